This is an optimization exercise on Yosys and OpenROAD, whose aim is small area and a short achievable clock period, not a production implementation.
RTL that was checked went through simulation tests only; none was proved equivalent to the original.
The runs stand in the order in which they began. Some may have run side by side, so a run need not build on the results above it, and the first need not be the original design.
Not every run is shown, and edits may drop behaviour that the tests do not exercise.
The RTL of runs 1 to 13 was laid out without a check of its function.
No activity file was given, so power comes from the tool's default toggle rates.

`flow/design.v`:
```
module round_mult (
    input logic [23:0] mantissa_in,           
    input logic guard_bit,                    
    input logic sticky_bit,                   
    input logic sign,                         
    input logic [2:0] round,                  
    output logic [24:0] result,               
    output logic inexact                      
);
    typedef enum logic [2:0] {
        IEEE_near = 3'b000,   
        IEEE_zero = 3'b001,   
        IEEE_pinf = 3'b010,   
        IEEE_ninf = 3'b011,   
        near_up  = 3'b100,    
        away_zero = 3'b101    
    } round_t;
    logic round_increment;        
    logic [24:0] mantissa_temp;   
    always_comb begin
        round_t rounding_mode;
        rounding_mode = round_t'(round);
        round_increment = 1'b0;
        unique case (rounding_mode)  
            IEEE_near: round_increment = (guard_bit && (sticky_bit || mantissa_in[0]));  
            IEEE_zero: round_increment = 1'b0;  
            IEEE_pinf: round_increment = (sign == 1'b0) && (guard_bit || sticky_bit);  
            IEEE_ninf: round_increment = (sign == 1'b1) && (guard_bit || sticky_bit);  
            near_up: round_increment = guard_bit && (sign == 1'b0 || sticky_bit);  
            away_zero: round_increment = guard_bit || sticky_bit;  
            default: round_increment = (guard_bit && (sticky_bit || mantissa_in[0]));  
        endcase
        mantissa_temp = {1'b0, mantissa_in} + round_increment;  
        inexact = guard_bit || sticky_bit;
        result = mantissa_temp;
    end
endmodule
module normalize_mult (
    input logic [47:0] P,                     
    input logic [9:0] exponent_sum,           
    output logic guard_bit,                   
    output logic sticky_bit,                  
    output logic [22:0] normalized_mantissa,  
    output logic [9:0] normalized_exponent    
);
    logic msb;         
    logic [22:0] mantissa_temp;  
    logic [21:0] sticky_source;  
    always_comb begin
        msb = P[47];
        if (msb == 1'b1) begin
            normalized_exponent = exponent_sum + 10'b0000000001;
            normalized_mantissa = P[46:24];
            guard_bit = P[23];
            sticky_source = P[22:0];
        end else begin
            normalized_exponent = exponent_sum;
            normalized_mantissa = P[45:23];
            guard_bit = P[22];
            sticky_source = P[21:0];
        end
        sticky_bit = |sticky_source;  
    end
endmodule
module exception_handling (
    input logic [31:0] a,  
    input logic [31:0] b,  
    input logic [31:0] z_calc,  
    input logic overflow,  
    input logic underflow,  
    input logic inexact,  
    input logic [2:0] round,  
    output logic [31:0] z,  
    output logic zero_f, 
    output logic inf_f,
    output logic nan_f,
    output logic tiny_f,
    output logic huge_f,
    output logic inexact_f
);
    typedef enum logic [2:0] {
        IEEE_near = 3'b000,   
        IEEE_zero = 3'b001,   
        IEEE_pinf = 3'b010,   
        IEEE_ninf = 3'b011,   
        near_up  = 3'b100,    
        away_zero = 3'b101    
    } round_t;
    typedef enum logic [2:0] {
        ZERO = 3'b000,
        INF = 3'b001,
        NORM = 3'b010,
        MIN_NORM = 3'b011,
        MAX_NORM = 3'b100
    } interp_t;
    function automatic interp_t num_interp(logic [31:0] value); 
        logic [7:0] exponent;
        begin
            exponent = value[30:23];
            if (exponent == 8'b00000000) begin
                num_interp = ZERO;  
            end else if (exponent == 8'b11111111) begin
                num_interp = INF;  
            end else begin
                num_interp = NORM;
            end
        end
    endfunction
    function automatic logic [30:0] z_num(interp_t interp);
        begin
            unique case (interp) 
                ZERO: z_num = 31'b0;  
                INF: z_num = 31'b1111111100000000000000000000000; 
                MIN_NORM: z_num = 31'b0000000100000000000000000000000;  
                MAX_NORM: z_num = 31'b1111111011111111111111111111111;  
                default: z_num = 31'b0;
            endcase
        end
    endfunction
    interp_t a_type;
    interp_t b_type;
    interp_t z_type;
    round_t round_mode;
    always_comb begin
        zero_f = 1'b0;
        inf_f = 1'b0;
        nan_f = 1'b0;
        tiny_f = 1'b0;
        huge_f = 1'b0;
        inexact_f = 1'b0;
        round_mode = round_t'(round);  
        a_type = num_interp(a);
        b_type = num_interp(b);
        z_type = num_interp(z_calc);
        unique case ({a_type, b_type})
            {ZERO, ZERO}, {ZERO, NORM}, {NORM, ZERO}: begin
                z = {z_calc[31], z_num(ZERO)};  
                zero_f = 1'b1;  
            end
            {ZERO, INF}, {INF, ZERO}: begin
                z = {1'b0, z_num(INF)};  
                inf_f = 1'b1;  
                nan_f = 1'b1;  
            end
            {INF, INF}, {INF, NORM}, {NORM, INF}: begin
                z = {z_calc[31], z_num(INF)};  
                inf_f = 1'b1;  
            end
            {NORM, NORM}: begin
                if (overflow) begin
                huge_f = 1'b1;     
                inexact_f = 1'b1;  
                case (round)
                    IEEE_near: begin
                        z = {z_calc[31], z_num(INF)};  
                        inf_f = 1'b1; 
                    end
                    IEEE_zero: z = {z_calc[31], z_num(MAX_NORM)};  
                    IEEE_pinf: if (z_calc[31]) begin
                        z = {z_calc[31], z_num(MAX_NORM)};  
                    end else begin
                        z = {z_calc[31], z_num(INF)};  
                        inf_f = 1'b1;
                    end
                    IEEE_ninf: if (z_calc[31]) begin
                        z = {z_calc[31], z_num(INF)};  
                        inf_f = 1'b1;
                    end else begin
                        z = {z_calc[31], z_num(MAX_NORM)};  
                    end
                    near_up: begin
                        z = {z_calc[31], z_num(INF)};  
                        inf_f = 1'b1;
                    end
                    away_zero: begin
                        z = {z_calc[31], z_num(INF)};  
                        inf_f = 1'b1;
                    end
                    default: begin
                        z = {z_calc[31], z_num(INF)};  
                        inf_f = 1'b1;
                    end
                endcase
                end else if (underflow) begin
                tiny_f = 1'b1;
                inexact_f = 1'b1;
                case (round)
                    IEEE_near: begin
                        z = {z_calc[31], z_num(ZERO)};  
                        zero_f = 1'b1;
                    end
                    IEEE_zero: begin 
                        z = {z_calc[31], z_num(ZERO)};
                        zero_f = 1'b1;
                    end
                    IEEE_pinf: begin
                        if (z_calc[31]) begin
                            z = {z_calc[31], z_num(ZERO)};  
                            zero_f = 1'b1;
                        end else begin
                            z = {z_calc[31], z_num(MIN_NORM)};  
                        end
                    end
                    IEEE_ninf: begin
                        if (z_calc[31]) begin
                            z = {z_calc[31], z_num(MIN_NORM)};  
                        end else begin
                            z = {z_calc[31], z_num(ZERO)};  
                            zero_f = 1'b1;
                        end
                    end
                    near_up: begin
                        z = {z_calc[31], z_num(ZERO)};  
                        zero_f = 1'b1;
                    end
                    away_zero: z = {z_calc[31], z_num(MIN_NORM)}; 
                    default: begin
                        z = {z_calc[31], z_num(ZERO)};  
                        zero_f = 1'b1;
                    end
                endcase
                end else begin
                z = z_calc;
                inexact_f = inexact;
                end
            end
            default: begin
                z = z_calc;  
                inexact_f = inexact;
            end
        endcase
    end
endmodule
module fp_mult (
    input logic [31:0] a,       
    input logic [31:0] b,       
    input logic [2:0] rnd,      
    output logic [31:0] z,      
    output logic [7:0] status   
);
    logic sign_a, sign_b, sign_z;
    logic [7:0] exp_a, exp_b; 
    logic [9:0] exp_sum, exp_norm;  
    logic [47:0] prod;
    logic [23:0] mant_a, mant_b;  
    logic [22:0] mant_norm;  
    logic guard_bit, sticky_bit;
    logic [24:0] mant_round;  
    logic overflow, underflow, inexact;
    logic zero_f, inf_f, nan_f, tiny_f, huge_f, inexact_f;
    logic [23:0] post_rounding_mantissa;
    logic [9:0] temp;
    logic addition;
    always_comb begin
        sign_a = a[31];
        sign_b = b[31];
        sign_z = sign_a ^ sign_b;  
        exp_a = a[30:23];
        exp_b = b[30:23];
        exp_sum = exp_a + exp_b - 8'd127;  
        mant_a = {1'b1, a[22:0]};
        mant_b = {1'b1, b[22:0]};
        prod = mant_a * mant_b;
        addition = (mant_round[24] == 1'b1) ? 1 : 0;  
        if (addition == 1) begin
            post_rounding_mantissa = mant_round >> 1;  
        end else begin
            post_rounding_mantissa = mant_round;  
        end
        temp = exp_norm + addition;  
        overflow = ($signed(temp) > $signed(254));
        underflow = ($signed(temp) < $signed(1));
        status = {2'b0, inexact_f, huge_f, tiny_f, nan_f, inf_f, zero_f};
    end
    normalize_mult norm_mult_inst (
        .P(prod),
        .exponent_sum(exp_sum[9:0]),
        .guard_bit(guard_bit),
        .sticky_bit(sticky_bit),
        .normalized_mantissa(mant_norm),
        .normalized_exponent(exp_norm)
    );
    round_mult round_mult_inst (
        .mantissa_in({1'b1, mant_norm}),
        .guard_bit(guard_bit),
        .sticky_bit(sticky_bit),
        .sign(sign_z),
        .round(rnd),
        .result(mant_round),
        .inexact(inexact)
    );
    exception_handling exc_handling_inst (
        .a(a),
        .b(b),
        .z_calc({sign_z, temp[7:0], post_rounding_mantissa[22:0]}),  
        .overflow(overflow),
        .underflow(underflow),
        .inexact(inexact),
        .round(rnd),
        .z(z),
        .zero_f(zero_f),
        .inf_f(inf_f),
        .nan_f(nan_f),
        .tiny_f(tiny_f),
        .huge_f(huge_f),
        .inexact_f(inexact_f)
    );
endmodule
module fp_mult_top (
     clk, rst, rnd, a, b, z, status
);
    input logic [31:0] a, b;   
    input logic [2:0] rnd;  
    output logic [31:0] z;     
    output logic [7:0] status;   
    input logic clk, rst; 
    logic [31:0] a1, b1;   
    logic [2:0] rnd1;  
    logic [31:0] z1;     
    logic [7:0] status1;   
    fp_mult multiplier(a1,b1,rnd1,z1,status1);
    always @(posedge clk)
       if (rst == 1)
          begin 
             a1 <= '0;
             b1 <= '0;
	     rnd1 <= '0;
             z <= '0;
             status <= '0;
          end
       else
          begin
             a1 <= a;
             b1 <= b;
	     rnd1 <= rnd;
             z <= z1;
             status <= status1;
          end
endmodule
```
`flow/run.sh`:
```
#!/bin/bash
# synth_recipe.tcl (not shown) runs the flow's synth.tcl, then flattens the netlist and writes it again
# the make line also repeats each setting of config.mk as NAME=value (left out here)
make -C /OpenROAD-flow-scripts/flow DESIGN_CONFIG=/design/flow/config.mk WORK_HOME=/design/flow/orfs CLKGATE_MAP_FILE= SYNTH_SCRIPT=/design/flow/synth_recipe.tcl finish
```
`flow/config.mk`:
```
export PLATFORM = sky130hd
export DESIGN_NAME = fp_mult_top
export DESIGN_NICKNAME = fp_mult_top
export VERILOG_FILES = /design/flow/design.v
export SDC_FILE = /design/flow/constraint.sdc
export NUM_CORES = 4
export LEC_CHECK = 0
export CAP_MARGIN = 20
export CORE_MARGIN = 2
export CORE_UTILIZATION = 40
export SLEW_MARGIN = 20
```
`flow/constraint.sdc`:
```
create_clock -name core_clock -period 11.0 [get_ports {clk}]
set_input_delay 2.2000 -clock core_clock [delete_from_list [all_inputs] [get_ports {clk}]]
set_output_delay 2.2000 -clock core_clock [all_outputs]
set_load 0.01 [all_outputs]
```
==> results of run 1 <==
[metrics by stage]
stage          util [%]  total power, µW
2_1_floorplan         -             3530
3_3_place_gp       44.9             5080
3_5_place_dp       44.9             5080
4_1_cts            45.4             5520
5_1_grt            46.0             6190
6_report           46.0             5630
[how the worst max path moves through the flow]
stage | startpoint | endpoint | slack [ns]
final | b1[11] | z[10] | 0.43
after global routing | b1[11] | z[23] | -0.01
after CTS | a1[21] | z[12] | 0.01
after detailed placement | a1[20] | z[11] | -0.28
after global placement | a1[20] | z[9] | 0.003
after floorplan | a1[12] | z[3] | 0.02
[timing repair]
item,CTS,global route
cloned,0,2
gates resized for setup,9,108
pin swaps,2,17
endpoints found under the setup margin,28,36
hold buffers,0,0
buffers inserted,1,7
[registers in the layout, summed over array words and instances, names as in the netlist]
| register | cells |
|---|---|
| a1 | 32 |
| b1 | 32 |
| rnd1 | 3 |
| status | 6 |
| z | 32 |
[logic make-up after synthesis]
family / share of synthesized area, %
AO/OA/AOI/OAI: 8.92
XOR/XNOR: 2.83
adder cells (fa/ha/maj): 48.8
buffers and inverters: 11.0
flip-flops: 8.51
multiplexers: 0.618
other: 0.0152
AND/OR/NAND/NOR: 19.3
[worst max-delay path, delay by kind of cell, from the launching register on]
kind                       cells  cell delay [ns]
DFF                            1             0.40
adders and majority gates     11             4.65
AOI/OAI and AO/OA             12             2.16
and+or+nand+nor               13             2.11
buffers and inverters         10             1.13
[layout make-up]
class                           instances  area share, %
Clock buffer                           10          0.810
Multi-Input combinational cell       2044           70.8
Tap cell                              790           3.50
Sequential cell                       105           7.65
Clock inverter                          6          0.217
Timing Repair Buffer                  274           9.23
Inverter                              581           7.75
[synthesized netlist by cell type, types with 20 or more instances]
cell type / number / area, µm²
sky130_fd_sc_hd__a21o_1: 26 / 195
sky130_fd_sc_hd__a21oi_1: 80 / 400
sky130_fd_sc_hd__and2_1: 233 / 1460
sky130_fd_sc_hd__buf_2: 20 / 100
sky130_fd_sc_hd__clkbuf_1: 104 / 390
sky130_fd_sc_hd__dfxtp_1: 105 / 2100
sky130_fd_sc_hd__fa_1: 483 / 9670
sky130_fd_sc_hd__ha_1: 190 / 2380
sky130_fd_sc_hd__inv_1: 578 / 2170
sky130_fd_sc_hd__nand2_1: 373 / 1400
sky130_fd_sc_hd__nand3_1: 36 / 180
sky130_fd_sc_hd__nand4_1: 21 / 131
sky130_fd_sc_hd__nor2_1: 100 / 375
sky130_fd_sc_hd__nor2b_1: 78 / 488
sky130_fd_sc_hd__nor3_1: 21 / 105
sky130_fd_sc_hd__o21ai_0: 56 / 280
sky130_fd_sc_hd__xnor2_1: 51 / 447
sky130_fd_sc_hd__xor2_1: 27 / 236
[where the power goes]
group / switching (µW) / leakage, µW / internal (µW)
sequential: 37.4 / 0.000881 / 425
clock: 202 / 0.000138 / 160
combinational: 2870 / 0.0124 / 1930
[metal layers]
layer | share of wire, % | vias to the layer above
met5 | 0 | -
met2 | 49 | 517
met4 | 2.4 | 0
li1 | - | 9099
met1 | 45 | 10005
met3 | 4.3 | 82
==> impl_metrics.sql, run 1 <==
INSERT INTO impl_metrics (metric_group, metric, value, unit) VALUES
('synthesis', 'postSynthAreaPerCell', '8.63', 'µm²'),
('global_routing', 'met2_track_demand_over_resource', '40.9', '%'),
('setup_path', 'crit_path_start_kind', 'register', ''),
('outcome', 'run_status', 'timing/DRC/antenna clean', ''),
('detailed_routing', 'drc', '0', ''),
('finish', 'layout.cells.most_common_list', 'sky130_fd_sc_hd__inv_1 (576), sky130_fd_sc_hd__fa_1 (481), sky130_fd_sc_hd__nand2_1 (372)', ''),
('global_routing', 'globalRoute.totalOverflow', '0', ''),
('global_routing', 'global_route.usage.met1', '32.8', '%'),
('place', 'preCtsSetupSlack', '-0.279', 'ns'),
('die', 'start_util', '40.2', '%'),
('power_and_ir_drop', 'power.density', '199', 'nW/µm²'),
('detailed_routing', 'vias', '19703', ''),
('synthesis', 'async_reset_ff_share', '0', '%'),
('global_routing', 'first_global_vias', '21275', ''),
('detailed_routing', 'remaining_number_of_nets_flagged_by_the_antenna_check_after_routing', '0', ''),
('finish', 'drive_gt1_share', '9.04', '%'),
('detailed_routing', 'drt-vias-per-instance', '5.17', ''),
('global_routing', 'antenna_violations_before_repair', '1', ''),
('setup_path', 'cp-end-kind', 'register', ''),
('synthesis', 'synth.ff_latch_count', '105', ''),
('sta', 'tns', '0', 'ns'),
('setup_path', 'critPathRequiredTime', '11.34', 'ns'),
('finish', 'antenna_cells', '0', ''),
('die', 'core.rowCount', '91', ''),
('sta', 'timing.final.hold_violations', '0', ''),
('sta', 'finalHoldWorstSlack', '0.771', 'ns'),
('worst_hold_path', 'hold_crit_start', 'a1[31]', ''),
('sta', 'maxClockFrequency', '94.6', 'MHz'),
('cts', 'clock_tree_from_tritoncts', 'yes', ''),
('setup_path', 'critPathKind', 'register to register', ''),
('cts', 'numCtsBuffers', '9', ''),
('setup_path', 'critPathMaxStageDelay', '0.60', 'ns'),
('worst_hold_path', 'min_to', 'z[31]', ''),
('power_and_ir_drop', 'irDropWorstVdd', '0.000263', 'V'),
('setup_path', 'r2r-start', 'b1[11]', ''),
('finish', 'register_area', '2160', 'µm²'),
('global_routing', 'grt_first_pass_wirelength', '119000', 'µm'),
('die', 'core', '61400', 'µm²'),
('detailed_routing', 'detail_route.wl_per_cell', '19.1', 'µm'),
('cts', 'clk_pin_slew', '0.09', 'ns'),
('finish', 'nets', '3757', ''),
('synthesis', 'synth-edff-count', '0', ''),
('setup_path', 'crit_arrival', '10.91', 'ns'),
('sta', 'fin_crit', '10.57', 'ns'),
('global_routing', 'global_route_usage_sum', '24.0', '%'),
('place', 'detailed_place_hpwl', '62500', 'µm'),
('place', 'dpl.cell_count', '3784', ''),
('die', 'width_of_the_die', '253', 'µm'),
('setup_path', 'setup.reg_to_reg.worst_slack', '0.43', 'ns'),
('synthesis', 'post_synth_instance_area', '24700', 'µm²'),
('finish', 'finished_layout_cell_area', '28300', 'µm²'),
('die', 'die-height', '253', 'µm'),
('place', 'gpl.final_weighted_congestion', '0.915', ''),
('die', 'pin_count', '109', ''),
('finish', 'layout.filler_cells', '5917', ''),
('finish', 'synthToLayoutAreaGrowth', '14.4', '%'),
('detailed_routing', 'wl', '72900', 'µm'),
('setup_path', 'rr_worst_depth', '46', ''),
('synthesis', 'synth_cell_type_count', '88', ''),
('setup_path', 'critPathSlowestCell', 'sky130_fd_sc_hd__fa_1', ''),
('worst_hold_path', 'hold_class', 'register to register', ''),
('worst_hold_path', 'worstHoldPathCells', '3', ''),
('cts', 'cts-htree-levels', '3', ''),
('sta', 'clock-skew-final', '0.0127', 'ns'),
('flow_run', 'timing.max_cap.violations', '0', ''),
('synthesis', 'syn-instance-count', '2861', ''),
('sta', 'setup_viol', '0', ''),
('cts', 'sinks_on_clock_net', '105', ''),
('sta', 'fin_crit_sh', '96.1', '%'),
('place', 'placement.io_buffers', '106', ''),
('cts', 'clk-insertion-delay-late', '0.41', 'ns');
==> run 2, diff against run 1 <==
==> flow/design.v (replaced) <==
module fp_mult_round (
    input  logic [47:22] p,       
    input  logic       s,
    input  logic       sticky,
    input  logic [7:0] e0,        
    input  logic [2:0] ovf,
    input  logic [2:0] unf,
    input  logic       rne, incg, incn, ovinf, unmin,
    input  logic       nn,        
    input  logic       cz, cnan, cinf,
    output logic [31:0] z,
    output logic [7:0]  status
);
    logic h, g, lsb, inc, carry, inexact, ov, un;
    logic [22:0] frac, fr;
    logic [7:0] ex;
    logic [1:0] k;
    always_comb begin
        h = p[47];
        frac = h ? p[46:24] : p[45:23];
        g = h ? p[23] : p[22];
        lsb = h ? p[24] : p[23];
        inc = g ? (incg | (rne & lsb)) : incn;
        fr = frac + {22'b0, inc};
        carry = inc & (&frac);
        k = {1'b0, h} + {1'b0, carry};
        ov = ovf[k];
        un = unf[k];
        ex = e0 + {6'b0, k};
        inexact = g | sticky;
        z[31] = s & ~cnan;
        if (nn & ov) z[30:0] = ovinf ? {8'hFF, 23'h0} : {8'hFE, 23'h7FFFFF};
        else if (nn & un) z[30:0] = unmin ? {8'h01, 23'h0} : 31'h0;
        else if (nn) z[30:0] = {ex, fr};
        else if (cnan | cinf) z[30:0] = {8'hFF, 23'h0};
        else z[30:0] = 31'h0;
        status[7:6] = 2'b00;
        status[5] = nn & (ov | un | inexact);
        status[4] = nn & ov;
        status[3] = nn & un;
        status[2] = cnan;
        status[1] = cnan | cinf | (nn & ov & ovinf);
        status[0] = cz | (nn & un & ~unmin);
    end
endmodule
module fp_mult_prep (
    input  logic [31:0] a,
    input  logic [31:0] b,
    output logic [25:1] x3,       
    output logic [7:0]  s1, s2, s3, s4,  
    output logic [6:0]  ng,       
    output logic [9:0]  e0,       
    output logic        cz,       
    output logic        cnan,     
    output logic        cinf,     
    output logic        sticky    
);
    logic [26:0] y;               
    logic [25:0] xa;
    logic az, ai, bz, bi;
    logic [22:0] za, zb;          
    logic nst;
    assign y = {2'b00, 1'b1, b[22:0], 1'b0};
    assign xa = {2'b00, 1'b1, a[22:0]};
    assign x3 = xa[25:1] + {xa[24:0]};
    genvar j;
    generate
        for (j = 0; j < 8; j = j + 1) begin : g_rec
            logic ya, yb, yc, ye;
            assign ya = y[3*j+3];
            assign yb = y[3*j+2];
            assign yc = y[3*j+1];
            assign ye = y[3*j];
            assign s1[j] = (yc ^ ye) & ~(ya ^ yb);
            assign s2[j] = (yb & ~yc & ~ye) | (~yb & yc & ye);
            assign s3[j] = (yc ^ ye) & (ya ^ yb);
            assign s4[j] = ya ? (~yb & ~yc & ~ye) : (yb & yc & ye);
            if (j < 7) begin : g_ng
                assign ng[j] = ya;
            end
        end
    endgenerate
    assign e0 = {2'b00, a[30:23]} + {2'b00, b[30:23]} - 10'd127;
    assign az = (a[30:23] == 8'h00);
    assign ai = (a[30:23] == 8'hFF);
    assign bz = (b[30:23] == 8'h00);
    assign bi = (b[30:23] == 8'hFF);
    assign cz = (az | bz) & ~(ai | bi);
    assign cnan = (az & bi) | (ai & bz);
    assign cinf = (ai | bi) & ~(az | bz);
    always_comb begin
        za[0] = 1'b1;
        zb[0] = 1'b1;
        for (int i = 1; i < 23; i++) begin
            za[i] = za[i-1] & ~a[i-1];
            zb[i] = zb[i-1] & ~b[i-1];
        end
        nst = 1'b0;
        for (int i = 0; i < 23; i++) nst = nst | (za[i] & zb[22-i]);
        sticky = ~nst;
    end
endmodule
module fp_mult_flags (
    input  logic [9:0] e0,        
    input  logic [2:0] rnd,
    input  logic       s,
    input  logic       sticky,
    output logic [2:0] ovf,       
    output logic [2:0] unf,       
    output logic       rne,       
    output logic       incg,      
    output logic       incn,      
    output logic       ovinf,     
    output logic       unmin      
);
    always_comb begin
        for (int k = 0; k < 3; k++) begin
            ovf[k] = $signed(e0) > $signed(10'd254 - 10'(k));
            unf[k] = $signed(e0) < $signed(10'd1 - 10'(k));
        end
        rne = 1'b0; incg = 1'b0; incn = 1'b0; ovinf = 1'b1; unmin = 1'b0;
        case (rnd)
            3'd1: begin ovinf = 1'b0; end
            3'd2: begin incg = ~s; incn = ~s & sticky; ovinf = ~s; unmin = ~s; end
            3'd3: begin incg = s; incn = s & sticky; ovinf = s; unmin = s; end
            3'd4: begin incg = ~s | sticky; end
            3'd5: begin incg = 1'b1; incn = sticky; unmin = 1'b1; end
            default: begin rne = 1'b1; incg = sticky; end
        endcase
    end
endmodule
module fp_mult_tree (
    input  logic [22:0] x,    
    input  logic [25:1] x3,   
    input  logic [7:0]  s1, s2, s3, s4,  
    input  logic [6:0]  ng,   
    output logic [47:22] p    
);
  logic pp0_0;
  logic pp0_1;
  logic pp0_2;
  logic pp0_3;
  logic pp0_4;
  logic pp0_5;
  logic pp0_6;
  logic pp0_7;
  logic pp0_8;
  logic pp0_9;
  logic pp0_10;
  logic pp0_11;
  logic pp0_12;
  logic pp0_13;
  logic pp0_14;
  logic pp0_15;
  logic pp0_16;
  logic pp0_17;
  logic pp0_18;
  logic pp0_19;
  logic pp0_20;
  logic pp0_21;
  logic pp0_22;
  logic pp0_23;
  logic pp0_24;
  logic pp0_25;
  logic ns0;
  logic pp1_0;
  logic pp1_1;
  logic pp1_2;
  logic pp1_3;
  logic pp1_4;
  logic pp1_5;
  logic pp1_6;
  logic pp1_7;
  logic pp1_8;
  logic pp1_9;
  logic pp1_10;
  logic pp1_11;
  logic pp1_12;
  logic pp1_13;
  logic pp1_14;
  logic pp1_15;
  logic pp1_16;
  logic pp1_17;
  logic pp1_18;
  logic pp1_19;
  logic pp1_20;
  logic pp1_21;
  logic pp1_22;
  logic pp1_23;
  logic pp1_24;
  logic pp1_25;
  logic ns1;
  logic pp2_0;
  logic pp2_1;
  logic pp2_2;
  logic pp2_3;
  logic pp2_4;
  logic pp2_5;
  logic pp2_6;
  logic pp2_7;
  logic pp2_8;
  logic pp2_9;
  logic pp2_10;
  logic pp2_11;
  logic pp2_12;
  logic pp2_13;
  logic pp2_14;
  logic pp2_15;
  logic pp2_16;
  logic pp2_17;
  logic pp2_18;
  logic pp2_19;
  logic pp2_20;
  logic pp2_21;
  logic pp2_22;
  logic pp2_23;
  logic pp2_24;
  logic pp2_25;
  logic ns2;
  logic pp3_0;
  logic pp3_1;
  logic pp3_2;
  logic pp3_3;
  logic pp3_4;
  logic pp3_5;
  logic pp3_6;
  logic pp3_7;
  logic pp3_8;
  logic pp3_9;
  logic pp3_10;
  logic pp3_11;
  logic pp3_12;
  logic pp3_13;
  logic pp3_14;
  logic pp3_15;
  logic pp3_16;
  logic pp3_17;
  logic pp3_18;
  logic pp3_19;
  logic pp3_20;
  logic pp3_21;
  logic pp3_22;
  logic pp3_23;
  logic pp3_24;
  logic pp3_25;
  logic ns3;
  logic pp4_0;
  logic pp4_1;
  logic pp4_2;
  logic pp4_3;
  logic pp4_4;
  logic pp4_5;
  logic pp4_6;
  logic pp4_7;
  logic pp4_8;
  logic pp4_9;
  logic pp4_10;
  logic pp4_11;
  logic pp4_12;
  logic pp4_13;
  logic pp4_14;
  logic pp4_15;
  logic pp4_16;
  logic pp4_17;
  logic pp4_18;
  logic pp4_19;
  logic pp4_20;
  logic pp4_21;
  logic pp4_22;
  logic pp4_23;
  logic pp4_24;
  logic pp4_25;
  logic ns4;
  logic pp5_0;
  logic pp5_1;
  logic pp5_2;
  logic pp5_3;
  logic pp5_4;
  logic pp5_5;
  logic pp5_6;
  logic pp5_7;
  logic pp5_8;
  logic pp5_9;
  logic pp5_10;
  logic pp5_11;
  logic pp5_12;
  logic pp5_13;
  logic pp5_14;
  logic pp5_15;
  logic pp5_16;
  logic pp5_17;
  logic pp5_18;
  logic pp5_19;
  logic pp5_20;
  logic pp5_21;
  logic pp5_22;
  logic pp5_23;
  logic pp5_24;
  logic pp5_25;
  logic ns5;
  logic pp6_0;
  logic pp6_1;
  logic pp6_2;
  logic pp6_3;
  logic pp6_4;
  logic pp6_5;
  logic pp6_6;
  logic pp6_7;
  logic pp6_8;
  logic pp6_9;
  logic pp6_10;
  logic pp6_11;
  logic pp6_12;
  logic pp6_13;
  logic pp6_14;
  logic pp6_15;
  logic pp6_16;
  logic pp6_17;
  logic pp6_18;
  logic pp6_19;
  logic pp6_20;
  logic pp6_21;
  logic pp6_22;
  logic pp6_23;
  logic pp6_24;
  logic pp6_25;
  logic ns6;
  logic pp7_0;
  logic pp7_1;
  logic pp7_2;
  logic pp7_3;
  logic pp7_4;
  logic pp7_5;
  logic pp7_6;
  logic pp7_7;
  logic pp7_8;
  logic pp7_9;
  logic pp7_10;
  logic pp7_11;
  logic pp7_12;
  logic pp7_13;
  logic pp7_14;
  logic pp7_15;
  logic pp7_16;
  logic pp7_17;
  logic pp7_18;
  logic pp7_19;
  logic pp7_20;
  logic pp7_21;
  logic pp7_22;
  logic pp7_23;
  logic pp7_24;
  logic pp7_25;
  logic hs0;
  logic hc0;
  logic hs1;
  logic hc1;
  logic hs2;
  logic hc2;
  logic fs3;
  logic fc3;
  logic hs4;
  logic hc4;
  logic fs5;
  logic fc5;
  logic hs6;
  logic hc6;
  logic fs7;
  logic fc7;
  logic hs8;
  logic hc8;
  logic fs9;
  logic fc9;
  logic fs10;
  logic fc10;
  logic hs11;
  logic hc11;
  logic fs12;
  logic fc12;
  logic fs13;
  logic fc13;
  logic hs14;
  logic hc14;
  logic fs15;
  logic fc15;
  logic fs16;
  logic fc16;
  logic hs17;
  logic hc17;
  logic fs18;
  logic fc18;
  logic fs19;
  logic fc19;
  logic fs20;
  logic fc20;
  logic hs21;
  logic hc21;
  logic fs22;
  logic fc22;
  logic fs23;
  logic fc23;
  logic fs24;
  logic fc24;
  logic hs25;
  logic hc25;
  logic fs26;
  logic fc26;
  logic fs27;
  logic fc27;
  logic fs28;
  logic fc28;
  logic hs29;
  logic hc29;
  logic fs30;
  logic fc30;
  logic fs31;
  logic fc31;
  logic fs32;
  logic fc32;
  logic fs33;
  logic fc33;
  logic hs34;
  logic hc34;
  logic fs35;
  logic fc35;
  logic fs36;
  logic fc36;
  logic fs37;
  logic fc37;
  logic fs38;
  logic fc38;
  logic hs39;
  logic hc39;
  logic fs40;
  logic fc40;
  logic fs41;
  logic fc41;
  logic fs42;
  logic fc42;
  logic fs43;
  logic fc43;
  logic hs44;
  logic hc44;
  logic fs45;
  logic fc45;
  logic fs46;
  logic fc46;
  logic fs47;
  logic fc47;
  logic fs48;
  logic fc48;
  logic fs49;
  logic fc49;
  logic hs50;
  logic hc50;
  logic fs51;
  logic fc51;
  logic fs52;
  logic fc52;
  logic fs53;
  logic fc53;
  logic fs54;
  logic fc54;
  logic fs55;
  logic fc55;
  logic hs56;
  logic hc56;
  logic fs57;
  logic fc57;
  logic fs58;
  logic fc58;
  logic fs59;
  logic fc59;
  logic fs60;
  logic fc60;
  logic fs61;
  logic fc61;
  logic hs62;
  logic hc62;
  logic fs63;
  logic fc63;
  logic fs64;
  logic fc64;
  logic fs65;
  logic fc65;
  logic fs66;
  logic fc66;
  logic fs67;
  logic fc67;
  logic fs68;
  logic fc68;
  logic hs69;
  logic hc69;
  logic fs70;
  logic fc70;
  logic fs71;
  logic fc71;
  logic fs72;
  logic fc72;
  logic fs73;
  logic fc73;
  logic fs74;
  logic fc74;
  logic fs75;
  logic fc75;
  logic hs76;
  logic hc76;
  logic fs77;
  logic fc77;
  logic fs78;
  logic fc78;
  logic fs79;
  logic fc79;
  logic fs80;
  logic fc80;
  logic fs81;
  logic fc81;
  logic fs82;
  logic fc82;
  logic hs83;
  logic hc83;
  logic fs84;
  logic fc84;
  logic fs85;
  logic fc85;
  logic fs86;
  logic fc86;
  logic fs87;
  logic fc87;
  logic fs88;
  logic fc88;
  logic fs89;
  logic fc89;
  logic fs90;
  logic fc90;
  logic fs91;
  logic fc91;
  logic fs92;
  logic fc92;
  logic fs93;
  logic fc93;
  logic fs94;
  logic fc94;
  logic fs95;
  logic fc95;
  logic fs96;
  logic fc96;
  logic fs97;
  logic fc97;
  logic fs98;
  logic fc98;
  logic fs99;
  logic fc99;
  logic fs100;
  logic fc100;
  logic fs101;
  logic fc101;
  logic fs102;
  logic fc102;
  logic fs103;
  logic fc103;
  logic fs104;
  logic fc104;
  logic hs105;
  logic hc105;
  logic fs106;
  logic fc106;
  logic fs107;
  logic fc107;
  logic fs108;
  logic fc108;
  logic fs109;
  logic fc109;
  logic fs110;
  logic fc110;
  logic fs111;
  logic fc111;
  logic fs112;
  logic fc112;
  logic hs113;
  logic hc113;
  logic fs114;
  logic fc114;
  logic fs115;
  logic fc115;
  logic fs116;
  logic fc116;
  logic fs117;
  logic fc117;
  logic fs118;
  logic fc118;
  logic fs119;
  logic fc119;
  logic fs120;
  logic fc120;
  logic hs121;
  logic hc121;
  logic fs122;
  logic fc122;
  logic fs123;
  logic fc123;
  logic fs124;
  logic fc124;
  logic fs125;
  logic fc125;
  logic fs126;
  logic fc126;
  logic fs127;
  logic fc127;
  logic fs128;
  logic fc128;
  logic fs129;
  logic fc129;
  logic fs130;
  logic fc130;
  logic fs131;
  logic fc131;
  logic fs132;
  logic fc132;
  logic fs133;
  logic fc133;
  logic fs134;
  logic fc134;
  logic hs135;
  logic hc135;
  logic fs136;
  logic fc136;
  logic fs137;
  logic fc137;
  logic fs138;
  logic fc138;
  logic fs139;
  logic fc139;
  logic fs140;
  logic fc140;
  logic fs141;
  logic fc141;
  logic hs142;
  logic hc142;
  logic fs143;
  logic fc143;
  logic fs144;
  logic fc144;
  logic fs145;
  logic fc145;
  logic fs146;
  logic fc146;
  logic fs147;
  logic fc147;
  logic fs148;
  logic fc148;
  logic fs149;
  logic fc149;
  logic fs150;
  logic fc150;
  logic fs151;
  logic fc151;
  logic fs152;
  logic fc152;
  logic fs153;
  logic fc153;
  logic hs154;
  logic hc154;
  logic fs155;
  logic fc155;
  logic fs156;
  logic fc156;
  logic fs157;
  logic fc157;
  logic fs158;
  logic fc158;
  logic fs159;
  logic fc159;
  logic hs160;
  logic hc160;
  logic fs161;
  logic fc161;
  logic fs162;
  logic fc162;
  logic fs163;
  logic fc163;
  logic fs164;
  logic fc164;
  logic fs165;
  logic fc165;
  logic fs166;
  logic fc166;
  logic fs167;
  logic fc167;
  logic fs168;
  logic fc168;
  logic fs169;
  logic fc169;
  logic hs170;
  logic hc170;
  logic fs171;
  logic fc171;
  logic fs172;
  logic fc172;
  logic fs173;
  logic fc173;
  logic fs174;
  logic fc174;
  logic hs175;
  logic hc175;
  logic fs176;
  logic fc176;
  logic fs177;
  logic fc177;
  logic fs178;
  logic fc178;
  logic fs179;
  logic fc179;
  logic fs180;
  logic fc180;
  logic fs181;
  logic fc181;
  logic fs182;
  logic fc182;
  logic hs183;
  logic hc183;
  logic fs184;
  logic fc184;
  logic fs185;
  logic fc185;
  logic fs186;
  logic fc186;
  logic hs187;
  logic hc187;
  logic fs188;
  logic fc188;
  logic fs189;
  logic fc189;
  logic fs190;
  logic fc190;
  logic fs191;
  logic fc191;
  logic fs192;
  logic fc192;
  logic hs193;
  logic hc193;
  logic fs194;
  logic fc194;
  logic fs195;
  logic fc195;
  logic hs196;
  logic hc196;
  logic fs197;
  logic fc197;
  logic fs198;
  logic fc198;
  logic fs199;
  logic fc199;
  logic hs200;
  logic hc200;
  logic fs201;
  logic fc201;
  logic hs202;
  logic hc202;
  logic hs203;
  logic hc203;
  assign pp0_0 = ng[0] ^ ((s1[0] & x[0]) | (s3[0] & x[0]));
  assign pp0_1 = ng[0] ^ ((s1[0] & x[1]) | (s2[0] & x[0]) | (s3[0] & x3[1]));
  assign pp0_2 = ng[0] ^ ((s1[0] & x[2]) | (s2[0] & x[1]) | (s4[0] & x[0]) | (s3[0] & x3[2]));
  assign pp0_3 = ng[0] ^ ((s1[0] & x[3]) | (s2[0] & x[2]) | (s4[0] & x[1]) | (s3[0] & x3[3]));
  assign pp0_4 = ng[0] ^ ((s1[0] & x[4]) | (s2[0] & x[3]) | (s4[0] & x[2]) | (s3[0] & x3[4]));
  assign pp0_5 = ng[0] ^ ((s1[0] & x[5]) | (s2[0] & x[4]) | (s4[0] & x[3]) | (s3[0] & x3[5]));
  assign pp0_6 = ng[0] ^ ((s1[0] & x[6]) | (s2[0] & x[5]) | (s4[0] & x[4]) | (s3[0] & x3[6]));
  assign pp0_7 = ng[0] ^ ((s1[0] & x[7]) | (s2[0] & x[6]) | (s4[0] & x[5]) | (s3[0] & x3[7]));
  assign pp0_8 = ng[0] ^ ((s1[0] & x[8]) | (s2[0] & x[7]) | (s4[0] & x[6]) | (s3[0] & x3[8]));
  assign pp0_9 = ng[0] ^ ((s1[0] & x[9]) | (s2[0] & x[8]) | (s4[0] & x[7]) | (s3[0] & x3[9]));
  assign pp0_10 = ng[0] ^ ((s1[0] & x[10]) | (s2[0] & x[9]) | (s4[0] & x[8]) | (s3[0] & x3[10]));
  assign pp0_11 = ng[0] ^ ((s1[0] & x[11]) | (s2[0] & x[10]) | (s4[0] & x[9]) | (s3[0] & x3[11]));
  assign pp0_12 = ng[0] ^ ((s1[0] & x[12]) | (s2[0] & x[11]) | (s4[0] & x[10]) | (s3[0] & x3[12]));
  assign pp0_13 = ng[0] ^ ((s1[0] & x[13]) | (s2[0] & x[12]) | (s4[0] & x[11]) | (s3[0] & x3[13]));
  assign pp0_14 = ng[0] ^ ((s1[0] & x[14]) | (s2[0] & x[13]) | (s4[0] & x[12]) | (s3[0] & x3[14]));
  assign pp0_15 = ng[0] ^ ((s1[0] & x[15]) | (s2[0] & x[14]) | (s4[0] & x[13]) | (s3[0] & x3[15]));
  assign pp0_16 = ng[0] ^ ((s1[0] & x[16]) | (s2[0] & x[15]) | (s4[0] & x[14]) | (s3[0] & x3[16]));
  assign pp0_17 = ng[0] ^ ((s1[0] & x[17]) | (s2[0] & x[16]) | (s4[0] & x[15]) | (s3[0] & x3[17]));
  assign pp0_18 = ng[0] ^ ((s1[0] & x[18]) | (s2[0] & x[17]) | (s4[0] & x[16]) | (s3[0] & x3[18]));
  assign pp0_19 = ng[0] ^ ((s1[0] & x[19]) | (s2[0] & x[18]) | (s4[0] & x[17]) | (s3[0] & x3[19]));
  assign pp0_20 = ng[0] ^ ((s1[0] & x[20]) | (s2[0] & x[19]) | (s4[0] & x[18]) | (s3[0] & x3[20]));
  assign pp0_21 = ng[0] ^ ((s1[0] & x[21]) | (s2[0] & x[20]) | (s4[0] & x[19]) | (s3[0] & x3[21]));
  assign pp0_22 = ng[0] ^ ((s1[0] & x[22]) | (s2[0] & x[21]) | (s4[0] & x[20]) | (s3[0] & x3[22]));
  assign pp0_23 = ng[0] ^ (s1[0] | (s2[0] & x[22]) | (s4[0] & x[21]) | (s3[0] & x3[23]));
  assign pp0_24 = ng[0] ^ (s2[0] | (s4[0] & x[22]) | (s3[0] & x3[24]));
  assign pp0_25 = ng[0] ^ (s4[0] | (s3[0] & x3[25]));
  assign ns0 = ~ng[0];
  assign pp1_0 = ng[1] ^ ((s1[1] & x[0]) | (s3[1] & x[0]));
  assign pp1_1 = ng[1] ^ ((s1[1] & x[1]) | (s2[1] & x[0]) | (s3[1] & x3[1]));
  assign pp1_2 = ng[1] ^ ((s1[1] & x[2]) | (s2[1] & x[1]) | (s4[1] & x[0]) | (s3[1] & x3[2]));
  assign pp1_3 = ng[1] ^ ((s1[1] & x[3]) | (s2[1] & x[2]) | (s4[1] & x[1]) | (s3[1] & x3[3]));
  assign pp1_4 = ng[1] ^ ((s1[1] & x[4]) | (s2[1] & x[3]) | (s4[1] & x[2]) | (s3[1] & x3[4]));
  assign pp1_5 = ng[1] ^ ((s1[1] & x[5]) | (s2[1] & x[4]) | (s4[1] & x[3]) | (s3[1] & x3[5]));
  assign pp1_6 = ng[1] ^ ((s1[1] & x[6]) | (s2[1] & x[5]) | (s4[1] & x[4]) | (s3[1] & x3[6]));
  assign pp1_7 = ng[1] ^ ((s1[1] & x[7]) | (s2[1] & x[6]) | (s4[1] & x[5]) | (s3[1] & x3[7]));
  assign pp1_8 = ng[1] ^ ((s1[1] & x[8]) | (s2[1] & x[7]) | (s4[1] & x[6]) | (s3[1] & x3[8]));
  assign pp1_9 = ng[1] ^ ((s1[1] & x[9]) | (s2[1] & x[8]) | (s4[1] & x[7]) | (s3[1] & x3[9]));
  assign pp1_10 = ng[1] ^ ((s1[1] & x[10]) | (s2[1] & x[9]) | (s4[1] & x[8]) | (s3[1] & x3[10]));
  assign pp1_11 = ng[1] ^ ((s1[1] & x[11]) | (s2[1] & x[10]) | (s4[1] & x[9]) | (s3[1] & x3[11]));
  assign pp1_12 = ng[1] ^ ((s1[1] & x[12]) | (s2[1] & x[11]) | (s4[1] & x[10]) | (s3[1] & x3[12]));
  assign pp1_13 = ng[1] ^ ((s1[1] & x[13]) | (s2[1] & x[12]) | (s4[1] & x[11]) | (s3[1] & x3[13]));
  assign pp1_14 = ng[1] ^ ((s1[1] & x[14]) | (s2[1] & x[13]) | (s4[1] & x[12]) | (s3[1] & x3[14]));
  assign pp1_15 = ng[1] ^ ((s1[1] & x[15]) | (s2[1] & x[14]) | (s4[1] & x[13]) | (s3[1] & x3[15]));
  assign pp1_16 = ng[1] ^ ((s1[1] & x[16]) | (s2[1] & x[15]) | (s4[1] & x[14]) | (s3[1] & x3[16]));
  assign pp1_17 = ng[1] ^ ((s1[1] & x[17]) | (s2[1] & x[16]) | (s4[1] & x[15]) | (s3[1] & x3[17]));
  assign pp1_18 = ng[1] ^ ((s1[1] & x[18]) | (s2[1] & x[17]) | (s4[1] & x[16]) | (s3[1] & x3[18]));
  assign pp1_19 = ng[1] ^ ((s1[1] & x[19]) | (s2[1] & x[18]) | (s4[1] & x[17]) | (s3[1] & x3[19]));
  assign pp1_20 = ng[1] ^ ((s1[1] & x[20]) | (s2[1] & x[19]) | (s4[1] & x[18]) | (s3[1] & x3[20]));
  assign pp1_21 = ng[1] ^ ((s1[1] & x[21]) | (s2[1] & x[20]) | (s4[1] & x[19]) | (s3[1] & x3[21]));
  assign pp1_22 = ng[1] ^ ((s1[1] & x[22]) | (s2[1] & x[21]) | (s4[1] & x[20]) | (s3[1] & x3[22]));
  assign pp1_23 = ng[1] ^ (s1[1] | (s2[1] & x[22]) | (s4[1] & x[21]) | (s3[1] & x3[23]));
  assign pp1_24 = ng[1] ^ (s2[1] | (s4[1] & x[22]) | (s3[1] & x3[24]));
  assign pp1_25 = ng[1] ^ (s4[1] | (s3[1] & x3[25]));
  assign ns1 = ~ng[1];
  assign pp2_0 = ng[2] ^ ((s1[2] & x[0]) | (s3[2] & x[0]));
  assign pp2_1 = ng[2] ^ ((s1[2] & x[1]) | (s2[2] & x[0]) | (s3[2] & x3[1]));
  assign pp2_2 = ng[2] ^ ((s1[2] & x[2]) | (s2[2] & x[1]) | (s4[2] & x[0]) | (s3[2] & x3[2]));
  assign pp2_3 = ng[2] ^ ((s1[2] & x[3]) | (s2[2] & x[2]) | (s4[2] & x[1]) | (s3[2] & x3[3]));
  assign pp2_4 = ng[2] ^ ((s1[2] & x[4]) | (s2[2] & x[3]) | (s4[2] & x[2]) | (s3[2] & x3[4]));
  assign pp2_5 = ng[2] ^ ((s1[2] & x[5]) | (s2[2] & x[4]) | (s4[2] & x[3]) | (s3[2] & x3[5]));
  assign pp2_6 = ng[2] ^ ((s1[2] & x[6]) | (s2[2] & x[5]) | (s4[2] & x[4]) | (s3[2] & x3[6]));
  assign pp2_7 = ng[2] ^ ((s1[2] & x[7]) | (s2[2] & x[6]) | (s4[2] & x[5]) | (s3[2] & x3[7]));
  assign pp2_8 = ng[2] ^ ((s1[2] & x[8]) | (s2[2] & x[7]) | (s4[2] & x[6]) | (s3[2] & x3[8]));
  assign pp2_9 = ng[2] ^ ((s1[2] & x[9]) | (s2[2] & x[8]) | (s4[2] & x[7]) | (s3[2] & x3[9]));
  assign pp2_10 = ng[2] ^ ((s1[2] & x[10]) | (s2[2] & x[9]) | (s4[2] & x[8]) | (s3[2] & x3[10]));
  assign pp2_11 = ng[2] ^ ((s1[2] & x[11]) | (s2[2] & x[10]) | (s4[2] & x[9]) | (s3[2] & x3[11]));
  assign pp2_12 = ng[2] ^ ((s1[2] & x[12]) | (s2[2] & x[11]) | (s4[2] & x[10]) | (s3[2] & x3[12]));
  assign pp2_13 = ng[2] ^ ((s1[2] & x[13]) | (s2[2] & x[12]) | (s4[2] & x[11]) | (s3[2] & x3[13]));
  assign pp2_14 = ng[2] ^ ((s1[2] & x[14]) | (s2[2] & x[13]) | (s4[2] & x[12]) | (s3[2] & x3[14]));
  assign pp2_15 = ng[2] ^ ((s1[2] & x[15]) | (s2[2] & x[14]) | (s4[2] & x[13]) | (s3[2] & x3[15]));
  assign pp2_16 = ng[2] ^ ((s1[2] & x[16]) | (s2[2] & x[15]) | (s4[2] & x[14]) | (s3[2] & x3[16]));
  assign pp2_17 = ng[2] ^ ((s1[2] & x[17]) | (s2[2] & x[16]) | (s4[2] & x[15]) | (s3[2] & x3[17]));
  assign pp2_18 = ng[2] ^ ((s1[2] & x[18]) | (s2[2] & x[17]) | (s4[2] & x[16]) | (s3[2] & x3[18]));
  assign pp2_19 = ng[2] ^ ((s1[2] & x[19]) | (s2[2] & x[18]) | (s4[2] & x[17]) | (s3[2] & x3[19]));
  assign pp2_20 = ng[2] ^ ((s1[2] & x[20]) | (s2[2] & x[19]) | (s4[2] & x[18]) | (s3[2] & x3[20]));
  assign pp2_21 = ng[2] ^ ((s1[2] & x[21]) | (s2[2] & x[20]) | (s4[2] & x[19]) | (s3[2] & x3[21]));
  assign pp2_22 = ng[2] ^ ((s1[2] & x[22]) | (s2[2] & x[21]) | (s4[2] & x[20]) | (s3[2] & x3[22]));
  assign pp2_23 = ng[2] ^ (s1[2] | (s2[2] & x[22]) | (s4[2] & x[21]) | (s3[2] & x3[23]));
  assign pp2_24 = ng[2] ^ (s2[2] | (s4[2] & x[22]) | (s3[2] & x3[24]));
  assign pp2_25 = ng[2] ^ (s4[2] | (s3[2] & x3[25]));
  assign ns2 = ~ng[2];
  assign pp3_0 = ng[3] ^ ((s1[3] & x[0]) | (s3[3] & x[0]));
  assign pp3_1 = ng[3] ^ ((s1[3] & x[1]) | (s2[3] & x[0]) | (s3[3] & x3[1]));
  assign pp3_2 = ng[3] ^ ((s1[3] & x[2]) | (s2[3] & x[1]) | (s4[3] & x[0]) | (s3[3] & x3[2]));
  assign pp3_3 = ng[3] ^ ((s1[3] & x[3]) | (s2[3] & x[2]) | (s4[3] & x[1]) | (s3[3] & x3[3]));
  assign pp3_4 = ng[3] ^ ((s1[3] & x[4]) | (s2[3] & x[3]) | (s4[3] & x[2]) | (s3[3] & x3[4]));
  assign pp3_5 = ng[3] ^ ((s1[3] & x[5]) | (s2[3] & x[4]) | (s4[3] & x[3]) | (s3[3] & x3[5]));
  assign pp3_6 = ng[3] ^ ((s1[3] & x[6]) | (s2[3] & x[5]) | (s4[3] & x[4]) | (s3[3] & x3[6]));
  assign pp3_7 = ng[3] ^ ((s1[3] & x[7]) | (s2[3] & x[6]) | (s4[3] & x[5]) | (s3[3] & x3[7]));
  assign pp3_8 = ng[3] ^ ((s1[3] & x[8]) | (s2[3] & x[7]) | (s4[3] & x[6]) | (s3[3] & x3[8]));
  assign pp3_9 = ng[3] ^ ((s1[3] & x[9]) | (s2[3] & x[8]) | (s4[3] & x[7]) | (s3[3] & x3[9]));
  assign pp3_10 = ng[3] ^ ((s1[3] & x[10]) | (s2[3] & x[9]) | (s4[3] & x[8]) | (s3[3] & x3[10]));
  assign pp3_11 = ng[3] ^ ((s1[3] & x[11]) | (s2[3] & x[10]) | (s4[3] & x[9]) | (s3[3] & x3[11]));
  assign pp3_12 = ng[3] ^ ((s1[3] & x[12]) | (s2[3] & x[11]) | (s4[3] & x[10]) | (s3[3] & x3[12]));
  assign pp3_13 = ng[3] ^ ((s1[3] & x[13]) | (s2[3] & x[12]) | (s4[3] & x[11]) | (s3[3] & x3[13]));
  assign pp3_14 = ng[3] ^ ((s1[3] & x[14]) | (s2[3] & x[13]) | (s4[3] & x[12]) | (s3[3] & x3[14]));
  assign pp3_15 = ng[3] ^ ((s1[3] & x[15]) | (s2[3] & x[14]) | (s4[3] & x[13]) | (s3[3] & x3[15]));
  assign pp3_16 = ng[3] ^ ((s1[3] & x[16]) | (s2[3] & x[15]) | (s4[3] & x[14]) | (s3[3] & x3[16]));
  assign pp3_17 = ng[3] ^ ((s1[3] & x[17]) | (s2[3] & x[16]) | (s4[3] & x[15]) | (s3[3] & x3[17]));
  assign pp3_18 = ng[3] ^ ((s1[3] & x[18]) | (s2[3] & x[17]) | (s4[3] & x[16]) | (s3[3] & x3[18]));
  assign pp3_19 = ng[3] ^ ((s1[3] & x[19]) | (s2[3] & x[18]) | (s4[3] & x[17]) | (s3[3] & x3[19]));
  assign pp3_20 = ng[3] ^ ((s1[3] & x[20]) | (s2[3] & x[19]) | (s4[3] & x[18]) | (s3[3] & x3[20]));
  assign pp3_21 = ng[3] ^ ((s1[3] & x[21]) | (s2[3] & x[20]) | (s4[3] & x[19]) | (s3[3] & x3[21]));
  assign pp3_22 = ng[3] ^ ((s1[3] & x[22]) | (s2[3] & x[21]) | (s4[3] & x[20]) | (s3[3] & x3[22]));
  assign pp3_23 = ng[3] ^ (s1[3] | (s2[3] & x[22]) | (s4[3] & x[21]) | (s3[3] & x3[23]));
  assign pp3_24 = ng[3] ^ (s2[3] | (s4[3] & x[22]) | (s3[3] & x3[24]));
  assign pp3_25 = ng[3] ^ (s4[3] | (s3[3] & x3[25]));
  assign ns3 = ~ng[3];
  assign pp4_0 = ng[4] ^ ((s1[4] & x[0]) | (s3[4] & x[0]));
  assign pp4_1 = ng[4] ^ ((s1[4] & x[1]) | (s2[4] & x[0]) | (s3[4] & x3[1]));
  assign pp4_2 = ng[4] ^ ((s1[4] & x[2]) | (s2[4] & x[1]) | (s4[4] & x[0]) | (s3[4] & x3[2]));
  assign pp4_3 = ng[4] ^ ((s1[4] & x[3]) | (s2[4] & x[2]) | (s4[4] & x[1]) | (s3[4] & x3[3]));
  assign pp4_4 = ng[4] ^ ((s1[4] & x[4]) | (s2[4] & x[3]) | (s4[4] & x[2]) | (s3[4] & x3[4]));
  assign pp4_5 = ng[4] ^ ((s1[4] & x[5]) | (s2[4] & x[4]) | (s4[4] & x[3]) | (s3[4] & x3[5]));
  assign pp4_6 = ng[4] ^ ((s1[4] & x[6]) | (s2[4] & x[5]) | (s4[4] & x[4]) | (s3[4] & x3[6]));
  assign pp4_7 = ng[4] ^ ((s1[4] & x[7]) | (s2[4] & x[6]) | (s4[4] & x[5]) | (s3[4] & x3[7]));
  assign pp4_8 = ng[4] ^ ((s1[4] & x[8]) | (s2[4] & x[7]) | (s4[4] & x[6]) | (s3[4] & x3[8]));
  assign pp4_9 = ng[4] ^ ((s1[4] & x[9]) | (s2[4] & x[8]) | (s4[4] & x[7]) | (s3[4] & x3[9]));
  assign pp4_10 = ng[4] ^ ((s1[4] & x[10]) | (s2[4] & x[9]) | (s4[4] & x[8]) | (s3[4] & x3[10]));
  assign pp4_11 = ng[4] ^ ((s1[4] & x[11]) | (s2[4] & x[10]) | (s4[4] & x[9]) | (s3[4] & x3[11]));
  assign pp4_12 = ng[4] ^ ((s1[4] & x[12]) | (s2[4] & x[11]) | (s4[4] & x[10]) | (s3[4] & x3[12]));
  assign pp4_13 = ng[4] ^ ((s1[4] & x[13]) | (s2[4] & x[12]) | (s4[4] & x[11]) | (s3[4] & x3[13]));
  assign pp4_14 = ng[4] ^ ((s1[4] & x[14]) | (s2[4] & x[13]) | (s4[4] & x[12]) | (s3[4] & x3[14]));
  assign pp4_15 = ng[4] ^ ((s1[4] & x[15]) | (s2[4] & x[14]) | (s4[4] & x[13]) | (s3[4] & x3[15]));
  assign pp4_16 = ng[4] ^ ((s1[4] & x[16]) | (s2[4] & x[15]) | (s4[4] & x[14]) | (s3[4] & x3[16]));
  assign pp4_17 = ng[4] ^ ((s1[4] & x[17]) | (s2[4] & x[16]) | (s4[4] & x[15]) | (s3[4] & x3[17]));
  assign pp4_18 = ng[4] ^ ((s1[4] & x[18]) | (s2[4] & x[17]) | (s4[4] & x[16]) | (s3[4] & x3[18]));
  assign pp4_19 = ng[4] ^ ((s1[4] & x[19]) | (s2[4] & x[18]) | (s4[4] & x[17]) | (s3[4] & x3[19]));
  assign pp4_20 = ng[4] ^ ((s1[4] & x[20]) | (s2[4] & x[19]) | (s4[4] & x[18]) | (s3[4] & x3[20]));
  assign pp4_21 = ng[4] ^ ((s1[4] & x[21]) | (s2[4] & x[20]) | (s4[4] & x[19]) | (s3[4] & x3[21]));
  assign pp4_22 = ng[4] ^ ((s1[4] & x[22]) | (s2[4] & x[21]) | (s4[4] & x[20]) | (s3[4] & x3[22]));
  assign pp4_23 = ng[4] ^ (s1[4] | (s2[4] & x[22]) | (s4[4] & x[21]) | (s3[4] & x3[23]));
  assign pp4_24 = ng[4] ^ (s2[4] | (s4[4] & x[22]) | (s3[4] & x3[24]));
  assign pp4_25 = ng[4] ^ (s4[4] | (s3[4] & x3[25]));
  assign ns4 = ~ng[4];
  assign pp5_0 = ng[5] ^ ((s1[5] & x[0]) | (s3[5] & x[0]));
  assign pp5_1 = ng[5] ^ ((s1[5] & x[1]) | (s2[5] & x[0]) | (s3[5] & x3[1]));
  assign pp5_2 = ng[5] ^ ((s1[5] & x[2]) | (s2[5] & x[1]) | (s4[5] & x[0]) | (s3[5] & x3[2]));
  assign pp5_3 = ng[5] ^ ((s1[5] & x[3]) | (s2[5] & x[2]) | (s4[5] & x[1]) | (s3[5] & x3[3]));
  assign pp5_4 = ng[5] ^ ((s1[5] & x[4]) | (s2[5] & x[3]) | (s4[5] & x[2]) | (s3[5] & x3[4]));
  assign pp5_5 = ng[5] ^ ((s1[5] & x[5]) | (s2[5] & x[4]) | (s4[5] & x[3]) | (s3[5] & x3[5]));
  assign pp5_6 = ng[5] ^ ((s1[5] & x[6]) | (s2[5] & x[5]) | (s4[5] & x[4]) | (s3[5] & x3[6]));
  assign pp5_7 = ng[5] ^ ((s1[5] & x[7]) | (s2[5] & x[6]) | (s4[5] & x[5]) | (s3[5] & x3[7]));
  assign pp5_8 = ng[5] ^ ((s1[5] & x[8]) | (s2[5] & x[7]) | (s4[5] & x[6]) | (s3[5] & x3[8]));
  assign pp5_9 = ng[5] ^ ((s1[5] & x[9]) | (s2[5] & x[8]) | (s4[5] & x[7]) | (s3[5] & x3[9]));
  assign pp5_10 = ng[5] ^ ((s1[5] & x[10]) | (s2[5] & x[9]) | (s4[5] & x[8]) | (s3[5] & x3[10]));
  assign pp5_11 = ng[5] ^ ((s1[5] & x[11]) | (s2[5] & x[10]) | (s4[5] & x[9]) | (s3[5] & x3[11]));
  assign pp5_12 = ng[5] ^ ((s1[5] & x[12]) | (s2[5] & x[11]) | (s4[5] & x[10]) | (s3[5] & x3[12]));
  assign pp5_13 = ng[5] ^ ((s1[5] & x[13]) | (s2[5] & x[12]) | (s4[5] & x[11]) | (s3[5] & x3[13]));
  assign pp5_14 = ng[5] ^ ((s1[5] & x[14]) | (s2[5] & x[13]) | (s4[5] & x[12]) | (s3[5] & x3[14]));
  assign pp5_15 = ng[5] ^ ((s1[5] & x[15]) | (s2[5] & x[14]) | (s4[5] & x[13]) | (s3[5] & x3[15]));
  assign pp5_16 = ng[5] ^ ((s1[5] & x[16]) | (s2[5] & x[15]) | (s4[5] & x[14]) | (s3[5] & x3[16]));
  assign pp5_17 = ng[5] ^ ((s1[5] & x[17]) | (s2[5] & x[16]) | (s4[5] & x[15]) | (s3[5] & x3[17]));
  assign pp5_18 = ng[5] ^ ((s1[5] & x[18]) | (s2[5] & x[17]) | (s4[5] & x[16]) | (s3[5] & x3[18]));
  assign pp5_19 = ng[5] ^ ((s1[5] & x[19]) | (s2[5] & x[18]) | (s4[5] & x[17]) | (s3[5] & x3[19]));
  assign pp5_20 = ng[5] ^ ((s1[5] & x[20]) | (s2[5] & x[19]) | (s4[5] & x[18]) | (s3[5] & x3[20]));
  assign pp5_21 = ng[5] ^ ((s1[5] & x[21]) | (s2[5] & x[20]) | (s4[5] & x[19]) | (s3[5] & x3[21]));
  assign pp5_22 = ng[5] ^ ((s1[5] & x[22]) | (s2[5] & x[21]) | (s4[5] & x[20]) | (s3[5] & x3[22]));
  assign pp5_23 = ng[5] ^ (s1[5] | (s2[5] & x[22]) | (s4[5] & x[21]) | (s3[5] & x3[23]));
  assign pp5_24 = ng[5] ^ (s2[5] | (s4[5] & x[22]) | (s3[5] & x3[24]));
  assign pp5_25 = ng[5] ^ (s4[5] | (s3[5] & x3[25]));
  assign ns5 = ~ng[5];
  assign pp6_0 = ng[6] ^ ((s1[6] & x[0]) | (s3[6] & x[0]));
  assign pp6_1 = ng[6] ^ ((s1[6] & x[1]) | (s2[6] & x[0]) | (s3[6] & x3[1]));
  assign pp6_2 = ng[6] ^ ((s1[6] & x[2]) | (s2[6] & x[1]) | (s4[6] & x[0]) | (s3[6] & x3[2]));
  assign pp6_3 = ng[6] ^ ((s1[6] & x[3]) | (s2[6] & x[2]) | (s4[6] & x[1]) | (s3[6] & x3[3]));
  assign pp6_4 = ng[6] ^ ((s1[6] & x[4]) | (s2[6] & x[3]) | (s4[6] & x[2]) | (s3[6] & x3[4]));
  assign pp6_5 = ng[6] ^ ((s1[6] & x[5]) | (s2[6] & x[4]) | (s4[6] & x[3]) | (s3[6] & x3[5]));
  assign pp6_6 = ng[6] ^ ((s1[6] & x[6]) | (s2[6] & x[5]) | (s4[6] & x[4]) | (s3[6] & x3[6]));
  assign pp6_7 = ng[6] ^ ((s1[6] & x[7]) | (s2[6] & x[6]) | (s4[6] & x[5]) | (s3[6] & x3[7]));
  assign pp6_8 = ng[6] ^ ((s1[6] & x[8]) | (s2[6] & x[7]) | (s4[6] & x[6]) | (s3[6] & x3[8]));
  assign pp6_9 = ng[6] ^ ((s1[6] & x[9]) | (s2[6] & x[8]) | (s4[6] & x[7]) | (s3[6] & x3[9]));
  assign pp6_10 = ng[6] ^ ((s1[6] & x[10]) | (s2[6] & x[9]) | (s4[6] & x[8]) | (s3[6] & x3[10]));
  assign pp6_11 = ng[6] ^ ((s1[6] & x[11]) | (s2[6] & x[10]) | (s4[6] & x[9]) | (s3[6] & x3[11]));
  assign pp6_12 = ng[6] ^ ((s1[6] & x[12]) | (s2[6] & x[11]) | (s4[6] & x[10]) | (s3[6] & x3[12]));
  assign pp6_13 = ng[6] ^ ((s1[6] & x[13]) | (s2[6] & x[12]) | (s4[6] & x[11]) | (s3[6] & x3[13]));
  assign pp6_14 = ng[6] ^ ((s1[6] & x[14]) | (s2[6] & x[13]) | (s4[6] & x[12]) | (s3[6] & x3[14]));
  assign pp6_15 = ng[6] ^ ((s1[6] & x[15]) | (s2[6] & x[14]) | (s4[6] & x[13]) | (s3[6] & x3[15]));
  assign pp6_16 = ng[6] ^ ((s1[6] & x[16]) | (s2[6] & x[15]) | (s4[6] & x[14]) | (s3[6] & x3[16]));
  assign pp6_17 = ng[6] ^ ((s1[6] & x[17]) | (s2[6] & x[16]) | (s4[6] & x[15]) | (s3[6] & x3[17]));
  assign pp6_18 = ng[6] ^ ((s1[6] & x[18]) | (s2[6] & x[17]) | (s4[6] & x[16]) | (s3[6] & x3[18]));
  assign pp6_19 = ng[6] ^ ((s1[6] & x[19]) | (s2[6] & x[18]) | (s4[6] & x[17]) | (s3[6] & x3[19]));
  assign pp6_20 = ng[6] ^ ((s1[6] & x[20]) | (s2[6] & x[19]) | (s4[6] & x[18]) | (s3[6] & x3[20]));
  assign pp6_21 = ng[6] ^ ((s1[6] & x[21]) | (s2[6] & x[20]) | (s4[6] & x[19]) | (s3[6] & x3[21]));
  assign pp6_22 = ng[6] ^ ((s1[6] & x[22]) | (s2[6] & x[21]) | (s4[6] & x[20]) | (s3[6] & x3[22]));
  assign pp6_23 = ng[6] ^ (s1[6] | (s2[6] & x[22]) | (s4[6] & x[21]) | (s3[6] & x3[23]));
  assign pp6_24 = ng[6] ^ (s2[6] | (s4[6] & x[22]) | (s3[6] & x3[24]));
  assign pp6_25 = ng[6] ^ (s4[6] | (s3[6] & x3[25]));
  assign ns6 = ~ng[6];
  assign pp7_0 = ~((s1[7] & x[0]) | (s3[7] & x[0]));
  assign pp7_1 = ~((s1[7] & x[1]) | (s2[7] & x[0]) | (s3[7] & x3[1]));
  assign pp7_2 = ~((s1[7] & x[2]) | (s2[7] & x[1]) | (s4[7] & x[0]) | (s3[7] & x3[2]));
  assign pp7_3 = ~((s1[7] & x[3]) | (s2[7] & x[2]) | (s4[7] & x[1]) | (s3[7] & x3[3]));
  assign pp7_4 = ~((s1[7] & x[4]) | (s2[7] & x[3]) | (s4[7] & x[2]) | (s3[7] & x3[4]));
  assign pp7_5 = ~((s1[7] & x[5]) | (s2[7] & x[4]) | (s4[7] & x[3]) | (s3[7] & x3[5]));
  assign pp7_6 = ~((s1[7] & x[6]) | (s2[7] & x[5]) | (s4[7] & x[4]) | (s3[7] & x3[6]));
  assign pp7_7 = ~((s1[7] & x[7]) | (s2[7] & x[6]) | (s4[7] & x[5]) | (s3[7] & x3[7]));
  assign pp7_8 = ~((s1[7] & x[8]) | (s2[7] & x[7]) | (s4[7] & x[6]) | (s3[7] & x3[8]));
  assign pp7_9 = ~((s1[7] & x[9]) | (s2[7] & x[8]) | (s4[7] & x[7]) | (s3[7] & x3[9]));
  assign pp7_10 = ~((s1[7] & x[10]) | (s2[7] & x[9]) | (s4[7] & x[8]) | (s3[7] & x3[10]));
  assign pp7_11 = ~((s1[7] & x[11]) | (s2[7] & x[10]) | (s4[7] & x[9]) | (s3[7] & x3[11]));
  assign pp7_12 = ~((s1[7] & x[12]) | (s2[7] & x[11]) | (s4[7] & x[10]) | (s3[7] & x3[12]));
  assign pp7_13 = ~((s1[7] & x[13]) | (s2[7] & x[12]) | (s4[7] & x[11]) | (s3[7] & x3[13]));
  assign pp7_14 = ~((s1[7] & x[14]) | (s2[7] & x[13]) | (s4[7] & x[12]) | (s3[7] & x3[14]));
  assign pp7_15 = ~((s1[7] & x[15]) | (s2[7] & x[14]) | (s4[7] & x[13]) | (s3[7] & x3[15]));
  assign pp7_16 = ~((s1[7] & x[16]) | (s2[7] & x[15]) | (s4[7] & x[14]) | (s3[7] & x3[16]));
  assign pp7_17 = ~((s1[7] & x[17]) | (s2[7] & x[16]) | (s4[7] & x[15]) | (s3[7] & x3[17]));
  assign pp7_18 = ~((s1[7] & x[18]) | (s2[7] & x[17]) | (s4[7] & x[16]) | (s3[7] & x3[18]));
  assign pp7_19 = ~((s1[7] & x[19]) | (s2[7] & x[18]) | (s4[7] & x[17]) | (s3[7] & x3[19]));
  assign pp7_20 = ~((s1[7] & x[20]) | (s2[7] & x[19]) | (s4[7] & x[18]) | (s3[7] & x3[20]));
  assign pp7_21 = ~((s1[7] & x[21]) | (s2[7] & x[20]) | (s4[7] & x[19]) | (s3[7] & x3[21]));
  assign pp7_22 = ~((s1[7] & x[22]) | (s2[7] & x[21]) | (s4[7] & x[20]) | (s3[7] & x3[22]));
  assign pp7_23 = ~(s1[7] | (s2[7] & x[22]) | (s4[7] & x[21]) | (s3[7] & x3[23]));
  assign pp7_24 = ~(s2[7] | (s4[7] & x[22]) | (s3[7] & x3[24]));
  assign pp7_25 = ~(s4[7] | (s3[7] & x3[25]));
  assign hs0 = ng[1] ^ pp0_3;
  assign hc0 = ng[1] & pp0_3;
  assign hs1 = pp0_4 ^ pp1_1;
  assign hc1 = pp0_4 & pp1_1;
  assign hs2 = pp0_5 ^ pp1_2;
  assign hc2 = pp0_5 & pp1_2;
  assign fs3 = ng[2] ^ pp0_6 ^ pp1_3;
  assign fc3 = (ng[2] & pp0_6) | (ng[2] & pp1_3) | (pp0_6 & pp1_3);
  assign hs4 = pp2_0 ^ hc2;
  assign hc4 = pp2_0 & hc2;
  assign fs5 = pp0_7 ^ pp1_4 ^ pp2_1;
  assign fc5 = (pp0_7 & pp1_4) | (pp0_7 & pp2_1) | (pp1_4 & pp2_1);
  assign hs6 = fc3 ^ hc4;
  assign hc6 = fc3 & hc4;
  assign fs7 = pp0_8 ^ pp1_5 ^ pp2_2;
  assign fc7 = (pp0_8 & pp1_5) | (pp0_8 & pp2_2) | (pp1_5 & pp2_2);
  assign hs8 = fc5 ^ fs7;
  assign hc8 = fc5 & fs7;
  assign fs9 = ng[3] ^ pp0_9 ^ pp1_6;
  assign fc9 = (ng[3] & pp0_9) | (ng[3] & pp1_6) | (pp0_9 & pp1_6);
  assign fs10 = pp2_3 ^ pp3_0 ^ fc7;
  assign fc10 = (pp2_3 & pp3_0) | (pp2_3 & fc7) | (pp3_0 & fc7);
  assign hs11 = fs9 ^ hc8;
  assign hc11 = fs9 & hc8;
  assign fs12 = pp0_10 ^ pp1_7 ^ pp2_4;
  assign fc12 = (pp0_10 & pp1_7) | (pp0_10 & pp2_4) | (pp1_7 & pp2_4);
  assign fs13 = pp3_1 ^ fc9 ^ fs12;
  assign fc13 = (pp3_1 & fc9) | (pp3_1 & fs12) | (fc9 & fs12);
  assign hs14 = fc10 ^ hc11;
  assign hc14 = fc10 & hc11;
  assign fs15 = pp0_11 ^ pp1_8 ^ pp2_5;
  assign fc15 = (pp0_11 & pp1_8) | (pp0_11 & pp2_5) | (pp1_8 & pp2_5);
  assign fs16 = pp3_2 ^ fc12 ^ fs15;
  assign fc16 = (pp3_2 & fc12) | (pp3_2 & fs15) | (fc12 & fs15);
  assign hs17 = fc13 ^ fs16;
  assign hc17 = fc13 & fs16;
  assign fs18 = ng[4] ^ pp0_12 ^ pp1_9;
  assign fc18 = (ng[4] & pp0_12) | (ng[4] & pp1_9) | (pp0_12 & pp1_9);
  assign fs19 = pp2_6 ^ pp3_3 ^ pp4_0;
  assign fc19 = (pp2_6 & pp3_3) | (pp2_6 & pp4_0) | (pp3_3 & pp4_0);
  assign fs20 = fc15 ^ fs18 ^ fs19;
  assign fc20 = (fc15 & fs18) | (fc15 & fs19) | (fs18 & fs19);
  assign hs21 = fc16 ^ fs20;
  assign hc21 = fc16 & fs20;
  assign fs22 = pp0_13 ^ pp1_10 ^ pp2_7;
  assign fc22 = (pp0_13 & pp1_10) | (pp0_13 & pp2_7) | (pp1_10 & pp2_7);
  assign fs23 = pp3_4 ^ pp4_1 ^ fc18;
  assign fc23 = (pp3_4 & pp4_1) | (pp3_4 & fc18) | (pp4_1 & fc18);
  assign fs24 = fc19 ^ fs22 ^ fc20;
  assign fc24 = (fc19 & fs22) | (fc19 & fc20) | (fs22 & fc20);
  assign hs25 = fs23 ^ hc21;
  assign hc25 = fs23 & hc21;
  assign fs26 = pp0_14 ^ pp1_11 ^ pp2_8;
  assign fc26 = (pp0_14 & pp1_11) | (pp0_14 & pp2_8) | (pp1_11 & pp2_8);
  assign fs27 = pp3_5 ^ pp4_2 ^ fc22;
  assign fc27 = (pp3_5 & pp4_2) | (pp3_5 & fc22) | (pp4_2 & fc22);
  assign fs28 = fs26 ^ fc23 ^ fs27;
  assign fc28 = (fs26 & fc23) | (fs26 & fs27) | (fc23 & fs27);
  assign hs29 = fc24 ^ hc25;
  assign hc29 = fc24 & hc25;
  assign fs30 = ng[5] ^ pp0_15 ^ pp1_12;
  assign fc30 = (ng[5] & pp0_15) | (ng[5] & pp1_12) | (pp0_15 & pp1_12);
  assign fs31 = pp2_9 ^ pp3_6 ^ pp4_3;
  assign fc31 = (pp2_9 & pp3_6) | (pp2_9 & pp4_3) | (pp3_6 & pp4_3);
  assign fs32 = pp5_0 ^ fc26 ^ fs30;
  assign fc32 = (pp5_0 & fc26) | (pp5_0 & fs30) | (fc26 & fs30);
  assign fs33 = fs31 ^ fc27 ^ fs32;
  assign fc33 = (fs31 & fc27) | (fs31 & fs32) | (fc27 & fs32);
  assign hs34 = fc28 ^ fs33;
  assign hc34 = fc28 & fs33;
  assign fs35 = pp0_16 ^ pp1_13 ^ pp2_10;
  assign fc35 = (pp0_16 & pp1_13) | (pp0_16 & pp2_10) | (pp1_13 & pp2_10);
  assign fs36 = pp3_7 ^ pp4_4 ^ pp5_1;
  assign fc36 = (pp3_7 & pp4_4) | (pp3_7 & pp5_1) | (pp4_4 & pp5_1);
  assign fs37 = fc30 ^ fc31 ^ fs35;
  assign fc37 = (fc30 & fc31) | (fc30 & fs35) | (fc31 & fs35);
  assign fs38 = fs36 ^ fc32 ^ fs37;
  assign fc38 = (fs36 & fc32) | (fs36 & fs37) | (fc32 & fs37);
  assign hs39 = fc33 ^ fs38;
  assign hc39 = fc33 & fs38;
  assign fs40 = pp0_17 ^ pp1_14 ^ pp2_11;
  assign fc40 = (pp0_17 & pp1_14) | (pp0_17 & pp2_11) | (pp1_14 & pp2_11);
  assign fs41 = pp3_8 ^ pp4_5 ^ pp5_2;
  assign fc41 = (pp3_8 & pp4_5) | (pp3_8 & pp5_2) | (pp4_5 & pp5_2);
  assign fs42 = fc35 ^ fc36 ^ fs40;
  assign fc42 = (fc35 & fc36) | (fc35 & fs40) | (fc36 & fs40);
  assign fs43 = fs41 ^ fc37 ^ fs42;
  assign fc43 = (fs41 & fc37) | (fs41 & fs42) | (fc37 & fs42);
  assign hs44 = fc38 ^ fs43;
  assign hc44 = fc38 & fs43;
  assign fs45 = ng[6] ^ pp0_18 ^ pp1_15;
  assign fc45 = (ng[6] & pp0_18) | (ng[6] & pp1_15) | (pp0_18 & pp1_15);
  assign fs46 = pp2_12 ^ pp3_9 ^ pp4_6;
  assign fc46 = (pp2_12 & pp3_9) | (pp2_12 & pp4_6) | (pp3_9 & pp4_6);
  assign fs47 = pp5_3 ^ pp6_0 ^ fc40;
  assign fc47 = (pp5_3 & pp6_0) | (pp5_3 & fc40) | (pp6_0 & fc40);
  assign fs48 = fc41 ^ fs45 ^ fs46;
  assign fc48 = (fc41 & fs45) | (fc41 & fs46) | (fs45 & fs46);
  assign fs49 = fc42 ^ fs47 ^ fs48;
  assign fc49 = (fc42 & fs47) | (fc42 & fs48) | (fs47 & fs48);
  assign hs50 = fc43 ^ fs49;
  assign hc50 = fc43 & fs49;
  assign fs51 = pp0_19 ^ pp1_16 ^ pp2_13;
  assign fc51 = (pp0_19 & pp1_16) | (pp0_19 & pp2_13) | (pp1_16 & pp2_13);
  assign fs52 = pp3_10 ^ pp4_7 ^ pp5_4;
  assign fc52 = (pp3_10 & pp4_7) | (pp3_10 & pp5_4) | (pp4_7 & pp5_4);
  assign fs53 = pp6_1 ^ fc45 ^ fc46;
  assign fc53 = (pp6_1 & fc45) | (pp6_1 & fc46) | (fc45 & fc46);
  assign fs54 = fs51 ^ fs52 ^ fc47;
  assign fc54 = (fs51 & fs52) | (fs51 & fc47) | (fs52 & fc47);
  assign fs55 = fc48 ^ fs53 ^ fs54;
  assign fc55 = (fc48 & fs53) | (fc48 & fs54) | (fs53 & fs54);
  assign hs56 = fc49 ^ hc50;
  assign hc56 = fc49 & hc50;
  assign fs57 = pp0_20 ^ pp1_17 ^ pp2_14;
  assign fc57 = (pp0_20 & pp1_17) | (pp0_20 & pp2_14) | (pp1_17 & pp2_14);
  assign fs58 = pp3_11 ^ pp4_8 ^ pp5_5;
  assign fc58 = (pp3_11 & pp4_8) | (pp3_11 & pp5_5) | (pp4_8 & pp5_5);
  assign fs59 = pp6_2 ^ fc51 ^ fc52;
  assign fc59 = (pp6_2 & fc51) | (pp6_2 & fc52) | (fc51 & fc52);
  assign fs60 = fs57 ^ fs58 ^ fc53;
  assign fc60 = (fs57 & fs58) | (fs57 & fc53) | (fs58 & fc53);
  assign fs61 = fs59 ^ fc54 ^ fs60;
  assign fc61 = (fs59 & fc54) | (fs59 & fs60) | (fc54 & fs60);
  assign hs62 = fc55 ^ fs61;
  assign hc62 = fc55 & fs61;
  assign fs63 = 1'b1 ^ pp0_21 ^ pp1_18;
  assign fc63 = (1'b1 & pp0_21) | (1'b1 & pp1_18) | (pp0_21 & pp1_18);
  assign fs64 = pp2_15 ^ pp3_12 ^ pp4_9;
  assign fc64 = (pp2_15 & pp3_12) | (pp2_15 & pp4_9) | (pp3_12 & pp4_9);
  assign fs65 = pp5_6 ^ pp6_3 ^ pp7_0;
  assign fc65 = (pp5_6 & pp6_3) | (pp5_6 & pp7_0) | (pp6_3 & pp7_0);
  assign fs66 = fc57 ^ fc58 ^ fs63;
  assign fc66 = (fc57 & fc58) | (fc57 & fs63) | (fc58 & fs63);
  assign fs67 = fs64 ^ fs65 ^ fc59;
  assign fc67 = (fs64 & fs65) | (fs64 & fc59) | (fs65 & fc59);
  assign fs68 = fs66 ^ fc60 ^ fs67;
  assign fc68 = (fs66 & fc60) | (fs66 & fs67) | (fc60 & fs67);
  assign hs69 = fc61 ^ fs68;
  assign hc69 = fc61 & fs68;
  assign fs70 = pp0_22 ^ pp1_19 ^ pp2_16;
  assign fc70 = (pp0_22 & pp1_19) | (pp0_22 & pp2_16) | (pp1_19 & pp2_16);
  assign fs71 = pp3_13 ^ pp4_10 ^ pp5_7;
  assign fc71 = (pp3_13 & pp4_10) | (pp3_13 & pp5_7) | (pp4_10 & pp5_7);
  assign fs72 = pp6_4 ^ pp7_1 ^ fc63;
  assign fc72 = (pp6_4 & pp7_1) | (pp6_4 & fc63) | (pp7_1 & fc63);
  assign fs73 = fc64 ^ fc65 ^ fs70;
  assign fc73 = (fc64 & fc65) | (fc64 & fs70) | (fc65 & fs70);
  assign fs74 = fs71 ^ fc66 ^ fs72;
  assign fc74 = (fs71 & fc66) | (fs71 & fs72) | (fc66 & fs72);
  assign fs75 = fs73 ^ fc67 ^ fs74;
  assign fc75 = (fs73 & fc67) | (fs73 & fs74) | (fc67 & fs74);
  assign hs76 = fc68 ^ fs75;
  assign hc76 = fc68 & fs75;
  assign fs77 = pp0_23 ^ pp1_20 ^ pp2_17;
  assign fc77 = (pp0_23 & pp1_20) | (pp0_23 & pp2_17) | (pp1_20 & pp2_17);
  assign fs78 = pp3_14 ^ pp4_11 ^ pp5_8;
  assign fc78 = (pp3_14 & pp4_11) | (pp3_14 & pp5_8) | (pp4_11 & pp5_8);
  assign fs79 = pp6_5 ^ pp7_2 ^ fc70;
  assign fc79 = (pp6_5 & pp7_2) | (pp6_5 & fc70) | (pp7_2 & fc70);
  assign fs80 = fc71 ^ fs77 ^ fs78;
  assign fc80 = (fc71 & fs77) | (fc71 & fs78) | (fs77 & fs78);
  assign fs81 = fc72 ^ fc73 ^ fs79;
  assign fc81 = (fc72 & fc73) | (fc72 & fs79) | (fc73 & fs79);
  assign fs82 = fs80 ^ fc74 ^ fs81;
  assign fc82 = (fs80 & fc74) | (fs80 & fs81) | (fc74 & fs81);
  assign hs83 = fc75 ^ fs82;
  assign hc83 = fc75 & fs82;
  assign fs84 = x[0] ^ pp0_24 ^ pp1_21;
  assign fc84 = (x[0] & pp0_24) | (x[0] & pp1_21) | (pp0_24 & pp1_21);
  assign fs85 = pp2_18 ^ pp3_15 ^ pp4_12;
  assign fc85 = (pp2_18 & pp3_15) | (pp2_18 & pp4_12) | (pp3_15 & pp4_12);
  assign fs86 = pp5_9 ^ pp6_6 ^ pp7_3;
  assign fc86 = (pp5_9 & pp6_6) | (pp5_9 & pp7_3) | (pp6_6 & pp7_3);
  assign fs87 = fc77 ^ fc78 ^ fs84;
  assign fc87 = (fc77 & fc78) | (fc77 & fs84) | (fc78 & fs84);
  assign fs88 = fs85 ^ fs86 ^ fc79;
  assign fc88 = (fs85 & fs86) | (fs85 & fc79) | (fs86 & fc79);
  assign fs89 = fc80 ^ fs87 ^ fc81;
  assign fc89 = (fc80 & fs87) | (fc80 & fc81) | (fs87 & fc81);
  assign fs90 = fs88 ^ fc82 ^ fs89;
  assign fc90 = (fs88 & fc82) | (fs88 & fs89) | (fc82 & fs89);
  assign fs91 = x[1] ^ pp0_25 ^ pp1_22;
  assign fc91 = (x[1] & pp0_25) | (x[1] & pp1_22) | (pp0_25 & pp1_22);
  assign fs92 = pp2_19 ^ pp3_16 ^ pp4_13;
  assign fc92 = (pp2_19 & pp3_16) | (pp2_19 & pp4_13) | (pp3_16 & pp4_13);
  assign fs93 = pp5_10 ^ pp6_7 ^ pp7_4;
  assign fc93 = (pp5_10 & pp6_7) | (pp5_10 & pp7_4) | (pp6_7 & pp7_4);
  assign fs94 = fc84 ^ fc85 ^ fc86;
  assign fc94 = (fc84 & fc85) | (fc84 & fc86) | (fc85 & fc86);
  assign fs95 = fs91 ^ fs92 ^ fs93;
  assign fc95 = (fs91 & fs92) | (fs91 & fs93) | (fs92 & fs93);
  assign fs96 = fc87 ^ fs94 ^ fs95;
  assign fc96 = (fc87 & fs94) | (fc87 & fs95) | (fs94 & fs95);
  assign fs97 = fc88 ^ fs96 ^ fc89;
  assign fc97 = (fc88 & fs96) | (fc88 & fc89) | (fs96 & fc89);
  assign fs98 = 1'b1 ^ ns0 ^ x[2];
  assign fc98 = (1'b1 & ns0) | (1'b1 & x[2]) | (ns0 & x[2]);
  assign fs99 = pp1_23 ^ pp2_20 ^ pp3_17;
  assign fc99 = (pp1_23 & pp2_20) | (pp1_23 & pp3_17) | (pp2_20 & pp3_17);
  assign fs100 = pp4_14 ^ pp5_11 ^ pp6_8;
  assign fc100 = (pp4_14 & pp5_11) | (pp4_14 & pp6_8) | (pp5_11 & pp6_8);
  assign fs101 = pp7_5 ^ fs98 ^ fc91;
  assign fc101 = (pp7_5 & fs98) | (pp7_5 & fc91) | (fs98 & fc91);
  assign fs102 = fc92 ^ fc93 ^ fs99;
  assign fc102 = (fc92 & fc93) | (fc92 & fs99) | (fc93 & fs99);
  assign fs103 = fs100 ^ fc94 ^ fc95;
  assign fc103 = (fs100 & fc94) | (fs100 & fc95) | (fc94 & fc95);
  assign fs104 = fs101 ^ fs102 ^ fc96;
  assign fc104 = (fs101 & fs102) | (fs101 & fc96) | (fs102 & fc96);
  assign hs105 = fs103 ^ fs104;
  assign hc105 = fs103 & fs104;
  assign fs106 = 1'b1 ^ x[3] ^ pp1_24;
  assign fc106 = (1'b1 & x[3]) | (1'b1 & pp1_24) | (x[3] & pp1_24);
  assign fs107 = pp2_21 ^ pp3_18 ^ pp4_15;
  assign fc107 = (pp2_21 & pp3_18) | (pp2_21 & pp4_15) | (pp3_18 & pp4_15);
  assign fs108 = pp5_12 ^ pp6_9 ^ pp7_6;
  assign fc108 = (pp5_12 & pp6_9) | (pp5_12 & pp7_6) | (pp6_9 & pp7_6);
  assign fs109 = fc98 ^ fc99 ^ fc100;
  assign fc109 = (fc98 & fc99) | (fc98 & fc100) | (fc99 & fc100);
  assign fs110 = fs106 ^ fs107 ^ fs108;
  assign fc110 = (fs106 & fs107) | (fs106 & fs108) | (fs107 & fs108);
  assign fs111 = fc101 ^ fc102 ^ fs109;
  assign fc111 = (fc101 & fc102) | (fc101 & fs109) | (fc102 & fs109);
  assign fs112 = fs110 ^ fc103 ^ fs111;
  assign fc112 = (fs110 & fc103) | (fs110 & fs111) | (fc103 & fs111);
  assign hs113 = fc104 ^ fs112;
  assign hc113 = fc104 & fs112;
  assign fs114 = 1'b1 ^ x[4] ^ pp1_25;
  assign fc114 = (1'b1 & x[4]) | (1'b1 & pp1_25) | (x[4] & pp1_25);
  assign fs115 = pp2_22 ^ pp3_19 ^ pp4_16;
  assign fc115 = (pp2_22 & pp3_19) | (pp2_22 & pp4_16) | (pp3_19 & pp4_16);
  assign fs116 = pp5_13 ^ pp6_10 ^ pp7_7;
  assign fc116 = (pp5_13 & pp6_10) | (pp5_13 & pp7_7) | (pp6_10 & pp7_7);
  assign fs117 = fc106 ^ fc107 ^ fc108;
  assign fc117 = (fc106 & fc107) | (fc106 & fc108) | (fc107 & fc108);
  assign fs118 = fs114 ^ fs115 ^ fs116;
  assign fc118 = (fs114 & fs115) | (fs114 & fs116) | (fs115 & fs116);
  assign fs119 = fc109 ^ fc110 ^ fs117;
  assign fc119 = (fc109 & fc110) | (fc109 & fs117) | (fc110 & fs117);
  assign fs120 = fs118 ^ fc111 ^ fs119;
  assign fc120 = (fs118 & fc111) | (fs118 & fs119) | (fc111 & fs119);
  assign hs121 = fc112 ^ fs120;
  assign hc121 = fc112 & fs120;
  assign fs122 = ns1 ^ x[5] ^ pp2_23;
  assign fc122 = (ns1 & x[5]) | (ns1 & pp2_23) | (x[5] & pp2_23);
  assign fs123 = pp3_20 ^ pp4_17 ^ pp5_14;
  assign fc123 = (pp3_20 & pp4_17) | (pp3_20 & pp5_14) | (pp4_17 & pp5_14);
  assign fs124 = pp6_11 ^ pp7_8 ^ fc114;
  assign fc124 = (pp6_11 & pp7_8) | (pp6_11 & fc114) | (pp7_8 & fc114);
  assign fs125 = fc115 ^ fc116 ^ fs122;
  assign fc125 = (fc115 & fc116) | (fc115 & fs122) | (fc116 & fs122);
  assign fs126 = fs123 ^ fc117 ^ fc118;
  assign fc126 = (fs123 & fc117) | (fs123 & fc118) | (fc117 & fc118);
  assign fs127 = fs124 ^ fs125 ^ fc119;
  assign fc127 = (fs124 & fs125) | (fs124 & fc119) | (fs125 & fc119);
  assign fs128 = fs126 ^ fc120 ^ fs127;
  assign fc128 = (fs126 & fc120) | (fs126 & fs127) | (fc120 & fs127);
  assign fs129 = 1'b1 ^ x[6] ^ pp2_24;
  assign fc129 = (1'b1 & x[6]) | (1'b1 & pp2_24) | (x[6] & pp2_24);
  assign fs130 = pp3_21 ^ pp4_18 ^ pp5_15;
  assign fc130 = (pp3_21 & pp4_18) | (pp3_21 & pp5_15) | (pp4_18 & pp5_15);
  assign fs131 = pp6_12 ^ pp7_9 ^ fc122;
  assign fc131 = (pp6_12 & pp7_9) | (pp6_12 & fc122) | (pp7_9 & fc122);
  assign fs132 = fc123 ^ fs129 ^ fs130;
  assign fc132 = (fc123 & fs129) | (fc123 & fs130) | (fs129 & fs130);
  assign fs133 = fc124 ^ fc125 ^ fs131;
  assign fc133 = (fc124 & fc125) | (fc124 & fs131) | (fc125 & fs131);
  assign fs134 = fs132 ^ fc126 ^ fs133;
  assign fc134 = (fs132 & fc126) | (fs132 & fs133) | (fc126 & fs133);
  assign hs135 = fc127 ^ fs134;
  assign hc135 = fc127 & fs134;
  assign fs136 = 1'b1 ^ x[7] ^ pp2_25;
  assign fc136 = (1'b1 & x[7]) | (1'b1 & pp2_25) | (x[7] & pp2_25);
  assign fs137 = pp3_22 ^ pp4_19 ^ pp5_16;
  assign fc137 = (pp3_22 & pp4_19) | (pp3_22 & pp5_16) | (pp4_19 & pp5_16);
  assign fs138 = pp6_13 ^ pp7_10 ^ fc129;
  assign fc138 = (pp6_13 & pp7_10) | (pp6_13 & fc129) | (pp7_10 & fc129);
  assign fs139 = fc130 ^ fs136 ^ fs137;
  assign fc139 = (fc130 & fs136) | (fc130 & fs137) | (fs136 & fs137);
  assign fs140 = fc131 ^ fc132 ^ fs138;
  assign fc140 = (fc131 & fc132) | (fc131 & fs138) | (fc132 & fs138);
  assign fs141 = fs139 ^ fc133 ^ fs140;
  assign fc141 = (fs139 & fc133) | (fs139 & fs140) | (fc133 & fs140);
  assign hs142 = fc134 ^ fs141;
  assign hc142 = fc134 & fs141;
  assign fs143 = ns2 ^ x[8] ^ pp3_23;
  assign fc143 = (ns2 & x[8]) | (ns2 & pp3_23) | (x[8] & pp3_23);
  assign fs144 = pp4_20 ^ pp5_17 ^ pp6_14;
  assign fc144 = (pp4_20 & pp5_17) | (pp4_20 & pp6_14) | (pp5_17 & pp6_14);
  assign fs145 = pp7_11 ^ fc136 ^ fc137;
  assign fc145 = (pp7_11 & fc136) | (pp7_11 & fc137) | (fc136 & fc137);
  assign fs146 = fs143 ^ fs144 ^ fc138;
  assign fc146 = (fs143 & fs144) | (fs143 & fc138) | (fs144 & fc138);
  assign fs147 = fc139 ^ fs145 ^ fc140;
  assign fc147 = (fc139 & fs145) | (fc139 & fc140) | (fs145 & fc140);
  assign fs148 = fs146 ^ fc141 ^ fs147;
  assign fc148 = (fs146 & fc141) | (fs146 & fs147) | (fc141 & fs147);
  assign fs149 = 1'b1 ^ x[9] ^ pp3_24;
  assign fc149 = (1'b1 & x[9]) | (1'b1 & pp3_24) | (x[9] & pp3_24);
  assign fs150 = pp4_21 ^ pp5_18 ^ pp6_15;
  assign fc150 = (pp4_21 & pp5_18) | (pp4_21 & pp6_15) | (pp5_18 & pp6_15);
  assign fs151 = pp7_12 ^ fc143 ^ fc144;
  assign fc151 = (pp7_12 & fc143) | (pp7_12 & fc144) | (fc143 & fc144);
  assign fs152 = fs149 ^ fs150 ^ fc145;
  assign fc152 = (fs149 & fs150) | (fs149 & fc145) | (fs150 & fc145);
  assign fs153 = fs151 ^ fc146 ^ fs152;
  assign fc153 = (fs151 & fc146) | (fs151 & fs152) | (fc146 & fs152);
  assign hs154 = fc147 ^ fs153;
  assign hc154 = fc147 & fs153;
  assign fs155 = 1'b1 ^ x[10] ^ pp3_25;
  assign fc155 = (1'b1 & x[10]) | (1'b1 & pp3_25) | (x[10] & pp3_25);
  assign fs156 = pp4_22 ^ pp5_19 ^ pp6_16;
  assign fc156 = (pp4_22 & pp5_19) | (pp4_22 & pp6_16) | (pp5_19 & pp6_16);
  assign fs157 = pp7_13 ^ fc149 ^ fc150;
  assign fc157 = (pp7_13 & fc149) | (pp7_13 & fc150) | (fc149 & fc150);
  assign fs158 = fs155 ^ fs156 ^ fc151;
  assign fc158 = (fs155 & fs156) | (fs155 & fc151) | (fs156 & fc151);
  assign fs159 = fs157 ^ fc152 ^ fs158;
  assign fc159 = (fs157 & fc152) | (fs157 & fs158) | (fc152 & fs158);
  assign hs160 = fc153 ^ fs159;
  assign hc160 = fc153 & fs159;
  assign fs161 = ns3 ^ x[11] ^ pp4_23;
  assign fc161 = (ns3 & x[11]) | (ns3 & pp4_23) | (x[11] & pp4_23);
  assign fs162 = pp5_20 ^ pp6_17 ^ pp7_14;
  assign fc162 = (pp5_20 & pp6_17) | (pp5_20 & pp7_14) | (pp6_17 & pp7_14);
  assign fs163 = fc155 ^ fc156 ^ fs161;
  assign fc163 = (fc155 & fc156) | (fc155 & fs161) | (fc156 & fs161);
  assign fs164 = fs162 ^ fc157 ^ fs163;
  assign fc164 = (fs162 & fc157) | (fs162 & fs163) | (fc157 & fs163);
  assign fs165 = fc158 ^ fs164 ^ fc159;
  assign fc165 = (fc158 & fs164) | (fc158 & fc159) | (fs164 & fc159);
  assign fs166 = 1'b1 ^ x[12] ^ pp4_24;
  assign fc166 = (1'b1 & x[12]) | (1'b1 & pp4_24) | (x[12] & pp4_24);
  assign fs167 = pp5_21 ^ pp6_18 ^ pp7_15;
  assign fc167 = (pp5_21 & pp6_18) | (pp5_21 & pp7_15) | (pp6_18 & pp7_15);
  assign fs168 = fc161 ^ fc162 ^ fs166;
  assign fc168 = (fc161 & fc162) | (fc161 & fs166) | (fc162 & fs166);
  assign fs169 = fs167 ^ fc163 ^ fs168;
  assign fc169 = (fs167 & fc163) | (fs167 & fs168) | (fc163 & fs168);
  assign hs170 = fc164 ^ fs169;
  assign hc170 = fc164 & fs169;
  assign fs171 = 1'b1 ^ x[13] ^ pp4_25;
  assign fc171 = (1'b1 & x[13]) | (1'b1 & pp4_25) | (x[13] & pp4_25);
  assign fs172 = pp5_22 ^ pp6_19 ^ pp7_16;
  assign fc172 = (pp5_22 & pp6_19) | (pp5_22 & pp7_16) | (pp6_19 & pp7_16);
  assign fs173 = fc166 ^ fc167 ^ fs171;
  assign fc173 = (fc166 & fc167) | (fc166 & fs171) | (fc167 & fs171);
  assign fs174 = fs172 ^ fc168 ^ fs173;
  assign fc174 = (fs172 & fc168) | (fs172 & fs173) | (fc168 & fs173);
  assign hs175 = fc169 ^ fs174;
  assign hc175 = fc169 & fs174;
  assign fs176 = ns4 ^ x[14] ^ pp5_23;
  assign fc176 = (ns4 & x[14]) | (ns4 & pp5_23) | (x[14] & pp5_23);
  assign fs177 = pp6_20 ^ pp7_17 ^ fc171;
  assign fc177 = (pp6_20 & pp7_17) | (pp6_20 & fc171) | (pp7_17 & fc171);
  assign fs178 = fc172 ^ fs176 ^ fc173;
  assign fc178 = (fc172 & fs176) | (fc172 & fc173) | (fs176 & fc173);
  assign fs179 = fs177 ^ fc174 ^ fs178;
  assign fc179 = (fs177 & fc174) | (fs177 & fs178) | (fc174 & fs178);
  assign fs180 = 1'b1 ^ x[15] ^ pp5_24;
  assign fc180 = (1'b1 & x[15]) | (1'b1 & pp5_24) | (x[15] & pp5_24);
  assign fs181 = pp6_21 ^ pp7_18 ^ fc176;
  assign fc181 = (pp6_21 & pp7_18) | (pp6_21 & fc176) | (pp7_18 & fc176);
  assign fs182 = fs180 ^ fc177 ^ fs181;
  assign fc182 = (fs180 & fc177) | (fs180 & fs181) | (fc177 & fs181);
  assign hs183 = fc178 ^ fs182;
  assign hc183 = fc178 & fs182;
  assign fs184 = 1'b1 ^ x[16] ^ pp5_25;
  assign fc184 = (1'b1 & x[16]) | (1'b1 & pp5_25) | (x[16] & pp5_25);
  assign fs185 = pp6_22 ^ pp7_19 ^ fc180;
  assign fc185 = (pp6_22 & pp7_19) | (pp6_22 & fc180) | (pp7_19 & fc180);
  assign fs186 = fs184 ^ fc181 ^ fs185;
  assign fc186 = (fs184 & fc181) | (fs184 & fs185) | (fc181 & fs185);
  assign hs187 = fc182 ^ fs186;
  assign hc187 = fc182 & fs186;
  assign fs188 = ns5 ^ x[17] ^ pp6_23;
  assign fc188 = (ns5 & x[17]) | (ns5 & pp6_23) | (x[17] & pp6_23);
  assign fs189 = pp7_20 ^ fc184 ^ fs188;
  assign fc189 = (pp7_20 & fc184) | (pp7_20 & fs188) | (fc184 & fs188);
  assign fs190 = fc185 ^ fs189 ^ fc186;
  assign fc190 = (fc185 & fs189) | (fc185 & fc186) | (fs189 & fc186);
  assign fs191 = 1'b1 ^ x[18] ^ pp6_24;
  assign fc191 = (1'b1 & x[18]) | (1'b1 & pp6_24) | (x[18] & pp6_24);
  assign fs192 = pp7_21 ^ fc188 ^ fs191;
  assign fc192 = (pp7_21 & fc188) | (pp7_21 & fs191) | (fc188 & fs191);
  assign hs193 = fc189 ^ fs192;
  assign hc193 = fc189 & fs192;
  assign fs194 = 1'b1 ^ x[19] ^ pp6_25;
  assign fc194 = (1'b1 & x[19]) | (1'b1 & pp6_25) | (x[19] & pp6_25);
  assign fs195 = pp7_22 ^ fc191 ^ fs194;
  assign fc195 = (pp7_22 & fc191) | (pp7_22 & fs194) | (fc191 & fs194);
  assign hs196 = fc192 ^ fs195;
  assign hc196 = fc192 & fs195;
  assign fs197 = ns6 ^ x[20] ^ pp7_23;
  assign fc197 = (ns6 & x[20]) | (ns6 & pp7_23) | (x[20] & pp7_23);
  assign fs198 = fc194 ^ fs197 ^ fc195;
  assign fc198 = (fc194 & fs197) | (fc194 & fc195) | (fs197 & fc195);
  assign fs199 = 1'b1 ^ x[21] ^ pp7_24;
  assign fc199 = (1'b1 & x[21]) | (1'b1 & pp7_24) | (x[21] & pp7_24);
  assign hs200 = fc197 ^ fs199;
  assign hc200 = fc197 & fs199;
  assign fs201 = 1'b1 ^ x[22] ^ pp7_25;
  assign fc201 = (1'b1 & x[22]) | (1'b1 & pp7_25) | (x[22] & pp7_25);
  assign hs202 = fc199 ^ fs201;
  assign hc202 = fc199 & fs201;
  assign hs203 = 1'b1 ^ fc201;
  assign hc203 = 1'b1 & fc201;
  logic [47:0] ra, rb, sum;
  assign ra = {hc202, hc200, fc198, hc196, hc193, fc190, hc187, hc183, fc179, hc175, hc170, fc165, hc160, hc154, fc148, hc142, hc135, fc128, hc121, hc113, hc105, fc97, fc90, hc83, hc76, hc69, hc62, hc56, fs55, hc44, hc39, hc34, hc29, fs28, fs24, hc17, hc14, fs13, fs10, hc6, fs5, fs3, hc1, hc0, pp1_0, pp0_2, pp0_1, pp0_0};
  assign rb = {hs203, hs202, hs200, fs198, hs196, hs193, fs190, hs187, hs183, fs179, hs175, hs170, fs165, hs160, hs154, fs148, hs142, hs135, fs128, hs121, hs113, hs105, fs97, fs90, hs83, hs76, hs69, hs62, hs56, hs50, hs44, hs39, hs34, hs29, hs25, hs21, hs17, hs14, hs11, hs8, hs6, hs4, hs2, hs1, hs0, 1'b0, 1'b0, ng[0]};
  assign sum = ra + rb;
  assign p = sum[47:22];
endmodule
module fp_mult_top (
     clk, rst, rnd, a, b, z, status
);
    input logic [31:0] a, b;
    input logic [2:0] rnd;
    output logic [31:0] z;
    output logic [7:0] status;
    input logic clk, rst;
    logic [25:1] x3_a;
    logic [7:0] s1_a, s2_a, s3_a, s4_a;
    logic [6:0] ng_a;
    logic [9:0] e0_a;
    logic cz_a, cnan_a, cinf_a, sticky_a;
    fp_mult_prep prep (
        .a(a), .b(b), .x3(x3_a), .s1(s1_a), .s2(s2_a), .s3(s3_a), .s4(s4_a),
        .ng(ng_a), .e0(e0_a), .cz(cz_a), .cnan(cnan_a), .cinf(cinf_a),
        .sticky(sticky_a)
    );
    logic [22:0] x1;
    logic [25:1] x31;
    logic [7:0] s11, s21, s31, s41;
    logic [6:0] ng1;
    logic [9:0] e01;
    logic [2:0] rnd1;
    logic sticky1, sg1, cz1, cnan1, cinf1;
    always_ff @(posedge clk) begin
        x1 <= a[22:0];
        x31 <= x3_a;
        s11 <= s1_a; s21 <= s2_a; s31 <= s3_a; s41 <= s4_a;
        ng1 <= ng_a;
        e01 <= e0_a;
        rnd1 <= rnd;
        sticky1 <= sticky_a;
    end
    always_ff @(posedge clk) begin
        if (rst) begin
            sg1 <= 1'b0; cz1 <= 1'b1; cnan1 <= 1'b0; cinf1 <= 1'b0;
        end else begin
            sg1 <= a[31] ^ b[31]; cz1 <= cz_a; cnan1 <= cnan_a; cinf1 <= cinf_a;
        end
    end
    logic [47:22] p_b;
    logic [2:0] ovf_b, unf_b;
    logic rne_b, incg_b, incn_b, ovinf_b, unmin_b;
    fp_mult_tree tree (
        .x(x1), .x3(x31), .s1(s11), .s2(s21), .s3(s31), .s4(s41), .ng(ng1),
        .p(p_b)
    );
    fp_mult_flags flags (
        .e0(e01), .rnd(rnd1), .s(sg1), .sticky(sticky1),
        .ovf(ovf_b), .unf(unf_b), .rne(rne_b), .incg(incg_b), .incn(incn_b),
        .ovinf(ovinf_b), .unmin(unmin_b)
    );
    logic [47:22] p2;
    logic [7:0] e02;
    logic [2:0] ovf2, unf2;
    logic rne2, incg2, incn2, ovinf2, unmin2, sticky2;
    logic sg2, nn2, cz2, cnan2, cinf2;
    always_ff @(posedge clk) begin
        p2 <= p_b;
        e02 <= e01[7:0];
        ovf2 <= ovf_b; unf2 <= unf_b;
        rne2 <= rne_b; incg2 <= incg_b; incn2 <= incn_b;
        ovinf2 <= ovinf_b; unmin2 <= unmin_b;
        sticky2 <= sticky1;
    end
    always_ff @(posedge clk) begin
        if (rst) begin
            sg2 <= 1'b0; nn2 <= 1'b0; cz2 <= 1'b0; cnan2 <= 1'b0; cinf2 <= 1'b0;
        end else begin
            sg2 <= sg1; nn2 <= ~(cz1 | cnan1 | cinf1);
            cz2 <= cz1; cnan2 <= cnan1; cinf2 <= cinf1;
        end
    end
    fp_mult_round round (
        .p(p2), .s(sg2), .sticky(sticky2), .e0(e02), .ovf(ovf2), .unf(unf2),
        .rne(rne2), .incg(incg2), .incn(incn2), .ovinf(ovinf2), .unmin(unmin2),
        .nn(nn2), .cz(cz2), .cnan(cnan2), .cinf(cinf2),
        .z(z), .status(status)
    );
endmodule
==> impl_metrics.sql, run 2 <==
INSERT INTO impl_metrics (metric_group, metric, value, unit) VALUES
('die', 'core', '46400', 'µm²'),
('cts', 'post_cts_repair_resize_count', '0', ''),
('finish', 'antenna_cells', '0', ''),
('cts', 'clk_root_buffer_cell', 'sky130_fd_sc_hd__clkbuf_16', ''),
('outcome', 'run_status', 'timing/DRC/antenna clean', ''),
('die', 'pin_count', '109', ''),
('global_routing', 'global_route_usage_sum', '27.1', '%'),
('synthesis', 'synthMostInstantiatedCell', 'sky130_fd_sc_hd__xnor2_1', ''),
('cts', 'clock_tree_from_tritoncts', 'yes', ''),
('die', 'die-height', '220', 'µm'),
('detailed_routing', 'dr.first_iter.drc_count', '1785', ''),
('place', 'gpl.final_weighted_congestion', '0.953', ''),
('cts', 'clk-insertion-delay-late', '0.50', 'ns'),
('detailed_routing', 'wl_met1', '27100', 'µm'),
('setup_path', 'critPathRequiredTime', '8.80', 'ns'),
('synthesis', 'post_synth_instance_area', '18700', 'µm²'),
('place', 'placement.io_buffers', '106', ''),
('sta', 'report.final.slew_viol_count', '0', ''),
('synthesis', 'ranking_of_synthesized_cells_by_area', 'sky130_fd_sc_hd__dfxtp_1 (17%), sky130_fd_sc_hd__fa_1 (16%), sky130_fd_sc_hd__xnor2_1 (10%)', ''),
('sta', 'tns', '0', 'ns'),
('sta', 'worst_slew_pin_slew', '1.15', 'ns'),
('global_routing', 'grt_first_pass_wirelength', '99300', 'µm'),
('place', 'detailed_place_hpwl', '44700', 'µm'),
('setup_path', 'cp-end-kind', 'output port', ''),
('synthesis', 'postSynthAreaPerCell', '8.69', 'µm²'),
('flow_run', 'timing.max_cap.violations', '0', ''),
('cts', 'ctsLongestPathBuffers', '2', ''),
('cts', 'cts-htree-levels', '4', ''),
('finish', 'mostFrequentLayoutCell', 'sky130_fd_sc_hd__xnor2_1', ''),
('worst_hold_path', 'hold_class', 'register to register', ''),
('synthesis', 'synth-edff-count', '0', ''),
('global_routing', 'grt_max_degree', '49', ''),
('synthesis', 'synth_sequential_area_ratio', '16.7', '%'),
('global_routing', 'antenna_violations_before_repair', '1', ''),
('die', 'core.rowCount', '79', ''),
('finish', 'drive_gt1_share', '4.74', '%'),
('sta', 'grt_setup_unrepaired', 'false', ''),
('cts', 'clk_pin_slew', '0.06', 'ns'),
('global_routing', 'globalRoute.totalOverflow', '0', ''),
('detailed_routing', 'remaining_number_of_nets_flagged_by_the_antenna_check_after_routing', '0', ''),
('global_routing', 'first_global_vias', '16679', ''),
('cts', 'hold_buffers', '0', ''),
('setup_path', 'crit_arrival', '4.80', 'ns'),
('synthesis', 'synth_cell_type_count', '73', ''),
('finish', 'layout.filler_cells', '4544', ''),
('detailed_routing', 'wl', '64900', 'µm'),
('synthesis', 'yosys-top-cells-count', 'sky130_fd_sc_hd__xnor2_1 (213), sky130_fd_sc_hd__inv_1 (204), sky130_fd_sc_hd__a221oi_1 (169), sky130_fd_sc_hd__clkbuf_1 (169), sky130_fd_sc_hd__a22o_1 (161)', ''),
('synthesis', 'post-synth-top-area-cell', 'sky130_fd_sc_hd__dfxtp_1', ''),
('setup_path', 'critPathKind', 'register to output port', ''),
('sta', 'timing.final.hold_violations', '0', ''),
('cts', 'postCtsSetupRepairBufs', '0', ''),
('cts', 'sinks_on_clock_net', '156', ''),
('synthesis', 'yosys_warnings', '4', ''),
('die', 'start_util', '40.3', '%'),
('sta', 'fin_crit_sh', '63.7', '%'),
('finish', 'synthToLayoutAreaGrowth', '11.0', '%'),
('synthesis', 'synth.ff_latch_count', '156', ''),
('sta', 'setup_viol', '0', ''),
('detailed_routing', 'vias', '16899', ''),
('detailed_routing', 'highest-signal-layer', 'met5', ''),
('synthesis', 'dominantRegCellSynth', 'sky130_fd_sc_hd__dfxtp_1', ''),
('setup_path', 'crit_path_start_kind', 'register', ''),
('cts', 'numCtsBuffers', '17', ''),
('finish', 'nets', '2499', ''),
('synthesis', 'yosys.area.top_type_share', '16.7', '%'),
('sta', 'maxClockFrequency', '143', 'MHz'),
('place', 'placed_cell_area', '20200', 'µm²'),
('finish', 'biggestRegsByFlops', 'p2 x26, x31 x25, x1 x23', ''),
('finish', 'layout.cells.most_common_list', 'sky130_fd_sc_hd__xnor2_1 (213), sky130_fd_sc_hd__inv_1 (204), sky130_fd_sc_hd__a221oi_1 (169)', ''),
('finish', 'largest_register', 'p2', ''),
('detailed_routing', 'detail_route.wl_per_cell', '23.5', 'µm'),
('detailed_routing', 'drt-vias-per-instance', '6.13', ''),
('detailed_routing', 'met2WireLength', '27900', 'µm'),
('sta', 'max-slew-margin-rel', '23.5', '%'),
('setup_path', 'path_max_fanout', '48', ''),
('detailed_routing', 'drc', '0', ''),
('die', 'floorplan_die_area', '48500', 'µm²'),
('finish', 'largest_reg_flops', '26', ''),
('sta', 'fin_crit', '7.00', 'ns'),
('die', 'width_of_the_die', '220', 'µm'),
('detailed_routing', 'met3_length', '7020', 'µm'),
('detailed_routing', 'drt-pass1-iter-count', '6', ''),
('finish', 'finished_layout_cell_area', '20800', 'µm²'),
('sta', 'clock-skew-final', '0.0243', 'ns'),
('synthesis', 'syn-instance-count', '2153', ''),
('synthesis', 'async_reset_ff_share', '0', '%');
## run 2: cell count changes after synthesis, sizes merged, moves of 161 or more
cell and change:
and2 -224, xnor2 +161, a221oi +165, nand2 -257, fa -329, a22o +161, inv -370
## run 2: layout make-up
| cell class | count | area [µm²] | area share (%) |
|---|---|---|---|
| repair buffers | 161 | 1470 | 7.10 |
| well taps | 607 | 759 | 3.66 |
| clock inverters | 13 | 128 | 0.615 |
| clock buffers | 18 | 439 | 2.12 |
| inverters | 210 | 788 | 3.80 |
| flip-flops and latches | 156 | 3120 | 15.0 |
| multi-input cells | 1593 | 14000 | 67.7 |
## run 2: cell families after synthesis
kind of cell	after synthesis	synth area share [%]
compound gates	646	26.5
xor+xnor	269	12.6
fa+ha+maj	291	25.7
buf+inv	405	8.22
flops	156	16.7
mux	13	0.696
other cells	1	0.0201
simple gates	372	9.66
## run 2: per-stage QoR
step	setup slack [ns]	std cells	utilization, %	hold WS, ns
after floorplan	5.19	2154	-	0.351
after global placement	4.45	2727	43.6	0.364
after detailed placement	4.38	2727	43.6	0.362
after CTS	3.85	2758	44.8	0.371
after global routing	3.51	2758	44.8	0.378
final	4.00	2758	44.8	0.370
## run 2: critical path: stages, from the launching register on
cell and delay (ns):
sky130_fd_sc_hd__dfxtp_1 0.32, sky130_fd_sc_hd__buf_4 0.41, sky130_fd_sc_hd__nand2_1 0.16, sky130_fd_sc_hd__and2_1 0.21
sky130_fd_sc_hd__nor3_1 0.19, sky130_fd_sc_hd__nand4_1 0.11, sky130_fd_sc_hd__nor4b_1 0.34, sky130_fd_sc_hd__ha_1 0.36
sky130_fd_sc_hd__mux2i_1 0.18, sky130_fd_sc_hd__o21ai_0 0.19, sky130_fd_sc_hd__nor3_1 0.80, sky130_fd_sc_hd__o21ai_0 0.21
sky130_fd_sc_hd__o31ai_1 0.24, sky130_fd_sc_hd__clkdlybuf4s50_1 0.58
## run 2: per-layer routing
layer,track usage [%],vias up
met5,0,-
met4,12.8,2
met3,8.14,206
met2,41.5,974
met1,34.9,8040
li1,-,7677
## run 2: final timing paths
| path | start | end | slack [ns] | cells past startpoint |
|---|---|---|---|---|
| worst max-delay path | p2[47] | z[6] | 4.00 | 13 |
| worst min-delay path | e01[6] | e02[6] | 0.37 | 0 |
| worst max register to register | s41[0] | p2[38] | 4.69 | 19 |
| worst min register to register | e01[6] | e02[6] | 0.37 | 0 |
Power of run 2 is not shown: the default activity estimate is doubtful for this run.
==> run 3, diff against run 2 <==
--- a/flow/config.mk
+++ b/flow/config.mk
@@ -7,2 +7,3 @@
 export LEC_CHECK = 0
+export ABC_CLOCK_PERIOD_IN_PS = 4000
 export CAP_MARGIN = 20
@@ -10,2 +11,3 @@
 export CORE_UTILIZATION = 40
+export SETUP_SLACK_MARGIN = 5
 export SLEW_MARGIN = 20
==> impl_metrics.sql, run 3 <==
INSERT INTO impl_metrics (metric_group, metric, value, unit) VALUES
('synthesis', 'yosys-top-cells-count', 'sky130_fd_sc_hd__xnor2_1 (213), sky130_fd_sc_hd__inv_1 (204), sky130_fd_sc_hd__a221oi_1 (169), sky130_fd_sc_hd__clkbuf_1 (169), sky130_fd_sc_hd__a22o_1 (161)', ''),
('sta', 'report.final.slew_viol_count', '0', ''),
('global_routing', 'grt_first_pass_wirelength', '100000', 'µm'),
('finish', 'biggestRegsByFlops', 'p2 x26, x31 x25, x1 x23', ''),
('synthesis', 'yosys.area.top_type_share', '16.7', '%'),
('sta', 'tns', '0', 'ns'),
('worst_hold_path', 'min_to', 'e02[6]', ''),
('detailed_routing', 'drc', '0', ''),
('setup_path', 'r2r-start', 'x31[19]', ''),
('die', 'width_of_the_die', '220', 'µm'),
('sta', 'fin_crit', '5.89', 'ns'),
('sta', 'worst_slew_pin_slew', '0.891', 'ns'),
('setup_path', 'crit_path_frequent_cell', 'sky130_fd_sc_hd__buf_4', ''),
('die', 'core', '46400', 'µm²'),
('sta', 'clock-skew-final', '0.0271', 'ns'),
('detailed_routing', 'wl', '66500', 'µm'),
('synthesis', 'yosys_warnings', '4', ''),
('synthesis', 'syn-instance-count', '2153', ''),
('setup_path', 'crit_arrival', '3.69', 'ns'),
('global_routing', 'globalRoute.totalOverflow', '0', ''),
('place', 'placement.io_buffers', '106', ''),
('sta', 'max-slew-margin-rel', '40.2', '%'),
('setup_path', 'cp-end-kind', 'output port', ''),
('global_routing', 'grt_max_degree', '29', ''),
('synthesis', 'synth_sequential_area_ratio', '16.7', '%'),
('finish', 'nets', '2530', ''),
('cts', 'clk-insertion-delay-late', '0.50', 'ns'),
('setup_path', 'critPathKind', 'register to output port', ''),
('detailed_routing', 'vias', '17130', ''),
('die', 'start_util', '40.3', '%'),
('finish', 'synthToLayoutAreaGrowth', '14.7', '%'),
('detailed_routing', 'dr.first_iter.drc_count', '1875', ''),
('finish', 'largest_reg_flops', '26', ''),
('finish', 'drive_gt1_share', '10.0', '%'),
('setup_path', 'path_max_fanout', '8', ''),
('synthesis', 'postSynthAreaPerCell', '8.69', 'µm²'),
('die', 'floorplan_die_area', '48500', 'µm²'),
('finish', 'layout.cells.most_common_list', 'sky130_fd_sc_hd__xnor2_1 (213), sky130_fd_sc_hd__inv_1 (203), sky130_fd_sc_hd__a22o_1 (161)', ''),
('synthesis', 'synth_cell_type_count', '73', ''),
('die', 'die-height', '220', 'µm'),
('synthesis', 'async_reset_ff_share', '0', '%'),
('synthesis', 'synthMostInstantiatedCell', 'sky130_fd_sc_hd__xnor2_1', ''),
('sta', 'fin_crit_sh', '53.5', '%'),
('place', 'gpl.final_weighted_congestion', '0.953', ''),
('detailed_routing', 'drt-pass1-iter-count', '6', ''),
('setup_path', 'critPathMaxStageDelay', '0.38', 'ns'),
('synthesis', 'post-synth-top-area-cell', 'sky130_fd_sc_hd__dfxtp_1', ''),
('cts', 'numCtsBuffers', '17', ''),
('sta', 'maxClockFrequency', '170', 'MHz'),
('synthesis', 'synth-edff-count', '0', ''),
('cts', 'sinks_on_clock_net', '156', ''),
('cts', 'clk_pin_slew', '0.06', 'ns'),
('setup_path', 'cp_cell_sequence', 'clkbuf_16 > nor2b_4 > a21o_1 > nand4_1 > nor4b_2 > ha_2 > buf_4 > mux2i_1 > o21ai_2 > buf_4 > nor2_4 > buf_4 > nand2_4 > o21ai_0 > clkdlybuf4s15_1', ''),
('die', 'pin_count', '109', ''),
('global_routing', 'first_global_vias', '16796', ''),
('setup_path', 'crit_family', 'simple AND/OR/NAND/NOR gates', ''),
('cts', 'clk_root_buffer_cell', 'sky130_fd_sc_hd__clkbuf_16', ''),
('finish', 'mostFrequentLayoutCell', 'sky130_fd_sc_hd__xnor2_1', ''),
('place', 'dpl.cell_count', '2727', ''),
('detailed_routing', 'drt-vias-per-instance', '6.14', ''),
('worst_hold_path', 'worstHoldPathCells', '0', ''),
('detailed_routing', 'detail_route.wl_per_cell', '23.8', 'µm'),
('flow_run', 'timing.max_cap.violations', '0', ''),
('setup_path', 'critPathRequiredTime', '8.80', 'ns'),
('finish', 'largest_register', 'p2', ''),
('outcome', 'run_status', 'timing/DRC/antenna clean', ''),
('worst_hold_path', 'hold_crit_start', 'e01[6]', ''),
('sta', 'grt_setup_unrepaired', 'true', ''),
('setup_path', 'buf_inv_on_cp', '5', ''),
('setup_path', 'setup.reg_to_reg.worst_slack', '5.15', 'ns'),
('worst_hold_path', 'hold_class', 'register to register', ''),
('synthesis', 'post_synth_instance_area', '18700', 'µm²'),
('global_routing', 'antenna_violations_before_repair', '1', ''),
('sta', 'setup_viol', '0', ''),
('cts', 'ctsLongestPathBuffers', '2', ''),
('setup_path', 'critPathSlowestCell', 'sky130_fd_sc_hd__dfxtp_4', ''),
('setup_path', 'critical_path_cell_count', '15', ''),
('sta', 'timing.final.hold_violations', '0', ''),
('sta', 'finalHoldWorstSlack', '0.370', 'ns'),
('synthesis', 'ranking_of_synthesized_cells_by_area', 'sky130_fd_sc_hd__dfxtp_1 (17%), sky130_fd_sc_hd__fa_1 (16%), sky130_fd_sc_hd__xnor2_1 (10%)', ''),
('setup_path', 'critical_path.reg2reg.endpoint', 'p2[38]', ''),
('cts', 'cts-htree-levels', '4', ''),
('place', 'detailed_place_hpwl', '44700', 'µm'),
('setup_path', 'rr_worst_depth', '19', ''),
('die', 'core.rowCount', '79', ''),
('finish', 'antenna_cells', '0', ''),
('finish', 'layout.cells.non_filler', '2789', ''),
('global_routing', 'global_route_usage_sum', '27.4', '%'),
('synthesis', 'synth.ff_latch_count', '156', ''),
('setup_path', 'crit_path_start_kind', 'register', ''),
('cts', 'clock_tree_from_tritoncts', 'yes', ''),
('detailed_routing', 'remaining_number_of_nets_flagged_by_the_antenna_check_after_routing', '0', ''),
('synthesis', 'dominantRegCellSynth', 'sky130_fd_sc_hd__dfxtp_1', '');
## run 3: cell counts after synthesis
Identical to the previous run, type by type.
## run 3: metal layers
metal | wire length, µm | vias to the layer above | GRT usage, % | share of wire [%]
li1 | - | 7747 | - | -
met5 | 11 | - | 0 | 0.017
met1 | 26600 | 8086 | 35.1 | 40
met3 | 7790 | 220 | 8.36 | 12
met2 | 29100 | 1075 | 42.3 | 44
met4 | 2940 | 2 | 12.5 | 4.4
## run 3: kinds of logic (layout without fill, tap and decap cells)
family,after synthesis,count (layout),share of synthesized area (%)
AOI/OAI and AO/OA,646,646,26.5
muxes,13,13,0.696
DFF,156,156,16.7
and+or+nand+nor,372,375,9.66
adders and majority gates,291,291,25.7
other,1,2,0.0201
buffers and inverters,405,430,8.22
xor gates and xnor gates,269,269,12.6
## run 3: worst max path at each step
stage / startpoint / to
global placement: p2[47] / z[6]
finish: p2[47] / z[2]
detailed placement: p2[47] / z[6]
CTS: p2[47] / z[12]
global route: p2[32] / z[21]
floorplan: p2[47] / z[22]
## run 3: through the flow
stage          setup WS, ns  cell area (µm²)  util, %
3_3_place_gp           4.45            20200     43.6
6_report               5.11            21500     46.3
4_1_cts                4.84            21000     45.3
5_1_grt                4.86            21500     46.3
3_5_place_dp           4.38            20200     43.6
2_1_floorplan          5.19            18700        -
## run 3: layout make-up
| cell class | instances | area [µm²] |
|---|---|---|
| fill | 4469 | 24900 |
| multi-input combinational | 1596 | 14400 |
| sequential | 156 | 3160 |
| timing repair buffer | 189 | 1750 |
| clock buffer | 18 | 439 |
| tap | 607 | 759 |
| clock inverter | 13 | 128 |
| inverter | 210 | 797 |
## run 3: what timing repair did
action / in CTS / in global routing
setup buffers: 11 / 14
setup endpoints to repair: 38 / 43
pin swaps: 7 / 18
cloned: 4 / 2
hold buffers: 0 / 0
gates resized for setup: 94 / 104
## run 3: worst reg2reg max path, cell delays in order, from the launching register on
cell and delay, ns:
sky130_fd_sc_hd__dfxtp_1 0.51, sky130_fd_sc_hd__a22o_1 0.29, sky130_fd_sc_hd__a221oi_1 0.30, sky130_fd_sc_hd__xor2_1 0.18
sky130_fd_sc_hd__fa_2 0.46, sky130_fd_sc_hd__fa_1 0.42, sky130_fd_sc_hd__fa_1 0.48, sky130_fd_sc_hd__inv_1 0.05
sky130_fd_sc_hd__fa_1 0.43, sky130_fd_sc_hd__ha_1 0.29, sky130_fd_sc_hd__ha_1 0.34, sky130_fd_sc_hd__and4_1 0.27
sky130_fd_sc_hd__and3_1 0.20, sky130_fd_sc_hd__nor4bb_1 0.14, sky130_fd_sc_hd__a221o_1 0.41, sky130_fd_sc_hd__o221ai_4 0.21
sky130_fd_sc_hd__o21ai_2 0.14, sky130_fd_sc_hd__or3_4 0.36, sky130_fd_sc_hd__a31oi_4 0.16, sky130_fd_sc_hd__xnor2_1 0.12
Power of run 3 is not shown: the default activity estimate is doubtful for this run.
==> run 4, diff against run 3 <==
--- a/flow/config.mk
+++ b/flow/config.mk
@@ -7,3 +7,2 @@
 export LEC_CHECK = 0
-export ABC_CLOCK_PERIOD_IN_PS = 4000
 export CAP_MARGIN = 20
==> impl_metrics.sql, run 4 <==
INSERT INTO impl_metrics (metric_group, metric, value, unit) VALUES
('cts', 'clock_tree_from_tritoncts', 'yes', ''),
('finish', 'antenna_cells', '0', ''),
('synthesis', 'synth.ff_latch_count', '156', ''),
('sta', 'timing.final.hold_violations', '0', ''),
('synthesis', 'dominantRegCellSynth', 'sky130_fd_sc_hd__dfxtp_1', ''),
('synthesis', 'async_reset_ff_share', '0', '%'),
('setup_path', 'buf_inv_on_cp', '5', ''),
('finish', 'layout.filler_cells', '4469', ''),
('finish', 'largest_reg_flops', '26', ''),
('flow_run', 'timing.max_cap.violations', '0', ''),
('setup_path', 'critPathMaxStageDelay', '0.38', 'ns'),
('die', 'pin_count', '109', ''),
('sta', 'maxClockFrequency', '170', 'MHz'),
('sta', 'fin_crit', '5.89', 'ns'),
('global_routing', 'global_route_usage_sum', '27.4', '%'),
('finish', 'synthToLayoutAreaGrowth', '14.7', '%'),
('synthesis', 'ranking_of_synthesized_cells_by_area', 'sky130_fd_sc_hd__dfxtp_1 (17%), sky130_fd_sc_hd__fa_1 (16%), sky130_fd_sc_hd__xnor2_1 (10%)', ''),
('setup_path', 'setup.reg_to_reg.worst_slack', '5.15', 'ns'),
('worst_hold_path', 'hold_class', 'register to register', ''),
('synthesis', 'yosys.area.top_type_share', '16.7', '%'),
('sta', 'worst_slew_pin_slew', '0.891', 'ns'),
('setup_path', 'crit_path_frequent_cell', 'sky130_fd_sc_hd__buf_4', ''),
('setup_path', 'crit_family', 'simple AND/OR/NAND/NOR gates', ''),
('place', 'placement.io_buffers', '106', ''),
('sta', 'report.final.slew_viol_count', '0', ''),
('synthesis', 'synthMostInstantiatedCell', 'sky130_fd_sc_hd__xnor2_1', ''),
('cts', 'ctsLongestPathBuffers', '2', ''),
('sta', 'fin_crit_sh', '53.5', '%'),
('die', 'core', '46400', 'µm²'),
('sta', 'clock-skew-final', '0.0271', 'ns'),
('setup_path', 'critical_path.reg2reg.endpoint', 'p2[38]', ''),
('detailed_routing', 'detail_route.wl_per_cell', '23.8', 'µm'),
('setup_path', 'crit_path_start_kind', 'register', ''),
('setup_path', 'cp_cell_sequence', 'clkbuf_16 > nor2b_4 > a21o_1 > nand4_1 > nor4b_2 > ha_2 > buf_4 > mux2i_1 > o21ai_2 > buf_4 > nor2_4 > buf_4 > nand2_4 > o21ai_0 > clkdlybuf4s15_1', ''),
('finish', 'mostFrequentLayoutCell', 'sky130_fd_sc_hd__xnor2_1', ''),
('synthesis', 'synth_cell_type_count', '73', ''),
('die', 'die-height', '220', 'µm'),
('place', 'gpl.final_weighted_congestion', '0.953', ''),
('finish', 'nets', '2530', ''),
('setup_path', 'rr_worst_depth', '19', ''),
('setup_path', 'path_max_fanout', '8', ''),
('global_routing', 'globalRoute.totalOverflow', '0', ''),
('detailed_routing', 'dr.first_iter.drc_count', '1875', ''),
('sta', 'setup_viol', '0', ''),
('global_routing', 'grt_max_degree', '29', ''),
('synthesis', 'synth_sequential_area_ratio', '16.7', '%'),
('finish', 'layout.cells.non_filler', '2789', ''),
('setup_path', 'crit_arrival', '3.69', 'ns'),
('global_routing', 'antenna_violations_before_repair', '1', ''),
('setup_path', 'critical_path_cell_count', '15', ''),
('detailed_routing', 'drt-pass1-iter-count', '6', ''),
('cts', 'clk_pin_slew', '0.06', 'ns'),
('synthesis', 'syn-instance-count', '2153', ''),
('cts', 'cts-htree-levels', '4', ''),
('die', 'core.rowCount', '79', ''),
('setup_path', 'worst_setup_path_startpoint', 'p2[47]', ''),
('finish', 'layout.cells.most_common_list', 'sky130_fd_sc_hd__xnor2_1 (213), sky130_fd_sc_hd__inv_1 (203), sky130_fd_sc_hd__a22o_1 (161)', ''),
('cts', 'clk_root_buffer_cell', 'sky130_fd_sc_hd__clkbuf_16', ''),
('global_routing', 'grt_first_pass_wirelength', '100000', 'µm'),
('detailed_routing', 'wl', '66500', 'µm'),
('detailed_routing', 'drc', '0', ''),
('cts', 'clk-insertion-delay-late', '0.50', 'ns'),
('place', 'dpl.cell_count', '2727', ''),
('synthesis', 'yosys-top-cells-count', 'sky130_fd_sc_hd__xnor2_1 (213), sky130_fd_sc_hd__inv_1 (204), sky130_fd_sc_hd__a221oi_1 (169), sky130_fd_sc_hd__clkbuf_1 (169), sky130_fd_sc_hd__a22o_1 (161)', ''),
('finish', 'largest_register', 'p2', ''),
('sta', 'tns', '0', 'ns'),
('global_routing', 'first_global_vias', '16796', ''),
('die', 'start_util', '40.3', '%'),
('detailed_routing', 'remaining_number_of_nets_flagged_by_the_antenna_check_after_routing', '0', ''),
('setup_path', 'worstSetupEndpoint', 'z[2]', ''),
('setup_path', 'critPathRequiredTime', '8.80', 'ns'),
('place', 'detailed_place_hpwl', '44700', 'µm'),
('cts', 'sinks_on_clock_net', '156', ''),
('finish', 'drive_gt1_share', '10.0', '%'),
('setup_path', 'r2r-start', 'x31[19]', ''),
('synthesis', 'synth-edff-count', '0', ''),
('detailed_routing', 'vias', '17130', ''),
('sta', 'grt_setup_unrepaired', 'true', ''),
('detailed_routing', 'drt-vias-per-instance', '6.14', ''),
('setup_path', 'critPathSlowestCell', 'sky130_fd_sc_hd__dfxtp_4', ''),
('outcome', 'run_status', 'timing/DRC/antenna clean', ''),
('sta', 'max-slew-margin-rel', '40.2', '%'),
('synthesis', 'post_synth_instance_area', '18700', 'µm²'),
('setup_path', 'cp-end-kind', 'output port', ''),
('die', 'width_of_the_die', '220', 'µm'),
('cts', 'numCtsBuffers', '17', ''),
('die', 'floorplan_die_area', '48500', 'µm²'),
('synthesis', 'postSynthAreaPerCell', '8.69', 'µm²'),
('finish', 'biggestRegsByFlops', 'p2 x26, x31 x25, x1 x23', ''),
('setup_path', 'critPathKind', 'register to output port', ''),
('synthesis', 'post-synth-top-area-cell', 'sky130_fd_sc_hd__dfxtp_1', ''),
('synthesis', 'yosys_warnings', '4', '');
## run 4: how the worst min path moves through the flow
stage | endpoint | slack (ns) | cells past startpoint | start
after global routing | e02[5] | 0.38 | 0 | e01[5]
after floorplan | e02[3] | 0.35 | 0 | e01[3]
final | e02[6] | 0.37 | 0 | e01[6]
after detailed placement | e02[5] | 0.36 | 0 | e01[5]
after global placement | e02[5] | 0.36 | 0 | e01[5]
after CTS | e02[5] | 0.37 | 0 | e01[5]
## run 4: through the flow
step	hold WS (ns)	cell area (µm²)	worst slack, ns	utilization (%)
floorplan	0.351	18700	5.19	-
global placement	0.364	20200	4.45	43.6
detailed placement	0.362	20200	4.38	43.6
CTS	0.371	21000	4.84	45.3
global route	0.378	21500	4.86	46.3
finish	0.370	21500	5.11	46.3
## run 4: kinds of logic after synthesis
logic type      Yosys count  share of synthesized area [%]
buf+inv                 405                           8.22
other cells               1                         0.0201
fa+ha+maj               291                           25.7
xor+xnor                269                           12.6
mux                      13                          0.696
simple gates            372                           9.66
flops                   156                           16.7
compound gates          646                           26.5
## run 4: routing by layer
| metal | GRT usage [%] | share of wire, % | vias to the layer above |
|---|---|---|---|
| met4 | 12.5 | 4.4 | 2 |
| li1 | - | - | 7747 |
| met1 | 35.1 | 40 | 8086 |
| met3 | 8.36 | 12 | 220 |
| met5 | 0 | 0.017 | - |
| met2 | 42.3 | 44 | 1075 |
## run 4: timing repair
item,in CTS,in global routing
setup endpoints to repair,38,43
hold buffers,0,0
pin swaps,7,18
gates resized for setup,94,104
cloned,4,2
setup buffers,11,14
## run 4: worst register-to-register path, stage by stage (launching register included)
cell and delay [ns]:
sky130_fd_sc_hd__dfxtp_1 0.51, sky130_fd_sc_hd__a22o_1 0.29, sky130_fd_sc_hd__a221oi_1 0.30, sky130_fd_sc_hd__xor2_1 0.18
sky130_fd_sc_hd__fa_2 0.46, sky130_fd_sc_hd__fa_1 0.42, sky130_fd_sc_hd__fa_1 0.48, sky130_fd_sc_hd__inv_1 0.05
sky130_fd_sc_hd__fa_1 0.43, sky130_fd_sc_hd__ha_1 0.29, sky130_fd_sc_hd__ha_1 0.34, sky130_fd_sc_hd__and4_1 0.27
sky130_fd_sc_hd__and3_1 0.20, sky130_fd_sc_hd__nor4bb_1 0.14, sky130_fd_sc_hd__a221o_1 0.41, sky130_fd_sc_hd__o221ai_4 0.21
sky130_fd_sc_hd__o21ai_2 0.14, sky130_fd_sc_hd__or3_4 0.36, sky130_fd_sc_hd__a31oi_4 0.16, sky130_fd_sc_hd__xnor2_1 0.12
## run 4: area by class of cell
class,count,area [µm²],share of cell area [%]
Sequential cell,156,3160,14.7
Tap cell,607,759,3.54
Timing Repair Buffer,189,1750,8.15
Clock inverter,13,128,0.595
Inverter,210,797,3.71
Clock buffer,18,439,2.05
Multi-Input combinational cell,1596,14400,67.2
Power of run 4 is not shown: the default activity estimate is doubtful for this run.
==> run 5, diff against run 4 <==
==> flow/flow/run.sh (new file) <==
#!/bin/bash
set -euo pipefail
bash standard.sh SETUP_SLACK_MARGIN=6 finish > standard_make.log 2>&1
==> flow/standard.sh (new file) <==
#!/bin/bash
# synth_recipe.tcl (not shown) runs the flow's synth.tcl, then flattens the netlist and writes it again
# the make line also repeats each setting of config.mk as NAME=value (left out here)
make -C /OpenROAD-flow-scripts/flow DESIGN_CONFIG=/design/flow/config.mk WORK_HOME=/design/flow/orfs CLKGATE_MAP_FILE= SYNTH_SCRIPT=/design/flow/synth_recipe.tcl "${@:-finish}"
--- a/flow/config.mk
+++ b/flow/config.mk
@@ -10,3 +10,2 @@
 export CORE_UTILIZATION = 40
-export SETUP_SLACK_MARGIN = 5
 export SLEW_MARGIN = 20
removed: flow/run.sh
==> impl_metrics.sql, run 5 <==
INSERT INTO impl_metrics (metric_group, metric, value, unit) VALUES
('synthesis', 'yosys_warnings', '4', ''),
('die', 'core.rowCount', '79', ''),
('synthesis', 'yosys.area.top_type_share', '16.7', '%'),
('global_routing', 'antenna_violations_before_repair', '0', ''),
('sta', 'tns', '0', 'ns'),
('setup_path', 'setup.reg_to_reg.worst_slack', '5.47', 'ns'),
('worst_hold_path', 'hold_class', 'register to register', ''),
('die', 'floorplan_die_area', '48500', 'µm²'),
('detailed_routing', 'drc', '0', ''),
('finish', 'nets', '2600', ''),
('setup_path', 'critPathRequiredTime', '8.80', 'ns'),
('synthesis', 'postSynthAreaPerCell', '8.69', 'µm²'),
('finish', 'synthToLayoutAreaGrowth', '24.4', '%'),
('finish', 'largest_reg_flops', '26', ''),
('cts', 'hold_buffers', '0', ''),
('cts', 'clk_pin_slew', '0.06', 'ns'),
('synthesis', 'post-synth-top-area-cell', 'sky130_fd_sc_hd__dfxtp_1', ''),
('detailed_routing', 'dr.first_iter.drc_count', '1691', ''),
('sta', 'setup_viol', '0', ''),
('global_routing', 'first_global_vias', '17335', ''),
('synthesis', 'syn-instance-count', '2153', ''),
('finish', 'largest_register', 'p2', ''),
('cts', 'clk_root_buffer_cell', 'sky130_fd_sc_hd__clkbuf_16', ''),
('synthesis', 'synthMostInstantiatedCell', 'sky130_fd_sc_hd__xnor2_1', ''),
('die', 'die-height', '220', 'µm'),
('outcome', 'run_status', 'timing/DRC/antenna clean', ''),
('synthesis', 'post_synth_instance_area', '18700', 'µm²'),
('finish', 'layout.cells.most_common_list', 'sky130_fd_sc_hd__xnor2_1 (210), sky130_fd_sc_hd__inv_1 (185), sky130_fd_sc_hd__a22o_1 (161)', ''),
('sta', 'fin_crit_sh', '51.4', '%'),
('global_routing', 'global_route_usage_sum', '26.8', '%'),
('sta', 'clock-skew-final', '0.0147', 'ns'),
('die', 'pin_count', '109', ''),
('die', 'core', '46400', 'µm²'),
('worst_hold_path', 'hold_crit_start', 'e01[3]', ''),
('global_routing', 'grt_max_degree', '29', ''),
('setup_path', 'crit_path_start_kind', 'register', ''),
('finish', 'antenna_cells', '0', ''),
('cts', 'clk-insertion-delay-late', '0.46', 'ns'),
('synthesis', 'synth_sequential_area_ratio', '16.7', '%'),
('setup_path', 'worst_setup_path_startpoint', 'p2[47]', ''),
('place', 'detailed_place_hpwl', '43900', 'µm'),
('cts', 'sinks_on_clock_net', '156', ''),
('synthesis', 'yosys-top-cells-count', 'sky130_fd_sc_hd__xnor2_1 (213), sky130_fd_sc_hd__inv_1 (204), sky130_fd_sc_hd__a221oi_1 (169), sky130_fd_sc_hd__clkbuf_1 (169), sky130_fd_sc_hd__a22o_1 (161)', ''),
('finish', 'biggestRegsByFlops', 'p2 x26, x31 x25, x1 x23', ''),
('sta', 'grt_setup_unrepaired', 'true', ''),
('die', 'start_util', '40.3', '%'),
('setup_path', 'worstSetupEndpoint', 'z[22]', ''),
('worst_hold_path', 'worstHoldPathCells', '0', ''),
('setup_path', 'path_max_fanout', '7', ''),
('cts', 'ctsLongestPathBuffers', '2', ''),
('synthesis', 'ranking_of_synthesized_cells_by_area', 'sky130_fd_sc_hd__dfxtp_1 (17%), sky130_fd_sc_hd__fa_1 (16%), sky130_fd_sc_hd__xnor2_1 (10%)', ''),
('setup_path', 'r2r-start', 'x1[20]', ''),
('cts', 'numCtsBuffers', '17', ''),
('detailed_routing', 'vias', '17539', ''),
('detailed_routing', 'drt-vias-per-instance', '6.13', ''),
('sta', 'fin_crit', '5.65', 'ns'),
('flow_run', 'timing.max_cap.violations', '0', ''),
('setup_path', 'critPathKind', 'register to output port', ''),
('detailed_routing', 'detail_route.wl_per_cell', '23.0', 'µm'),
('sta', 'timing.final.hold_violations', '0', ''),
('setup_path', 'cp-end-kind', 'output port', ''),
('detailed_routing', 'remaining_number_of_nets_flagged_by_the_antenna_check_after_routing', '0', ''),
('synthesis', 'synth.ff_latch_count', '156', ''),
('synthesis', 'dominantRegCellSynth', 'sky130_fd_sc_hd__dfxtp_1', ''),
('detailed_routing', 'drt-pass1-iter-count', '5', ''),
('synthesis', 'synth-edff-count', '0', ''),
('sta', 'report.final.slew_viol_count', '0', ''),
('die', 'width_of_the_die', '220', 'µm'),
('place', 'gpl.final_weighted_congestion', '0.908', ''),
('sta', 'max-slew-margin-rel', '51.7', '%'),
('synthesis', 'synth_cell_type_count', '73', ''),
('cts', 'cts-htree-levels', '4', ''),
('setup_path', 'crit_arrival', '3.45', 'ns'),
('cts', 'clock_tree_from_tritoncts', 'yes', ''),
('sta', 'worst_slew_pin_slew', '0.723', 'ns'),
('setup_path', 'rr_worst_depth', '21', ''),
('finish', 'mostFrequentLayoutCell', 'sky130_fd_sc_hd__xnor2_1', ''),
('place', 'placement.io_buffers', '106', ''),
('setup_path', 'critical_path.reg2reg.endpoint', 'p2[33]', ''),
('detailed_routing', 'wl', '65800', 'µm'),
('finish', 'drive_gt1_share', '22.5', '%'),
('global_routing', 'globalRoute.totalOverflow', '0', ''),
('synthesis', 'async_reset_ff_share', '0', '%'),
('global_routing', 'grt_first_pass_wirelength', '100000', 'µm'),
('sta', 'maxClockFrequency', '177', 'MHz');
-- run 5: changes by cell type in the layout (fill, tap and decap cells not counted), moves of 25 or more --
cell	change
sky130_fd_sc_hd__ha_1	-25
sky130_fd_sc_hd__buf_6	+35
sky130_fd_sc_hd__fa_2	+26
sky130_fd_sc_hd__a221oi_1	-42
sky130_fd_sc_hd__fa_1	-26
sky130_fd_sc_hd__a221oi_2	+41
sky130_fd_sc_hd__buf_2	+28
-- run 5: per-layer routing --
layer,vias to the layer above,global-route usage [%],part of all wire (%)
li1,7904,-,-
met1,8549,34.2,41
met2,914,42.2,45
met3,172,7.67,10
met4,0,11.6,3.9
met5,-,0,0
-- run 5: logic make-up after synthesis --
kind of cell / count (synthesis) / synth area share (%)
other cells: 1 / 0.0201
flops: 156 / 16.7
compound gates: 646 / 26.5
buf+inv: 405 / 8.22
xor+xnor: 269 / 12.6
mux: 13 / 0.696
simple gates: 372 / 9.66
fa+ha+maj: 291 / 25.7
-- run 5: worst min-delay path by stage --
stage	end	slack (ns)
final	e02[3]	0.37
after CTS	e02[2]	0.37
after floorplan	e02[3]	0.35
after detailed placement	e02[2]	0.36
after global placement	e02[2]	0.36
after global routing	e02[2]	0.38
-- run 5: what timing repair did --
item | CTS | global route
resized for setup | 407 | 111
setup endpoints to repair | 62 | 64
gates cloned | 6 | 2
setup buffers | 72 | 27
pin swaps | 114 | 108
hold endpoints to repair | 0 | 0
-- run 5: critical path, stage by stage (launching register included) --
cell and delay [ns]:
sky130_fd_sc_hd__dfxtp_4 0.37, sky130_fd_sc_hd__buf_4 0.15, sky130_fd_sc_hd__mux2i_1 0.12, sky130_fd_sc_hd__nor2_2 0.19, sky130_fd_sc_hd__nand3_1 0.17, sky130_fd_sc_hd__nor4b_2 0.30, sky130_fd_sc_hd__ha_2 0.37, sky130_fd_sc_hd__mux2i_1 0.21
sky130_fd_sc_hd__o21ai_2 0.11, sky130_fd_sc_hd__buf_12 0.14, sky130_fd_sc_hd__nor3_4 0.25, sky130_fd_sc_hd__buf_4 0.17, sky130_fd_sc_hd__buf_6 0.10, sky130_fd_sc_hd__o31ai_2 0.05, sky130_fd_sc_hd__o21ai_1 0.13, sky130_fd_sc_hd__buf_2 0.15
-- run 5: metrics by stage --
stage / area (µm²) / utilization (%) / hold WS, ns / std cells / worst slack (ns)
2_1_floorplan: 19300 / - / 0.351 / 2154 / 5.83
3_3_place_gp: 20500 / 44.2 / 0.363 / 2721 / 4.57
3_5_place_dp: 20500 / 44.2 / 0.361 / 2721 / 4.57
4_1_cts: 22500 / 48.6 / 0.373 / 2830 / 5.29
5_1_grt: 23300 / 50.2 / 0.380 / 2859 / 5.20
6_report: 23300 / 50.2 / 0.371 / 2859 / 5.35
-- run 5: area by class of cell --
cell class	instances	area, µm²
fillers	4305	23100
repair buffers	260	2500
flip-flops and latches	156	3230
multi-input cells	1595	15400
inverters	210	803
clock inverters	11	109
clock buffers	20	467
well taps	607	759
Power of run 5 is left out: the tool's default activity adds up to more than one toggle a clock period on the data nets, which glitch-free logic cannot reach.
==> run 6, diff against run 5 <==
==> flow/flow/run.sh (replaced) <==
#!/bin/bash
set -euo pipefail
bash standard.sh SETUP_SLACK_MARGIN=7 finish > standard_make.log 2>&1
==> impl_metrics.sql, run 6 <==
INSERT INTO impl_metrics (metric_group, metric, value, unit) VALUES
('outcome', 'run_status', 'timing/DRC/antenna clean', ''),
('sta', 'fin_crit_sh', '51.1', '%'),
('synthesis', 'yosys.area.top_type_share', '16.7', '%'),
('sta', 'maxClockFrequency', '178', 'MHz'),
('finish', 'nets', '2612', ''),
('sta', 'max-slew-margin-rel', '51.2', '%'),
('cts', 'ctsLongestPathBuffers', '2', ''),
('synthesis', 'synth.ff_latch_count', '156', ''),
('die', 'width_of_the_die', '220', 'µm'),
('synthesis', 'async_reset_ff_share', '0', '%'),
('detailed_routing', 'drt-pass1-iter-count', '7', ''),
('synthesis', 'post_synth_instance_area', '18700', 'µm²'),
('place', 'gpl.final_weighted_congestion', '0.911', ''),
('setup_path', 'critPathSlowestCell', 'sky130_fd_sc_hd__ha_2', ''),
('sta', 'worst_slew_pin_slew', '0.731', 'ns'),
('die', 'pin_count', '109', ''),
('setup_path', 'crit_path_start_kind', 'register', ''),
('place', 'detailed_place_hpwl', '44900', 'µm'),
('flow_run', 'timing.max_cap.violations', '0', ''),
('detailed_routing', 'dr.first_iter.drc_count', '1440', ''),
('detailed_routing', 'wl', '66100', 'µm'),
('global_routing', 'grt_first_pass_wirelength', '102000', 'µm'),
('sta', 'tns', '0', 'ns'),
('synthesis', 'post-synth-top-area-cell', 'sky130_fd_sc_hd__dfxtp_1', ''),
('global_routing', 'antenna_violations_before_repair', '0', ''),
('setup_path', 'cp-end-kind', 'output port', ''),
('setup_path', 'path_max_fanout', '6', ''),
('synthesis', 'ranking_of_synthesized_cells_by_area', 'sky130_fd_sc_hd__dfxtp_1 (17%), sky130_fd_sc_hd__fa_1 (16%), sky130_fd_sc_hd__xnor2_1 (10%)', ''),
('setup_path', 'critPathMaxStageDelay', '0.39', 'ns'),
('synthesis', 'synth_cell_type_count', '73', ''),
('die', 'core.rowCount', '79', ''),
('synthesis', 'yosys-top-cells-count', 'sky130_fd_sc_hd__xnor2_1 (213), sky130_fd_sc_hd__inv_1 (204), sky130_fd_sc_hd__a221oi_1 (169), sky130_fd_sc_hd__clkbuf_1 (169), sky130_fd_sc_hd__a22o_1 (161)', ''),
('die', 'core', '46400', 'µm²'),
('finish', 'synthToLayoutAreaGrowth', '30.6', '%'),
('setup_path', 'critPathRequiredTime', '8.80', 'ns'),
('die', 'floorplan_die_area', '48500', 'µm²'),
('die', 'start_util', '40.3', '%'),
('place', 'placement.io_buffers', '106', ''),
('cts', 'sinks_on_clock_net', '156', ''),
('finish', 'largest_reg_flops', '26', ''),
('sta', 'timing.final.hold_violations', '0', ''),
('sta', 'fin_crit', '5.62', 'ns'),
('sta', 'setup_viol', '0', ''),
('cts', 'numCtsBuffers', '17', ''),
('synthesis', 'syn-instance-count', '2153', ''),
('sta', 'finalHoldWorstSlack', '0.370', 'ns'),
('sta', 'grt_setup_unrepaired', 'true', ''),
('synthesis', 'synth-edff-count', '0', ''),
('synthesis', 'dominantRegCellSynth', 'sky130_fd_sc_hd__dfxtp_1', ''),
('synthesis', 'synthMostInstantiatedCell', 'sky130_fd_sc_hd__xnor2_1', ''),
('global_routing', 'grt_max_degree', '29', ''),
('global_routing', 'global_route_usage_sum', '26.9', '%'),
('detailed_routing', 'remaining_number_of_nets_flagged_by_the_antenna_check_after_routing', '0', ''),
('synthesis', 'postSynthAreaPerCell', '8.69', 'µm²'),
('cts', 'clk_root_buffer_cell', 'sky130_fd_sc_hd__clkbuf_16', ''),
('cts', 'clock_tree_from_tritoncts', 'yes', ''),
('detailed_routing', 'detail_route.wl_per_cell', '23.0', 'µm'),
('sta', 'report.final.slew_viol_count', '0', ''),
('worst_hold_path', 'hold_class', 'register to register', ''),
('synthesis', 'yosys_warnings', '4', ''),
('detailed_routing', 'drt-vias-per-instance', '6.11', ''),
('finish', 'layout.cells.most_common_list', 'sky130_fd_sc_hd__xnor2_1 (204), sky130_fd_sc_hd__inv_1 (187), sky130_fd_sc_hd__a22o_1 (161)', ''),
('cts', 'clk-insertion-delay-late', '0.43', 'ns'),
('detailed_routing', 'drc', '0', ''),
('setup_path', 'critPathKind', 'register to output port', ''),
('synthesis', 'synth_sequential_area_ratio', '16.7', '%'),
('finish', 'biggestRegsByFlops', 'p2 x26, x31 x25, x1 x23', ''),
('finish', 'drive_gt1_share', '28.2', '%'),
('setup_path', 'cp_cell_sequence', 'buf_6 > nand2b_4 > and2_4 > nor3_2 > nand4_1 > nor4b_2 > ha_2 > mux2i_2 > o21ai_4 > nand2_4 > or2_4 > buf_6 > buf_6 > o21ai_4 > buf_6', ''),
('cts', 'clk_pin_slew', '0.07', 'ns'),
('die', 'die-height', '220', 'µm'),
('setup_path', 'crit_path_frequent_cell', 'sky130_fd_sc_hd__buf_6', ''),
('setup_path', 'crit_arrival', '3.42', 'ns'),
('finish', 'antenna_cells', '0', ''),
('finish', 'mostFrequentLayoutCell', 'sky130_fd_sc_hd__xnor2_1', ''),
('global_routing', 'first_global_vias', '17667', ''),
('cts', 'cts-htree-levels', '4', ''),
('global_routing', 'globalRoute.totalOverflow', '0', ''),
('sta', 'clock-skew-final', '0.0126', 'ns'),
('cts', 'hold_buffers', '0', ''),
('finish', 'largest_register', 'p2', ''),
('detailed_routing', 'vias', '17551', '');
## run 6: metal layers
layer / routed length, µm / GRT usage, % / up-vias
met4: 2900 / 11.0 / 0
met3: 6550 / 5.81 / 213
met1: 27700 / 36.0 / 8464
met5: 0 / 0 / -
met2: 29000 / 42.0 / 953
li1: - / - / 7921
## run 6: critical path: cells and delay by family, from the launching register on
kind | cells | cell delay (ns)
buffers and inverters | 4 | 0.49
DFF | 1 | 0.38
AOI/OAI and AO/OA | 2 | 0.30
muxes | 1 | 0.18
adders and majority gates | 1 | 0.39
and+or+nand+nor | 7 | 1.25
## run 6: what timing repair did
action	4_1_cts	5_1_grt
endpoints found under the setup margin	84	72
setup buffers	79	33
pin swaps	133	122
resized for setup	499	155
cloned	6	2
## run 6: cell families (layout without fill, tap and decap cells)
| kind of cell | after synthesis | count (layout) | share of synthesized area, % |
|---|---|---|---|
| AO/OA/AOI/OAI | 646 | 646 | 26.5 |
| multiplexers | 13 | 13 | 0.696 |
| flip-flops | 156 | 156 | 16.7 |
| AND/OR/NAND/NOR | 372 | 375 | 9.66 |
| XOR/XNOR | 269 | 269 | 12.6 |
| buffers and inverters | 405 | 513 | 8.22 |
| other | 1 | 2 | 0.0201 |
| adder cells (fa/ha/maj) | 291 | 291 | 25.7 |
## run 6: area by class of cell
cell class | instances | area, µm²
repair buffers | 271 | 2740
inverters | 210 | 825
fillers | 4176 | 21900
clock inverters | 13 | 123
multi-input cells | 1596 | 16300
clock buffers | 19 | 453
flip-flops and latches | 156 | 3220
well taps | 607 | 759
## run 6: stage by stage
stage / util [%] / setup WS [ns] / area (µm²) / std cells
6_report: 52.7 / 5.38 / 24400 / 2872
5_1_grt: 52.7 / 5.23 / 24400 / 2872
4_1_cts: 50.7 / 5.27 / 23500 / 2837
3_5_place_dp: 45.5 / 4.44 / 21100 / 2720
3_3_place_gp: 45.5 / 4.52 / 21100 / 2720
2_1_floorplan: - / 5.83 / 20000 / 2154
## run 6: path summary, 6_finish.rpt
check	start	to	cells after the start	slack [ns]
hold / removal	e01[5]	e02[5]	0	0.37
hold reg to reg	e01[5]	e02[5]	0	0.37
setup / recovery	p2[47]	z[21]	15	5.38
setup reg to reg	s41[0]	p2[38]	20	5.46
Power of run 6 is not shown: the default activity estimate is doubtful for this run.
==> run 7, diff against run 6 <==
--- a/flow/design.v
+++ b/flow/design.v
@@ -1,3 +1,5 @@
 module fp_mult_round (
-    input  logic [47:22] p,       
+    input  logic [23:0] hp,       
+    input  logic       p23,
+    input  logic       p22,
     input  logic       s,
@@ -13,32 +15,51 @@
 );
-    logic h, g, lsb, inc, carry, inexact, ov, un;
-    logic [22:0] frac, fr;
-    logic [7:0] ex;
-    logic [1:0] k;
+    function automatic logic [39:0] fmt(input logic [22:0] fr, input logic [7:0] ex,
+                                        input logic ov, input logic un, input logic inexact,
+                                        input logic s, input logic ovinf, input logic unmin,
+                                        input logic nn, input logic cz, input logic cnan,
+                                        input logic cinf);
+        logic [31:0] zz;
+        logic [7:0] st;
+        zz[31] = s & ~cnan;
+        if (nn & ov) zz[30:0] = ovinf ? {8'hFF, 23'h0} : {8'hFE, 23'h7FFFFF};
+        else if (nn & un) zz[30:0] = unmin ? {8'h01, 23'h0} : 31'h0;
+        else if (nn) zz[30:0] = {ex, fr};
+        else if (cnan | cinf) zz[30:0] = {8'hFF, 23'h0};
+        else zz[30:0] = 31'h0;
+        st[7:6] = 2'b00;
+        st[5] = nn & (ov | un | inexact);
+        st[4] = nn & ov;
+        st[3] = nn & un;
+        st[2] = cnan;
+        st[1] = cnan | cinf | (nn & ov & ovinf);
+        st[0] = cz | (nn & un & ~unmin);
+        fmt = {st, zz};
+    endfunction
+    logic h, inc1, inc0, up0, c, inexact;
+    logic [24:0] t;               
+    logic [22:0] fr;
+    logic [39:0] r0, r1;
     always_comb begin
-        h = p[47];
-        frac = h ? p[46:24] : p[45:23];
-        g = h ? p[23] : p[22];
-        lsb = h ? p[24] : p[23];
-        inc = g ? (incg | (rne & lsb)) : incn;
-        fr = frac + {22'b0, inc};
-        carry = inc & (&frac);
-        k = {1'b0, h} + {1'b0, carry};
-        ov = ovf[k];
-        un = unf[k];
-        ex = e0 + {6'b0, k};
-        inexact = g | sticky;
-        z[31] = s & ~cnan;
-        if (nn & ov) z[30:0] = ovinf ? {8'hFF, 23'h0} : {8'hFE, 23'h7FFFFF};
-        else if (nn & un) z[30:0] = unmin ? {8'h01, 23'h0} : 31'h0;
-        else if (nn) z[30:0] = {ex, fr};
-        else if (cnan | cinf) z[30:0] = {8'hFF, 23'h0};
-        else z[30:0] = 31'h0;
-        status[7:6] = 2'b00;
-        status[5] = nn & (ov | un | inexact);
-        status[4] = nn & ov;
-        status[3] = nn & un;
-        status[2] = cnan;
-        status[1] = cnan | cinf | (nn & ov & ovinf);
-        status[0] = cz | (nn & un & ~unmin);
+        h = hp[23];
+        t = {hp, 1'b1};
+        for (int l = 0; l < 5; l++)
+            for (int i = 1; i < 25; i++)
+                if (((i - 1) >> l) & 1) t[i] = t[i] & t[(((i - 1) >> l) << l)];
+        inc1 = p23 ? (incg | (rne & hp[0])) : incn;
+        inc0 = p22 ? (incg | (rne & p23)) : incn;
+        up0 = inc0 & p23;
+        if (h) begin
+            fr = hp[22:0] ^ ({23{inc1}} & t[22:0]);
+            c = inc1 & t[24];
+            inexact = p23 | sticky;
+        end else begin
+            fr = {hp[21:0] ^ ({22{up0}} & t[21:0]), p23 ^ inc0};
+            c = up0 & t[23];
+            inexact = p22 | sticky;
+        end
+        r0 = fmt(fr, e0 + {7'b0, h}, h ? ovf[1] : ovf[0], h ? unf[1] : unf[0], inexact,
+                 s, ovinf, unmin, nn, cz, cnan, cinf);
+        r1 = fmt(23'h0, e0 + {6'b0, h, ~h}, h ? ovf[2] : ovf[1], h ? unf[2] : unf[1], inexact,
+                 s, ovinf, unmin, nn, cz, cnan, cinf);
+        {status, z} = c ? r1 : r0;
     end
@@ -395,4 +416,4 @@
   logic fc20;
-  logic hs21;
-  logic hc21;
+  logic fs21;
+  logic fc21;
   logic fs22;
@@ -403,4 +424,4 @@
   logic fc24;
-  logic hs25;
-  logic hc25;
+  logic fs25;
+  logic fc25;
   logic fs26;
@@ -411,4 +432,4 @@
   logic fc28;
-  logic hs29;
-  logic hc29;
+  logic fs29;
+  logic fc29;
   logic fs30;
@@ -421,4 +442,4 @@
   logic fc33;
-  logic hs34;
-  logic hc34;
+  logic fs34;
+  logic fc34;
   logic fs35;
@@ -429,10 +450,10 @@
   logic fc37;
-  logic fs38;
-  logic fc38;
-  logic hs39;
-  logic hc39;
+  logic hs38;
+  logic hc38;
+  logic fs39;
+  logic fc39;
   logic fs40;
   logic fc40;
-  logic fs41;
-  logic fc41;
+  logic hs41;
+  logic hc41;
   logic fs42;
@@ -441,34 +462,34 @@
   logic fc43;
-  logic hs44;
-  logic hc44;
-  logic fs45;
-  logic fc45;
+  logic fs44;
+  logic fc44;
+  logic hs45;
+  logic hc45;
   logic fs46;
   logic fc46;
-  logic fs47;
-  logic fc47;
+  logic hs47;
+  logic hc47;
   logic fs48;
   logic fc48;
-  logic fs49;
-  logic fc49;
+  logic hs49;
+  logic hc49;
   logic hs50;
   logic hc50;
-  logic fs51;
-  logic fc51;
-  logic fs52;
-  logic fc52;
-  logic fs53;
-  logic fc53;
+  logic hs51;
+  logic hc51;
+  logic hs52;
+  logic hc52;
+  logic hs53;
+  logic hc53;
   logic fs54;
   logic fc54;
-  logic fs55;
-  logic fc55;
-  logic hs56;
-  logic hc56;
-  logic fs57;
-  logic fc57;
+  logic hs55;
+  logic hc55;
+  logic fs56;
+  logic fc56;
+  logic hs57;
+  logic hc57;
   logic fs58;
   logic fc58;
-  logic fs59;
-  logic fc59;
+  logic hs59;
+  logic hc59;
   logic fs60;
@@ -477,4 +498,4 @@
   logic fc61;
-  logic hs62;
-  logic hc62;
+  logic fs62;
+  logic fc62;
   logic fs63;
@@ -491,4 +512,4 @@
   logic fc68;
-  logic hs69;
-  logic hc69;
+  logic fs69;
+  logic fc69;
   logic fs70;
@@ -505,4 +526,4 @@
   logic fc75;
-  logic hs76;
-  logic hc76;
+  logic fs76;
+  logic fc76;
   logic fs77;
@@ -519,4 +540,4 @@
   logic fc82;
-  logic hs83;
-  logic hc83;
+  logic fs83;
+  logic fc83;
   logic fs84;
@@ -563,4 +584,4 @@
   logic fc104;
-  logic hs105;
-  logic hc105;
+  logic fs105;
+  logic fc105;
   logic fs106;
@@ -571,8 +592,8 @@
   logic fc108;
-  logic fs109;
-  logic fc109;
+  logic hs109;
+  logic hc109;
   logic fs110;
   logic fc110;
-  logic fs111;
-  logic fc111;
+  logic hs111;
+  logic hc111;
   logic fs112;
@@ -581,10 +602,10 @@
   logic hc113;
-  logic fs114;
-  logic fc114;
-  logic fs115;
-  logic fc115;
-  logic fs116;
-  logic fc116;
-  logic fs117;
-  logic fc117;
+  logic hs114;
+  logic hc114;
+  logic hs115;
+  logic hc115;
+  logic hs116;
+  logic hc116;
+  logic hs117;
+  logic hc117;
   logic fs118;
@@ -595,4 +616,4 @@
   logic fc120;
-  logic hs121;
-  logic hc121;
+  logic fs121;
+  logic fc121;
   logic fs122;
@@ -623,4 +644,4 @@
   logic fc134;
-  logic hs135;
-  logic hc135;
+  logic fs135;
+  logic fc135;
   logic fs136;
@@ -637,4 +658,4 @@
   logic fc141;
-  logic hs142;
-  logic hc142;
+  logic fs142;
+  logic fc142;
   logic fs143;
@@ -663,14 +684,14 @@
   logic hc154;
-  logic fs155;
-  logic fc155;
-  logic fs156;
-  logic fc156;
-  logic fs157;
-  logic fc157;
-  logic fs158;
-  logic fc158;
+  logic hs155;
+  logic hc155;
+  logic hs156;
+  logic hc156;
+  logic hs157;
+  logic hc157;
+  logic hs158;
+  logic hc158;
   logic fs159;
   logic fc159;
-  logic hs160;
-  logic hc160;
+  logic fs160;
+  logic fc160;
   logic fs161;
@@ -693,4 +714,4 @@
   logic fc169;
-  logic hs170;
-  logic hc170;
+  logic fs170;
+  logic fc170;
   logic fs171;
@@ -703,4 +724,4 @@
   logic fc174;
-  logic hs175;
-  logic hc175;
+  logic fs175;
+  logic fc175;
   logic fs176;
@@ -719,4 +740,4 @@
   logic fc182;
-  logic hs183;
-  logic hc183;
+  logic fs183;
+  logic fc183;
   logic fs184;
@@ -727,4 +748,4 @@
   logic fc186;
-  logic hs187;
-  logic hc187;
+  logic fs187;
+  logic fc187;
   logic fs188;
@@ -739,4 +760,4 @@
   logic fc192;
-  logic hs193;
-  logic hc193;
+  logic fs193;
+  logic fc193;
   logic fs194;
@@ -745,4 +766,4 @@
   logic fc195;
-  logic hs196;
-  logic hc196;
+  logic fs196;
+  logic fc196;
   logic fs197;
@@ -755,8 +776,2 @@
   logic hc200;
-  logic fs201;
-  logic fc201;
-  logic hs202;
-  logic hc202;
-  logic hs203;
-  logic hc203;
   assign pp0_0 = ng[0] ^ ((s1[0] & x[0]) | (s3[0] & x[0]));
@@ -976,413 +991,407 @@
   assign pp7_25 = ~(s4[7] | (s3[7] & x3[25]));
-  assign hs0 = ng[1] ^ pp0_3;
-  assign hc0 = ng[1] & pp0_3;
-  assign hs1 = pp0_4 ^ pp1_1;
-  assign hc1 = pp0_4 & pp1_1;
-  assign hs2 = pp0_5 ^ pp1_2;
-  assign hc2 = pp0_5 & pp1_2;
-  assign fs3 = ng[2] ^ pp0_6 ^ pp1_3;
-  assign fc3 = (ng[2] & pp0_6) | (ng[2] & pp1_3) | (pp0_6 & pp1_3);
-  assign hs4 = pp2_0 ^ hc2;
-  assign hc4 = pp2_0 & hc2;
-  assign fs5 = pp0_7 ^ pp1_4 ^ pp2_1;
-  assign fc5 = (pp0_7 & pp1_4) | (pp0_7 & pp2_1) | (pp1_4 & pp2_1);
-  assign hs6 = fc3 ^ hc4;
-  assign hc6 = fc3 & hc4;
-  assign fs7 = pp0_8 ^ pp1_5 ^ pp2_2;
-  assign fc7 = (pp0_8 & pp1_5) | (pp0_8 & pp2_2) | (pp1_5 & pp2_2);
-  assign hs8 = fc5 ^ fs7;
-  assign hc8 = fc5 & fs7;
-  assign fs9 = ng[3] ^ pp0_9 ^ pp1_6;
-  assign fc9 = (ng[3] & pp0_9) | (ng[3] & pp1_6) | (pp0_9 & pp1_6);
-  assign fs10 = pp2_3 ^ pp3_0 ^ fc7;
-  assign fc10 = (pp2_3 & pp3_0) | (pp2_3 & fc7) | (pp3_0 & fc7);
-  assign hs11 = fs9 ^ hc8;
-  assign hc11 = fs9 & hc8;
-  assign fs12 = pp0_10 ^ pp1_7 ^ pp2_4;
-  assign fc12 = (pp0_10 & pp1_7) | (pp0_10 & pp2_4) | (pp1_7 & pp2_4);
-  assign fs13 = pp3_1 ^ fc9 ^ fs12;
-  assign fc13 = (pp3_1 & fc9) | (pp3_1 & fs12) | (fc9 & fs12);
-  assign hs14 = fc10 ^ hc11;
-  assign hc14 = fc10 & hc11;
-  assign fs15 = pp0_11 ^ pp1_8 ^ pp2_5;
-  assign fc15 = (pp0_11 & pp1_8) | (pp0_11 & pp2_5) | (pp1_8 & pp2_5);
-  assign fs16 = pp3_2 ^ fc12 ^ fs15;
-  assign fc16 = (pp3_2 & fc12) | (pp3_2 & fs15) | (fc12 & fs15);
-  assign hs17 = fc13 ^ fs16;
-  assign hc17 = fc13 & fs16;
-  assign fs18 = ng[4] ^ pp0_12 ^ pp1_9;
-  assign fc18 = (ng[4] & pp0_12) | (ng[4] & pp1_9) | (pp0_12 & pp1_9);
-  assign fs19 = pp2_6 ^ pp3_3 ^ pp4_0;
-  assign fc19 = (pp2_6 & pp3_3) | (pp2_6 & pp4_0) | (pp3_3 & pp4_0);
-  assign fs20 = fc15 ^ fs18 ^ fs19;
-  assign fc20 = (fc15 & fs18) | (fc15 & fs19) | (fs18 & fs19);
-  assign hs21 = fc16 ^ fs20;
-  assign hc21 = fc16 & fs20;
-  assign fs22 = pp0_13 ^ pp1_10 ^ pp2_7;
-  assign fc22 = (pp0_13 & pp1_10) | (pp0_13 & pp2_7) | (pp1_10 & pp2_7);
-  assign fs23 = pp3_4 ^ pp4_1 ^ fc18;
-  assign fc23 = (pp3_4 & pp4_1) | (pp3_4 & fc18) | (pp4_1 & fc18);
-  assign fs24 = fc19 ^ fs22 ^ fc20;
-  assign fc24 = (fc19 & fs22) | (fc19 & fc20) | (fs22 & fc20);
-  assign hs25 = fs23 ^ hc21;
-  assign hc25 = fs23 & hc21;
-  assign fs26 = pp0_14 ^ pp1_11 ^ pp2_8;
-  assign fc26 = (pp0_14 & pp1_11) | (pp0_14 & pp2_8) | (pp1_11 & pp2_8);
-  assign fs27 = pp3_5 ^ pp4_2 ^ fc22;
-  assign fc27 = (pp3_5 & pp4_2) | (pp3_5 & fc22) | (pp4_2 & fc22);
-  assign fs28 = fs26 ^ fc23 ^ fs27;
-  assign fc28 = (fs26 & fc23) | (fs26 & fs27) | (fc23 & fs27);
-  assign hs29 = fc24 ^ hc25;
-  assign hc29 = fc24 & hc25;
-  assign fs30 = ng[5] ^ pp0_15 ^ pp1_12;
-  assign fc30 = (ng[5] & pp0_15) | (ng[5] & pp1_12) | (pp0_15 & pp1_12);
-  assign fs31 = pp2_9 ^ pp3_6 ^ pp4_3;
-  assign fc31 = (pp2_9 & pp3_6) | (pp2_9 & pp4_3) | (pp3_6 & pp4_3);
-  assign fs32 = pp5_0 ^ fc26 ^ fs30;
-  assign fc32 = (pp5_0 & fc26) | (pp5_0 & fs30) | (fc26 & fs30);
-  assign fs33 = fs31 ^ fc27 ^ fs32;
-  assign fc33 = (fs31 & fc27) | (fs31 & fs32) | (fc27 & fs32);
-  assign hs34 = fc28 ^ fs33;
-  assign hc34 = fc28 & fs33;
-  assign fs35 = pp0_16 ^ pp1_13 ^ pp2_10;
-  assign fc35 = (pp0_16 & pp1_13) | (pp0_16 & pp2_10) | (pp1_13 & pp2_10);
-  assign fs36 = pp3_7 ^ pp4_4 ^ pp5_1;
-  assign fc36 = (pp3_7 & pp4_4) | (pp3_7 & pp5_1) | (pp4_4 & pp5_1);
-  assign fs37 = fc30 ^ fc31 ^ fs35;
-  assign fc37 = (fc30 & fc31) | (fc30 & fs35) | (fc31 & fs35);
-  assign fs38 = fs36 ^ fc32 ^ fs37;
-  assign fc38 = (fs36 & fc32) | (fs36 & fs37) | (fc32 & fs37);
-  assign hs39 = fc33 ^ fs38;
-  assign hc39 = fc33 & fs38;
-  assign fs40 = pp0_17 ^ pp1_14 ^ pp2_11;
-  assign fc40 = (pp0_17 & pp1_14) | (pp0_17 & pp2_11) | (pp1_14 & pp2_11);
-  assign fs41 = pp3_8 ^ pp4_5 ^ pp5_2;
-  assign fc41 = (pp3_8 & pp4_5) | (pp3_8 & pp5_2) | (pp4_5 & pp5_2);
-  assign fs42 = fc35 ^ fc36 ^ fs40;
-  assign fc42 = (fc35 & fc36) | (fc35 & fs40) | (fc36 & fs40);
-  assign fs43 = fs41 ^ fc37 ^ fs42;
-  assign fc43 = (fs41 & fc37) | (fs41 & fs42) | (fc37 & fs42);
-  assign hs44 = fc38 ^ fs43;
-  assign hc44 = fc38 & fs43;
-  assign fs45 = ng[6] ^ pp0_18 ^ pp1_15;
-  assign fc45 = (ng[6] & pp0_18) | (ng[6] & pp1_15) | (pp0_18 & pp1_15);
-  assign fs46 = pp2_12 ^ pp3_9 ^ pp4_6;
-  assign fc46 = (pp2_12 & pp3_9) | (pp2_12 & pp4_6) | (pp3_9 & pp4_6);
-  assign fs47 = pp5_3 ^ pp6_0 ^ fc40;
-  assign fc47 = (pp5_3 & pp6_0) | (pp5_3 & fc40) | (pp6_0 & fc40);
-  assign fs48 = fc41 ^ fs45 ^ fs46;
-  assign fc48 = (fc41 & fs45) | (fc41 & fs46) | (fs45 & fs46);
-  assign fs49 = fc42 ^ fs47 ^ fs48;
-  assign fc49 = (fc42 & fs47) | (fc42 & fs48) | (fs47 & fs48);
-  assign hs50 = fc43 ^ fs49;
-  assign hc50 = fc43 & fs49;
-  assign fs51 = pp0_19 ^ pp1_16 ^ pp2_13;
-  assign fc51 = (pp0_19 & pp1_16) | (pp0_19 & pp2_13) | (pp1_16 & pp2_13);
-  assign fs52 = pp3_10 ^ pp4_7 ^ pp5_4;
-  assign fc52 = (pp3_10 & pp4_7) | (pp3_10 & pp5_4) | (pp4_7 & pp5_4);
-  assign fs53 = pp6_1 ^ fc45 ^ fc46;
-  assign fc53 = (pp6_1 & fc45) | (pp6_1 & fc46) | (fc45 & fc46);
-  assign fs54 = fs51 ^ fs52 ^ fc47;
-  assign fc54 = (fs51 & fs52) | (fs51 & fc47) | (fs52 & fc47);
-  assign fs55 = fc48 ^ fs53 ^ fs54;
-  assign fc55 = (fc48 & fs53) | (fc48 & fs54) | (fs53 & fs54);
-  assign hs56 = fc49 ^ hc50;
-  assign hc56 = fc49 & hc50;
-  assign fs57 = pp0_20 ^ pp1_17 ^ pp2_14;
-  assign fc57 = (pp0_20 & pp1_17) | (pp0_20 & pp2_14) | (pp1_17 & pp2_14);
-  assign fs58 = pp3_11 ^ pp4_8 ^ pp5_5;
-  assign fc58 = (pp3_11 & pp4_8) | (pp3_11 & pp5_5) | (pp4_8 & pp5_5);
-  assign fs59 = pp6_2 ^ fc51 ^ fc52;
-  assign fc59 = (pp6_2 & fc51) | (pp6_2 & fc52) | (fc51 & fc52);
-  assign fs60 = fs57 ^ fs58 ^ fc53;
-  assign fc60 = (fs57 & fs58) | (fs57 & fc53) | (fs58 & fc53);
-  assign fs61 = fs59 ^ fc54 ^ fs60;
-  assign fc61 = (fs59 & fc54) | (fs59 & fs60) | (fc54 & fs60);
-  assign hs62 = fc55 ^ fs61;
-  assign hc62 = fc55 & fs61;
-  assign fs63 = 1'b1 ^ pp0_21 ^ pp1_18;
-  assign fc63 = (1'b1 & pp0_21) | (1'b1 & pp1_18) | (pp0_21 & pp1_18);
-  assign fs64 = pp2_15 ^ pp3_12 ^ pp4_9;
-  assign fc64 = (pp2_15 & pp3_12) | (pp2_15 & pp4_9) | (pp3_12 & pp4_9);
-  assign fs65 = pp5_6 ^ pp6_3 ^ pp7_0;
-  assign fc65 = (pp5_6 & pp6_3) | (pp5_6 & pp7_0) | (pp6_3 & pp7_0);
-  assign fs66 = fc57 ^ fc58 ^ fs63;
-  assign fc66 = (fc57 & fc58) | (fc57 & fs63) | (fc58 & fs63);
-  assign fs67 = fs64 ^ fs65 ^ fc59;
-  assign fc67 = (fs64 & fs65) | (fs64 & fc59) | (fs65 & fc59);
-  assign fs68 = fs66 ^ fc60 ^ fs67;
-  assign fc68 = (fs66 & fc60) | (fs66 & fs67) | (fc60 & fs67);
-  assign hs69 = fc61 ^ fs68;
-  assign hc69 = fc61 & fs68;
-  assign fs70 = pp0_22 ^ pp1_19 ^ pp2_16;
-  assign fc70 = (pp0_22 & pp1_19) | (pp0_22 & pp2_16) | (pp1_19 & pp2_16);
-  assign fs71 = pp3_13 ^ pp4_10 ^ pp5_7;
-  assign fc71 = (pp3_13 & pp4_10) | (pp3_13 & pp5_7) | (pp4_10 & pp5_7);
-  assign fs72 = pp6_4 ^ pp7_1 ^ fc63;
-  assign fc72 = (pp6_4 & pp7_1) | (pp6_4 & fc63) | (pp7_1 & fc63);
-  assign fs73 = fc64 ^ fc65 ^ fs70;
-  assign fc73 = (fc64 & fc65) | (fc64 & fs70) | (fc65 & fs70);
-  assign fs74 = fs71 ^ fc66 ^ fs72;
-  assign fc74 = (fs71 & fc66) | (fs71 & fs72) | (fc66 & fs72);
-  assign fs75 = fs73 ^ fc67 ^ fs74;
-  assign fc75 = (fs73 & fc67) | (fs73 & fs74) | (fc67 & fs74);
-  assign hs76 = fc68 ^ fs75;
-  assign hc76 = fc68 & fs75;
-  assign fs77 = pp0_23 ^ pp1_20 ^ pp2_17;
-  assign fc77 = (pp0_23 & pp1_20) | (pp0_23 & pp2_17) | (pp1_20 & pp2_17);
-  assign fs78 = pp3_14 ^ pp4_11 ^ pp5_8;
-  assign fc78 = (pp3_14 & pp4_11) | (pp3_14 & pp5_8) | (pp4_11 & pp5_8);
-  assign fs79 = pp6_5 ^ pp7_2 ^ fc70;
-  assign fc79 = (pp6_5 & pp7_2) | (pp6_5 & fc70) | (pp7_2 & fc70);
-  assign fs80 = fc71 ^ fs77 ^ fs78;
-  assign fc80 = (fc71 & fs77) | (fc71 & fs78) | (fs77 & fs78);
-  assign fs81 = fc72 ^ fc73 ^ fs79;
-  assign fc81 = (fc72 & fc73) | (fc72 & fs79) | (fc73 & fs79);
-  assign fs82 = fs80 ^ fc74 ^ fs81;
-  assign fc82 = (fs80 & fc74) | (fs80 & fs81) | (fc74 & fs81);
-  assign hs83 = fc75 ^ fs82;
-  assign hc83 = fc75 & fs82;
-  assign fs84 = x[0] ^ pp0_24 ^ pp1_21;
-  assign fc84 = (x[0] & pp0_24) | (x[0] & pp1_21) | (pp0_24 & pp1_21);
-  assign fs85 = pp2_18 ^ pp3_15 ^ pp4_12;
-  assign fc85 = (pp2_18 & pp3_15) | (pp2_18 & pp4_12) | (pp3_15 & pp4_12);
-  assign fs86 = pp5_9 ^ pp6_6 ^ pp7_3;
-  assign fc86 = (pp5_9 & pp6_6) | (pp5_9 & pp7_3) | (pp6_6 & pp7_3);
-  assign fs87 = fc77 ^ fc78 ^ fs84;
-  assign fc87 = (fc77 & fc78) | (fc77 & fs84) | (fc78 & fs84);
-  assign fs88 = fs85 ^ fs86 ^ fc79;
-  assign fc88 = (fs85 & fs86) | (fs85 & fc79) | (fs86 & fc79);
-  assign fs89 = fc80 ^ fs87 ^ fc81;
-  assign fc89 = (fc80 & fs87) | (fc80 & fc81) | (fs87 & fc81);
-  assign fs90 = fs88 ^ fc82 ^ fs89;
-  assign fc90 = (fs88 & fc82) | (fs88 & fs89) | (fc82 & fs89);
-  assign fs91 = x[1] ^ pp0_25 ^ pp1_22;
-  assign fc91 = (x[1] & pp0_25) | (x[1] & pp1_22) | (pp0_25 & pp1_22);
-  assign fs92 = pp2_19 ^ pp3_16 ^ pp4_13;
-  assign fc92 = (pp2_19 & pp3_16) | (pp2_19 & pp4_13) | (pp3_16 & pp4_13);
-  assign fs93 = pp5_10 ^ pp6_7 ^ pp7_4;
-  assign fc93 = (pp5_10 & pp6_7) | (pp5_10 & pp7_4) | (pp6_7 & pp7_4);
-  assign fs94 = fc84 ^ fc85 ^ fc86;
-  assign fc94 = (fc84 & fc85) | (fc84 & fc86) | (fc85 & fc86);
-  assign fs95 = fs91 ^ fs92 ^ fs93;
-  assign fc95 = (fs91 & fs92) | (fs91 & fs93) | (fs92 & fs93);
-  assign fs96 = fc87 ^ fs94 ^ fs95;
-  assign fc96 = (fc87 & fs94) | (fc87 & fs95) | (fs94 & fs95);
-  assign fs97 = fc88 ^ fs96 ^ fc89;
-  assign fc97 = (fc88 & fs96) | (fc88 & fc89) | (fs96 & fc89);
-  assign fs98 = 1'b1 ^ ns0 ^ x[2];
-  assign fc98 = (1'b1 & ns0) | (1'b1 & x[2]) | (ns0 & x[2]);
-  assign fs99 = pp1_23 ^ pp2_20 ^ pp3_17;
-  assign fc99 = (pp1_23 & pp2_20) | (pp1_23 & pp3_17) | (pp2_20 & pp3_17);
-  assign fs100 = pp4_14 ^ pp5_11 ^ pp6_8;
-  assign fc100 = (pp4_14 & pp5_11) | (pp4_14 & pp6_8) | (pp5_11 & pp6_8);
-  assign fs101 = pp7_5 ^ fs98 ^ fc91;
-  assign fc101 = (pp7_5 & fs98) | (pp7_5 & fc91) | (fs98 & fc91);
-  assign fs102 = fc92 ^ fc93 ^ fs99;
-  assign fc102 = (fc92 & fc93) | (fc92 & fs99) | (fc93 & fs99);
-  assign fs103 = fs100 ^ fc94 ^ fc95;
-  assign fc103 = (fs100 & fc94) | (fs100 & fc95) | (fc94 & fc95);
-  assign fs104 = fs101 ^ fs102 ^ fc96;
-  assign fc104 = (fs101 & fs102) | (fs101 & fc96) | (fs102 & fc96);
-  assign hs105 = fs103 ^ fs104;
-  assign hc105 = fs103 & fs104;
-  assign fs106 = 1'b1 ^ x[3] ^ pp1_24;
-  assign fc106 = (1'b1 & x[3]) | (1'b1 & pp1_24) | (x[3] & pp1_24);
-  assign fs107 = pp2_21 ^ pp3_18 ^ pp4_15;
-  assign fc107 = (pp2_21 & pp3_18) | (pp2_21 & pp4_15) | (pp3_18 & pp4_15);
-  assign fs108 = pp5_12 ^ pp6_9 ^ pp7_6;
-  assign fc108 = (pp5_12 & pp6_9) | (pp5_12 & pp7_6) | (pp6_9 & pp7_6);
-  assign fs109 = fc98 ^ fc99 ^ fc100;
-  assign fc109 = (fc98 & fc99) | (fc98 & fc100) | (fc99 & fc100);
-  assign fs110 = fs106 ^ fs107 ^ fs108;
-  assign fc110 = (fs106 & fs107) | (fs106 & fs108) | (fs107 & fs108);
-  assign fs111 = fc101 ^ fc102 ^ fs109;
-  assign fc111 = (fc101 & fc102) | (fc101 & fs109) | (fc102 & fs109);
-  assign fs112 = fs110 ^ fc103 ^ fs111;
-  assign fc112 = (fs110 & fc103) | (fs110 & fs111) | (fc103 & fs111);
-  assign hs113 = fc104 ^ fs112;
-  assign hc113 = fc104 & fs112;
-  assign fs114 = 1'b1 ^ x[4] ^ pp1_25;
-  assign fc114 = (1'b1 & x[4]) | (1'b1 & pp1_25) | (x[4] & pp1_25);
-  assign fs115 = pp2_22 ^ pp3_19 ^ pp4_16;
-  assign fc115 = (pp2_22 & pp3_19) | (pp2_22 & pp4_16) | (pp3_19 & pp4_16);
-  assign fs116 = pp5_13 ^ pp6_10 ^ pp7_7;
-  assign fc116 = (pp5_13 & pp6_10) | (pp5_13 & pp7_7) | (pp6_10 & pp7_7);
-  assign fs117 = fc106 ^ fc107 ^ fc108;
-  assign fc117 = (fc106 & fc107) | (fc106 & fc108) | (fc107 & fc108);
-  assign fs118 = fs114 ^ fs115 ^ fs116;
-  assign fc118 = (fs114 & fs115) | (fs114 & fs116) | (fs115 & fs116);
-  assign fs119 = fc109 ^ fc110 ^ fs117;
-  assign fc119 = (fc109 & fc110) | (fc109 & fs117) | (fc110 & fs117);
-  assign fs120 = fs118 ^ fc111 ^ fs119;
-  assign fc120 = (fs118 & fc111) | (fs118 & fs119) | (fc111 & fs119);
-  assign hs121 = fc112 ^ fs120;
-  assign hc121 = fc112 & fs120;
-  assign fs122 = ns1 ^ x[5] ^ pp2_23;
-  assign fc122 = (ns1 & x[5]) | (ns1 & pp2_23) | (x[5] & pp2_23);
-  assign fs123 = pp3_20 ^ pp4_17 ^ pp5_14;
-  assign fc123 = (pp3_20 & pp4_17) | (pp3_20 & pp5_14) | (pp4_17 & pp5_14);
-  assign fs124 = pp6_11 ^ pp7_8 ^ fc114;
-  assign fc124 = (pp6_11 & pp7_8) | (pp6_11 & fc114) | (pp7_8 & fc114);
-  assign fs125 = fc115 ^ fc116 ^ fs122;
-  assign fc125 = (fc115 & fc116) | (fc115 & fs122) | (fc116 & fs122);
-  assign fs126 = fs123 ^ fc117 ^ fc118;
-  assign fc126 = (fs123 & fc117) | (fs123 & fc118) | (fc117 & fc118);
-  assign fs127 = fs124 ^ fs125 ^ fc119;
-  assign fc127 = (fs124 & fs125) | (fs124 & fc119) | (fs125 & fc119);
-  assign fs128 = fs126 ^ fc120 ^ fs127;
-  assign fc128 = (fs126 & fc120) | (fs126 & fs127) | (fc120 & fs127);
-  assign fs129 = 1'b1 ^ x[6] ^ pp2_24;
-  assign fc129 = (1'b1 & x[6]) | (1'b1 & pp2_24) | (x[6] & pp2_24);
-  assign fs130 = pp3_21 ^ pp4_18 ^ pp5_15;
-  assign fc130 = (pp3_21 & pp4_18) | (pp3_21 & pp5_15) | (pp4_18 & pp5_15);
-  assign fs131 = pp6_12 ^ pp7_9 ^ fc122;
-  assign fc131 = (pp6_12 & pp7_9) | (pp6_12 & fc122) | (pp7_9 & fc122);
-  assign fs132 = fc123 ^ fs129 ^ fs130;
-  assign fc132 = (fc123 & fs129) | (fc123 & fs130) | (fs129 & fs130);
-  assign fs133 = fc124 ^ fc125 ^ fs131;
-  assign fc133 = (fc124 & fc125) | (fc124 & fs131) | (fc125 & fs131);
-  assign fs134 = fs132 ^ fc126 ^ fs133;
-  assign fc134 = (fs132 & fc126) | (fs132 & fs133) | (fc126 & fs133);
-  assign hs135 = fc127 ^ fs134;
-  assign hc135 = fc127 & fs134;
-  assign fs136 = 1'b1 ^ x[7] ^ pp2_25;
-  assign fc136 = (1'b1 & x[7]) | (1'b1 & pp2_25) | (x[7] & pp2_25);
-  assign fs137 = pp3_22 ^ pp4_19 ^ pp5_16;
-  assign fc137 = (pp3_22 & pp4_19) | (pp3_22 & pp5_16) | (pp4_19 & pp5_16);
-  assign fs138 = pp6_13 ^ pp7_10 ^ fc129;
-  assign fc138 = (pp6_13 & pp7_10) | (pp6_13 & fc129) | (pp7_10 & fc129);
-  assign fs139 = fc130 ^ fs136 ^ fs137;
-  assign fc139 = (fc130 & fs136) | (fc130 & fs137) | (fs136 & fs137);
-  assign fs140 = fc131 ^ fc132 ^ fs138;
-  assign fc140 = (fc131 & fc132) | (fc131 & fs138) | (fc132 & fs138);
-  assign fs141 = fs139 ^ fc133 ^ fs140;
-  assign fc141 = (fs139 & fc133) | (fs139 & fs140) | (fc133 & fs140);
-  assign hs142 = fc134 ^ fs141;
-  assign hc142 = fc134 & fs141;
-  assign fs143 = ns2 ^ x[8] ^ pp3_23;
-  assign fc143 = (ns2 & x[8]) | (ns2 & pp3_23) | (x[8] & pp3_23);
-  assign fs144 = pp4_20 ^ pp5_17 ^ pp6_14;
-  assign fc144 = (pp4_20 & pp5_17) | (pp4_20 & pp6_14) | (pp5_17 & pp6_14);
-  assign fs145 = pp7_11 ^ fc136 ^ fc137;
-  assign fc145 = (pp7_11 & fc136) | (pp7_11 & fc137) | (fc136 & fc137);
-  assign fs146 = fs143 ^ fs144 ^ fc138;
-  assign fc146 = (fs143 & fs144) | (fs143 & fc138) | (fs144 & fc138);
-  assign fs147 = fc139 ^ fs145 ^ fc140;
-  assign fc147 = (fc139 & fs145) | (fc139 & fc140) | (fs145 & fc140);
-  assign fs148 = fs146 ^ fc141 ^ fs147;
-  assign fc148 = (fs146 & fc141) | (fs146 & fs147) | (fc141 & fs147);
-  assign fs149 = 1'b1 ^ x[9] ^ pp3_24;
-  assign fc149 = (1'b1 & x[9]) | (1'b1 & pp3_24) | (x[9] & pp3_24);
-  assign fs150 = pp4_21 ^ pp5_18 ^ pp6_15;
-  assign fc150 = (pp4_21 & pp5_18) | (pp4_21 & pp6_15) | (pp5_18 & pp6_15);
-  assign fs151 = pp7_12 ^ fc143 ^ fc144;
-  assign fc151 = (pp7_12 & fc143) | (pp7_12 & fc144) | (fc143 & fc144);
-  assign fs152 = fs149 ^ fs150 ^ fc145;
-  assign fc152 = (fs149 & fs150) | (fs149 & fc145) | (fs150 & fc145);
-  assign fs153 = fs151 ^ fc146 ^ fs152;
-  assign fc153 = (fs151 & fc146) | (fs151 & fs152) | (fc146 & fs152);
-  assign hs154 = fc147 ^ fs153;
-  assign hc154 = fc147 & fs153;
-  assign fs155 = 1'b1 ^ x[10] ^ pp3_25;
-  assign fc155 = (1'b1 & x[10]) | (1'b1 & pp3_25) | (x[10] & pp3_25);
-  assign fs156 = pp4_22 ^ pp5_19 ^ pp6_16;
-  assign fc156 = (pp4_22 & pp5_19) | (pp4_22 & pp6_16) | (pp5_19 & pp6_16);
-  assign fs157 = pp7_13 ^ fc149 ^ fc150;
-  assign fc157 = (pp7_13 & fc149) | (pp7_13 & fc150) | (fc149 & fc150);
-  assign fs158 = fs155 ^ fs156 ^ fc151;
-  assign fc158 = (fs155 & fs156) | (fs155 & fc151) | (fs156 & fc151);
-  assign fs159 = fs157 ^ fc152 ^ fs158;
-  assign fc159 = (fs157 & fc152) | (fs157 & fs158) | (fc152 & fs158);
-  assign hs160 = fc153 ^ fs159;
-  assign hc160 = fc153 & fs159;
-  assign fs161 = ns3 ^ x[11] ^ pp4_23;
-  assign fc161 = (ns3 & x[11]) | (ns3 & pp4_23) | (x[11] & pp4_23);
-  assign fs162 = pp5_20 ^ pp6_17 ^ pp7_14;
-  assign fc162 = (pp5_20 & pp6_17) | (pp5_20 & pp7_14) | (pp6_17 & pp7_14);
-  assign fs163 = fc155 ^ fc156 ^ fs161;
-  assign fc163 = (fc155 & fc156) | (fc155 & fs161) | (fc156 & fs161);
-  assign fs164 = fs162 ^ fc157 ^ fs163;
-  assign fc164 = (fs162 & fc157) | (fs162 & fs163) | (fc157 & fs163);
-  assign fs165 = fc158 ^ fs164 ^ fc159;
-  assign fc165 = (fc158 & fs164) | (fc158 & fc159) | (fs164 & fc159);
-  assign fs166 = 1'b1 ^ x[12] ^ pp4_24;
-  assign fc166 = (1'b1 & x[12]) | (1'b1 & pp4_24) | (x[12] & pp4_24);
-  assign fs167 = pp5_21 ^ pp6_18 ^ pp7_15;
-  assign fc167 = (pp5_21 & pp6_18) | (pp5_21 & pp7_15) | (pp6_18 & pp7_15);
-  assign fs168 = fc161 ^ fc162 ^ fs166;
-  assign fc168 = (fc161 & fc162) | (fc161 & fs166) | (fc162 & fs166);
-  assign fs169 = fs167 ^ fc163 ^ fs168;
-  assign fc169 = (fs167 & fc163) | (fs167 & fs168) | (fc163 & fs168);
-  assign hs170 = fc164 ^ fs169;
-  assign hc170 = fc164 & fs169;
-  assign fs171 = 1'b1 ^ x[13] ^ pp4_25;
-  assign fc171 = (1'b1 & x[13]) | (1'b1 & pp4_25) | (x[13] & pp4_25);
-  assign fs172 = pp5_22 ^ pp6_19 ^ pp7_16;
-  assign fc172 = (pp5_22 & pp6_19) | (pp5_22 & pp7_16) | (pp6_19 & pp7_16);
-  assign fs173 = fc166 ^ fc167 ^ fs171;
-  assign fc173 = (fc166 & fc167) | (fc166 & fs171) | (fc167 & fs171);
-  assign fs174 = fs172 ^ fc168 ^ fs173;
-  assign fc174 = (fs172 & fc168) | (fs172 & fs173) | (fc168 & fs173);
-  assign hs175 = fc169 ^ fs174;
-  assign hc175 = fc169 & fs174;
-  assign fs176 = ns4 ^ x[14] ^ pp5_23;
-  assign fc176 = (ns4 & x[14]) | (ns4 & pp5_23) | (x[14] & pp5_23);
-  assign fs177 = pp6_20 ^ pp7_17 ^ fc171;
-  assign fc177 = (pp6_20 & pp7_17) | (pp6_20 & fc171) | (pp7_17 & fc171);
-  assign fs178 = fc172 ^ fs176 ^ fc173;
-  assign fc178 = (fc172 & fs176) | (fc172 & fc173) | (fs176 & fc173);
-  assign fs179 = fs177 ^ fc174 ^ fs178;
-  assign fc179 = (fs177 & fc174) | (fs177 & fs178) | (fc174 & fs178);
-  assign fs180 = 1'b1 ^ x[15] ^ pp5_24;
-  assign fc180 = (1'b1 & x[15]) | (1'b1 & pp5_24) | (x[15] & pp5_24);
-  assign fs181 = pp6_21 ^ pp7_18 ^ fc176;
-  assign fc181 = (pp6_21 & pp7_18) | (pp6_21 & fc176) | (pp7_18 & fc176);
-  assign fs182 = fs180 ^ fc177 ^ fs181;
-  assign fc182 = (fs180 & fc177) | (fs180 & fs181) | (fc177 & fs181);
-  assign hs183 = fc178 ^ fs182;
-  assign hc183 = fc178 & fs182;
-  assign fs184 = 1'b1 ^ x[16] ^ pp5_25;
-  assign fc184 = (1'b1 & x[16]) | (1'b1 & pp5_25) | (x[16] & pp5_25);
-  assign fs185 = pp6_22 ^ pp7_19 ^ fc180;
-  assign fc185 = (pp6_22 & pp7_19) | (pp6_22 & fc180) | (pp7_19 & fc180);
-  assign fs186 = fs184 ^ fc181 ^ fs185;
-  assign fc186 = (fs184 & fc181) | (fs184 & fs185) | (fc181 & fs185);
-  assign hs187 = fc182 ^ fs186;
-  assign hc187 = fc182 & fs186;
-  assign fs188 = ns5 ^ x[17] ^ pp6_23;
-  assign fc188 = (ns5 & x[17]) | (ns5 & pp6_23) | (x[17] & pp6_23);
-  assign fs189 = pp7_20 ^ fc184 ^ fs188;
-  assign fc189 = (pp7_20 & fc184) | (pp7_20 & fs188) | (fc184 & fs188);
-  assign fs190 = fc185 ^ fs189 ^ fc186;
-  assign fc190 = (fc185 & fs189) | (fc185 & fc186) | (fs189 & fc186);
-  assign fs191 = 1'b1 ^ x[18] ^ pp6_24;
-  assign fc191 = (1'b1 & x[18]) | (1'b1 & pp6_24) | (x[18] & pp6_24);
-  assign fs192 = pp7_21 ^ fc188 ^ fs191;
-  assign fc192 = (pp7_21 & fc188) | (pp7_21 & fs191) | (fc188 & fs191);
-  assign hs193 = fc189 ^ fs192;
-  assign hc193 = fc189 & fs192;
-  assign fs194 = 1'b1 ^ x[19] ^ pp6_25;
-  assign fc194 = (1'b1 & x[19]) | (1'b1 & pp6_25) | (x[19] & pp6_25);
-  assign fs195 = pp7_22 ^ fc191 ^ fs194;
-  assign fc195 = (pp7_22 & fc191) | (pp7_22 & fs194) | (fc191 & fs194);
-  assign hs196 = fc192 ^ fs195;
-  assign hc196 = fc192 & fs195;
-  assign fs197 = ns6 ^ x[20] ^ pp7_23;
-  assign fc197 = (ns6 & x[20]) | (ns6 & pp7_23) | (x[20] & pp7_23);
-  assign fs198 = fc194 ^ fs197 ^ fc195;
-  assign fc198 = (fc194 & fs197) | (fc194 & fc195) | (fs197 & fc195);
-  assign fs199 = 1'b1 ^ x[21] ^ pp7_24;
-  assign fc199 = (1'b1 & x[21]) | (1'b1 & pp7_24) | (x[21] & pp7_24);
-  assign hs200 = fc197 ^ fs199;
-  assign hc200 = fc197 & fs199;
-  assign fs201 = 1'b1 ^ x[22] ^ pp7_25;
-  assign fc201 = (1'b1 & x[22]) | (1'b1 & pp7_25) | (x[22] & pp7_25);
-  assign hs202 = fc199 ^ fs201;
-  assign hc202 = fc199 & fs201;
-  assign hs203 = 1'b1 ^ fc201;
-  assign hc203 = 1'b1 & fc201;
+  assign hs0 = ng[5] ^ pp0_15;
+  assign hc0 = ng[5] & pp0_15;
+  assign hs1 = pp0_16 ^ pp1_13;
+  assign hc1 = pp0_16 & pp1_13;
+  assign hs2 = pp0_17 ^ pp1_14;
+  assign hc2 = pp0_17 & pp1_14;
+  assign fs3 = ng[6] ^ pp0_18 ^ pp1_15;
+  assign fc3 = (ng[6] & pp0_18) | (ng[6] & pp1_15) | (pp0_18 & pp1_15);
+  assign hs4 = pp2_12 ^ pp3_9;
+  assign hc4 = pp2_12 & pp3_9;
+  assign fs5 = pp0_19 ^ pp1_16 ^ pp2_13;
+  assign fc5 = (pp0_19 & pp1_16) | (pp0_19 & pp2_13) | (pp1_16 & pp2_13);
+  assign hs6 = pp3_10 ^ pp4_7;
+  assign hc6 = pp3_10 & pp4_7;
+  assign fs7 = pp0_20 ^ pp1_17 ^ pp2_14;
+  assign fc7 = (pp0_20 & pp1_17) | (pp0_20 & pp2_14) | (pp1_17 & pp2_14);
+  assign hs8 = pp3_11 ^ pp4_8;
+  assign hc8 = pp3_11 & pp4_8;
+  assign fs9 = 1'b1 ^ pp0_21 ^ pp1_18;
+  assign fc9 = (1'b1 & pp0_21) | (1'b1 & pp1_18) | (pp0_21 & pp1_18);
+  assign fs10 = pp2_15 ^ pp3_12 ^ pp4_9;
+  assign fc10 = (pp2_15 & pp3_12) | (pp2_15 & pp4_9) | (pp3_12 & pp4_9);
+  assign hs11 = pp5_6 ^ pp6_3;
+  assign hc11 = pp5_6 & pp6_3;
+  assign fs12 = pp0_22 ^ pp1_19 ^ pp2_16;
+  assign fc12 = (pp0_22 & pp1_19) | (pp0_22 & pp2_16) | (pp1_19 & pp2_16);
+  assign fs13 = pp3_13 ^ pp4_10 ^ pp5_7;
+  assign fc13 = (pp3_13 & pp4_10) | (pp3_13 & pp5_7) | (pp4_10 & pp5_7);
+  assign hs14 = pp6_4 ^ pp7_1;
+  assign hc14 = pp6_4 & pp7_1;
+  assign fs15 = pp0_23 ^ pp1_20 ^ pp2_17;
+  assign fc15 = (pp0_23 & pp1_20) | (pp0_23 & pp2_17) | (pp1_20 & pp2_17);
+  assign fs16 = pp3_14 ^ pp4_11 ^ pp5_8;
+  assign fc16 = (pp3_14 & pp4_11) | (pp3_14 & pp5_8) | (pp4_11 & pp5_8);
+  assign hs17 = pp6_5 ^ pp7_2;
+  assign hc17 = pp6_5 & pp7_2;
+  assign fs18 = x[0] ^ pp0_24 ^ pp1_21;
+  assign fc18 = (x[0] & pp0_24) | (x[0] & pp1_21) | (pp0_24 & pp1_21);
+  assign fs19 = pp2_18 ^ pp3_15 ^ pp4_12;
+  assign fc19 = (pp2_18 & pp3_15) | (pp2_18 & pp4_12) | (pp3_15 & pp4_12);
+  assign fs20 = pp5_9 ^ pp6_6 ^ pp7_3;
+  assign fc20 = (pp5_9 & pp6_6) | (pp5_9 & pp7_3) | (pp6_6 & pp7_3);
+  assign fs21 = x[1] ^ pp0_25 ^ pp1_22;
+  assign fc21 = (x[1] & pp0_25) | (x[1] & pp1_22) | (pp0_25 & pp1_22);
+  assign fs22 = pp2_19 ^ pp3_16 ^ pp4_13;
+  assign fc22 = (pp2_19 & pp3_16) | (pp2_19 & pp4_13) | (pp3_16 & pp4_13);
+  assign fs23 = pp5_10 ^ pp6_7 ^ pp7_4;
+  assign fc23 = (pp5_10 & pp6_7) | (pp5_10 & pp7_4) | (pp6_7 & pp7_4);
+  assign fs24 = ng[0] ^ x[2] ^ pp1_23;
+  assign fc24 = (ng[0] & x[2]) | (ng[0] & pp1_23) | (x[2] & pp1_23);
+  assign fs25 = pp2_20 ^ pp3_17 ^ pp4_14;
+  assign fc25 = (pp2_20 & pp3_17) | (pp2_20 & pp4_14) | (pp3_17 & pp4_14);
+  assign fs26 = pp5_11 ^ pp6_8 ^ pp7_5;
+  assign fc26 = (pp5_11 & pp6_8) | (pp5_11 & pp7_5) | (pp6_8 & pp7_5);
+  assign fs27 = ng[0] ^ x[3] ^ pp1_24;
+  assign fc27 = (ng[0] & x[3]) | (ng[0] & pp1_24) | (x[3] & pp1_24);
+  assign fs28 = pp2_21 ^ pp3_18 ^ pp4_15;
+  assign fc28 = (pp2_21 & pp3_18) | (pp2_21 & pp4_15) | (pp3_18 & pp4_15);
+  assign fs29 = pp5_12 ^ pp6_9 ^ pp7_6;
+  assign fc29 = (pp5_12 & pp6_9) | (pp5_12 & pp7_6) | (pp6_9 & pp7_6);
+  assign fs30 = ng[0] ^ x[4] ^ pp1_25;
+  assign fc30 = (ng[0] & x[4]) | (ng[0] & pp1_25) | (x[4] & pp1_25);
+  assign fs31 = pp2_22 ^ pp3_19 ^ pp4_16;
+  assign fc31 = (pp2_22 & pp3_19) | (pp2_22 & pp4_16) | (pp3_19 & pp4_16);
+  assign fs32 = pp5_13 ^ pp6_10 ^ pp7_7;
+  assign fc32 = (pp5_13 & pp6_10) | (pp5_13 & pp7_7) | (pp6_10 & pp7_7);
+  assign fs33 = ns0 ^ ns1 ^ x[5];
+  assign fc33 = (ns0 & ns1) | (ns0 & x[5]) | (ns1 & x[5]);
+  assign fs34 = pp2_23 ^ pp3_20 ^ pp4_17;
+  assign fc34 = (pp2_23 & pp3_20) | (pp2_23 & pp4_17) | (pp3_20 & pp4_17);
+  assign fs35 = pp5_14 ^ pp6_11 ^ pp7_8;
+  assign fc35 = (pp5_14 & pp6_11) | (pp5_14 & pp7_8) | (pp6_11 & pp7_8);
+  assign fs36 = 1'b1 ^ x[6] ^ pp2_24;
+  assign fc36 = (1'b1 & x[6]) | (1'b1 & pp2_24) | (x[6] & pp2_24);
+  assign fs37 = pp3_21 ^ pp4_18 ^ pp5_15;
+  assign fc37 = (pp3_21 & pp4_18) | (pp3_21 & pp5_15) | (pp4_18 & pp5_15);
+  assign hs38 = pp6_12 ^ pp7_9;
+  assign hc38 = pp6_12 & pp7_9;
+  assign fs39 = 1'b1 ^ x[7] ^ pp2_25;
+  assign fc39 = (1'b1 & x[7]) | (1'b1 & pp2_25) | (x[7] & pp2_25);
+  assign fs40 = pp3_22 ^ pp4_19 ^ pp5_16;
+  assign fc40 = (pp3_22 & pp4_19) | (pp3_22 & pp5_16) | (pp4_19 & pp5_16);
+  assign hs41 = pp6_13 ^ pp7_10;
+  assign hc41 = pp6_13 & pp7_10;
+  assign fs42 = ns2 ^ x[8] ^ pp3_23;
+  assign fc42 = (ns2 & x[8]) | (ns2 & pp3_23) | (x[8] & pp3_23);
+  assign fs43 = pp4_20 ^ pp5_17 ^ pp6_14;
+  assign fc43 = (pp4_20 & pp5_17) | (pp4_20 & pp6_14) | (pp5_17 & pp6_14);
+  assign fs44 = 1'b1 ^ x[9] ^ pp3_24;
+  assign fc44 = (1'b1 & x[9]) | (1'b1 & pp3_24) | (x[9] & pp3_24);
+  assign hs45 = pp4_21 ^ pp5_18;
+  assign hc45 = pp4_21 & pp5_18;
+  assign fs46 = 1'b1 ^ x[10] ^ pp3_25;
+  assign fc46 = (1'b1 & x[10]) | (1'b1 & pp3_25) | (x[10] & pp3_25);
+  assign hs47 = pp4_22 ^ pp5_19;
+  assign hc47 = pp4_22 & pp5_19;
+  assign fs48 = ns3 ^ x[11] ^ pp4_23;
+  assign fc48 = (ns3 & x[11]) | (ns3 & pp4_23) | (x[11] & pp4_23);
+  assign hs49 = 1'b1 ^ x[12];
+  assign hc49 = 1'b1 & x[12];
+  assign hs50 = 1'b1 ^ x[13];
+  assign hc50 = 1'b1 & x[13];
+  assign hs51 = ng[3] ^ pp0_9;
+  assign hc51 = ng[3] & pp0_9;
+  assign hs52 = pp0_10 ^ pp1_7;
+  assign hc52 = pp0_10 & pp1_7;
+  assign hs53 = pp0_11 ^ pp1_8;
+  assign hc53 = pp0_11 & pp1_8;
+  assign fs54 = ng[4] ^ pp0_12 ^ pp1_9;
+  assign fc54 = (ng[4] & pp0_12) | (ng[4] & pp1_9) | (pp0_12 & pp1_9);
+  assign hs55 = pp2_6 ^ pp3_3;
+  assign hc55 = pp2_6 & pp3_3;
+  assign fs56 = pp0_13 ^ pp1_10 ^ pp2_7;
+  assign fc56 = (pp0_13 & pp1_10) | (pp0_13 & pp2_7) | (pp1_10 & pp2_7);
+  assign hs57 = pp3_4 ^ pp4_1;
+  assign hc57 = pp3_4 & pp4_1;
+  assign fs58 = pp0_14 ^ pp1_11 ^ pp2_8;
+  assign fc58 = (pp0_14 & pp1_11) | (pp0_14 & pp2_8) | (pp1_11 & pp2_8);
+  assign hs59 = pp3_5 ^ pp4_2;
+  assign hc59 = pp3_5 & pp4_2;
+  assign fs60 = pp1_12 ^ pp2_9 ^ pp3_6;
+  assign fc60 = (pp1_12 & pp2_9) | (pp1_12 & pp3_6) | (pp2_9 & pp3_6);
+  assign fs61 = pp4_3 ^ pp5_0 ^ hs0;
+  assign fc61 = (pp4_3 & pp5_0) | (pp4_3 & hs0) | (pp5_0 & hs0);
+  assign fs62 = pp2_10 ^ pp3_7 ^ pp4_4;
+  assign fc62 = (pp2_10 & pp3_7) | (pp2_10 & pp4_4) | (pp3_7 & pp4_4);
+  assign fs63 = pp5_1 ^ hc0 ^ hs1;
+  assign fc63 = (pp5_1 & hc0) | (pp5_1 & hs1) | (hc0 & hs1);
+  assign fs64 = pp2_11 ^ pp3_8 ^ pp4_5;
+  assign fc64 = (pp2_11 & pp3_8) | (pp2_11 & pp4_5) | (pp3_8 & pp4_5);
+  assign fs65 = pp5_2 ^ hc1 ^ hs2;
+  assign fc65 = (pp5_2 & hc1) | (pp5_2 & hs2) | (hc1 & hs2);
+  assign fs66 = pp4_6 ^ pp5_3 ^ pp6_0;
+  assign fc66 = (pp4_6 & pp5_3) | (pp4_6 & pp6_0) | (pp5_3 & pp6_0);
+  assign fs67 = hc2 ^ hs4 ^ fs3;
+  assign fc67 = (hc2 & hs4) | (hc2 & fs3) | (hs4 & fs3);
+  assign fs68 = pp5_4 ^ pp6_1 ^ hc4;
+  assign fc68 = (pp5_4 & pp6_1) | (pp5_4 & hc4) | (pp6_1 & hc4);
+  assign fs69 = hs6 ^ fc3 ^ fs5;
+  assign fc69 = (hs6 & fc3) | (hs6 & fs5) | (fc3 & fs5);
+  assign fs70 = pp5_5 ^ pp6_2 ^ hc6;
+  assign fc70 = (pp5_5 & pp6_2) | (pp5_5 & hc6) | (pp6_2 & hc6);
+  assign fs71 = hs8 ^ fc5 ^ fs7;
+  assign fc71 = (hs8 & fc5) | (hs8 & fs7) | (fc5 & fs7);
+  assign fs72 = pp7_0 ^ hc8 ^ hs11;
+  assign fc72 = (pp7_0 & hc8) | (pp7_0 & hs11) | (hc8 & hs11);
+  assign fs73 = fc7 ^ fs9 ^ fs10;
+  assign fc73 = (fc7 & fs9) | (fc7 & fs10) | (fs9 & fs10);
+  assign fs74 = hc11 ^ hs14 ^ fc9;
+  assign fc74 = (hc11 & hs14) | (hc11 & fc9) | (hs14 & fc9);
+  assign fs75 = fc10 ^ fs12 ^ fs13;
+  assign fc75 = (fc10 & fs12) | (fc10 & fs13) | (fs12 & fs13);
+  assign fs76 = hc14 ^ hs17 ^ fc12;
+  assign fc76 = (hc14 & hs17) | (hc14 & fc12) | (hs17 & fc12);
+  assign fs77 = fc13 ^ fs15 ^ fs16;
+  assign fc77 = (fc13 & fs15) | (fc13 & fs16) | (fs15 & fs16);
+  assign fs78 = hc17 ^ fc15 ^ fc16;
+  assign fc78 = (hc17 & fc15) | (hc17 & fc16) | (fc15 & fc16);
+  assign fs79 = fs18 ^ fs19 ^ fs20;
+  assign fc79 = (fs18 & fs19) | (fs18 & fs20) | (fs19 & fs20);
+  assign fs80 = fc18 ^ fc19 ^ fc20;
+  assign fc80 = (fc18 & fc19) | (fc18 & fc20) | (fc19 & fc20);
+  assign fs81 = fs21 ^ fs22 ^ fs23;
+  assign fc81 = (fs21 & fs22) | (fs21 & fs23) | (fs22 & fs23);
+  assign fs82 = fc21 ^ fc22 ^ fc23;
+  assign fc82 = (fc21 & fc22) | (fc21 & fc23) | (fc22 & fc23);
+  assign fs83 = fs24 ^ fs25 ^ fs26;
+  assign fc83 = (fs24 & fs25) | (fs24 & fs26) | (fs25 & fs26);
+  assign fs84 = fc24 ^ fc25 ^ fc26;
+  assign fc84 = (fc24 & fc25) | (fc24 & fc26) | (fc25 & fc26);
+  assign fs85 = fs27 ^ fs28 ^ fs29;
+  assign fc85 = (fs27 & fs28) | (fs27 & fs29) | (fs28 & fs29);
+  assign fs86 = fc27 ^ fc28 ^ fc29;
+  assign fc86 = (fc27 & fc28) | (fc27 & fc29) | (fc28 & fc29);
+  assign fs87 = fs30 ^ fs31 ^ fs32;
+  assign fc87 = (fs30 & fs31) | (fs30 & fs32) | (fs31 & fs32);
+  assign fs88 = fs33 ^ fc30 ^ fc31;
+  assign fc88 = (fs33 & fc30) | (fs33 & fc31) | (fc30 & fc31);
+  assign fs89 = fc32 ^ fs34 ^ fs35;
+  assign fc89 = (fc32 & fs34) | (fc32 & fs35) | (fs34 & fs35);
+  assign fs90 = fc33 ^ hs38 ^ fc34;
+  assign fc90 = (fc33 & hs38) | (fc33 & fc34) | (hs38 & fc34);
+  assign fs91 = fc35 ^ fs36 ^ fs37;
+  assign fc91 = (fc35 & fs36) | (fc35 & fs37) | (fs36 & fs37);
+  assign fs92 = hc38 ^ hs41 ^ fc36;
+  assign fc92 = (hc38 & hs41) | (hc38 & fc36) | (hs41 & fc36);
+  assign fs93 = fc37 ^ fs39 ^ fs40;
+  assign fc93 = (fc37 & fs39) | (fc37 & fs40) | (fs39 & fs40);
+  assign fs94 = pp7_11 ^ hc41 ^ fc39;
+  assign fc94 = (pp7_11 & hc41) | (pp7_11 & fc39) | (hc41 & fc39);
+  assign fs95 = fc40 ^ fs42 ^ fs43;
+  assign fc95 = (fc40 & fs42) | (fc40 & fs43) | (fs42 & fs43);
+  assign fs96 = pp6_15 ^ pp7_12 ^ hs45;
+  assign fc96 = (pp6_15 & pp7_12) | (pp6_15 & hs45) | (pp7_12 & hs45);
+  assign fs97 = fc42 ^ fc43 ^ fs44;
+  assign fc97 = (fc42 & fc43) | (fc42 & fs44) | (fc43 & fs44);
+  assign fs98 = pp6_16 ^ pp7_13 ^ hc45;
+  assign fc98 = (pp6_16 & pp7_13) | (pp6_16 & hc45) | (pp7_13 & hc45);
+  assign fs99 = hs47 ^ fc44 ^ fs46;
+  assign fc99 = (hs47 & fc44) | (hs47 & fs46) | (fc44 & fs46);
+  assign fs100 = pp5_20 ^ pp6_17 ^ pp7_14;
+  assign fc100 = (pp5_20 & pp6_17) | (pp5_20 & pp7_14) | (pp6_17 & pp7_14);
+  assign fs101 = hc47 ^ fc46 ^ fs48;
+  assign fc101 = (hc47 & fc46) | (hc47 & fs48) | (fc46 & fs48);
+  assign fs102 = pp4_24 ^ pp5_21 ^ pp6_18;
+  assign fc102 = (pp4_24 & pp5_21) | (pp4_24 & pp6_18) | (pp5_21 & pp6_18);
+  assign fs103 = pp7_15 ^ hs49 ^ fc48;
+  assign fc103 = (pp7_15 & hs49) | (pp7_15 & fc48) | (hs49 & fc48);
+  assign fs104 = hc49 ^ pp4_25 ^ pp5_22;
+  assign fc104 = (hc49 & pp4_25) | (hc49 & pp5_22) | (pp4_25 & pp5_22);
+  assign fs105 = pp6_19 ^ pp7_16 ^ hs50;
+  assign fc105 = (pp6_19 & pp7_16) | (pp6_19 & hs50) | (pp7_16 & hs50);
+  assign fs106 = ns4 ^ x[14] ^ hc50;
+  assign fc106 = (ns4 & x[14]) | (ns4 & hc50) | (x[14] & hc50);
+  assign fs107 = pp5_23 ^ pp6_20 ^ pp7_17;
+  assign fc107 = (pp5_23 & pp6_20) | (pp5_23 & pp7_17) | (pp6_20 & pp7_17);
+  assign fs108 = 1'b1 ^ x[15] ^ pp5_24;
+  assign fc108 = (1'b1 & x[15]) | (1'b1 & pp5_24) | (x[15] & pp5_24);
+  assign hs109 = pp6_21 ^ pp7_18;
+  assign hc109 = pp6_21 & pp7_18;
+  assign fs110 = 1'b1 ^ x[16] ^ pp5_25;
+  assign fc110 = (1'b1 & x[16]) | (1'b1 & pp5_25) | (x[16] & pp5_25);
+  assign hs111 = pp6_22 ^ pp7_19;
+  assign hc111 = pp6_22 & pp7_19;
+  assign fs112 = ns5 ^ x[17] ^ pp6_23;
+  assign fc112 = (ns5 & x[17]) | (ns5 & pp6_23) | (x[17] & pp6_23);
+  assign hs113 = 1'b1 ^ x[18];
+  assign hc113 = 1'b1 & x[18];
+  assign hs114 = 1'b1 ^ x[19];
+  assign hc114 = 1'b1 & x[19];
+  assign hs115 = ng[2] ^ pp0_6;
+  assign hc115 = ng[2] & pp0_6;
+  assign hs116 = pp0_7 ^ pp1_4;
+  assign hc116 = pp0_7 & pp1_4;
+  assign hs117 = pp0_8 ^ pp1_5;
+  assign hc117 = pp0_8 & pp1_5;
+  assign fs118 = pp1_6 ^ pp2_3 ^ pp3_0;
+  assign fc118 = (pp1_6 & pp2_3) | (pp1_6 & pp3_0) | (pp2_3 & pp3_0);
+  assign fs119 = pp2_4 ^ pp3_1 ^ hc51;
+  assign fc119 = (pp2_4 & pp3_1) | (pp2_4 & hc51) | (pp3_1 & hc51);
+  assign fs120 = pp2_5 ^ pp3_2 ^ hc52;
+  assign fc120 = (pp2_5 & pp3_2) | (pp2_5 & hc52) | (pp3_2 & hc52);
+  assign fs121 = pp4_0 ^ hc53 ^ hs55;
+  assign fc121 = (pp4_0 & hc53) | (pp4_0 & hs55) | (hc53 & hs55);
+  assign fs122 = hc55 ^ hs57 ^ fc54;
+  assign fc122 = (hc55 & hs57) | (hc55 & fc54) | (hs57 & fc54);
+  assign fs123 = hc57 ^ hs59 ^ fc56;
+  assign fc123 = (hc57 & hs59) | (hc57 & fc56) | (hs59 & fc56);
+  assign fs124 = hc59 ^ fc58 ^ fs60;
+  assign fc124 = (hc59 & fc58) | (hc59 & fs60) | (fc58 & fs60);
+  assign fs125 = fc60 ^ fs62 ^ fc61;
+  assign fc125 = (fc60 & fs62) | (fc60 & fc61) | (fs62 & fc61);
+  assign fs126 = fc62 ^ fs64 ^ fc63;
+  assign fc126 = (fc62 & fs64) | (fc62 & fc63) | (fs64 & fc63);
+  assign fs127 = fc64 ^ fs66 ^ fc65;
+  assign fc127 = (fc64 & fs66) | (fc64 & fc65) | (fs66 & fc65);
+  assign fs128 = fc66 ^ fs68 ^ fc67;
+  assign fc128 = (fc66 & fs68) | (fc66 & fc67) | (fs68 & fc67);
+  assign fs129 = fc68 ^ fs70 ^ fc69;
+  assign fc129 = (fc68 & fs70) | (fc68 & fc69) | (fs70 & fc69);
+  assign fs130 = fc70 ^ fs72 ^ fc71;
+  assign fc130 = (fc70 & fs72) | (fc70 & fc71) | (fs72 & fc71);
+  assign fs131 = fc72 ^ fc73 ^ fs74;
+  assign fc131 = (fc72 & fc73) | (fc72 & fs74) | (fc73 & fs74);
+  assign fs132 = fc74 ^ fc75 ^ fs76;
+  assign fc132 = (fc74 & fc75) | (fc74 & fs76) | (fc75 & fs76);
+  assign fs133 = fc76 ^ fc77 ^ fs78;
+  assign fc133 = (fc76 & fc77) | (fc76 & fs78) | (fc77 & fs78);
+  assign fs134 = fc78 ^ fc79 ^ fs80;
+  assign fc134 = (fc78 & fc79) | (fc78 & fs80) | (fc79 & fs80);
+  assign fs135 = fc80 ^ fc81 ^ fs82;
+  assign fc135 = (fc80 & fc81) | (fc80 & fs82) | (fc81 & fs82);
+  assign fs136 = fc82 ^ fc83 ^ fs84;
+  assign fc136 = (fc82 & fc83) | (fc82 & fs84) | (fc83 & fs84);
+  assign fs137 = fc84 ^ fc85 ^ fs86;
+  assign fc137 = (fc84 & fc85) | (fc84 & fs86) | (fc85 & fs86);
+  assign fs138 = fc86 ^ fc87 ^ fs88;
+  assign fc138 = (fc86 & fc87) | (fc86 & fs88) | (fc87 & fs88);
+  assign fs139 = fc88 ^ fc89 ^ fs90;
+  assign fc139 = (fc88 & fc89) | (fc88 & fs90) | (fc89 & fs90);
+  assign fs140 = fc90 ^ fc91 ^ fs92;
+  assign fc140 = (fc90 & fc91) | (fc90 & fs92) | (fc91 & fs92);
+  assign fs141 = fc92 ^ fc93 ^ fs94;
+  assign fc141 = (fc92 & fc93) | (fc92 & fs94) | (fc93 & fs94);
+  assign fs142 = fc94 ^ fs96 ^ fc95;
+  assign fc142 = (fc94 & fs96) | (fc94 & fc95) | (fs96 & fc95);
+  assign fs143 = fc96 ^ fs98 ^ fc97;
+  assign fc143 = (fc96 & fs98) | (fc96 & fc97) | (fs98 & fc97);
+  assign fs144 = fs100 ^ fc98 ^ fc99;
+  assign fc144 = (fs100 & fc98) | (fs100 & fc99) | (fc98 & fc99);
+  assign fs145 = fc100 ^ fs102 ^ fc101;
+  assign fc145 = (fc100 & fs102) | (fc100 & fc101) | (fs102 & fc101);
+  assign fs146 = fc102 ^ fs104 ^ fs105;
+  assign fc146 = (fc102 & fs104) | (fc102 & fs105) | (fs104 & fs105);
+  assign fs147 = fc104 ^ fc105 ^ fs106;
+  assign fc147 = (fc104 & fc105) | (fc104 & fs106) | (fc105 & fs106);
+  assign fs148 = hs109 ^ fc106 ^ fc107;
+  assign fc148 = (hs109 & fc106) | (hs109 & fc107) | (fc106 & fc107);
+  assign fs149 = hc109 ^ hs111 ^ fc108;
+  assign fc149 = (hc109 & hs111) | (hc109 & fc108) | (hs111 & fc108);
+  assign fs150 = pp7_20 ^ hc111 ^ fc110;
+  assign fc150 = (pp7_20 & hc111) | (pp7_20 & fc110) | (hc111 & fc110);
+  assign fs151 = pp6_24 ^ pp7_21 ^ hs113;
+  assign fc151 = (pp6_24 & pp7_21) | (pp6_24 & hs113) | (pp7_21 & hs113);
+  assign fs152 = hc113 ^ pp6_25 ^ pp7_22;
+  assign fc152 = (hc113 & pp6_25) | (hc113 & pp7_22) | (pp6_25 & pp7_22);
+  assign fs153 = ns6 ^ x[20] ^ hc114;
+  assign fc153 = (ns6 & x[20]) | (ns6 & hc114) | (x[20] & hc114);
+  assign hs154 = 1'b1 ^ x[21];
+  assign hc154 = 1'b1 & x[21];
+  assign hs155 = 1'b1 ^ x[22];
+  assign hc155 = 1'b1 & x[22];
+  assign hs156 = ng[1] ^ pp0_3;
+  assign hc156 = ng[1] & pp0_3;
+  assign hs157 = pp0_4 ^ pp1_1;
+  assign hc157 = pp0_4 & pp1_1;
+  assign hs158 = pp0_5 ^ pp1_2;
+  assign hc158 = pp0_5 & pp1_2;
+  assign fs159 = pp1_3 ^ pp2_0 ^ hs115;
+  assign fc159 = (pp1_3 & pp2_0) | (pp1_3 & hs115) | (pp2_0 & hs115);
+  assign fs160 = pp2_1 ^ hc115 ^ hs116;
+  assign fc160 = (pp2_1 & hc115) | (pp2_1 & hs116) | (hc115 & hs116);
+  assign fs161 = pp2_2 ^ hc116 ^ hs117;
+  assign fc161 = (pp2_2 & hc116) | (pp2_2 & hs117) | (hc116 & hs117);
+  assign fs162 = hc117 ^ hs51 ^ fs118;
+  assign fc162 = (hc117 & hs51) | (hc117 & fs118) | (hs51 & fs118);
+  assign fs163 = hs52 ^ fc118 ^ fs119;
+  assign fc163 = (hs52 & fc118) | (hs52 & fs119) | (fc118 & fs119);
+  assign fs164 = hs53 ^ fc119 ^ fs120;
+  assign fc164 = (hs53 & fc119) | (hs53 & fs120) | (fc119 & fs120);
+  assign fs165 = fs54 ^ fc120 ^ fs121;
+  assign fc165 = (fs54 & fc120) | (fs54 & fs121) | (fc120 & fs121);
+  assign fs166 = fs56 ^ fc121 ^ fs122;
+  assign fc166 = (fs56 & fc121) | (fs56 & fs122) | (fc121 & fs122);
+  assign fs167 = fs58 ^ fc122 ^ fs123;
+  assign fc167 = (fs58 & fc122) | (fs58 & fs123) | (fc122 & fs123);
+  assign fs168 = fc123 ^ fs61 ^ fs124;
+  assign fc168 = (fc123 & fs61) | (fc123 & fs124) | (fs61 & fs124);
+  assign fs169 = fs63 ^ fc124 ^ fs125;
+  assign fc169 = (fs63 & fc124) | (fs63 & fs125) | (fc124 & fs125);
+  assign fs170 = fs65 ^ fc125 ^ fs126;
+  assign fc170 = (fs65 & fc125) | (fs65 & fs126) | (fc125 & fs126);
+  assign fs171 = fs67 ^ fc126 ^ fs127;
+  assign fc171 = (fs67 & fc126) | (fs67 & fs127) | (fc126 & fs127);
+  assign fs172 = fs69 ^ fc127 ^ fs128;
+  assign fc172 = (fs69 & fc127) | (fs69 & fs128) | (fc127 & fs128);
+  assign fs173 = fs71 ^ fc128 ^ fs129;
+  assign fc173 = (fs71 & fc128) | (fs71 & fs129) | (fc128 & fs129);
+  assign fs174 = fs73 ^ fc129 ^ fs130;
+  assign fc174 = (fs73 & fc129) | (fs73 & fs130) | (fc129 & fs130);
+  assign fs175 = fs75 ^ fc130 ^ fs131;
+  assign fc175 = (fs75 & fc130) | (fs75 & fs131) | (fc130 & fs131);
+  assign fs176 = fs77 ^ fc131 ^ fs132;
+  assign fc176 = (fs77 & fc131) | (fs77 & fs132) | (fc131 & fs132);
+  assign fs177 = fs79 ^ fc132 ^ fs133;
+  assign fc177 = (fs79 & fc132) | (fs79 & fs133) | (fc132 & fs133);
+  assign fs178 = fs81 ^ fc133 ^ fs134;
+  assign fc178 = (fs81 & fc133) | (fs81 & fs134) | (fc133 & fs134);
+  assign fs179 = fs83 ^ fc134 ^ fs135;
+  assign fc179 = (fs83 & fc134) | (fs83 & fs135) | (fc134 & fs135);
+  assign fs180 = fs85 ^ fc135 ^ fs136;
+  assign fc180 = (fs85 & fc135) | (fs85 & fs136) | (fc135 & fs136);
+  assign fs181 = fs87 ^ fc136 ^ fs137;
+  assign fc181 = (fs87 & fc136) | (fs87 & fs137) | (fc136 & fs137);
+  assign fs182 = fs89 ^ fc137 ^ fs138;
+  assign fc182 = (fs89 & fc137) | (fs89 & fs138) | (fc137 & fs138);
+  assign fs183 = fs91 ^ fc138 ^ fs139;
+  assign fc183 = (fs91 & fc138) | (fs91 & fs139) | (fc138 & fs139);
+  assign fs184 = fs93 ^ fc139 ^ fs140;
+  assign fc184 = (fs93 & fc139) | (fs93 & fs140) | (fc139 & fs140);
+  assign fs185 = fs95 ^ fc140 ^ fs141;
+  assign fc185 = (fs95 & fc140) | (fs95 & fs141) | (fc140 & fs141);
+  assign fs186 = fs97 ^ fc141 ^ fs142;
+  assign fc186 = (fs97 & fc141) | (fs97 & fs142) | (fc141 & fs142);
+  assign fs187 = fs99 ^ fc142 ^ fs143;
+  assign fc187 = (fs99 & fc142) | (fs99 & fs143) | (fc142 & fs143);
+  assign fs188 = fs101 ^ fc143 ^ fs144;
+  assign fc188 = (fs101 & fc143) | (fs101 & fs144) | (fc143 & fs144);
+  assign fs189 = fs103 ^ fc144 ^ fs145;
+  assign fc189 = (fs103 & fc144) | (fs103 & fs145) | (fc144 & fs145);
+  assign fs190 = fc103 ^ fs146 ^ fc145;
+  assign fc190 = (fc103 & fs146) | (fc103 & fc145) | (fs146 & fc145);
+  assign fs191 = fs107 ^ fc146 ^ fs147;
+  assign fc191 = (fs107 & fc146) | (fs107 & fs147) | (fc146 & fs147);
+  assign fs192 = fs108 ^ fc147 ^ fs148;
+  assign fc192 = (fs108 & fc147) | (fs108 & fs148) | (fc147 & fs148);
+  assign fs193 = fs110 ^ fc148 ^ fs149;
+  assign fc193 = (fs110 & fc148) | (fs110 & fs149) | (fc148 & fs149);
+  assign fs194 = fs112 ^ fc149 ^ fs150;
+  assign fc194 = (fs112 & fc149) | (fs112 & fs150) | (fc149 & fs150);
+  assign fs195 = fc112 ^ fs151 ^ fc150;
+  assign fc195 = (fc112 & fs151) | (fc112 & fc150) | (fs151 & fc150);
+  assign fs196 = hs114 ^ fc151 ^ fs152;
+  assign fc196 = (hs114 & fc151) | (hs114 & fs152) | (fc151 & fs152);
+  assign fs197 = pp7_23 ^ fc152 ^ fs153;
+  assign fc197 = (pp7_23 & fc152) | (pp7_23 & fs153) | (fc152 & fs153);
+  assign fs198 = pp7_24 ^ hs154 ^ fc153;
+  assign fc198 = (pp7_24 & hs154) | (pp7_24 & fc153) | (hs154 & fc153);
+  assign fs199 = hc154 ^ pp7_25 ^ hs155;
+  assign fc199 = (hc154 & pp7_25) | (hc154 & hs155) | (pp7_25 & hs155);
+  assign hs200 = 1'b1 ^ hc155;
+  assign hc200 = 1'b1 & hc155;
   logic [47:0] ra, rb, sum;
-  assign ra = {hc202, hc200, fc198, hc196, hc193, fc190, hc187, hc183, fc179, hc175, hc170, fc165, hc160, hc154, fc148, hc142, hc135, fc128, hc121, hc113, hc105, fc97, fc90, hc83, hc76, hc69, hc62, hc56, fs55, hc44, hc39, hc34, hc29, fs28, fs24, hc17, hc14, fs13, fs10, hc6, fs5, fs3, hc1, hc0, pp1_0, pp0_2, pp0_1, pp0_0};
-  assign rb = {hs203, hs202, hs200, fs198, hs196, hs193, fs190, hs187, hs183, fs179, hs175, hs170, fs165, hs160, hs154, fs148, hs142, hs135, fs128, hs121, hs113, hs105, fs97, fs90, hs83, hs76, hs69, hs62, hs56, hs50, hs44, hs39, hs34, hs29, hs25, hs21, hs17, hs14, hs11, hs8, hs6, hs4, hs2, hs1, hs0, 1'b0, 1'b0, ng[0]};
+  assign ra = {fc199, fc198, fc197, fc196, fc195, fc194, fc193, fc192, fc191, fc190, fc189, fc188, fc187, fc186, fc185, fc184, fc183, fc182, fc181, fc180, fc179, fc178, fc177, fc176, fc175, fc174, fc173, fc172, fc171, fc170, fc169, fc168, fc167, fc166, fc165, fc164, fc163, fc162, fc161, fc160, fc159, hc158, hc157, hc156, hs156, pp0_2, pp0_1, ng[0]};
+  assign rb = {hs200, fs199, fs198, fs197, fs196, fs195, fs194, fs193, fs192, fs191, fs190, fs189, fs188, fs187, fs186, fs185, fs184, fs183, fs182, fs181, fs180, fs179, fs178, fs177, fs176, fs175, fs174, fs173, fs172, fs171, fs170, fs169, fs168, fs167, fs166, fs165, fs164, fs163, fs162, fs161, fs160, fs159, hs158, hs157, pp1_0, 1'b0, 1'b0, pp0_0};
   assign sum = ra + rb;
@@ -1465,3 +1474,3 @@
     fp_mult_round round (
-        .p(p2), .s(sg2), .sticky(sticky2), .e0(e02), .ovf(ovf2), .unf(unf2),
+        .hp(p2[47:24]), .p23(p2[23]), .p22(p2[22]), .s(sg2), .sticky(sticky2), .e0(e02), .ovf(ovf2), .unf(unf2),
         .rne(rne2), .incg(incg2), .incn(incn2), .ovinf(ovinf2), .unmin(unmin2),
==> flow/run.sh (new file) <==
#!/bin/bash
# synth_recipe.tcl (not shown) runs the flow's synth.tcl, then flattens the netlist and writes it again
# the make line also repeats each setting of config.mk as NAME=value (left out here)
make -C /OpenROAD-flow-scripts/flow DESIGN_CONFIG=/design/flow/config.mk WORK_HOME=/design/flow/orfs CLKGATE_MAP_FILE= SYNTH_SCRIPT=/design/flow/synth_recipe.tcl finish
--- a/flow/config.mk
+++ b/flow/config.mk
@@ -10,2 +10,3 @@
 export CORE_UTILIZATION = 40
+export SETUP_SLACK_MARGIN = 5
 export SLEW_MARGIN = 20
removed: flow/flow/run.sh
removed: flow/standard.sh
==> impl_metrics.sql, run 7 <==
INSERT INTO impl_metrics (metric_group, metric, value, unit) VALUES
('global_routing', 'groute.layer.met3.usage', '7.70', '%'),
('cts', 'clk_pin_slew', '0.07', 'ns'),
('die', 'floorplan_die_area', '50100', 'µm²'),
('finish', 'layout.cells.most_common_list', 'sky130_fd_sc_hd__xnor2_1 (213), sky130_fd_sc_hd__inv_1 (185), sky130_fd_sc_hd__a221oi_1 (168)', ''),
('global_routing', 'grt_first_pass_wirelength', '103000', 'µm'),
('global_routing', 'first_global_vias', '17794', ''),
('synthesis', 'yosys_warnings', '4', ''),
('cts', 'numCtsBuffers', '17', ''),
('setup_path', 'crit_path_start_kind', 'register', ''),
('finish', 'mostFrequentLayoutCell', 'sky130_fd_sc_hd__xnor2_1', ''),
('synthesis', 'postSynthAreaPerCell', '8.60', 'µm²'),
('finish', 'antenna_cells', '0', ''),
('detailed_routing', 'dr.first_iter.drc_count', '2052', ''),
('sta', 'tns', '0', 'ns'),
('detailed_routing', 'drt-pass1-iter-count', '7', ''),
('finish', 'largest_register', 'p2', ''),
('setup_path', 'r2r-start', 'ng1[3]', ''),
('sta', 'fin_crit_sh', '52.5', '%'),
('die', 'die-height', '224', 'µm'),
('place', 'gpl.final_weighted_congestion', '0.941', ''),
('die', 'core', '47700', 'µm²'),
('setup_path', 'crit_arrival', '3.58', 'ns'),
('synthesis', 'synth.ff_latch_count', '156', ''),
('sta', 'finalHoldWorstSlack', '0.374', 'ns'),
('setup_path', 'critPathKind', 'register to output port', ''),
('cts', 'ctsLongestPathBuffers', '2', ''),
('global_routing', 'global_route.usage.met1', '34.8', '%'),
('flow_run', 'timing.max_cap.violations', '0', ''),
('die', 'width_of_the_die', '224', 'µm'),
('die', 'start_util', '40.5', '%'),
('finish', 'synthToLayoutAreaGrowth', '11.2', '%'),
('detailed_routing', 'drt-vias-per-instance', '6.30', ''),
('worst_hold_path', 'hold_class', 'register to register', ''),
('worst_hold_path', 'hold_crit_start', 'e01[5]', ''),
('synthesis', 'post-synth-top-area-cell', 'sky130_fd_sc_hd__fa_1', ''),
('cts', 'clk-insertion-delay-late', '0.46', 'ns'),
('finish', 'layout.cells.non_filler', '2835', ''),
('setup_path', 'critPathMaxStageDelay', '0.47', 'ns'),
('global_routing', 'met2_track_demand_over_resource', '40.0', '%'),
('global_routing', 'globalRoute.totalOverflow', '0', ''),
('setup_path', 'cp-end-kind', 'output port', ''),
('synthesis', 'syn-instance-count', '2245', ''),
('cts', 'clk_root_buffer_cell', 'sky130_fd_sc_hd__clkbuf_16', ''),
('setup_path', 'worst_setup_path_startpoint', 'p2[23]', ''),
('sta', 'setup_viol', '0', ''),
('finish', 'nets', '2560', ''),
('sta', 'clock-skew-final', '0.0127', 'ns'),
('synthesis', 'yosys.area.top_type_share', '16.9', '%'),
('detailed_routing', 'remaining_number_of_nets_flagged_by_the_antenna_check_after_routing', '0', ''),
('setup_path', 'buf_inv_on_cp', '3', ''),
('place', 'dpl.cell_count', '2785', ''),
('global_routing', 'busiest_layer', 'met2', ''),
('finish', 'largest_reg_flops', '26', ''),
('setup_path', 'crit_family', 'simple AND/OR/NAND/NOR gates', ''),
('synthesis', 'async_reset_ff_share', '0', '%'),
('sta', 'worst_slew_pin_slew', '0.959', 'ns'),
('synthesis', 'dominantRegCellSynth', 'sky130_fd_sc_hd__dfxtp_1', ''),
('sta', 'timing.final.hold_violations', '0', ''),
('setup_path', 'critPathSlowestCell', 'sky130_fd_sc_hd__clkdlybuf4s50_1', ''),
('synthesis', 'yosys-top-cells-count', 'sky130_fd_sc_hd__xnor2_1 (213), sky130_fd_sc_hd__inv_1 (188), sky130_fd_sc_hd__clkbuf_1 (182)', ''),
('setup_path', 'path_max_fanout', '6', ''),
('synthesis', 'synthMostInstantiatedCell', 'sky130_fd_sc_hd__xnor2_1', ''),
('outcome', 'run_status', 'timing/DRC/antenna clean', ''),
('synthesis', 'synth_sequential_area_ratio', '16.2', '%'),
('global_routing', 'global_route_usage_sum', '26.4', '%'),
('synthesis', 'synth_cell_type_count', '83', ''),
('detailed_routing', 'detail_route.wl_per_cell', '23.4', 'µm'),
('cts', 'cts-htree-levels', '4', ''),
('setup_path', 'critPathRequiredTime', '8.80', 'ns'),
('place', 'placement.io_buffers', '106', ''),
('detailed_routing', 'vias', '17872', ''),
('cts', 'clock_tree_from_tritoncts', 'yes', ''),
('synthesis', 'synth-edff-count', '0', ''),
('cts', 'sinks_on_clock_net', '156', ''),
('finish', 'drive_gt1_share', '7.75', '%'),
('setup_path', 'cp_cell_sequence', 'a21oi_1 > a21oi_1 > ha_2 > and4_2 > nand2_2 > nor2_4 > a21oi_2 > nor3_4 > buf_6 > buf_4 > mux2i_1 > nand2_1 > and3_1 > a21o_1 > clkdlybuf4s50_1', ''),
('die', 'core.rowCount', '80', ''),
('sta', 'report.final.slew_viol_count', '0', ''),
('sta', 'maxClockFrequency', '173', 'MHz'),
('detailed_routing', 'wl', '66400', 'µm'),
('place', 'detailed_place_hpwl', '46000', 'µm'),
('detailed_routing', 'drc', '0', ''),
('sta', 'max-slew-margin-rel', '36.0', '%'),
('global_routing', 'antenna_violations_before_repair', '0', ''),
('setup_path', 'crit_path_frequent_cell', 'sky130_fd_sc_hd__a21oi_1', ''),
('sta', 'grt_setup_unrepaired', 'false', ''),
('global_routing', 'grt_max_degree', '57', ''),
('synthesis', 'post_synth_instance_area', '19300', 'µm²'),
('die', 'pin_count', '109', ''),
('synthesis', 'ranking_of_synthesized_cells_by_area', 'sky130_fd_sc_hd__fa_1 (17%), sky130_fd_sc_hd__dfxtp_1 (16%), sky130_fd_sc_hd__xnor2_1 (9.7%)', ''),
('finish', 'biggestRegsByFlops', 'p2 x26, x31 x25, x1 x23', ''),
('sta', 'fin_crit', '5.78', 'ns');
==> run 7: cell count changes in the layout (fill, tap and decap cells not counted), sizes merged, moves of 15 or more <==
| cell | delta |
|---|---|
| ha | -16 |
| a21oi | +40 |
| clkdlybuf4s50 | +56 |
| inv | -19 |
| buf | -153 |
| o21ai | +27 |
| nand2b | -15 |
==> run 7: area by class of cell <==
| cell class | count | area [µm²] |
|---|---|---|
| timing repair buffer | 157 | 1460 |
| timing repair inverter | 1 | 5.00 |
| tap | 615 | 769 |
| fill | 4652 | 26300 |
| clock buffer | 17 | 425 |
| sequential | 156 | 3180 |
| clock inverter | 15 | 219 |
| multi-input combinational | 1682 | 14700 |
| inverter | 192 | 734 |
==> run 7: worst paths after layout <==
kind	endpoint	slack (ns)	cells past startpoint
min reg2reg	e02[5]	0.37	0
min	e02[5]	0.37	0
max reg2reg	p2[47]	5.28	17
max	status[0]	5.22	15
==> run 7: routing by layer <==
layer / vias to the layer above / wire length, µm
met1: 8573 / 27800
met4: 0 / 2660
li1: 8019 / -
met3: 213 / 7870
met5: - / 0
met2: 1067 / 28100
==> run 7: timing repair <==
item	CTS	global route
pin swaps	2	3
resized for setup	15	35
hold buffers	0	0
setup buffers	5	10
endpoints found under the setup margin	56	44
cloned	1	2
==> run 7: cell families after synthesis <==
family,count (synthesis),synth area share (%)
compound gates,751,29.0
buf+inv,409,8.18
simple gates,368,9.30
fa+ha+maj,284,24.7
xor+xnor,262,11.9
flops,156,16.2
mux,14,0.758
other cells,1,0.0194
==> run 7: stage by stage <==
step | setup slack [ns] | area [µm²] | util, %
6_report | 5.22 | 21500 | 45.0
3_3_place_gp | 4.64 | 20600 | 43.1
5_1_grt | 5.01 | 21500 | 45.0
2_1_floorplan | 5.84 | 19300 | -
4_1_cts | 5.00 | 21300 | 44.6
3_5_place_dp | 4.46 | 20600 | 43.1
Power of run 7 is not shown: the default activity estimate is doubtful for this run.
==> run 8, diff against run 7 <==
==> flow/flow/run.sh (new file) <==
#!/bin/bash
set -euo pipefail
bash standard.sh SETUP_SLACK_MARGIN=6 finish > standard_make.log 2>&1
==> flow/standard.sh (new file) <==
#!/bin/bash
# synth_recipe.tcl (not shown) runs the flow's synth.tcl, then flattens the netlist and writes it again
# the make line also repeats each setting of config.mk as NAME=value (left out here)
make -C /OpenROAD-flow-scripts/flow DESIGN_CONFIG=/design/flow/config.mk WORK_HOME=/design/flow/orfs CLKGATE_MAP_FILE= SYNTH_SCRIPT=/design/flow/synth_recipe.tcl "${@:-finish}"
--- a/flow/config.mk
+++ b/flow/config.mk
@@ -10,3 +10,2 @@
 export CORE_UTILIZATION = 40
-export SETUP_SLACK_MARGIN = 5
 export SLEW_MARGIN = 20
removed: flow/run.sh
==> impl_metrics.sql, run 8 <==
INSERT INTO impl_metrics (metric_group, metric, value, unit) VALUES
('synthesis', 'postSynthAreaPerCell', '8.60', 'µm²'),
('place', 'detailed_place_hpwl', '45700', 'µm'),
('detailed_routing', 'wl_met1', '28800', 'µm'),
('synthesis', 'post_synth_instance_area', '19300', 'µm²'),
('finish', 'register_area', '3280', 'µm²'),
('finish', 'drive_gt1_share', '21.6', '%'),
('setup_path', 'r2r-start', 's31[1]', ''),
('global_routing', 'grt_first_pass_wirelength', '110000', 'µm'),
('detailed_routing', 'dr.first_iter.drc_count', '2352', ''),
('detailed_routing', 'remaining_number_of_nets_flagged_by_the_antenna_check_after_routing', '0', ''),
('cts', 'clk_root_buffer_cell', 'sky130_fd_sc_hd__clkbuf_16', ''),
('finish', 'nets', '2641', ''),
('die', 'start_util', '40.5', '%'),
('setup_path', 'critPathKind', 'register to output port', ''),
('cts', 'clk_pin_slew', '0.07', 'ns'),
('setup_path', 'setup.reg_to_reg.worst_slack', '5.79', 'ns'),
('synthesis', 'dominantRegCellSynth', 'sky130_fd_sc_hd__dfxtp_1', ''),
('finish', 'synthToLayoutAreaGrowth', '23.1', '%'),
('global_routing', 'first_global_vias', '18682', ''),
('worst_hold_path', 'min_to', 'e02[5]', ''),
('flow_run', 'timing.max_cap.violations', '0', ''),
('setup_path', 'critPathSlowestCell', 'sky130_fd_sc_hd__dfxtp_4', ''),
('die', 'pin_count', '109', ''),
('sta', 'setup_viol', '0', ''),
('synthesis', 'synth_simple_gate_area_share', '9.30', '%'),
('synthesis', 'yosys.area.top_type_share', '16.9', '%'),
('detailed_routing', 'met2WireLength', '30400', 'µm'),
('sta', 'report.final.slew_viol_count', '0', ''),
('sta', 'max-slew-margin-rel', '23.1', '%'),
('die', 'core', '47700', 'µm²'),
('die', 'core.rowCount', '80', ''),
('die', 'floorplan_die_area', '50100', 'µm²'),
('sta', 'fin_crit', '5.26', 'ns'),
('cts', 'sinks_on_clock_net', '156', ''),
('sta', 'timing.final.hold_violations', '0', ''),
('outcome', 'run_status', 'timing/DRC/antenna clean', ''),
('sta', 'worst_slew_pin_slew', '1.15', 'ns'),
('detailed_routing', 'met3_length', '9170', 'µm'),
('setup_path', 'cp-end-kind', 'output port', ''),
('global_routing', 'antenna_violations_before_repair', '1', ''),
('place', 'gpl.final_weighted_congestion', '0.916', ''),
('setup_path', 'critPathMaxStageDelay', '0.39', 'ns'),
('detailed_routing', 'highest-signal-layer', 'met5', ''),
('finish', 'mostFrequentLayoutCell', 'sky130_fd_sc_hd__xnor2_1', ''),
('synthesis', 'synth_compound_gate_area_share', '29.0', '%'),
('sta', 'fin_crit_sh', '47.8', '%'),
('setup_path', 'cp_cell_sequence', 'and3_1 > and2_4 > and4_2 > nand2_2 > nor3_4 > buf_6 > mux2i_2 > mux2i_2 > a21boi_2 > buf_6 > o311ai_2 > buf_2', ''),
('detailed_routing', 'wl', '72400', 'µm'),
('finish', 'largest_register', 'p2', ''),
('detailed_routing', 'detail_route.wl_per_cell', '24.8', 'µm'),
('setup_path', 'crit_path_start_kind', 'register', ''),
('global_routing', 'global_route_usage_sum', '28.5', '%'),
('synthesis', 'synth_sequential_area_ratio', '16.2', '%'),
('finish', 'layout.filler_cells', '4465', ''),
('synthesis', 'dominant_combinational_cell_family_by_area_after_synthesis', 'compound AO/OA/AOI/OAI gates', ''),
('setup_path', 'critical_path.reg2reg.endpoint', 'p2[40]', ''),
('synthesis', 'yosys-mux-area-fraction', '0.758', '%'),
('global_routing', 'globalRoute.totalOverflow', '0', ''),
('synthesis', 'synthMostInstantiatedCell', 'sky130_fd_sc_hd__xnor2_1', ''),
('synthesis', 'synth_xor_area_share', '11.9', '%'),
('synthesis', 'syn-instance-count', '2245', ''),
('synthesis', 'synth_cell_type_count', '83', ''),
('worst_hold_path', 'hold_class', 'register to register', ''),
('die', 'width_of_the_die', '224', 'µm'),
('finish', 'multiInputGateArea', '15900', 'µm²'),
('synthesis', 'synth-edff-count', '0', ''),
('setup_path', 'rr_worst_depth', '20', ''),
('synthesis', 'adder_cell_fraction_of_synth_area', '24.7', '%'),
('finish', 'layout.cells.most_common_list', 'sky130_fd_sc_hd__xnor2_1 (206), sky130_fd_sc_hd__inv_1 (182), sky130_fd_sc_hd__a22o_1 (161)', ''),
('synthesis', 'async_reset_ff_share', '0', '%'),
('detailed_routing', 'vias', '18588', ''),
('sta', 'clock-skew-final', '0.00856', 'ns'),
('detailed_routing', 'drt-vias-per-instance', '6.37', ''),
('die', 'die-height', '224', 'µm'),
('place', 'placement.io_buffers', '106', ''),
('sta', 'tns', '0', 'ns'),
('setup_path', 'crit_arrival', '3.06', 'ns'),
('cts', 'cts-htree-levels', '4', ''),
('synthesis', 'yosys-top-cells-count', 'sky130_fd_sc_hd__xnor2_1 (213), sky130_fd_sc_hd__inv_1 (188), sky130_fd_sc_hd__clkbuf_1 (182)', ''),
('detailed_routing', 'drc', '0', ''),
('synthesis', 'ranking_of_synthesized_cells_by_area', 'sky130_fd_sc_hd__fa_1 (17%), sky130_fd_sc_hd__dfxtp_1 (16%), sky130_fd_sc_hd__xnor2_1 (9.7%)', ''),
('synthesis', 'post-synth-top-area-cell', 'sky130_fd_sc_hd__fa_1', ''),
('finish', 'largest_reg_flops', '26', ''),
('cts', 'clock_tree_from_tritoncts', 'yes', ''),
('cts', 'numCtsBuffers', '17', ''),
('setup_path', 'path_max_fanout', '8', ''),
('detailed_routing', 'drt-pass1-iter-count', '9', ''),
('worst_hold_path', 'hold_crit_start', 'e01[5]', ''),
('synthesis', 'synth.ff_latch_count', '156', ''),
('cts', 'ctsLongestPathBuffers', '2', ''),
('cts', 'clk-insertion-delay-late', '0.45', 'ns'),
('global_routing', 'grt_max_degree', '58', ''),
('finish', 'antenna_cells', '0', ''),
('sta', 'maxClockFrequency', '190', 'MHz'),
('worst_hold_path', 'worstHoldPathCells', '0', ''),
('finish', 'biggestRegsByFlops', 'p2 x26, x31 x25, x1 x23', ''),
('synthesis', 'yosys_warnings', '4', ''),
('sta', 'grt_setup_unrepaired', 'true', ''),
('setup_path', 'critPathRequiredTime', '8.80', 'ns');
[run 8: cells by family after synthesis]
| kind of cell | Yosys count |
|---|---|
| adder cells (fa/ha/maj) | 284 |
| AND/OR/NAND/NOR | 368 |
| flip-flops | 156 |
| XOR/XNOR | 262 |
| AO/OA/AOI/OAI | 751 |
| multiplexers | 14 |
| other | 1 |
| buffers and inverters | 409 |
[run 8: worst max path at each step]
stage / startpoint / endpoint / slack [ns] / cells after the start
5_1_grt: p2[23] / z[30] / 5.59 / 15
2_1_floorplan: x1[19] / p2[47] / 6.01 / 20
3_3_place_gp: ng1[1] / p2[42] / 4.60 / 16
4_1_cts: p2[23] / z[30] / 5.65 / 14
3_5_place_dp: ng1[1] / p2[42] / 4.51 / 16
6_report: p2[32] / z[30] / 5.74 / 12
[run 8: area by class of cell]
class | instances | share of cell area, %
Timing Repair Buffer | 236 | 10.2
Sequential cell | 156 | 13.8
Multi-Input combinational cell | 1684 | 66.9
Timing Repair inverter | 1 | 0.0211
Inverter | 192 | 3.09
Clock inverter | 15 | 0.984
Tap cell | 615 | 3.24
Clock buffer | 17 | 1.79
[run 8: routing by layer]
layer | track usage, % | vias up
met2 | 42.8 | 1191
met4 | 14.0 | 2
met3 | 11.0 | 317
met5 | 0 | -
li1 | - | 8208
met1 | 35.6 | 8870
[run 8: critical path, delay by kind of cell, from the launching register on]
kind | cells | cell delay (ns)
compound gates | 2 | 0.28
buf+inv | 3 | 0.49
mux | 2 | 0.33
flops | 1 | 0.39
simple gates | 5 | 1.11
[run 8: timing repair]
action / 4_1_cts / 5_1_grt
resized for setup: 459 / 122
pin swaps: 66 / 38
setup buffers: 61 / 22
gates cloned: 11 / 1
hold buffers: 0 / 0
endpoints found under the setup margin: 62 / 61
[run 8: per-stage QoR]
stage	cells	area (µm²)	setup slack (ns)	hold slack (ns)	utilization, %
after floorplan	2246	19300	6.01	0.351	-
after global placement	2789	20600	4.60	0.363	43.1
after detailed placement	2789	20600	4.51	0.359	43.1
after CTS	2893	23100	5.65	0.367	48.4
after global routing	2916	23800	5.59	0.374	49.8
final	2916	23800	5.74	0.366	49.8
Power of run 8 is not shown: the default activity estimate is doubtful for this run.
==> run 9, diff against run 8 <==
==> flow/flow/run.sh (replaced) <==
#!/bin/bash
# Standard layout; repair_timing aims for 5 ns of setup slack at the design's
# clock period, and the port buffers are buf_2 cells.
set -euo pipefail
bash standard.sh SETUP_SLACK_MARGIN=5 "BUFFER_PORTS_ARGS=-buffer_cell sky130_fd_sc_hd__buf_2" finish > standard_make.log 2>&1
--- a/flow/config.mk
+++ b/flow/config.mk
@@ -9,3 +9,3 @@
 export CORE_MARGIN = 2
-export CORE_UTILIZATION = 40
+export CORE_UTILIZATION = 60
 export SLEW_MARGIN = 20
==> impl_metrics.sql, run 9 <==
INSERT INTO impl_metrics (metric_group, metric, value, unit) VALUES
('outcome', 'run_status', 'timing/DRC/antenna clean', ''),
('setup_path', 'path_max_fanout', '17', ''),
('setup_path', 'critPathSlowestCell', 'sky130_fd_sc_hd__dfxtp_2', ''),
('synthesis', 'synth-edff-count', '0', ''),
('setup_path', 'cp-end-kind', 'register', ''),
('synthesis', 'async_reset_ff_share', '0', '%'),
('setup_path', 'buf_inv_on_cp', '2', ''),
('setup_path', 'cp_cell_sequence', 'inv_2 > xnor2_1 > fa_1 > fa_1 > inv_1 > fa_1 > fa_1 > ha_1 > a21oi_1 > o21a_1 > o21ai_0 > a221oi_1 > o2111ai_1 > a221oi_2 > o21ai_1 > a211oi_1 > xnor2_1', ''),
('cts', 'hold_buffers', '0', ''),
('sta', 'fin_crit_sh', '51.9', '%'),
('die', 'pin_count', '109', ''),
('finish', 'nets', '2548', ''),
('sta', 'tns', '0', 'ns'),
('die', 'width_of_the_die', '183', 'µm'),
('setup_path', 'critPathMaxStageDelay', '0.63', 'ns'),
('synthesis', 'synth_cell_type_count', '83', ''),
('detailed_routing', 'remaining_number_of_nets_flagged_by_the_antenna_check_after_routing', '0', ''),
('setup_path', 'crit_arrival', '6.07', 'ns'),
('detailed_routing', 'wl', '60400', 'µm'),
('synthesis', 'postSynthAreaPerCell', '8.60', 'µm²'),
('global_routing', 'globalRoute.totalOverflow', '0', ''),
('global_routing', 'grt_max_degree', '57', ''),
('cts', 'clk_root_buffer_cell', 'sky130_fd_sc_hd__clkbuf_16', ''),
('sta', 'fin_crit', '5.71', 'ns'),
('cts', 'clk-insertion-delay-late', '0.45', 'ns'),
('place', 'gpl.final_weighted_congestion', '0.971', ''),
('global_routing', 'grt_first_pass_wirelength', '96000', 'µm'),
('finish', 'layout.cells.most_common_list', 'sky130_fd_sc_hd__xnor2_1 (213), sky130_fd_sc_hd__inv_1 (187), sky130_fd_sc_hd__a221oi_1 (169)', ''),
('sta', 'timing.final.hold_violations', '0', ''),
('cts', 'ctsLongestPathBuffers', '2', ''),
('finish', 'largest_register', 'p2', ''),
('synthesis', 'yosys-top-cells-count', 'sky130_fd_sc_hd__xnor2_1 (213), sky130_fd_sc_hd__inv_1 (188), sky130_fd_sc_hd__clkbuf_1 (182)', ''),
('detailed_routing', 'drc', '0', ''),
('finish', 'drive_gt1_share', '11.1', '%'),
('die', 'core.rowCount', '65', ''),
('finish', 'layout.filler_cells', '2794', ''),
('setup_path', 'crit_path_frequent_cell', 'sky130_fd_sc_hd__fa_1', ''),
('finish', 'largest_reg_flops', '26', ''),
('setup_path', 'critPathKind', 'register to register', ''),
('synthesis', 'yosys_warnings', '4', ''),
('sta', 'worst_slew_pin_slew', '1.19', 'ns'),
('finish', 'synthToLayoutAreaGrowth', '6.00', '%'),
('sta', 'grt_setup_unrepaired', 'false', ''),
('cts', 'sinks_on_clock_net', '156', ''),
('synthesis', 'syn-instance-count', '2245', ''),
('sta', 'max-slew-margin-rel', '20.7', '%'),
('cts', 'cts-htree-levels', '4', ''),
('detailed_routing', 'vias', '17728', ''),
('synthesis', 'synthMostInstantiatedCell', 'sky130_fd_sc_hd__xnor2_1', ''),
('synthesis', 'yosys.area.top_type_share', '16.9', '%'),
('place', 'placement.io_buffers', '106', ''),
('synthesis', 'post-synth-top-area-cell', 'sky130_fd_sc_hd__fa_1', ''),
('die', 'die-height', '183', 'µm'),
('synthesis', 'ranking_of_synthesized_cells_by_area', 'sky130_fd_sc_hd__fa_1 (17%), sky130_fd_sc_hd__dfxtp_1 (16%), sky130_fd_sc_hd__xnor2_1 (9.7%)', ''),
('place', 'detailed_place_hpwl', '42600', 'µm'),
('synthesis', 'post_synth_instance_area', '19300', 'µm²'),
('detailed_routing', 'dr.first_iter.drc_count', '2426', ''),
('finish', 'biggestRegsByFlops', 'p2 x26, x31 x25, x1 x23', ''),
('worst_hold_path', 'hold_class', 'register to register', ''),
('cts', 'clk_pin_slew', '0.06', 'ns'),
('finish', 'antenna_cells', '0', ''),
('global_routing', 'antenna_violations_before_repair', '1', ''),
('flow_run', 'timing.max_cap.violations', '0', ''),
('global_routing', 'first_global_vias', '17338', ''),
('die', 'start_util', '61.1', '%'),
('synthesis', 'synth_sequential_area_ratio', '16.2', '%'),
('detailed_routing', 'drt-pass1-iter-count', '8', ''),
('detailed_routing', 'drt-vias-per-instance', '6.79', ''),
('sta', 'setup_viol', '0', ''),
('synthesis', 'synth.ff_latch_count', '156', ''),
('die', 'core', '31600', 'µm²'),
('finish', 'mostFrequentLayoutCell', 'sky130_fd_sc_hd__xnor2_1', ''),
('detailed_routing', 'detail_route.wl_per_cell', '23.1', 'µm'),
('setup_path', 'crit_family', 'adder cells', ''),
('cts', 'clock_tree_from_tritoncts', 'yes', ''),
('cts', 'numCtsBuffers', '17', ''),
('setup_path', 'critPathRequiredTime', '11.36', 'ns'),
('sta', 'clock-skew-final', '0.0146', 'ns'),
('global_routing', 'global_route_usage_sum', '36.4', '%'),
('die', 'floorplan_die_area', '33600', 'µm²'),
('setup_path', 'crit_path_start_kind', 'register', ''),
('synthesis', 'dominantRegCellSynth', 'sky130_fd_sc_hd__dfxtp_1', ''),
('sta', 'report.final.slew_viol_count', '0', ''),
('sta', 'maxClockFrequency', '175', 'MHz');
run 9: cell count changes in the layout (fill, tap and decap cells not counted), sizes merged:
cell / delta
inv: -2
nand2: -2
nor3: -1
bufinv: -3
clkdlybuf4s50: -70
clkbuf: +3
buf: -12
bufbuf: -6
run 9: final timing paths:
kind,start,endpoint,slack (ns),depth (start not counted)
worst max-delay path,ng1[3],p2[47],5.29,17
worst min-delay path,e01[6],e02[6],0.38,0
worst max register to register,ng1[3],p2[47],5.29,17
worst min register to register,e01[6],e02[6],0.38,0
run 9: worst register-to-register path: stages (launching register included):
cell                        delay (ns)
sky130_fd_sc_hd__dfxtp_2          0.63
sky130_fd_sc_hd__inv_2            0.40
sky130_fd_sc_hd__xnor2_1          0.39
sky130_fd_sc_hd__fa_1             0.51
sky130_fd_sc_hd__fa_1             0.38
sky130_fd_sc_hd__inv_1            0.10
sky130_fd_sc_hd__fa_1             0.44
sky130_fd_sc_hd__fa_1             0.44
sky130_fd_sc_hd__ha_1             0.36
sky130_fd_sc_hd__a21oi_1          0.17
sky130_fd_sc_hd__o21a_1           0.14
sky130_fd_sc_hd__o21ai_0          0.11
sky130_fd_sc_hd__a221oi_1         0.35
sky130_fd_sc_hd__o2111ai_1        0.22
sky130_fd_sc_hd__a221oi_2         0.37
sky130_fd_sc_hd__o21ai_1          0.16
sky130_fd_sc_hd__a211oi_1         0.30
sky130_fd_sc_hd__xnor2_1          0.15
run 9: area by class of cell:
cell class | instances | area, µm² | area share (%)
clock buffer | 21 | 470 | 2.30
timing repair buffer | 147 | 846 | 4.13
multi-input combinational | 1681 | 14600 | 71.4
tap | 402 | 503 | 2.46
sequential | 156 | 3170 | 15.5
clock inverter | 11 | 134 | 0.654
inverter | 192 | 727 | 3.55
run 9: logic make-up (layout without fill, tap and decap cells):
logic type      after synthesis  in the layout  share of synthesized area [%]
compound gates              751            751                           29.0
xor+xnor                    262            262                           11.9
fa+ha+maj                   284            284                           24.7
buf+inv                     409            371                           8.18
flops                       156            156                           16.2
mux                          14             14                          0.758
other cells                   1              2                         0.0194
simple gates                368            368                           9.30
run 9: what timing repair did:
item,in CTS,in global routing
buffers inserted,0,3
pin swaps,0,1
resized for setup,6,28
setup endpoints to repair,17,20
run 9: metal layers:
| metal | GRT usage (%) | part of all wire (%) | vias up |
|---|---|---|---|
| li1 | - | - | 7998 |
| met4 | 17.6 | 4.8 | 2 |
| met3 | 10.5 | 12 | 247 |
| met5 | 0 | 0.028 | - |
| met2 | 55.0 | 43 | 1174 |
| met1 | 47.9 | 41 | 8307 |
run 9: through the flow:
step	utilization (%)	hold WS (ns)	instance area (µm²)	setup WS (ns)	cells
final	64.7	0.379	20500	5.29	2610
after global routing	64.7	0.381	20500	5.01	2610
after CTS	64.5	0.375	20400	5.03	2607
after detailed placement	62.5	0.362	19800	4.51	2575
after global placement	62.5	0.358	19800	4.72	2575
after floorplan	-	0.351	19300	5.84	2246
Power of run 9 is not shown: the default activity estimate is doubtful for this run.
==> run 10: too many edits to list; what changed since run 9 <==
flow/design.v: 1480 -> 1464 lines; modules unchanged: 3
  fp_mult_tree: edited, 1247 -> 1230 lines, shown in part
  fp_mult_top: edited, 81 -> 82 lines
==> module fp_mult_tree, changes in run 10, first 109 of 1153 lines <==
@@ -5,2 +5,3 @@
     input  logic [6:0]  ng,   
+    input  logic [6:0]  ns,   
     output logic [47:22] p    
@@ -33,3 +34,2 @@
   logic pp0_25;
-  logic ns0;
   logic pp1_0;
@@ -60,3 +60,2 @@
   logic pp1_25;
-  logic ns1;
   logic pp2_0;
@@ -87,3 +86,2 @@
   logic pp2_25;
-  logic ns2;
   logic pp3_0;
@@ -114,3 +112,2 @@
   logic pp3_25;
-  logic ns3;
   logic pp4_0;
@@ -141,3 +138,2 @@
   logic pp4_25;
-  logic ns4;
   logic pp5_0;
@@ -168,3 +164,2 @@
   logic pp5_25;
-  logic ns5;
   logic pp6_0;
@@ -195,29 +190,54 @@
   logic pp6_25;
-  logic ns6;
   logic pp7_0;
+  logic m7_0;
   logic pp7_1;
+  logic m7_1;
   logic pp7_2;
+  logic m7_2;
   logic pp7_3;
+  logic m7_3;
   logic pp7_4;
+  logic m7_4;
   logic pp7_5;
+  logic m7_5;
   logic pp7_6;
+  logic m7_6;
   logic pp7_7;
+  logic m7_7;
   logic pp7_8;
+  logic m7_8;
   logic pp7_9;
+  logic m7_9;
   logic pp7_10;
+  logic m7_10;
   logic pp7_11;
+  logic m7_11;
   logic pp7_12;
+  logic m7_12;
   logic pp7_13;
+  logic m7_13;
   logic pp7_14;
+  logic m7_14;
   logic pp7_15;
+  logic m7_15;
   logic pp7_16;
+  logic m7_16;
   logic pp7_17;
+  logic m7_17;
   logic pp7_18;
+  logic m7_18;
   logic pp7_19;
+  logic m7_19;
   logic pp7_20;
+  logic m7_20;
   logic pp7_21;
+  logic m7_21;
   logic pp7_22;
+  logic m7_22;
   logic pp7_23;
+  logic m7_23;
   logic pp7_24;
+  logic m7_24;
   logic pp7_25;
+  logic m7_25;
   logic hs0;
@@ -244,16 +264,16 @@
   logic fc10;
-  logic hs11;
-  logic hc11;
+  logic fs11;
+  logic fc11;
   logic fs12;
   logic fc12;
-  logic fs13;
-  logic fc13;
-  logic hs14;
-  logic hc14;
+  logic hs13;
+  logic hc13;
+  logic fs14;
+  logic fc14;
   logic fs15;
   logic fc15;
-  logic fs16;
-  logic fc16;
-  logic hs17;
-  logic hc17;
+  logic hs16;
+  logic hc16;
+  logic fs17;
==> module fp_mult_top, changes in run 10 <==
@@ -21,3 +21,3 @@
     logic [7:0] s11, s21, s31, s41;
-    logic [6:0] ng1;
+    logic [6:0] ng1, ns1;    
     logic [9:0] e01;
@@ -30,2 +30,3 @@
         ng1 <= ng_a;
+        ns1 <= ~ng_a;
         e01 <= e0_a;
@@ -45,3 +46,3 @@
     fp_mult_tree tree (
-        .x(x1), .x3(x31), .s1(s11), .s2(s21), .s3(s31), .s4(s41), .ng(ng1),
+        .x(x1), .x3(x31), .s1(s11), .s2(s21), .s3(s31), .s4(s41), .ng(ng1), .ns(ns1),
         .p(p_b)
==> flow/flow/run.sh (replaced) <==
#!/bin/bash
# The standard layout (standard.sh) with these make settings:
#  - port buffers are sky130_fd_sc_hd__buf_2 cells
#  - SYNTH_ARGS=-noabc: Yosys synth skips its early generic ABC pass, so that the
#    adder extraction sees the RTL's full adders as written
set -euo pipefail
bash standard.sh SETUP_SLACK_MARGIN=5.5 "BUFFER_PORTS_ARGS=-buffer_cell sky130_fd_sc_hd__buf_2" "SYNTH_ARGS=-noabc" finish > standard_make.log 2>&1
==> impl_metrics.sql, run 10 <==
INSERT INTO impl_metrics (metric_group, metric, value, unit) VALUES
('outcome', 'run_status', 'timing/DRC/antenna clean', ''),
('synthesis', 'post_synth_instance_area', '18500', 'µm²'),
('place', 'gpl.final_weighted_congestion', '0.902', ''),
('global_routing', 'first_global_vias', '16185', ''),
('setup_path', 'path_max_fanout', '8', ''),
('setup_path', 'critPathRequiredTime', '11.34', 'ns'),
('setup_path', 'critPathKind', 'register to register', ''),
('finish', 'synthToLayoutAreaGrowth', '11.8', '%'),
('sta', 'max-slew-margin-rel', '51.2', '%'),
('die', 'pin_count', '109', ''),
('cts', 'ctsLongestPathBuffers', '2', ''),
('synthesis', 'dominant_combinational_cell_family_by_area_after_synthesis', 'compound AO/OA/AOI/OAI gates', ''),
('finish', 'antenna_cells', '0', ''),
('setup_path', 'critPathSlowestCell', 'sky130_fd_sc_hd__dfxtp_1', ''),
('global_routing', 'grt_first_pass_wirelength', '91600', 'µm'),
('cts', 'clk_pin_slew', '0.07', 'ns'),
('sta', 'fin_crit_sh', '50.2', '%'),
('cts', 'sinks_on_clock_net', '163', ''),
('synthesis', 'synth_sequential_area_ratio', '17.6', '%'),
('setup_path', 'rr_worst_depth', '15', ''),
('die', 'start_util', '60.7', '%'),
('synthesis', 'synth.ff_latch_count', '163', ''),
('cts', 'numCtsBuffers', '17', ''),
('cts', 'clk-insertion-delay-late', '0.45', 'ns'),
('synthesis', 'synth_simple_gate_area_share', '10.2', '%'),
('sta', 'worst_slew_pin_slew', '0.721', 'ns'),
('sta', 'fin_crit', '5.53', 'ns'),
('synthesis', 'post-synth-top-area-cell', 'sky130_fd_sc_hd__fa_1', ''),
('setup_path', 'r2r-start', 'x31[22]', ''),
('sta', 'clock-skew-final', '0.0155', 'ns'),
('global_routing', 'antenna_violations_before_repair', '0', ''),
('die', 'die-height', '180', 'µm'),
('detailed_routing', 'wl', '59400', 'µm'),
('synthesis', 'yosys_warnings', '4', ''),
('flow_run', 'timing.max_cap.violations', '0', ''),
('sta', 'tns', '0', 'ns'),
('synthesis', 'yosys.area.top_type_share', '18.4', '%'),
('setup_path', 'cp-end-kind', 'register', ''),
('cts', 'cts-htree-levels', '4', ''),
('finish', 'largest_register', 'p2', ''),
('sta', 'finalHoldWorstSlack', '0.369', 'ns'),
('synthesis', 'yosys-mux-area-fraction', '0.405', '%'),
('place', 'placement.io_buffers', '106', ''),
('cts', 'clock_tree_from_tritoncts', 'yes', ''),
('die', 'core', '30500', 'µm²'),
('setup_path', 'crit_arrival', '5.87', 'ns'),
('synthesis', 'synthMostInstantiatedCell', 'sky130_fd_sc_hd__xnor2_1', ''),
('sta', 'report.final.slew_viol_count', '0', ''),
('die', 'floorplan_die_area', '32300', 'µm²'),
('global_routing', 'grt_max_degree', '70', ''),
('setup_path', 'critPathMaxStageDelay', '0.66', 'ns'),
('setup_path', 'buf_inv_on_cp', '0', ''),
('synthesis', 'synth_xor_area_share', '12.7', '%'),
('detailed_routing', 'vias', '17154', ''),
('setup_path', 'crit_path_start_kind', 'register', ''),
('finish', 'biggestRegsByFlops', 'p2 x26, x31 x25, x1 x23', ''),
('setup_path', 'worst_setup_path_startpoint', 'x31[22]', ''),
('finish', 'nets', '2383', ''),
('synthesis', 'async_reset_ff_share', '0', '%'),
('finish', 'postLayoutCoreUtil', '67.9', '%'),
('setup_path', 'crit_family', 'adder cells', ''),
('detailed_routing', 'drt-pass1-iter-count', '9', ''),
('synthesis', 'postSynthAreaPerCell', '9.05', 'µm²'),
('sta', 'setup_viol', '0', ''),
('place', 'detailed_place_hpwl', '41900', 'µm'),
('setup_path', 'critical_path.reg2reg.endpoint', 'p2[44]', ''),
('sta', 'timing.final.hold_violations', '0', ''),
('die', 'width_of_the_die', '180', 'µm'),
('setup_path', 'cp_cell_sequence', 'a22o_1 > a221oi_2 > xnor2_1 > fa_1 > fa_1 > fa_1 > fa_1 > ha_2 > a21o_1 > a21oi_2 > o221ai_4 > a22o_4 > a221o_1 > or4_1 > and4_1', ''),
('setup_path', 'setup.reg_to_reg.worst_slack', '5.47', 'ns'),
('synthesis', 'synth-edff-count', '0', ''),
('detailed_routing', 'drc', '0', ''),
('detailed_routing', 'dr.first_iter.drc_count', '2156', ''),
('synthesis', 'adder_cell_fraction_of_synth_area', '25.5', '%'),
('finish', 'drive_gt1_share', '17.9', '%'),
('global_routing', 'global_route_usage_sum', '35.7', '%'),
('synthesis', 'syn-instance-count', '2048', ''),
('finish', 'mostFrequentLayoutCell', 'sky130_fd_sc_hd__xnor2_1', ''),
('worst_hold_path', 'hold_class', 'register to register', ''),
('die', 'core.rowCount', '64', ''),
('finish', 'layout.cells.most_common_list', 'sky130_fd_sc_hd__xnor2_1 (221), sky130_fd_sc_hd__fa_1 (160), sky130_fd_sc_hd__a22o_1 (159)', ''),
('setup_path', 'worstSetupEndpoint', 'p2[44]', ''),
('synthesis', 'synth_compound_gate_area_share', '28.1', '%'),
('global_routing', 'globalRoute.totalOverflow', '0', ''),
('detailed_routing', 'detail_route.wl_per_cell', '24.3', 'µm'),
('synthesis', 'ranking_of_synthesized_cells_by_area', 'sky130_fd_sc_hd__fa_1 (18%), sky130_fd_sc_hd__dfxtp_1 (18%), sky130_fd_sc_hd__xnor2_1 (11%)', ''),
('cts', 'clk_root_buffer_cell', 'sky130_fd_sc_hd__clkbuf_16', ''),
('synthesis', 'dominantRegCellSynth', 'sky130_fd_sc_hd__dfxtp_1', ''),
('detailed_routing', 'remaining_number_of_nets_flagged_by_the_antenna_check_after_routing', '0', ''),
('finish', 'largest_reg_flops', '26', ''),
('synthesis', 'synth_cell_type_count', '70', ''),
('setup_path', 'crit_path_frequent_cell', 'sky130_fd_sc_hd__fa_1', ''),
('setup_path', 'critical_path_cell_count', '15', ''),
('detailed_routing', 'drt-vias-per-instance', '7.01', ''),
('sta', 'maxClockFrequency', '181', 'MHz'),
('synthesis', 'yosys-top-cells-count', 'sky130_fd_sc_hd__xnor2_1 (227), sky130_fd_sc_hd__clkbuf_1 (186), sky130_fd_sc_hd__a221oi_1 (170), sky130_fd_sc_hd__fa_1 (170), sky130_fd_sc_hd__dfxtp_1 (163)', ''),
('sta', 'grt_setup_unrepaired', 'true', '');
## run 10: cell types whose count changed in the layout (fill, tap and decap cells not counted), sizes merged, moves of 8 or more
cell | before | now
buf | 147 | 180
mux2i | 12 | 3
nand2 | 116 | 107
a21o | 32 | 24
xnor2 | 213 | 227
inv | 192 | 56
a21oi | 125 | 107
o21ai | 99 | 68
ha | 121 | 106
or4 | 1 | 11
## run 10: layer usage
| metal | routed length, µm | up-vias | GRT usage, % |
|---|---|---|---|
| met5 | 0 | - | 0.148 |
| met4 | 2310 | 0 | 14.1 |
| met3 | 7570 | 223 | 10.5 |
| met2 | 24800 | 1099 | 50.8 |
| met1 | 24800 | 8224 | 50.9 |
| li1 | - | 7608 | - |
## run 10: cell families (layout without fill, tap and decap cells)
family | after synthesis | in the layout
buffers and inverters | 259 | 261
AO/OA/AOI/OAI | 688 | 688
multiplexers | 7 | 7
adder cells (fa/ha/maj) | 276 | 276
flip-flops | 163 | 163
AND/OR/NAND/NOR | 385 | 385
XOR/XNOR | 269 | 269
other | 1 | 2
## run 10: timing repair
item | 4_1_cts | 5_1_grt
endpoints found under the setup margin | 33 | 51
pin swaps | 15 | 46
setup buffers | 16 | 19
hold buffers | 0 | 0
resized for setup | 95 | 108
## run 10: through the flow
step	instance area (µm²)	std cells	setup WS (ns)
after global routing	20700	2447	5.34
after floorplan	18600	2049	5.50
after CTS	20100	2428	5.49
after global placement	19000	2380	4.47
final	20700	2447	5.47
after detailed placement	19000	2380	4.41
## run 10: final cells by class
type / count / area, µm²
clock buffers: 18 / 429
clock inverters: 14 / 161
fillers: 2496 / 9790
inverters: 49 / 184
multi-input cells: 1627 / 14900
flip-flops and latches: 163 / 3390
well taps: 396 / 495
repair buffers: 180 / 1170
## run 10: how the worst min path moves through the flow
stage | startpoint | slack, ns | cells past startpoint | to
floorplan | sticky1 | 0.34 | 0 | sticky2
global placement | e01[6] | 0.37 | 0 | e02[6]
detailed placement | e01[5] | 0.37 | 0 | e02[5]
CTS | e01[2] | 0.37 | 0 | e02[2]
global route | e01[3] | 0.38 | 0 | e02[3]
finish | e01[2] | 0.37 | 0 | e02[2]
Power of run 10 is not shown: the default activity estimate is doubtful for this run.
==> run 11, diff against run 10 <==
--- a/flow/design.v
+++ b/flow/design.v
@@ -1379,3 +1379,437 @@
   assign rb = {m7_25, fs186, fs185, fs184, fs183, fs182, fs181, fs180, fs179, fs178, fs177, fs176, fs175, fs174, fs173, fs172, fs171, fs170, fs169, fs168, fs167, fs166, fs165, fs164, fs163, fs162, fs161, fs160, fs159, fs158, fs157, fs156, fs155, fs154, fs153, fs152, fs151, fs150, fs149, fs148, fs147, fs146, hs145, hs144, pp1_0, 1'b0, 1'b0, pp0_0};
-  assign sum = ra + rb;
+  logic [47:0] g, pr;
+  assign g = ra & rb;
+  assign pr = ra ^ rb;
+  logic G0_1, P0_1;
+  assign G0_1 = g[1] | (pr[1] & g[0]);
+  assign P0_1 = pr[1] & pr[0];
+  logic G0_3, P0_3;
+  assign G0_3 = g[3] | (pr[3] & g[2]);
+  assign P0_3 = pr[3] & pr[2];
+  logic G0_5, P0_5;
+  assign G0_5 = g[5] | (pr[5] & g[4]);
+  assign P0_5 = pr[5] & pr[4];
+  logic G0_7, P0_7;
+  assign G0_7 = g[7] | (pr[7] & g[6]);
+  assign P0_7 = pr[7] & pr[6];
+  logic G0_9, P0_9;
+  assign G0_9 = g[9] | (pr[9] & g[8]);
+  assign P0_9 = pr[9] & pr[8];
+  logic G0_11, P0_11;
+  assign G0_11 = g[11] | (pr[11] & g[10]);
+  assign P0_11 = pr[11] & pr[10];
+  logic G0_13, P0_13;
+  assign G0_13 = g[13] | (pr[13] & g[12]);
+  assign P0_13 = pr[13] & pr[12];
+  logic G0_15, P0_15;
+  assign G0_15 = g[15] | (pr[15] & g[14]);
+  assign P0_15 = pr[15] & pr[14];
+  logic G0_17, P0_17;
+  assign G0_17 = g[17] | (pr[17] & g[16]);
+  assign P0_17 = pr[17] & pr[16];
+  logic G0_19, P0_19;
+  assign G0_19 = g[19] | (pr[19] & g[18]);
+  assign P0_19 = pr[19] & pr[18];
+  logic G0_21, P0_21;
+  assign G0_21 = g[21] | (pr[21] & g[20]);
+  assign P0_21 = pr[21] & pr[20];
+  logic G0_23, P0_23;
+  assign G0_23 = g[23] | (pr[23] & g[22]);
+  assign P0_23 = pr[23] & pr[22];
+  logic G0_25, P0_25;
+  assign G0_25 = g[25] | (pr[25] & g[24]);
+  assign P0_25 = pr[25] & pr[24];
+  logic G0_27, P0_27;
+  assign G0_27 = g[27] | (pr[27] & g[26]);
+  assign P0_27 = pr[27] & pr[26];
+  logic G0_29, P0_29;
+  assign G0_29 = g[29] | (pr[29] & g[28]);
+  assign P0_29 = pr[29] & pr[28];
+  logic G0_31, P0_31;
+  assign G0_31 = g[31] | (pr[31] & g[30]);
+  assign P0_31 = pr[31] & pr[30];
+  logic G0_33, P0_33;
+  assign G0_33 = g[33] | (pr[33] & g[32]);
+  assign P0_33 = pr[33] & pr[32];
+  logic G0_35, P0_35;
+  assign G0_35 = g[35] | (pr[35] & g[34]);
+  assign P0_35 = pr[35] & pr[34];
+  logic G0_37, P0_37;
+  assign G0_37 = g[37] | (pr[37] & g[36]);
+  assign P0_37 = pr[37] & pr[36];
+  logic G0_39, P0_39;
+  assign G0_39 = g[39] | (pr[39] & g[38]);
+  assign P0_39 = pr[39] & pr[38];
+  logic G0_41, P0_41;
+  assign G0_41 = g[41] | (pr[41] & g[40]);
+  assign P0_41 = pr[41] & pr[40];
+  logic G0_43, P0_43;
+  assign G0_43 = g[43] | (pr[43] & g[42]);
+  assign P0_43 = pr[43] & pr[42];
+  logic G0_45, P0_45;
+  assign G0_45 = g[45] | (pr[45] & g[44]);
+  assign P0_45 = pr[45] & pr[44];
+  logic G0_47, P0_47;
+  assign G0_47 = g[47] | (pr[47] & g[46]);
+  assign P0_47 = pr[47] & pr[46];
+  logic G1_2, P1_2;
+  assign G1_2 = g[2] | (pr[2] & G0_1);
+  assign P1_2 = pr[2] & P0_1;
+  logic G1_3, P1_3;
+  assign G1_3 = G0_3 | (P0_3 & G0_1);
+  assign P1_3 = P0_3 & P0_1;
+  logic G1_6, P1_6;
+  assign G1_6 = g[6] | (pr[6] & G0_5);
+  assign P1_6 = pr[6] & P0_5;
+  logic G1_7, P1_7;
+  assign G1_7 = G0_7 | (P0_7 & G0_5);
+  assign P1_7 = P0_7 & P0_5;
+  logic G1_10, P1_10;
+  assign G1_10 = g[10] | (pr[10] & G0_9);
+  assign P1_10 = pr[10] & P0_9;
+  logic G1_11, P1_11;
+  assign G1_11 = G0_11 | (P0_11 & G0_9);
+  assign P1_11 = P0_11 & P0_9;
+  logic G1_14, P1_14;
+  assign G1_14 = g[14] | (pr[14] & G0_13);
+  assign P1_14 = pr[14] & P0_13;
+  logic G1_15, P1_15;
+  assign G1_15 = G0_15 | (P0_15 & G0_13);
+  assign P1_15 = P0_15 & P0_13;
+  logic G1_18, P1_18;
+  assign G1_18 = g[18] | (pr[18] & G0_17);
+  assign P1_18 = pr[18] & P0_17;
+  logic G1_19, P1_19;
+  assign G1_19 = G0_19 | (P0_19 & G0_17);
+  assign P1_19 = P0_19 & P0_17;
+  logic G1_22, P1_22;
+  assign G1_22 = g[22] | (pr[22] & G0_21);
+  assign P1_22 = pr[22] & P0_21;
+  logic G1_23, P1_23;
+  assign G1_23 = G0_23 | (P0_23 & G0_21);
+  assign P1_23 = P0_23 & P0_21;
+  logic G1_26, P1_26;
+  assign G1_26 = g[26] | (pr[26] & G0_25);
+  assign P1_26 = pr[26] & P0_25;
+  logic G1_27, P1_27;
+  assign G1_27 = G0_27 | (P0_27 & G0_25);
+  assign P1_27 = P0_27 & P0_25;
+  logic G1_30, P1_30;
+  assign G1_30 = g[30] | (pr[30] & G0_29);
+  assign P1_30 = pr[30] & P0_29;
+  logic G1_31, P1_31;
+  assign G1_31 = G0_31 | (P0_31 & G0_29);
+  assign P1_31 = P0_31 & P0_29;
+  logic G1_34, P1_34;
+  assign G1_34 = g[34] | (pr[34] & G0_33);
+  assign P1_34 = pr[34] & P0_33;
+  logic G1_35, P1_35;
+  assign G1_35 = G0_35 | (P0_35 & G0_33);
+  assign P1_35 = P0_35 & P0_33;
+  logic G1_38, P1_38;
+  assign G1_38 = g[38] | (pr[38] & G0_37);
+  assign P1_38 = pr[38] & P0_37;
+  logic G1_39, P1_39;
+  assign G1_39 = G0_39 | (P0_39 & G0_37);
+  assign P1_39 = P0_39 & P0_37;
+  logic G1_42, P1_42;
+  assign G1_42 = g[42] | (pr[42] & G0_41);
+  assign P1_42 = pr[42] & P0_41;
+  logic G1_43, P1_43;
+  assign G1_43 = G0_43 | (P0_43 & G0_41);
+  assign P1_43 = P0_43 & P0_41;
+  logic G1_46, P1_46;
+  assign G1_46 = g[46] | (pr[46] & G0_45);
+  assign P1_46 = pr[46] & P0_45;
+  logic G1_47, P1_47;
+  assign G1_47 = G0_47 | (P0_47 & G0_45);
+  assign P1_47 = P0_47 & P0_45;
+  logic G2_4, P2_4;
+  assign G2_4 = g[4] | (pr[4] & G1_3);
+  assign P2_4 = pr[4] & P1_3;
+  logic G2_5, P2_5;
+  assign G2_5 = G0_5 | (P0_5 & G1_3);
+  assign P2_5 = P0_5 & P1_3;
+  logic G2_6, P2_6;
+  assign G2_6 = G1_6 | (P1_6 & G1_3);
+  assign P2_6 = P1_6 & P1_3;
+  logic G2_7, P2_7;
+  assign G2_7 = G1_7 | (P1_7 & G1_3);
+  assign P2_7 = P1_7 & P1_3;
+  logic G2_12, P2_12;
+  assign G2_12 = g[12] | (pr[12] & G1_11);
+  assign P2_12 = pr[12] & P1_11;
+  logic G2_13, P2_13;
+  assign G2_13 = G0_13 | (P0_13 & G1_11);
+  assign P2_13 = P0_13 & P1_11;
+  logic G2_14, P2_14;
+  assign G2_14 = G1_14 | (P1_14 & G1_11);
+  assign P2_14 = P1_14 & P1_11;
+  logic G2_15, P2_15;
+  assign G2_15 = G1_15 | (P1_15 & G1_11);
+  assign P2_15 = P1_15 & P1_11;
+  logic G2_20, P2_20;
+  assign G2_20 = g[20] | (pr[20] & G1_19);
+  assign P2_20 = pr[20] & P1_19;
+  logic G2_21, P2_21;
+  assign G2_21 = G0_21 | (P0_21 & G1_19);
+  assign P2_21 = P0_21 & P1_19;
+  logic G2_22, P2_22;
+  assign G2_22 = G1_22 | (P1_22 & G1_19);
+  assign P2_22 = P1_22 & P1_19;
+  logic G2_23, P2_23;
+  assign G2_23 = G1_23 | (P1_23 & G1_19);
+  assign P2_23 = P1_23 & P1_19;
+  logic G2_28, P2_28;
+  assign G2_28 = g[28] | (pr[28] & G1_27);
+  assign P2_28 = pr[28] & P1_27;
+  logic G2_29, P2_29;
+  assign G2_29 = G0_29 | (P0_29 & G1_27);
+  assign P2_29 = P0_29 & P1_27;
+  logic G2_30, P2_30;
+  assign G2_30 = G1_30 | (P1_30 & G1_27);
+  assign P2_30 = P1_30 & P1_27;
+  logic G2_31, P2_31;
+  assign G2_31 = G1_31 | (P1_31 & G1_27);
+  assign P2_31 = P1_31 & P1_27;
+  logic G2_36, P2_36;
+  assign G2_36 = g[36] | (pr[36] & G1_35);
+  assign P2_36 = pr[36] & P1_35;
+  logic G2_37, P2_37;
+  assign G2_37 = G0_37 | (P0_37 & G1_35);
+  assign P2_37 = P0_37 & P1_35;
+  logic G2_38, P2_38;
+  assign G2_38 = G1_38 | (P1_38 & G1_35);
+  assign P2_38 = P1_38 & P1_35;
+  logic G2_39, P2_39;
+  assign G2_39 = G1_39 | (P1_39 & G1_35);
+  assign P2_39 = P1_39 & P1_35;
+  logic G2_44, P2_44;
+  assign G2_44 = g[44] | (pr[44] & G1_43);
+  assign P2_44 = pr[44] & P1_43;
+  logic G2_45, P2_45;
+  assign G2_45 = G0_45 | (P0_45 & G1_43);
+  assign P2_45 = P0_45 & P1_43;
+  logic G2_46, P2_46;
+  assign G2_46 = G1_46 | (P1_46 & G1_43);
+  assign P2_46 = P1_46 & P1_43;
+  logic G2_47, P2_47;
+  assign G2_47 = G1_47 | (P1_47 & G1_43);
+  assign P2_47 = P1_47 & P1_43;
+  logic G3_8, P3_8;
+  assign G3_8 = g[8] | (pr[8] & G2_7);
+  assign P3_8 = pr[8] & P2_7;
+  logic G3_9, P3_9;
+  assign G3_9 = G0_9 | (P0_9 & G2_7);
+  assign P3_9 = P0_9 & P2_7;
+  logic G3_10, P3_10;
+  assign G3_10 = G1_10 | (P1_10 & G2_7);
+  assign P3_10 = P1_10 & P2_7;
+  logic G3_11, P3_11;
+  assign G3_11 = G1_11 | (P1_11 & G2_7);
+  assign P3_11 = P1_11 & P2_7;
+  logic G3_12, P3_12;
+  assign G3_12 = G2_12 | (P2_12 & G2_7);
+  assign P3_12 = P2_12 & P2_7;
+  logic G3_13, P3_13;
+  assign G3_13 = G2_13 | (P2_13 & G2_7);
+  assign P3_13 = P2_13 & P2_7;
+  logic G3_14, P3_14;
+  assign G3_14 = G2_14 | (P2_14 & G2_7);
+  assign P3_14 = P2_14 & P2_7;
+  logic G3_15, P3_15;
+  assign G3_15 = G2_15 | (P2_15 & G2_7);
+  assign P3_15 = P2_15 & P2_7;
+  logic G3_24, P3_24;
+  assign G3_24 = g[24] | (pr[24] & G2_23);
+  assign P3_24 = pr[24] & P2_23;
+  logic G3_25, P3_25;
+  assign G3_25 = G0_25 | (P0_25 & G2_23);
+  assign P3_25 = P0_25 & P2_23;
+  logic G3_26, P3_26;
+  assign G3_26 = G1_26 | (P1_26 & G2_23);
+  assign P3_26 = P1_26 & P2_23;
+  logic G3_27, P3_27;
+  assign G3_27 = G1_27 | (P1_27 & G2_23);
+  assign P3_27 = P1_27 & P2_23;
+  logic G3_28, P3_28;
+  assign G3_28 = G2_28 | (P2_28 & G2_23);
+  assign P3_28 = P2_28 & P2_23;
+  logic G3_29, P3_29;
+  assign G3_29 = G2_29 | (P2_29 & G2_23);
+  assign P3_29 = P2_29 & P2_23;
+  logic G3_30, P3_30;
+  assign G3_30 = G2_30 | (P2_30 & G2_23);
+  assign P3_30 = P2_30 & P2_23;
+  logic G3_31, P3_31;
+  assign G3_31 = G2_31 | (P2_31 & G2_23);
+  assign P3_31 = P2_31 & P2_23;
+  logic G3_40, P3_40;
+  assign G3_40 = g[40] | (pr[40] & G2_39);
+  assign P3_40 = pr[40] & P2_39;
+  logic G3_41, P3_41;
+  assign G3_41 = G0_41 | (P0_41 & G2_39);
+  assign P3_41 = P0_41 & P2_39;
+  logic G3_42, P3_42;
+  assign G3_42 = G1_42 | (P1_42 & G2_39);
+  assign P3_42 = P1_42 & P2_39;
+  logic G3_43, P3_43;
+  assign G3_43 = G1_43 | (P1_43 & G2_39);
+  assign P3_43 = P1_43 & P2_39;
+  logic G3_44, P3_44;
+  assign G3_44 = G2_44 | (P2_44 & G2_39);
+  assign P3_44 = P2_44 & P2_39;
+  logic G3_45, P3_45;
+  assign G3_45 = G2_45 | (P2_45 & G2_39);
+  assign P3_45 = P2_45 & P2_39;
+  logic G3_46, P3_46;
+  assign G3_46 = G2_46 | (P2_46 & G2_39);
+  assign P3_46 = P2_46 & P2_39;
+  logic G3_47, P3_47;
+  assign G3_47 = G2_47 | (P2_47 & G2_39);
+  assign P3_47 = P2_47 & P2_39;
+  logic G4_16, P4_16;
+  assign G4_16 = g[16] | (pr[16] & G3_15);
+  assign P4_16 = pr[16] & P3_15;
+  logic G4_17, P4_17;
+  assign G4_17 = G0_17 | (P0_17 & G3_15);
+  assign P4_17 = P0_17 & P3_15;
+  logic G4_18, P4_18;
+  assign G4_18 = G1_18 | (P1_18 & G3_15);
+  assign P4_18 = P1_18 & P3_15;
+  logic G4_19, P4_19;
+  assign G4_19 = G1_19 | (P1_19 & G3_15);
+  assign P4_19 = P1_19 & P3_15;
+  logic G4_20, P4_20;
+  assign G4_20 = G2_20 | (P2_20 & G3_15);
+  assign P4_20 = P2_20 & P3_15;
+  logic G4_21, P4_21;
+  assign G4_21 = G2_21 | (P2_21 & G3_15);
+  assign P4_21 = P2_21 & P3_15;
+  logic G4_22, P4_22;
+  assign G4_22 = G2_22 | (P2_22 & G3_15);
+  assign P4_22 = P2_22 & P3_15;
+  logic G4_23, P4_23;
+  assign G4_23 = G2_23 | (P2_23 & G3_15);
+  assign P4_23 = P2_23 & P3_15;
+  logic G4_24, P4_24;
+  assign G4_24 = G3_24 | (P3_24 & G3_15);
+  assign P4_24 = P3_24 & P3_15;
+  logic G4_25, P4_25;
+  assign G4_25 = G3_25 | (P3_25 & G3_15);
+  assign P4_25 = P3_25 & P3_15;
+  logic G4_26, P4_26;
+  assign G4_26 = G3_26 | (P3_26 & G3_15);
+  assign P4_26 = P3_26 & P3_15;
+  logic G4_27, P4_27;
+  assign G4_27 = G3_27 | (P3_27 & G3_15);
+  assign P4_27 = P3_27 & P3_15;
+  logic G4_28, P4_28;
+  assign G4_28 = G3_28 | (P3_28 & G3_15);
+  assign P4_28 = P3_28 & P3_15;
+  logic G4_29, P4_29;
+  assign G4_29 = G3_29 | (P3_29 & G3_15);
+  assign P4_29 = P3_29 & P3_15;
+  logic G4_30, P4_30;
+  assign G4_30 = G3_30 | (P3_30 & G3_15);
+  assign P4_30 = P3_30 & P3_15;
+  logic G4_31, P4_31;
+  assign G4_31 = G3_31 | (P3_31 & G3_15);
+  assign P4_31 = P3_31 & P3_15;
+  logic G5_32, P5_32;
+  assign G5_32 = g[32] | (pr[32] & G4_31);
+  assign P5_32 = pr[32] & P4_31;
+  logic G5_33, P5_33;
+  assign G5_33 = G0_33 | (P0_33 & G4_31);
+  assign P5_33 = P0_33 & P4_31;
+  logic G5_34, P5_34;
+  assign G5_34 = G1_34 | (P1_34 & G4_31);
+  assign P5_34 = P1_34 & P4_31;
+  logic G5_35, P5_35;
+  assign G5_35 = G1_35 | (P1_35 & G4_31);
+  assign P5_35 = P1_35 & P4_31;
+  logic G5_36, P5_36;
+  assign G5_36 = G2_36 | (P2_36 & G4_31);
+  assign P5_36 = P2_36 & P4_31;
+  logic G5_37, P5_37;
+  assign G5_37 = G2_37 | (P2_37 & G4_31);
+  assign P5_37 = P2_37 & P4_31;
+  logic G5_38, P5_38;
+  assign G5_38 = G2_38 | (P2_38 & G4_31);
+  assign P5_38 = P2_38 & P4_31;
+  logic G5_39, P5_39;
+  assign G5_39 = G2_39 | (P2_39 & G4_31);
+  assign P5_39 = P2_39 & P4_31;
+  logic G5_40, P5_40;
+  assign G5_40 = G3_40 | (P3_40 & G4_31);
+  assign P5_40 = P3_40 & P4_31;
+  logic G5_41, P5_41;
+  assign G5_41 = G3_41 | (P3_41 & G4_31);
+  assign P5_41 = P3_41 & P4_31;
+  logic G5_42, P5_42;
+  assign G5_42 = G3_42 | (P3_42 & G4_31);
+  assign P5_42 = P3_42 & P4_31;
+  logic G5_43, P5_43;
+  assign G5_43 = G3_43 | (P3_43 & G4_31);
+  assign P5_43 = P3_43 & P4_31;
+  logic G5_44, P5_44;
+  assign G5_44 = G3_44 | (P3_44 & G4_31);
+  assign P5_44 = P3_44 & P4_31;
+  logic G5_45, P5_45;
+  assign G5_45 = G3_45 | (P3_45 & G4_31);
+  assign P5_45 = P3_45 & P4_31;
+  logic G5_46, P5_46;
+  assign G5_46 = G3_46 | (P3_46 & G4_31);
+  assign P5_46 = P3_46 & P4_31;
+  logic G5_47, P5_47;
+  assign G5_47 = G3_47 | (P3_47 & G4_31);
+  assign P5_47 = P3_47 & P4_31;
+  assign sum[0] = pr[0];
+  assign sum[1] = pr[1] ^ g[0];
+  assign sum[2] = pr[2] ^ G0_1;
+  assign sum[3] = pr[3] ^ G1_2;
+  assign sum[4] = pr[4] ^ G1_3;
+  assign sum[5] = pr[5] ^ G2_4;
+  assign sum[6] = pr[6] ^ G2_5;
+  assign sum[7] = pr[7] ^ G2_6;
+  assign sum[8] = pr[8] ^ G2_7;
+  assign sum[9] = pr[9] ^ G3_8;
+  assign sum[10] = pr[10] ^ G3_9;
+  assign sum[11] = pr[11] ^ G3_10;
+  assign sum[12] = pr[12] ^ G3_11;
+  assign sum[13] = pr[13] ^ G3_12;
+  assign sum[14] = pr[14] ^ G3_13;
+  assign sum[15] = pr[15] ^ G3_14;
+  assign sum[16] = pr[16] ^ G3_15;
+  assign sum[17] = pr[17] ^ G4_16;
+  assign sum[18] = pr[18] ^ G4_17;
+  assign sum[19] = pr[19] ^ G4_18;
+  assign sum[20] = pr[20] ^ G4_19;
+  assign sum[21] = pr[21] ^ G4_20;
+  assign sum[22] = pr[22] ^ G4_21;
+  assign sum[23] = pr[23] ^ G4_22;
+  assign sum[24] = pr[24] ^ G4_23;
+  assign sum[25] = pr[25] ^ G4_24;
+  assign sum[26] = pr[26] ^ G4_25;
+  assign sum[27] = pr[27] ^ G4_26;
+  assign sum[28] = pr[28] ^ G4_27;
+  assign sum[29] = pr[29] ^ G4_28;
+  assign sum[30] = pr[30] ^ G4_29;
+  assign sum[31] = pr[31] ^ G4_30;
+  assign sum[32] = pr[32] ^ G4_31;
+  assign sum[33] = pr[33] ^ G5_32;
+  assign sum[34] = pr[34] ^ G5_33;
+  assign sum[35] = pr[35] ^ G5_34;
+  assign sum[36] = pr[36] ^ G5_35;
+  assign sum[37] = pr[37] ^ G5_36;
+  assign sum[38] = pr[38] ^ G5_37;
+  assign sum[39] = pr[39] ^ G5_38;
+  assign sum[40] = pr[40] ^ G5_39;
+  assign sum[41] = pr[41] ^ G5_40;
+  assign sum[42] = pr[42] ^ G5_41;
+  assign sum[43] = pr[43] ^ G5_42;
+  assign sum[44] = pr[44] ^ G5_43;
+  assign sum[45] = pr[45] ^ G5_44;
+  assign sum[46] = pr[46] ^ G5_45;
+  assign sum[47] = pr[47] ^ G5_46;
   assign p = sum[47:22];
==> impl_metrics.sql, run 11 <==
INSERT INTO impl_metrics (metric_group, metric, value, unit) VALUES
('global_routing', 'first_global_vias', '16299', ''),
('synthesis', 'yosys_warnings', '4', ''),
('global_routing', 'antenna_violations_before_repair', '0', ''),
('setup_path', 'rr_worst_depth', '19', ''),
('sta', 'fin_crit', '5.55', 'ns'),
('setup_path', 'worst_setup_path_startpoint', 's11[0]', ''),
('detailed_routing', 'wl', '62400', 'µm'),
('finish', 'biggestRegsByFlops', 'p2 x26, x31 x25, x1 x23', ''),
('synthesis', 'synth_simple_gate_area_share', '9.70', '%'),
('setup_path', 'worstSetupEndpoint', 'p2[29]', ''),
('synthesis', 'yosys.area.top_type_share', '18.7', '%'),
('setup_path', 'path_max_fanout', '24', ''),
('detailed_routing', 'detail_route.wl_per_cell', '25.6', 'µm'),
('cts', 'sinks_on_clock_net', '163', ''),
('finish', 'largest_register', 'p2', ''),
('sta', 'tns', '0', 'ns'),
('worst_hold_path', 'hold_crit_start', 'e01[6]', ''),
('synthesis', 'synthMostInstantiatedCell', 'sky130_fd_sc_hd__xnor2_1', ''),
('die', 'floorplan_die_area', '31900', 'µm²'),
('worst_hold_path', 'hold_class', 'register to register', ''),
('sta', 'grt_setup_unrepaired', 'true', ''),
('die', 'pin_count', '109', ''),
('detailed_routing', 'dr.first_iter.drc_count', '2498', ''),
('synthesis', 'synth.ff_latch_count', '163', ''),
('synthesis', 'dominant_combinational_cell_family_by_area_after_synthesis', 'compound AO/OA/AOI/OAI gates', ''),
('setup_path', 'crit_path_start_kind', 'register', ''),
('synthesis', 'postSynthAreaPerCell', '9.10', 'µm²'),
('synthesis', 'synth-edff-count', '0', ''),
('flow_run', 'timing.max_cap.violations', '0', ''),
('place', 'gpl.final_weighted_congestion', '0.978', ''),
('finish', 'drive_gt1_share', '21.7', '%'),
('setup_path', 'setup.reg_to_reg.worst_slack', '5.45', 'ns'),
('cts', 'clk-insertion-delay-late', '0.45', 'ns'),
('outcome', 'run_status', 'timing/DRC/antenna clean', ''),
('finish', 'layout.filler_cells', '2275', ''),
('place', 'placement.io_buffers', '106', ''),
('synthesis', 'yosys-mux-area-fraction', '0.417', '%'),
('setup_path', 'critical_path.reg2reg.endpoint', 'p2[29]', ''),
('setup_path', 'r2r-start', 's11[0]', ''),
('finish', 'mostFrequentLayoutCell', 'sky130_fd_sc_hd__xnor2_1', ''),
('setup_path', 'critPathRequiredTime', '11.36', 'ns'),
('finish', 'largest_reg_flops', '26', ''),
('sta', 'clock-skew-final', '0.0117', 'ns'),
('synthesis', 'adder_cell_fraction_of_synth_area', '25.9', '%'),
('sta', 'report.final.slew_viol_count', '0', ''),
('die', 'width_of_the_die', '179', 'µm'),
('sta', 'timing.final.hold_violations', '0', ''),
('detailed_routing', 'drt-vias-per-instance', '7.18', ''),
('synthesis', 'synth_xor_area_share', '12.3', '%'),
('cts', 'ctsLongestPathBuffers', '2', ''),
('cts', 'numCtsBuffers', '17', ''),
('synthesis', 'ranking_of_synthesized_cells_by_area', 'sky130_fd_sc_hd__fa_1 (19%), sky130_fd_sc_hd__dfxtp_1 (18%), sky130_fd_sc_hd__xnor2_1 (11%)', ''),
('cts', 'cts-htree-levels', '4', ''),
('sta', 'setup_viol', '0', ''),
('finish', 'multiInputGateArea', '15000', 'µm²'),
('setup_path', 'crit_arrival', '5.90', 'ns'),
('sta', 'worst_slew_pin_slew', '0.926', 'ns'),
('synthesis', 'syn-instance-count', '2013', ''),
('synthesis', 'synth_cell_type_count', '76', ''),
('detailed_routing', 'drt-pass1-iter-count', '9', ''),
('synthesis', 'synth_compound_gate_area_share', '28.5', '%'),
('cts', 'hold_buffers', '0', ''),
('place', 'detailed_place_hpwl', '42000', 'µm'),
('global_routing', 'grt_first_pass_wirelength', '93300', 'µm'),
('sta', 'fin_crit_sh', '50.4', '%'),
('finish', 'nets', '2381', ''),
('sta', 'maxClockFrequency', '180', 'MHz'),
('finish', 'antenna_cells', '0', ''),
('setup_path', 'critPathKind', 'register to register', ''),
('setup_path', 'cp-end-kind', 'register', ''),
('detailed_routing', 'remaining_number_of_nets_flagged_by_the_antenna_check_after_routing', '0', ''),
('synthesis', 'dominantRegCellSynth', 'sky130_fd_sc_hd__dfxtp_1', ''),
('global_routing', 'globalRoute.totalOverflow', '0', ''),
('cts', 'clk_root_buffer_cell', 'sky130_fd_sc_hd__clkbuf_16', ''),
('sta', 'max-slew-margin-rel', '38.1', '%'),
('synthesis', 'post_synth_instance_area', '18300', 'µm²'),
('global_routing', 'global_route_usage_sum', '38.3', '%'),
('finish', 'register_area', '3390', 'µm²'),
('finish', 'layout.cells.most_common_list', 'sky130_fd_sc_hd__xnor2_1 (216), sky130_fd_sc_hd__a22o_1 (159), sky130_fd_sc_hd__fa_1 (146)', ''),
('finish', 'synthToLayoutAreaGrowth', '15.5', '%'),
('die', 'core.rowCount', '63', ''),
('synthesis', 'yosys-top-cells-count', 'sky130_fd_sc_hd__xnor2_1 (222), sky130_fd_sc_hd__a221oi_1 (174), sky130_fd_sc_hd__fa_1 (171)', ''),
('die', 'start_util', '61.3', '%'),
('cts', 'clock_tree_from_tritoncts', 'yes', ''),
('detailed_routing', 'drc', '0', ''),
('synthesis', 'post-synth-top-area-cell', 'sky130_fd_sc_hd__fa_1', ''),
('global_routing', 'grt_max_degree', '70', ''),
('synthesis', 'async_reset_ff_share', '0', '%'),
('die', 'die-height', '179', 'µm'),
('die', 'core', '29900', 'µm²'),
('synthesis', 'synth_sequential_area_ratio', '17.8', '%'),
('cts', 'clk_pin_slew', '0.08', 'ns'),
('detailed_routing', 'vias', '17496', '');
-- run 11: changes by cell type after synthesis, sizes merged, moves of 7 or more --
| cell | previous run | this run |
|---|---|---|
| and3 | 20 | 10 |
| buf | 23 | 32 |
| clkbuf | 187 | 167 |
| nand2 | 107 | 122 |
| nand3 | 32 | 25 |
| o21a | 15 | 8 |
| o21ai | 68 | 79 |
| or4 | 11 | 3 |
-- run 11: worst max-delay path: stages, from the launching register on --
cell	delay, ns
sky130_fd_sc_hd__dfxtp_2	0.75
sky130_fd_sc_hd__a221oi_2	0.14
sky130_fd_sc_hd__xnor2_1	0.22
sky130_fd_sc_hd__fa_1	0.48
sky130_fd_sc_hd__fa_2	0.43
sky130_fd_sc_hd__fa_1	0.56
sky130_fd_sc_hd__fa_1	0.42
sky130_fd_sc_hd__ha_1	0.30
sky130_fd_sc_hd__o21ai_1	0.06
sky130_fd_sc_hd__o21a_2	0.24
sky130_fd_sc_hd__o21ai_2	0.19
sky130_fd_sc_hd__nor4_4	0.05
sky130_fd_sc_hd__buf_4	0.16
sky130_fd_sc_hd__buf_4	0.14
sky130_fd_sc_hd__o311ai_4	0.30
sky130_fd_sc_hd__a21oi_2	0.11
sky130_fd_sc_hd__o21bai_1	0.26
sky130_fd_sc_hd__a21o_1	0.20
sky130_fd_sc_hd__a21o_1	0.18
sky130_fd_sc_hd__xor2_1	0.22
-- run 11: timing repair --
item	in CTS	in global routing
gates resized for setup	190	92
setup endpoints to repair	60	44
gates cloned	3	3
buffers inserted	18	22
pin swaps	67	53
-- run 11: cells by family after synthesis --
logic type	count (synthesis)
muxes	7
other	1
DFF	163
buffers and inverters	251
AOI/OAI and AO/OA	683
and+or+nand+nor	373
adders and majority gates	277
xor gates and xnor gates	258
-- run 11: stage by stage --
step | area [µm²] | setup WS [ns] | std cells | utilization [%] | hold WS, ns
floorplan | 18400 | 5.51 | 2014 | - | 0.350
global placement | 19000 | 4.57 | 2360 | 63.6 | 0.363
detailed placement | 19000 | 4.42 | 2360 | 63.6 | 0.366
CTS | 20500 | 5.50 | 2413 | 68.8 | 0.370
global route | 21200 | 5.32 | 2438 | 70.8 | 0.365
finish | 21200 | 5.45 | 2438 | 70.8 | 0.369
-- run 11: cell type report --
| type | instances | share of cell area, % |
|---|---|---|
| sequential | 163 | 16.0 |
| timing repair buffer | 200 | 7.21 |
| inverter | 52 | 0.946 |
| clock inverter | 14 | 0.651 |
| tap | 390 | 2.31 |
| multi-input combinational | 1601 | 70.8 |
| clock buffer | 18 | 2.03 |
-- run 11: per-layer routing --
metal / part of all wire [%] / global-route usage [%] / vias up
li1: - / - / 7532
met2: 42 / 55.1 / 1291
met4: 4.3 / 13.8 / 0
met1: 40 / 52.8 / 8395
met3: 14 / 14.0 / 278
met5: 0 / 0 / -
-- run 11: worst min-delay path by stage --
stage,endpoint,slack (ns),cells past startpoint
detailed placement,e02[2],0.37,0
global route,e02[6],0.36,0
CTS,e02[6],0.37,0
finish,e02[6],0.37,0
floorplan,e02[3],0.35,0
global placement,e02[5],0.36,0
Power of run 11 is not shown: the default activity estimate is doubtful for this run.
==> run 12, diff against run 11 <==
--- a/flow/design.v
+++ b/flow/design.v
@@ -2,2 +2,3 @@
     input  logic [23:0] hp,       
+    input  logic       hn,        
     input  logic       p23,
@@ -50,11 +51,6 @@
         up0 = inc0 & p23;
-        if (h) begin
-            fr = hp[22:0] ^ ({23{inc1}} & t[22:0]);
-            c = inc1 & t[24];
-            inexact = p23 | sticky;
-        end else begin
-            fr = {hp[21:0] ^ ({22{up0}} & t[21:0]), p23 ^ inc0};
-            c = up0 & t[23];
-            inexact = p22 | sticky;
-        end
+        fr = hn ? {hp[21:0] ^ ({22{up0}} & t[21:0]), p23 ^ inc0}
+                : hp[22:0] ^ ({23{inc1}} & t[22:0]);
+        c = h ? inc1 & t[24] : up0 & t[23];
+        inexact = h ? p23 | sticky : p22 | sticky;
         r0 = fmt(fr, e0 + {7'b0, h}, h ? ovf[1] : ovf[0], h ? unf[1] : unf[0], inexact,
@@ -1385,2 +1381,5 @@
   assign P0_1 = pr[1] & pr[0];
+  logic G0_2, P0_2;
+  assign G0_2 = g[2] | (pr[2] & g[1]);
+  assign P0_2 = pr[2] & pr[1];
   logic G0_3, P0_3;
@@ -1388,2 +1387,5 @@
   assign P0_3 = pr[3] & pr[2];
+  logic G0_4, P0_4;
+  assign G0_4 = g[4] | (pr[4] & g[3]);
+  assign P0_4 = pr[4] & pr[3];
   logic G0_5, P0_5;
@@ -1391,2 +1393,5 @@
   assign P0_5 = pr[5] & pr[4];
+  logic G0_6, P0_6;
+  assign G0_6 = g[6] | (pr[6] & g[5]);
+  assign P0_6 = pr[6] & pr[5];
   logic G0_7, P0_7;
@@ -1394,2 +1399,5 @@
   assign P0_7 = pr[7] & pr[6];
+  logic G0_8, P0_8;
+  assign G0_8 = g[8] | (pr[8] & g[7]);
+  assign P0_8 = pr[8] & pr[7];
   logic G0_9, P0_9;
@@ -1397,2 +1405,5 @@
   assign P0_9 = pr[9] & pr[8];
+  logic G0_10, P0_10;
+  assign G0_10 = g[10] | (pr[10] & g[9]);
+  assign P0_10 = pr[10] & pr[9];
   logic G0_11, P0_11;
@@ -1400,2 +1411,5 @@
   assign P0_11 = pr[11] & pr[10];
+  logic G0_12, P0_12;
+  assign G0_12 = g[12] | (pr[12] & g[11]);
+  assign P0_12 = pr[12] & pr[11];
   logic G0_13, P0_13;
@@ -1403,2 +1417,5 @@
   assign P0_13 = pr[13] & pr[12];
+  logic G0_14, P0_14;
+  assign G0_14 = g[14] | (pr[14] & g[13]);
+  assign P0_14 = pr[14] & pr[13];
   logic G0_15, P0_15;
@@ -1406,2 +1423,5 @@
   assign P0_15 = pr[15] & pr[14];
+  logic G0_16, P0_16;
+  assign G0_16 = g[16] | (pr[16] & g[15]);
+  assign P0_16 = pr[16] & pr[15];
   logic G0_17, P0_17;
@@ -1409,2 +1429,5 @@
   assign P0_17 = pr[17] & pr[16];
+  logic G0_18, P0_18;
+  assign G0_18 = g[18] | (pr[18] & g[17]);
+  assign P0_18 = pr[18] & pr[17];
   logic G0_19, P0_19;
@@ -1412,2 +1435,5 @@
   assign P0_19 = pr[19] & pr[18];
+  logic G0_20, P0_20;
+  assign G0_20 = g[20] | (pr[20] & g[19]);
+  assign P0_20 = pr[20] & pr[19];
   logic G0_21, P0_21;
@@ -1415,2 +1441,5 @@
   assign P0_21 = pr[21] & pr[20];
+  logic G0_22, P0_22;
+  assign G0_22 = g[22] | (pr[22] & g[21]);
+  assign P0_22 = pr[22] & pr[21];
   logic G0_23, P0_23;
@@ -1418,2 +1447,5 @@
   assign P0_23 = pr[23] & pr[22];
+  logic G0_24, P0_24;
+  assign G0_24 = g[24] | (pr[24] & g[23]);
+  assign P0_24 = pr[24] & pr[23];
   logic G0_25, P0_25;
@@ -1421,2 +1453,5 @@
   assign P0_25 = pr[25] & pr[24];
+  logic G0_26, P0_26;
+  assign G0_26 = g[26] | (pr[26] & g[25]);
+  assign P0_26 = pr[26] & pr[25];
   logic G0_27, P0_27;
@@ -1424,2 +1459,5 @@
   assign P0_27 = pr[27] & pr[26];
+  logic G0_28, P0_28;
+  assign G0_28 = g[28] | (pr[28] & g[27]);
+  assign P0_28 = pr[28] & pr[27];
   logic G0_29, P0_29;
@@ -1427,2 +1465,5 @@
   assign P0_29 = pr[29] & pr[28];
+  logic G0_30, P0_30;
+  assign G0_30 = g[30] | (pr[30] & g[29]);
+  assign P0_30 = pr[30] & pr[29];
   logic G0_31, P0_31;
@@ -1430,2 +1471,5 @@
   assign P0_31 = pr[31] & pr[30];
+  logic G0_32, P0_32;
+  assign G0_32 = g[32] | (pr[32] & g[31]);
+  assign P0_32 = pr[32] & pr[31];
   logic G0_33, P0_33;
@@ -1433,2 +1477,5 @@
   assign P0_33 = pr[33] & pr[32];
+  logic G0_34, P0_34;
+  assign G0_34 = g[34] | (pr[34] & g[33]);
+  assign P0_34 = pr[34] & pr[33];
   logic G0_35, P0_35;
@@ -1436,2 +1483,5 @@
   assign P0_35 = pr[35] & pr[34];
+  logic G0_36, P0_36;
+  assign G0_36 = g[36] | (pr[36] & g[35]);
+  assign P0_36 = pr[36] & pr[35];
   logic G0_37, P0_37;
@@ -1439,2 +1489,5 @@
   assign P0_37 = pr[37] & pr[36];
+  logic G0_38, P0_38;
+  assign G0_38 = g[38] | (pr[38] & g[37]);
+  assign P0_38 = pr[38] & pr[37];
   logic G0_39, P0_39;
@@ -1442,2 +1495,5 @@
   assign P0_39 = pr[39] & pr[38];
+  logic G0_40, P0_40;
+  assign G0_40 = g[40] | (pr[40] & g[39]);
+  assign P0_40 = pr[40] & pr[39];
   logic G0_41, P0_41;
@@ -1445,2 +1501,5 @@
   assign P0_41 = pr[41] & pr[40];
+  logic G0_42, P0_42;
+  assign G0_42 = g[42] | (pr[42] & g[41]);
+  assign P0_42 = pr[42] & pr[41];
   logic G0_43, P0_43;
@@ -1448,2 +1507,5 @@
   assign P0_43 = pr[43] & pr[42];
+  logic G0_44, P0_44;
+  assign G0_44 = g[44] | (pr[44] & g[43]);
+  assign P0_44 = pr[44] & pr[43];
   logic G0_45, P0_45;
@@ -1451,2 +1513,5 @@
   assign P0_45 = pr[45] & pr[44];
+  logic G0_46, P0_46;
+  assign G0_46 = g[46] | (pr[46] & g[45]);
+  assign P0_46 = pr[46] & pr[45];
   logic G0_47, P0_47;
@@ -1455,4 +1520,4 @@
   logic G1_2, P1_2;
-  assign G1_2 = g[2] | (pr[2] & G0_1);
-  assign P1_2 = pr[2] & P0_1;
+  assign G1_2 = G0_2 | (P0_2 & g[0]);
+  assign P1_2 = P0_2 & pr[0];
   logic G1_3, P1_3;
@@ -1460,5 +1525,11 @@
   assign P1_3 = P0_3 & P0_1;
+  logic G1_4, P1_4;
+  assign G1_4 = G0_4 | (P0_4 & G0_2);
+  assign P1_4 = P0_4 & P0_2;
+  logic G1_5, P1_5;
+  assign G1_5 = G0_5 | (P0_5 & G0_3);
+  assign P1_5 = P0_5 & P0_3;
   logic G1_6, P1_6;
-  assign G1_6 = g[6] | (pr[6] & G0_5);
-  assign P1_6 = pr[6] & P0_5;
+  assign G1_6 = G0_6 | (P0_6 & G0_4);
+  assign P1_6 = P0_6 & P0_4;
   logic G1_7, P1_7;
@@ -1466,5 +1537,11 @@
   assign P1_7 = P0_7 & P0_5;
+  logic G1_8, P1_8;
+  assign G1_8 = G0_8 | (P0_8 & G0_6);
+  assign P1_8 = P0_8 & P0_6;
+  logic G1_9, P1_9;
+  assign G1_9 = G0_9 | (P0_9 & G0_7);
+  assign P1_9 = P0_9 & P0_7;
   logic G1_10, P1_10;
-  assign G1_10 = g[10] | (pr[10] & G0_9);
-  assign P1_10 = pr[10] & P0_9;
+  assign G1_10 = G0_10 | (P0_10 & G0_8);
+  assign P1_10 = P0_10 & P0_8;
   logic G1_11, P1_11;
@@ -1472,5 +1549,11 @@
   assign P1_11 = P0_11 & P0_9;
+  logic G1_12, P1_12;
+  assign G1_12 = G0_12 | (P0_12 & G0_10);
+  assign P1_12 = P0_12 & P0_10;
+  logic G1_13, P1_13;
+  assign G1_13 = G0_13 | (P0_13 & G0_11);
+  assign P1_13 = P0_13 & P0_11;
   logic G1_14, P1_14;
-  assign G1_14 = g[14] | (pr[14] & G0_13);
-  assign P1_14 = pr[14] & P0_13;
+  assign G1_14 = G0_14 | (P0_14 & G0_12);
+  assign P1_14 = P0_14 & P0_12;
   logic G1_15, P1_15;
@@ -1478,5 +1561,11 @@
   assign P1_15 = P0_15 & P0_13;
+  logic G1_16, P1_16;
+  assign G1_16 = G0_16 | (P0_16 & G0_14);
+  assign P1_16 = P0_16 & P0_14;
+  logic G1_17, P1_17;
+  assign G1_17 = G0_17 | (P0_17 & G0_15);
+  assign P1_17 = P0_17 & P0_15;
   logic G1_18, P1_18;
-  assign G1_18 = g[18] | (pr[18] & G0_17);
-  assign P1_18 = pr[18] & P0_17;
+  assign G1_18 = G0_18 | (P0_18 & G0_16);
+  assign P1_18 = P0_18 & P0_16;
   logic G1_19, P1_19;
@@ -1484,5 +1573,11 @@
   assign P1_19 = P0_19 & P0_17;
+  logic G1_20, P1_20;
+  assign G1_20 = G0_20 | (P0_20 & G0_18);
+  assign P1_20 = P0_20 & P0_18;
+  logic G1_21, P1_21;
+  assign G1_21 = G0_21 | (P0_21 & G0_19);
+  assign P1_21 = P0_21 & P0_19;
   logic G1_22, P1_22;
-  assign G1_22 = g[22] | (pr[22] & G0_21);
-  assign P1_22 = pr[22] & P0_21;
+  assign G1_22 = G0_22 | (P0_22 & G0_20);
+  assign P1_22 = P0_22 & P0_20;
   logic G1_23, P1_23;
@@ -1490,5 +1585,11 @@
   assign P1_23 = P0_23 & P0_21;
+  logic G1_24, P1_24;
+  assign G1_24 = G0_24 | (P0_24 & G0_22);
+  assign P1_24 = P0_24 & P0_22;
+  logic G1_25, P1_25;
+  assign G1_25 = G0_25 | (P0_25 & G0_23);
+  assign P1_25 = P0_25 & P0_23;
   logic G1_26, P1_26;
-  assign G1_26 = g[26] | (pr[26] & G0_25);
-  assign P1_26 = pr[26] & P0_25;
+  assign G1_26 = G0_26 | (P0_26 & G0_24);
+  assign P1_26 = P0_26 & P0_24;
   logic G1_27, P1_27;
@@ -1496,5 +1597,11 @@
   assign P1_27 = P0_27 & P0_25;
+  logic G1_28, P1_28;
+  assign G1_28 = G0_28 | (P0_28 & G0_26);
+  assign P1_28 = P0_28 & P0_26;
+  logic G1_29, P1_29;
+  assign G1_29 = G0_29 | (P0_29 & G0_27);
+  assign P1_29 = P0_29 & P0_27;
   logic G1_30, P1_30;
-  assign G1_30 = g[30] | (pr[30] & G0_29);
-  assign P1_30 = pr[30] & P0_29;
+  assign G1_30 = G0_30 | (P0_30 & G0_28);
+  assign P1_30 = P0_30 & P0_28;
   logic G1_31, P1_31;
@@ -1502,5 +1609,11 @@
   assign P1_31 = P0_31 & P0_29;
+  logic G1_32, P1_32;
+  assign G1_32 = G0_32 | (P0_32 & G0_30);
+  assign P1_32 = P0_32 & P0_30;
+  logic G1_33, P1_33;
+  assign G1_33 = G0_33 | (P0_33 & G0_31);
+  assign P1_33 = P0_33 & P0_31;
   logic G1_34, P1_34;
-  assign G1_34 = g[34] | (pr[34] & G0_33);
-  assign P1_34 = pr[34] & P0_33;
+  assign G1_34 = G0_34 | (P0_34 & G0_32);
+  assign P1_34 = P0_34 & P0_32;
   logic G1_35, P1_35;
@@ -1508,5 +1621,11 @@
   assign P1_35 = P0_35 & P0_33;
+  logic G1_36, P1_36;
+  assign G1_36 = G0_36 | (P0_36 & G0_34);
+  assign P1_36 = P0_36 & P0_34;
+  logic G1_37, P1_37;
+  assign G1_37 = G0_37 | (P0_37 & G0_35);
+  assign P1_37 = P0_37 & P0_35;
   logic G1_38, P1_38;
-  assign G1_38 = g[38] | (pr[38] & G0_37);
-  assign P1_38 = pr[38] & P0_37;
+  assign G1_38 = G0_38 | (P0_38 & G0_36);
+  assign P1_38 = P0_38 & P0_36;
   logic G1_39, P1_39;
@@ -1514,5 +1633,11 @@
   assign P1_39 = P0_39 & P0_37;
+  logic G1_40, P1_40;
+  assign G1_40 = G0_40 | (P0_40 & G0_38);
+  assign P1_40 = P0_40 & P0_38;
+  logic G1_41, P1_41;
+  assign G1_41 = G0_41 | (P0_41 & G0_39);
+  assign P1_41 = P0_41 & P0_39;
   logic G1_42, P1_42;
-  assign G1_42 = g[42] | (pr[42] & G0_41);
-  assign P1_42 = pr[42] & P0_41;
+  assign G1_42 = G0_42 | (P0_42 & G0_40);
+  assign P1_42 = P0_42 & P0_40;
   logic G1_43, P1_43;
@@ -1520,5 +1645,11 @@
   assign P1_43 = P0_43 & P0_41;
+  logic G1_44, P1_44;
+  assign G1_44 = G0_44 | (P0_44 & G0_42);
+  assign P1_44 = P0_44 & P0_42;
+  logic G1_45, P1_45;
+  assign G1_45 = G0_45 | (P0_45 & G0_43);
+  assign P1_45 = P0_45 & P0_43;
   logic G1_46, P1_46;
-  assign G1_46 = g[46] | (pr[46] & G0_45);
-  assign P1_46 = pr[46] & P0_45;
+  assign G1_46 = G0_46 | (P0_46 & G0_44);
+  assign P1_46 = P0_46 & P0_44;
   logic G1_47, P1_47;
@@ -1527,10 +1658,10 @@
   logic G2_4, P2_4;
-  assign G2_4 = g[4] | (pr[4] & G1_3);
-  assign P2_4 = pr[4] & P1_3;
+  assign G2_4 = G1_4 | (P1_4 & g[0]);
+  assign P2_4 = P1_4 & pr[0];
   logic G2_5, P2_5;
-  assign G2_5 = G0_5 | (P0_5 & G1_3);
-  assign P2_5 = P0_5 & P1_3;
+  assign G2_5 = G1_5 | (P1_5 & G0_1);
+  assign P2_5 = P1_5 & P0_1;
   logic G2_6, P2_6;
-  assign G2_6 = G1_6 | (P1_6 & G1_3);
-  assign P2_6 = P1_6 & P1_3;
+  assign G2_6 = G1_6 | (P1_6 & G1_2);
+  assign P2_6 = P1_6 & P1_2;
   logic G2_7, P2_7;
@@ -1538,11 +1669,23 @@
   assign P2_7 = P1_7 & P1_3;
+  logic G2_8, P2_8;
+  assign G2_8 = G1_8 | (P1_8 & G1_4);
+  assign P2_8 = P1_8 & P1_4;
+  logic G2_9, P2_9;
+  assign G2_9 = G1_9 | (P1_9 & G1_5);
+  assign P2_9 = P1_9 & P1_5;
+  logic G2_10, P2_10;
+  assign G2_10 = G1_10 | (P1_10 & G1_6);
+  assign P2_10 = P1_10 & P1_6;
+  logic G2_11, P2_11;
+  assign G2_11 = G1_11 | (P1_11 & G1_7);
+  assign P2_11 = P1_11 & P1_7;
   logic G2_12, P2_12;
-  assign G2_12 = g[12] | (pr[12] & G1_11);
-  assign P2_12 = pr[12] & P1_11;
+  assign G2_12 = G1_12 | (P1_12 & G1_8);
+  assign P2_12 = P1_12 & P1_8;
   logic G2_13, P2_13;
-  assign G2_13 = G0_13 | (P0_13 & G1_11);
-  assign P2_13 = P0_13 & P1_11;
+  assign G2_13 = G1_13 | (P1_13 & G1_9);
+  assign P2_13 = P1_13 & P1_9;
   logic G2_14, P2_14;
-  assign G2_14 = G1_14 | (P1_14 & G1_11);
-  assign P2_14 = P1_14 & P1_11;
+  assign G2_14 = G1_14 | (P1_14 & G1_10);
+  assign P2_14 = P1_14 & P1_10;
   logic G2_15, P2_15;
@@ -1550,11 +1693,23 @@
   assign P2_15 = P1_15 & P1_11;
+  logic G2_16, P2_16;
+  assign G2_16 = G1_16 | (P1_16 & G1_12);
+  assign P2_16 = P1_16 & P1_12;
+  logic G2_17, P2_17;
+  assign G2_17 = G1_17 | (P1_17 & G1_13);
+  assign P2_17 = P1_17 & P1_13;
+  logic G2_18, P2_18;
+  assign G2_18 = G1_18 | (P1_18 & G1_14);
+  assign P2_18 = P1_18 & P1_14;
+  logic G2_19, P2_19;
+  assign G2_19 = G1_19 | (P1_19 & G1_15);
+  assign P2_19 = P1_19 & P1_15;
   logic G2_20, P2_20;
-  assign G2_20 = g[20] | (pr[20] & G1_19);
-  assign P2_20 = pr[20] & P1_19;
+  assign G2_20 = G1_20 | (P1_20 & G1_16);
+  assign P2_20 = P1_20 & P1_16;
   logic G2_21, P2_21;
-  assign G2_21 = G0_21 | (P0_21 & G1_19);
-  assign P2_21 = P0_21 & P1_19;
+  assign G2_21 = G1_21 | (P1_21 & G1_17);
+  assign P2_21 = P1_21 & P1_17;
   logic G2_22, P2_22;
-  assign G2_22 = G1_22 | (P1_22 & G1_19);
-  assign P2_22 = P1_22 & P1_19;
+  assign G2_22 = G1_22 | (P1_22 & G1_18);
+  assign P2_22 = P1_22 & P1_18;
   logic G2_23, P2_23;
@@ -1562,11 +1717,23 @@
   assign P2_23 = P1_23 & P1_19;
+  logic G2_24, P2_24;
+  assign G2_24 = G1_24 | (P1_24 & G1_20);
+  assign P2_24 = P1_24 & P1_20;
+  logic G2_25, P2_25;
+  assign G2_25 = G1_25 | (P1_25 & G1_21);
+  assign P2_25 = P1_25 & P1_21;
+  logic G2_26, P2_26;
+  assign G2_26 = G1_26 | (P1_26 & G1_22);
+  assign P2_26 = P1_26 & P1_22;
+  logic G2_27, P2_27;
+  assign G2_27 = G1_27 | (P1_27 & G1_23);
+  assign P2_27 = P1_27 & P1_23;
   logic G2_28, P2_28;
-  assign G2_28 = g[28] | (pr[28] & G1_27);
-  assign P2_28 = pr[28] & P1_27;
+  assign G2_28 = G1_28 | (P1_28 & G1_24);
+  assign P2_28 = P1_28 & P1_24;
   logic G2_29, P2_29;
-  assign G2_29 = G0_29 | (P0_29 & G1_27);
-  assign P2_29 = P0_29 & P1_27;
+  assign G2_29 = G1_29 | (P1_29 & G1_25);
+  assign P2_29 = P1_29 & P1_25;
   logic G2_30, P2_30;
-  assign G2_30 = G1_30 | (P1_30 & G1_27);
-  assign P2_30 = P1_30 & P1_27;
+  assign G2_30 = G1_30 | (P1_30 & G1_26);
+  assign P2_30 = P1_30 & P1_26;
   logic G2_31, P2_31;
@@ -1574,11 +1741,23 @@
   assign P2_31 = P1_31 & P1_27;
+  logic G2_32, P2_32;
+  assign G2_32 = G1_32 | (P1_32 & G1_28);
+  assign P2_32 = P1_32 & P1_28;
+  logic G2_33, P2_33;
+  assign G2_33 = G1_33 | (P1_33 & G1_29);
+  assign P2_33 = P1_33 & P1_29;
+  logic G2_34, P2_34;
+  assign G2_34 = G1_34 | (P1_34 & G1_30);
+  assign P2_34 = P1_34 & P1_30;
+  logic G2_35, P2_35;
+  assign G2_35 = G1_35 | (P1_35 & G1_31);
+  assign P2_35 = P1_35 & P1_31;
   logic G2_36, P2_36;
-  assign G2_36 = g[36] | (pr[36] & G1_35);
-  assign P2_36 = pr[36] & P1_35;
+  assign G2_36 = G1_36 | (P1_36 & G1_32);
+  assign P2_36 = P1_36 & P1_32;
   logic G2_37, P2_37;
-  assign G2_37 = G0_37 | (P0_37 & G1_35);
-  assign P2_37 = P0_37 & P1_35;
+  assign G2_37 = G1_37 | (P1_37 & G1_33);
+  assign P2_37 = P1_37 & P1_33;
   logic G2_38, P2_38;
-  assign G2_38 = G1_38 | (P1_38 & G1_35);
-  assign P2_38 = P1_38 & P1_35;
+  assign G2_38 = G1_38 | (P1_38 & G1_34);
+  assign P2_38 = P1_38 & P1_34;
   logic G2_39, P2_39;
@@ -1586,11 +1765,23 @@
   assign P2_39 = P1_39 & P1_35;
+  logic G2_40, P2_40;
+  assign G2_40 = G1_40 | (P1_40 & G1_36);
+  assign P2_40 = P1_40 & P1_36;
+  logic G2_41, P2_41;
+  assign G2_41 = G1_41 | (P1_41 & G1_37);
+  assign P2_41 = P1_41 & P1_37;
+  logic G2_42, P2_42;
+  assign G2_42 = G1_42 | (P1_42 & G1_38);
+  assign P2_42 = P1_42 & P1_38;
+  logic G2_43, P2_43;
+  assign G2_43 = G1_43 | (P1_43 & G1_39);
+  assign P2_43 = P1_43 & P1_39;
   logic G2_44, P2_44;
-  assign G2_44 = g[44] | (pr[44] & G1_43);
-  assign P2_44 = pr[44] & P1_43;
+  assign G2_44 = G1_44 | (P1_44 & G1_40);
+  assign P2_44 = P1_44 & P1_40;
   logic G2_45, P2_45;
-  assign G2_45 = G0_45 | (P0_45 & G1_43);
-  assign P2_45 = P0_45 & P1_43;
+  assign G2_45 = G1_45 | (P1_45 & G1_41);
+  assign P2_45 = P1_45 & P1_41;
   logic G2_46, P2_46;
-  assign G2_46 = G1_46 | (P1_46 & G1_43);
-  assign P2_46 = P1_46 & P1_43;
+  assign G2_46 = G1_46 | (P1_46 & G1_42);
+  assign P2_46 = P1_46 & P1_42;
   logic G2_47, P2_47;
@@ -1599,22 +1790,22 @@
   logic G3_8, P3_8;
-  assign G3_8 = g[8] | (pr[8] & G2_7);
-  assign P3_8 = pr[8] & P2_7;
+  assign G3_8 = G2_8 | (P2_8 & g[0]);
+  assign P3_8 = P2_8 & pr[0];
   logic G3_9, P3_9;
-  assign G3_9 = G0_9 | (P0_9 & G2_7);
-  assign P3_9 = P0_9 & P2_7;
+  assign G3_9 = G2_9 | (P2_9 & G0_1);
+  assign P3_9 = P2_9 & P0_1;
   logic G3_10, P3_10;
-  assign G3_10 = G1_10 | (P1_10 & G2_7);
-  assign P3_10 = P1_10 & P2_7;
+  assign G3_10 = G2_10 | (P2_10 & G1_2);
+  assign P3_10 = P2_10 & P1_2;
   logic G3_11, P3_11;
-  assign G3_11 = G1_11 | (P1_11 & G2_7);
-  assign P3_11 = P1_11 & P2_7;
+  assign G3_11 = G2_11 | (P2_11 & G1_3);
+  assign P3_11 = P2_11 & P1_3;
   logic G3_12, P3_12;
-  assign G3_12 = G2_12 | (P2_12 & G2_7);
-  assign P3_12 = P2_12 & P2_7;
+  assign G3_12 = G2_12 | (P2_12 & G2_4);
+  assign P3_12 = P2_12 & P2_4;
   logic G3_13, P3_13;
-  assign G3_13 = G2_13 | (P2_13 & G2_7);
-  assign P3_13 = P2_13 & P2_7;
+  assign G3_13 = G2_13 | (P2_13 & G2_5);
+  assign P3_13 = P2_13 & P2_5;
   logic G3_14, P3_14;
-  assign G3_14 = G2_14 | (P2_14 & G2_7);
-  assign P3_14 = P2_14 & P2_7;
+  assign G3_14 = G2_14 | (P2_14 & G2_6);
+  assign P3_14 = P2_14 & P2_6;
   logic G3_15, P3_15;
@@ -1622,23 +1813,47 @@
   assign P3_15 = P2_15 & P2_7;
+  logic G3_16, P3_16;
+  assign G3_16 = G2_16 | (P2_16 & G2_8);
+  assign P3_16 = P2_16 & P2_8;
+  logic G3_17, P3_17;
+  assign G3_17 = G2_17 | (P2_17 & G2_9);
+  assign P3_17 = P2_17 & P2_9;
+  logic G3_18, P3_18;
+  assign G3_18 = G2_18 | (P2_18 & G2_10);
+  assign P3_18 = P2_18 & P2_10;
+  logic G3_19, P3_19;
+  assign G3_19 = G2_19 | (P2_19 & G2_11);
+  assign P3_19 = P2_19 & P2_11;
+  logic G3_20, P3_20;
+  assign G3_20 = G2_20 | (P2_20 & G2_12);
+  assign P3_20 = P2_20 & P2_12;
+  logic G3_21, P3_21;
+  assign G3_21 = G2_21 | (P2_21 & G2_13);
+  assign P3_21 = P2_21 & P2_13;
+  logic G3_22, P3_22;
+  assign G3_22 = G2_22 | (P2_22 & G2_14);
+  assign P3_22 = P2_22 & P2_14;
+  logic G3_23, P3_23;
+  assign G3_23 = G2_23 | (P2_23 & G2_15);
+  assign P3_23 = P2_23 & P2_15;
   logic G3_24, P3_24;
-  assign G3_24 = g[24] | (pr[24] & G2_23);
-  assign P3_24 = pr[24] & P2_23;
+  assign G3_24 = G2_24 | (P2_24 & G2_16);
+  assign P3_24 = P2_24 & P2_16;
   logic G3_25, P3_25;
-  assign G3_25 = G0_25 | (P0_25 & G2_23);
-  assign P3_25 = P0_25 & P2_23;
+  assign G3_25 = G2_25 | (P2_25 & G2_17);
+  assign P3_25 = P2_25 & P2_17;
   logic G3_26, P3_26;
-  assign G3_26 = G1_26 | (P1_26 & G2_23);
-  assign P3_26 = P1_26 & P2_23;
+  assign G3_26 = G2_26 | (P2_26 & G2_18);
+  assign P3_26 = P2_26 & P2_18;
   logic G3_27, P3_27;
-  assign G3_27 = G1_27 | (P1_27 & G2_23);
-  assign P3_27 = P1_27 & P2_23;
+  assign G3_27 = G2_27 | (P2_27 & G2_19);
+  assign P3_27 = P2_27 & P2_19;
   logic G3_28, P3_28;
-  assign G3_28 = G2_28 | (P2_28 & G2_23);
-  assign P3_28 = P2_28 & P2_23;
+  assign G3_28 = G2_28 | (P2_28 & G2_20);
+  assign P3_28 = P2_28 & P2_20;
   logic G3_29, P3_29;
-  assign G3_29 = G2_29 | (P2_29 & G2_23);
-  assign P3_29 = P2_29 & P2_23;
+  assign G3_29 = G2_29 | (P2_29 & G2_21);
+  assign P3_29 = P2_29 & P2_21;
   logic G3_30, P3_30;
-  assign G3_30 = G2_30 | (P2_30 & G2_23);
-  assign P3_30 = P2_30 & P2_23;
+  assign G3_30 = G2_30 | (P2_30 & G2_22);
+  assign P3_30 = P2_30 & P2_22;
   logic G3_31, P3_31;
@@ -1646,23 +1861,47 @@
   assign P3_31 = P2_31 & P2_23;
+  logic G3_32, P3_32;
+  assign G3_32 = G2_32 | (P2_32 & G2_24);
+  assign P3_32 = P2_32 & P2_24;
+  logic G3_33, P3_33;
+  assign G3_33 = G2_33 | (P2_33 & G2_25);
+  assign P3_33 = P2_33 & P2_25;
+  logic G3_34, P3_34;
+  assign G3_34 = G2_34 | (P2_34 & G2_26);
+  assign P3_34 = P2_34 & P2_26;
+  logic G3_35, P3_35;
+  assign G3_35 = G2_35 | (P2_35 & G2_27);
+  assign P3_35 = P2_35 & P2_27;
+  logic G3_36, P3_36;
+  assign G3_36 = G2_36 | (P2_36 & G2_28);
+  assign P3_36 = P2_36 & P2_28;
+  logic G3_37, P3_37;
+  assign G3_37 = G2_37 | (P2_37 & G2_29);
+  assign P3_37 = P2_37 & P2_29;
+  logic G3_38, P3_38;
+  assign G3_38 = G2_38 | (P2_38 & G2_30);
+  assign P3_38 = P2_38 & P2_30;
+  logic G3_39, P3_39;
+  assign G3_39 = G2_39 | (P2_39 & G2_31);
+  assign P3_39 = P2_39 & P2_31;
   logic G3_40, P3_40;
-  assign G3_40 = g[40] | (pr[40] & G2_39);
-  assign P3_40 = pr[40] & P2_39;
+  assign G3_40 = G2_40 | (P2_40 & G2_32);
+  assign P3_40 = P2_40 & P2_32;
   logic G3_41, P3_41;
-  assign G3_41 = G0_41 | (P0_41 & G2_39);
-  assign P3_41 = P0_41 & P2_39;
+  assign G3_41 = G2_41 | (P2_41 & G2_33);
+  assign P3_41 = P2_41 & P2_33;
   logic G3_42, P3_42;
-  assign G3_42 = G1_42 | (P1_42 & G2_39);
-  assign P3_42 = P1_42 & P2_39;
+  assign G3_42 = G2_42 | (P2_42 & G2_34);
+  assign P3_42 = P2_42 & P2_34;
   logic G3_43, P3_43;
-  assign G3_43 = G1_43 | (P1_43 & G2_39);
-  assign P3_43 = P1_43 & P2_39;
+  assign G3_43 = G2_43 | (P2_43 & G2_35);
+  assign P3_43 = P2_43 & P2_35;
   logic G3_44, P3_44;
-  assign G3_44 = G2_44 | (P2_44 & G2_39);
-  assign P3_44 = P2_44 & P2_39;
+  assign G3_44 = G2_44 | (P2_44 & G2_36);
+  assign P3_44 = P2_44 & P2_36;
   logic G3_45, P3_45;
-  assign G3_45 = G2_45 | (P2_45 & G2_39);
-  assign P3_45 = P2_45 & P2_39;
+  assign G3_45 = G2_45 | (P2_45 & G2_37);
+  assign P3_45 = P2_45 & P2_37;
   logic G3_46, P3_46;
-  assign G3_46 = G2_46 | (P2_46 & G2_39);
-  assign P3_46 = P2_46 & P2_39;
+  assign G3_46 = G2_46 | (P2_46 & G2_38);
+  assign P3_46 = P2_46 & P2_38;
   logic G3_47, P3_47;
@@ -1671,46 +1910,46 @@
   logic G4_16, P4_16;
-  assign G4_16 = g[16] | (pr[16] & G3_15);
-  assign P4_16 = pr[16] & P3_15;
+  assign G4_16 = G3_16 | (P3_16 & g[0]);
+  assign P4_16 = P3_16 & pr[0];
   logic G4_17, P4_17;
-  assign G4_17 = G0_17 | (P0_17 & G3_15);
-  assign P4_17 = P0_17 & P3_15;
+  assign G4_17 = G3_17 | (P3_17 & G0_1);
+  assign P4_17 = P3_17 & P0_1;
   logic G4_18, P4_18;
-  assign G4_18 = G1_18 | (P1_18 & G3_15);
-  assign P4_18 = P1_18 & P3_15;
+  assign G4_18 = G3_18 | (P3_18 & G1_2);
+  assign P4_18 = P3_18 & P1_2;
   logic G4_19, P4_19;
-  assign G4_19 = G1_19 | (P1_19 & G3_15);
-  assign P4_19 = P1_19 & P3_15;
+  assign G4_19 = G3_19 | (P3_19 & G1_3);
+  assign P4_19 = P3_19 & P1_3;
   logic G4_20, P4_20;
-  assign G4_20 = G2_20 | (P2_20 & G3_15);
-  assign P4_20 = P2_20 & P3_15;
+  assign G4_20 = G3_20 | (P3_20 & G2_4);
+  assign P4_20 = P3_20 & P2_4;
   logic G4_21, P4_21;
-  assign G4_21 = G2_21 | (P2_21 & G3_15);
-  assign P4_21 = P2_21 & P3_15;
+  assign G4_21 = G3_21 | (P3_21 & G2_5);
+  assign P4_21 = P3_21 & P2_5;
   logic G4_22, P4_22;
-  assign G4_22 = G2_22 | (P2_22 & G3_15);
-  assign P4_22 = P2_22 & P3_15;
+  assign G4_22 = G3_22 | (P3_22 & G2_6);
+  assign P4_22 = P3_22 & P2_6;
   logic G4_23, P4_23;
-  assign G4_23 = G2_23 | (P2_23 & G3_15);
-  assign P4_23 = P2_23 & P3_15;
+  assign G4_23 = G3_23 | (P3_23 & G2_7);
+  assign P4_23 = P3_23 & P2_7;
   logic G4_24, P4_24;
-  assign G4_24 = G3_24 | (P3_24 & G3_15);
-  assign P4_24 = P3_24 & P3_15;
+  assign G4_24 = G3_24 | (P3_24 & G3_8);
+  assign P4_24 = P3_24 & P3_8;
   logic G4_25, P4_25;
-  assign G4_25 = G3_25 | (P3_25 & G3_15);
-  assign P4_25 = P3_25 & P3_15;
+  assign G4_25 = G3_25 | (P3_25 & G3_9);
+  assign P4_25 = P3_25 & P3_9;
   logic G4_26, P4_26;
-  assign G4_26 = G3_26 | (P3_26 & G3_15);
-  assign P4_26 = P3_26 & P3_15;
+  assign G4_26 = G3_26 | (P3_26 & G3_10);
+  assign P4_26 = P3_26 & P3_10;
   logic G4_27, P4_27;
-  assign G4_27 = G3_27 | (P3_27 & G3_15);
-  assign P4_27 = P3_27 & P3_15;
+  assign G4_27 = G3_27 | (P3_27 & G3_11);
+  assign P4_27 = P3_27 & P3_11;
   logic G4_28, P4_28;
-  assign G4_28 = G3_28 | (P3_28 & G3_15);
-  assign P4_28 = P3_28 & P3_15;
+  assign G4_28 = G3_28 | (P3_28 & G3_12);
+  assign P4_28 = P3_28 & P3_12;
   logic G4_29, P4_29;
-  assign G4_29 = G3_29 | (P3_29 & G3_15);
-  assign P4_29 = P3_29 & P3_15;
+  assign G4_29 = G3_29 | (P3_29 & G3_13);
+  assign P4_29 = P3_29 & P3_13;
   logic G4_30, P4_30;
-  assign G4_30 = G3_30 | (P3_30 & G3_15);
-  assign P4_30 = P3_30 & P3_15;
+  assign G4_30 = G3_30 | (P3_30 & G3_14);
+  assign P4_30 = P3_30 & P3_14;
   logic G4_31, P4_31;
@@ -1718,50 +1957,98 @@
   assign P4_31 = P3_31 & P3_15;
+  logic G4_32, P4_32;
+  assign G4_32 = G3_32 | (P3_32 & G3_16);
+  assign P4_32 = P3_32 & P3_16;
+  logic G4_33, P4_33;
+  assign G4_33 = G3_33 | (P3_33 & G3_17);
+  assign P4_33 = P3_33 & P3_17;
+  logic G4_34, P4_34;
+  assign G4_34 = G3_34 | (P3_34 & G3_18);
+  assign P4_34 = P3_34 & P3_18;
+  logic G4_35, P4_35;
+  assign G4_35 = G3_35 | (P3_35 & G3_19);
+  assign P4_35 = P3_35 & P3_19;
+  logic G4_36, P4_36;
+  assign G4_36 = G3_36 | (P3_36 & G3_20);
+  assign P4_36 = P3_36 & P3_20;
+  logic G4_37, P4_37;
+  assign G4_37 = G3_37 | (P3_37 & G3_21);
+  assign P4_37 = P3_37 & P3_21;
+  logic G4_38, P4_38;
+  assign G4_38 = G3_38 | (P3_38 & G3_22);
+  assign P4_38 = P3_38 & P3_22;
+  logic G4_39, P4_39;
+  assign G4_39 = G3_39 | (P3_39 & G3_23);
+  assign P4_39 = P3_39 & P3_23;
+  logic G4_40, P4_40;
+  assign G4_40 = G3_40 | (P3_40 & G3_24);
+  assign P4_40 = P3_40 & P3_24;
+  logic G4_41, P4_41;
+  assign G4_41 = G3_41 | (P3_41 & G3_25);
+  assign P4_41 = P3_41 & P3_25;
+  logic G4_42, P4_42;
+  assign G4_42 = G3_42 | (P3_42 & G3_26);
+  assign P4_42 = P3_42 & P3_26;
+  logic G4_43, P4_43;
+  assign G4_43 = G3_43 | (P3_43 & G3_27);
+  assign P4_43 = P3_43 & P3_27;
+  logic G4_44, P4_44;
+  assign G4_44 = G3_44 | (P3_44 & G3_28);
+  assign P4_44 = P3_44 & P3_28;
+  logic G4_45, P4_45;
+  assign G4_45 = G3_45 | (P3_45 & G3_29);
+  assign P4_45 = P3_45 & P3_29;
+  logic G4_46, P4_46;
+  assign G4_46 = G3_46 | (P3_46 & G3_30);
+  assign P4_46 = P3_46 & P3_30;
+  logic G4_47, P4_47;
+  assign G4_47 = G3_47 | (P3_47 & G3_31);
+  assign P4_47 = P3_47 & P3_31;
   logic G5_32, P5_32;
-  assign G5_32 = g[32] | (pr[32] & G4_31);
-  assign P5_32 = pr[32] & P4_31;
+  assign G5_32 = G4_32 | (P4_32 & g[0]);
+  assign P5_32 = P4_32 & pr[0];
   logic G5_33, P5_33;
-  assign G5_33 = G0_33 | (P0_33 & G4_31);
-  assign P5_33 = P0_33 & P4_31;
+  assign G5_33 = G4_33 | (P4_33 & G0_1);
+  assign P5_33 = P4_33 & P0_1;
   logic G5_34, P5_34;
-  assign G5_34 = G1_34 | (P1_34 & G4_31);
-  assign P5_34 = P1_34 & P4_31;
+  assign G5_34 = G4_34 | (P4_34 & G1_2);
+  assign P5_34 = P4_34 & P1_2;
   logic G5_35, P5_35;
-  assign G5_35 = G1_35 | (P1_35 & G4_31);
-  assign P5_35 = P1_35 & P4_31;
+  assign G5_35 = G4_35 | (P4_35 & G1_3);
+  assign P5_35 = P4_35 & P1_3;
   logic G5_36, P5_36;
-  assign G5_36 = G2_36 | (P2_36 & G4_31);
-  assign P5_36 = P2_36 & P4_31;
+  assign G5_36 = G4_36 | (P4_36 & G2_4);
+  assign P5_36 = P4_36 & P2_4;
   logic G5_37, P5_37;
-  assign G5_37 = G2_37 | (P2_37 & G4_31);
-  assign P5_37 = P2_37 & P4_31;
+  assign G5_37 = G4_37 | (P4_37 & G2_5);
+  assign P5_37 = P4_37 & P2_5;
   logic G5_38, P5_38;
-  assign G5_38 = G2_38 | (P2_38 & G4_31);
-  assign P5_38 = P2_38 & P4_31;
+  assign G5_38 = G4_38 | (P4_38 & G2_6);
+  assign P5_38 = P4_38 & P2_6;
   logic G5_39, P5_39;
-  assign G5_39 = G2_39 | (P2_39 & G4_31);
-  assign P5_39 = P2_39 & P4_31;
+  assign G5_39 = G4_39 | (P4_39 & G2_7);
+  assign P5_39 = P4_39 & P2_7;
   logic G5_40, P5_40;
-  assign G5_40 = G3_40 | (P3_40 & G4_31);
-  assign P5_40 = P3_40 & P4_31;
+  assign G5_40 = G4_40 | (P4_40 & G3_8);
+  assign P5_40 = P4_40 & P3_8;
   logic G5_41, P5_41;
-  assign G5_41 = G3_41 | (P3_41 & G4_31);
-  assign P5_41 = P3_41 & P4_31;
+  assign G5_41 = G4_41 | (P4_41 & G3_9);
+  assign P5_41 = P4_41 & P3_9;
   logic G5_42, P5_42;
-  assign G5_42 = G3_42 | (P3_42 & G4_31);
-  assign P5_42 = P3_42 & P4_31;
+  assign G5_42 = G4_42 | (P4_42 & G3_10);
+  assign P5_42 = P4_42 & P3_10;
   logic G5_43, P5_43;
-  assign G5_43 = G3_43 | (P3_43 & G4_31);
-  assign P5_43 = P3_43 & P4_31;
+  assign G5_43 = G4_43 | (P4_43 & G3_11);
+  assign P5_43 = P4_43 & P3_11;
   logic G5_44, P5_44;
-  assign G5_44 = G3_44 | (P3_44 & G4_31);
-  assign P5_44 = P3_44 & P4_31;
+  assign G5_44 = G4_44 | (P4_44 & G3_12);
+  assign P5_44 = P4_44 & P3_12;
   logic G5_45, P5_45;
-  assign G5_45 = G3_45 | (P3_45 & G4_31);
-  assign P5_45 = P3_45 & P4_31;
+  assign G5_45 = G4_45 | (P4_45 & G3_13);
+  assign P5_45 = P4_45 & P3_13;
   logic G5_46, P5_46;
-  assign G5_46 = G3_46 | (P3_46 & G4_31);
-  assign P5_46 = P3_46 & P4_31;
+  assign G5_46 = G4_46 | (P4_46 & G3_14);
+  assign P5_46 = P4_46 & P3_14;
   logic G5_47, P5_47;
-  assign G5_47 = G3_47 | (P3_47 & G4_31);
-  assign P5_47 = P3_47 & P4_31;
+  assign G5_47 = G4_47 | (P4_47 & G3_15);
+  assign P5_47 = P4_47 & P3_15;
   assign sum[0] = pr[0];
@@ -1871,2 +2158,3 @@
     logic [47:22] p2;
+    logic hn2;               
     logic [7:0] e02;
@@ -1877,2 +2165,3 @@
         p2 <= p_b;
+        hn2 <= ~p_b[47];
         e02 <= e01[7:0];
@@ -1892,3 +2181,3 @@
     fp_mult_round round (
-        .hp(p2[47:24]), .p23(p2[23]), .p22(p2[22]), .s(sg2), .sticky(sticky2), .e0(e02), .ovf(ovf2), .unf(unf2),
+        .hp(p2[47:24]), .hn(hn2), .p23(p2[23]), .p22(p2[22]), .s(sg2), .sticky(sticky2), .e0(e02), .ovf(ovf2), .unf(unf2),
         .rne(rne2), .incg(incg2), .incn(incn2), .ovinf(ovinf2), .unmin(unmin2),
--- a/flow/config.mk
+++ b/flow/config.mk
@@ -10,2 +10,3 @@
 export CORE_UTILIZATION = 60
+export CTS_BUF_LIST = sky130_fd_sc_hd__clkbuf_4 sky130_fd_sc_hd__clkbuf_8
 export SLEW_MARGIN = 20
==> impl_metrics.sql, run 12 <==
INSERT INTO impl_metrics (metric_group, metric, value, unit) VALUES
('outcome', 'run_status', 'timing/DRC/antenna clean', ''),
('sta', 'setup_viol', '0', ''),
('sta', 'tns', '0', 'ns'),
('place', 'detailed_place_hpwl', '45200', 'µm'),
('flow_run', 'timing.max_cap.violations', '0', ''),
('synthesis', 'yosys-top-cells-count', 'sky130_fd_sc_hd__xnor2_1 (233), sky130_fd_sc_hd__clkbuf_1 (172), sky130_fd_sc_hd__fa_1 (170)', ''),
('detailed_routing', 'vias', '17619', ''),
('cts', 'clk_pin_slew', '0.09', 'ns'),
('synthesis', 'async_reset_ff_share', '0', '%'),
('sta', 'fin_crit_sh', '49.5', '%'),
('sta', 'timing.final.hold_violations', '0', ''),
('detailed_routing', 'met2WireLength', '25600', 'µm'),
('setup_path', 'crit_path_start_kind', 'register', ''),
('setup_path', 'critPathRequiredTime', '11.35', 'ns'),
('sta', 'maxClockFrequency', '184', 'MHz'),
('die', 'core.rowCount', '64', ''),
('global_routing', 'first_global_vias', '16121', ''),
('global_routing', 'globalRoute.totalOverflow', '0', ''),
('detailed_routing', 'remaining_number_of_nets_flagged_by_the_antenna_check_after_routing', '0', ''),
('finish', 'antenna_cells', '0', ''),
('worst_hold_path', 'hold_class', 'register to register', ''),
('detailed_routing', 'wl_met1', '27400', 'µm'),
('finish', 'drive_gt1_share', '17.0', '%'),
('finish', 'nets', '2428', ''),
('detailed_routing', 'detail_route.wl_per_cell', '25.6', 'µm'),
('finish', 'largest_reg_flops', '26', ''),
('detailed_routing', 'drc', '0', ''),
('finish', 'layout.cells.non_filler', '2491', ''),
('finish', 'mostFrequentLayoutCell', 'sky130_fd_sc_hd__xnor2_1', ''),
('die', 'width_of_the_die', '181', 'µm'),
('finish', 'layout.cells.most_common_list', 'sky130_fd_sc_hd__xnor2_1 (230), sky130_fd_sc_hd__fa_1 (165), sky130_fd_sc_hd__a22o_1 (158)', ''),
('synthesis', 'synth.ff_latch_count', '164', ''),
('die', 'pin_count', '109', ''),
('detailed_routing', 'met3_length', '8590', 'µm'),
('detailed_routing', 'drt-pass1-iter-count', '11', ''),
('cts', 'clock_tree_from_tritoncts', 'yes', ''),
('synthesis', 'yosys.area.top_type_share', '18.1', '%'),
('cts', 'ctsLongestPathBuffers', '2', ''),
('finish', 'synthToLayoutAreaGrowth', '9.83', '%'),
('cts', 'numCtsBuffers', '17', ''),
('cts', 'sinks_on_clock_net', '164', ''),
('finish', 'largest_register', 'p2', ''),
('sta', 'report.final.slew_viol_count', '0', ''),
('die', 'start_util', '61.2', '%'),
('global_routing', 'grt_first_pass_wirelength', '95900', 'µm'),
('die', 'die-height', '181', 'µm'),
('setup_path', 'path_max_fanout', '8', ''),
('finish', 'biggestRegsByFlops', 'p2 x26, x31 x25, x1 x23', ''),
('detailed_routing', 'drt-vias-per-instance', '7.07', ''),
('detailed_routing', 'highest-signal-layer', 'met4', ''),
('place', 'dpl.cell_count', '2429', ''),
('global_routing', 'global_route_usage_sum', '37.4', '%'),
('cts', 'cts-htree-levels', '4', ''),
('detailed_routing', 'wl', '63700', 'µm'),
('synthesis', 'synth-edff-count', '0', ''),
('cts', 'clk-insertion-delay-late', '0.46', 'ns'),
('synthesis', 'yosys_warnings', '4', ''),
('global_routing', 'grt_max_degree', '49', ''),
('synthesis', 'dominantRegCellSynth', 'sky130_fd_sc_hd__dfxtp_1', ''),
('synthesis', 'synthMostInstantiatedCell', 'sky130_fd_sc_hd__xnor2_1', ''),
('die', 'floorplan_die_area', '32700', 'µm²'),
('sta', 'grt_setup_unrepaired', 'true', ''),
('synthesis', 'post_synth_instance_area', '18800', 'µm²'),
('place', 'placement.io_buffers', '106', ''),
('synthesis', 'synth_cell_type_count', '75', ''),
('setup_path', 'cp-end-kind', 'register', ''),
('setup_path', 'crit_arrival', '5.79', 'ns'),
('sta', 'clock-skew-final', '0.0170', 'ns'),
('sta', 'max-slew-margin-rel', '40.2', '%'),
('sta', 'worst_slew_pin_slew', '0.874', 'ns'),
('die', 'core', '30700', 'µm²'),
('synthesis', 'syn-instance-count', '2093', ''),
('sta', 'fin_crit', '5.44', 'ns'),
('setup_path', 'critPathKind', 'register to register', ''),
('detailed_routing', 'dr.first_iter.drc_count', '2603', ''),
('synthesis', 'post-synth-top-area-cell', 'sky130_fd_sc_hd__fa_1', ''),
('synthesis', 'synth_sequential_area_ratio', '17.5', '%'),
('cts', 'clk_root_buffer_cell', 'sky130_fd_sc_hd__clkbuf_8', ''),
('synthesis', 'ranking_of_synthesized_cells_by_area', 'sky130_fd_sc_hd__fa_1 (18%), sky130_fd_sc_hd__dfxtp_1 (17%), sky130_fd_sc_hd__xnor2_1 (11%)', ''),
('synthesis', 'postSynthAreaPerCell', '8.97', 'µm²'),
('place', 'gpl.final_weighted_congestion', '0.967', ''),
('global_routing', 'antenna_violations_before_repair', '0', '');
==> run 12: metal layers <==
metal | vias to the layer above | global-route usage, %
met4 | 0 | 9.39
li1 | 7730 | -
met5 | - | 0
met2 | 1175 | 52.5
met1 | 8485 | 55.9
met3 | 229 | 11.2
==> run 12: cell families (layout without fill, tap and decap cells) <==
| group | after synthesis | in the layout | share of synthesized area, % |
|---|---|---|---|
| other | 1 | 2 | 0.0200 |
| buffers and inverters | 270 | 271 | 5.70 |
| adders and majority gates | 276 | 276 | 25.2 |
| muxes | 14 | 14 | 0.767 |
| xor gates and xnor gates | 271 | 271 | 12.6 |
| and+or+nand+nor | 401 | 401 | 10.3 |
| DFF | 164 | 164 | 17.5 |
| AOI/OAI and AO/OA | 696 | 696 | 27.8 |
==> run 12: stage by stage <==
stage / cell area (µm²) / setup slack, ns / hold slack [ns] / util (%)
after CTS: 20100 / 5.48 / 0.373 / 65.4
after detailed placement: 19200 / 4.74 / 0.360 / 62.7
final: 20600 / 5.56 / 0.375 / 67.2
after global routing: 20600 / 5.43 / 0.382 / 67.2
after global placement: 19200 / 4.82 / 0.360 / 62.7
after floorplan: 18800 / 5.55 / 0.337 / -
==> run 12: worst paths after layout <==
check,end,cells after the start,slack [ns],startpoint
min,e02[4],0,0.38,e01[4]
min reg2reg,e02[4],0,0.38,e01[4]
max,p2[46],15,5.56,x31[5]
max reg2reg,p2[46],15,5.56,x31[5]
==> run 12: cell type report <==
cell class	instances	area (µm²)
multi-input combinational	1660	14900
sequential	164	3450
inverter	71	270
clock buffer	18	248
timing repair buffer	169	1090
clock inverter	13	144
fill	2561	10100
tap	396	495
==> run 12: worst max-delay path, cell delays in order (launching register included) <==
cell                       delay, ns
sky130_fd_sc_hd__dfxtp_1        0.53
sky130_fd_sc_hd__a22o_1         0.30
sky130_fd_sc_hd__a221oi_1       0.43
sky130_fd_sc_hd__xnor2_1        0.17
sky130_fd_sc_hd__fa_1           0.54
sky130_fd_sc_hd__fa_1           0.53
sky130_fd_sc_hd__fa_1           0.50
sky130_fd_sc_hd__ha_1           0.34
sky130_fd_sc_hd__a21o_1         0.19
sky130_fd_sc_hd__a311o_1        0.36
sky130_fd_sc_hd__a31o_2         0.25
sky130_fd_sc_hd__and2_4         0.15
sky130_fd_sc_hd__nor3_4         0.30
sky130_fd_sc_hd__a21oi_2        0.13
sky130_fd_sc_hd__or4_1          0.49
sky130_fd_sc_hd__o311ai_1       0.11
==> run 12: timing repair <==
| action | 4_1_cts | 5_1_grt |
|---|---|---|
| pin swaps | 10 | 27 |
| gates cloned | 0 | 0 |
| gates resized for setup | 125 | 77 |
| setup buffers | 12 | 19 |
| endpoints found under the setup margin | 59 | 34 |
| hold buffers | 0 | 0 |
Power of run 12 is not shown: the default activity estimate is doubtful for this run.
==> run 13, diff against run 12 <==
==> flow/flow/run.sh (replaced) <==
#!/bin/bash
# The standard layout (standard.sh, synthesis unchanged) with two make settings:
#  - the port buffers are sky130_fd_sc_hd__buf_2 cells
set -euo pipefail
bash standard.sh SETUP_SLACK_MARGIN=5.5 "BUFFER_PORTS_ARGS=-buffer_cell sky130_fd_sc_hd__buf_2" finish > standard_make.log 2>&1
==> impl_metrics.sql, run 13 <==
INSERT INTO impl_metrics (metric_group, metric, value, unit) VALUES
('detailed_routing', 'vias', '18011', ''),
('place', 'placement.io_buffers', '106', ''),
('cts', 'clk-insertion-delay-late', '0.51', 'ns'),
('die', 'core.rowCount', '66', ''),
('setup_path', 'critPathKind', 'register to register', ''),
('setup_path', 'r2r-start', 's11[3]', ''),
('synthesis', 'synth.ff_latch_count', '164', ''),
('die', 'pin_count', '109', ''),
('global_routing', 'first_global_vias', '17125', ''),
('sta', 'fin_crit_sh', '50.1', '%'),
('place', 'dpl.cell_count', '2667', ''),
('synthesis', 'post-synth-top-area-cell', 'sky130_fd_sc_hd__fa_1', ''),
('sta', 'tns', '0', 'ns'),
('die', 'start_util', '60.5', '%'),
('setup_path', 'crit_path_frequent_cell', 'sky130_fd_sc_hd__fa_1', ''),
('setup_path', 'rr_worst_depth', '18', ''),
('finish', 'finished_layout_cell_area', '21100', 'µm²'),
('finish', 'drive_gt1_share', '13.6', '%'),
('synthesis', 'post_synth_instance_area', '19500', 'µm²'),
('setup_path', 'critPathSlowestCell', 'sky130_fd_sc_hd__dfxtp_2', ''),
('detailed_routing', 'detail_route.wl_per_cell', '23.1', 'µm'),
('detailed_routing', 'drt-pass1-iter-count', '7', ''),
('outcome', 'run_status', 'timing/DRC/antenna clean', ''),
('setup_path', 'cp_cell_sequence', 'a221oi_2 > xnor2_1 > fa_1 > inv_1 > fa_1 > fa_1 > fa_1 > inv_1 > ha_2 > nand4_1 > buf_4 > nor3_4 > a22oi_2 > and3_4 > nand2_2 > a211oi_4 > or4b_1 > nand3_1', ''),
('sta', 'timing.final.hold_violations', '0', ''),
('sta', 'setup_viol', '0', ''),
('synthesis', 'synth-edff-count', '0', ''),
('cts', 'clock_tree_from_tritoncts', 'yes', ''),
('worst_hold_path', 'hold_class', 'register to register', ''),
('sta', 'clock-skew-final', '0.0167', 'ns'),
('finish', 'largest_register', 'p2', ''),
('setup_path', 'critPathRequiredTime', '11.44', 'ns'),
('detailed_routing', 'remaining_number_of_nets_flagged_by_the_antenna_check_after_routing', '0', ''),
('synthesis', 'syn-instance-count', '2284', ''),
('finish', 'largest_reg_flops', '26', ''),
('global_routing', 'globalRoute.totalOverflow', '0', ''),
('synthesis', 'postSynthAreaPerCell', '8.56', 'µm²'),
('synthesis', 'synthMostInstantiatedCell', 'sky130_fd_sc_hd__inv_1', ''),
('setup_path', 'crit_path_start_kind', 'register', ''),
('setup_path', 'critical_path.reg2reg.endpoint', 'p2[44]', ''),
('synthesis', 'yosys-top-cells-count', 'sky130_fd_sc_hd__inv_1 (222), sky130_fd_sc_hd__xnor2_1 (193), sky130_fd_sc_hd__clkbuf_1 (173)', ''),
('setup_path', 'cp-end-kind', 'register', ''),
('synthesis', 'yosys_warnings', '4', ''),
('finish', 'layout.cells.most_common_list', 'sky130_fd_sc_hd__inv_1 (222), sky130_fd_sc_hd__xnor2_1 (192), sky130_fd_sc_hd__fa_1 (170)', ''),
('place', 'detailed_place_hpwl', '45200', 'µm'),
('detailed_routing', 'drc', '0', ''),
('finish', 'mostFrequentLayoutCell', 'sky130_fd_sc_hd__inv_1', ''),
('synthesis', 'ranking_of_synthesized_cells_by_area', 'sky130_fd_sc_hd__fa_1 (17%), sky130_fd_sc_hd__dfxtp_1 (17%), sky130_fd_sc_hd__xnor2_1 (8.6%)', ''),
('setup_path', 'critPathMaxStageDelay', '0.82', 'ns'),
('die', 'floorplan_die_area', '34000', 'µm²'),
('synthesis', 'synth_cell_type_count', '83', ''),
('flow_run', 'timing.max_cap.violations', '0', ''),
('finish', 'antenna_cells', '0', ''),
('sta', 'grt_setup_unrepaired', 'true', ''),
('global_routing', 'grt_first_pass_wirelength', '96100', 'µm'),
('sta', 'report.final.slew_viol_count', '0', ''),
('finish', 'synthToLayoutAreaGrowth', '7.93', '%'),
('detailed_routing', 'wl', '62400', 'µm'),
('setup_path', 'setup.reg_to_reg.worst_slack', '5.49', 'ns'),
('global_routing', 'grt_max_degree', '59', ''),
('setup_path', 'path_max_fanout', '24', ''),
('place', 'placed_cell_area', '20100', 'µm²'),
('sta', 'worst_slew_pin_slew', '0.779', 'ns'),
('cts', 'clk_root_buffer_cell', 'sky130_fd_sc_hd__clkbuf_8', ''),
('cts', 'hold_buffers', '0', ''),
('finish', 'layout.cells.non_filler', '2708', ''),
('cts', 'ctsLongestPathBuffers', '2', ''),
('synthesis', 'synth_sequential_area_ratio', '16.8', '%'),
('sta', 'max-slew-margin-rel', '47.7', '%'),
('global_routing', 'antenna_violations_before_repair', '0', ''),
('die', 'width_of_the_die', '184', 'µm'),
('cts', 'numCtsBuffers', '17', ''),
('detailed_routing', 'dr.first_iter.drc_count', '2028', ''),
('cts', 'clk_pin_slew', '0.09', 'ns'),
('cts', 'sinks_on_clock_net', '164', ''),
('setup_path', 'crit_arrival', '5.95', 'ns'),
('finish', 'biggestRegsByFlops', 'p2 x26, x31 x25, x1 x23', ''),
('worst_hold_path', 'hold_crit_start', 'e01[3]', ''),
('sta', 'maxClockFrequency', '181', 'MHz'),
('worst_hold_path', 'worstHoldPathCells', '0', ''),
('detailed_routing', 'drt-vias-per-instance', '6.65', ''),
('synthesis', 'dominantRegCellSynth', 'sky130_fd_sc_hd__dfxtp_1', ''),
('sta', 'finalHoldWorstSlack', '0.376', 'ns'),
('global_routing', 'global_route_usage_sum', '37.0', '%'),
('synthesis', 'yosys.area.top_type_share', '17.4', '%'),
('sta', 'fin_crit', '5.51', 'ns'),
('synthesis', 'async_reset_ff_share', '0', '%'),
('die', 'die-height', '184', 'µm'),
('place', 'gpl.final_weighted_congestion', '0.926', ''),
('die', 'core', '32300', 'µm²'),
('cts', 'cts-htree-levels', '4', ''),
('finish', 'nets', '2600', ''),
('worst_hold_path', 'min_to', 'e02[3]', '');
run 13: changes by cell type after synthesis, sizes merged, moves of 6 or more:
cell,before,now
nand2b,17,10
a22oi,32,24
xor2,38,74
nand2,136,123
buf,26,40
nor2,85,108
inv,70,224
xnor2,233,193
o31ai,3,10
a21o,19,13
a21oi,119,139
nor3,35,29
o211ai,7,13
nand4,15,21
run 13: routing by layer:
| metal | routed length [µm] | up-vias | GRT usage [%] | part of all wire [%] |
|---|---|---|---|---|
| met5 | 0 | - | 0 | 0 |
| met4 | 3220 | 0 | 18.3 | 5.2 |
| met3 | 6420 | 246 | 9.43 | 10 |
| met2 | 27800 | 1018 | 57.5 | 45 |
| met1 | 25000 | 8639 | 47.9 | 40 |
| li1 | - | 8108 | - | - |
run 13: worst max path at each step:
stage                     startpoint  endpoint  slack, ns
after CTS                     s41[6]    p2[44]       5.46
after floorplan               ng1[0]    p2[44]       5.70
after detailed placement      ng1[4]    p2[43]       4.98
after global routing          s11[3]    p2[44]       5.33
final                         s11[3]    p2[44]       5.49
after global placement        s31[0]    p2[44]       5.00
run 13: worst max-delay path: cells and delay by family, from the launching register on:
family	cells	cell delay, ns
AOI/OAI and AO/OA	3	0.41
xor gates and xnor gates	1	0.19
adders and majority gates	5	2.31
buffers and inverters	3	0.31
DFF	1	0.82
and+or+nand+nor	6	1.38
run 13: final cells by class:
type / instances / area, µm²
Timing Repair Buffer: 163 / 992
Sequential cell: 164 / 3350
Inverter: 225 / 845
Clock buffer: 19 / 262
Fill cell: 2825 / 11200
Multi-Input combinational cell: 1683 / 14900
Clock inverter: 12 / 168
Tap cell: 442 / 553
run 13: cell families (layout without fill, tap and decap cells):
logic type / Yosys count / after routing / share of synthesized area, %
AOI/OAI and AO/OA: 719 / 719 / 27.5
xor gates and xnor gates: 267 / 267 / 12.0
adders and majority gates: 277 / 277 / 24.3
buffers and inverters: 438 / 419 / 8.64
DFF: 164 / 164 / 16.8
muxes: 10 / 10 / 0.519
other: 1 / 2 / 0.0192
and+or+nand+nor: 408 / 408 / 10.3
run 13: metrics by stage:
step                      utilization, %  setup WS [ns]
after detailed placement            62.4           4.98
after floorplan                        -           5.70
after global placement              62.4           5.00
after global routing                65.3           5.33
after CTS                           64.0           5.46
final                               65.3           5.49
run 13: repair_timing:
| item | 4_1_cts | 5_1_grt |
|---|---|---|
| setup endpoints to repair | 23 | 41 |
| setup buffers | 1 | 9 |
| gates resized for setup | 29 | 87 |
| pin swaps | 3 | 14 |
Power of run 13 is not shown: the default activity estimate is doubtful for this run.
==> run 14, diff against run 13 <==
--- a/flow/design.v
+++ b/flow/design.v
@@ -132,2 +132,3 @@
 );
+    logic m1, m2, m3, m4, m5, up;
     always_comb begin
@@ -137,11 +138,13 @@
         end
-        rne = 1'b0; incg = 1'b0; incn = 1'b0; ovinf = 1'b1; unmin = 1'b0;
-        case (rnd)
-            3'd1: begin ovinf = 1'b0; end
-            3'd2: begin incg = ~s; incn = ~s & sticky; ovinf = ~s; unmin = ~s; end
-            3'd3: begin incg = s; incn = s & sticky; ovinf = s; unmin = s; end
-            3'd4: begin incg = ~s | sticky; end
-            3'd5: begin incg = 1'b1; incn = sticky; unmin = 1'b1; end
-            default: begin rne = 1'b1; incg = sticky; end
-        endcase
+        m1 = (rnd == 3'd1);
+        m2 = (rnd == 3'd2);
+        m3 = (rnd == 3'd3);
+        m4 = (rnd == 3'd4);
+        m5 = (rnd == 3'd5);
+        up = (m2 & ~s) | (m3 & s);       
+        rne = ~(m1 | m2 | m3 | m4 | m5);
+        incg = up | m5 | (m4 & (~s | sticky)) | (rne & sticky);
+        incn = sticky & (up | m5);
+        ovinf = ~(m1 | (m2 & s) | (m3 & ~s));
+        unmin = up | m5;
     end
==> flow/flow/run.sh (replaced) <==
#!/bin/bash
# The standard layout (standard.sh) with these make settings:
#  - port buffers are sky130_fd_sc_hd__buf_2 cells
#  - SYNTH_ARGS=-noabc: Yosys synth skips its early generic ABC pass, so that the
#    adder extraction sees the RTL's full adders as written
set -euo pipefail
bash standard.sh SETUP_SLACK_MARGIN=5.5 "BUFFER_PORTS_ARGS=-buffer_cell sky130_fd_sc_hd__buf_2" "SYNTH_ARGS=-noabc" finish > standard_make.log 2>&1
==> impl_metrics.sql, run 14 <==
INSERT INTO impl_metrics (metric_group, metric, value, unit) VALUES
('synthesis', 'synth_cell_type_count', '81', ''),
('finish', 'antenna_cells', '0', ''),
('die', 'core', '30700', 'µm²'),
('detailed_routing', 'drc', '0', ''),
('synthesis', 'dominantRegCellSynth', 'sky130_fd_sc_hd__dfxtp_1', ''),
('finish', 'layout.cells.most_common_list', 'sky130_fd_sc_hd__xnor2_1 (228), sky130_fd_sc_hd__fa_1 (162), sky130_fd_sc_hd__a22o_1 (159)', ''),
('setup_path', 'setup.reg_to_reg.worst_slack', '5.63', 'ns'),
('setup_path', 'crit_path_start_kind', 'register', ''),
('global_routing', 'grt_first_pass_wirelength', '96000', 'µm'),
('finish', 'largest_register', 'p2', ''),
('setup_path', 'rr_worst_depth', '17', ''),
('global_routing', 'antenna_violations_before_repair', '1', ''),
('sta', 'clock-skew-final', '0.0138', 'ns'),
('die', 'die-height', '181', 'µm'),
('synthesis', 'synth.ff_latch_count', '164', ''),
('synthesis', 'syn-instance-count', '2110', ''),
('setup_path', 'critical_path.reg2reg.endpoint', 'hn2', ''),
('detailed_routing', 'detail_route.wl_per_cell', '25.9', 'µm'),
('sta', 'fin_crit', '5.37', 'ns'),
('detailed_routing', 'wl', '64800', 'µm'),
('finish', 'mostFrequentLayoutCell', 'sky130_fd_sc_hd__xnor2_1', ''),
('setup_path', 'critPathRequiredTime', '11.36', 'ns'),
('place', 'gpl.final_weighted_congestion', '0.983', ''),
('cts', 'clk_pin_slew', '0.09', 'ns'),
('synthesis', 'post_synth_instance_area', '18900', 'µm²'),
('finish', 'synthToLayoutAreaGrowth', '9.45', '%'),
('flow_run', 'timing.max_cap.violations', '0', ''),
('die', 'start_util', '61.3', '%'),
('synthesis', 'yosys-top-cells-count', 'sky130_fd_sc_hd__xnor2_1 (228), sky130_fd_sc_hd__fa_1 (170), sky130_fd_sc_hd__a221oi_1 (168), sky130_fd_sc_hd__clkbuf_1 (168), sky130_fd_sc_hd__dfxtp_1 (164)', ''),
('cts', 'sinks_on_clock_net', '164', ''),
('setup_path', 'cp_cell_sequence', 'a22o_1 > a221oi_1 > xnor2_1 > fa_1 > fa_1 > fa_1 > fa_1 > ha_2 > a21o_1 > a21o_1 > a21oi_1 > inv_1 > a2111oi_4 > buf_4 > a21oi_4 > and3_1 > or3_1', ''),
('synthesis', 'synth-edff-count', '0', ''),
('synthesis', 'async_reset_ff_share', '0', '%'),
('die', 'width_of_the_die', '181', 'µm'),
('synthesis', 'synthMostInstantiatedCell', 'sky130_fd_sc_hd__xnor2_1', ''),
('cts', 'clk_root_buffer_cell', 'sky130_fd_sc_hd__clkbuf_8', ''),
('synthesis', 'synth_sequential_area_ratio', '17.4', '%'),
('sta', 'timing.final.hold_violations', '0', ''),
('synthesis', 'adder_cell_fraction_of_synth_area', '25.1', '%'),
('sta', 'worst_slew_pin_slew', '1.08', 'ns'),
('synthesis', 'postSynthAreaPerCell', '8.94', 'µm²'),
('setup_path', 'r2r-start', 'x31[21]', ''),
('worst_hold_path', 'hold_class', 'register to register', ''),
('synthesis', 'synth_compound_gate_area_share', '28.6', '%'),
('sta', 'max-slew-margin-rel', '27.9', '%'),
('detailed_routing', 'dr.first_iter.drc_count', '2729', ''),
('sta', 'grt_setup_unrepaired', 'false', ''),
('synthesis', 'ranking_of_synthesized_cells_by_area', 'sky130_fd_sc_hd__fa_1 (18%), sky130_fd_sc_hd__dfxtp_1 (17%), sky130_fd_sc_hd__xnor2_1 (11%)', ''),
('place', 'preCtsSetupSlack', '4.97', 'ns'),
('finish', 'largest_reg_flops', '26', ''),
('place', 'placement.io_buffers', '106', ''),
('setup_path', 'crit_family', 'adder cells', ''),
('global_routing', 'grt_max_degree', '45', ''),
('finish', 'layout.filler_cells', '2519', ''),
('detailed_routing', 'drt-pass1-iter-count', '10', ''),
('synthesis', 'dominant_combinational_cell_family_by_area_after_synthesis', 'compound AO/OA/AOI/OAI gates', ''),
('sta', 'tns', '0', 'ns'),
('sta', 'finalHoldWorstSlack', '0.379', 'ns'),
('die', 'floorplan_die_area', '32900', 'µm²'),
('sta', 'setup_viol', '0', ''),
('synthesis', 'synth_xor_area_share', '12.2', '%'),
('cts', 'clock_tree_from_tritoncts', 'yes', ''),
('synthesis', 'post-synth-top-area-cell', 'sky130_fd_sc_hd__fa_1', ''),
('global_routing', 'first_global_vias', '16083', ''),
('setup_path', 'crit_path_frequent_cell', 'sky130_fd_sc_hd__fa_1', ''),
('detailed_routing', 'vias', '17668', ''),
('setup_path', 'critPathMaxStageDelay', '0.55', 'ns'),
('setup_path', 'crit_arrival', '5.73', 'ns'),
('cts', 'ctsLongestPathBuffers', '2', ''),
('sta', 'report.final.slew_viol_count', '0', ''),
('cts', 'clk-insertion-delay-late', '0.48', 'ns'),
('global_routing', 'globalRoute.totalOverflow', '0', ''),
('setup_path', 'critical_path_cell_count', '17', ''),
('finish', 'nets', '2436', ''),
('cts', 'numCtsBuffers', '17', ''),
('detailed_routing', 'remaining_number_of_nets_flagged_by_the_antenna_check_after_routing', '0', ''),
('cts', 'cts-htree-levels', '4', ''),
('synthesis', 'yosys_warnings', '4', ''),
('sta', 'maxClockFrequency', '186', 'MHz'),
('sta', 'fin_crit_sh', '48.8', '%'),
('global_routing', 'global_route_usage_sum', '37.9', '%'),
('die', 'core.rowCount', '64', ''),
('setup_path', 'cp-end-kind', 'register', ''),
('sta', 'fin_ws', '5.63', 'ns'),
('setup_path', 'worstSetupEndpoint', 'hn2', ''),
('synthesis', 'yosys.area.top_type_share', '18.0', '%'),
('synthesis', 'synth_simple_gate_area_share', '10.7', '%'),
('finish', 'biggestRegsByFlops', 'p2 x26, x31 x25, x1 x23', ''),
('setup_path', 'worst_setup_path_startpoint', 'x31[21]', ''),
('cts', 'hold_buffers', '0', ''),
('setup_path', 'critPathSlowestCell', 'sky130_fd_sc_hd__fa_1', ''),
('finish', 'postLayoutCoreUtil', '67.1', '%'),
('setup_path', 'path_max_fanout', '8', ''),
('finish', 'drive_gt1_share', '16.4', '%'),
('place', 'detailed_place_hpwl', '47300', 'µm'),
('die', 'pin_count', '109', ''),
('synthesis', 'yosys-mux-area-fraction', '0.617', '%'),
('detailed_routing', 'drt-vias-per-instance', '7.07', ''),
('setup_path', 'critPathKind', 'register to register', ''),
('outcome', 'run_status', 'timing/DRC/antenna clean', ''),
('setup_path', 'buf_inv_on_cp', '2', '');
-- run 14: cell types whose count changed in the layout (fill, tap and decap cells not counted), moves of 29 or more --
cell / before / now
sky130_fd_sc_hd__inv_1: 222 / 58
sky130_fd_sc_hd__xor2_1: 74 / 35
sky130_fd_sc_hd__xnor2_1: 192 / 228
sky130_fd_sc_hd__a221oi_1: 144 / 110
sky130_fd_sc_hd__a221oi_2: 24 / 56
sky130_fd_sc_hd__nand2_1: 121 / 150
-- run 14: kinds of logic after synthesis --
group,after synthesis
compound gates,711
xor+xnor,263
fa+ha+maj,276
buf+inv,259
flops,164
mux,11
other cells,1
simple gates,425
-- run 14: metrics by stage --
stage	instances	cell area, µm²
global route	2500	20600
floorplan	2111	18900
finish	2500	20600
CTS	2481	19900
detailed placement	2446	19400
global placement	2446	19400
-- run 14: worst min path at each step --
stage,from,to,slack [ns],depth (start not counted)
2_1_floorplan,e01[2],e02[2],0.35,0
3_3_place_gp,e01[6],e02[6],0.36,0
3_5_place_dp,e01[6],e02[6],0.37,0
4_1_cts,e01[6],e02[6],0.38,0
5_1_grt,e01[6],e02[6],0.39,0
6_report,e01[4],e02[4],0.38,0
-- run 14: layer usage --
metal  track usage (%)  part of all wire (%)  vias to the layer above
met3              14.9                    14                      247
li1                  -                     -                     7771
met4              11.9                   4.3                        4
met1              53.4                    41                     8463
met5              1.93                  0.15                        -
met2              53.0                    40                     1183
-- run 14: timing repair --
item	in CTS	in global routing
pin swaps	0	23
resized for setup	42	136
setup buffers	3	19
hold endpoints to repair	0	0
endpoints found under the setup margin	53	48
-- run 14: final cells by class --
type | count | area, µm² | share of cell area [%]
Multi-Input combinational cell | 1688 | 15100 | 73.2
Sequential cell | 164 | 3420 | 16.6
Timing Repair Buffer | 162 | 1040 | 5.03
Tap cell | 396 | 495 | 2.40
Clock buffer | 19 | 255 | 1.24
Inverter | 58 | 218 | 1.05
Clock inverter | 13 | 116 | 0.564
Power of run 14 is not shown: the default activity estimate is doubtful for this run.
==> run 15, diff against run 14 <==
==> flow/flow/run.sh (replaced) <==
#!/bin/bash
# The standard layout (standard.sh) with these make settings:
#  - port buffers are sky130_fd_sc_hd__buf_2 cells
#  - SYNTH_ARGS=-noabc: Yosys synth skips its early generic ABC pass (the
#    registers and their names come out as in the standard synthesis)
#  - DONT_USE_CELLS: the platform's list, plus the slow stacked OR3/OR4/AND4
#    cells, so that mapping builds wide ORs/ANDs from NAND/NOR gates
set -euo pipefail
DU="sky130_fd_sc_hd__probe_p_8 sky130_fd_sc_hd__probec_p_8 sky130_fd_sc_hd__lpflow_bleeder_1 sky130_fd_sc_hd__lpflow_clkbufkapwr_1 sky130_fd_sc_hd__lpflow_clkbufkapwr_16 sky130_fd_sc_hd__lpflow_clkbufkapwr_2 sky130_fd_sc_hd__lpflow_clkbufkapwr_4 sky130_fd_sc_hd__lpflow_clkbufkapwr_8 sky130_fd_sc_hd__lpflow_clkinvkapwr_1 sky130_fd_sc_hd__lpflow_clkinvkapwr_16 sky130_fd_sc_hd__lpflow_clkinvkapwr_2 sky130_fd_sc_hd__lpflow_clkinvkapwr_4 sky130_fd_sc_hd__lpflow_clkinvkapwr_8 sky130_fd_sc_hd__lpflow_decapkapwr_12 sky130_fd_sc_hd__lpflow_decapkapwr_3 sky130_fd_sc_hd__lpflow_decapkapwr_4 sky130_fd_sc_hd__lpflow_decapkapwr_6 sky130_fd_sc_hd__lpflow_decapkapwr_8 sky130_fd_sc_hd__lpflow_inputiso0n_1 sky130_fd_sc_hd__lpflow_inputiso0p_1 sky130_fd_sc_hd__lpflow_inputiso1n_1 sky130_fd_sc_hd__lpflow_inputiso1p_1 sky130_fd_sc_hd__lpflow_inputisolatch_1 sky130_fd_sc_hd__lpflow_isobufsrc_1 sky130_fd_sc_hd__lpflow_isobufsrc_16 sky130_fd_sc_hd__lpflow_isobufsrc_2 sky130_fd_sc_hd__lpflow_isobufsrc_4 sky130_fd_sc_hd__lpflow_isobufsrc_8 sky130_fd_sc_hd__lpflow_isobufsrckapwr_16 sky130_fd_sc_hd__lpflow_lsbuf_lh_hl_isowell_tap_1 sky130_fd_sc_hd__lpflow_lsbuf_lh_hl_isowell_tap_2 sky130_fd_sc_hd__lpflow_lsbuf_lh_hl_isowell_tap_4 sky130_fd_sc_hd__lpflow_lsbuf_lh_isowell_4 sky130_fd_sc_hd__lpflow_lsbuf_lh_isowell_tap_1 sky130_fd_sc_hd__lpflow_lsbuf_lh_isowell_tap_2 sky130_fd_sc_hd__lpflow_lsbuf_lh_isowell_tap_4"
DU="$DU sky130_fd_sc_hd__or4_1 sky130_fd_sc_hd__or4_2 sky130_fd_sc_hd__or4_4"
DU="$DU sky130_fd_sc_hd__or4b_1 sky130_fd_sc_hd__or4b_2 sky130_fd_sc_hd__or4b_4"
DU="$DU sky130_fd_sc_hd__or4bb_1 sky130_fd_sc_hd__or4bb_2 sky130_fd_sc_hd__or4bb_4"
DU="$DU sky130_fd_sc_hd__or3_1 sky130_fd_sc_hd__or3_2 sky130_fd_sc_hd__or3_4"
DU="$DU sky130_fd_sc_hd__or3b_1 sky130_fd_sc_hd__or3b_2 sky130_fd_sc_hd__or3b_4"
DU="$DU sky130_fd_sc_hd__and4_1 sky130_fd_sc_hd__and4_2 sky130_fd_sc_hd__and4_4"
bash standard.sh SETUP_SLACK_MARGIN=5.5 "BUFFER_PORTS_ARGS=-buffer_cell sky130_fd_sc_hd__buf_2" \
    "SYNTH_ARGS=-noabc" "DONT_USE_CELLS=$DU" finish > standard_make.log 2>&1
==> impl_metrics.sql, run 15 <==
INSERT INTO impl_metrics (metric_group, metric, value, unit) VALUES
('outcome', 'run_status', 'timing/DRC/antenna clean', ''),
('die', 'start_util', '60.5', '%'),
('die', 'pin_count', '109', ''),
('cts', 'clk-insertion-delay-late', '0.50', 'ns'),
('finish', 'synthToLayoutAreaGrowth', '8.80', '%'),
('setup_path', 'critical_path_cell_count', '16', ''),
('synthesis', 'synth-edff-count', '0', ''),
('setup_path', 'buf_inv_on_cp', '1', ''),
('synthesis', 'synth_cell_type_count', '87', ''),
('sta', 'setup_viol', '0', ''),
('setup_path', 'critPathKind', 'register to register', ''),
('synthesis', 'syn-instance-count', '2105', ''),
('synthesis', 'synth.ff_latch_count', '164', ''),
('setup_path', 'critPathSlowestCell', 'sky130_fd_sc_hd__dfxtp_1', ''),
('die', 'die-height', '182', 'µm'),
('finish', 'mostFrequentLayoutCell', 'sky130_fd_sc_hd__xnor2_1', ''),
('setup_path', 'cp_cell_sequence', 'a22o_1 > a221oi_1 > xnor2_1 > fa_1 > fa_1 > fa_1 > fa_1 > ha_1 > nand4_1 > nor4_2 > o211ai_2 > a31o_4 > a211oi_4 > buf_4 > a21oi_1 > xnor2_1', ''),
('detailed_routing', 'wl', '60200', 'µm'),
('sta', 'grt_setup_unrepaired', 'true', ''),
('global_routing', 'first_global_vias', '16141', ''),
('detailed_routing', 'detail_route.wl_per_cell', '24.0', 'µm'),
('global_routing', 'global_route_usage_sum', '35.3', '%'),
('synthesis', 'synth_xor_area_share', '12.2', '%'),
('detailed_routing', 'vias', '17531', ''),
('detailed_routing', 'drt-vias-per-instance', '6.99', ''),
('die', 'core', '31300', 'µm²'),
('finish', 'largest_register', 'p2', ''),
('sta', 'worst_slew_pin_slew', '1.05', 'ns'),
('cts', 'ctsLongestPathBuffers', '2', ''),
('finish', 'nets', '2439', ''),
('sta', 'finalHoldWorstSlack', '0.371', 'ns'),
('sta', 'fin_crit_sh', '49.5', '%'),
('sta', 'tns', '0', 'ns'),
('global_routing', 'grt_max_degree', '45', ''),
('place', 'detailed_place_hpwl', '43300', 'µm'),
('finish', 'largest_reg_flops', '26', ''),
('synthesis', 'yosys-mux-area-fraction', '0.561', '%'),
('worst_hold_path', 'hold_class', 'register to register', ''),
('synthesis', 'synthMostInstantiatedCell', 'sky130_fd_sc_hd__xnor2_1', ''),
('synthesis', 'async_reset_ff_share', '0', '%'),
('synthesis', 'post_synth_instance_area', '18900', 'µm²'),
('finish', 'biggestRegsByFlops', 'p2 x26, x31 x25, x1 x23', ''),
('sta', 'fin_crit', '5.45', 'ns'),
('synthesis', 'synth_compound_gate_area_share', '28.3', '%'),
('sta', 'clock-skew-final', '0.0205', 'ns'),
('synthesis', 'dominantRegCellSynth', 'sky130_fd_sc_hd__dfxtp_1', ''),
('finish', 'layout.filler_cells', '2657', ''),
('synthesis', 'adder_cell_fraction_of_synth_area', '25.0', '%'),
('die', 'core.rowCount', '65', ''),
('finish', 'drive_gt1_share', '15.6', '%'),
('setup_path', 'path_max_fanout', '8', ''),
('cts', 'clk_root_buffer_cell', 'sky130_fd_sc_hd__clkbuf_8', ''),
('setup_path', 'crit_path_start_kind', 'register', ''),
('detailed_routing', 'drc', '0', ''),
('synthesis', 'postSynthAreaPerCell', '9.00', 'µm²'),
('cts', 'hold_buffers', '0', ''),
('cts', 'numCtsBuffers', '17', ''),
('die', 'width_of_the_die', '182', 'µm'),
('setup_path', 'cp-end-kind', 'register', ''),
('setup_path', 'rr_worst_depth', '16', ''),
('sta', 'report.final.slew_viol_count', '0', ''),
('synthesis', 'post-synth-top-area-cell', 'sky130_fd_sc_hd__fa_1', ''),
('global_routing', 'grt_first_pass_wirelength', '91400', 'µm'),
('cts', 'clk_pin_slew', '0.10', 'ns'),
('synthesis', 'synth_sequential_area_ratio', '17.3', '%'),
('sta', 'max-slew-margin-rel', '29.1', '%'),
('place', 'placement.io_buffers', '106', ''),
('synthesis', 'yosys-top-cells-count', 'sky130_fd_sc_hd__xnor2_1 (231), sky130_fd_sc_hd__fa_1 (170), sky130_fd_sc_hd__a221oi_1 (169)', ''),
('cts', 'clock_tree_from_tritoncts', 'yes', ''),
('setup_path', 'crit_family', 'adder cells', ''),
('flow_run', 'timing.max_cap.violations', '0', ''),
('place', 'preCtsSetupSlack', '5.03', 'ns'),
('sta', 'maxClockFrequency', '183', 'MHz'),
('sta', 'timing.final.hold_violations', '0', ''),
('finish', 'finished_layout_cell_area', '20600', 'µm²'),
('synthesis', 'yosys.area.top_type_share', '18.0', '%'),
('setup_path', 'critPathRequiredTime', '11.39', 'ns'),
('finish', 'antenna_cells', '0', ''),
('cts', 'sinks_on_clock_net', '164', ''),
('detailed_routing', 'drt-pass1-iter-count', '6', ''),
('sta', 'fin_ws', '5.55', 'ns'),
('finish', 'layout.cells.most_common_list', 'sky130_fd_sc_hd__xnor2_1 (228), sky130_fd_sc_hd__fa_1 (165), sky130_fd_sc_hd__a22o_1 (160)', ''),
('place', 'placed_cell_area', '19400', 'µm²'),
('die', 'floorplan_die_area', '33000', 'µm²'),
('synthesis', 'ranking_of_synthesized_cells_by_area', 'sky130_fd_sc_hd__fa_1 (18%), sky130_fd_sc_hd__dfxtp_1 (17%), sky130_fd_sc_hd__xnor2_1 (11%)', ''),
('cts', 'cts-htree-levels', '4', ''),
('setup_path', 'crit_arrival', '5.84', 'ns'),
('detailed_routing', 'dr.first_iter.drc_count', '2546', ''),
('worst_hold_path', 'worstHoldPathCells', '0', ''),
('global_routing', 'antenna_violations_before_repair', '0', ''),
('synthesis', 'dominant_combinational_cell_family_by_area_after_synthesis', 'compound AO/OA/AOI/OAI gates', ''),
('detailed_routing', 'remaining_number_of_nets_flagged_by_the_antenna_check_after_routing', '0', ''),
('synthesis', 'yosys_warnings', '4', ''),
('synthesis', 'synth_simple_gate_area_share', '11.3', '%'),
('setup_path', 'crit_path_frequent_cell', 'sky130_fd_sc_hd__fa_1', ''),
('place', 'gpl.final_weighted_congestion', '0.936', ''),
('global_routing', 'globalRoute.totalOverflow', '0', ''),
('setup_path', 'critPathMaxStageDelay', '0.51', 'ns');
-- run 15: logic make-up (layout without fill, tap and decap cells) --
group           after synthesis  in the layout
mux                          10             10
buf+inv                     260            260
flops                       164            164
other cells                   1              2
fa+ha+maj                   276            276
xor+xnor                    264            264
compound gates              699            700
simple gates                431            431
-- run 15: repair_timing --
action                                  in CTS  in global routing
cloned                                       0                  1
gates resized for setup                     43                 89
setup buffers                                4                 26
pin swaps                                    0                 16
endpoints found under the setup margin      59                 23
-- run 15: layer usage --
metal | vias up | wire length [µm] | track usage, % | share of wire, %
met5 | - | 0 | 0 | 0
met4 | 0 | 2250 | 13.8 | 3.7
met3 | 174 | 7160 | 10.1 | 12
met2 | 1086 | 26100 | 51.7 | 43
met1 | 8472 | 24700 | 49.4 | 41
li1 | 7799 | - | - | -
-- run 15: worst paths after layout --
path,from,to,slack (ns)
setup / recovery,x31[16],p2[40],5.55
hold / removal,e01[2],e02[2],0.37
setup reg to reg,x31[16],p2[40],5.55
hold reg to reg,e01[2],e02[2],0.37
-- run 15: stage by stage --
| step | instances | util (%) |
|---|---|---|
| 2_1_floorplan | 2106 | - |
| 3_3_place_gp | 2446 | 62.1 |
| 3_5_place_dp | 2446 | 62.1 |
| 4_1_cts | 2482 | 63.9 |
| 5_1_grt | 2509 | 65.8 |
| 6_report | 2509 | 65.8 |
-- run 15: final cells by class --
type / count / area, µm² / share of cell area (%)
Timing Repair Buffer: 167 / 1050 / 5.09
Sequential cell: 164 / 3400 / 16.5
Inverter: 61 / 229 / 1.11
Tap cell: 402 / 503 / 2.44
Multi-Input combinational cell: 1683 / 15000 / 72.7
Clock buffer: 17 / 234 / 1.14
Clock inverter: 15 / 208 / 1.01
Power of run 15 is not shown: the default activity estimate is doubtful for this run.
==> run 16, diff against run 15 <==
--- a/flow/flow/run.sh
+++ b/flow/flow/run.sh
@@ -15,3 +15,3 @@
 DU="$DU sky130_fd_sc_hd__and4_1 sky130_fd_sc_hd__and4_2 sky130_fd_sc_hd__and4_4"
-bash standard.sh SETUP_SLACK_MARGIN=5.5 "BUFFER_PORTS_ARGS=-buffer_cell sky130_fd_sc_hd__buf_2" \
+bash standard.sh SETUP_SLACK_MARGIN=5.75 "BUFFER_PORTS_ARGS=-buffer_cell sky130_fd_sc_hd__buf_2" \
     "SYNTH_ARGS=-noabc" "DONT_USE_CELLS=$DU" finish > standard_make.log 2>&1
==> impl_metrics.sql, run 16 <==
INSERT INTO impl_metrics (metric_group, metric, value, unit) VALUES
('setup_path', 'buf_inv_on_cp', '3', ''),
('synthesis', 'synth.ff_latch_count', '164', ''),
('cts', 'clk_root_buffer_cell', 'sky130_fd_sc_hd__clkbuf_8', ''),
('die', 'floorplan_die_area', '33000', 'µm²'),
('setup_path', 'critPathSlowestCell', 'sky130_fd_sc_hd__fa_2', ''),
('sta', 'report.final.slew_viol_count', '0', ''),
('place', 'placed_cell_area', '19500', 'µm²'),
('setup_path', 'crit_arrival', '5.57', 'ns'),
('global_routing', 'grt_first_pass_wirelength', '93900', 'µm'),
('global_routing', 'first_global_vias', '16502', ''),
('synthesis', 'post_synth_instance_area', '18900', 'µm²'),
('sta', 'grt_setup_unrepaired', 'true', ''),
('synthesis', 'dominantRegCellSynth', 'sky130_fd_sc_hd__dfxtp_1', ''),
('setup_path', 'critPathRequiredTime', '11.37', 'ns'),
('finish', 'largest_register', 'p2', ''),
('synthesis', 'async_reset_ff_share', '0', '%'),
('finish', 'finished_layout_cell_area', '21200', 'µm²'),
('sta', 'tns', '0', 'ns'),
('global_routing', 'globalRoute.totalOverflow', '0', ''),
('outcome', 'run_status', 'timing/DRC/antenna clean', ''),
('die', 'core', '31300', 'µm²'),
('sta', 'clock-skew-final', '0.0287', 'ns'),
('cts', 'hold_buffers', '0', ''),
('sta', 'worst_slew_pin_slew', '1.09', 'ns'),
('setup_path', 'critPathMaxStageDelay', '0.54', 'ns'),
('global_routing', 'antenna_violations_before_repair', '0', ''),
('finish', 'nets', '2460', ''),
('synthesis', 'post-synth-top-area-cell', 'sky130_fd_sc_hd__fa_1', ''),
('detailed_routing', 'detail_route.wl_per_cell', '24.8', 'µm'),
('setup_path', 'crit_path_start_kind', 'register', ''),
('sta', 'maxClockFrequency', '192', 'MHz'),
('setup_path', 'path_max_fanout', '25', ''),
('finish', 'mostFrequentLayoutCell', 'sky130_fd_sc_hd__xnor2_1', ''),
('place', 'detailed_place_hpwl', '43000', 'µm'),
('finish', 'antenna_cells', '0', ''),
('global_routing', 'grt_max_degree', '45', ''),
('synthesis', 'syn-instance-count', '2105', ''),
('sta', 'timing.final.hold_violations', '0', ''),
('detailed_routing', 'drt-pass1-iter-count', '8', ''),
('finish', 'layout.cells.most_common_list', 'sky130_fd_sc_hd__xnor2_1 (227), sky130_fd_sc_hd__a22o_1 (160), sky130_fd_sc_hd__fa_1 (160)', ''),
('finish', 'biggestRegsByFlops', 'p2 x26, x31 x25, x1 x23', ''),
('die', 'start_util', '60.5', '%'),
('cts', 'sinks_on_clock_net', '164', ''),
('synthesis', 'yosys-top-cells-count', 'sky130_fd_sc_hd__xnor2_1 (231), sky130_fd_sc_hd__fa_1 (170), sky130_fd_sc_hd__a221oi_1 (169)', ''),
('cts', 'numCtsBuffers', '17', ''),
('detailed_routing', 'drt-vias-per-instance', '7.02', ''),
('detailed_routing', 'wl', '62600', 'µm'),
('cts', 'clk_pin_slew', '0.09', 'ns'),
('synthesis', 'synthMostInstantiatedCell', 'sky130_fd_sc_hd__xnor2_1', ''),
('synthesis', 'postSynthAreaPerCell', '9.00', 'µm²'),
('setup_path', 'crit_family', 'adder cells', ''),
('cts', 'ctsLongestPathBuffers', '2', ''),
('detailed_routing', 'vias', '17766', ''),
('detailed_routing', 'drc', '0', ''),
('finish', 'drive_gt1_share', '19.2', '%'),
('die', 'width_of_the_die', '182', 'µm'),
('synthesis', 'yosys_warnings', '4', ''),
('cts', 'cts-htree-levels', '4', ''),
('detailed_routing', 'dr.first_iter.drc_count', '2160', ''),
('die', 'pin_count', '109', ''),
('flow_run', 'timing.max_cap.violations', '0', ''),
('setup_path', 'critPathKind', 'register to register', ''),
('sta', 'fin_crit_sh', '47.3', '%'),
('synthesis', 'yosys.area.top_type_share', '18.0', '%'),
('setup_path', 'cp_cell_sequence', 'buf_6 > a22o_1 > a221oi_2 > xnor2_1 > fa_1 > fa_2 > fa_2 > fa_1 > ha_4 > nand4_1 > buf_4 > a211oi_2 > a21o_1 > a21oi_2 > buf_6 > a31o_4 > a21oi_4 > nand2_2 > a211o_1', ''),
('worst_hold_path', 'hold_class', 'register to register', ''),
('cts', 'clock_tree_from_tritoncts', 'yes', ''),
('setup_path', 'cp-end-kind', 'register', ''),
('place', 'gpl.final_weighted_congestion', '0.955', ''),
('sta', 'max-slew-margin-rel', '26.9', '%'),
('synthesis', 'synth_cell_type_count', '87', ''),
('place', 'placement.io_buffers', '106', ''),
('global_routing', 'global_route_usage_sum', '36.4', '%'),
('synthesis', 'synth_sequential_area_ratio', '17.3', '%'),
('cts', 'clk-insertion-delay-late', '0.49', 'ns'),
('sta', 'fin_crit', '5.21', 'ns'),
('finish', 'synthToLayoutAreaGrowth', '12.1', '%'),
('synthesis', 'synth-edff-count', '0', ''),
('die', 'core.rowCount', '65', ''),
('die', 'die-height', '182', 'µm'),
('sta', 'setup_viol', '0', ''),
('finish', 'largest_reg_flops', '26', ''),
('synthesis', 'ranking_of_synthesized_cells_by_area', 'sky130_fd_sc_hd__fa_1 (18%), sky130_fd_sc_hd__dfxtp_1 (17%), sky130_fd_sc_hd__xnor2_1 (11%)', ''),
('finish', 'layout.filler_cells', '2579', ''),
('detailed_routing', 'remaining_number_of_nets_flagged_by_the_antenna_check_after_routing', '0', '');
-- run 16: cell count changes in the layout (fill, tap and decap cells not counted), moves of 6 or more --
cell,delta
sky130_fd_sc_hd__a221oi_1,-21
sky130_fd_sc_hd__a221oi_2,+20
sky130_fd_sc_hd__buf_12,+7
sky130_fd_sc_hd__buf_4,+9
sky130_fd_sc_hd__clkinv_8,-7
sky130_fd_sc_hd__dfxtp_1,-16
sky130_fd_sc_hd__dfxtp_2,+12
sky130_fd_sc_hd__ha_1,-6
-- run 16: layout make-up --
type / count / area [µm²] / area share [%]
Clock inverter: 15 / 191 / 0.901
Inverter: 61 / 229 / 1.08
Sequential cell: 164 / 3430 / 16.2
Tap cell: 402 / 503 / 2.37
Clock buffer: 17 / 234 / 1.10
Multi-Input combinational cell: 1683 / 15300 / 71.9
Timing Repair Buffer: 188 / 1380 / 6.48
-- run 16: cells by family after synthesis --
family	after synthesis	synth area share, %
xor+xnor	264	12.2
compound gates	699	28.3
buf+inv	260	5.31
fa+ha+maj	276	25.0
flops	164	17.3
mux	10	0.561
simple gates	431	11.3
other cells	1	0.0198
-- run 16: stage by stage --
step	hold WS (ns)	setup slack (ns)	instances	util [%]
after floorplan	0.351	5.77	2106	-
after global placement	0.363	5.10	2448	62.1
after detailed placement	0.360	5.07	2448	62.1
after CTS	0.373	5.75	2492	64.9
after global routing	0.389	5.60	2530	67.9
final	0.371	5.79	2530	67.9
-- run 16: routing by layer --
layer	share of wire, %	vias up	wire length [µm]	global-route usage, %
li1	-	7845	-	-
met1	41	8606	25500	50.2
met2	43	1078	27200	54.0
met3	11	237	7000	9.35
met4	4.7	0	2920	16.0
met5	0	-	0	0
-- run 16: final timing paths --
| kind | from | end | slack (ns) | depth (start not counted) |
|---|---|---|---|---|
| setup / recovery | x1[11] | hn2 | 5.79 | 19 |
| hold / removal | e01[2] | e02[2] | 0.37 | 0 |
| setup reg to reg | x1[11] | hn2 | 5.79 | 19 |
| hold reg to reg | e01[2] | e02[2] | 0.37 | 0 |
-- run 16: timing repair --
action | CTS | global route
pin swaps | 15 | 59
setup buffers | 11 | 33
gates resized for setup | 107 | 118
setup endpoints to repair | 62 | 29
cloned | 1 | 5
-- run 16: worst register-to-register path, cell delays in order (launching register included) --
cell	delay, ns
sky130_fd_sc_hd__dfxtp_1	0.32
sky130_fd_sc_hd__buf_6	0.18
sky130_fd_sc_hd__a22o_1	0.25
sky130_fd_sc_hd__a221oi_2	0.23
sky130_fd_sc_hd__xnor2_1	0.16
sky130_fd_sc_hd__fa_1	0.53
sky130_fd_sc_hd__fa_2	0.36
sky130_fd_sc_hd__fa_2	0.54
sky130_fd_sc_hd__fa_1	0.45
sky130_fd_sc_hd__ha_4	0.31
sky130_fd_sc_hd__nand4_1	0.15
sky130_fd_sc_hd__buf_4	0.19
sky130_fd_sc_hd__a211oi_2	0.19
sky130_fd_sc_hd__a21o_1	0.15
sky130_fd_sc_hd__a21oi_2	0.04
sky130_fd_sc_hd__buf_6	0.14
sky130_fd_sc_hd__a31o_4	0.27
sky130_fd_sc_hd__a21oi_4	0.25
sky130_fd_sc_hd__nand2_2	0.10
sky130_fd_sc_hd__a211o_1	0.29
Power of run 16 is not shown: the default activity estimate is doubtful for this run.
==> run 17, diff against run 16 <==
--- a/flow/config.mk
+++ b/flow/config.mk
@@ -9,3 +9,3 @@
 export CORE_MARGIN = 2
-export CORE_UTILIZATION = 60
+export CORE_UTILIZATION = 66
 export CTS_BUF_LIST = sky130_fd_sc_hd__clkbuf_4 sky130_fd_sc_hd__clkbuf_8
==> impl_metrics.sql, run 17 <==
INSERT INTO impl_metrics (metric_group, metric, value, unit) VALUES
('cts', 'numCtsBuffers', '17', ''),
('synthesis', 'ranking_of_synthesized_cells_by_area', 'sky130_fd_sc_hd__fa_1 (18%), sky130_fd_sc_hd__dfxtp_1 (17%), sky130_fd_sc_hd__xnor2_1 (11%)', ''),
('setup_path', 'crit_arrival', '5.68', 'ns'),
('finish', 'mostFrequentLayoutCell', 'sky130_fd_sc_hd__xnor2_1', ''),
('die', 'core.rowCount', '62', ''),
('setup_path', 'crit_path_frequent_cell', 'sky130_fd_sc_hd__fa_1', ''),
('detailed_routing', 'wl', '65800', 'µm'),
('synthesis', 'synthMostInstantiatedCell', 'sky130_fd_sc_hd__xnor2_1', ''),
('sta', 'maxClockFrequency', '190', 'MHz'),
('setup_path', 'critPathSlowestCell', 'sky130_fd_sc_hd__dfxtp_1', ''),
('sta', 'timing.final.hold_violations', '0', ''),
('synthesis', 'async_reset_ff_share', '0', '%'),
('place', 'placed_cell_area', '19500', 'µm²'),
('sta', 'fin_crit', '5.27', 'ns'),
('finish', 'synthToLayoutAreaGrowth', '11.4', '%'),
('flow_run', 'timing.max_cap.violations', '0', ''),
('global_routing', 'grt_max_degree', '45', ''),
('setup_path', 'critPathRequiredTime', '11.41', 'ns'),
('sta', 'clock-skew-final', '0.0149', 'ns'),
('global_routing', 'global_route_usage_sum', '41.5', '%'),
('global_routing', 'antenna_violations_before_repair', '1', ''),
('synthesis', 'dominantRegCellSynth', 'sky130_fd_sc_hd__dfxtp_1', ''),
('outcome', 'run_status', 'timing/DRC/antenna clean', ''),
('synthesis', 'post-synth-top-area-cell', 'sky130_fd_sc_hd__fa_1', ''),
('setup_path', 'path_max_fanout', '8', ''),
('synthesis', 'yosys_warnings', '4', ''),
('finish', 'biggestRegsByFlops', 'p2 x26, x31 x25, x1 x23', ''),
('detailed_routing', 'remaining_number_of_nets_flagged_by_the_antenna_check_after_routing', '0', ''),
('setup_path', 'critPathMaxStageDelay', '0.81', 'ns'),
('finish', 'finished_layout_cell_area', '21100', 'µm²'),
('synthesis', 'yosys-top-cells-count', 'sky130_fd_sc_hd__xnor2_1 (231), sky130_fd_sc_hd__fa_1 (170), sky130_fd_sc_hd__a221oi_1 (169)', ''),
('synthesis', 'post_synth_instance_area', '18900', 'µm²'),
('detailed_routing', 'drt-vias-per-instance', '7.31', ''),
('synthesis', 'synth-edff-count', '0', ''),
('detailed_routing', 'detail_route.wl_per_cell', '26.2', 'µm'),
('cts', 'clk_pin_slew', '0.10', 'ns'),
('die', 'floorplan_die_area', '30100', 'µm²'),
('finish', 'largest_register', 'p2', ''),
('global_routing', 'first_global_vias', '16985', ''),
('place', 'detailed_place_hpwl', '44700', 'µm'),
('die', 'core', '28500', 'µm²'),
('place', 'placement.io_buffers', '106', ''),
('die', 'pin_count', '109', ''),
('die', 'start_util', '66.5', '%'),
('sta', 'tns', '0', 'ns'),
('setup_path', 'cp_cell_sequence', 'a22o_1 > a221oi_2 > xnor2_1 > ha_1 > fa_1 > fa_1 > fa_1 > ha_4 > nand4_1 > a211oi_2 > a21o_1 > a21oi_2 > buf_6 > a31o_4 > a211oi_4 > nor2_1 > o311ai_2', ''),
('cts', 'hold_buffers', '0', ''),
('finish', 'layout.cells.most_common_list', 'sky130_fd_sc_hd__xnor2_1 (229), sky130_fd_sc_hd__a22o_1 (160), sky130_fd_sc_hd__fa_1 (158)', ''),
('sta', 'fin_crit_sh', '47.9', '%'),
('synthesis', 'synth_sequential_area_ratio', '17.3', '%'),
('cts', 'ctsLongestPathBuffers', '2', ''),
('die', 'width_of_the_die', '173', 'µm'),
('finish', 'postLayoutCoreUtil', '74.1', '%'),
('setup_path', 'crit_family', 'adder cells', ''),
('worst_hold_path', 'hold_class', 'register to register', ''),
('detailed_routing', 'drc', '0', ''),
('sta', 'grt_setup_unrepaired', 'true', ''),
('cts', 'cts-htree-levels', '4', ''),
('cts', 'clk-insertion-delay-late', '0.50', 'ns'),
('detailed_routing', 'vias', '18346', ''),
('detailed_routing', 'drt-pass1-iter-count', '10', ''),
('setup_path', 'crit_path_start_kind', 'register', ''),
('synthesis', 'synth.ff_latch_count', '164', ''),
('sta', 'report.final.slew_viol_count', '0', ''),
('cts', 'sinks_on_clock_net', '164', ''),
('synthesis', 'yosys.area.top_type_share', '18.0', '%'),
('sta', 'finalHoldWorstSlack', '0.377', 'ns'),
('finish', 'largest_reg_flops', '26', ''),
('sta', 'worst_slew_pin_slew', '1.15', 'ns'),
('synthesis', 'syn-instance-count', '2105', ''),
('finish', 'drive_gt1_share', '18.6', '%'),
('synthesis', 'postSynthAreaPerCell', '9.00', 'µm²'),
('detailed_routing', 'dr.first_iter.drc_count', '2531', ''),
('finish', 'antenna_cells', '0', ''),
('sta', 'setup_viol', '0', ''),
('global_routing', 'globalRoute.totalOverflow', '0', ''),
('setup_path', 'critPathKind', 'register to register', ''),
('place', 'gpl.final_weighted_congestion', '0.993', ''),
('cts', 'clock_tree_from_tritoncts', 'yes', ''),
('cts', 'clk_root_buffer_cell', 'sky130_fd_sc_hd__clkbuf_8', ''),
('finish', 'nets', '2457', ''),
('setup_path', 'buf_inv_on_cp', '1', ''),
('setup_path', 'cp-end-kind', 'register', ''),
('sta', 'max-slew-margin-rel', '22.7', '%'),
('synthesis', 'synth_cell_type_count', '87', ''),
('die', 'die-height', '173', 'µm'),
('global_routing', 'grt_first_pass_wirelength', '96900', 'µm');
==> run 17: cell type report <==
| class | instances | area (µm²) |
|---|---|---|
| Timing Repair Buffer | 186 | 1290 |
| Multi-Input combinational cell | 1682 | 15300 |
| Tap cell | 384 | 480 |
| Fill cell | 2090 | 7370 |
| Clock buffer | 17 | 234 |
| Sequential cell | 164 | 3400 |
| Inverter | 61 | 229 |
| Clock inverter | 15 | 190 |
==> run 17: final timing paths <==
| kind | from | to | slack [ns] | depth (start not counted) |
|---|---|---|---|---|
| max | x31[4] | p2[44] | 5.73 | 17 |
| min | e01[2] | e02[2] | 0.38 | 0 |
| max reg2reg | x31[4] | p2[44] | 5.73 | 17 |
| min reg2reg | e01[2] | e02[2] | 0.38 | 0 |
==> run 17: stage by stage <==
stage	setup slack (ns)	std cells
after floorplan	5.77	2106
after global placement	5.19	2438
after detailed placement	5.13	2438
after CTS	5.75	2482
after global routing	5.56	2509
final	5.73	2509
==> run 17: worst register-to-register path: cells and delay by family, from the launching register on <==
family | cells | cell delay, ns
adders and majority gates | 5 | 2.18
and+or+nand+nor | 2 | 0.28
buffers and inverters | 1 | 0.13
DFF | 1 | 0.81
AOI/OAI and AO/OA | 8 | 1.59
xor gates and xnor gates | 1 | 0.17
==> run 17: metal layers <==
metal  up-vias  GRT usage (%)  share of wire [%]
li1       7823              -                  -
met1      8842           55.3                 38
met2      1347           60.9                 42
met3       330           13.7                 14
met4         4           19.8                5.2
met5         -              0              0.067
==> run 17: timing repair <==
| item | 4_1_cts | 5_1_grt |
|---|---|---|
| resized for setup | 91 | 116 |
| gates cloned | 0 | 2 |
| endpoints found under the setup margin | 63 | 34 |
| buffers inserted | 12 | 25 |
| pin swaps | 12 | 31 |
==> run 17: cell families after synthesis <==
kind of cell             Yosys count  share of synthesized area, %
XOR/XNOR                         264                          12.2
adder cells (fa/ha/maj)          276                          25.0
other                              1                        0.0198
buffers and inverters            260                          5.31
AND/OR/NAND/NOR                  431                          11.3
flip-flops                       164                          17.3
multiplexers                      10                         0.561
AO/OA/AOI/OAI                    699                          28.3
Power of run 17 is not shown: the default activity estimate is doubtful for this run.
==> run 18, diff against run 17 <==
--- a/flow/flow/run.sh
+++ b/flow/flow/run.sh
@@ -2,3 +2,3 @@
 # The standard layout (standard.sh) with these make settings:
-#  - port buffers are sky130_fd_sc_hd__buf_2 cells
+#  - port buffers are sky130_fd_sc_hd__buf_1 cells
 #  - SYNTH_ARGS=-noabc: Yosys synth skips its early generic ABC pass (the
@@ -15,3 +15,3 @@
 DU="$DU sky130_fd_sc_hd__and4_1 sky130_fd_sc_hd__and4_2 sky130_fd_sc_hd__and4_4"
-bash standard.sh SETUP_SLACK_MARGIN=5.75 "BUFFER_PORTS_ARGS=-buffer_cell sky130_fd_sc_hd__buf_2" \
+bash standard.sh SETUP_SLACK_MARGIN=5.75 "BUFFER_PORTS_ARGS=-buffer_cell sky130_fd_sc_hd__buf_1" \
     "SYNTH_ARGS=-noabc" "DONT_USE_CELLS=$DU" finish > standard_make.log 2>&1
--- a/flow/config.mk
+++ b/flow/config.mk
@@ -9,3 +9,3 @@
 export CORE_MARGIN = 2
-export CORE_UTILIZATION = 66
+export CORE_UTILIZATION = 60
 export CTS_BUF_LIST = sky130_fd_sc_hd__clkbuf_4 sky130_fd_sc_hd__clkbuf_8
==> impl_metrics.sql, run 18 <==
INSERT INTO impl_metrics (metric_group, metric, value, unit) VALUES
('worst_hold_path', 'hold_class', 'register to register', ''),
('sta', 'clock-skew-final', '0.0171', 'ns'),
('global_routing', 'first_global_vias', '16484', ''),
('setup_path', 'path_max_fanout', '25', ''),
('sta', 'grt_setup_unrepaired', 'true', ''),
('cts', 'cts-htree-levels', '4', ''),
('die', 'core', '31300', 'µm²'),
('synthesis', 'synth-edff-count', '0', ''),
('synthesis', 'synth_cell_type_count', '87', ''),
('flow_run', 'timing.max_cap.violations', '0', ''),
('cts', 'ctsLongestPathBuffers', '2', ''),
('worst_hold_path', 'hold_crit_start', 'e01[2]', ''),
('setup_path', 'r2r-start', 'x1[14]', ''),
('place', 'gpl.final_weighted_congestion', '0.957', ''),
('synthesis', 'syn-instance-count', '2105', ''),
('sta', 'setup_viol', '0', ''),
('finish', 'postLayoutCoreUtil', '67.6', '%'),
('sta', 'fin_crit_sh', '47.5', '%'),
('sta', 'maxClockFrequency', '191', 'MHz'),
('synthesis', 'yosys-top-cells-count', 'sky130_fd_sc_hd__xnor2_1 (231), sky130_fd_sc_hd__fa_1 (170), sky130_fd_sc_hd__a221oi_1 (169)', ''),
('finish', 'biggestRegsByFlops', 'p2 x26, x31 x25, x1 x23', ''),
('finish', 'synthToLayoutAreaGrowth', '11.7', '%'),
('cts', 'clk_pin_slew', '0.10', 'ns'),
('place', 'placement.io_buffers', '106', ''),
('setup_path', 'crit_path_start_kind', 'register', ''),
('setup_path', 'setup.reg_to_reg.worst_slack', '5.77', 'ns'),
('setup_path', 'cp-end-kind', 'register', ''),
('synthesis', 'dominantRegCellSynth', 'sky130_fd_sc_hd__dfxtp_1', ''),
('sta', 'worst_slew_pin_slew', '0.974', 'ns'),
('detailed_routing', 'drt-vias-per-instance', '7.01', ''),
('global_routing', 'grt_first_pass_wirelength', '93400', 'µm'),
('detailed_routing', 'remaining_number_of_nets_flagged_by_the_antenna_check_after_routing', '0', ''),
('setup_path', 'rr_worst_depth', '19', ''),
('setup_path', 'crit_family', 'adder cells', ''),
('finish', 'layout.filler_cells', '2556', ''),
('global_routing', 'grt_max_degree', '45', ''),
('sta', 'max-slew-margin-rel', '34.5', '%'),
('finish', 'layout.cells.non_filler', '2529', ''),
('worst_hold_path', 'min_to', 'e02[2]', ''),
('setup_path', 'buf_inv_on_cp', '3', ''),
('cts', 'clk_root_buffer_cell', 'sky130_fd_sc_hd__clkbuf_8', ''),
('die', 'floorplan_die_area', '33000', 'µm²'),
('synthesis', 'synth.ff_latch_count', '164', ''),
('finish', 'layout.cells.most_common_list', 'sky130_fd_sc_hd__xnor2_1 (229), sky130_fd_sc_hd__a22o_1 (160), sky130_fd_sc_hd__fa_1 (154)', ''),
('finish', 'mostFrequentLayoutCell', 'sky130_fd_sc_hd__xnor2_1', ''),
('setup_path', 'critPathSlowestCell', 'sky130_fd_sc_hd__fa_1', ''),
('sta', 'report.final.slew_viol_count', '0', ''),
('die', 'die-height', '182', 'µm'),
('outcome', 'run_status', 'timing/DRC/antenna clean', ''),
('sta', 'tns', '0', 'ns'),
('cts', 'clock_tree_from_tritoncts', 'yes', ''),
('setup_path', 'critPathKind', 'register to register', ''),
('detailed_routing', 'vias', '17721', ''),
('detailed_routing', 'wl', '62500', 'µm'),
('place', 'placed_cell_area', '19300', 'µm²'),
('worst_hold_path', 'worstHoldPathCells', '0', ''),
('setup_path', 'critical_path.reg2reg.endpoint', 'p2[46]', ''),
('finish', 'largest_reg_flops', '26', ''),
('finish', 'drive_gt1_share', '15.3', '%'),
('synthesis', 'async_reset_ff_share', '0', '%'),
('finish', 'finished_layout_cell_area', '21200', 'µm²'),
('detailed_routing', 'detail_route.wl_per_cell', '24.7', 'µm'),
('cts', 'hold_buffers', '0', ''),
('cts', 'sinks_on_clock_net', '164', ''),
('place', 'dpl.cell_count', '2446', ''),
('global_routing', 'globalRoute.totalOverflow', '0', ''),
('global_routing', 'antenna_violations_before_repair', '0', ''),
('synthesis', 'yosys.area.top_type_share', '18.0', '%'),
('synthesis', 'postSynthAreaPerCell', '9.00', 'µm²'),
('place', 'detailed_place_hpwl', '42700', 'µm'),
('detailed_routing', 'drc', '0', ''),
('cts', 'clk-insertion-delay-late', '0.49', 'ns'),
('synthesis', 'post-synth-top-area-cell', 'sky130_fd_sc_hd__fa_1', ''),
('cts', 'numCtsBuffers', '17', ''),
('setup_path', 'cp_cell_sequence', 'buf_6 > a22o_1 > a221oi_2 > xnor2_1 > ha_1 > fa_1 > fa_1 > fa_1 > ha_4 > a21o_1 > a311oi_2 > o21ai_1 > a21oi_2 > buf_6 > a31o_4 > a21oi_4 > buf_6 > and3_1 > a211o_1', ''),
('finish', 'nets', '2459', ''),
('die', 'pin_count', '109', ''),
('synthesis', 'synthMostInstantiatedCell', 'sky130_fd_sc_hd__xnor2_1', ''),
('global_routing', 'global_route_usage_sum', '36.2', '%'),
('detailed_routing', 'dr.first_iter.drc_count', '2380', ''),
('die', 'width_of_the_die', '182', 'µm'),
('synthesis', 'yosys_warnings', '4', ''),
('setup_path', 'crit_arrival', '5.61', 'ns'),
('finish', 'antenna_cells', '0', ''),
('die', 'core.rowCount', '65', ''),
('finish', 'largest_register', 'p2', ''),
('synthesis', 'post_synth_instance_area', '18900', 'µm²'),
('setup_path', 'critPathRequiredTime', '11.38', 'ns'),
('sta', 'timing.final.hold_violations', '0', ''),
('die', 'start_util', '60.5', '%'),
('sta', 'fin_crit', '5.23', 'ns'),
('detailed_routing', 'drt-pass1-iter-count', '8', ''),
('synthesis', 'ranking_of_synthesized_cells_by_area', 'sky130_fd_sc_hd__fa_1 (18%), sky130_fd_sc_hd__dfxtp_1 (17%), sky130_fd_sc_hd__xnor2_1 (11%)', ''),
('synthesis', 'synth_sequential_area_ratio', '17.3', '%'),
('setup_path', 'critPathMaxStageDelay', '0.60', 'ns');
==> run 18: metrics by stage <==
stage,hold slack (ns),setup slack [ns]
2_1_floorplan,0.351,5.77
3_3_place_gp,0.364,5.12
3_5_place_dp,0.361,4.99
4_1_cts,0.379,5.75
5_1_grt,0.401,5.68
6_report,0.378,5.77
==> run 18: worst reg2reg max path: stages (launching register included) <==
cell	delay, ns
sky130_fd_sc_hd__dfxtp_1	0.32
sky130_fd_sc_hd__buf_6	0.19
sky130_fd_sc_hd__a22o_1	0.30
sky130_fd_sc_hd__a221oi_2	0.26
sky130_fd_sc_hd__xnor2_1	0.13
sky130_fd_sc_hd__ha_1	0.37
sky130_fd_sc_hd__fa_1	0.45
sky130_fd_sc_hd__fa_1	0.49
sky130_fd_sc_hd__fa_1	0.60
sky130_fd_sc_hd__ha_4	0.23
sky130_fd_sc_hd__a21o_1	0.17
sky130_fd_sc_hd__a311oi_2	0.30
sky130_fd_sc_hd__o21ai_1	0.13
sky130_fd_sc_hd__a21oi_2	0.17
sky130_fd_sc_hd__buf_6	0.14
sky130_fd_sc_hd__a31o_4	0.22
sky130_fd_sc_hd__a21oi_4	0.11
sky130_fd_sc_hd__buf_6	0.16
sky130_fd_sc_hd__and3_1	0.14
sky130_fd_sc_hd__a211o_1	0.26
==> run 18: cell families (layout without fill, tap and decap cells) <==
| kind of cell | after synthesis | in the layout | share of synthesized area (%) |
|---|---|---|---|
| AOI/OAI and AO/OA | 699 | 699 | 28.3 |
| buffers and inverters | 260 | 281 | 5.31 |
| adders and majority gates | 276 | 276 | 25.0 |
| other | 1 | 2 | 0.0198 |
| muxes | 10 | 10 | 0.561 |
| xor gates and xnor gates | 264 | 264 | 12.2 |
| DFF | 164 | 164 | 17.3 |
| and+or+nand+nor | 431 | 431 | 11.3 |
==> run 18: layer usage <==
metal	up-vias	track usage [%]	share of wire [%]
li1	7840	-	-
met4	0	17.5	5.0
met1	8560	50.1	41
met2	1071	53.2	43
met5	-	0	0
met3	250	8.60	11
==> run 18: area by class of cell <==
| class | count | area (µm²) | area share [%] |
|---|---|---|---|
| multi-input cells | 1682 | 15300 | 72.6 |
| repair buffers | 188 | 1240 | 5.86 |
| clock inverters | 15 | 153 | 0.722 |
| well taps | 402 | 503 | 2.38 |
| inverters | 61 | 229 | 1.08 |
| clock buffers | 17 | 234 | 1.11 |
| flip-flops and latches | 164 | 3450 | 16.3 |
==> run 18: repair_timing <==
item	in CTS	in global routing
resized for setup	124	134
setup buffers	17	31
pin swaps	14	74
cloned	0	3
endpoints found under the hold margin	0	0
endpoints found under the setup margin	63	29
==> run 18: worst max-delay path by stage <==
stage	start	end	slack, ns	depth (start not counted)
floorplan	ng1[5]	p2[42]	5.77	16
global placement	s31[4]	p2[42]	5.12	16
detailed placement	s31[4]	p2[42]	4.99	16
CTS	x1[17]	p2[36]	5.75	18
global route	x1[17]	p2[46]	5.68	16
finish	x1[14]	p2[46]	5.77	19
Power of run 18 is not shown: the default activity estimate is doubtful for this run.
==> run 19, diff against run 18 <==
--- a/flow/config.mk
+++ b/flow/config.mk
@@ -12 +12,2 @@
 export SLEW_MARGIN = 20
+export TNS_END_PERCENT = 0
==> impl_metrics.sql, run 19 <==
INSERT INTO impl_metrics (metric_group, metric, value, unit) VALUES
('outcome', 'run_status', 'timing/DRC/antenna clean', ''),
('synthesis', 'yosys-top-cells-count', 'sky130_fd_sc_hd__xnor2_1 (231), sky130_fd_sc_hd__fa_1 (170), sky130_fd_sc_hd__a221oi_1 (169)', ''),
('die', 'core', '31300', 'µm²'),
('global_routing', 'antenna_violations_before_repair', '0', ''),
('detailed_routing', 'detail_route.wl_per_cell', '24.3', 'µm'),
('cts', 'clock_tree_from_tritoncts', 'yes', ''),
('place', 'dpl.cell_count', '2446', ''),
('setup_path', 'r2r-start', 'x1[14]', ''),
('sta', 'fin_crit_sh', '47.8', '%'),
('finish', 'nets', '2438', ''),
('setup_path', 'critPathSlowestCell', 'sky130_fd_sc_hd__fa_1', ''),
('die', 'start_util', '60.5', '%'),
('setup_path', 'setup.reg_to_reg.worst_slack', '5.74', 'ns'),
('synthesis', 'yosys.area.top_type_share', '18.0', '%'),
('synthesis', 'async_reset_ff_share', '0', '%'),
('worst_hold_path', 'worstHoldPathCells', '0', ''),
('detailed_routing', 'drc', '0', ''),
('cts', 'sinks_on_clock_net', '164', ''),
('die', 'floorplan_die_area', '33000', 'µm²'),
('detailed_routing', 'dr.first_iter.drc_count', '2298', ''),
('setup_path', 'path_max_fanout', '25', ''),
('detailed_routing', 'remaining_number_of_nets_flagged_by_the_antenna_check_after_routing', '0', ''),
('die', 'pin_count', '109', ''),
('sta', 'clock-skew-final', '0.0158', 'ns'),
('detailed_routing', 'wl', '61000', 'µm'),
('setup_path', 'critPathRequiredTime', '11.38', 'ns'),
('setup_path', 'critPathMaxStageDelay', '0.60', 'ns'),
('finish', 'mostFrequentLayoutCell', 'sky130_fd_sc_hd__xnor2_1', ''),
('sta', 'maxClockFrequency', '190', 'MHz'),
('cts', 'ctsLongestPathBuffers', '2', ''),
('sta', 'max-slew-margin-rel', '42.0', '%'),
('cts', 'cts-htree-levels', '4', ''),
('finish', 'synthToLayoutAreaGrowth', '9.27', '%'),
('die', 'die-height', '182', 'µm'),
('worst_hold_path', 'hold_class', 'register to register', ''),
('cts', 'clk-insertion-delay-late', '0.49', 'ns'),
('place', 'gpl.final_weighted_congestion', '0.957', ''),
('sta', 'fin_crit', '5.26', 'ns'),
('synthesis', 'dominantRegCellSynth', 'sky130_fd_sc_hd__dfxtp_1', ''),
('worst_hold_path', 'hold_crit_start', 'e01[2]', ''),
('flow_run', 'timing.max_cap.violations', '0', ''),
('finish', 'biggestRegsByFlops', 'p2 x26, x31 x25, x1 x23', ''),
('finish', 'layout.cells.most_common_list', 'sky130_fd_sc_hd__xnor2_1 (231), sky130_fd_sc_hd__a22o_1 (160), sky130_fd_sc_hd__fa_1 (158)', ''),
('cts', 'hold_buffers', '0', ''),
('cts', 'numCtsBuffers', '17', ''),
('global_routing', 'grt_first_pass_wirelength', '93200', 'µm'),
('sta', 'grt_setup_unrepaired', 'true', ''),
('synthesis', 'ranking_of_synthesized_cells_by_area', 'sky130_fd_sc_hd__fa_1 (18%), sky130_fd_sc_hd__dfxtp_1 (17%), sky130_fd_sc_hd__xnor2_1 (11%)', ''),
('synthesis', 'synthMostInstantiatedCell', 'sky130_fd_sc_hd__xnor2_1', ''),
('setup_path', 'rr_worst_depth', '19', ''),
('finish', 'drive_gt1_share', '12.8', '%'),
('setup_path', 'crit_path_frequent_cell', 'sky130_fd_sc_hd__fa_1', ''),
('global_routing', 'global_route_usage_sum', '36.1', '%'),
('cts', 'clk_root_buffer_cell', 'sky130_fd_sc_hd__clkbuf_8', ''),
('synthesis', 'synth_sequential_area_ratio', '17.3', '%'),
('global_routing', 'grt_max_degree', '45', ''),
('setup_path', 'critical_path.reg2reg.endpoint', 'p2[46]', ''),
('sta', 'tns', '0', 'ns'),
('setup_path', 'crit_arrival', '5.64', 'ns'),
('synthesis', 'syn-instance-count', '2105', ''),
('sta', 'timing.final.hold_violations', '0', ''),
('synthesis', 'post_synth_instance_area', '18900', 'µm²'),
('finish', 'largest_register', 'p2', ''),
('synthesis', 'post-synth-top-area-cell', 'sky130_fd_sc_hd__fa_1', ''),
('cts', 'clk_pin_slew', '0.10', 'ns'),
('finish', 'largest_reg_flops', '26', ''),
('place', 'placement.io_buffers', '106', ''),
('detailed_routing', 'drt-pass1-iter-count', '9', ''),
('setup_path', 'critPathKind', 'register to register', ''),
('sta', 'worst_slew_pin_slew', '0.868', 'ns'),
('synthesis', 'synth-edff-count', '0', ''),
('sta', 'setup_viol', '0', ''),
('synthesis', 'postSynthAreaPerCell', '9.00', 'µm²'),
('sta', 'report.final.slew_viol_count', '0', ''),
('worst_hold_path', 'min_to', 'e02[2]', ''),
('setup_path', 'cp_cell_sequence', 'buf_6 > a22o_1 > a221oi_2 > xnor2_1 > ha_1 > fa_1 > fa_1 > fa_1 > ha_4 > a21o_1 > a311oi_2 > o21ai_1 > a21oi_2 > buf_4 > a31o_4 > a21oi_4 > buf_4 > and3_1 > a211o_1', ''),
('synthesis', 'yosys_warnings', '4', ''),
('die', 'core.rowCount', '65', ''),
('synthesis', 'synth_cell_type_count', '87', ''),
('detailed_routing', 'drt-vias-per-instance', '7.00', ''),
('place', 'detailed_place_hpwl', '42700', 'µm'),
('global_routing', 'globalRoute.totalOverflow', '0', ''),
('setup_path', 'crit_path_start_kind', 'register', ''),
('setup_path', 'cp-end-kind', 'register', ''),
('die', 'width_of_the_die', '182', 'µm'),
('global_routing', 'first_global_vias', '16427', ''),
('detailed_routing', 'vias', '17565', ''),
('synthesis', 'synth.ff_latch_count', '164', ''),
('finish', 'layout.cells.non_filler', '2509', '');
## run 19: cell counts after synthesis
No cell type changed its count.
## run 19: final cells by class
type                       instances  area, µm²
tap                              402        503
timing repair buffer             167        973
multi-input combinational       1682      15200
inverter                          61        229
sequential                       164       3420
fill                            2612      10600
clock inverter                    15        153
clock buffer                      17        234
antenna                            1       2.50
## run 19: worst max path at each step
| stage | depth (start not counted) | from | endpoint |
|---|---|---|---|
| 6_report | 19 | x1[14] | p2[46] |
| 5_1_grt | 17 | x1[17] | p2[37] |
| 4_1_cts | 9 | p2[24] | z[20] |
| 3_5_place_dp | 16 | s31[4] | p2[42] |
| 3_3_place_gp | 16 | s31[4] | p2[42] |
| 2_1_floorplan | 16 | ng1[5] | p2[42] |
## run 19: cell families after synthesis
kind of cell,after synthesis,synth area share (%)
AOI/OAI and AO/OA,699,28.3
muxes,10,0.561
xor gates and xnor gates,264,12.2
other,1,0.0198
buffers and inverters,260,5.31
adders and majority gates,276,25.0
DFF,164,17.3
and+or+nand+nor,431,11.3
## run 19: metal layers
layer  vias to the layer above  wire length, µm  track usage [%]  part of all wire [%]
met3                       211             6540             8.26                    11
met4                         0             2890             17.8                   4.7
met5                         -                0                0                     0
met2                      1061            26400             53.0                    43
li1                       7781                -                -                     -
met1                      8512            25200             50.1                    41
## run 19: per-stage QoR
stage / worst slack (ns) / utilization [%] / hold WS [ns] / instance area (µm²)
floorplan: 5.77 / - / 0.351 / 18900
global placement: 5.12 / 61.7 / 0.364 / 19300
detailed placement: 4.99 / 61.7 / 0.361 / 19300
CTS: 5.73 / 64.4 / 0.379 / 20200
global route: 5.62 / 66.1 / 0.401 / 20700
finish: 5.74 / 66.1 / 0.379 / 20700
## run 19: timing repair
action                     in CTS  in global routing
setup endpoints to repair      63                 31
pin swaps                      13                 49
resized for setup             114                 91
cloned                          0                  1
buffers inserted               14                 15
## run 19: worst max-delay path: cells and delay by family, from the launching register on
family / cells / cell delay, ns
AOI/OAI and AO/OA: 9 / 1.82
xor gates and xnor gates: 1 / 0.13
adders and majority gates: 5 / 2.17
buffers and inverters: 3 / 0.52
DFF: 1 / 0.32
and+or+nand+nor: 1 / 0.14
Power of run 19 is not shown: the default activity estimate is doubtful for this run.
==> run 20, diff against run 19 <==
--- a/flow/flow/run.sh
+++ b/flow/flow/run.sh
@@ -7,2 +7,3 @@
 #    cells, so that mapping builds wide ORs/ANDs from NAND/NOR gates
+#  - SKIP_CTS_REPAIR_TIMING=1: timing repair runs once, after global routing
 set -euo pipefail
@@ -15,3 +16,3 @@
 DU="$DU sky130_fd_sc_hd__and4_1 sky130_fd_sc_hd__and4_2 sky130_fd_sc_hd__and4_4"
-bash standard.sh SETUP_SLACK_MARGIN=5.75 "BUFFER_PORTS_ARGS=-buffer_cell sky130_fd_sc_hd__buf_1" \
-    "SYNTH_ARGS=-noabc" "DONT_USE_CELLS=$DU" finish > standard_make.log 2>&1
+bash standard.sh SETUP_SLACK_MARGIN=6 "BUFFER_PORTS_ARGS=-buffer_cell sky130_fd_sc_hd__buf_1" \
+    "SYNTH_ARGS=-noabc" "DONT_USE_CELLS=$DU" SKIP_CTS_REPAIR_TIMING=1 finish > standard_make.log 2>&1
==> impl_metrics.sql, run 20 <==
INSERT INTO impl_metrics (metric_group, metric, value, unit) VALUES
('sta', 'setup_viol', '0', ''),
('setup_path', 'cp_cell_sequence', 'buf_4 > buf_6 > a22o_1 > a221oi_1 > xnor2_1 > ha_1 > fa_1 > fa_1 > ha_1 > a211oi_1 > o211ai_1 > a21o_1 > a21oi_2 > buf_4 > a31o_4 > a21oi_4 > buf_12 > buf_4 > a221oi_2 > xnor2_1', ''),
('synthesis', 'dominantRegCellSynth', 'sky130_fd_sc_hd__dfxtp_1', ''),
('sta', 'max-slew-margin-rel', '46.3', '%'),
('die', 'die-height', '182', 'µm'),
('synthesis', 'synth-edff-count', '0', ''),
('global_routing', 'grt_max_degree', '45', ''),
('die', 'core', '31300', 'µm²'),
('detailed_routing', 'drt-vias-per-instance', '7.22', ''),
('finish', 'synthToLayoutAreaGrowth', '11.8', '%'),
('sta', 'tns', '0', 'ns'),
('synthesis', 'synth.ff_latch_count', '164', ''),
('cts', 'numCtsBuffers', '17', ''),
('global_routing', 'globalRoute.totalOverflow', '0', ''),
('setup_path', 'crit_path_start_kind', 'register', ''),
('synthesis', 'synth_xor_area_share', '12.2', '%'),
('sta', 'fin_crit_sh', '48.0', '%'),
('die', 'start_util', '60.5', '%'),
('sta', 'timing.final.hold_violations', '0', ''),
('synthesis', 'synth_sequential_area_ratio', '17.3', '%'),
('cts', 'clk_pin_slew', '0.10', 'ns'),
('outcome', 'run_status', 'timing/DRC/antenna clean', ''),
('synthesis', 'synth_cell_type_count', '87', ''),
('place', 'placement.io_buffers', '106', ''),
('setup_path', 'critical_path_cell_count', '20', ''),
('setup_path', 'critPathRequiredTime', '11.42', 'ns'),
('global_routing', 'global_route_usage_sum', '36.8', '%'),
('synthesis', 'async_reset_ff_share', '0', '%'),
('global_routing', 'met2_track_demand_over_resource', '54.1', '%'),
('global_routing', 'antenna_violations_before_repair', '1', ''),
('cts', 'ctsLongestPathBuffers', '2', ''),
('sta', 'fin_crit', '5.28', 'ns'),
('synthesis', 'post_synth_instance_area', '18900', 'µm²'),
('cts', 'sinks_on_clock_net', '164', ''),
('finish', 'largest_register', 'p2', ''),
('setup_path', 'crit_path_frequent_cell', 'sky130_fd_sc_hd__buf_4', ''),
('global_routing', 'grt_first_pass_wirelength', '94700', 'µm'),
('synthesis', 'synth_compound_gate_area_share', '28.3', '%'),
('flow_run', 'timing.max_cap.violations', '0', ''),
('global_routing', 'busiest_layer', 'met2', ''),
('synthesis', 'postSynthAreaPerCell', '9.00', 'µm²'),
('setup_path', 'critPathMaxStageDelay', '0.52', 'ns'),
('worst_hold_path', 'worstHoldPathCells', '0', ''),
('sta', 'fin_ws', '5.72', 'ns'),
('setup_path', 'r2r-start', 's41[0]', ''),
('sta', 'maxClockFrequency', '189', 'MHz'),
('setup_path', 'critPathSlowestCell', 'sky130_fd_sc_hd__a221oi_1', ''),
('synthesis', 'synth_simple_gate_area_share', '11.3', '%'),
('worst_hold_path', 'hold_class', 'register to register', ''),
('finish', 'mostFrequentLayoutCell', 'sky130_fd_sc_hd__xnor2_1', ''),
('cts', 'clk_root_buffer_cell', 'sky130_fd_sc_hd__clkbuf_8', ''),
('die', 'core.rowCount', '65', ''),
('setup_path', 'rr_worst_depth', '20', ''),
('synthesis', 'dominant_combinational_cell_family_by_area_after_synthesis', 'compound AO/OA/AOI/OAI gates', ''),
('die', 'floorplan_die_area', '33000', 'µm²'),
('finish', 'biggestRegsByFlops', 'p2 x26, x31 x25, x1 x23', ''),
('synthesis', 'syn-instance-count', '2105', ''),
('detailed_routing', 'drc', '0', ''),
('setup_path', 'cp-end-kind', 'register', ''),
('setup_path', 'worst_setup_path_startpoint', 's41[0]', ''),
('cts', 'cts-htree-levels', '4', ''),
('synthesis', 'adder_cell_fraction_of_synth_area', '25.0', '%'),
('sta', 'worst_slew_pin_slew', '0.806', 'ns'),
('synthesis', 'yosys.area.top_type_share', '18.0', '%'),
('place', 'preCtsSetupSlack', '5.10', 'ns'),
('global_routing', 'first_global_vias', '16177', ''),
('place', 'detailed_place_hpwl', '44600', 'µm'),
('global_routing', 'groute.layer.met3.usage', '10.2', '%'),
('detailed_routing', 'detail_route.wl_per_cell', '26.2', 'µm'),
('sta', 'grt_setup_unrepaired', 'true', ''),
('finish', 'antenna_cells', '0', '');
[run 20: cell families after synthesis]
logic type / count (synthesis)
xor+xnor: 264
buf+inv: 260
compound gates: 699
mux: 10
simple gates: 431
fa+ha+maj: 276
other cells: 1
flops: 164
[run 20: metrics by stage]
step	instance area [µm²]	util, %	instances
final	21200	67.6	2550
after detailed placement	19400	62.0	2444
after CTS	19800	63.3	2476
after floorplan	19100	-	2106
after global placement	19400	62.0	2444
after global routing	21200	67.6	2550
[run 20: metal layers]
layer / vias up / part of all wire (%)
li1: 7861 / -
met1: 8793 / 39
met2: 1396 / 41
met3: 362 / 13
met4: 2 / 6.0
met5: - / 0.019
[run 20: layout make-up]
class	count	area, µm²
Multi-Input combinational cell	1682	15200
Fill cell	2560	10100
Sequential cell	164	3450
Timing Repair Buffer	209	1400
Tap cell	402	503
Clock buffer	18	241
Inverter	61	229
Clock inverter	14	158
[run 20: worst paths after layout]
check	to	slack, ns
max reg2reg	p2[41]	5.72
max	p2[41]	5.72
min	e02[6]	0.38
min reg2reg	e02[6]	0.38
Power of run 20 is not shown: the default activity estimate is doubtful for this run.

-- re-timing with driven ports --
The flow's constraints put no driver on any port. The routed layouts listed below were extracted and timed again, unchanged, in two steps. Step 1 assumes that a clkbuf_16 drives the clock port and a buf_2 every other input. Step 2, shift: input delay + t, output delay - t, t = (earliest + latest rising clock arrival at the registers) / 2. This alone moves slack from input paths to output paths. a / b / c = ideal ports / drivers / drivers and shift; a / b = the first two.
run	t, ns	slack for setup (ns)	cell pins on the clock port's net
run 1	0.457	0.425 / 0.425 / 0.425	1
run 2	0.542	3.995 / 3.944 / 4.485	1
run 3	0.540	5.113 / 5.062 / 5.116	1
run 4	0.540	5.113 / 5.062 / 5.116	1
run 5	0.504	5.351 / 5.296 / 5.472	1
run 6	0.475	5.375 / 5.326 / 5.460	1
run 7	0.510	5.221 / 5.163 / 5.283	1
run 8	0.506	5.741 / 5.686 / 5.642	1
run 9	0.500	5.295 / 5.263 / 5.295	1
run 10	0.493	5.474 / 5.474 / 5.474	1
run 11	0.498	5.455 / 5.455 / 5.455	1
run 12	0.510	5.557 / 5.522 / 5.557	1
run 13	0.549	5.487 / 5.487 / 5.487	1
run 14	0.526	5.630 / 5.630 / 5.630	1
run 15	0.546	5.550 / 5.550 / 5.550	1
run 16	0.530	5.793 / 5.793 / 5.793	1
run 17	0.542	5.731 / 5.731 / 5.731	1
run 18	0.534	5.771 / 5.771 / 5.771	1
run 19	0.539	5.737 / 5.737 / 5.737	1
run 20	0.545	5.719 / 5.719 / 5.719	1
After both steps every run listed still meets setup and hold. For run 8, which loses most, drivers alone change the setup slack by -0.055 ns; drivers and shift together by -0.099 ns.
